Context: an optimization exercise on an open-source flow, tuned for small area and a short achievable clock period. The choices shown serve that exercise and are no tape-out recipe. Function was checked by simulation only, so behaviour that the tests miss may differ from the original. The runs stand in the order in which they began. Some may have run side by side, so a run need not build on the results above it, and the first need not be the original design. The series may have gaps, and a smaller design here may also do less where the tests do not look.

## design/flow/config.mk

```make
export PLATFORM = sky130hd
export DESIGN_NAME = notch_filter
export DESIGN_NICKNAME = notch_filter
export VERILOG_FILES = /design/flow/design.v
export SDC_FILE = /design/flow/constraint.sdc
export NUM_CORES = 4
export LEC_CHECK = 0
export CAP_MARGIN = 20
export CORE_MARGIN = 2
export CORE_UTILIZATION = 40
export SLEW_MARGIN = 20
```

## design/flow/constraint.sdc

```tcl
create_clock -name core_clock -period 12.0 [get_ports {clk}]
set_input_delay 2.4000 -clock core_clock [delete_from_list [all_inputs] [get_ports {clk}]]
set_output_delay 2.4000 -clock core_clock [all_outputs]
set_load 0.01 [all_outputs]
```

## design/flow/design.v

```verilog
`timescale 1ns / 1ps
module notch_filter #(
    parameter int DATA_WIDTH = 16
)(
    input  logic                    clk,
    input  logic                    rst_n,
    input  logic                    valid_i,
    input  logic signed [DATA_WIDTH-1:0] data_i,
    output logic                    valid_o,
    output logic signed [DATA_WIDTH-1:0] data_o
);
    localparam signed [15:0] B0 = 16'd15725; 
    localparam signed [15:0] B1 = 16'd25443; 
    localparam signed [15:0] B2 = 16'd15725; 
    localparam signed [15:0] A1 = 16'd25443; 
    localparam signed [15:0] A2 = 16'd15066; 
    logic signed [31:0] s1, s2;
    logic signed [DATA_WIDTH-1:0] x_reg;  
    logic signed [31:0] y_reg;            
    typedef enum logic { ST_CALC_OUT, ST_UPDATE_STATE } state_t;
    state_t state;
    always_ff @(posedge clk or negedge rst_n) begin
        if (!rst_n) begin
            valid_o <= 0;
            data_o  <= 0;
            s1      <= 0;
            s2      <= 0;
            x_reg   <= 0;
            y_reg   <= 0;
            state   <= ST_CALC_OUT;
        end else begin
            valid_o <= 0;  
            case (state)
                ST_CALC_OUT: begin
                    if (valid_i) begin
                        x_reg <= data_i;
                        y_reg <= (data_i * B0) + s1;
                        state <= ST_UPDATE_STATE;
                    end
                end
                ST_UPDATE_STATE: begin
                    data_o  <= y_reg[29:14];  
                    valid_o <= 1;             
                    s1 <= (x_reg * B1) - ((y_reg >>> 14) * A1) + s2;
                    s2 <= (x_reg * B2) - ((y_reg >>> 14) * A2);
                    state <= ST_CALC_OUT;
                end
            endcase
        end
    end
endmodule
```

## design/flow/run.sh

```bash
#!/bin/bash
# synth_recipe.tcl (not shown) runs the flow's synth.tcl, then flattens the netlist and writes it again
# the make line also repeats each setting of config.mk as NAME=value (left out here)
make -C /OpenROAD-flow-scripts/flow DESIGN_CONFIG=/design/flow/config.mk WORK_HOME=/design/flow/orfs CLKGATE_MAP_FILE= SYNTH_SCRIPT=/design/flow/synth_recipe.tcl finish
```

==> results of run 1 <==
==> cells in the final DEF (no fill, tap or decap), types with 4 or more instances in the layout <==
cell type,n
a211oi_1,14
nand2b_1,15
o21ai_1,13
o21a_1,18
nor2b_1,6
clkbuf_16,17
clkdlybuf4s50_1,34
o211ai_1,6
buf_4,20
ha_1,579
or3_1,10
o21ai_0,89
xnor2_1,77
mux2i_1,8
a31oi_1,6
nand2_1,102
nand3b_1,5
nand4_1,10
xor2_1,44
inv_1,1082
mux2_2,41
and3_1,7
nor2_1,63
dfrtp_1,114
o31ai_1,7
a21oi_1,84
o21bai_1,12
a21o_1,51
or2_2,7
fa_1,692
nor3_1,14
clkinvlp_4,4
nand3_1,18
==> final cells by class <==
| class | count | share of cell area [%] |
|---|---|---|
| Tap cell | 1070 | 3.77 |
| Multi-Input combinational cell | 2047 | 73.5 |
| Timing Repair Buffer | 55 | 1.41 |
| Clock inverter | 13 | 0.486 |
| Inverter | 1083 | 11.4 |
| Sequential cell | 116 | 8.18 |
| Clock buffer | 19 | 1.25 |
==> worst register-to-register path, delay by kind of cell, from the launching register on <==
kind / cells / cell delay [ps]
adders and majority gates: 14 / 5920
AOI/OAI and AO/OA: 13 / 2690
xor gates and xnor gates: 2 / 700
DFF: 1 / 600
buffers and inverters: 9 / 560
and+or+nand+nor: 4 / 450
muxes: 1 / 270
==> routing by layer <==
metal	global-route usage [%]	up-vias	share of wire [%]
li1	-	9940	-
met2	34.9	413	47
met3	4.70	87	5.8
met1	29.3	10900	44
met4	6.01	4	2.8
met5	0	-	0.029
==> worst paths after layout <==
kind                                        from            endpoint  slack (ps)  cells after the start
max                        y_reg[22]$_DFFE_PN0P_  s2[31]$_DFFE_PN0P_         720                     43
min                            s1[0]$_DFFE_PN0P_   s1[0]$_DFFE_PN0P_         500                      1
max reg2reg                y_reg[22]$_DFFE_PN0P_  s2[31]$_DFFE_PN0P_         720                     43
min reg2reg                    s1[0]$_DFFE_PN0P_   s1[0]$_DFFE_PN0P_         500                      1
max in group asynchronous                  rst_n     state$_DFF_PN0_        8720                      2
min in group asynchronous                  rst_n  s2[18]$_DFFE_PN0P_        1880                      1
==> through the flow <==
step	util, %	cells	hold WS (ps)	area (sq um)	setup WS [ps]
floorplan	-	3272	352	33200	1300
global placement	42.6	4371	491	34900	1090
detailed placement	42.6	4371	494	34900	853
CTS	43.3	4403	507	35600	812
global route	43.3	4403	531	35600	124
finish	43.3	4403	504	35600	725
==> cell families (layout without fill, tap and decap cells) <==
logic type / count (synthesis) / count (layout)
buffers and inverters: 1109 / 1170
and+or+nand+nor: 272 / 272
adders and majority gates: 1271 / 1271
muxes: 51 / 51
AOI/OAI and AO/OA: 331 / 331
DFF: 116 / 116
xor gates and xnor gates: 122 / 122
==> flow_metrics.tcl, run 1 <==
set metrics [dict create \
    drive_above_1_share_pct 3.39 \
    drtIter0Drc 1097 \
    synthCells 3272 \
    postCtsHoldBufs 0 \
    synthArstFlopShare_pct 100 \
    grt_overflow 0 \
    synth_top_flop_cell "dfrtp_1" \
    clock-root-buffer "clkbuf_16" \
    yosys_warnings 1 \
    n_antenna_cell 0 \
    crit_buf_inv 9 \
    antenna_found_initial 1 \
    dp_hpwl_microns 76600 \
    drc_errors 0 \
    slowest_stage "dfrtp_1" \
    synth_area_leaders "fa_1 42%, ha_1 22%, inv_1 12%" \
    hold_path_class "flop to flop" \
    routed_wl_microns 86000 \
    fp.dieW_microns 292 \
    ys_seq_area_share_pct 8.75 \
    synth-compound-area-share_pct 6.31 \
    finClkSkew_ps 31.3 \
    cts_sinks 116 \
    cts_tree "yes" \
    start_kind "flop" \
    max_cap_violations 0 \
    io_buffers 35 \
    cts_resized 0 \
    critical_path.top_delay_family "adder cells" \
    synth_common_cells "1082 x inv_1, 692 x fa_1, 579 x ha_1" \
    fillers 7979 \
    yosysMostFrequentCell "inv_1" \
    slew_headroom_pct 29.6 \
    synth.area.mux_share_pct 1.70 \
    setup_violations 0 \
    rsz0062_at_grt "no" \
    cts_setup_buffers 0 \
    yosysTopAreaCell "fa_1" \
    synth_xor_area_share_pct 3.26 \
    worst_pin_slew_ps 1060 \
    multi_input_area_sq_um 26100 \
    cp_data_arrival_time_ps 11670 \
    syn-cell-area_sq_um 33200 \
    clkTransAtPathRegs_ps 80 \
    outcome "no timing/DRC/antenna violations" \
    cp_max_fo 8 \
    period_share_pct 94.0 \
    timing.fmax_mhz 88.7 \
    syn-num-nets 4562 \
    core_sq_um 82100 \
    cts_max_level 4 \
    ys_ff_latch 116 \
    antenna_left 0 \
    dr_total_vias 21300 \
    critPathKind "flop to flop" \
    synth_top_family_by_area "adder cells" \
    syn_to_final_growth_pct 7.12 \
    vias_per_cell 4.85 \
    avgSynthCellArea_sq_um 10.1 \
    endpoint_kind "flop" \
    synth-simple-area-share_pct 3.88 \
    globalplace.congestion 0.969 \
    ys_types 67 \
    cpPeakStageDelay_ps 600 \
    io_pins 36 \
    slew_violations 0 \
    synth_edf_count 0 \
    cts_buffers 17 \
    clk_latency_ps 510 \
    grt_pass1_vias 23100 \
    grt_pass1_wl_microns 136000 \
    grt_usage_pct 21.6 \
    fin_crit_ps 11280 \
    cts.path.max_buffers 2 \
    synth_top_area_share_pct 41.7 \
    die_y_microns 292 \
    rows 105 \
    start_util_pct 40.4 \
    nNetsFinal 4610 \
    cp.required_ps 12390 \
    dieArea_sq_um 85300 \
    hold_viol 0 \
    grt_max_degree 67 \
    firstDrtPassIters 5 \
    fin_setup_tns_ps 0 \
    wl_per_cell_microns 19.5 \
    seq_area_sq_um 2910 \
    synth_fa_ha_area_share_pct 63.6 \
]
Power of run 1 is left out: the tool's default activity adds up to more than one toggle a clock period on the data nets, which glitch-free logic cannot reach.
==> run 2, diff against run 1 <==
==> design/flow/design.v (replaced) <==
`timescale 1ns / 1ps
module notch_filter #(
    parameter int DATA_WIDTH = 16
)(
    input  logic                    clk,
    input  logic                    rst_n,
    input  logic                    valid_i,
    input  logic signed [DATA_WIDTH-1:0] data_i,
    output logic                    valid_o,
    output logic signed [DATA_WIDTH-1:0] data_o
);
    logic signed [15:0] x;
    logic signed [31:0] s1, s2;
    logic signed [18:0] d;
    logic p1, p2, p3;
    logic signed [31:0] xw, yq, dw, y, s1n, s2n;
    assign xw = 32'(x);
    assign yq = s1 >>> 14;
    assign dw = 32'(d);
    assign y   = (xw <<< 14) - (xw <<< 9) - (xw <<< 7) - (xw <<< 4) - (xw <<< 2) + xw + s1;
    assign s1n = (dw <<< 14) + (dw <<< 13) + (dw <<< 9) + (dw <<< 8) + (dw <<< 6) + (dw <<< 5) + (dw <<< 1) + dw + s2;
    assign s2n = (xw <<< 14) - (xw <<< 9) - (xw <<< 7) - (xw <<< 4) - (xw <<< 2) + xw
               - (yq <<< 14) + (yq <<< 10) + (yq <<< 8) + (yq <<< 5) + (yq <<< 3) - (yq <<< 1);
    always_ff @(posedge clk or negedge rst_n) begin
        if (!rst_n) begin
            p1 <= 1'b0; p2 <= 1'b0; p3 <= 1'b0;
            s1 <= '0; s2 <= '0; x <= '0; d <= '0;
        end else begin
            p1 <= valid_i;
            p2 <= p1;
            p3 <= p2;
            if (valid_i) x <= data_i;
            if (p1) s1 <= y;
            if (p2) d <= 19'(xw - yq);
            if (p3) begin
                s1 <= s1n;
                s2 <= s2n;
            end
        end
    end
    assign valid_o = p2;
    assign data_o  = s1[29:14];
endmodule
==> flow_metrics.tcl, run 2 <==
set metrics [dict create \
    outcome "no timing/DRC/antenna violations" \
    period_share_pct 70.5 \
    cts_tree "yes" \
    cts.path.max_buffers 2 \
    rows 79 \
    yosys_warnings 1 \
    clk_latency_ps 390 \
    syn-num-nets 2525 \
    cp.required_ps 12270 \
    min_to "s2[1]$_DFFE_PN0P_" \
    antenna_found_initial 0 \
    start_util_pct 40.6 \
    grt_pass1_vias 14300 \
    final_cell_mix "378 x inv_1, 281 x ha_1, 268 x fa_1" \
    slowest_stage "fa_1" \
    r2r-start "x[5]$_DFFE_PN0P_" \
    ys_seq_area_share_pct 13.5 \
    synthArstFlopShare_pct 100 \
    drtIter0Drc 698 \
    finClkSkew_ps 9.41 \
    endpoint_kind "flop" \
    worstHoldPathCells 2 \
    firstDrtPassIters 7 \
    r2r-end "s2[29]$_DFFE_PN0P_" \
    ys_ff_latch 102 \
    cpPeakStageDelay_ps 550 \
    final_common_cell "inv_1" \
    dr_total_vias 13500 \
    max_cap_violations 0 \
    clkTransAtPathRegs_ps 80 \
    die_y_microns 221 \
    fin_cells 2578 \
    fin_setup_tns_ps 0 \
    io_pins 36 \
    critical_path.top_delay_family "adder cells" \
    postCtsHoldBufs 0 \
    grt_max_degree 82 \
    dieArea_sq_um 49000 \
    syn-cell-area_sq_um 18900 \
    yosysTopAreaCell "fa_1" \
    crit_top_cell "fa_1" \
    drive_above_1_share_pct 4.57 \
    synth_area_leaders "fa_1 28%, ha_1 19%, dfrtp_1 14%" \
    worst_pin_slew_ps 1020 \
    io_buffers 35 \
    cts_resized 0 \
    grt_pass1_wl_microns 76500 \
    antenna_left 0 \
    yosysMostFrequentCell "inv_1" \
    hold_ws_ps 534 \
    synth_top_flop_cell "dfrtp_1" \
    nNetsFinal 2534 \
    hold_path_class "flop to flop" \
    dp_hpwl_microns 38400 \
    grt_overflow 0 \
    grt_usage_pct 19.8 \
    core_sq_um 46600 \
    cp_max_fo 6 \
    fp.dieW_microns 221 \
    timing.fmax_mhz 118 \
    clock-root-buffer "clkbuf_16" \
    cp_data_arrival_time_ps 8730 \
    n_antenna_cell 0 \
    start_kind "flop" \
    wl_per_cell_microns 18.0 \
    critPathKind "flop to flop" \
    setup_violations 0 \
    globalplace.congestion 0.888 \
    synth_top_area_share_pct 28.4 \
    vias_per_cell 5.25 \
    rsz0062_at_grt "no" \
    cts_buffers 9 \
    synth_edf_count 0 \
    slew_violations 0 \
    reg2reg_depth 28 \
    synth_common_cells "378 x inv_1, 281 x ha_1, 268 x fa_1" \
    avgSynthCellArea_sq_um 9.66 \
    synthCells 1957 \
    cts_setup_buffers 0 \
    syn_to_final_growth_pct 6.68 \
    reg2reg_slack_ps 3540 \
    cts_max_level 3 \
    hold_viol 0 \
    placed_cells 2562 \
    fin_crit_ps 8460 \
    routed_wl_microns 46300 \
    crit_buf_inv 5 \
    slew_headroom_pct 31.9 \
    hold_path.startpoint "s2[1]$_DFFE_PN0P_" \
    cts_sinks 102 \
    drc_errors 0 \
    ys_types 73 \
]
run 2: changes by cell type in the layout (fill, tap and decap cells not counted), sizes merged, moves of 10 or more:
cell	delta
inv	-703
fa	-424
ha	-298
a21oi	+24
xnor2	+19
mux2i	+16
buf	-14
dfrtp	-14
nor2	+11
clkbuf	-10
run 2: logic make-up after synthesis:
family	Yosys count	synth area share, %
fa+ha+maj	549	47.0
buf+inv	421	8.68
compound gates	393	13.7
simple gates	289	7.07
xor+xnor	141	6.54
flops	102	13.5
mux	62	3.56
run 2: worst max path at each step:
stage                                  from            endpoint  slack (ps)  cells after the start
after floorplan           x[15]$_DFFE_PN0P_  s2[29]$_DFFE_PN0P_        4330                     27
after global placement     x[2]$_DFFE_PN0P_  s2[29]$_DFFE_PN0P_        3820                     28
after detailed placement   x[0]$_DFFE_PN0P_  s2[29]$_DFFE_PN0P_        3600                     28
after CTS                  x[8]$_DFFE_PN0P_  s2[29]$_DFFE_PN0P_        3560                     29
after global routing      x[15]$_DFFE_PN0P_  s2[31]$_DFFE_PN0P_        2950                     28
final                      x[5]$_DFFE_PN0P_  s2[29]$_DFFE_PN0P_        3540                     28
run 2: cell type report:
| class | instances | area (sq um) |
|---|---|---|
| repair buffers | 41 | 393 |
| clock inverters | 7 | 104 |
| fillers | 4513 | 26400 |
| inverters | 378 | 1420 |
| flip-flops and latches | 102 | 2550 |
| multi-input cells | 1434 | 14700 |
| clock buffers | 9 | 225 |
| well taps | 607 | 759 |
run 2: stage by stage:
| step | utilization [%] | setup slack [ps] | area [sq um] |
|---|---|---|---|
| 2_1_floorplan | - | 4330 | 18900 |
| 4_1_cts | 43.3 | 3560 | 20200 |
| 3_3_place_gp | 42.6 | 3820 | 19800 |
| 5_1_grt | 43.3 | 2950 | 20200 |
| 6_report | 43.3 | 3540 | 20200 |
| 3_5_place_dp | 42.6 | 3600 | 19800 |
run 2: metal layers:
layer | GRT usage, % | routed length (microns) | up-vias
met5 | 0 | 0 | -
met4 | 6.04 | 1400 | 0
met3 | 2.50 | 1570 | 60
met2 | 33.1 | 22000 | 250
met1 | 26.9 | 21300 | 6778
li1 | - | - | 6443
run 2: worst reg2reg max path: cells and delay by family (launching register included):
| kind | cells | cell delay [ps] |
|---|---|---|
| xor+xnor | 2 | 290 |
| buf+inv | 5 | 480 |
| mux | 1 | 260 |
| compound gates | 7 | 1970 |
| fa+ha+maj | 9 | 3770 |
| simple gates | 4 | 1080 |
| flops | 1 | 520 |
Power of run 2 is left out for the same reason.
==> run 3, diff against run 2 <==
==> design/flow/design.v (replaced) <==
`timescale 1ns / 1ps
module notch_filter #(
    parameter int DATA_WIDTH = 16
)(
    input  logic                    clk,
    input  logic                    rst_n,
    input  logic                    valid_i,
    input  logic signed [DATA_WIDTH-1:0] data_i,
    output logic                    valid_o,
    output logic signed [DATA_WIDTH-1:0] data_o
);
    logic [15:0] x;
    logic [31:0] s1, s2;
    logic [6:1] p;
    logic n80;
    logic n81;
    logic n82;
    logic n83;
    logic n84;
    logic n85;
    logic n86;
    logic n87;
    logic n88;
    logic n89;
    logic n90;
    logic n91;
    logic n92;
    logic n93;
    logic n94;
    logic n95;
    logic n96;
    logic n97;
    logic n98;
    logic n99;
    logic n100;
    logic n101;
    logic n102;
    logic n103;
    logic n104;
    logic n105;
    logic n106;
    logic n107;
    logic n108;
    logic n109;
    logic n110;
    logic n111;
    logic n112;
    logic n113;
    logic n114;
    logic n115;
    logic n116;
    logic n117;
    logic n118;
    logic n119;
    logic n120;
    logic n121;
    logic n122;
    logic n123;
    logic n124;
    logic n125;
    logic n126;
    logic n127;
    logic n128;
    logic n129;
    logic n130;
    logic n131;
    logic n132;
    logic n133;
    logic n134;
    logic n135;
    logic n136;
    logic n137;
    logic n138;
    logic n139;
    logic n140;
    logic n141;
    logic n142;
    logic n143;
    logic n144;
    logic n145;
    logic n146;
    logic n147;
    logic n148;
    logic n149;
    logic n150;
    logic n151;
    logic n152;
    logic n153;
    logic n154;
    logic n155;
    logic n156;
    logic n157;
    logic n158;
    logic n159;
    logic n160;
    logic n161;
    logic n162;
    logic n163;
    logic n164;
    logic n165;
    logic n166;
    logic n167;
    logic n168;
    logic n169;
    logic n170;
    logic n171;
    logic n172;
    logic n173;
    logic n174;
    logic n175;
    logic n176;
    logic n177;
    logic n178;
    logic n179;
    logic n180;
    logic n181;
    logic n182;
    logic n183;
    logic n184;
    logic n185;
    logic n186;
    logic n187;
    logic n188;
    logic n189;
    logic n190;
    logic n191;
    logic n192;
    logic n193;
    logic n194;
    logic n195;
    logic n196;
    logic n197;
    logic n198;
    logic n199;
    logic n200;
    logic n201;
    logic n202;
    logic n203;
    logic n204;
    logic n205;
    logic n206;
    logic n207;
    logic n208;
    logic n209;
    logic n210;
    logic n211;
    logic n212;
    logic n213;
    logic n214;
    logic n215;
    logic n216;
    logic n217;
    logic n218;
    logic n219;
    logic n220;
    logic n221;
    logic n222;
    logic n223;
    logic n224;
    logic n225;
    logic n226;
    logic n227;
    logic n228;
    logic n229;
    logic n230;
    logic n231;
    logic n232;
    logic n233;
    logic n234;
    logic n235;
    logic n236;
    logic n237;
    logic n238;
    logic n239;
    logic n240;
    logic n241;
    logic n242;
    logic n243;
    logic n244;
    logic n245;
    logic n246;
    logic n247;
    logic n248;
    logic n249;
    logic n250;
    logic n251;
    logic n252;
    logic n253;
    logic n254;
    logic n255;
    logic n256;
    logic n257;
    logic n258;
    logic n259;
    logic n260;
    logic n261;
    logic n262;
    logic n263;
    logic n264;
    logic n265;
    logic n266;
    logic n267;
    logic n268;
    logic n269;
    logic n270;
    logic n271;
    logic n272;
    logic n273;
    logic n274;
    logic n275;
    logic n276;
    logic n277;
    logic n278;
    logic n279;
    logic n280;
    logic n281;
    logic n282;
    logic n283;
    logic n284;
    logic n285;
    logic n286;
    logic n287;
    logic n288;
    logic n289;
    logic n290;
    logic n291;
    logic n292;
    logic n293;
    logic n294;
    logic n295;
    logic n296;
    logic n297;
    logic n298;
    logic n299;
    logic n300;
    logic n301;
    logic n302;
    logic n303;
    logic n304;
    logic n305;
    logic n306;
    logic n307;
    logic n308;
    logic n309;
    logic n310;
    logic n311;
    logic n312;
    logic n313;
    logic n314;
    logic n315;
    logic n316;
    logic n317;
    logic n318;
    logic n319;
    logic n320;
    logic n321;
    logic n322;
    logic n323;
    logic n324;
    logic n325;
    logic n326;
    logic n327;
    logic n328;
    logic n329;
    logic n330;
    logic n331;
    logic n332;
    logic n333;
    logic n334;
    logic n335;
    logic n336;
    logic n337;
    logic n338;
    logic n339;
    logic n340;
    logic n341;
    logic n342;
    logic n343;
    logic n344;
    logic n345;
    logic n346;
    logic n347;
    logic n348;
    logic n349;
    logic n350;
    logic n351;
    logic n352;
    logic n353;
    logic n354;
    logic n355;
    logic n356;
    logic n357;
    logic n358;
    logic n359;
    logic n360;
    logic n361;
    logic n362;
    logic n363;
    logic n364;
    logic n365;
    logic n366;
    logic n367;
    logic n368;
    logic n369;
    logic n370;
    logic n371;
    logic n372;
    logic n373;
    logic n374;
    logic n375;
    logic n376;
    logic n377;
    logic n378;
    logic n379;
    logic n380;
    logic n381;
    logic n382;
    logic n383;
    logic n384;
    logic n385;
    logic n386;
    logic n387;
    logic n388;
    logic n389;
    logic n390;
    logic n391;
    logic n392;
    logic n393;
    logic n394;
    logic n395;
    logic n396;
    logic n397;
    logic n398;
    logic n399;
    logic n400;
    logic n401;
    logic n402;
    logic n403;
    logic n404;
    logic n405;
    logic n406;
    logic n407;
    logic n408;
    logic n409;
    logic n410;
    logic n411;
    logic n412;
    logic n413;
    logic n414;
    logic n415;
    logic n416;
    logic n417;
    logic n418;
    logic n419;
    logic n420;
    logic n421;
    logic n422;
    logic n423;
    logic n424;
    logic n425;
    logic n426;
    logic n427;
    logic n428;
    logic n429;
    logic n430;
    logic n431;
    logic n432;
    logic n433;
    logic n434;
    logic n435;
    logic n436;
    logic n437;
    logic n438;
    logic n439;
    logic n440;
    logic n441;
    logic n442;
    logic n443;
    logic n444;
    logic n445;
    logic n446;
    logic n447;
    logic n448;
    logic n449;
    logic n450;
    logic n451;
    logic n452;
    logic n453;
    logic n454;
    logic n455;
    logic n456;
    logic n457;
    logic n458;
    logic n459;
    logic n460;
    logic n461;
    logic n462;
    logic n463;
    logic n464;
    logic n465;
    logic n466;
    logic n467;
    logic n468;
    logic n469;
    logic n470;
    logic n471;
    logic n472;
    logic n473;
    logic n474;
    logic n475;
    logic n476;
    logic n477;
    logic n478;
    logic n479;
    logic n480;
    logic n481;
    logic n482;
    logic n483;
    logic n484;
    logic n485;
    logic n486;
    logic n487;
    logic n488;
    logic n489;
    logic n490;
    logic n491;
    logic n492;
    logic n493;
    logic n494;
    logic n495;
    logic n496;
    logic n497;
    logic n498;
    logic n499;
    logic n500;
    logic n501;
    logic n502;
    logic n503;
    logic n504;
    logic n505;
    logic n506;
    logic n507;
    logic n508;
    logic n509;
    logic n510;
    logic n511;
    logic n512;
    logic n513;
    logic n514;
    logic n515;
    logic n516;
    logic n517;
    logic n518;
    logic n519;
    logic n520;
    logic n521;
    logic n522;
    logic n523;
    logic n524;
    logic n525;
    logic n526;
    logic n527;
    logic n528;
    logic n529;
    logic n530;
    logic n531;
    logic n532;
    logic n533;
    logic n534;
    logic n535;
    logic n536;
    logic n537;
    logic n538;
    logic n539;
    logic n540;
    logic n541;
    logic n542;
    logic n543;
    logic n544;
    logic n545;
    logic n546;
    logic n547;
    logic n548;
    logic n549;
    logic n550;
    logic n551;
    logic n552;
    logic n553;
    logic n554;
    logic n555;
    logic n556;
    logic n557;
    logic n558;
    logic n559;
    logic n560;
    logic n561;
    logic n562;
    logic n563;
    logic n564;
    logic n565;
    logic n566;
    logic n567;
    logic n568;
    logic n569;
    logic n570;
    logic n571;
    logic n572;
    logic n573;
    logic n574;
    logic n575;
    logic n576;
    logic n577;
    logic n578;
    logic n579;
    logic n580;
    logic n581;
    logic n582;
    logic n583;
    logic n584;
    logic n585;
    logic n586;
    logic n587;
    logic n588;
    logic n589;
    logic n590;
    logic n591;
    logic n592;
    logic n593;
    logic n594;
    logic n595;
    logic n596;
    logic n597;
    logic n598;
    logic n599;
    logic n600;
    logic n601;
    logic n602;
    logic n603;
    logic n604;
    logic n605;
    logic n606;
    logic n607;
    logic n608;
    logic n609;
    logic n610;
    logic n611;
    logic n612;
    logic n613;
    logic n614;
    logic n615;
    logic n616;
    logic n617;
    logic n618;
    logic n619;
    logic n620;
    logic n621;
    logic n622;
    logic n623;
    logic n624;
    logic n625;
    logic n626;
    logic n627;
    logic n628;
    logic n629;
    logic n630;
    logic n631;
    logic n632;
    logic n633;
    logic n634;
    logic n635;
    logic n636;
    logic n637;
    logic n638;
    logic n639;
    logic n640;
    logic n641;
    logic n642;
    logic n643;
    logic n644;
    logic n645;
    logic n646;
    logic n647;
    logic n648;
    logic n649;
    logic n650;
    logic n651;
    logic n652;
    logic n653;
    logic n654;
    logic n655;
    logic n656;
    logic n657;
    logic n658;
    logic n659;
    logic n660;
    logic n661;
    logic n662;
    logic n663;
    logic n664;
    logic n665;
    logic n666;
    logic n667;
    logic n668;
    logic n669;
    logic n670;
    logic n671;
    logic n672;
    logic n673;
    logic n674;
    logic n675;
    logic n676;
    logic n677;
    logic n678;
    logic n679;
    logic n680;
    logic n681;
    logic n682;
    logic n683;
    logic n684;
    logic n685;
    logic n686;
    logic n687;
    logic n688;
    logic n689;
    logic n690;
    logic n691;
    logic n692;
    logic n693;
    logic n694;
    logic n695;
    logic n696;
    logic n697;
    logic n698;
    logic n699;
    logic n700;
    logic n701;
    logic n702;
    logic n703;
    logic n704;
    logic n705;
    logic n706;
    logic n707;
    logic n708;
    logic n709;
    logic n710;
    logic n711;
    logic n712;
    logic n713;
    logic n714;
    logic n715;
    logic n716;
    logic n717;
    logic n718;
    logic n719;
    logic n720;
    logic n721;
    logic n722;
    logic n723;
    logic n724;
    logic n725;
    logic n726;
    logic n727;
    logic n728;
    logic n729;
    logic n730;
    logic n731;
    logic n732;
    logic n733;
    logic n734;
    logic n735;
    logic n736;
    logic n737;
    logic n738;
    logic n739;
    logic n740;
    logic n741;
    logic n742;
    logic n743;
    logic n744;
    logic n745;
    logic n746;
    logic n747;
    logic n748;
    logic n749;
    logic n750;
    logic n751;
    logic n752;
    logic n753;
    logic n754;
    logic n755;
    logic n756;
    logic n757;
    logic n758;
    logic n759;
    logic n760;
    logic n761;
    logic n762;
    logic n763;
    logic n764;
    logic n765;
    logic n766;
    logic n767;
    logic n768;
    logic n769;
    logic n770;
    logic n771;
    logic n772;
    logic n773;
    logic n774;
    logic n775;
    logic n776;
    logic n777;
    logic n778;
    logic n779;
    logic n780;
    logic n781;
    logic n782;
    logic n783;
    logic n784;
    logic n785;
    logic n786;
    logic n787;
    logic n788;
    logic n789;
    logic n790;
    logic n791;
    logic n792;
    logic n793;
    logic n794;
    logic n795;
    logic n796;
    logic n797;
    logic n798;
    logic n799;
    logic n800;
    logic n801;
    logic n802;
    logic n803;
    logic n804;
    logic n805;
    logic n806;
    logic n807;
    logic n808;
    logic n809;
    logic n810;
    logic n811;
    logic n812;
    logic n813;
    logic n814;
    logic n815;
    logic n816;
    logic n817;
    logic n818;
    logic n819;
    logic n820;
    logic n821;
    logic n822;
    logic n823;
    logic n824;
    logic n825;
    logic n826;
    logic n827;
    logic n828;
    logic n829;
    logic n830;
    logic n831;
    logic n832;
    logic n833;
    logic n834;
    logic n835;
    logic n836;
    logic n837;
    logic n838;
    logic n839;
    logic n840;
    logic n841;
    logic n842;
    logic n843;
    logic n844;
    logic n845;
    logic n846;
    logic n847;
    logic n88_d1;
    logic n90_d1;
    logic n92_d1;
    logic n94_d1;
    logic n96_d1;
    logic n98_d1;
    logic n99_d1;
    logic n108_d1;
    logic n109_d1;
    logic n120_d1;
    logic n121_d1;
    logic n138_d1;
    logic n140_d1;
    logic n141_d1;
    logic n145_d1;
    logic n162_d1;
    logic n163_d1;
    logic n180_d1;
    logic n181_d1;
    logic n200_d1;
    logic n201_d1;
    logic n222_d1;
    logic n223_d1;
    logic n240_d1;
    logic n241_d1;
    logic n258_d1;
    logic n260_d1;
    logic n261_d1;
    logic n285_d1;
    logic n303_d1;
    logic n321_d1;
    logic n330_d1;
    logic n330_d2;
    logic n332_d1;
    logic n332_d2;
    logic n334_d1;
    logic n334_d2;
    logic n335_d1;
    logic n336_d1;
    logic n338_d1;
    logic n338_d2;
    logic n340_d1;
    logic n340_d2;
    logic n342_d1;
    logic n342_d2;
    logic n344_d1;
    logic n344_d2;
    logic n346_d1;
    logic n346_d2;
    logic n348_d1;
    logic n348_d2;
    logic n350_d1;
    logic n350_d2;
    logic n352_d1;
    logic n352_d2;
    logic n354_d1;
    logic n354_d2;
    logic n355_d1;
    logic n356_d1;
    logic n358_d1;
    logic n358_d2;
    logic n360_d1;
    logic n360_d2;
    logic n362_d1;
    logic n362_d2;
    logic n364_d1;
    logic n364_d2;
    logic n366_d1;
    logic n366_d2;
    logic n375_d1;
    logic n394_d1;
    logic n394_d2;
    logic n395_d1;
    logic n396_d1;
    logic n398_d1;
    logic n400_d1;
    logic n402_d1;
    logic n404_d1;
    logic n406_d1;
    logic n408_d1;
    logic n410_d1;
    logic n412_d1;
    logic n414_d1;
    logic n415_d1;
    logic n422_d1;
    logic n424_d1;
    logic n426_d1;
    logic n428_d1;
    logic n429_d1;
    logic n430_d1;
    logic n432_d1;
    logic n434_d1;
    logic n436_d1;
    logic n438_d1;
    logic n439_d1;
    logic n442_d1;
    logic n444_d1;
    logic n446_d1;
    logic n448_d1;
    logic n450_d1;
    logic n452_d1;
    logic n454_d1;
    logic n456_d1;
    logic n458_d1;
    logic n459_d1;
    logic n462_d1;
    logic n464_d1;
    logic n466_d1;
    logic n467_d1;
    logic n468_d1;
    logic n469_d1;
    logic n486_d1;
    logic n488_d1;
    logic n489_d1;
    logic n506_d1;
    logic n508_d1;
    logic n509_d1;
    logic n517_d1;
    logic n531_d1;
    logic n549_d1;
    logic n569_d1;
    logic n580_d1;
    logic n582_d1;
    logic n583_d1;
    logic n596_d1;
    logic n598_d1;
    logic n600_d1;
    logic n602_d1;
    logic n603_d1;
    logic n616_d1;
    logic n618_d1;
    logic n618_d2;
    logic n621_d1;
    logic n641_d1;
    logic n648_d1;
    logic n650_d1;
    logic n652_d1;
    logic n654_d1;
    logic n656_d1;
    logic n658_d1;
    logic n659_d1;
    logic n668_d1;
    logic n670_d1;
    logic n672_d1;
    logic n674_d1;
    logic n676_d1;
    logic n678_d1;
    logic n679_d1;
    logic n688_d1;
    logic n689_d1;
    logic n706_d1;
    logic n708_d1;
    logic n709_d1;
    logic n723_d1;
    logic n740_d1;
    logic n741_d1;
    logic n758_d1;
    logic n759_d1;
    logic n778_d1;
    logic n779_d1;
    logic n800_d1;
    logic n801_d1;
    logic n818_d1;
    logic n819_d1;
    logic n838_d1;
    logic n839_d1;
    logic xd15_1;
    assign n80 = x[2] ^ x[0];
    assign n81 = x[2] & x[0];
    assign n82 = x[3] ^ x[1] ^ n81;
    assign n83 = (x[3] & x[1]) | (x[3] & n81) | (x[1] & n81);
    assign n84 = x[4] ^ x[2] ^ n83;
    assign n85 = (x[4] & x[2]) | (x[4] & n83) | (x[2] & n83);
    assign n86 = x[5] ^ x[3] ^ n85;
    assign n87 = (x[5] & x[3]) | (x[5] & n85) | (x[3] & n85);
    assign n88 = x[6] ^ x[4] ^ n87;
    assign n89 = (x[6] & x[4]) | (x[6] & n87) | (x[4] & n87);
    assign n90 = x[7] ^ x[5] ^ n89;
    assign n91 = (x[7] & x[5]) | (x[7] & n89) | (x[5] & n89);
    assign n92 = x[8] ^ x[6] ^ n91;
    assign n93 = (x[8] & x[6]) | (x[8] & n91) | (x[6] & n91);
    assign n94 = x[9] ^ x[7] ^ n93;
    assign n95 = (x[9] & x[7]) | (x[9] & n93) | (x[7] & n93);
    assign n96 = x[10] ^ x[8] ^ n95;
    assign n97 = (x[10] & x[8]) | (x[10] & n95) | (x[8] & n95);
    assign n98 = x[11] ^ x[9] ^ n97;
    assign n99 = (x[11] & x[9]) | (x[11] & n97) | (x[9] & n97);
    assign n100 = x[12] ^ x[10] ^ n99_d1;
    assign n101 = (x[12] & x[10]) | (x[12] & n99_d1) | (x[10] & n99_d1);
    assign n102 = x[13] ^ x[11] ^ n101;
    assign n103 = (x[13] & x[11]) | (x[13] & n101) | (x[11] & n101);
    assign n104 = x[14] ^ x[12] ^ n103;
    assign n105 = (x[14] & x[12]) | (x[14] & n103) | (x[12] & n103);
    assign n106 = x[15] ^ x[13] ^ n105;
    assign n107 = (x[15] & x[13]) | (x[15] & n105) | (x[13] & n105);
    assign n108 = x[15] ^ x[14] ^ n107;
    assign n109 = (x[15] & x[14]) | (x[15] & n107) | (x[14] & n107);
    assign n110 = n86 ^ x[0];
    assign n111 = n86 & x[0];
    assign n112 = n88 ^ x[1] ^ n111;
    assign n113 = (n88 & x[1]) | (n88 & n111) | (x[1] & n111);
    assign n114 = n90 ^ n80 ^ n113;
    assign n115 = (n90 & n80) | (n90 & n113) | (n80 & n113);
    assign n116 = n92 ^ n82 ^ n115;
    assign n117 = (n92 & n82) | (n92 & n115) | (n82 & n115);
    assign n118 = n94 ^ n84 ^ n117;
    assign n119 = (n94 & n84) | (n94 & n117) | (n84 & n117);
    assign n120 = n96 ^ n86 ^ n119;
    assign n121 = (n96 & n86) | (n96 & n119) | (n86 & n119);
    assign n122 = n98_d1 ^ n88_d1 ^ n121_d1;
    assign n123 = (n98_d1 & n88_d1) | (n98_d1 & n121_d1) | (n88_d1 & n121_d1);
    assign n124 = n100 ^ n90_d1 ^ n123;
    assign n125 = (n100 & n90_d1) | (n100 & n123) | (n90_d1 & n123);
    assign n126 = n102 ^ n92_d1 ^ n125;
    assign n127 = (n102 & n92_d1) | (n102 & n125) | (n92_d1 & n125);
    assign n128 = n104 ^ n94_d1 ^ n127;
    assign n129 = (n104 & n94_d1) | (n104 & n127) | (n94_d1 & n127);
    assign n130 = n106 ^ n96_d1 ^ n129;
    assign n131 = (n106 & n96_d1) | (n106 & n129) | (n96_d1 & n129);
    assign n132 = n108 ^ n98_d1 ^ n131;
    assign n133 = (n108 & n98_d1) | (n108 & n131) | (n98_d1 & n131);
    assign n134 = n109 ^ n100 ^ n133;
    assign n135 = (n109 & n100) | (n109 & n133) | (n100 & n133);
    assign n136 = x[15] ^ n102 ^ n135;
    assign n137 = (x[15] & n102) | (x[15] & n135) | (n102 & n135);
    assign n138 = x[15] ^ n104 ^ n137;
    assign n139 = (x[15] & n104) | (x[15] & n137) | (n104 & n137);
    assign n140 = x[15] ^ n106 ^ n139;
    assign n141 = (x[15] & n106) | (x[15] & n139) | (n106 & n139);
    assign n142 = x[15] ^ n108_d1 ^ n141_d1;
    assign n143 = (x[15] & n108_d1) | (x[15] & n141_d1) | (n108_d1 & n141_d1);
    assign n144 = x[15] ^ n109_d1 ^ n143;
    assign n145 = (x[15] & n109_d1) | (x[15] & n143) | (n109_d1 & n143);
    assign n146 = ~x[1] ^ ~x[0];
    assign n147 = ~x[1] & ~x[0];
    assign n148 = ~n80 ^ n147;
    assign n149 = ~n80 & n147;
    assign n150 = ~n82 ^ n149;
    assign n151 = ~n82 & n149;
    assign n152 = ~n84 ^ n151;
    assign n153 = ~n84 & n151;
    assign n154 = ~n110 ^ n153;
    assign n155 = ~n110 & n153;
    assign n156 = ~n112 ^ n155;
    assign n157 = ~n112 & n155;
    assign n158 = ~n114 ^ n157;
    assign n159 = ~n114 & n157;
    assign n160 = ~n116 ^ n159;
    assign n161 = ~n116 & n159;
    assign n162 = ~n118 ^ n161;
    assign n163 = ~n118 & n161;
    assign n164 = ~n120_d1 ^ n163_d1;
    assign n165 = ~n120_d1 & n163_d1;
    assign n166 = ~n122 ^ n165;
    assign n167 = ~n122 & n165;
    assign n168 = x[0] ^ ~n124 ^ n167;
    assign n169 = (x[0] & ~n124) | (x[0] & n167) | (~n124 & n167);
    assign n170 = x[1] ^ ~n126 ^ n169;
    assign n171 = (x[1] & ~n126) | (x[1] & n169) | (~n126 & n169);
    assign n172 = x[2] ^ ~n128 ^ n171;
    assign n173 = (x[2] & ~n128) | (x[2] & n171) | (~n128 & n171);
    assign n174 = x[3] ^ ~n130 ^ n173;
    assign n175 = (x[3] & ~n130) | (x[3] & n173) | (~n130 & n173);
    assign n176 = x[4] ^ ~n132 ^ n175;
    assign n177 = (x[4] & ~n132) | (x[4] & n175) | (~n132 & n175);
    assign n178 = x[5] ^ ~n134 ^ n177;
    assign n179 = (x[5] & ~n134) | (x[5] & n177) | (~n134 & n177);
    assign n180 = x[6] ^ ~n136 ^ n179;
    assign n181 = (x[6] & ~n136) | (x[6] & n179) | (~n136 & n179);
    assign n182 = x[7] ^ ~n138_d1 ^ n181_d1;
    assign n183 = (x[7] & ~n138_d1) | (x[7] & n181_d1) | (~n138_d1 & n181_d1);
    assign n184 = x[8] ^ ~n140_d1 ^ n183;
    assign n185 = (x[8] & ~n140_d1) | (x[8] & n183) | (~n140_d1 & n183);
    assign n186 = x[9] ^ ~n142 ^ n185;
    assign n187 = (x[9] & ~n142) | (x[9] & n185) | (~n142 & n185);
    assign n188 = x[10] ^ ~n144 ^ n187;
    assign n189 = (x[10] & ~n144) | (x[10] & n187) | (~n144 & n187);
    assign n190 = x[11] ^ ~n145 ^ n189;
    assign n191 = (x[11] & ~n145) | (x[11] & n189) | (~n145 & n189);
    assign n192 = x[12] ^ ~n145 ^ n191;
    assign n193 = (x[12] & ~n145) | (x[12] & n191) | (~n145 & n191);
    assign n194 = x[13] ^ ~n145 ^ n193;
    assign n195 = (x[13] & ~n145) | (x[13] & n193) | (~n145 & n193);
    assign n196 = x[14] ^ ~n145 ^ n195;
    assign n197 = (x[14] & ~n145) | (x[14] & n195) | (~n145 & n195);
    assign n198 = x[15] ^ ~n145 ^ n197;
    assign n199 = (x[15] & ~n145) | (x[15] & n197) | (~n145 & n197);
    assign n200 = x[15] ^ ~n145 ^ n199;
    assign n201 = (x[15] & ~n145) | (x[15] & n199) | (~n145 & n199);
    assign n202 = x[15] ^ ~n145_d1 ^ n201_d1;
    assign n203 = (x[15] & ~n145_d1) | (x[15] & n201_d1) | (~n145_d1 & n201_d1);
    assign n204 = x[15] ^ ~n145_d1 ^ n203;
    assign n205 = (x[15] & ~n145_d1) | (x[15] & n203) | (~n145_d1 & n203);
    assign n206 = x[15] ^ ~n145_d1 ^ n205;
    assign n207 = (x[15] & ~n145_d1) | (x[15] & n205) | (~n145_d1 & n205);
    assign n208 = x[3] ^ n146 ^ n81;
    assign n209 = (x[3] & n146) | (x[3] & n81) | (n146 & n81);
    assign n210 = x[4] ^ n148 ^ n209;
    assign n211 = (x[4] & n148) | (x[4] & n209) | (n148 & n209);
    assign n212 = x[5] ^ n150 ^ n211;
    assign n213 = (x[5] & n150) | (x[5] & n211) | (n150 & n211);
    assign n214 = x[6] ^ n152 ^ n213;
    assign n215 = (x[6] & n152) | (x[6] & n213) | (n152 & n213);
    assign n216 = x[7] ^ n154 ^ n215;
    assign n217 = (x[7] & n154) | (x[7] & n215) | (n154 & n215);
    assign n218 = x[8] ^ n156 ^ n217;
    assign n219 = (x[8] & n156) | (x[8] & n217) | (n156 & n217);
    assign n220 = x[9] ^ n158 ^ n219;
    assign n221 = (x[9] & n158) | (x[9] & n219) | (n158 & n219);
    assign n222 = x[10] ^ n160 ^ n221;
    assign n223 = (x[10] & n160) | (x[10] & n221) | (n160 & n221);
    assign n224 = x[11] ^ n162_d1 ^ n223_d1;
    assign n225 = (x[11] & n162_d1) | (x[11] & n223_d1) | (n162_d1 & n223_d1);
    assign n226 = x[12] ^ n164 ^ n225;
    assign n227 = (x[12] & n164) | (x[12] & n225) | (n164 & n225);
    assign n228 = x[13] ^ n166 ^ n227;
    assign n229 = (x[13] & n166) | (x[13] & n227) | (n166 & n227);
    assign n230 = x[14] ^ n168 ^ n229;
    assign n231 = (x[14] & n168) | (x[14] & n229) | (n168 & n229);
    assign n232 = x[15] ^ n170 ^ n231;
    assign n233 = (x[15] & n170) | (x[15] & n231) | (n170 & n231);
    assign n234 = x[15] ^ n172 ^ n233;
    assign n235 = (x[15] & n172) | (x[15] & n233) | (n172 & n233);
    assign n236 = x[15] ^ n174 ^ n235;
    assign n237 = (x[15] & n174) | (x[15] & n235) | (n174 & n235);
    assign n238 = x[15] ^ n176 ^ n237;
    assign n239 = (x[15] & n176) | (x[15] & n237) | (n176 & n237);
    assign n240 = x[15] ^ n178 ^ n239;
    assign n241 = (x[15] & n178) | (x[15] & n239) | (n178 & n239);
    assign n242 = x[15] ^ n180_d1 ^ n241_d1;
    assign n243 = (x[15] & n180_d1) | (x[15] & n241_d1) | (n180_d1 & n241_d1);
    assign n244 = x[15] ^ n182 ^ n243;
    assign n245 = (x[15] & n182) | (x[15] & n243) | (n182 & n243);
    assign n246 = x[15] ^ n184 ^ n245;
    assign n247 = (x[15] & n184) | (x[15] & n245) | (n184 & n245);
    assign n248 = x[15] ^ n186 ^ n247;
    assign n249 = (x[15] & n186) | (x[15] & n247) | (n186 & n247);
    assign n250 = x[15] ^ n188 ^ n249;
    assign n251 = (x[15] & n188) | (x[15] & n249) | (n188 & n249);
    assign n252 = x[15] ^ n190 ^ n251;
    assign n253 = (x[15] & n190) | (x[15] & n251) | (n190 & n251);
    assign n254 = x[15] ^ n192 ^ n253;
    assign n255 = (x[15] & n192) | (x[15] & n253) | (n192 & n253);
    assign n256 = x[15] ^ n194 ^ n255;
    assign n257 = (x[15] & n194) | (x[15] & n255) | (n194 & n255);
    assign n258 = x[15] ^ n196 ^ n257;
    assign n259 = (x[15] & n196) | (x[15] & n257) | (n196 & n257);
    assign n260 = x[15] ^ n198 ^ n259;
    assign n261 = (x[15] & n198) | (x[15] & n259) | (n198 & n259);
    assign n262 = x[15] ^ n200_d1 ^ n261_d1;
    assign n263 = (x[15] & n200_d1) | (x[15] & n261_d1) | (n200_d1 & n261_d1);
    assign n264 = x[15] ^ n200_d1 ^ n263;
    assign n265 = (x[15] & n200_d1) | (x[15] & n263) | (n200_d1 & n263);
    assign n266 = s1[0] ^ x[0];
    assign n267 = s1[0] & x[0];
    assign n268 = s1[1] ^ x[1] ^ n267;
    assign n269 = (s1[1] & x[1]) | (s1[1] & n267) | (x[1] & n267);
    assign n270 = s1[2] ^ n80 ^ n269;
    assign n271 = (s1[2] & n80) | (s1[2] & n269) | (n80 & n269);
    assign n272 = s1[3] ^ n208 ^ n271;
    assign n273 = (s1[3] & n208) | (s1[3] & n271) | (n208 & n271);
    assign n274 = s1[4] ^ n210 ^ n273;
    assign n275 = (s1[4] & n210) | (s1[4] & n273) | (n210 & n273);
    assign n276 = s1[5] ^ n212 ^ n275;
    assign n277 = (s1[5] & n212) | (s1[5] & n275) | (n212 & n275);
    assign n278 = s1[6] ^ n214 ^ n277;
    assign n279 = (s1[6] & n214) | (s1[6] & n277) | (n214 & n277);
    assign n280 = s1[7] ^ n216 ^ n279;
    assign n281 = (s1[7] & n216) | (s1[7] & n279) | (n216 & n279);
    assign n282 = s1[8] ^ n218 ^ n281;
    assign n283 = (s1[8] & n218) | (s1[8] & n281) | (n218 & n281);
    assign n284 = s1[9] ^ n220 ^ n283;
    assign n285 = (s1[9] & n220) | (s1[9] & n283) | (n220 & n283);
    assign n286 = s1[10] ^ n222_d1 ^ n285_d1;
    assign n287 = (s1[10] & n222_d1) | (s1[10] & n285_d1) | (n222_d1 & n285_d1);
    assign n288 = s1[11] ^ n224 ^ n287;
    assign n289 = (s1[11] & n224) | (s1[11] & n287) | (n224 & n287);
    assign n290 = s1[12] ^ n226 ^ n289;
    assign n291 = (s1[12] & n226) | (s1[12] & n289) | (n226 & n289);
    assign n292 = s1[13] ^ n228 ^ n291;
    assign n293 = (s1[13] & n228) | (s1[13] & n291) | (n228 & n291);
    assign n294 = s1[14] ^ n230 ^ n293;
    assign n295 = (s1[14] & n230) | (s1[14] & n293) | (n230 & n293);
    assign n296 = s1[15] ^ n232 ^ n295;
    assign n297 = (s1[15] & n232) | (s1[15] & n295) | (n232 & n295);
    assign n298 = s1[16] ^ n234 ^ n297;
    assign n299 = (s1[16] & n234) | (s1[16] & n297) | (n234 & n297);
    assign n300 = s1[17] ^ n236 ^ n299;
    assign n301 = (s1[17] & n236) | (s1[17] & n299) | (n236 & n299);
    assign n302 = s1[18] ^ n238 ^ n301;
    assign n303 = (s1[18] & n238) | (s1[18] & n301) | (n238 & n301);
    assign n304 = s1[19] ^ n240_d1 ^ n303_d1;
    assign n305 = (s1[19] & n240_d1) | (s1[19] & n303_d1) | (n240_d1 & n303_d1);
    assign n306 = s1[20] ^ n242 ^ n305;
    assign n307 = (s1[20] & n242) | (s1[20] & n305) | (n242 & n305);
    assign n308 = s1[21] ^ n244 ^ n307;
    assign n309 = (s1[21] & n244) | (s1[21] & n307) | (n244 & n307);
    assign n310 = s1[22] ^ n246 ^ n309;
    assign n311 = (s1[22] & n246) | (s1[22] & n309) | (n246 & n309);
    assign n312 = s1[23] ^ n248 ^ n311;
    assign n313 = (s1[23] & n248) | (s1[23] & n311) | (n248 & n311);
    assign n314 = s1[24] ^ n250 ^ n313;
    assign n315 = (s1[24] & n250) | (s1[24] & n313) | (n250 & n313);
    assign n316 = s1[25] ^ n252 ^ n315;
    assign n317 = (s1[25] & n252) | (s1[25] & n315) | (n252 & n315);
    assign n318 = s1[26] ^ n254 ^ n317;
    assign n319 = (s1[26] & n254) | (s1[26] & n317) | (n254 & n317);
    assign n320 = s1[27] ^ n256 ^ n319;
    assign n321 = (s1[27] & n256) | (s1[27] & n319) | (n256 & n319);
    assign n322 = s1[28] ^ n258_d1 ^ n321_d1;
    assign n323 = (s1[28] & n258_d1) | (s1[28] & n321_d1) | (n258_d1 & n321_d1);
    assign n324 = s1[29] ^ n260_d1 ^ n323;
    assign n325 = (s1[29] & n260_d1) | (s1[29] & n323) | (n260_d1 & n323);
    assign n326 = s1[30] ^ n262 ^ n325;
    assign n327 = (s1[30] & n262) | (s1[30] & n325) | (n262 & n325);
    assign n328 = s1[31] ^ n262 ^ n327;
    assign n329 = (s1[31] & n262) | (s1[31] & n327) | (n262 & n327);
    assign n330 = ~x[0] ^ n294;
    assign n331 = ~x[0] & n294;
    assign n332 = ~x[1] ^ n296 ^ n331;
    assign n333 = (~x[1] & n296) | (~x[1] & n331) | (n296 & n331);
    assign n334 = ~x[2] ^ n298 ^ n333;
    assign n335 = (~x[2] & n298) | (~x[2] & n333) | (n298 & n333);
    assign n336 = ~x[3] ^ s1[17] ^ n335_d1;
    assign n337 = (~x[3] & s1[17]) | (~x[3] & n335_d1) | (s1[17] & n335_d1);
    assign n338 = ~x[4] ^ s1[18] ^ n337;
    assign n339 = (~x[4] & s1[18]) | (~x[4] & n337) | (s1[18] & n337);
    assign n340 = ~x[5] ^ n304 ^ n339;
    assign n341 = (~x[5] & n304) | (~x[5] & n339) | (n304 & n339);
    assign n342 = ~x[6] ^ n306 ^ n341;
    assign n343 = (~x[6] & n306) | (~x[6] & n341) | (n306 & n341);
    assign n344 = ~x[7] ^ n308 ^ n343;
    assign n345 = (~x[7] & n308) | (~x[7] & n343) | (n308 & n343);
    assign n346 = ~x[8] ^ n310 ^ n345;
    assign n347 = (~x[8] & n310) | (~x[8] & n345) | (n310 & n345);
    assign n348 = ~x[9] ^ n312 ^ n347;
    assign n349 = (~x[9] & n312) | (~x[9] & n347) | (n312 & n347);
    assign n350 = ~x[10] ^ n314 ^ n349;
    assign n351 = (~x[10] & n314) | (~x[10] & n349) | (n314 & n349);
    assign n352 = ~x[11] ^ n316 ^ n351;
    assign n353 = (~x[11] & n316) | (~x[11] & n351) | (n316 & n351);
    assign n354 = ~x[12] ^ n318 ^ n353;
    assign n355 = (~x[12] & n318) | (~x[12] & n353) | (n318 & n353);
    assign n356 = ~x[13] ^ s1[27] ^ n355_d1;
    assign n357 = (~x[13] & s1[27]) | (~x[13] & n355_d1) | (s1[27] & n355_d1);
    assign n358 = ~x[14] ^ n322 ^ n357;
    assign n359 = (~x[14] & n322) | (~x[14] & n357) | (n322 & n357);
    assign n360 = ~x[15] ^ n324 ^ n359;
    assign n361 = (~x[15] & n324) | (~x[15] & n359) | (n324 & n359);
    assign n362 = ~x[15] ^ n326 ^ n361;
    assign n363 = (~x[15] & n326) | (~x[15] & n361) | (n326 & n361);
    assign n364 = ~x[15] ^ n328 ^ n363;
    assign n365 = (~x[15] & n328) | (~x[15] & n363) | (n328 & n363);
    assign n366 = ~x[15] ^ n328 ^ n365;
    assign n367 = (~x[15] & n328) | (~x[15] & n365) | (n328 & n365);
    assign n368 = ~x[15] ^ n328 ^ n367;
    assign n369 = (~x[15] & n328) | (~x[15] & n367) | (n328 & n367);
    assign n370 = ~x[15] ^ n328 ^ n369;
    assign n371 = (~x[15] & n328) | (~x[15] & n369) | (n328 & n369);
    assign n372 = ~x[15] ^ n328 ^ n371;
    assign n373 = (~x[15] & n328) | (~x[15] & n371) | (n328 & n371);
    assign n374 = ~x[15] ^ n328 ^ n373;
    assign n375 = (~x[15] & n328) | (~x[15] & n373) | (n328 & n373);
    assign n376 = ~xd15_1 ^ s1[31] ^ n375_d1;
    assign n377 = (~xd15_1 & s1[31]) | (~xd15_1 & n375_d1) | (s1[31] & n375_d1);
    assign n378 = ~xd15_1 ^ s1[31] ^ n377;
    assign n379 = (~xd15_1 & s1[31]) | (~xd15_1 & n377) | (s1[31] & n377);
    assign n380 = ~xd15_1 ^ s1[31] ^ n379;
    assign n381 = (~xd15_1 & s1[31]) | (~xd15_1 & n379) | (s1[31] & n379);
    assign n382 = ~xd15_1 ^ s1[31] ^ n381;
    assign n383 = (~xd15_1 & s1[31]) | (~xd15_1 & n381) | (s1[31] & n381);
    assign n384 = ~xd15_1 ^ s1[31] ^ n383;
    assign n385 = (~xd15_1 & s1[31]) | (~xd15_1 & n383) | (s1[31] & n383);
    assign n386 = ~xd15_1 ^ s1[31] ^ n385;
    assign n387 = (~xd15_1 & s1[31]) | (~xd15_1 & n385) | (s1[31] & n385);
    assign n388 = ~xd15_1 ^ s1[31] ^ n387;
    assign n389 = (~xd15_1 & s1[31]) | (~xd15_1 & n387) | (s1[31] & n387);
    assign n390 = ~xd15_1 ^ s1[31] ^ n389;
    assign n391 = (~xd15_1 & s1[31]) | (~xd15_1 & n389) | (s1[31] & n389);
    assign n392 = ~xd15_1 ^ s1[31] ^ n391;
    assign n393 = (~xd15_1 & s1[31]) | (~xd15_1 & n391) | (s1[31] & n391);
    assign n394 = ~n332 ^ ~n330;
    assign n395 = ~n332 & ~n330;
    assign n396 = n334_d1 ^ n332_d1 ^ ~n395_d1;
    assign n397 = (n334_d1 & n332_d1) | (n334_d1 & ~n395_d1) | (n332_d1 & ~n395_d1);
    assign n398 = n336 ^ n334_d1 ^ n397;
    assign n399 = (n336 & n334_d1) | (n336 & n397) | (n334_d1 & n397);
    assign n400 = n338 ^ n336 ^ n399;
    assign n401 = (n338 & n336) | (n338 & n399) | (n336 & n399);
    assign n402 = n340 ^ n338 ^ n401;
    assign n403 = (n340 & n338) | (n340 & n401) | (n338 & n401);
    assign n404 = n342 ^ n340 ^ n403;
    assign n405 = (n342 & n340) | (n342 & n403) | (n340 & n403);
    assign n406 = n344 ^ n342 ^ n405;
    assign n407 = (n344 & n342) | (n344 & n405) | (n342 & n405);
    assign n408 = n346 ^ n344 ^ n407;
    assign n409 = (n346 & n344) | (n346 & n407) | (n344 & n407);
    assign n410 = n348 ^ n346 ^ n409;
    assign n411 = (n348 & n346) | (n348 & n409) | (n346 & n409);
    assign n412 = n350 ^ n348 ^ n411;
    assign n413 = (n350 & n348) | (n350 & n411) | (n348 & n411);
    assign n414 = n352 ^ n350 ^ n413;
    assign n415 = (n352 & n350) | (n352 & n413) | (n350 & n413);
    assign n416 = n354_d1 ^ n352_d1 ^ n415_d1;
    assign n417 = (n354_d1 & n352_d1) | (n354_d1 & n415_d1) | (n352_d1 & n415_d1);
    assign n418 = n356 ^ n354_d1 ^ n417;
    assign n419 = (n356 & n354_d1) | (n356 & n417) | (n354_d1 & n417);
    assign n420 = n358 ^ n356 ^ n419;
    assign n421 = (n358 & n356) | (n358 & n419) | (n356 & n419);
    assign n422 = n360 ^ n358 ^ n421;
    assign n423 = (n360 & n358) | (n360 & n421) | (n358 & n421);
    assign n424 = n362 ^ n360 ^ n423;
    assign n425 = (n362 & n360) | (n362 & n423) | (n360 & n423);
    assign n426 = n364 ^ n362 ^ n425;
    assign n427 = (n364 & n362) | (n364 & n425) | (n362 & n425);
    assign n428 = n366 ^ n364 ^ n427;
    assign n429 = (n366 & n364) | (n366 & n427) | (n364 & n427);
    assign n430 = ~n402 ^ ~n330_d1;
    assign n431 = ~n402 & ~n330_d1;
    assign n432 = ~n404 ^ n394_d1 ^ n431;
    assign n433 = (~n404 & n394_d1) | (~n404 & n431) | (n394_d1 & n431);
    assign n434 = n406 ^ n396 ^ ~n433;
    assign n435 = (n406 & n396) | (n406 & ~n433) | (n396 & ~n433);
    assign n436 = n408 ^ n398 ^ n435;
    assign n437 = (n408 & n398) | (n408 & n435) | (n398 & n435);
    assign n438 = n410 ^ n400 ^ n437;
    assign n439 = (n410 & n400) | (n410 & n437) | (n400 & n437);
    assign n440 = n412_d1 ^ n402_d1 ^ n439_d1;
    assign n441 = (n412_d1 & n402_d1) | (n412_d1 & n439_d1) | (n402_d1 & n439_d1);
    assign n442 = n414_d1 ^ n404_d1 ^ n441;
    assign n443 = (n414_d1 & n404_d1) | (n414_d1 & n441) | (n404_d1 & n441);
    assign n444 = n416 ^ n406_d1 ^ n443;
    assign n445 = (n416 & n406_d1) | (n416 & n443) | (n406_d1 & n443);
    assign n446 = n418 ^ n408_d1 ^ n445;
    assign n447 = (n418 & n408_d1) | (n418 & n445) | (n408_d1 & n445);
    assign n448 = n420 ^ n410_d1 ^ n447;
    assign n449 = (n420 & n410_d1) | (n420 & n447) | (n410_d1 & n447);
    assign n450 = n422 ^ n412_d1 ^ n449;
    assign n451 = (n422 & n412_d1) | (n422 & n449) | (n412_d1 & n449);
    assign n452 = n424 ^ n414_d1 ^ n451;
    assign n453 = (n424 & n414_d1) | (n424 & n451) | (n414_d1 & n451);
    assign n454 = n426 ^ n416 ^ n453;
    assign n455 = (n426 & n416) | (n426 & n453) | (n416 & n453);
    assign n456 = n428 ^ n418 ^ n455;
    assign n457 = (n428 & n418) | (n428 & n455) | (n418 & n455);
    assign n458 = n429 ^ n420 ^ n457;
    assign n459 = (n429 & n420) | (n429 & n457) | (n420 & n457);
    assign n460 = n429_d1 ^ n422_d1 ^ n459_d1;
    assign n461 = (n429_d1 & n422_d1) | (n429_d1 & n459_d1) | (n422_d1 & n459_d1);
    assign n462 = n429_d1 ^ n424_d1 ^ n461;
    assign n463 = (n429_d1 & n424_d1) | (n429_d1 & n461) | (n424_d1 & n461);
    assign n464 = n429_d1 ^ n426_d1 ^ n463;
    assign n465 = (n429_d1 & n426_d1) | (n429_d1 & n463) | (n426_d1 & n463);
    assign n466 = n429_d1 ^ n428_d1 ^ n465;
    assign n467 = (n429_d1 & n428_d1) | (n429_d1 & n465) | (n428_d1 & n465);
    assign n468 = ~n436 ^ ~n330_d1;
    assign n469 = ~n436 & ~n330_d1;
    assign n470 = ~n438_d1 ^ n394_d2 ^ n469_d1;
    assign n471 = (~n438_d1 & n394_d2) | (~n438_d1 & n469_d1) | (n394_d2 & n469_d1);
    assign n472 = n440 ^ n396_d1 ^ ~n471;
    assign n473 = (n440 & n396_d1) | (n440 & ~n471) | (n396_d1 & ~n471);
    assign n474 = n442 ^ n398_d1 ^ n473;
    assign n475 = (n442 & n398_d1) | (n442 & n473) | (n398_d1 & n473);
    assign n476 = n444 ^ n400_d1 ^ n475;
    assign n477 = (n444 & n400_d1) | (n444 & n475) | (n400_d1 & n475);
    assign n478 = n446 ^ ~n430_d1 ^ n477;
    assign n479 = (n446 & ~n430_d1) | (n446 & n477) | (~n430_d1 & n477);
    assign n480 = n448 ^ ~n432_d1 ^ n479;
    assign n481 = (n448 & ~n432_d1) | (n448 & n479) | (~n432_d1 & n479);
    assign n482 = n450 ^ n434_d1 ^ n481;
    assign n483 = (n450 & n434_d1) | (n450 & n481) | (n434_d1 & n481);
    assign n484 = n452 ^ n436_d1 ^ n483;
    assign n485 = (n452 & n436_d1) | (n452 & n483) | (n436_d1 & n483);
    assign n486 = n454 ^ n438_d1 ^ n485;
    assign n487 = (n454 & n438_d1) | (n454 & n485) | (n438_d1 & n485);
    assign n488 = n456 ^ n440 ^ n487;
    assign n489 = (n456 & n440) | (n456 & n487) | (n440 & n487);
    assign n490 = n458_d1 ^ n442_d1 ^ n489_d1;
    assign n491 = (n458_d1 & n442_d1) | (n458_d1 & n489_d1) | (n442_d1 & n489_d1);
    assign n492 = n460 ^ n444_d1 ^ n491;
    assign n493 = (n460 & n444_d1) | (n460 & n491) | (n444_d1 & n491);
    assign n494 = n462 ^ n446_d1 ^ n493;
    assign n495 = (n462 & n446_d1) | (n462 & n493) | (n446_d1 & n493);
    assign n496 = n464 ^ n448_d1 ^ n495;
    assign n497 = (n464 & n448_d1) | (n464 & n495) | (n448_d1 & n495);
    assign n498 = n466 ^ n450_d1 ^ n497;
    assign n499 = (n466 & n450_d1) | (n466 & n497) | (n450_d1 & n497);
    assign n500 = n467 ^ n452_d1 ^ n499;
    assign n501 = (n467 & n452_d1) | (n467 & n499) | (n452_d1 & n499);
    assign n502 = n467 ^ n454_d1 ^ n501;
    assign n503 = (n467 & n454_d1) | (n467 & n501) | (n454_d1 & n501);
    assign n504 = n467 ^ n456_d1 ^ n503;
    assign n505 = (n467 & n456_d1) | (n467 & n503) | (n456_d1 & n503);
    assign n506 = n467 ^ n458_d1 ^ n505;
    assign n507 = (n467 & n458_d1) | (n467 & n505) | (n458_d1 & n505);
    assign n508 = n467 ^ n460 ^ n507;
    assign n509 = (n467 & n460) | (n467 & n507) | (n460 & n507);
    assign n510 = n467_d1 ^ n462_d1 ^ n509_d1;
    assign n511 = (n467_d1 & n462_d1) | (n467_d1 & n509_d1) | (n462_d1 & n509_d1);
    assign n512 = n467_d1 ^ n464_d1 ^ n511;
    assign n513 = (n467_d1 & n464_d1) | (n467_d1 & n511) | (n464_d1 & n511);
    assign n514 = n467_d1 ^ n466_d1 ^ n513;
    assign n515 = (n467_d1 & n466_d1) | (n467_d1 & n513) | (n466_d1 & n513);
    assign n516 = ~n330 ^ s2[0];
    assign n517 = ~n330 & s2[0];
    assign n518 = n394_d1 ^ s2[1] ^ n517_d1;
    assign n519 = (n394_d1 & s2[1]) | (n394_d1 & n517_d1) | (s2[1] & n517_d1);
    assign n520 = ~n396 ^ s2[2] ^ n519;
    assign n521 = (~n396 & s2[2]) | (~n396 & n519) | (s2[2] & n519);
    assign n522 = ~n398 ^ s2[3] ^ n521;
    assign n523 = (~n398 & s2[3]) | (~n398 & n521) | (s2[3] & n521);
    assign n524 = ~n400 ^ s2[4] ^ n523;
    assign n525 = (~n400 & s2[4]) | (~n400 & n523) | (s2[4] & n523);
    assign n526 = n430 ^ s2[5] ^ n525;
    assign n527 = (n430 & s2[5]) | (n430 & n525) | (s2[5] & n525);
    assign n528 = n432 ^ s2[6] ^ n527;
    assign n529 = (n432 & s2[6]) | (n432 & n527) | (s2[6] & n527);
    assign n530 = ~n434 ^ s2[7] ^ n529;
    assign n531 = (~n434 & s2[7]) | (~n434 & n529) | (s2[7] & n529);
    assign n532 = n468_d1 ^ s2[8] ^ n531_d1;
    assign n533 = (n468_d1 & s2[8]) | (n468_d1 & n531_d1) | (s2[8] & n531_d1);
    assign n534 = n470 ^ s2[9] ^ n533;
    assign n535 = (n470 & s2[9]) | (n470 & n533) | (s2[9] & n533);
    assign n536 = ~n472 ^ s2[10] ^ n535;
    assign n537 = (~n472 & s2[10]) | (~n472 & n535) | (s2[10] & n535);
    assign n538 = ~n474 ^ s2[11] ^ n537;
    assign n539 = (~n474 & s2[11]) | (~n474 & n537) | (s2[11] & n537);
    assign n540 = ~n476 ^ s2[12] ^ n539;
    assign n541 = (~n476 & s2[12]) | (~n476 & n539) | (s2[12] & n539);
    assign n542 = ~n478 ^ s2[13] ^ n541;
    assign n543 = (~n478 & s2[13]) | (~n478 & n541) | (s2[13] & n541);
    assign n544 = ~n480 ^ s2[14] ^ n543;
    assign n545 = (~n480 & s2[14]) | (~n480 & n543) | (s2[14] & n543);
    assign n546 = ~n482 ^ s2[15] ^ n545;
    assign n547 = (~n482 & s2[15]) | (~n482 & n545) | (s2[15] & n545);
    assign n548 = ~n484 ^ s2[16] ^ n547;
    assign n549 = (~n484 & s2[16]) | (~n484 & n547) | (s2[16] & n547);
    assign n550 = ~n486_d1 ^ s2[17] ^ n549_d1;
    assign n551 = (~n486_d1 & s2[17]) | (~n486_d1 & n549_d1) | (s2[17] & n549_d1);
    assign n552 = ~n488_d1 ^ s2[18] ^ n551;
    assign n553 = (~n488_d1 & s2[18]) | (~n488_d1 & n551) | (s2[18] & n551);
    assign n554 = ~n490 ^ s2[19] ^ n553;
    assign n555 = (~n490 & s2[19]) | (~n490 & n553) | (s2[19] & n553);
    assign n556 = ~n492 ^ s2[20] ^ n555;
    assign n557 = (~n492 & s2[20]) | (~n492 & n555) | (s2[20] & n555);
    assign n558 = ~n494 ^ s2[21] ^ n557;
    assign n559 = (~n494 & s2[21]) | (~n494 & n557) | (s2[21] & n557);
    assign n560 = ~n496 ^ s2[22] ^ n559;
    assign n561 = (~n496 & s2[22]) | (~n496 & n559) | (s2[22] & n559);
    assign n562 = ~n498 ^ s2[23] ^ n561;
    assign n563 = (~n498 & s2[23]) | (~n498 & n561) | (s2[23] & n561);
    assign n564 = ~n500 ^ s2[24] ^ n563;
    assign n565 = (~n500 & s2[24]) | (~n500 & n563) | (s2[24] & n563);
    assign n566 = ~n502 ^ s2[25] ^ n565;
    assign n567 = (~n502 & s2[25]) | (~n502 & n565) | (s2[25] & n565);
    assign n568 = ~n504 ^ s2[26] ^ n567;
    assign n569 = (~n504 & s2[26]) | (~n504 & n567) | (s2[26] & n567);
    assign n570 = ~n506_d1 ^ s2[27] ^ n569_d1;
    assign n571 = (~n506_d1 & s2[27]) | (~n506_d1 & n569_d1) | (s2[27] & n569_d1);
    assign n572 = ~n508_d1 ^ s2[28] ^ n571;
    assign n573 = (~n508_d1 & s2[28]) | (~n508_d1 & n571) | (s2[28] & n571);
    assign n574 = ~n510 ^ s2[29] ^ n573;
    assign n575 = (~n510 & s2[29]) | (~n510 & n573) | (s2[29] & n573);
    assign n576 = ~n512 ^ s2[30] ^ n575;
    assign n577 = (~n512 & s2[30]) | (~n512 & n575) | (s2[30] & n575);
    assign n578 = ~n514 ^ s2[31] ^ n577;
    assign n579 = (~n514 & s2[31]) | (~n514 & n577) | (s2[31] & n577);
    assign n580 = n330 ^ n294;
    assign n581 = n330 & n294;
    assign n582 = n332 ^ n296 ^ n581;
    assign n583 = (n332 & n296) | (n332 & n581) | (n296 & n581);
    assign n584 = n334_d1 ^ s1[16] ^ n583_d1;
    assign n585 = (n334_d1 & s1[16]) | (n334_d1 & n583_d1) | (s1[16] & n583_d1);
    assign n586 = n336 ^ s1[17] ^ n585;
    assign n587 = (n336 & s1[17]) | (n336 & n585) | (s1[17] & n585);
    assign n588 = n338 ^ s1[18] ^ n587;
    assign n589 = (n338 & s1[18]) | (n338 & n587) | (s1[18] & n587);
    assign n590 = n340 ^ n304 ^ n589;
    assign n591 = (n340 & n304) | (n340 & n589) | (n304 & n589);
    assign n592 = n342 ^ n306 ^ n591;
    assign n593 = (n342 & n306) | (n342 & n591) | (n306 & n591);
    assign n594 = n344 ^ n308 ^ n593;
    assign n595 = (n344 & n308) | (n344 & n593) | (n308 & n593);
    assign n596 = n346 ^ n310 ^ n595;
    assign n597 = (n346 & n310) | (n346 & n595) | (n310 & n595);
    assign n598 = n348 ^ n312 ^ n597;
    assign n599 = (n348 & n312) | (n348 & n597) | (n312 & n597);
    assign n600 = n350 ^ n314 ^ n599;
    assign n601 = (n350 & n314) | (n350 & n599) | (n314 & n599);
    assign n602 = n352 ^ n316 ^ n601;
    assign n603 = (n352 & n316) | (n352 & n601) | (n316 & n601);
    assign n604 = n354_d1 ^ s1[26] ^ n603_d1;
    assign n605 = (n354_d1 & s1[26]) | (n354_d1 & n603_d1) | (s1[26] & n603_d1);
    assign n606 = n356 ^ s1[27] ^ n605;
    assign n607 = (n356 & s1[27]) | (n356 & n605) | (s1[27] & n605);
    assign n608 = n358 ^ n322 ^ n607;
    assign n609 = (n358 & n322) | (n358 & n607) | (n322 & n607);
    assign n610 = n360 ^ n324 ^ n609;
    assign n611 = (n360 & n324) | (n360 & n609) | (n324 & n609);
    assign n612 = n362 ^ n326 ^ n611;
    assign n613 = (n362 & n326) | (n362 & n611) | (n326 & n611);
    assign n614 = n364 ^ n328 ^ n613;
    assign n615 = (n364 & n328) | (n364 & n613) | (n328 & n613);
    assign n616 = n366 ^ n328 ^ n615;
    assign n617 = (n366 & n328) | (n366 & n615) | (n328 & n615);
    assign n618 = n366 ^ n328 ^ n617;
    assign n619 = (n366 & n328) | (n366 & n617) | (n328 & n617);
    assign n620 = n366 ^ n328 ^ n619;
    assign n621 = (n366 & n328) | (n366 & n619) | (n328 & n619);
    assign n622 = n366_d1 ^ s1[31] ^ n621_d1;
    assign n623 = (n366_d1 & s1[31]) | (n366_d1 & n621_d1) | (s1[31] & n621_d1);
    assign n624 = n366_d1 ^ s1[31] ^ n623;
    assign n625 = (n366_d1 & s1[31]) | (n366_d1 & n623) | (s1[31] & n623);
    assign n626 = n366_d1 ^ s1[31] ^ n625;
    assign n627 = (n366_d1 & s1[31]) | (n366_d1 & n625) | (s1[31] & n625);
    assign n628 = n366_d1 ^ s1[31] ^ n627;
    assign n629 = (n366_d1 & s1[31]) | (n366_d1 & n627) | (s1[31] & n627);
    assign n630 = n366_d1 ^ s1[31] ^ n629;
    assign n631 = (n366_d1 & s1[31]) | (n366_d1 & n629) | (s1[31] & n629);
    assign n632 = n366_d1 ^ s1[31] ^ n631;
    assign n633 = (n366_d1 & s1[31]) | (n366_d1 & n631) | (s1[31] & n631);
    assign n634 = n366_d1 ^ s1[31] ^ n633;
    assign n635 = (n366_d1 & s1[31]) | (n366_d1 & n633) | (s1[31] & n633);
    assign n636 = n366_d1 ^ s1[31] ^ n635;
    assign n637 = (n366_d1 & s1[31]) | (n366_d1 & n635) | (s1[31] & n635);
    assign n638 = n366_d1 ^ s1[31] ^ n637;
    assign n639 = (n366_d1 & s1[31]) | (n366_d1 & n637) | (s1[31] & n637);
    assign n640 = n366_d1 ^ s1[31] ^ n639;
    assign n641 = (n366_d1 & s1[31]) | (n366_d1 & n639) | (s1[31] & n639);
    assign n642 = n366_d2 ^ s1[31] ^ n641_d1;
    assign n643 = (n366_d2 & s1[31]) | (n366_d2 & n641_d1) | (s1[31] & n641_d1);
    assign n644 = ~n584 ^ ~n580_d1;
    assign n645 = ~n584 & ~n580_d1;
    assign n646 = n586 ^ n582_d1 ^ ~n645;
    assign n647 = (n586 & n582_d1) | (n586 & ~n645) | (n582_d1 & ~n645);
    assign n648 = n588 ^ n584 ^ n647;
    assign n649 = (n588 & n584) | (n588 & n647) | (n584 & n647);
    assign n650 = n590 ^ n586 ^ n649;
    assign n651 = (n590 & n586) | (n590 & n649) | (n586 & n649);
    assign n652 = n592 ^ n588 ^ n651;
    assign n653 = (n592 & n588) | (n592 & n651) | (n588 & n651);
    assign n654 = n594 ^ n590 ^ n653;
    assign n655 = (n594 & n590) | (n594 & n653) | (n590 & n653);
    assign n656 = n596 ^ n592 ^ n655;
    assign n657 = (n596 & n592) | (n596 & n655) | (n592 & n655);
    assign n658 = n598 ^ n594 ^ n657;
    assign n659 = (n598 & n594) | (n598 & n657) | (n594 & n657);
    assign n660 = n600_d1 ^ n596_d1 ^ n659_d1;
    assign n661 = (n600_d1 & n596_d1) | (n600_d1 & n659_d1) | (n596_d1 & n659_d1);
    assign n662 = n602_d1 ^ n598_d1 ^ n661;
    assign n663 = (n602_d1 & n598_d1) | (n602_d1 & n661) | (n598_d1 & n661);
    assign n664 = n604 ^ n600_d1 ^ n663;
    assign n665 = (n604 & n600_d1) | (n604 & n663) | (n600_d1 & n663);
    assign n666 = n606 ^ n602_d1 ^ n665;
    assign n667 = (n606 & n602_d1) | (n606 & n665) | (n602_d1 & n665);
    assign n668 = n608 ^ n604 ^ n667;
    assign n669 = (n608 & n604) | (n608 & n667) | (n604 & n667);
    assign n670 = n610 ^ n606 ^ n669;
    assign n671 = (n610 & n606) | (n610 & n669) | (n606 & n669);
    assign n672 = n612 ^ n608 ^ n671;
    assign n673 = (n612 & n608) | (n612 & n671) | (n608 & n671);
    assign n674 = n614 ^ n610 ^ n673;
    assign n675 = (n614 & n610) | (n614 & n673) | (n610 & n673);
    assign n676 = n616 ^ n612 ^ n675;
    assign n677 = (n616 & n612) | (n616 & n675) | (n612 & n675);
    assign n678 = n618 ^ n614 ^ n677;
    assign n679 = (n618 & n614) | (n618 & n677) | (n614 & n677);
    assign n680 = n618_d1 ^ n616_d1 ^ n679_d1;
    assign n681 = (n618_d1 & n616_d1) | (n618_d1 & n679_d1) | (n616_d1 & n679_d1);
    assign n682 = ~n650 ^ ~n580_d1;
    assign n683 = ~n650 & ~n580_d1;
    assign n684 = n652 ^ n582_d1 ^ ~n683;
    assign n685 = (n652 & n582_d1) | (n652 & ~n683) | (n582_d1 & ~n683);
    assign n686 = n654 ^ ~n644 ^ n685;
    assign n687 = (n654 & ~n644) | (n654 & n685) | (~n644 & n685);
    assign n688 = n656 ^ n646 ^ n687;
    assign n689 = (n656 & n646) | (n656 & n687) | (n646 & n687);
    assign n690 = n658_d1 ^ n648_d1 ^ n689_d1;
    assign n691 = (n658_d1 & n648_d1) | (n658_d1 & n689_d1) | (n648_d1 & n689_d1);
    assign n692 = n660 ^ n650_d1 ^ n691;
    assign n693 = (n660 & n650_d1) | (n660 & n691) | (n650_d1 & n691);
    assign n694 = n662 ^ n652_d1 ^ n693;
    assign n695 = (n662 & n652_d1) | (n662 & n693) | (n652_d1 & n693);
    assign n696 = n664 ^ n654_d1 ^ n695;
    assign n697 = (n664 & n654_d1) | (n664 & n695) | (n654_d1 & n695);
    assign n698 = n666 ^ n656_d1 ^ n697;
    assign n699 = (n666 & n656_d1) | (n666 & n697) | (n656_d1 & n697);
    assign n700 = n668 ^ n658_d1 ^ n699;
    assign n701 = (n668 & n658_d1) | (n668 & n699) | (n658_d1 & n699);
    assign n702 = n670 ^ n660 ^ n701;
    assign n703 = (n670 & n660) | (n670 & n701) | (n660 & n701);
    assign n704 = n672 ^ n662 ^ n703;
    assign n705 = (n672 & n662) | (n672 & n703) | (n662 & n703);
    assign n706 = n674 ^ n664 ^ n705;
    assign n707 = (n674 & n664) | (n674 & n705) | (n664 & n705);
    assign n708 = n676 ^ n666 ^ n707;
    assign n709 = (n676 & n666) | (n676 & n707) | (n666 & n707);
    assign n710 = n678_d1 ^ n668_d1 ^ n709_d1;
    assign n711 = (n678_d1 & n668_d1) | (n678_d1 & n709_d1) | (n668_d1 & n709_d1);
    assign n712 = n680 ^ n670_d1 ^ n711;
    assign n713 = (n680 & n670_d1) | (n680 & n711) | (n670_d1 & n711);
    assign n714 = n681 ^ n672_d1 ^ n713;
    assign n715 = (n681 & n672_d1) | (n681 & n713) | (n672_d1 & n713);
    assign n716 = n681 ^ n674_d1 ^ n715;
    assign n717 = (n681 & n674_d1) | (n681 & n715) | (n674_d1 & n715);
    assign n718 = n681 ^ n676_d1 ^ n717;
    assign n719 = (n681 & n676_d1) | (n681 & n717) | (n676_d1 & n717);
    assign n720 = n681 ^ n678_d1 ^ n719;
    assign n721 = (n681 & n678_d1) | (n681 & n719) | (n678_d1 & n719);
    assign n722 = n681 ^ n680 ^ n721;
    assign n723 = (n681 & n680) | (n681 & n721) | (n680 & n721);
    assign n724 = n582_d1 ^ n580_d1;
    assign n725 = n582_d1 & n580_d1;
    assign n726 = ~n580_d1 ^ n584 ^ n725;
    assign n727 = (~n580_d1 & n584) | (~n580_d1 & n725) | (n584 & n725);
    assign n728 = ~n582_d1 ^ n586 ^ n727;
    assign n729 = (~n582_d1 & n586) | (~n582_d1 & n727) | (n586 & n727);
    assign n730 = n644 ^ n588 ^ n729;
    assign n731 = (n644 & n588) | (n644 & n729) | (n588 & n729);
    assign n732 = ~n646 ^ n590 ^ n731;
    assign n733 = (~n646 & n590) | (~n646 & n731) | (n590 & n731);
    assign n734 = ~n648 ^ n592 ^ n733;
    assign n735 = (~n648 & n592) | (~n648 & n733) | (n592 & n733);
    assign n736 = n682 ^ n594 ^ n735;
    assign n737 = (n682 & n594) | (n682 & n735) | (n594 & n735);
    assign n738 = ~n684 ^ n596 ^ n737;
    assign n739 = (~n684 & n596) | (~n684 & n737) | (n596 & n737);
    assign n740 = ~n686 ^ n598 ^ n739;
    assign n741 = (~n686 & n598) | (~n686 & n739) | (n598 & n739);
    assign n742 = ~n688_d1 ^ n600_d1 ^ n741_d1;
    assign n743 = (~n688_d1 & n600_d1) | (~n688_d1 & n741_d1) | (n600_d1 & n741_d1);
    assign n744 = ~n690 ^ n602_d1 ^ n743;
    assign n745 = (~n690 & n602_d1) | (~n690 & n743) | (n602_d1 & n743);
    assign n746 = ~n692 ^ n604 ^ n745;
    assign n747 = (~n692 & n604) | (~n692 & n745) | (n604 & n745);
    assign n748 = ~n694 ^ n606 ^ n747;
    assign n749 = (~n694 & n606) | (~n694 & n747) | (n606 & n747);
    assign n750 = ~n696 ^ n608 ^ n749;
    assign n751 = (~n696 & n608) | (~n696 & n749) | (n608 & n749);
    assign n752 = ~n698 ^ n610 ^ n751;
    assign n753 = (~n698 & n610) | (~n698 & n751) | (n610 & n751);
    assign n754 = ~n700 ^ n612 ^ n753;
    assign n755 = (~n700 & n612) | (~n700 & n753) | (n612 & n753);
    assign n756 = ~n702 ^ n614 ^ n755;
    assign n757 = (~n702 & n614) | (~n702 & n755) | (n614 & n755);
    assign n758 = ~n704 ^ n616 ^ n757;
    assign n759 = (~n704 & n616) | (~n704 & n757) | (n616 & n757);
    assign n760 = ~n706_d1 ^ n618_d1 ^ n759_d1;
    assign n761 = (~n706_d1 & n618_d1) | (~n706_d1 & n759_d1) | (n618_d1 & n759_d1);
    assign n762 = ~n708_d1 ^ n618_d1 ^ n761;
    assign n763 = (~n708_d1 & n618_d1) | (~n708_d1 & n761) | (n618_d1 & n761);
    assign n764 = ~n710 ^ n618_d1 ^ n763;
    assign n765 = (~n710 & n618_d1) | (~n710 & n763) | (n618_d1 & n763);
    assign n766 = ~n712 ^ n618_d1 ^ n765;
    assign n767 = (~n712 & n618_d1) | (~n712 & n765) | (n618_d1 & n765);
    assign n768 = ~n714 ^ n618_d1 ^ n767;
    assign n769 = (~n714 & n618_d1) | (~n714 & n767) | (n618_d1 & n767);
    assign n770 = ~n716 ^ n618_d1 ^ n769;
    assign n771 = (~n716 & n618_d1) | (~n716 & n769) | (n618_d1 & n769);
    assign n772 = ~n718 ^ n618_d1 ^ n771;
    assign n773 = (~n718 & n618_d1) | (~n718 & n771) | (n618_d1 & n771);
    assign n774 = ~n720 ^ n618_d1 ^ n773;
    assign n775 = (~n720 & n618_d1) | (~n720 & n773) | (n618_d1 & n773);
    assign n776 = ~n722 ^ n618_d1 ^ n775;
    assign n777 = (~n722 & n618_d1) | (~n722 & n775) | (n618_d1 & n775);
    assign n778 = ~n723 ^ n618_d1 ^ n777;
    assign n779 = (~n723 & n618_d1) | (~n723 & n777) | (n618_d1 & n777);
    assign n780 = ~n723_d1 ^ n618_d2 ^ n779_d1;
    assign n781 = (~n723_d1 & n618_d2) | (~n723_d1 & n779_d1) | (n618_d2 & n779_d1);
    assign n782 = ~n723_d1 ^ n618_d2 ^ n781;
    assign n783 = (~n723_d1 & n618_d2) | (~n723_d1 & n781) | (n618_d2 & n781);
    assign n784 = ~n723_d1 ^ n618_d2 ^ n783;
    assign n785 = (~n723_d1 & n618_d2) | (~n723_d1 & n783) | (n618_d2 & n783);
    assign n786 = ~n724 ^ n580_d1;
    assign n787 = ~n724 & n580_d1;
    assign n788 = ~n726 ^ n787;
    assign n789 = ~n726 & n787;
    assign n790 = ~n728 ^ n789;
    assign n791 = ~n728 & n789;
    assign n792 = ~n730 ^ n791;
    assign n793 = ~n730 & n791;
    assign n794 = ~n732 ^ n793;
    assign n795 = ~n732 & n793;
    assign n796 = ~n734 ^ n795;
    assign n797 = ~n734 & n795;
    assign n798 = ~n736 ^ n797;
    assign n799 = ~n736 & n797;
    assign n800 = ~n738 ^ n799;
    assign n801 = ~n738 & n799;
    assign n802 = ~n740_d1 ^ n801_d1;
    assign n803 = ~n740_d1 & n801_d1;
    assign n804 = ~n742 ^ n803;
    assign n805 = ~n742 & n803;
    assign n806 = ~n744 ^ n805;
    assign n807 = ~n744 & n805;
    assign n808 = ~n746 ^ n807;
    assign n809 = ~n746 & n807;
    assign n810 = ~n748 ^ n809;
    assign n811 = ~n748 & n809;
    assign n812 = n330_d2 ^ n750 ^ ~n811;
    assign n813 = (n330_d2 & n750) | (n330_d2 & ~n811) | (n750 & ~n811);
    assign n814 = n332_d2 ^ n752 ^ n813;
    assign n815 = (n332_d2 & n752) | (n332_d2 & n813) | (n752 & n813);
    assign n816 = n334_d2 ^ n754 ^ n815;
    assign n817 = (n334_d2 & n754) | (n334_d2 & n815) | (n754 & n815);
    assign n818 = n336_d1 ^ n756 ^ n817;
    assign n819 = (n336_d1 & n756) | (n336_d1 & n817) | (n756 & n817);
    assign n820 = n338_d2 ^ n758_d1 ^ n819_d1;
    assign n821 = (n338_d2 & n758_d1) | (n338_d2 & n819_d1) | (n758_d1 & n819_d1);
    assign n822 = n340_d2 ^ n760 ^ n821;
    assign n823 = (n340_d2 & n760) | (n340_d2 & n821) | (n760 & n821);
    assign n824 = n342_d2 ^ n762 ^ n823;
    assign n825 = (n342_d2 & n762) | (n342_d2 & n823) | (n762 & n823);
    assign n826 = n344_d2 ^ n764 ^ n825;
    assign n827 = (n344_d2 & n764) | (n344_d2 & n825) | (n764 & n825);
    assign n828 = n346_d2 ^ n766 ^ n827;
    assign n829 = (n346_d2 & n766) | (n346_d2 & n827) | (n766 & n827);
    assign n830 = n348_d2 ^ n768 ^ n829;
    assign n831 = (n348_d2 & n768) | (n348_d2 & n829) | (n768 & n829);
    assign n832 = n350_d2 ^ n770 ^ n831;
    assign n833 = (n350_d2 & n770) | (n350_d2 & n831) | (n770 & n831);
    assign n834 = n352_d2 ^ n772 ^ n833;
    assign n835 = (n352_d2 & n772) | (n352_d2 & n833) | (n772 & n833);
    assign n836 = n354_d2 ^ n774 ^ n835;
    assign n837 = (n354_d2 & n774) | (n354_d2 & n835) | (n774 & n835);
    assign n838 = n356_d1 ^ n776 ^ n837;
    assign n839 = (n356_d1 & n776) | (n356_d1 & n837) | (n776 & n837);
    assign n840 = n358_d2 ^ n778_d1 ^ n839_d1;
    assign n841 = (n358_d2 & n778_d1) | (n358_d2 & n839_d1) | (n778_d1 & n839_d1);
    assign n842 = n360_d2 ^ n778_d1 ^ n841;
    assign n843 = (n360_d2 & n778_d1) | (n360_d2 & n841) | (n778_d1 & n841);
    assign n844 = n362_d2 ^ n778_d1 ^ n843;
    assign n845 = (n362_d2 & n778_d1) | (n362_d2 & n843) | (n778_d1 & n843);
    assign n846 = n364_d2 ^ n778_d1 ^ n845;
    assign n847 = (n364_d2 & n778_d1) | (n364_d2 & n845) | (n778_d1 & n845);
    always_ff @(posedge clk) begin
        n88_d1 <= n88;
        n90_d1 <= n90;
        n92_d1 <= n92;
        n94_d1 <= n94;
        n96_d1 <= n96;
        n98_d1 <= n98;
        n99_d1 <= n99;
        n108_d1 <= n108;
        n109_d1 <= n109;
        n120_d1 <= n120;
        n121_d1 <= n121;
        n138_d1 <= n138;
        n140_d1 <= n140;
        n141_d1 <= n141;
        n145_d1 <= n145;
        n162_d1 <= n162;
        n163_d1 <= n163;
        n180_d1 <= n180;
        n181_d1 <= n181;
        n200_d1 <= n200;
        n201_d1 <= n201;
        n222_d1 <= n222;
        n223_d1 <= n223;
        n240_d1 <= n240;
        n241_d1 <= n241;
        n258_d1 <= n258;
        n260_d1 <= n260;
        n261_d1 <= n261;
        n285_d1 <= n285;
        n303_d1 <= n303;
        n321_d1 <= n321;
        n330_d1 <= n330;
        n330_d2 <= n330_d1;
        n332_d1 <= n332;
        n332_d2 <= n332_d1;
        n334_d1 <= n334;
        n334_d2 <= n334_d1;
        n335_d1 <= n335;
        n336_d1 <= n336;
        n338_d1 <= n338;
        n338_d2 <= n338_d1;
        n340_d1 <= n340;
        n340_d2 <= n340_d1;
        n342_d1 <= n342;
        n342_d2 <= n342_d1;
        n344_d1 <= n344;
        n344_d2 <= n344_d1;
        n346_d1 <= n346;
        n346_d2 <= n346_d1;
        n348_d1 <= n348;
        n348_d2 <= n348_d1;
        n350_d1 <= n350;
        n350_d2 <= n350_d1;
        n352_d1 <= n352;
        n352_d2 <= n352_d1;
        n354_d1 <= n354;
        n354_d2 <= n354_d1;
        n355_d1 <= n355;
        n356_d1 <= n356;
        n358_d1 <= n358;
        n358_d2 <= n358_d1;
        n360_d1 <= n360;
        n360_d2 <= n360_d1;
        n362_d1 <= n362;
        n362_d2 <= n362_d1;
        n364_d1 <= n364;
        n364_d2 <= n364_d1;
        n366_d1 <= n366;
        n366_d2 <= n366_d1;
        n375_d1 <= n375;
        n394_d1 <= n394;
        n394_d2 <= n394_d1;
        n395_d1 <= n395;
        n396_d1 <= n396;
        n398_d1 <= n398;
        n400_d1 <= n400;
        n402_d1 <= n402;
        n404_d1 <= n404;
        n406_d1 <= n406;
        n408_d1 <= n408;
        n410_d1 <= n410;
        n412_d1 <= n412;
        n414_d1 <= n414;
        n415_d1 <= n415;
        n422_d1 <= n422;
        n424_d1 <= n424;
        n426_d1 <= n426;
        n428_d1 <= n428;
        n429_d1 <= n429;
        n430_d1 <= n430;
        n432_d1 <= n432;
        n434_d1 <= n434;
        n436_d1 <= n436;
        n438_d1 <= n438;
        n439_d1 <= n439;
        n442_d1 <= n442;
        n444_d1 <= n444;
        n446_d1 <= n446;
        n448_d1 <= n448;
        n450_d1 <= n450;
        n452_d1 <= n452;
        n454_d1 <= n454;
        n456_d1 <= n456;
        n458_d1 <= n458;
        n459_d1 <= n459;
        n462_d1 <= n462;
        n464_d1 <= n464;
        n466_d1 <= n466;
        n467_d1 <= n467;
        n468_d1 <= n468;
        n469_d1 <= n469;
        n486_d1 <= n486;
        n488_d1 <= n488;
        n489_d1 <= n489;
        n506_d1 <= n506;
        n508_d1 <= n508;
        n509_d1 <= n509;
        n517_d1 <= n517;
        n531_d1 <= n531;
        n549_d1 <= n549;
        n569_d1 <= n569;
        n580_d1 <= n580;
        n582_d1 <= n582;
        n583_d1 <= n583;
        n596_d1 <= n596;
        n598_d1 <= n598;
        n600_d1 <= n600;
        n602_d1 <= n602;
        n603_d1 <= n603;
        n616_d1 <= n616;
        n618_d1 <= n618;
        n618_d2 <= n618_d1;
        n621_d1 <= n621;
        n641_d1 <= n641;
        n648_d1 <= n648;
        n650_d1 <= n650;
        n652_d1 <= n652;
        n654_d1 <= n654;
        n656_d1 <= n656;
        n658_d1 <= n658;
        n659_d1 <= n659;
        n668_d1 <= n668;
        n670_d1 <= n670;
        n672_d1 <= n672;
        n674_d1 <= n674;
        n676_d1 <= n676;
        n678_d1 <= n678;
        n679_d1 <= n679;
        n688_d1 <= n688;
        n689_d1 <= n689;
        n706_d1 <= n706;
        n708_d1 <= n708;
        n709_d1 <= n709;
        n723_d1 <= n723;
        n740_d1 <= n740;
        n741_d1 <= n741;
        n758_d1 <= n758;
        n759_d1 <= n759;
        n778_d1 <= n778;
        n779_d1 <= n779;
        n800_d1 <= n800;
        n801_d1 <= n801;
        n818_d1 <= n818;
        n819_d1 <= n819;
        n838_d1 <= n838;
        n839_d1 <= n839;
        xd15_1 <= x[15];
        if (valid_i) x <= data_i;
    end
    always_ff @(posedge clk or negedge rst_n) begin
        if (!rst_n) begin
            p  <= '0;
            s1 <= '0;
            s2 <= '0;
        end else begin
            p <= {p[5:1], valid_i};
            if (p[2]) s1[0] <= n516;
            if (p[3]) s1[1] <= n518;
            if (p[3]) s1[2] <= n520;
            if (p[3]) s1[3] <= n522;
            if (p[3]) s1[4] <= n524;
            if (p[3]) s1[5] <= n526;
            if (p[3]) s1[6] <= n528;
            if (p[3]) s1[7] <= n530;
            if (p[4]) s1[8] <= n532;
            if (p[4]) s1[9] <= n534;
            if (p[4]) s1[10] <= n536;
            if (p[4]) s1[11] <= n538;
            if (p[4]) s1[12] <= n540;
            if (p[4]) s1[13] <= n542;
            if (p[2]) s1[14] <= n294;
            if (p[4]) s1[14] <= n544;
            if (p[2]) s1[15] <= n296;
            if (p[4]) s1[15] <= n546;
            if (p[2]) s1[16] <= n298;
            if (p[4]) s1[16] <= n548;
            if (p[2]) s1[17] <= n300;
            if (p[5]) s1[17] <= n550;
            if (p[2]) s1[18] <= n302;
            if (p[5]) s1[18] <= n552;
            if (p[3]) s1[19] <= n304;
            if (p[5]) s1[19] <= n554;
            if (p[3]) s1[20] <= n306;
            if (p[5]) s1[20] <= n556;
            if (p[3]) s1[21] <= n308;
            if (p[5]) s1[21] <= n558;
            if (p[3]) s1[22] <= n310;
            if (p[5]) s1[22] <= n560;
            if (p[3]) s1[23] <= n312;
            if (p[5]) s1[23] <= n562;
            if (p[3]) s1[24] <= n314;
            if (p[5]) s1[24] <= n564;
            if (p[3]) s1[25] <= n316;
            if (p[5]) s1[25] <= n566;
            if (p[3]) s1[26] <= n318;
            if (p[5]) s1[26] <= n568;
            if (p[3]) s1[27] <= n320;
            if (p[6]) s1[27] <= n570;
            if (p[4]) s1[28] <= n322;
            if (p[6]) s1[28] <= n572;
            if (p[4]) s1[29] <= n324;
            if (p[6]) s1[29] <= n574;
            if (p[4]) s1[30] <= n326;
            if (p[6]) s1[30] <= n576;
            if (p[4]) s1[31] <= n328;
            if (p[6]) s1[31] <= n578;
            if (p[2]) s2[0] <= ~n580;
            if (p[3]) s2[1] <= n786;
            if (p[3]) s2[2] <= n788;
            if (p[3]) s2[3] <= n790;
            if (p[3]) s2[4] <= n792;
            if (p[3]) s2[5] <= n794;
            if (p[3]) s2[6] <= n796;
            if (p[3]) s2[7] <= n798;
            if (p[4]) s2[8] <= n800_d1;
            if (p[4]) s2[9] <= n802;
            if (p[4]) s2[10] <= n804;
            if (p[4]) s2[11] <= n806;
            if (p[4]) s2[12] <= n808;
            if (p[4]) s2[13] <= n810;
            if (p[4]) s2[14] <= ~n812;
            if (p[4]) s2[15] <= ~n814;
            if (p[4]) s2[16] <= ~n816;
            if (p[5]) s2[17] <= ~n818_d1;
            if (p[5]) s2[18] <= ~n820;
            if (p[5]) s2[19] <= ~n822;
            if (p[5]) s2[20] <= ~n824;
            if (p[5]) s2[21] <= ~n826;
            if (p[5]) s2[22] <= ~n828;
            if (p[5]) s2[23] <= ~n830;
            if (p[5]) s2[24] <= ~n832;
            if (p[5]) s2[25] <= ~n834;
            if (p[5]) s2[26] <= ~n836;
            if (p[6]) s2[27] <= ~n838_d1;
            if (p[6]) s2[28] <= ~n840;
            if (p[6]) s2[29] <= ~n842;
            if (p[6]) s2[30] <= ~n844;
            if (p[6]) s2[31] <= ~n846;
        end
    end
    assign valid_o = p[4];
    assign data_o[0] = s1[14];
    assign data_o[1] = s1[15];
    assign data_o[2] = s1[16];
    assign data_o[3] = s1[17];
    assign data_o[4] = s1[18];
    assign data_o[5] = s1[19];
    assign data_o[6] = s1[20];
    assign data_o[7] = s1[21];
    assign data_o[8] = s1[22];
    assign data_o[9] = s1[23];
    assign data_o[10] = s1[24];
    assign data_o[11] = s1[25];
    assign data_o[12] = s1[26];
    assign data_o[13] = s1[27];
    assign data_o[14] = n322;
    assign data_o[15] = n324;
endmodule
==> flow_metrics.tcl, run 3 <==
set metrics [dict create \
    io_pins 36 \
    critPathKind "flop to flop" \
    firstDrtPassIters 4 \
    slew_headroom_pct 43.5 \
    wl_per_cell_microns 17.2 \
    fin_setup_tns_ps 0 \
    grt_pass1_wl_microns 45600 \
    wl_met1_microns 12800 \
    avgSynthCellArea_sq_um 13.0 \
    vias_per_cell 4.38 \
    cts.path.max_buffers 3 \
    synthCells 1104 \
    dp_slack_ps 6460 \
    cp.required_ps 12400 \
    dieArea_sq_um 37300 \
    cts_sinks 242 \
    cp_data_arrival_time_ps 5870 \
    r2r-end "s1[18]$_DFFE_PN0P_" \
    worst_pin_slew_ps 847 \
    rows 69 \
    drc_errors 0 \
    grt_overflow 0 \
    die_y_microns 193 \
    antenna_left 0 \
    yosysTopAreaCell "fa_1" \
    ys_types 34 \
    cts_buffers 27 \
    cp-endpoint "s1[18]$_DFFE_PN0P_" \
    period_share_pct 45.6 \
    synth_top_flop_cell "dfxtp_1" \
    n_antenna_cell 0 \
    start_util_pct 40.4 \
    cts_max_level 1 \
    reg2reg_slack_ps 6520 \
    cts_tree "yes" \
    clock-root-buffer "clkbuf_16" \
    wl_met2_microns 13900 \
    top_layer "met4" \
    syn-cell-area_sq_um 14300 \
    ys_seq_area_share_pct 37.4 \
    synth_area_leaders "fa_1 41%, dfxtp_1 22%, dfrtp_1 12%" \
    yosys_warnings 1 \
    multi_input_area_sq_um 7480 \
    hold_path.startpoint "n358_d1$_DFF_P_" \
    syn_to_final_growth_pct 11.8 \
    final_cell_mix "347 x inv_1, 295 x fa_1, 156 x dfxtp_1" \
    dp_hpwl_microns 22900 \
    grt_usage_pct 16.6 \
    slew_violations 0 \
    grt_pass1_vias 8226 \
    synth_top_area_share_pct 41.3 \
    ys_ff_latch 242 \
    timing.fmax_mhz 183 \
    routed_wl_microns 28000 \
    layout_setup_ws_ps 6520 \
    hold_path_class "flop to flop" \
    reg2reg_depth 16 \
    seq_area_sq_um 5360 \
    yosysMostFrequentCell "inv_1" \
    dr_wl_met3_microns 792 \
    cp-startpoint "x[10]$_DFFE_PP_" \
    r2r-start "x[10]$_DFFE_PP_" \
    fillers 3255 \
    dr_total_vias 7119 \
    synthArstFlopShare_pct 28.9 \
    synth_common_cells "347 x inv_1, 295 x fa_1, 156 x dfxtp_1" \
    fin_crit_ps 5480 \
    antenna_found_initial 0 \
    finClkSkew_ps 13.0 \
    rsz0062_at_grt "no" \
    core_sq_um 35400 \
    fp.dieW_microns 193 \
    final_common_cell "inv_1" \
    cts_setup_buffers 0 \
    setup_violations 0 \
    io_buffers 35 \
    hold_ws_ps 328 \
    drtIter0Drc 266 \
    clkTransAtPathRegs_ps 60 \
    postCtsHoldBufs 0 \
    max_cap_violations 0 \
    grt_max_degree 71 \
    clk_latency_ps 540 \
    synth_edf_count 16 \
    outcome "no timing/DRC/antenna violations" \
    endpoint_kind "flop" \
    syn-num-nets 1454 \
    drive_above_1_share_pct 6.19 \
    globalplace.congestion 0.808 \
    start_kind "flop" \
    nNetsFinal 1493 \
    hold_viol 0 \
    cp_max_fo 3 \
    cts_resized 0 \
]
==> run 3: critical path: stages (launching register included) <==
cell and delay [ps]:
edfxtp_1 490, inv_1 190, fa_1 470, fa_1 390
fa_1 550, inv_1 70, fa_1 480, fa_1 420
fa_1 490, inv_1 50, fa_1 510, inv_1 60
fa_1 380, inv_1 70, fa_1 400, a211oi_1 250
a21oi_1 60
==> run 3: worst min path at each step <==
stage,to,cells after the start
3_5_place_dp,n358_d2$_DFF_P_,0
5_1_grt,n342_d2$_DFF_P_,0
4_1_cts,n358_d2$_DFF_P_,0
3_3_place_gp,n358_d2$_DFF_P_,0
2_1_floorplan,n338_d2$_DFF_P_,0
6_report,n358_d2$_DFF_P_,0
==> run 3: routing by layer <==
layer  up-vias  global-route usage (%)
li1       3224                       -
met1      3776                    22.7
met2        83                    28.4
met3        36                    2.21
met4         0                    3.44
met5         -                       0
==> run 3: area by class of cell <==
class / count / area share, %
multi-input cells: 486 / 46.7
well taps: 461 / 3.61
clock buffers: 40 / 5.10
flip-flops and latches: 242 / 33.5
inverters: 348 / 8.17
clock inverters: 10 / 0.548
repair buffers: 38 / 2.34
==> run 3: kinds of logic (layout without fill, tap and decap cells) <==
group / Yosys count / in the layout / share of synthesized area (%)
buf+inv: 376 / 436 / 10.3
compound gates: 52 / 52 / 2.13
fa+ha+maj: 333 / 333 / 44.6
simple gates: 42 / 42 / 1.22
xor+xnor: 13 / 13 / 0.962
mux: 46 / 46 / 3.38
flops: 242 / 242 / 37.4
==> run 3: through the flow <==
step | instances | utilization (%) | area (sq um)
after floorplan | 1104 | - | 14300
after CTS | 1625 | 45.2 | 16000
after global placement | 1575 | 42.6 | 15100
final | 1625 | 45.2 | 16000
after detailed placement | 1575 | 42.6 | 15100
after global routing | 1625 | 45.2 | 16000
Power of run 3 is left out for the same reason.
==> run 4, diff against run 3 <==
--- a/design/flow/config.mk
+++ b/design/flow/config.mk
@@ -9,3 +9,5 @@
 export CORE_MARGIN = 2
 export CORE_UTILIZATION = 40
+export CTS_BUF_LIST = sky130_fd_sc_hd__clkbuf_8
+export CTS_CLUSTER_SIZE = 30
 export SLEW_MARGIN = 20
==> flow_metrics.tcl, run 4 <==
set metrics [dict create \
    reg2reg_slack_ps 6540 \
    cp_data_arrival_time_ps 5860 \
    final_common_cell "inv_1" \
    synth_area_leaders "fa_1 41%, dfxtp_1 22%, dfrtp_1 12%" \
    critPathKind "flop to flop" \
    slew_violations 0 \
    vias_per_cell 4.37 \
    ys_ff_latch 242 \
    n_antenna_cell 0 \
    cts_resized 0 \
    start_kind "flop" \
    cpPeakStageDelay_ps 550 \
    synthCells 1104 \
    syn-num-nets 1454 \
    avgSynthCellArea_sq_um 13.0 \
    globalplace.congestion 0.808 \
    crit_top_cell "fa_1" \
    start_util_pct 40.4 \
    fin_crit_ps 5460 \
    clk_latency_ps 540 \
    cp-startpoint "x[10]$_DFFE_PP_" \
    cts_tree "yes" \
    synth_edf_count 16 \
    yosys_warnings 1 \
    top_layer "met4" \
    wl_per_cell_microns 17.0 \
    cts.path.max_buffers 3 \
    ys_seq_area_share_pct 37.4 \
    hold_viol 0 \
    drive_above_1_share_pct 7.80 \
    cts_buffers 42 \
    place_area_sq_um 15100 \
    core_sq_um 35400 \
    worst_pin_slew_ps 852 \
    firstDrtPassIters 4 \
    grt_pass1_vias 8407 \
    rsz0062_at_grt "no" \
    dp_hpwl_microns 22900 \
    r2r-start "x[10]$_DFFE_PP_" \
    cp.required_ps 12400 \
    routed_wl_microns 28200 \
    outcome "no timing/DRC/antenna violations" \
    dr_wl_met3_microns 794 \
    synth_top_flop_cell "dfxtp_1" \
    nNetsFinal 1508 \
    max_cap_violations 0 \
    slew_headroom_pct 43.2 \
    ys_types 34 \
    grt_max_degree 71 \
    period_share_pct 45.5 \
    fin_area_sq_um 16000 \
    hold_path_class "flop to flop" \
    hold_ws_ps 324 \
    synth_top_area_share_pct 41.3 \
    syn_to_final_growth_pct 12.1 \
    fp.dieW_microns 193 \
    rows 69 \
    wl_met1_microns 12800 \
    finClkSkew_ps 16.2 \
    grt_pass1_wl_microns 46100 \
    timing.fmax_mhz 183 \
    crit_chain "inv_1 -> fa_1 -> fa_1 -> fa_1 -> inv_1 -> fa_1 -> fa_1 -> fa_1 -> inv_1 -> fa_1 -> inv_1 -> fa_1 -> inv_1 -> fa_1 -> a211oi_1 -> a21oi_1" \
    yosysMostFrequentCell "inv_1" \
    setup_violations 0 \
    io_buffers 35 \
    final_cell_mix "359 x inv_1, 295 x fa_1, 156 x dfxtp_1" \
    fin_setup_tns_ps 0 \
    grt_overflow 0 \
    endpoint_kind "flop" \
    cts_setup_buffers 0 \
    cts_sinks 242 \
    slowest_stage "fa_1" \
    grt_usage_pct 16.8 \
    antenna_left 0 \
    drtIter0Drc 277 \
    drc_errors 0 \
    dp_slack_ps 6460 \
    layout_setup_ws_ps 6540 \
    die_y_microns 193 \
    clkTransAtPathRegs_ps 60 \
    synthArstFlopShare_pct 28.9 \
    crit_buf_inv 5 \
    wl_met2_microns 14000 \
    antenna_found_initial 0 \
    cts_max_level 2 \
    critical_path.top_delay_family "adder cells" \
    dieArea_sq_um 37300 \
    yosysTopAreaCell "fa_1" \
    cp_max_fo 3 \
    postCtsHoldBufs 0 \
    hold_path.startpoint "n342_d1$_DFF_P_" \
    syn-cell-area_sq_um 14300 \
    clock-root-buffer "clkbuf_8" \
    synth_common_cells "347 x inv_1, 295 x fa_1, 156 x dfxtp_1" \
    dr_total_vias 7219 \
    io_pins 36 \
]
==> run 4: changes by cell type in the layout (fill, tap and decap cells not counted) <==
| cell | change |
|---|---|
| clkinvlp_4 | -2 |
| inv_6 | -2 |
| inv_1 | +12 |
| bufinv_16 | +2 |
| clkbuf_16 | -28 |
| clkinv_2 | +1 |
| clkbuf_8 | +50 |
| clkbuf_1 | -5 |
==> run 4: worst paths after layout <==
check | to | depth (start not counted)
max | s1[18]$_DFFE_PN0P_ | 16
min | n342_d2$_DFF_P_ | 0
max reg2reg | s1[18]$_DFFE_PN0P_ | 16
min reg2reg | n342_d2$_DFF_P_ | 0
max in group asynchronous | p[4]$_DFF_PN0_ | 1
min in group asynchronous | p[5]$_DFF_PN0_ | 1
==> run 4: per-layer routing <==
metal	GRT usage (%)	vias to the layer above
met5	0	-
met4	4.63	0
met3	2.66	54
met2	28.4	107
met1	22.5	3796
li1	-	3262
==> run 4: stage by stage <==
step                cells  utilization, %
floorplan            1104               -
finish               1653            45.3
global route         1653            45.3
CTS                  1653            45.3
global placement     1575            42.6
detailed placement   1575            42.6
==> run 4: layout make-up <==
type | instances | area (sq um)
Clock inverter | 21 | 165
Inverter | 348 | 1310
Tap cell | 461 | 577
Clock buffer | 57 | 785
Fill cell | 3260 | 19400
Sequential cell | 242 | 5360
Multi-Input combinational cell | 486 | 7480
Timing Repair Buffer | 38 | 374
==> run 4: logic make-up (layout without fill, tap and decap cells) <==
kind of cell	Yosys count	in the layout	share of synthesized area (%)
buffers and inverters	376	464	10.3
DFF	242	242	37.4
AOI/OAI and AO/OA	52	52	2.13
muxes	46	46	3.38
xor gates and xnor gates	13	13	0.962
and+or+nand+nor	42	42	1.22
adders and majority gates	333	333	44.6
Power of run 4 is left out for the same reason.
==> run 5, diff against run 4 <==
--- a/design/flow/config.mk
+++ b/design/flow/config.mk
@@ -8,6 +8,6 @@
 export CAP_MARGIN = 20
 export CORE_MARGIN = 2
-export CORE_UTILIZATION = 40
-export CTS_BUF_LIST = sky130_fd_sc_hd__clkbuf_8
-export CTS_CLUSTER_SIZE = 30
+export CORE_UTILIZATION = 60
+export CTS_BUF_LIST = sky130_fd_sc_hd__clkbuf_4 sky130_fd_sc_hd__clkbuf_8
+export PLACE_DENSITY = 0.75
 export SLEW_MARGIN = 20
==> flow_metrics.tcl, run 5 <==
set metrics [dict create \
    worst_pin_slew_ps 772 \
    clkTransAtPathRegs_ps 60 \
    antenna_found_initial 0 \
    slew_headroom_pct 48.4 \
    firstDrtPassIters 4 \
    die_y_microns 158 \
    synthArstFlopShare_pct 28.9 \
    endpoint_kind "flop" \
    cts_setup_buffers 0 \
    ys_seq_area_share_pct 37.4 \
    fillers 1654 \
    hold_viol 0 \
    cts_resized 0 \
    core_sq_um 23500 \
    cts_sinks 242 \
    timing.fmax_mhz 182 \
    finClkSkew_ps 19.8 \
    routed_wl_microns 27600 \
    grt_pass1_vias 8683 \
    drc_errors 0 \
    synth_top_flop_cell "dfxtp_1" \
    clock-root-buffer "clkbuf_8" \
    reg2reg_slack_ps 6510 \
    cts_max_level 2 \
    cts_buffers 42 \
    synth_edf_count 16 \
    dieArea_sq_um 25100 \
    io_pins 36 \
    nNetsFinal 1510 \
    grt_overflow 0 \
    setup_violations 0 \
    cp.required_ps 12420 \
    dp_hpwl_microns 22600 \
    grt_max_degree 52 \
    outcome "no timing/DRC/antenna violations" \
    critPathKind "flop to flop" \
    synth_top_area_share_pct 41.3 \
    yosysMostFrequentCell "inv_1" \
    yosysTopAreaCell "fa_1" \
    cp_data_arrival_time_ps 5910 \
    grt_usage_pct 25.0 \
    globalplace.congestion 0.871 \
    hold_path_class "flop to flop" \
    rsz0062_at_grt "no" \
    n_antenna_cell 0 \
    vias_per_cell 4.82 \
    io_buffers 35 \
    dr_total_vias 7283 \
    synth_common_cells "347 x inv_1, 295 x fa_1, 156 x dfxtp_1" \
    max_cap_violations 0 \
    postCtsHoldBufs 0 \
    final_cell_mix "347 x inv_1, 295 x fa_1, 156 x dfxtp_1" \
    syn_to_final_growth_pct 10.5 \
    grt_pass1_wl_microns 45500 \
    clk_latency_ps 550 \
    syn-num-nets 1454 \
    synthCells 1104 \
    period_share_pct 45.8 \
    yosys_warnings 1 \
    slew_violations 0 \
    avgSynthCellArea_sq_um 13.0 \
    fin_setup_tns_ps 0 \
    wl_per_cell_microns 18.3 \
    synth_area_leaders "fa_1 41%, dfxtp_1 22%, dfrtp_1 12%" \
    drtIter0Drc 327 \
    antenna_left 0 \
    ys_types 34 \
    start_util_pct 61.0 \
    cp_max_fo 3 \
    fin_crit_ps 5490 \
    final_common_cell "inv_1" \
    cts_tree "yes" \
    fp.dieW_microns 158 \
    rows 56 \
    ys_ff_latch 242 \
    start_kind "flop" \
    cts.path.max_buffers 3 \
    drive_above_1_share_pct 8.56 \
    syn-cell-area_sq_um 14300 \
]
run 5: metrics by stage:
stage	cells	cell area [sq um]	hold WS (ps)	util [%]	worst slack, ps
global placement	1435	14900	313	63.6	6600
finish	1511	15800	329	67.3	6510
CTS	1511	15800	328	67.3	6460
detailed placement	1435	14900	312	63.6	6460
floorplan	1104	14300	310	-	6330
global route	1511	15800	329	67.3	6230
run 5: per-layer routing:
layer / GRT usage (%) / part of all wire, % / up-vias
li1: - / - / 3267
met1: 33.1 / 40 / 3790
met2: 42.7 / 51 / 177
met3: 4.76 / 6.5 / 49
met4: 7.55 / 2.5 / 0
met5: 0 / 0 / -
run 5: worst max-delay path: stages (launching register included):
cell      delay, ps
edfxtp_1        480
inv_1           180
fa_1            460
fa_1            400
fa_1            560
inv_1            80
fa_1            480
fa_1            510
inv_1            50
fa_1            420
fa_1            500
inv_1            60
fa_1            380
inv_1            80
fa_1            400
a211oi_1        250
a21oi_1          60
run 5: kinds of logic (layout without fill, tap and decap cells):
group | count (synthesis) | count (layout) | synth area share (%)
xor+xnor | 13 | 13 | 0.962
flops | 242 | 242 | 37.4
compound gates | 52 | 52 | 2.13
buf+inv | 376 | 464 | 10.3
mux | 46 | 46 | 3.38
simple gates | 42 | 42 | 1.22
fa+ha+maj | 333 | 333 | 44.6
run 5: worst paths after layout:
check / depth (start not counted) / start / endpoint
min in group asynchronous: 1 / rst_n / s2[15]$_DFFE_PN0P_
worst min register to register: 0 / n360_d1$_DFF_P_ / n360_d2$_DFF_P_
max in group asynchronous: 2 / rst_n / s2[31]$_DFFE_PN0P_
worst max-delay path: 16 / x[10]$_DFFE_PP_ / s1[18]$_DFFE_PN0P_
worst max register to register: 16 / x[10]$_DFFE_PP_ / s1[18]$_DFFE_PN0P_
worst min-delay path: 0 / n360_d1$_DFF_P_ / n360_d2$_DFF_P_
run 5: cell type report:
cell class	count	area, sq um	area share [%]
sequential	242	5360	33.9
tap	319	399	2.53
multi-input combinational	486	7480	47.3
clock inverter	10	75.1	0.475
inverter	348	1310	8.26
timing repair buffer	40	385	2.44
clock buffer	66	808	5.11
Power of run 5 is left out for the same reason.
--- run 6: outline of the changes from run 5 ---
design/flow/design.v: 1996 -> 1942 lines; modules unchanged: 0
  notch_filter: edited, 1995 -> 1941 lines, shown in part
==> module notch_filter, changes in run 6, first 51 of 1651 lines <==
@@ -262,22 +262,4 @@
     logic n328;
     logic n329;
-    logic n330;
-    logic n331;
-    logic n332;
-    logic n333;
-    logic n334;
-    logic n335;
-    logic n336;
-    logic n337;
-    logic n338;
-    logic n339;
-    logic n340;
-    logic n341;
-    logic n342;
-    logic n343;
-    logic n344;
-    logic n345;
-    logic n346;
-    logic n347;
     logic n348;
     logic n349;
@@ -770,14 +752,4 @@
     logic n836;
     logic n837;
-    logic n838;
-    logic n839;
-    logic n840;
-    logic n841;
-    logic n842;
-    logic n843;
-    logic n844;
-    logic n845;
-    logic n846;
-    logic n847;
     logic n88_d1;
     logic n90_d1;
@@ -809,24 +781,7 @@
     logic n261_d1;
     logic n285_d1;
+    logic n302_d1;
     logic n303_d1;
     logic n321_d1;
-    logic n330_d1;
-    logic n330_d2;
-    logic n332_d1;
-    logic n332_d2;
-    logic n334_d1;
-    logic n334_d2;
-    logic n335_d1;
--- a/design/flow/config.mk
+++ b/design/flow/config.mk
@@ -8,6 +8,4 @@
 export CAP_MARGIN = 20
 export CORE_MARGIN = 2
-export CORE_UTILIZATION = 60
-export CTS_BUF_LIST = sky130_fd_sc_hd__clkbuf_4 sky130_fd_sc_hd__clkbuf_8
-export PLACE_DENSITY = 0.75
+export CORE_UTILIZATION = 40
 export SLEW_MARGIN = 20
==> flow_metrics.tcl, run 6 <==
set metrics [dict create \
    worst_pin_slew_ps 974 \
    final_common_cell "inv_1" \
    cp-startpoint "x[15]$_DFFE_PP_" \
    core_sq_um 34600 \
    antenna_left 0 \
    n_antenna_cell 0 \
    synth.area.mux_share_pct 1.88 \
    drc_errors 0 \
    final_core_util_pct 46.0 \
    nNetsFinal 1499 \
    cts_resized 0 \
    top_layer "met4" \
    wl_met2_microns 14100 \
    antenna_found_initial 0 \
    slew_headroom_pct 35.0 \
    yosysMostFrequentCell "inv_1" \
    ys_types 31 \
    synth_top_family_by_area "adder cells" \
    syn_to_final_growth_pct 13.2 \
    firstDrtPassIters 6 \
    io_buffers 35 \
    period_share_pct 44.7 \
    syn-cell-area_sq_um 14100 \
    dieArea_sq_um 36700 \
    synth_xor_area_share_pct 0.853 \
    ys_seq_area_share_pct 38.3 \
    max_cap_violations 0 \
    reg2reg_slack_ps 6630 \
    start_kind "flop" \
    yosysTopAreaCell "fa_1" \
    fp.dieW_microns 192 \
    layout_setup_ws_ps 6630 \
    start_util_pct 40.7 \
    timing.fmax_mhz 186 \
    synth_common_cells "359 x inv_1, 296 x fa_1, 158 x dfxtp_1" \
    syn-num-nets 1448 \
    critPathKind "flop to flop" \
    clkTransAtPathRegs_ps 60 \
    slew_violations 0 \
    synth_area_leaders "fa_1 42%, dfxtp_1 22%, dfrtp_1 12%" \
    cts_sinks 244 \
    synthArstFlopShare_pct 28.7 \
    clk_latency_ps 530 \
    clock-root-buffer "clkbuf_16" \
    cts.path.max_buffers 3 \
    synth_edf_count 16 \
    synth_fa_ha_area_share_pct 44.6 \
    slowest_stage "edfxtp_1" \
    cts_tree "yes" \
    grt_pass1_vias 8296 \
    rsz0062_at_grt "no" \
    crit_buf_inv 4 \
    reg2reg_depth 12 \
    fin_crit_ps 5370 \
    synth-simple-area-share_pct 1.63 \
    ys_ff_latch 244 \
    cts_setup_buffers 0 \
    io_pins 36 \
    synth_top_flop_cell "dfxtp_1" \
    cp-endpoint "n792_d1$_DFF_P_" \
    wl_met1_microns 12500 \
    vias_per_cell 4.38 \
    postCtsHoldBufs 0 \
    wl_per_cell_microns 17.2 \
    grt_max_degree 71 \
    yosys_warnings 1 \
    rows 68 \
    dp_hpwl_microns 23200 \
    finClkSkew_ps 12.5 \
    grt_pass1_wl_microns 46200 \
    crit_chain "fa_1 -> fa_1 -> fa_1 -> inv_1 -> fa_1 -> inv_1 -> fa_1 -> inv_1 -> fa_1 -> fa_1 -> inv_1 -> fa_1" \
    final_cell_mix "359 x inv_1, 296 x fa_1, 158 x dfxtp_1" \
    cp_data_arrival_time_ps 5780 \
    setup_violations 0 \
    cp_max_fo 9 \
    drive_above_1_share_pct 5.00 \
    endpoint_kind "flop" \
    grt_overflow 0 \
    synthCells 1109 \
    dp_slack_ps 6580 \
    crit_top_cell "fa_1" \
    cts_max_level 1 \
    cp_num_cells 12 \
    drtIter0Drc 284 \
    hold_viol 0 \
    cts_buffers 26 \
    hold_path_class "flop to flop" \
    avgSynthCellArea_sq_um 12.7 \
    r2r-end "n792_d1$_DFF_P_" \
    fin_setup_tns_ps 0 \
    dr_total_vias 7163 \
    r2r-start "x[15]$_DFFE_PP_" \
    die_y_microns 192 \
    globalplace.congestion 0.833 \
    cp.required_ps 12410 \
    grt_usage_pct 17.0 \
    dr_wl_met3_microns 818 \
    outcome "no timing/DRC/antenna violations" \
    routed_wl_microns 28100 \
    synth-compound-area-share_pct 2.66 \
    cpPeakStageDelay_ps 720 \
    synth_top_area_share_pct 42.1 \
    critical_path.top_delay_family "adder cells" \
]
-- run 6: cell families after synthesis --
family	after synthesis
and+or+nand+nor	59
buffers and inverters	375
adders and majority gates	325
DFF	244
xor gates and xnor gates	12
AOI/OAI and AO/OA	68
muxes	26
-- run 6: layer usage --
metal,global-route usage [%],vias up
met2,29.4,101
met3,1.79,42
met1,22.9,3769
met4,4.35,0
li1,-,3251
met5,0,-
-- run 6: final cells by class --
class | instances | area (sq um)
sequential | 244 | 5400
fill | 3099 | 18700
multi-input combinational | 490 | 7270
tap | 455 | 569
timing repair buffer | 39 | 378
inverter | 359 | 1350
clock inverter | 12 | 194
clock buffer | 36 | 791
-- run 6: worst min-delay path by stage --
stage / from / end / slack, ps / cells past startpoint
2_1_floorplan: n360_d1$_DFF_P_ / n360_d2$_DFF_P_ / 310 / 0
3_3_place_gp: n364_d1$_DFF_P_ / n364_d2$_DFF_P_ / 310 / 0
3_5_place_dp: n366_d1$_DFF_P_ / n366_d2$_DFF_P_ / 310 / 0
4_1_cts: n366_d1$_DFF_P_ / n366_d2$_DFF_P_ / 330 / 0
5_1_grt: n366_d1$_DFF_P_ / n366_d2$_DFF_P_ / 350 / 0
6_report: n364_d1$_DFF_P_ / n364_d2$_DFF_P_ / 330 / 0
-- run 6: per-stage QoR --
step / hold WS, ps / cell area (sq um) / std cells
2_1_floorplan: 310 / 14100 / 1109
3_3_place_gp: 313 / 15000 / 1587
3_5_place_dp: 313 / 15000 / 1587
5_1_grt: 348 / 15900 / 1635
4_1_cts: 334 / 15900 / 1635
6_report: 334 / 15900 / 1635
Power of run 6 is left out for the same reason.
==> run 7, diff against run 6 <==
--- a/design/flow/design.v
+++ b/design/flow/design.v
@@ -12,5 +12,5 @@
     logic [15:0] x;
     logic [31:0] s1, s2;
-    logic [6:1] p;
+    logic [8:1] p;
     logic n80;
     logic n81;
@@ -513,244 +513,4 @@
     logic n596;
     logic n597;
-    logic n598;
-    logic n599;
-    logic n600;
-    logic n601;
-    logic n602;
-    logic n603;
-    logic n604;
-    logic n605;
-    logic n606;
-    logic n607;
-    logic n608;
-    logic n609;
-    logic n610;
-    logic n611;
-    logic n612;
-    logic n613;
-    logic n614;
-    logic n615;
-    logic n616;
-    logic n617;
-    logic n618;
-    logic n619;
-    logic n620;
-    logic n621;
-    logic n622;
-    logic n623;
-    logic n624;
-    logic n625;
-    logic n626;
-    logic n627;
-    logic n628;
-    logic n629;
-    logic n630;
-    logic n631;
-    logic n632;
-    logic n633;
-    logic n634;
-    logic n635;
-    logic n636;
-    logic n637;
-    logic n638;
-    logic n639;
-    logic n640;
-    logic n641;
-    logic n642;
-    logic n643;
-    logic n644;
-    logic n645;
-    logic n646;
-    logic n647;
-    logic n648;
-    logic n649;
-    logic n650;
-    logic n651;
-    logic n652;
-    logic n653;
-    logic n654;
-    logic n655;
-    logic n656;
-    logic n657;
-    logic n658;
-    logic n659;
-    logic n660;
-    logic n661;
-    logic n662;
-    logic n663;
-    logic n664;
-    logic n665;
-    logic n666;
-    logic n667;
-    logic n668;
-    logic n669;
-    logic n670;
-    logic n671;
-    logic n672;
-    logic n673;
-    logic n674;
-    logic n675;
-    logic n676;
-    logic n677;
-    logic n678;
-    logic n679;
-    logic n680;
-    logic n681;
-    logic n682;
-    logic n683;
-    logic n684;
-    logic n685;
-    logic n686;
-    logic n687;
-    logic n688;
-    logic n689;
-    logic n690;
-    logic n691;
-    logic n692;
-    logic n693;
-    logic n694;
-    logic n695;
-    logic n696;
-    logic n697;
-    logic n698;
-    logic n699;
-    logic n700;
-    logic n701;
-    logic n702;
-    logic n703;
-    logic n704;
-    logic n705;
-    logic n706;
-    logic n707;
-    logic n708;
-    logic n709;
-    logic n710;
-    logic n711;
-    logic n712;
-    logic n713;
-    logic n714;
-    logic n715;
-    logic n716;
-    logic n717;
-    logic n718;
-    logic n719;
-    logic n720;
-    logic n721;
-    logic n722;
-    logic n723;
-    logic n724;
-    logic n725;
-    logic n726;
-    logic n727;
-    logic n728;
-    logic n729;
-    logic n730;
-    logic n731;
-    logic n732;
-    logic n733;
-    logic n734;
-    logic n735;
-    logic n736;
-    logic n737;
-    logic n738;
-    logic n739;
-    logic n740;
-    logic n741;
-    logic n742;
-    logic n743;
-    logic n744;
-    logic n745;
-    logic n746;
-    logic n747;
-    logic n748;
-    logic n749;
-    logic n750;
-    logic n751;
-    logic n752;
-    logic n753;
-    logic n754;
-    logic n755;
-    logic n756;
-    logic n757;
-    logic n758;
-    logic n759;
-    logic n760;
-    logic n761;
-    logic n762;
-    logic n763;
-    logic n764;
-    logic n765;
-    logic n766;
-    logic n767;
-    logic n768;
-    logic n769;
-    logic n770;
-    logic n771;
-    logic n772;
-    logic n773;
-    logic n774;
-    logic n775;
-    logic n776;
-    logic n777;
-    logic n778;
-    logic n779;
-    logic n780;
-    logic n781;
-    logic n782;
-    logic n783;
-    logic n784;
-    logic n785;
-    logic n786;
-    logic n787;
-    logic n788;
-    logic n789;
-    logic n790;
-    logic n791;
-    logic n792;
-    logic n793;
-    logic n794;
-    logic n795;
-    logic n796;
-    logic n797;
-    logic n798;
-    logic n799;
-    logic n800;
-    logic n801;
-    logic n802;
-    logic n803;
-    logic n804;
-    logic n805;
-    logic n806;
-    logic n807;
-    logic n808;
-    logic n809;
-    logic n810;
-    logic n811;
-    logic n812;
-    logic n813;
-    logic n814;
-    logic n815;
-    logic n816;
-    logic n817;
-    logic n818;
-    logic n819;
-    logic n820;
-    logic n821;
-    logic n822;
-    logic n823;
-    logic n824;
-    logic n825;
-    logic n826;
-    logic n827;
-    logic n828;
-    logic n829;
-    logic n830;
-    logic n831;
-    logic n832;
-    logic n833;
-    logic n834;
-    logic n835;
-    logic n836;
-    logic n837;
     logic n88_d1;
     logic n90_d1;
@@ -786,37 +546,11 @@
     logic n321_d1;
     logic n348_d1;
-    logic n348_d2;
     logic n350_d1;
-    logic n350_d2;
     logic n352_d1;
-    logic n352_d2;
     logic n353_d1;
-    logic n354_d1;
-    logic n356_d1;
-    logic n358_d1;
-    logic n360_d1;
-    logic n360_d2;
-    logic n362_d1;
-    logic n362_d2;
-    logic n364_d1;
-    logic n364_d2;
-    logic n366_d1;
-    logic n366_d2;
     logic n368_d1;
-    logic n368_d2;
     logic n370_d1;
-    logic n370_d2;
     logic n372_d1;
-    logic n372_d2;
     logic n373_d1;
-    logic n374_d1;
-    logic n376_d1;
-    logic n378_d1;
-    logic n380_d1;
-    logic n380_d2;
-    logic n382_d1;
-    logic n382_d2;
-    logic n384_d1;
-    logic n384_d2;
     logic n391_d1;
     logic n409_d1;
@@ -873,50 +607,5 @@
     logic n586_d1;
     logic n587_d1;
-    logic n598_d1;
-    logic n600_d1;
-    logic n601_d1;
-    logic n614_d1;
-    logic n616_d1;
-    logic n618_d1;
-    logic n620_d1;
-    logic n621_d1;
-    logic n634_d1;
-    logic n636_d1;
-    logic n636_d2;
-    logic n639_d1;
-    logic n659_d1;
-    logic n666_d1;
-    logic n668_d1;
-    logic n670_d1;
-    logic n672_d1;
-    logic n674_d1;
-    logic n676_d1;
-    logic n677_d1;
-    logic n686_d1;
-    logic n688_d1;
-    logic n690_d1;
-    logic n692_d1;
-    logic n694_d1;
-    logic n696_d1;
-    logic n697_d1;
-    logic n706_d1;
-    logic n707_d1;
-    logic n724_d1;
-    logic n726_d1;
-    logic n727_d1;
-    logic n741_d1;
-    logic n752_d1;
-    logic n753_d1;
-    logic n772_d1;
-    logic n773_d1;
-    logic n790_d1;
-    logic n792_d1;
-    logic n793_d1;
-    logic n808_d1;
-    logic n810_d1;
-    logic n811_d1;
-    logic n828_d1;
-    logic n830_d1;
-    logic n831_d1;
+    logic n596_d1;
     logic xd15_1;
     logic xd15_2;
@@ -1421,244 +1110,4 @@
     assign n596 = n532 ^ s2[31] ^ n595;
     assign n597 = (n532 & s2[31]) | (n532 & n595) | (s2[31] & n595);
-    assign n598 = n348 ^ n294;
-    assign n599 = n348 & n294;
-    assign n600 = n350 ^ n296 ^ n599;
-    assign n601 = (n350 & n296) | (n350 & n599) | (n296 & n599);
-    assign n602 = n352_d1 ^ ~s1[16] ^ n601_d1;
-    assign n603 = (n352_d1 & ~s1[16]) | (n352_d1 & n601_d1) | (~s1[16] & n601_d1);
-    assign n604 = n354 ^ s1[17] ^ ~n603;
-    assign n605 = (n354 & s1[17]) | (n354 & ~n603) | (s1[17] & ~n603);
-    assign n606 = n356 ^ ~n302_d1 ^ n605;
-    assign n607 = (n356 & ~n302_d1) | (n356 & n605) | (~n302_d1 & n605);
-    assign n608 = n358 ^ ~n304 ^ n607;
-    assign n609 = (n358 & ~n304) | (n358 & n607) | (~n304 & n607);
-    assign n610 = n360 ^ ~n306 ^ n609;
-    assign n611 = (n360 & ~n306) | (n360 & n609) | (~n306 & n609);
-    assign n612 = n362 ^ ~n308 ^ n611;
-    assign n613 = (n362 & ~n308) | (n362 & n611) | (~n308 & n611);
-    assign n614 = n364 ^ ~n310 ^ n613;
-    assign n615 = (n364 & ~n310) | (n364 & n613) | (~n310 & n613);
-    assign n616 = n366 ^ ~n312 ^ n615;
-    assign n617 = (n366 & ~n312) | (n366 & n615) | (~n312 & n615);
-    assign n618 = n368 ^ ~n314 ^ n617;
-    assign n619 = (n368 & ~n314) | (n368 & n617) | (~n314 & n617);
-    assign n620 = n370 ^ ~n316 ^ n619;
-    assign n621 = (n370 & ~n316) | (n370 & n619) | (~n316 & n619);
-    assign n622 = n372_d1 ^ s1[26] ^ n621_d1;
-    assign n623 = (n372_d1 & s1[26]) | (n372_d1 & n621_d1) | (s1[26] & n621_d1);
-    assign n624 = n374 ^ s1[27] ^ n623;
-    assign n625 = (n374 & s1[27]) | (n374 & n623) | (s1[27] & n623);
-    assign n626 = n376 ^ ~n322 ^ n625;
-    assign n627 = (n376 & ~n322) | (n376 & n625) | (~n322 & n625);
-    assign n628 = n378 ^ ~n324 ^ n627;
-    assign n629 = (n378 & ~n324) | (n378 & n627) | (~n324 & n627);
-    assign n630 = n380 ^ ~n326 ^ n629;
-    assign n631 = (n380 & ~n326) | (n380 & n629) | (~n326 & n629);
-    assign n632 = n382 ^ ~n328 ^ n631;
-    assign n633 = (n382 & ~n328) | (n382 & n631) | (~n328 & n631);
-    assign n634 = n384 ^ ~n328 ^ n633;
-    assign n635 = (n384 & ~n328) | (n384 & n633) | (~n328 & n633);
-    assign n636 = n384 ^ ~n328 ^ n635;
-    assign n637 = (n384 & ~n328) | (n384 & n635) | (~n328 & n635);
-    assign n638 = n384 ^ ~n328 ^ n637;
-    assign n639 = (n384 & ~n328) | (n384 & n637) | (~n328 & n637);
-    assign n640 = n384_d1 ^ s1[31] ^ n639_d1;
-    assign n641 = (n384_d1 & s1[31]) | (n384_d1 & n639_d1) | (s1[31] & n639_d1);
-    assign n642 = n384_d1 ^ s1[31] ^ n641;
-    assign n643 = (n384_d1 & s1[31]) | (n384_d1 & n641) | (s1[31] & n641);
-    assign n644 = n384_d1 ^ s1[31] ^ n643;
-    assign n645 = (n384_d1 & s1[31]) | (n384_d1 & n643) | (s1[31] & n643);
-    assign n646 = n384_d1 ^ s1[31] ^ n645;
-    assign n647 = (n384_d1 & s1[31]) | (n384_d1 & n645) | (s1[31] & n645);
-    assign n648 = n384_d1 ^ s1[31] ^ n647;
-    assign n649 = (n384_d1 & s1[31]) | (n384_d1 & n647) | (s1[31] & n647);
-    assign n650 = n384_d1 ^ s1[31] ^ n649;
-    assign n651 = (n384_d1 & s1[31]) | (n384_d1 & n649) | (s1[31] & n649);
-    assign n652 = n384_d1 ^ s1[31] ^ n651;
-    assign n653 = (n384_d1 & s1[31]) | (n384_d1 & n651) | (s1[31] & n651);
-    assign n654 = n384_d1 ^ s1[31] ^ n653;
-    assign n655 = (n384_d1 & s1[31]) | (n384_d1 & n653) | (s1[31] & n653);
-    assign n656 = n384_d1 ^ s1[31] ^ n655;
-    assign n657 = (n384_d1 & s1[31]) | (n384_d1 & n655) | (s1[31] & n655);
-    assign n658 = n384_d1 ^ s1[31] ^ n657;
-    assign n659 = (n384_d1 & s1[31]) | (n384_d1 & n657) | (s1[31] & n657);
-    assign n660 = n384_d2 ^ s1[31] ^ n659_d1;
-    assign n661 = (n384_d2 & s1[31]) | (n384_d2 & n659_d1) | (s1[31] & n659_d1);
-    assign n662 = ~n602 ^ ~n598_d1;
-    assign n663 = ~n602 & ~n598_d1;
-    assign n664 = n604 ^ ~n600_d1 ^ n663;
-    assign n665 = (n604 & ~n600_d1) | (n604 & n663) | (~n600_d1 & n663);
-    assign n666 = n606 ^ ~n602 ^ n665;
-    assign n667 = (n606 & ~n602) | (n606 & n665) | (~n602 & n665);
-    assign n668 = n608 ^ n604 ^ n667;
-    assign n669 = (n608 & n604) | (n608 & n667) | (n604 & n667);
-    assign n670 = n610 ^ n606 ^ n669;
-    assign n671 = (n610 & n606) | (n610 & n669) | (n606 & n669);
-    assign n672 = n612 ^ n608 ^ n671;
-    assign n673 = (n612 & n608) | (n612 & n671) | (n608 & n671);
-    assign n674 = n614 ^ n610 ^ n673;
-    assign n675 = (n614 & n610) | (n614 & n673) | (n610 & n673);
-    assign n676 = n616 ^ n612 ^ n675;
-    assign n677 = (n616 & n612) | (n616 & n675) | (n612 & n675);
-    assign n678 = n618_d1 ^ n614_d1 ^ n677_d1;
-    assign n679 = (n618_d1 & n614_d1) | (n618_d1 & n677_d1) | (n614_d1 & n677_d1);
-    assign n680 = n620_d1 ^ n616_d1 ^ n679;
-    assign n681 = (n620_d1 & n616_d1) | (n620_d1 & n679) | (n616_d1 & n679);
-    assign n682 = n622 ^ n618_d1 ^ n681;
-    assign n683 = (n622 & n618_d1) | (n622 & n681) | (n618_d1 & n681);
-    assign n684 = n624 ^ n620_d1 ^ n683;
-    assign n685 = (n624 & n620_d1) | (n624 & n683) | (n620_d1 & n683);
-    assign n686 = n626 ^ n622 ^ n685;
-    assign n687 = (n626 & n622) | (n626 & n685) | (n622 & n685);
-    assign n688 = n628 ^ n624 ^ n687;
-    assign n689 = (n628 & n624) | (n628 & n687) | (n624 & n687);
-    assign n690 = n630 ^ n626 ^ n689;
-    assign n691 = (n630 & n626) | (n630 & n689) | (n626 & n689);
-    assign n692 = n632 ^ n628 ^ n691;
-    assign n693 = (n632 & n628) | (n632 & n691) | (n628 & n691);
-    assign n694 = n634 ^ n630 ^ n693;
-    assign n695 = (n634 & n630) | (n634 & n693) | (n630 & n693);
-    assign n696 = n636 ^ n632 ^ n695;
-    assign n697 = (n636 & n632) | (n636 & n695) | (n632 & n695);
-    assign n698 = n636_d1 ^ n634_d1 ^ n697_d1;
-    assign n699 = (n636_d1 & n634_d1) | (n636_d1 & n697_d1) | (n634_d1 & n697_d1);
-    assign n700 = n668 ^ ~n598_d1;
-    assign n701 = n668 & ~n598_d1;
-    assign n702 = n670 ^ ~n600_d1 ^ n701;
-    assign n703 = (n670 & ~n600_d1) | (n670 & n701) | (~n600_d1 & n701);
-    assign n704 = n672 ^ n662 ^ n703;
-    assign n705 = (n672 & n662) | (n672 & n703) | (n662 & n703);
-    assign n706 = n674 ^ n664 ^ n705;
-    assign n707 = (n674 & n664) | (n674 & n705) | (n664 & n705);
-    assign n708 = n676_d1 ^ n666_d1 ^ n707_d1;
-    assign n709 = (n676_d1 & n666_d1) | (n676_d1 & n707_d1) | (n666_d1 & n707_d1);
-    assign n710 = n678 ^ n668_d1 ^ n709;
-    assign n711 = (n678 & n668_d1) | (n678 & n709) | (n668_d1 & n709);
-    assign n712 = n680 ^ n670_d1 ^ n711;
-    assign n713 = (n680 & n670_d1) | (n680 & n711) | (n670_d1 & n711);
-    assign n714 = n682 ^ n672_d1 ^ n713;
-    assign n715 = (n682 & n672_d1) | (n682 & n713) | (n672_d1 & n713);
-    assign n716 = n684 ^ n674_d1 ^ n715;
-    assign n717 = (n684 & n674_d1) | (n684 & n715) | (n674_d1 & n715);
-    assign n718 = n686 ^ n676_d1 ^ n717;
-    assign n719 = (n686 & n676_d1) | (n686 & n717) | (n676_d1 & n717);
-    assign n720 = n688 ^ n678 ^ n719;
-    assign n721 = (n688 & n678) | (n688 & n719) | (n678 & n719);
-    assign n722 = n690 ^ n680 ^ n721;
-    assign n723 = (n690 & n680) | (n690 & n721) | (n680 & n721);
-    assign n724 = n692 ^ n682 ^ n723;
-    assign n725 = (n692 & n682) | (n692 & n723) | (n682 & n723);
-    assign n726 = n694 ^ n684 ^ n725;
-    assign n727 = (n694 & n684) | (n694 & n725) | (n684 & n725);
-    assign n728 = n696_d1 ^ n686_d1 ^ n727_d1;
-    assign n729 = (n696_d1 & n686_d1) | (n696_d1 & n727_d1) | (n686_d1 & n727_d1);
-    assign n730 = n698 ^ n688_d1 ^ n729;
-    assign n731 = (n698 & n688_d1) | (n698 & n729) | (n688_d1 & n729);
-    assign n732 = n699 ^ n690_d1 ^ n731;
-    assign n733 = (n699 & n690_d1) | (n699 & n731) | (n690_d1 & n731);
-    assign n734 = n699 ^ n692_d1 ^ n733;
-    assign n735 = (n699 & n692_d1) | (n699 & n733) | (n692_d1 & n733);
-    assign n736 = n699 ^ n694_d1 ^ n735;
-    assign n737 = (n699 & n694_d1) | (n699 & n735) | (n694_d1 & n735);
-    assign n738 = n699 ^ n696_d1 ^ n737;
-    assign n739 = (n699 & n696_d1) | (n699 & n737) | (n696_d1 & n737);
-    assign n740 = n699 ^ n698 ^ n739;
-    assign n741 = (n699 & n698) | (n699 & n739) | (n698 & n739);
-    assign n742 = ~n348_d2 ^ n626;
-    assign n743 = ~n348_d2 & n626;
-    assign n744 = ~n350_d2 ^ n628 ^ n743;
-    assign n745 = (~n350_d2 & n628) | (~n350_d2 & n743) | (n628 & n743);
-    assign n746 = ~n352_d2 ^ n630 ^ n745;
-    assign n747 = (~n352_d2 & n630) | (~n352_d2 & n745) | (n630 & n745);
-    assign n748 = n354_d1 ^ n632 ^ n747;
-    assign n749 = (n354_d1 & n632) | (n354_d1 & n747) | (n632 & n747);
-    assign n750 = n356_d1 ^ n634 ^ n749;
-    assign n751 = (n356_d1 & n634) | (n356_d1 & n749) | (n634 & n749);
-    assign n752 = n358_d1 ^ n636 ^ n751;
-    assign n753 = (n358_d1 & n636) | (n358_d1 & n751) | (n636 & n751);
-    assign n754 = n360_d2 ^ n636_d1 ^ n753_d1;
-    assign n755 = (n360_d2 & n636_d1) | (n360_d2 & n753_d1) | (n636_d1 & n753_d1);
-    assign n756 = n362_d2 ^ n636_d1 ^ n755;
-    assign n757 = (n362_d2 & n636_d1) | (n362_d2 & n755) | (n636_d1 & n755);
-    assign n758 = n364_d2 ^ n636_d1 ^ n757;
-    assign n759 = (n364_d2 & n636_d1) | (n364_d2 & n757) | (n636_d1 & n757);
-    assign n760 = n366_d2 ^ n636_d1 ^ n759;
-    assign n761 = (n366_d2 & n636_d1) | (n366_d2 & n759) | (n636_d1 & n759);
-    assign n762 = n368_d2 ^ n636_d1 ^ n761;
-    assign n763 = (n368_d2 & n636_d1) | (n368_d2 & n761) | (n636_d1 & n761);
-    assign n764 = n370_d2 ^ n636_d1 ^ n763;
-    assign n765 = (n370_d2 & n636_d1) | (n370_d2 & n763) | (n636_d1 & n763);
-    assign n766 = n372_d2 ^ n636_d1 ^ n765;
-    assign n767 = (n372_d2 & n636_d1) | (n372_d2 & n765) | (n636_d1 & n765);
-    assign n768 = n374_d1 ^ n636_d1 ^ n767;
-    assign n769 = (n374_d1 & n636_d1) | (n374_d1 & n767) | (n636_d1 & n767);
-    assign n770 = n376_d1 ^ n636_d1 ^ n769;
-    assign n771 = (n376_d1 & n636_d1) | (n376_d1 & n769) | (n636_d1 & n769);
-    assign n772 = n378_d1 ^ n636_d1 ^ n771;
-    assign n773 = (n378_d1 & n636_d1) | (n378_d1 & n771) | (n636_d1 & n771);
-    assign n774 = n380_d2 ^ n636_d2 ^ n773_d1;
-    assign n775 = (n380_d2 & n636_d2) | (n380_d2 & n773_d1) | (n636_d2 & n773_d1);
-    assign n776 = n382_d2 ^ n636_d2 ^ n775;
-    assign n777 = (n382_d2 & n636_d2) | (n382_d2 & n775) | (n636_d2 & n775);
-    assign n778 = n602 ^ ~n598_d1;
-    assign n779 = n602 & ~n598_d1;
-    assign n780 = n604 ^ n600_d1 ^ ~n779;
-    assign n781 = (n604 & n600_d1) | (n604 & ~n779) | (n600_d1 & ~n779);
-    assign n782 = n606 ^ ~n662 ^ n781;
-    assign n783 = (n606 & ~n662) | (n606 & n781) | (~n662 & n781);
-    assign n784 = n608 ^ ~n664 ^ n783;
-    assign n785 = (n608 & ~n664) | (n608 & n783) | (~n664 & n783);
-    assign n786 = n610 ^ ~n666 ^ n785;
-    assign n787 = (n610 & ~n666) | (n610 & n785) | (~n666 & n785);
-    assign n788 = n612 ^ ~n700 ^ n787;
-    assign n789 = (n612 & ~n700) | (n612 & n787) | (~n700 & n787);
-    assign n790 = n614 ^ ~n702 ^ n789;
-    assign n791 = (n614 & ~n702) | (n614 & n789) | (~n702 & n789);
-    assign n792 = n616 ^ ~n704 ^ n791;
-    assign n793 = (n616 & ~n704) | (n616 & n791) | (~n704 & n791);
-    assign n794 = n618_d1 ^ ~n706_d1 ^ n793_d1;
-    assign n795 = (n618_d1 & ~n706_d1) | (n618_d1 & n793_d1) | (~n706_d1 & n793_d1);
-    assign n796 = n620_d1 ^ ~n708 ^ n795;
-    assign n797 = (n620_d1 & ~n708) | (n620_d1 & n795) | (~n708 & n795);
-    assign n798 = n622 ^ ~n710 ^ n797;
-    assign n799 = (n622 & ~n710) | (n622 & n797) | (~n710 & n797);
-    assign n800 = n624 ^ ~n712 ^ n799;
-    assign n801 = (n624 & ~n712) | (n624 & n799) | (~n712 & n799);
-    assign n802 = n742 ^ ~n714 ^ n801;
-    assign n803 = (n742 & ~n714) | (n742 & n801) | (~n714 & n801);
-    assign n804 = n744 ^ ~n716 ^ n803;
-    assign n805 = (n744 & ~n716) | (n744 & n803) | (~n716 & n803);
-    assign n806 = n746 ^ ~n718 ^ n805;
-    assign n807 = (n746 & ~n718) | (n746 & n805) | (~n718 & n805);
-    assign n808 = n748 ^ ~n720 ^ n807;
-    assign n809 = (n748 & ~n720) | (n748 & n807) | (~n720 & n807);
-    assign n810 = n750 ^ ~n722 ^ n809;
-    assign n811 = (n750 & ~n722) | (n750 & n809) | (~n722 & n809);
-    assign n812 = n752_d1 ^ ~n724_d1 ^ n811_d1;
-    assign n813 = (n752_d1 & ~n724_d1) | (n752_d1 & n811_d1) | (~n724_d1 & n811_d1);
-    assign n814 = n754 ^ ~n726_d1 ^ n813;
-    assign n815 = (n754 & ~n726_d1) | (n754 & n813) | (~n726_d1 & n813);
-    assign n816 = n756 ^ ~n728 ^ n815;
-    assign n817 = (n756 & ~n728) | (n756 & n815) | (~n728 & n815);
-    assign n818 = n758 ^ ~n730 ^ n817;
-    assign n819 = (n758 & ~n730) | (n758 & n817) | (~n730 & n817);
-    assign n820 = n760 ^ ~n732 ^ n819;
-    assign n821 = (n760 & ~n732) | (n760 & n819) | (~n732 & n819);
-    assign n822 = n762 ^ ~n734 ^ n821;
-    assign n823 = (n762 & ~n734) | (n762 & n821) | (~n734 & n821);
-    assign n824 = n764 ^ ~n736 ^ n823;
-    assign n825 = (n764 & ~n736) | (n764 & n823) | (~n736 & n823);
-    assign n826 = n766 ^ ~n738 ^ n825;
-    assign n827 = (n766 & ~n738) | (n766 & n825) | (~n738 & n825);
-    assign n828 = n768 ^ ~n740 ^ n827;
-    assign n829 = (n768 & ~n740) | (n768 & n827) | (~n740 & n827);
-    assign n830 = n770 ^ ~n741 ^ n829;
-    assign n831 = (n770 & ~n741) | (n770 & n829) | (~n741 & n829);
-    assign n832 = n772_d1 ^ ~n741_d1 ^ n831_d1;
-    assign n833 = (n772_d1 & ~n741_d1) | (n772_d1 & n831_d1) | (~n741_d1 & n831_d1);
-    assign n834 = n774 ^ ~n741_d1 ^ n833;
-    assign n835 = (n774 & ~n741_d1) | (n774 & n833) | (~n741_d1 & n833);
-    assign n836 = n776 ^ ~n741_d1 ^ n835;
-    assign n837 = (n776 & ~n741_d1) | (n776 & n835) | (~n741_d1 & n835);
     always_ff @(posedge clk) begin
         n88_d1 <= n88;
@@ -1695,37 +1144,11 @@
         n321_d1 <= n321;
         n348_d1 <= n348;
-        n348_d2 <= n348_d1;
         n350_d1 <= n350;
-        n350_d2 <= n350_d1;
         n352_d1 <= n352;
-        n352_d2 <= n352_d1;
         n353_d1 <= n353;
-        n354_d1 <= n354;
-        n356_d1 <= n356;
-        n358_d1 <= n358;
-        n360_d1 <= n360;
-        n360_d2 <= n360_d1;
-        n362_d1 <= n362;
-        n362_d2 <= n362_d1;
-        n364_d1 <= n364;
-        n364_d2 <= n364_d1;
-        n366_d1 <= n366;
-        n366_d2 <= n366_d1;
         n368_d1 <= n368;
-        n368_d2 <= n368_d1;
         n370_d1 <= n370;
-        n370_d2 <= n370_d1;
         n372_d1 <= n372;
-        n372_d2 <= n372_d1;
         n373_d1 <= n373;
-        n374_d1 <= n374;
-        n376_d1 <= n376;
-        n378_d1 <= n378;
-        n380_d1 <= n380;
-        n380_d2 <= n380_d1;
-        n382_d1 <= n382;
-        n382_d2 <= n382_d1;
-        n384_d1 <= n384;
-        n384_d2 <= n384_d1;
         n391_d1 <= n391;
         n409_d1 <= n409;
@@ -1782,50 +1205,5 @@
         n586_d1 <= n586;
         n587_d1 <= n587;
-        n598_d1 <= n598;
-        n600_d1 <= n600;
-        n601_d1 <= n601;
-        n614_d1 <= n614;
-        n616_d1 <= n616;
-        n618_d1 <= n618;
-        n620_d1 <= n620;
-        n621_d1 <= n621;
-        n634_d1 <= n634;
-        n636_d1 <= n636;
-        n636_d2 <= n636_d1;
-        n639_d1 <= n639;
-        n659_d1 <= n659;
-        n666_d1 <= n666;
-        n668_d1 <= n668;
-        n670_d1 <= n670;
-        n672_d1 <= n672;
-        n674_d1 <= n674;
-        n676_d1 <= n676;
-        n677_d1 <= n677;
-        n686_d1 <= n686;
-        n688_d1 <= n688;
-        n690_d1 <= n690;
-        n692_d1 <= n692;
-        n694_d1 <= n694;
-        n696_d1 <= n696;
-        n697_d1 <= n697;
-        n706_d1 <= n706;
-        n707_d1 <= n707;
-        n724_d1 <= n724;
-        n726_d1 <= n726;
-        n727_d1 <= n727;
-        n741_d1 <= n741;
-        n752_d1 <= n752;
-        n753_d1 <= n753;
-        n772_d1 <= n772;
-        n773_d1 <= n773;
-        n790_d1 <= n790;
-        n792_d1 <= n792;
-        n793_d1 <= n793;
-        n808_d1 <= n808;
-        n810_d1 <= n810;
-        n811_d1 <= n811;
-        n828_d1 <= n828;
-        n830_d1 <= n830;
-        n831_d1 <= n831;
+        n596_d1 <= n596;
         xd15_1 <= x[15];
         xd15_2 <= xd15_1;
@@ -1838,5 +1216,5 @@
             s2 <= '0;
         end else begin
-            p <= {p[5:1], valid_i};
+            p <= {p[7:1], valid_i};
             if (p[2]) s1[0] <= n534;
             if (p[3]) s1[1] <= n536;
@@ -1888,39 +1266,61 @@
             if (p[6]) s1[30] <= n594;
             if (p[4]) s1[31] <= ~n328;
-            if (p[6]) s1[31] <= n596;
-            if (p[2]) s2[0] <= ~n598;
-            if (p[3]) s2[1] <= ~n600_d1;
-            if (p[3]) s2[2] <= ~n778;
-            if (p[3]) s2[3] <= n780;
-            if (p[3]) s2[4] <= n782;
-            if (p[3]) s2[5] <= n784;
-            if (p[3]) s2[6] <= n786;
-            if (p[3]) s2[7] <= n788;
-            if (p[4]) s2[8] <= n790_d1;
-            if (p[4]) s2[9] <= n792_d1;
-            if (p[4]) s2[10] <= n794;
-            if (p[4]) s2[11] <= n796;
-            if (p[4]) s2[12] <= n798;
-            if (p[4]) s2[13] <= n800;
-            if (p[4]) s2[14] <= n802;
-            if (p[4]) s2[15] <= n804;
-            if (p[4]) s2[16] <= n806;
-            if (p[5]) s2[17] <= n808_d1;
-            if (p[5]) s2[18] <= n810_d1;
-            if (p[5]) s2[19] <= n812;
-            if (p[5]) s2[20] <= n814;
-            if (p[5]) s2[21] <= n816;
-            if (p[5]) s2[22] <= n818;
-            if (p[5]) s2[23] <= n820;
-            if (p[5]) s2[24] <= n822;
-            if (p[5]) s2[25] <= n824;
-            if (p[5]) s2[26] <= n826;
-            if (p[6]) s2[27] <= n828_d1;
-            if (p[6]) s2[28] <= n830_d1;
-            if (p[6]) s2[29] <= n832;
-            if (p[6]) s2[30] <= n834;
-            if (p[6]) s2[31] <= n836;
+            if (p[7]) s1[31] <= n596_d1;
+            if (p[5]) s2[7:0] <= ds_s2;
+            if (p[6]) s2[15:8] <= ds_s2;
+            if (p[7]) s2[23:16] <= ds_s2;
+            if (p[8]) s2[31:24] <= ds_s2;
         end
     end
+    function automatic logic [8:0] add8(input logic [7:0] a, input logic [7:0] b, input logic cin);
+        logic c;
+        c = cin;
+        for (int i = 0; i < 8; i++) begin
+            add8[i] = a[i] ^ b[i] ^ c;
+            c = (a[i] & b[i]) | (a[i] & c) | (b[i] & c);
+        end
+        add8[8] = c;
+    endfunction
+    logic [15:0] ds_xq1;
+    logic [15:0] ds_xq2;
+    logic [15:0] ds_xq3;
+    logic [7:0] ds_x, ds_q, ds_d, ds_e, ds_e5, ds_e165, ds_t2, ds_s2;
+    logic [7:0] ds_rd, ds_rd1, ds_rd2, ds_re;
+    logic [1:0] ds_eh, ds_e165h;
+    logic [4:0] ds_e5h;
+    logic ds_ca1, ds_ca2, ds_cb1, ds_cb2, ds_cc1, ds_cc2;
+    logic [8:0] ds_sa1, ds_sa2, ds_sb1, ds_sb2, ds_sc1, ds_sc2;
+    assign ds_x = p[4] ? x[7:0] : p[5] ? ds_xq1[15:8] : p[6] ? {8{ds_xq2[15]}} : {8{ds_xq3[15]}};
+    assign ds_q = p[4] ? s1[21:14] : p[5] ? s1[29:22] : p[6] ? {{6{s1[31]}}, s1[31:30]} : {8{s1[31]}};
+    assign ds_sa1 = add8(ds_x, ds_q, p[4] | ds_ca1);
+    assign ds_d = ds_sa1[7:0];
+    assign ds_sa2 = add8(ds_d, ds_q, p[4] | ds_ca2);
+    assign ds_e = ds_sa2[7:0];
+    assign ds_sb1 = add8(ds_re, {ds_re[5:0], p[5] ? 2'b0 : ds_eh}, ~p[5] & ds_cb1);
+    assign ds_e5 = ds_sb1[7:0];
+    assign ds_sb2 = add8(ds_e5, {ds_e5[2:0], p[5] ? 5'b0 : ds_e5h}, ~p[5] & ds_cb2);
+    assign ds_e165 = ds_sb2[7:0];
+    assign ds_sc1 = add8(ds_re, {p[5] ? 2'b0 : ds_rd1[1:0], (p[5] | p[6]) ? 6'b0 : ds_rd2[7:2]}, ~p[5] & ds_cc1);
+    assign ds_t2 = ds_sc1[7:0];
+    assign ds_sc2 = add8(ds_t2, ~{ds_e165[5:0], p[5] ? 2'b0 : ds_e165h}, p[5] | ds_cc2);
+    assign ds_s2 = ds_sc2[7:0];
+    always_ff @(posedge clk) begin
+        ds_xq1 <= x;
+        ds_xq2 <= ds_xq1;
+        ds_xq3 <= ds_xq2;
+        ds_ca1 <= ds_sa1[8];
+        ds_ca2 <= ds_sa2[8];
+        ds_re <= ds_e;
+        ds_rd <= ds_d;
+        ds_rd1 <= ds_rd;
+        ds_rd2 <= ds_rd1;
+        ds_cb1 <= ds_sb1[8];
+        ds_cb2 <= ds_sb2[8];
+        ds_cc1 <= ds_sc1[8];
+        ds_cc2 <= ds_sc2[8];
+        ds_eh <= ds_re[7:6];
+        ds_e5h <= ds_e5[7:3];
+        ds_e165h <= ds_e165[7:6];
+    end
     assign valid_o = p[4];
     assign data_o[0] = ~s1[14];
==> flow_metrics.tcl, run 7 <==
set metrics [dict create \
    grt_use_met2_pct 30.1 \
    worstHoldPathCells 0 \
    cts_max_level 1 \
    final_cell_mix "281 x inv_1, 244 x fa_1, 146 x dfxtp_1" \
    core_sq_um 31600 \
    cts.path.max_buffers 3 \
    firstDrtPassIters 4 \
    cp_data_arrival_time_ps 6310 \
    dp_hpwl_microns 21300 \
    grt_pass1_wl_microns 43000 \
    drc_errors 0 \
    fin_setup_tns_ps 0 \
    wl_per_cell_microns 18.0 \
    top_usage_layer "met2" \
    met1_usage_pct 23.6 \
    setup_violations 0 \
    syn-cell-area_sq_um 12900 \
    clkTransAtPathRegs_ps 70 \
    period_share_pct 49.1 \
    cts_setup_buffers 0 \
    yosysMostFrequentCell "inv_1" \
    io_pins 36 \
    fp.dieW_microns 183 \
    max_cap_violations 0 \
    cts_tree "yes" \
    hold_path.startpoint "ds_rd1[6]$_DFF_P_" \
    reg2reg_slack_ps 6110 \
    endpoint_kind "flop" \
    r2r-start "p[5]$_DFF_PN0_" \
    grt_max_degree 73 \
    ys_types 35 \
    synth_fa_ha_area_share_pct 39.8 \
    synth-compound-area-share_pct 4.13 \
    synth_common_cells "281 x inv_1, 244 x fa_1, 146 x dfxtp_1" \
    drive_above_1_share_pct 5.53 \
    ys_seq_area_share_pct 40.4 \
    critPathKind "flop to flop" \
    dr_total_vias 6697 \
    start_util_pct 40.7 \
    antenna_found_initial 0 \
    slew_violations 0 \
    cp.required_ps 12410 \
    ys_ff_latch 234 \
    fillers 2813 \
    dieArea_sq_um 33600 \
    grt_pass1_vias 7564 \
    multi_input_area_sq_um 6490 \
    globalplace.congestion 0.848 \
    seq_area_sq_um 5210 \
    vias_per_cell 4.50 \
    synth-simple-area-share_pct 2.93 \
    n_antenna_cell 0 \
    fin_crit_ps 5890 \
    antenna_left 0 \
    synth_top_flop_cell "dfxtp_1" \
    slew_headroom_pct 33.8 \
    hold_viol 0 \
    synth.area.mux_share_pct 2.87 \
    cts_buffers 25 \
    die_y_microns 183 \
    postCtsHoldBufs 0 \
    cts_sinks 234 \
    hold_path_class "flop to flop" \
    grt_overflow 0 \
    yosys_warnings 1 \
    reg2reg_depth 13 \
    syn_to_final_growth_pct 12.6 \
    clock-root-buffer "clkbuf_16" \
    synth_area_leaders "fa_1 38%, dfxtp_1 23%, dfrtp_1 14%" \
    min_to "ds_rd2[6]$_DFF_P_" \
    final_common_cell "inv_1" \
    clk_latency_ps 540 \
    synth_top_family_by_area "adder cells" \
    r2r-end "ds_re[7]$_DFF_P_" \
    rsz0062_at_grt "no" \
    cp_max_fo 60 \
    synthCells 1025 \
    worst_pin_slew_ps 992 \
    routed_wl_microns 26800 \
    io_buffers 35 \
    timing.fmax_mhz 170 \
    synth_xor_area_share_pct 0.602 \
    use_met3_pct 1.58 \
    grt_usage_pct 17.3 \
    synth_top_area_share_pct 37.9 \
    avgSynthCellArea_sq_um 12.6 \
    start_kind "flop" \
    yosysTopAreaCell "fa_1" \
    drtIter0Drc 319 \
    finClkSkew_ps 30.0 \
    nNetsFinal 1347 \
    syn-num-nets 1306 \
    cts_resized 0 \
    outcome "no timing/DRC/antenna violations" \
    synth_edf_count 16 \
    synthArstFlopShare_pct 30.8 \
    rows 65 \
]
==> run 7: worst max-delay path, cell delays in order, from the launching register on <==
cell      delay [ps]
dfrtp_2          340
buf_4            520
nor2_1           290
a211oi_1         290
a21oi_1           90
fa_1             450
fa_1             480
fa_1             460
fa_1             460
fa_1             460
fa_1             460
fa_1             540
fa_1             450
fa_1             430
==> run 7: layout make-up <==
cell class	count	share of cell area, %
clock buffers	30	4.81
clock inverters	16	1.19
inverters	281	7.27
multi-input cells	485	44.7
flip-flops and latches	234	35.9
well taps	402	3.47
repair buffers	39	2.61
==> run 7: kinds of logic (layout without fill, tap and decap cells) <==
kind of cell,Yosys count,count (layout)
buffers and inverters,306,366
xor gates and xnor gates,8,8
and+or+nand+nor,85,85
muxes,36,36
DFF,234,234
AOI/OAI and AO/OA,92,92
adders and majority gates,264,264
==> run 7: through the flow <==
stage / worst slack [ps] / util, % / std cells / cell area, sq um / hold WS [ps]
6_report: 6110 / 45.8 / 1487 / 14500 / 326
5_1_grt: 5890 / 45.8 / 1487 / 14500 / 330
4_1_cts: 6140 / 45.8 / 1487 / 14500 / 325
3_5_place_dp: 6170 / 43.1 / 1441 / 13600 / 312
3_3_place_gp: 6210 / 43.1 / 1441 / 13600 / 313
2_1_floorplan: 6510 / - / 1025 / 12900 / 310
==> run 7: how the worst max path moves through the flow <==
stage                     slack, ps            start  cells past startpoint                 end
after floorplan                6510  x[15]$_DFFE_PP_                     13  s1[27]$_DFFE_PN0P_
after global placement         6210   p[5]$_DFF_PN0_                     13    ds_re[7]$_DFF_P_
after detailed placement       6170   p[5]$_DFF_PN0_                     13    ds_re[7]$_DFF_P_
after CTS                      6140   p[5]$_DFF_PN0_                     13    ds_re[7]$_DFF_P_
after global routing           5890   p[5]$_DFF_PN0_                     13    ds_re[7]$_DFF_P_
final                          6110   p[5]$_DFF_PN0_                     13    ds_re[7]$_DFF_P_
==> run 7: routing by layer <==
| layer | vias to the layer above | share of wire [%] | routed length (microns) |
|---|---|---|---|
| li1 | 3096 | - | - |
| met1 | 3470 | 45 | 12100 |
| met2 | 90 | 50 | 13400 |
| met3 | 41 | 2.8 | 747 |
| met4 | 0 | 2.2 | 579 |
| met5 | - | 0 | 0 |
Power of run 7 is left out for the same reason.
==> run 8: too many edits to list; what changed since run 7 <==
design/flow/design.v: 1342 -> 1049 lines; modules unchanged: 0
  nf_fa: new, 4 lines
  nf_ha: new, 4 lines
  nf_add8: new, 8 lines, not shown
  notch_filter: edited, 1341 -> 1032 lines, shown in part
==> module nf_fa as of run 8 <==
module nf_fa (input logic a, input logic b, input logic c, output logic s, output logic co);
    assign s = a ^ b ^ c;
    assign co = (a & b) | (a & c) | (b & c);
endmodule
==> module nf_ha as of run 8 <==
module nf_ha (input logic a, input logic b, output logic s, output logic co);
    assign s = a ^ b;
    assign co = a & b;
endmodule
==> module notch_filter, changes in run 8, first 41 of 907 lines <==
@@ -134,10 +134,4 @@
     logic n200;
     logic n201;
-    logic n202;
-    logic n203;
-    logic n204;
-    logic n205;
-    logic n206;
-    logic n207;
     logic n208;
     logic n209;
@@ -196,6 +190,4 @@
     logic n262;
     logic n263;
-    logic n264;
-    logic n265;
     logic n266;
     logic n267;
@@ -300,30 +292,4 @@
     logic n384;
     logic n385;
-    logic n386;
-    logic n387;
-    logic n388;
-    logic n389;
-    logic n390;
-    logic n391;
-    logic n392;
-    logic n393;
-    logic n394;
-    logic n395;
-    logic n396;
-    logic n397;
-    logic n398;
-    logic n399;
-    logic n400;
-    logic n401;
-    logic n402;
-    logic n403;
-    logic n404;
-    logic n405;
--- a/design/flow/config.mk
+++ b/design/flow/config.mk
@@ -10,2 +10,3 @@
 export CORE_UTILIZATION = 40
 export SLEW_MARGIN = 20
+export SYNTH_HIERARCHICAL = 1
==> flow_metrics.tcl, run 8 <==
set metrics [dict create \
    globalplace.congestion 0.791 \
    clkTransAtPathRegs_ps 60 \
    syn-cell-area_sq_um 12500 \
    outcome "no timing/DRC/antenna violations" \
    slowest_stage "fa_1" \
    dieArea_sq_um 32800 \
    final_common_cell "fa_1" \
    wl_per_cell_microns 20.1 \
    hold_viol 0 \
    antenna_left 0 \
    yosys_warnings 7 \
    ys_ff_latch 250 \
    dr_total_vias 5827 \
    cts_buffers 27 \
    firstDrtPassIters 4 \
    timing.fmax_mhz 183 \
    antenna_found_initial 0 \
    synthArstFlopShare_pct 28.8 \
    use_met3_pct 2.56 \
    place_area_sq_um 13200 \
    grt_use_met2_pct 26.4 \
    cp.required_ps 12410 \
    drive_above_1_share_pct 12.2 \
    crit_buf_inv 1 \
    drc_errors 0 \
    met1_usage_pct 24.2 \
    cts_max_level 1 \
    clock-root-buffer "clkbuf_16" \
    grt_usage_pct 16.5 \
    routed_wl_microns 25300 \
    io_pins 36 \
    synthCells 797 \
    setup_violations 0 \
    period_share_pct 45.4 \
    grt_pass1_wl_microns 40700 \
    fin_crit_ps 5450 \
    avgSynthCellArea_sq_um 15.7 \
    max_cap_violations 0 \
    cpPeakStageDelay_ps 590 \
    syn_to_final_growth_pct 13.2 \
    crit_chain "buf_4 -> nor2_1 -> and2_1 -> fa_1 -> fa_1 -> fa_1 -> fa_1 -> fa_1 -> fa_1 -> fa_1 -> fa_1 -> fa_1 -> mux2_2" \
    cts_resized 0 \
    critical_path.top_delay_family "adder cells" \
    vias_per_cell 4.64 \
    postCtsHoldBufs 0 \
    synth_top_area_share_pct 40.6 \
    slew_violations 0 \
    rows 64 \
    ys_types 28 \
    die_y_microns 181 \
    start_kind "flop" \
    slew_headroom_pct 46.3 \
    synth_edf_count 16 \
    cts_sinks 250 \
    n_antenna_cell 0 \
    cts.path.max_buffers 3 \
    cp_data_arrival_time_ps 5860 \
    synth_top_flop_cell "dfxtp_1" \
    yosysMostFrequentCell "fa_1" \
    io_buffers 35 \
    syn-num-nets 1089 \
    final_cell_mix "254 x fa_1, 162 x dfxtp_1, 72 x dfrtp_1" \
    nNetsFinal 1132 \
    cp_max_fo 40 \
    cts_tree "yes" \
    yosysTopAreaCell "fa_1" \
    critPathKind "flop to flop" \
    start_util_pct 40.8 \
    fp.dieW_microns 181 \
    grt_max_degree 73 \
    hold_path_class "flop to flop" \
    synth_common_cells "254 x fa_1, 162 x dfxtp_1, 72 x dfrtp_1" \
    finClkSkew_ps 22.3 \
    rsz0062_at_grt "no" \
    clk_latency_ps 540 \
    fin_area_sq_um 14200 \
    endpoint_kind "flop" \
    dp_hpwl_microns 20000 \
    grt_overflow 0 \
    ys_seq_area_share_pct 44.1 \
    core_sq_um 30700 \
    crit_top_cell "fa_1" \
    cts_setup_buffers 0 \
    drtIter0Drc 266 \
    fin_setup_tns_ps 0 \
    top_usage_layer "met2" \
    worst_pin_slew_ps 803 \
    grt_pass1_vias 6761 \
    synth_area_leaders "fa_1 41%, dfxtp_1 26%, dfrtp_1 14%" \
]
==> run 8: cell count changes after synthesis, sizes merged, moves of 10 or more <==
cell,before,now
o21ai,19,29
dfxtp,146,162
inv,281,71
mux2i,29,6
nor2,34,11
a21oi,45,7
buf,13,24
fa,244,254
mux2,7,46
clkbuf,12,2
a211oi,19,7
==> run 8: cell families (layout without fill, tap and decap cells) <==
kind of cell	after synthesis	in the layout	share of synthesized area [%]
buffers and inverters	97	161	3.51
and+or+nand+nor	70	70	2.58
adders and majority gates	273	273	42.4
DFF	250	250	44.1
AOI/OAI and AO/OA	55	55	2.78
muxes	52	52	4.61
==> run 8: per-stage QoR <==
step / util (%) / hold WS [ps] / worst slack, ps / cells
floorplan: - / 310 / 6380 / 797
global placement: 43.1 / 310 / 6570 / 1207
detailed placement: 43.1 / 312 / 6520 / 1207
CTS: 46.1 / 322 / 6500 / 1257
global route: 46.2 / 329 / 6340 / 1257
finish: 46.2 / 324 / 6550 / 1257
==> run 8: Yosys stat by module, one instance, submodules excluded <==
module	flops+latches	cell area (sq um)	times used
notch_filter	250	7180	1
nf_fa	0	20.0	254
nf_ha	0	12.5	19
nf_add8	0	7.51	5
==> run 8: cell type report <==
| class | count | area [sq um] |
|---|---|---|
| Fill cell | 2739 | 16600 |
| Sequential cell | 250 | 5530 |
| Timing Repair Buffer | 40 | 389 |
| Multi-Input combinational cell | 450 | 6570 |
| Inverter | 71 | 267 |
| Tap cell | 396 | 495 |
| Clock buffer | 37 | 806 |
| Clock inverter | 13 | 135 |
==> run 8: path summary, 6_finish.rpt <==
path,from,endpoint,slack (ps),depth (start not counted)
worst max-delay path,p[5]$_DFF_PN0_,s2[15]$_DFFE_PN0P_,6550,13
worst min-delay path,ds_rd2[7]$_DFF_P_,ds_rd3[7]$_DFF_P_,320,0
worst max register to register,p[5]$_DFF_PN0_,s2[15]$_DFFE_PN0P_,6550,13
worst min register to register,ds_rd2[7]$_DFF_P_,ds_rd3[7]$_DFF_P_,320,0
max in group asynchronous,rst_n,s2[15]$_DFFE_PN0P_,9570,1
min in group asynchronous,rst_n,s1[29]$_DFFE_PN0P_,1840,1
==> run 8: metal layers <==
layer  vias to the layer above  share of wire [%]
met5                         -                  0
met4                         0                1.8
met3                        33                6.1
met2                       115                 47
met1                      3106                 45
li1                       2573                  -
Power of run 8 is left out for the same reason.
==> run 9, diff against run 8 <==
--- a/design/flow/design.v
+++ b/design/flow/design.v
@@ -8,4 +8,9 @@
     assign co = a & b;
 endmodule
+module nf_csa8 (input logic [7:0] a, input logic [7:0] b, input logic [7:0] c, output logic [15:0] y);
+    for (genvar i = 0; i < 8; i++) begin : g
+        nf_fa u (.a(a[i]), .b(b[i]), .c(c[i]), .s(y[i]), .co(y[8 + i]));
+    end
+endmodule
 module nf_add8 (input logic [7:0] a, input logic [7:0] b, input logic cin, output logic [8:0] y);
     logic [8:0] c;
@@ -495,4 +500,7 @@
     logic n596;
     logic n597;
+    logic xs1;
+    logic xs2;
+    logic xs3;
     logic n88_d1;
     logic n90_d1;
@@ -594,5 +602,4 @@
     logic n587_d1;
     logic xd15_1;
-    logic xd15_2;
     nf_ha u80 (.a(x[2]), .b(x[0]), .s(n80), .co(n81));
     nf_fa u82 (.a(x[3]), .b(x[1]), .c(n81), .s(n82), .co(n83));
@@ -608,6 +615,6 @@
     nf_fa u102 (.a(x[13]), .b(x[11]), .c(n101), .s(n102), .co(n103));
     nf_fa u104 (.a(x[14]), .b(x[12]), .c(n103), .s(n104), .co(n105));
-    nf_fa u106 (.a(x[15]), .b(x[13]), .c(n105), .s(n106), .co(n107));
-    nf_fa u108 (.a(x[15]), .b(x[14]), .c(n107), .s(n108), .co(n109));
+    nf_fa u106 (.a(xs1), .b(x[13]), .c(n105), .s(n106), .co(n107));
+    nf_fa u108 (.a(xs1), .b(x[14]), .c(n107), .s(n108), .co(n109));
     nf_ha u110 (.a(n86), .b(x[0]), .s(n110), .co(n111));
     nf_fa u112 (.a(n88), .b(x[1]), .c(n111), .s(n112), .co(n113));
@@ -623,9 +630,9 @@
     nf_fa u132 (.a(n108), .b(n98_d1), .c(n131), .s(n132), .co(n133));
     nf_fa u134 (.a(n109), .b(n100), .c(n133), .s(n134), .co(n135));
-    nf_fa u136 (.a(x[15]), .b(n102), .c(n135), .s(n136), .co(n137));
-    nf_fa u138 (.a(x[15]), .b(n104), .c(n137), .s(n138), .co(n139));
-    nf_fa u140 (.a(x[15]), .b(n106), .c(n139), .s(n140), .co(n141));
-    nf_fa u142 (.a(x[15]), .b(n108_d1), .c(n141_d1), .s(n142), .co(n143));
-    nf_fa u144 (.a(x[15]), .b(n109_d1), .c(n143), .s(n144), .co(n145));
+    nf_fa u136 (.a(xs1), .b(n102), .c(n135), .s(n136), .co(n137));
+    nf_fa u138 (.a(xs1), .b(n104), .c(n137), .s(n138), .co(n139));
+    nf_fa u140 (.a(xs1), .b(n106), .c(n139), .s(n140), .co(n141));
+    nf_fa u142 (.a(xs2), .b(n108_d1), .c(n141_d1), .s(n142), .co(n143));
+    nf_fa u144 (.a(xs2), .b(n109_d1), .c(n143), .s(n144), .co(n145));
     nf_ha u146 (.a(~x[1]), .b(~x[0]), .s(n146), .co(n147));
     nf_ha u148 (.a(~n80), .b(n147), .s(n148), .co(n149));
@@ -654,6 +661,6 @@
     nf_fa u194 (.a(x[13]), .b(~n145), .c(n193), .s(n194), .co(n195));
     nf_fa u196 (.a(x[14]), .b(~n145), .c(n195), .s(n196), .co(n197));
-    nf_fa u198 (.a(x[15]), .b(~n145), .c(n197), .s(n198), .co(n199));
-    nf_fa u200 (.a(x[15]), .b(~n145), .c(n199), .s(n200), .co(n201));
+    nf_fa u198 (.a(xs2), .b(~n145), .c(n197), .s(n198), .co(n199));
+    nf_fa u200 (.a(xs2), .b(~n145), .c(n199), .s(n200), .co(n201));
     nf_fa u208 (.a(x[3]), .b(n146), .c(n81), .s(n208), .co(n209));
     nf_fa u210 (.a(x[4]), .b(n148), .c(n209), .s(n210), .co(n211));
@@ -668,20 +675,20 @@
     nf_fa u228 (.a(x[13]), .b(n166), .c(n227), .s(n228), .co(n229));
     nf_fa u230 (.a(x[14]), .b(n168), .c(n229), .s(n230), .co(n231));
-    nf_fa u232 (.a(x[15]), .b(n170), .c(n231), .s(n232), .co(n233));
-    nf_fa u234 (.a(x[15]), .b(n172), .c(n233), .s(n234), .co(n235));
-    nf_fa u236 (.a(x[15]), .b(n174), .c(n235), .s(n236), .co(n237));
-    nf_fa u238 (.a(x[15]), .b(n176), .c(n237), .s(n238), .co(n239));
-    nf_fa u240 (.a(x[15]), .b(n178), .c(n239), .s(n240), .co(n241));
-    nf_fa u242 (.a(x[15]), .b(n180_d1), .c(n241_d1), .s(n242), .co(n243));
-    nf_fa u244 (.a(x[15]), .b(n182), .c(n243), .s(n244), .co(n245));
-    nf_fa u246 (.a(x[15]), .b(n184), .c(n245), .s(n246), .co(n247));
-    nf_fa u248 (.a(x[15]), .b(n186), .c(n247), .s(n248), .co(n249));
-    nf_fa u250 (.a(x[15]), .b(n188), .c(n249), .s(n250), .co(n251));
-    nf_fa u252 (.a(x[15]), .b(n190), .c(n251), .s(n252), .co(n253));
-    nf_fa u254 (.a(x[15]), .b(n192), .c(n253), .s(n254), .co(n255));
-    nf_fa u256 (.a(x[15]), .b(n194), .c(n255), .s(n256), .co(n257));
-    nf_fa u258 (.a(x[15]), .b(n196), .c(n257), .s(n258), .co(n259));
-    nf_fa u260 (.a(x[15]), .b(n198), .c(n259), .s(n260), .co(n261));
-    nf_fa u262 (.a(x[15]), .b(n200_d1), .c(n261_d1), .s(n262), .co(n263));
+    nf_fa u232 (.a(xs1), .b(n170), .c(n231), .s(n232), .co(n233));
+    nf_fa u234 (.a(xs1), .b(n172), .c(n233), .s(n234), .co(n235));
+    nf_fa u236 (.a(xs1), .b(n174), .c(n235), .s(n236), .co(n237));
+    nf_fa u238 (.a(xs1), .b(n176), .c(n237), .s(n238), .co(n239));
+    nf_fa u240 (.a(xs1), .b(n178), .c(n239), .s(n240), .co(n241));
+    nf_fa u242 (.a(xs2), .b(n180_d1), .c(n241_d1), .s(n242), .co(n243));
+    nf_fa u244 (.a(xs2), .b(n182), .c(n243), .s(n244), .co(n245));
+    nf_fa u246 (.a(xs2), .b(n184), .c(n245), .s(n246), .co(n247));
+    nf_fa u248 (.a(xs2), .b(n186), .c(n247), .s(n248), .co(n249));
+    nf_fa u250 (.a(xs2), .b(n188), .c(n249), .s(n250), .co(n251));
+    nf_fa u252 (.a(xs2), .b(n190), .c(n251), .s(n252), .co(n253));
+    nf_fa u254 (.a(xs2), .b(n192), .c(n253), .s(n254), .co(n255));
+    nf_fa u256 (.a(xs2), .b(n194), .c(n255), .s(n256), .co(n257));
+    nf_fa u258 (.a(xs2), .b(n196), .c(n257), .s(n258), .co(n259));
+    nf_fa u260 (.a(xs2), .b(n198), .c(n259), .s(n260), .co(n261));
+    nf_fa u262 (.a(xs3), .b(n200_d1), .c(n261_d1), .s(n262), .co(n263));
     nf_ha u266 (.a(s1[0]), .b(x[0]), .s(n266), .co(n267));
     nf_fa u268 (.a(s1[1]), .b(x[1]), .c(n267), .s(n268), .co(n269));
@@ -731,8 +738,8 @@
     nf_fa u374 (.a(x[13]), .b(s1[27]), .c(n373_d1), .s(n374), .co(n375));
     nf_fa u376 (.a(x[14]), .b(~n322), .c(n375), .s(n376), .co(n377));
-    nf_fa u378 (.a(x[15]), .b(~n324), .c(n377), .s(n378), .co(n379));
-    nf_fa u380 (.a(x[15]), .b(~n326), .c(n379), .s(n380), .co(n381));
-    nf_fa u382 (.a(x[15]), .b(~n328), .c(n381), .s(n382), .co(n383));
-    nf_fa u384 (.a(x[15]), .b(~n328), .c(n383), .s(n384), .co(n385));
+    nf_fa u378 (.a(xs3), .b(~n324), .c(n377), .s(n378), .co(n379));
+    nf_fa u380 (.a(xs3), .b(~n326), .c(n379), .s(n380), .co(n381));
+    nf_fa u382 (.a(xs3), .b(~n328), .c(n381), .s(n382), .co(n383));
+    nf_fa u384 (.a(xs3), .b(~n328), .c(n383), .s(n384), .co(n385));
     nf_ha u412 (.a(~n350), .b(~n348), .s(n412), .co(n413));
     nf_fa u414 (.a(n352_d1), .b(n350_d1), .c(~n413_d1), .s(n414), .co(n415));
@@ -829,4 +836,7 @@
     nf_fa u596 (.a(n532), .b(s2[31]), .c(n595), .s(n596), .co(n597));
     always_ff @(posedge clk) begin
+        xs1 <= x[15];
+        xs2 <= xs1;
+        xs3 <= xs2;
         n88_d1 <= n88;
         n90_d1 <= n90;
@@ -928,5 +938,4 @@
         n587_d1 <= n587;
         xd15_1 <= x[15];
-        xd15_2 <= xd15_1;
         if (valid_i) x <= data_i;
     end
@@ -1000,5 +1009,7 @@
     logic [7:0] ds_rd, ds_rd1, ds_rd2, ds_rd3, ds_re, ds_re165, ds_dr, ds_qr;
     logic [1:0] ds_eh, ds_e165h;
-    logic [4:0] ds_e5h;
+    logic [6:0] ds_e5h;
+    logic [7:0] ds_re5, ds_v, ds_w;
+    logic [15:0] ds_cs;
     logic ds_ca1, ds_ca2, ds_cb1, ds_cb2, ds_cc1, ds_cc2;
     logic [8:0] ds_sa1, ds_sa2, ds_sb1, ds_sb2, ds_sc1, ds_sc2;
@@ -1007,9 +1018,10 @@
     nf_add8 u_ds_sb1 (.a(ds_e), .b({ds_e[5:0], p[4] ? 2'b0 : ds_eh}), .cin(~p[4] & ds_cb1), .y(ds_sb1));
     assign ds_e5 = ds_sb1[7:0];
-    nf_add8 u_ds_sb2 (.a(ds_e5), .b({ds_e5[2:0], p[4] ? 5'b0 : ds_e5h}), .cin(~p[4] & ds_cb2), .y(ds_sb2));
-    assign ds_e165 = ds_sb2[7:0];
-    nf_add8 u_ds_sc1 (.a(ds_re), .b({p[5] ? 2'b0 : ds_rd2[1:0], (p[5] | p[6]) ? 6'b0 : ds_rd3[7:2]}), .cin(~p[5] & ds_cc1), .y(ds_sc1));
+    nf_add8 u_ds_sc1 (.a(ds_e), .b({p[4] ? 2'b0 : ds_rd1[1:0], (p[4] | p[5]) ? 6'b0 : ds_rd2[7:2]}), .cin(~p[4] & ds_cc1), .y(ds_sc1));
     assign ds_t2 = ds_sc1[7:0];
-    nf_add8 u_ds_sc2 (.a(ds_t2), .b(~{ds_re165[5:0], p[5] ? 2'b0 : ds_e165h}), .cin(p[5] | ds_cc2), .y(ds_sc2));
+    assign ds_v = ~{ds_re5[5:0], p[5] ? 2'b0 : ds_e5h[6:5]};
+    assign ds_w = ~{ds_re5[0], p[5] ? 7'b0 : ds_e5h};
+    nf_csa8 u_ds_cs (.a(ds_re), .b(ds_v), .c(ds_w), .y(ds_cs));
+    nf_add8 u_ds_sc2 (.a(ds_cs[7:0]), .b({ds_cs[14:8], p[5] | ds_cb2}), .cin(p[5] | ds_cc2), .y(ds_sc2));
     assign ds_s2 = ds_sc2[7:0];
     always_ff @(posedge clk) begin
@@ -1018,15 +1030,13 @@
         ds_ca2 <= ds_sa2[8];
         ds_cb1 <= ds_sb1[8];
-        ds_cb2 <= ds_sb2[8];
+        ds_cb2 <= ds_cs[15];
         ds_eh <= ds_e[7:6];
-        ds_e5h <= ds_e5[7:3];
-        ds_re <= ds_e;
-        ds_re165 <= ds_e165;
+        ds_e5h <= ds_re5[7:1];
+        ds_re <= ds_t2;
+        ds_re5 <= ds_e5;
         ds_rd1 <= ds_dr;
         ds_rd2 <= ds_rd1;
-        ds_rd3 <= ds_rd2;
         ds_cc1 <= ds_sc1[8];
         ds_cc2 <= ds_sc2[8];
-        ds_e165h <= ds_re165[7:6];
     end
     assign valid_o = p[4];
==> flow_metrics.tcl, run 9 <==
set metrics [dict create \
    synth-simple-area-share_pct 2.54 \
    ys_types 28 \
    synth_top_family_by_area "adder cells" \
    hold_path.startpoint "ds_rd1[5]$_DFF_P_" \
    core_sq_um 30600 \
    syn-cell-area_sq_um 12400 \
    critPathKind "flop to flop" \
    drive_above_1_share_pct 12.4 \
    vias_per_cell 4.60 \
    crit_chain "buf_4 -> inv_1 -> nand2_1 -> fa_1 -> fa_1 -> fa_1 -> fa_1 -> fa_1 -> fa_1 -> fa_1 -> fa_1 -> fa_1 -> mux2_2" \
    syn-num-nets 1085 \
    ys_ff_latch 247 \
    synth_edf_count 16 \
    grt_pass1_vias 6546 \
    grt_overflow 0 \
    clkTransAtPathRegs_ps 60 \
    cts_sinks 247 \
    outcome "no timing/DRC/antenna violations" \
    synth_common_cells "254 x fa_1, 159 x dfxtp_1, 72 x dfrtp_1" \
    hold_viol 0 \
    avgSynthCellArea_sq_um 15.7 \
    cp_max_fo 38 \
    yosysTopAreaCell "fa_1" \
    start_util_pct 40.7 \
    rsz0062_at_grt "no" \
    clk_latency_ps 540 \
    die_y_microns 180 \
    start_kind "flop" \
    grt_max_degree 73 \
    fp.dieW_microns 180 \
    layout_setup_ws_ps 6680 \
    cp_data_arrival_time_ps 5730 \
    cts_buffers 28 \
    place_area_sq_um 13200 \
    slew_headroom_pct 33.1 \
    endpoint_kind "flop" \
    yosysMostFrequentCell "fa_1" \
    timing.fmax_mhz 188 \
    fillers 2670 \
    crit_top_cell "fa_1" \
    grt_usage_pct 15.7 \
    fin_area_sq_um 14200 \
    fin_setup_tns_ps 0 \
    cts.path.max_buffers 3 \
    n_antenna_cell 0 \
    synth.area.mux_share_pct 4.64 \
    synthCells 793 \
    rows 64 \
    synth_xor_area_share_pct 0 \
    antenna_found_initial 0 \
    io_buffers 35 \
    cp-startpoint "p[5]$_DFF_PN0_" \
    r2r-start "p[5]$_DFF_PN0_" \
    ys_seq_area_share_pct 43.9 \
    max_cap_violations 0 \
    cts_tree "yes" \
    period_share_pct 44.4 \
    wl_per_cell_microns 19.3 \
    cts_resized 0 \
    synth-compound-area-share_pct 2.70 \
    finClkSkew_ps 14.5 \
    synth_fa_ha_area_share_pct 42.8 \
    clock-root-buffer "clkbuf_16" \
    drc_errors 0 \
    firstDrtPassIters 4 \
    hold_path_class "flop to flop" \
    io_pins 36 \
    synth_area_leaders "fa_1 41%, dfxtp_1 26%, dfrtp_1 14%" \
    cpPeakStageDelay_ps 500 \
    postCtsHoldBufs 0 \
    final_common_cell "fa_1" \
    slew_violations 0 \
    synth_top_flop_cell "dfxtp_1" \
    cts_max_level 1 \
    dieArea_sq_um 32500 \
    nNetsFinal 1129 \
    synth_top_area_share_pct 40.8 \
    setup_violations 0 \
    dr_total_vias 5766 \
    synthArstFlopShare_pct 29.1 \
    slowest_stage "fa_1" \
    fin_crit_ps 5320 \
    globalplace.congestion 0.831 \
    reg2reg_slack_ps 6680 \
    grt_pass1_wl_microns 38500 \
    drtIter0Drc 267 \
    routed_wl_microns 24200 \
    yosys_warnings 7 \
    dp_hpwl_microns 19100 \
    cp.required_ps 12410 \
    antenna_left 0 \
    worst_pin_slew_ps 1000 \
    final_cell_mix "254 x fa_1, 159 x dfxtp_1, 72 x dfrtp_1" \
    syn_to_final_growth_pct 14.0 \
    cts_setup_buffers 0 \
    dp_slack_ps 6680 \
]
run 9: cell count changes in the layout (fill, tap and decap cells not counted), moves of 3 or more:
cell / change
clkbuf_16: +3
clkbuf_8: -3
clkinv_2: +4
dfxtp_1: -3
inv_4: -3
nand2_1: +5
nor2b_1: -6
run 9: per-stage QoR:
stage,hold WS (ps),cells,util [%]
2_1_floorplan,310,793,-
3_3_place_gp,311,1202,43.0
3_5_place_dp,312,1202,43.0
4_1_cts,326,1253,46.3
5_1_grt,340,1254,46.4
6_report,327,1254,46.4
run 9: final timing paths:
kind,end,cells past startpoint
worst max-delay path,s2[7]$_DFFE_PN0P_,13
worst min-delay path,ds_rd2[5]$_DFF_P_,0
worst max register to register,s2[7]$_DFFE_PN0P_,13
worst min register to register,ds_rd2[5]$_DFF_P_,0
max in group asynchronous,s2[7]$_DFFE_PN0P_,1
min in group asynchronous,p[4]$_DFF_PN0_,1
run 9: final cells by class:
type	count	area [sq um]	share of cell area [%]
well taps	396	495	3.49
clock inverters	16	191	1.35
inverters	71	267	1.88
flip-flops and latches	247	5470	38.5
clock buffers	35	832	5.86
repair buffers	39	385	2.72
multi-input cells	450	6550	46.2
run 9: worst max-delay path: cells and delay by family, from the launching register on:
kind                       cells  cell delay [ps]
DFF                            1              320
buffers and inverters          2              660
adders and majority gates      9             3750
muxes                          1              290
and+or+nand+nor                1              180
run 9: layer usage:
metal | track usage (%) | vias to the layer above | routed length [microns]
met3 | 2.93 | 37 | 1230
li1 | - | 2561 | -
met2 | 23.8 | 115 | 10800
met5 | 0 | - | 0
met1 | 23.5 | 3053 | 11600
met4 | 4.00 | 0 | 588
run 9: cell families after synthesis:
logic type      after synthesis
fa+ha+maj                   273
flops                       247
buf+inv                      96
simple gates                 70
compound gates               55
mux                          52
run 9: per-module statistics from Yosys (local to each module, per instance), excerpt:
module / times used / flip-flops and latches
notch_filter: 1 / 247
nf_fa: 254 / 0
nf_ha: 19 / 0
nf_add8: 4 / 0
Power of run 9 is left out for the same reason.
==> run 10, diff against run 9 <==
--- a/design/flow/design.v
+++ b/design/flow/design.v
@@ -510,4 +510,5 @@
     logic n98_d1;
     logic n99_d1;
+    logic n106_d1;
     logic n108_d1;
     logic n109_d1;
@@ -515,6 +516,5 @@
     logic n121_d1;
     logic n138_d1;
-    logic n140_d1;
-    logic n141_d1;
+    logic n139_d1;
     logic n145_d1;
     logic n162_d1;
@@ -522,6 +522,6 @@
     logic n180_d1;
     logic n181_d1;
-    logic n200_d1;
-    logic n201_d1;
+    logic n198_d1;
+    logic n199_d1;
     logic n222_d1;
     logic n223_d1;
@@ -529,9 +529,9 @@
     logic n241_d1;
     logic n258_d1;
-    logic n260_d1;
-    logic n261_d1;
+    logic n259_d1;
     logic n285_d1;
     logic n302_d1;
     logic n303_d1;
+    logic n320_d1;
     logic n321_d1;
     logic n348_d1;
@@ -543,6 +543,5 @@
     logic n368_d1;
     logic n370_d1;
-    logic n372_d1;
-    logic n373_d1;
+    logic n371_d1;
     logic n380_d1;
     logic n382_d1;
@@ -562,4 +561,5 @@
     logic n430_d1;
     logic n431_d1;
+    logic n438_d1;
     logic n440_d1;
     logic n442_d1;
@@ -582,6 +582,6 @@
     logic n472_d1;
     logic n474_d1;
+    logic n475_d1;
     logic n476_d1;
-    logic n477_d1;
     logic n478_d1;
     logic n480_d1;
@@ -593,12 +593,12 @@
     logic n504_d1;
     logic n505_d1;
-    logic n524_d1;
-    logic n525_d1;
+    logic n522_d1;
+    logic n523_d1;
     logic n535_d1;
     logic n549_d1;
     logic n566_d1;
     logic n567_d1;
-    logic n586_d1;
-    logic n587_d1;
+    logic n584_d1;
+    logic n585_d1;
     logic xd15_1;
     nf_ha u80 (.a(x[2]), .b(x[0]), .s(n80), .co(n81));
@@ -632,6 +632,6 @@
     nf_fa u136 (.a(xs1), .b(n102), .c(n135), .s(n136), .co(n137));
     nf_fa u138 (.a(xs1), .b(n104), .c(n137), .s(n138), .co(n139));
-    nf_fa u140 (.a(xs1), .b(n106), .c(n139), .s(n140), .co(n141));
-    nf_fa u142 (.a(xs2), .b(n108_d1), .c(n141_d1), .s(n142), .co(n143));
+    nf_fa u140 (.a(xs2), .b(n106_d1), .c(n139_d1), .s(n140), .co(n141));
+    nf_fa u142 (.a(xs2), .b(n108_d1), .c(n141), .s(n142), .co(n143));
     nf_fa u144 (.a(xs2), .b(n109_d1), .c(n143), .s(n144), .co(n145));
     nf_ha u146 (.a(~x[1]), .b(~x[0]), .s(n146), .co(n147));
@@ -654,5 +654,5 @@
     nf_fa u180 (.a(x[6]), .b(~n136), .c(n179), .s(n180), .co(n181));
     nf_fa u182 (.a(x[7]), .b(~n138_d1), .c(n181_d1), .s(n182), .co(n183));
-    nf_fa u184 (.a(x[8]), .b(~n140_d1), .c(n183), .s(n184), .co(n185));
+    nf_fa u184 (.a(x[8]), .b(~n140), .c(n183), .s(n184), .co(n185));
     nf_fa u186 (.a(x[9]), .b(~n142), .c(n185), .s(n186), .co(n187));
     nf_fa u188 (.a(x[10]), .b(~n144), .c(n187), .s(n188), .co(n189));
@@ -662,5 +662,5 @@
     nf_fa u196 (.a(x[14]), .b(~n145), .c(n195), .s(n196), .co(n197));
     nf_fa u198 (.a(xs2), .b(~n145), .c(n197), .s(n198), .co(n199));
-    nf_fa u200 (.a(xs2), .b(~n145), .c(n199), .s(n200), .co(n201));
+    nf_fa u200 (.a(xs3), .b(~n145_d1), .c(n199_d1), .s(n200), .co(n201));
     nf_fa u208 (.a(x[3]), .b(n146), .c(n81), .s(n208), .co(n209));
     nf_fa u210 (.a(x[4]), .b(n148), .c(n209), .s(n210), .co(n211));
@@ -689,6 +689,6 @@
     nf_fa u256 (.a(xs2), .b(n194), .c(n255), .s(n256), .co(n257));
     nf_fa u258 (.a(xs2), .b(n196), .c(n257), .s(n258), .co(n259));
-    nf_fa u260 (.a(xs2), .b(n198), .c(n259), .s(n260), .co(n261));
-    nf_fa u262 (.a(xs3), .b(n200_d1), .c(n261_d1), .s(n262), .co(n263));
+    nf_fa u260 (.a(xs3), .b(n198_d1), .c(n259_d1), .s(n260), .co(n261));
+    nf_fa u262 (.a(xs3), .b(n200), .c(n261), .s(n262), .co(n263));
     nf_ha u266 (.a(s1[0]), .b(x[0]), .s(n266), .co(n267));
     nf_fa u268 (.a(s1[1]), .b(x[1]), .c(n267), .s(n268), .co(n269));
@@ -720,5 +720,5 @@
     nf_fa u320 (.a(s1[27]), .b(n256), .c(n319), .s(n320), .co(n321));
     nf_fa u322 (.a(s1[28]), .b(n258_d1), .c(n321_d1), .s(n322), .co(n323));
-    nf_fa u324 (.a(s1[29]), .b(n260_d1), .c(n323), .s(n324), .co(n325));
+    nf_fa u324 (.a(s1[29]), .b(n260), .c(n323), .s(n324), .co(n325));
     nf_fa u326 (.a(s1[30]), .b(n262), .c(n325), .s(n326), .co(n327));
     nf_fa u328 (.a(s1[31]), .b(n262), .c(n327), .s(n328), .co(n329));
@@ -735,6 +735,6 @@
     nf_fa u368 (.a(x[10]), .b(~n314), .c(n367), .s(n368), .co(n369));
     nf_fa u370 (.a(x[11]), .b(~n316), .c(n369), .s(n370), .co(n371));
-    nf_fa u372 (.a(x[12]), .b(~n318), .c(n371), .s(n372), .co(n373));
-    nf_fa u374 (.a(x[13]), .b(s1[27]), .c(n373_d1), .s(n374), .co(n375));
+    nf_fa u372 (.a(x[12]), .b(s1[26]), .c(n371_d1), .s(n372), .co(n373));
+    nf_fa u374 (.a(x[13]), .b(~n320_d1), .c(n373), .s(n374), .co(n375));
     nf_fa u376 (.a(x[14]), .b(~n322), .c(n375), .s(n376), .co(n377));
     nf_fa u378 (.a(xs3), .b(~n324), .c(n377), .s(n378), .co(n379));
@@ -753,6 +753,6 @@
     nf_fa u430 (.a(n368), .b(n366), .c(n429), .s(n430), .co(n431));
     nf_fa u432 (.a(n370_d1), .b(n368_d1), .c(n431_d1), .s(n432), .co(n433));
-    nf_fa u434 (.a(n372_d1), .b(n370_d1), .c(n433), .s(n434), .co(n435));
-    nf_fa u436 (.a(n374), .b(n372_d1), .c(n435), .s(n436), .co(n437));
+    nf_fa u434 (.a(n372), .b(n370_d1), .c(n433), .s(n434), .co(n435));
+    nf_fa u436 (.a(n374), .b(n372), .c(n435), .s(n436), .co(n437));
     nf_fa u438 (.a(n376), .b(n374), .c(n437), .s(n438), .co(n439));
     nf_fa u440 (.a(n378), .b(n376), .c(n439), .s(n440), .co(n441));
@@ -774,6 +774,6 @@
     nf_fa u472 (.a(n444), .b(n434), .c(n471), .s(n472), .co(n473));
     nf_fa u474 (.a(n446), .b(n436), .c(n473), .s(n474), .co(n475));
-    nf_fa u476 (.a(n447), .b(n438), .c(n475), .s(n476), .co(n477));
-    nf_fa u478 (.a(n447_d1), .b(n440_d1), .c(n477_d1), .s(n478), .co(n479));
+    nf_fa u476 (.a(n447_d1), .b(n438_d1), .c(n475_d1), .s(n476), .co(n477));
+    nf_fa u478 (.a(n447_d1), .b(n440_d1), .c(n477), .s(n478), .co(n479));
     nf_fa u480 (.a(n447_d1), .b(n442_d1), .c(n479), .s(n480), .co(n481));
     nf_fa u482 (.a(n447_d1), .b(n444_d1), .c(n481), .s(n482), .co(n483));
@@ -790,5 +790,5 @@
     nf_fa u504 (.a(n472), .b(n456_d1), .c(n503), .s(n504), .co(n505));
     nf_fa u506 (.a(n474_d1), .b(n458_d1), .c(n505_d1), .s(n506), .co(n507));
-    nf_fa u508 (.a(n476_d1), .b(n460_d1), .c(n507), .s(n508), .co(n509));
+    nf_fa u508 (.a(n476), .b(n460_d1), .c(n507), .s(n508), .co(n509));
     nf_fa u510 (.a(n478), .b(n462_d1), .c(n509), .s(n510), .co(n511));
     nf_fa u512 (.a(n480), .b(n464_d1), .c(n511), .s(n512), .co(n513));
@@ -798,6 +798,6 @@
     nf_fa u520 (.a(n485), .b(n472_d1), .c(n519), .s(n520), .co(n521));
     nf_fa u522 (.a(n485), .b(n474_d1), .c(n521), .s(n522), .co(n523));
-    nf_fa u524 (.a(n485), .b(n476_d1), .c(n523), .s(n524), .co(n525));
-    nf_fa u526 (.a(n485_d1), .b(n478_d1), .c(n525_d1), .s(n526), .co(n527));
+    nf_fa u524 (.a(n485_d1), .b(n476_d1), .c(n523_d1), .s(n524), .co(n525));
+    nf_fa u526 (.a(n485_d1), .b(n478_d1), .c(n525), .s(n526), .co(n527));
     nf_fa u528 (.a(n485_d1), .b(n480_d1), .c(n527), .s(n528), .co(n529));
     nf_fa u530 (.a(n485_d1), .b(n482_d1), .c(n529), .s(n530), .co(n531));
@@ -829,6 +829,6 @@
     nf_fa u582 (.a(n518), .b(s2[24]), .c(n581), .s(n582), .co(n583));
     nf_fa u584 (.a(n520), .b(s2[25]), .c(n583), .s(n584), .co(n585));
-    nf_fa u586 (.a(n522), .b(s2[26]), .c(n585), .s(n586), .co(n587));
-    nf_fa u588 (.a(n524_d1), .b(s2[27]), .c(n587_d1), .s(n588), .co(n589));
+    nf_fa u586 (.a(n522_d1), .b(s2[26]), .c(n585_d1), .s(n586), .co(n587));
+    nf_fa u588 (.a(n524), .b(s2[27]), .c(n587), .s(n588), .co(n589));
     nf_fa u590 (.a(n526), .b(s2[28]), .c(n589), .s(n590), .co(n591));
     nf_fa u592 (.a(n528), .b(s2[29]), .c(n591), .s(n592), .co(n593));
@@ -846,4 +846,5 @@
         n98_d1 <= n98;
         n99_d1 <= n99;
+        n106_d1 <= n106;
         n108_d1 <= n108;
         n109_d1 <= n109;
@@ -851,6 +852,5 @@
         n121_d1 <= n121;
         n138_d1 <= n138;
-        n140_d1 <= n140;
-        n141_d1 <= n141;
+        n139_d1 <= n139;
         n145_d1 <= n145;
         n162_d1 <= n162;
@@ -858,6 +858,6 @@
         n180_d1 <= n180;
         n181_d1 <= n181;
-        n200_d1 <= n200;
-        n201_d1 <= n201;
+        n198_d1 <= n198;
+        n199_d1 <= n199;
         n222_d1 <= n222;
         n223_d1 <= n223;
@@ -865,9 +865,9 @@
         n241_d1 <= n241;
         n258_d1 <= n258;
-        n260_d1 <= n260;
-        n261_d1 <= n261;
+        n259_d1 <= n259;
         n285_d1 <= n285;
         n302_d1 <= n302;
         n303_d1 <= n303;
+        n320_d1 <= n320;
         n321_d1 <= n321;
         n348_d1 <= n348;
@@ -879,6 +879,5 @@
         n368_d1 <= n368;
         n370_d1 <= n370;
-        n372_d1 <= n372;
-        n373_d1 <= n373;
+        n371_d1 <= n371;
         n380_d1 <= n380;
         n382_d1 <= n382;
@@ -898,4 +897,5 @@
         n430_d1 <= n430;
         n431_d1 <= n431;
+        n438_d1 <= n438;
         n440_d1 <= n440;
         n442_d1 <= n442;
@@ -918,6 +918,6 @@
         n472_d1 <= n472;
         n474_d1 <= n474;
+        n475_d1 <= n475;
         n476_d1 <= n476;
-        n477_d1 <= n477;
         n478_d1 <= n478;
         n480_d1 <= n480;
@@ -929,12 +929,12 @@
         n504_d1 <= n504;
         n505_d1 <= n505;
-        n524_d1 <= n524;
-        n525_d1 <= n525;
+        n522_d1 <= n522;
+        n523_d1 <= n523;
         n535_d1 <= n535;
         n549_d1 <= n549;
         n566_d1 <= n566;
         n567_d1 <= n567;
-        n586_d1 <= n586;
-        n587_d1 <= n587;
+        n584_d1 <= n584;
+        n585_d1 <= n585;
         xd15_1 <= x[15];
         if (valid_i) x <= data_i;
@@ -984,8 +984,8 @@
             if (p[5]) s1[24] <= n582;
             if (p[3]) s1[25] <= ~n316;
-            if (p[5]) s1[25] <= n584;
+            if (p[6]) s1[25] <= n584_d1;
             if (p[3]) s1[26] <= ~n318;
-            if (p[6]) s1[26] <= n586_d1;
-            if (p[3]) s1[27] <= ~n320;
+            if (p[6]) s1[26] <= n586;
+            if (p[4]) s1[27] <= ~n320_d1;
             if (p[6]) s1[27] <= n588;
             if (p[4]) s1[28] <= ~n322;
@@ -1014,29 +1014,29 @@
     logic ds_ca1, ds_ca2, ds_cb1, ds_cb2, ds_cc1, ds_cc2;
     logic [8:0] ds_sa1, ds_sa2, ds_sb1, ds_sb2, ds_sc1, ds_sc2;
-    nf_add8 u_ds_sa2 (.a(ds_dr), .b(ds_qr), .cin(p[4] | ds_ca2), .y(ds_sa2));
+    nf_add8 u_ds_sa2 (.a(ds_dr), .b(ds_qr), .cin(ds_ca2), .y(ds_sa2));
     assign ds_e = ds_sa2[7:0];
-    nf_add8 u_ds_sb1 (.a(ds_e), .b({ds_e[5:0], p[4] ? 2'b0 : ds_eh}), .cin(~p[4] & ds_cb1), .y(ds_sb1));
+    nf_add8 u_ds_sb1 (.a(ds_e), .b({ds_e[5:0], ds_eh}), .cin(ds_cb1), .y(ds_sb1));
     assign ds_e5 = ds_sb1[7:0];
-    nf_add8 u_ds_sc1 (.a(ds_e), .b({p[4] ? 2'b0 : ds_rd1[1:0], (p[4] | p[5]) ? 6'b0 : ds_rd2[7:2]}), .cin(~p[4] & ds_cc1), .y(ds_sc1));
+    nf_add8 u_ds_sc1 (.a(ds_e), .b({ds_rd1[1:0], ds_rd2[7:2]}), .cin(ds_cc1), .y(ds_sc1));
     assign ds_t2 = ds_sc1[7:0];
-    assign ds_v = ~{ds_re5[5:0], p[5] ? 2'b0 : ds_e5h[6:5]};
-    assign ds_w = ~{ds_re5[0], p[5] ? 7'b0 : ds_e5h};
+    assign ds_v = ~{ds_re5[5:0], ds_e5h[6:5]};
+    assign ds_w = ~{ds_re5[0], ds_e5h};
     nf_csa8 u_ds_cs (.a(ds_re), .b(ds_v), .c(ds_w), .y(ds_cs));
-    nf_add8 u_ds_sc2 (.a(ds_cs[7:0]), .b({ds_cs[14:8], p[5] | ds_cb2}), .cin(p[5] | ds_cc2), .y(ds_sc2));
+    nf_add8 u_ds_sc2 (.a(ds_cs[7:0]), .b({ds_cs[14:8], ds_cb2}), .cin(ds_cc2), .y(ds_sc2));
     assign ds_s2 = ds_sc2[7:0];
     always_ff @(posedge clk) begin
-        ds_dr <= p[3] ? {n362, n360, n358, n356, n354, ~n352_d1, ~n350_d1, ~n348_d1} : p[4] ? {n378, n376, n374, n372_d1, n370_d1, n368_d1, n366_d1, n364_d1} : p[5] ? {n384_d1, n384_d1, n384_d1, n384_d1, n384_d1, n384_d1, n382_d1, n380_d1} : {n384_d2, n384_d2, n384_d2, n384_d2, n384_d2, n384_d2, n384_d2, n384_d2};
-        ds_qr <= p[3] ? {~n308, ~n306, ~n304, ~n302_d1, s1[17], s1[16], s1[15], s1[14]} : p[4] ? {~n324, ~n322, s1[27], s1[26], s1[25], s1[24], s1[23], s1[22]} : p[5] ? {s1[31], s1[31], s1[31], s1[31], s1[31], s1[31], s1[31], s1[30]} : {s1[31], s1[31], s1[31], s1[31], s1[31], s1[31], s1[31], s1[31]};
-        ds_ca2 <= ds_sa2[8];
-        ds_cb1 <= ds_sb1[8];
-        ds_cb2 <= ds_cs[15];
-        ds_eh <= ds_e[7:6];
-        ds_e5h <= ds_re5[7:1];
+        ds_dr <= p[3] ? {n362, n360, n358, n356, n354, ~n352_d1, ~n350_d1, ~n348_d1} : p[4] ? {n378, n376, n374, n372, n370_d1, n368_d1, n366_d1, n364_d1} : p[5] ? {n384_d1, n384_d1, n384_d1, n384_d1, n384_d1, n384_d1, n382_d1, n380_d1} : {n384_d2, n384_d2, n384_d2, n384_d2, n384_d2, n384_d2, n384_d2, n384_d2};
+        ds_qr <= p[3] ? {~n308, ~n306, ~n304, ~n302_d1, s1[17], s1[16], s1[15], s1[14]} : p[4] ? {~n324, ~n322, ~n320_d1, s1[26], s1[25], s1[24], s1[23], s1[22]} : p[5] ? {s1[31], s1[31], s1[31], s1[31], s1[31], s1[31], s1[31], s1[30]} : {s1[31], s1[31], s1[31], s1[31], s1[31], s1[31], s1[31], s1[31]};
+        ds_ca2 <= p[3] | ds_sa2[8];
+        ds_cb1 <= ~p[3] & ds_sb1[8];
+        ds_cc1 <= ~p[3] & ds_sc1[8];
+        ds_eh <= p[3] ? 2'b0 : ds_e[7:6];
+        ds_rd1 <= p[3] ? 8'b0 : ds_dr;
+        ds_rd2 <= (p[3] | p[4]) ? 8'b0 : ds_rd1;
         ds_re <= ds_t2;
         ds_re5 <= ds_e5;
-        ds_rd1 <= ds_dr;
-        ds_rd2 <= ds_rd1;
-        ds_cc1 <= ds_sc1[8];
-        ds_cc2 <= ds_sc2[8];
+        ds_cb2 <= p[4] | ds_cs[15];
+        ds_cc2 <= p[4] | ds_sc2[8];
+        ds_e5h <= p[4] ? 7'b0 : ds_re5[7:1];
     end
     assign valid_o = p[4];
@@ -1054,5 +1054,5 @@
     assign data_o[11] = ~s1[25];
     assign data_o[12] = ~s1[26];
-    assign data_o[13] = ~s1[27];
+    assign data_o[13] = n320_d1;
     assign data_o[14] = n322;
     assign data_o[15] = n324;
==> flow_metrics.tcl, run 10 <==
set metrics [dict create \
    worstHoldPathCells 0 \
    setup_violations 0 \
    drtIter0Drc 252 \
    fin_crit_ps 5210 \
    final_common_cell "fa_1" \
    endpoint_kind "flop" \
    layout_setup_ws_ps 6790 \
    synth_top_area_share_pct 40.5 \
    io_pins 36 \
    finClkSkew_ps 9.95 \
    synthArstFlopShare_pct 28.9 \
    cts_max_level 1 \
    io_buffers 35 \
    rsz0062_at_grt "no" \
    clkTransAtPathRegs_ps 60 \
    n_antenna_cell 0 \
    grt_max_degree 70 \
    cp_max_fo 5 \
    hold_ws_ps 343 \
    cts_sinks 249 \
    slew_headroom_pct 35.5 \
    grt_usage_pct 16.0 \
    cts_resized 0 \
    core_sq_um 30700 \
    ys_types 31 \
    hold_path.startpoint "x[15]$_DFFE_PP_" \
    r2r-end "n566_d1$_DFF_P_" \
    worst_pin_slew_ps 968 \
    timing.fmax_mhz 192 \
    syn-cell-area_sq_um 12500 \
    die_y_microns 181 \
    syn_to_final_growth_pct 12.9 \
    hold_viol 0 \
    slew_violations 0 \
    avgSynthCellArea_sq_um 15.6 \
    drive_above_1_share_pct 12.8 \
    firstDrtPassIters 4 \
    synth_top_flop_cell "dfxtp_1" \
    dp_hpwl_microns 19700 \
    cts_tree "yes" \
    synth_area_leaders "fa_1 41%, dfxtp_1 26%, dfrtp_1 14%" \
    yosys_warnings 7 \
    outcome "no timing/DRC/antenna violations" \
    fp.dieW_microns 181 \
    ys_seq_area_share_pct 43.9 \
    vias_per_cell 4.61 \
    dp_slack_ps 6710 \
    fin_cells 1262 \
    final_cell_mix "254 x fa_1, 161 x dfxtp_1, 76 x inv_1" \
    syn-num-nets 1094 \
    start_kind "flop" \
    cts_setup_buffers 0 \
    postCtsHoldBufs 0 \
    reg2reg_slack_ps 6790 \
    clk_latency_ps 540 \
    reg2reg_depth 9 \
    cts_buffers 27 \
    cp.required_ps 12410 \
    synth_edf_count 16 \
    r2r-start "x[12]$_DFFE_PP_" \
    synthCells 802 \
    start_util_pct 40.8 \
    clock-root-buffer "clkbuf_16" \
    ys_ff_latch 249 \
    dieArea_sq_um 32800 \
    rows 64 \
    grt_pass1_wl_microns 39400 \
    max_cap_violations 0 \
    yosysTopAreaCell "fa_1" \
    wl_per_cell_microns 19.5 \
    cts.path.max_buffers 3 \
    drc_errors 0 \
    antenna_left 0 \
    dr_total_vias 5817 \
    grt_pass1_vias 6697 \
    placed_cells 1212 \
    routed_wl_microns 24600 \
    cp_data_arrival_time_ps 5620 \
    fin_setup_tns_ps 0 \
    period_share_pct 43.4 \
    yosysMostFrequentCell "fa_1" \
    globalplace.congestion 0.790 \
    grt_overflow 0 \
    synth_common_cells "254 x fa_1, 161 x dfxtp_1, 76 x inv_1" \
    nNetsFinal 1137 \
    min_to "xs1$_DFF_P_" \
    hold_path_class "flop to flop" \
    critPathKind "flop to flop" \
    antenna_found_initial 2 \
]
[run 10: changes by cell type in the layout (fill, tap and decap cells not counted), sizes merged, moves of 2 or more]
cell      previous run  this run
a211oi               7         5
dfxtp              159       161
nor2b                8        16
o22ai                7         2
o221a                0         5
clkinvlp             3         1
bufinv               4         1
inv                 71        83
nand2               40        31
o21ai               29        31
[run 10: per-stage QoR]
stage,area [sq um],utilization [%]
5_1_grt,14200,46.1
3_3_place_gp,13300,43.2
4_1_cts,14200,46.1
3_5_place_dp,13300,43.2
6_report,14200,46.1
2_1_floorplan,12500,-
[run 10: how the worst max path moves through the flow]
stage	slack [ps]	start	endpoint
4_1_cts	6700	xs2$_DFF_P_	n456_d1$_DFF_P_
2_1_floorplan	7000	xs2$_DFF_P_	n456_d1$_DFF_P_
5_1_grt	6510	xs2$_DFF_P_	n456_d1$_DFF_P_
6_report	6790	x[12]$_DFFE_PP_	n566_d1$_DFF_P_
3_3_place_gp	6740	xs2$_DFF_P_	s1[7]$_DFFE_PN0P_
3_5_place_dp	6710	xs2$_DFF_P_	s1[7]$_DFFE_PN0P_
[run 10: cells by family (layout without fill, tap and decap cells)]
| family | count (synthesis) | in the layout | share of synthesized area, % |
|---|---|---|---|
| buffers and inverters | 103 | 167 | 3.53 |
| multiplexers | 52 | 52 | 4.61 |
| AO/OA/AOI/OAI | 55 | 55 | 2.88 |
| adder cells (fa/ha/maj) | 273 | 273 | 42.4 |
| AND/OR/NAND/NOR | 70 | 70 | 2.68 |
| flip-flops | 249 | 249 | 43.9 |
[run 10: critical path: stages (launching register included)]
cell,delay [ps]
edfxtp_1,620
fa_1,660
fa_1,590
fa_1,480
fa_1,400
fa_1,400
fa_1,510
fa_1,530
fa_1,440
fa_1,450
[run 10: layout make-up]
cell class	count	area, sq um
Clock inverter	15	133
Fill cell	2759	16600
Sequential cell	249	5510
Inverter	78	293
Tap cell	396	495
Clock buffer	35	767
Multi-Input combinational cell	450	6600
Timing Repair Buffer	39	378
[run 10: metal layers]
| layer | routed length [microns] | global-route usage (%) |
|---|---|---|
| met1 | 11900 | 23.7 |
| met2 | 11500 | 25.3 |
| met3 | 841 | 2.34 |
| met4 | 463 | 3.61 |
| met5 | 0 | 0 |
[run 10: modules after synthesis, one instance, submodules excluded, a selection]
module / area (sq um) / flops+latches
notch_filter: 7190 / 249
nf_add8: 7.51 / 0
nf_fa: 20.0 / 0
nf_ha: 12.5 / 0
Power of run 10 is left out for the same reason.
==> run 11, diff against run 10 <==
--- a/design/flow/design.v
+++ b/design/flow/design.v
@@ -615,6 +615,6 @@
     nf_fa u102 (.a(x[13]), .b(x[11]), .c(n101), .s(n102), .co(n103));
     nf_fa u104 (.a(x[14]), .b(x[12]), .c(n103), .s(n104), .co(n105));
-    nf_fa u106 (.a(xs1), .b(x[13]), .c(n105), .s(n106), .co(n107));
-    nf_fa u108 (.a(xs1), .b(x[14]), .c(n107), .s(n108), .co(n109));
+    nf_fa u106 (.a(x[15]), .b(x[13]), .c(n105), .s(n106), .co(n107));
+    nf_fa u108 (.a(x[15]), .b(x[14]), .c(n107), .s(n108), .co(n109));
     nf_ha u110 (.a(n86), .b(x[0]), .s(n110), .co(n111));
     nf_fa u112 (.a(n88), .b(x[1]), .c(n111), .s(n112), .co(n113));
@@ -630,9 +630,9 @@
     nf_fa u132 (.a(n108), .b(n98_d1), .c(n131), .s(n132), .co(n133));
     nf_fa u134 (.a(n109), .b(n100), .c(n133), .s(n134), .co(n135));
-    nf_fa u136 (.a(xs1), .b(n102), .c(n135), .s(n136), .co(n137));
-    nf_fa u138 (.a(xs1), .b(n104), .c(n137), .s(n138), .co(n139));
+    nf_fa u136 (.a(x[15]), .b(n102), .c(n135), .s(n136), .co(n137));
+    nf_fa u138 (.a(x[15]), .b(n104), .c(n137), .s(n138), .co(n139));
     nf_fa u140 (.a(xs2), .b(n106_d1), .c(n139_d1), .s(n140), .co(n141));
     nf_fa u142 (.a(xs2), .b(n108_d1), .c(n141), .s(n142), .co(n143));
-    nf_fa u144 (.a(xs2), .b(n109_d1), .c(n143), .s(n144), .co(n145));
+    nf_fa u144 (.a(x[15]), .b(n109_d1), .c(n143), .s(n144), .co(n145));
     nf_ha u146 (.a(~x[1]), .b(~x[0]), .s(n146), .co(n147));
     nf_ha u148 (.a(~n80), .b(n147), .s(n148), .co(n149));
@@ -684,9 +684,9 @@
     nf_fa u246 (.a(xs2), .b(n184), .c(n245), .s(n246), .co(n247));
     nf_fa u248 (.a(xs2), .b(n186), .c(n247), .s(n248), .co(n249));
-    nf_fa u250 (.a(xs2), .b(n188), .c(n249), .s(n250), .co(n251));
-    nf_fa u252 (.a(xs2), .b(n190), .c(n251), .s(n252), .co(n253));
+    nf_fa u250 (.a(xs1), .b(n188), .c(n249), .s(n250), .co(n251));
+    nf_fa u252 (.a(x[15]), .b(n190), .c(n251), .s(n252), .co(n253));
     nf_fa u254 (.a(xs2), .b(n192), .c(n253), .s(n254), .co(n255));
-    nf_fa u256 (.a(xs2), .b(n194), .c(n255), .s(n256), .co(n257));
-    nf_fa u258 (.a(xs2), .b(n196), .c(n257), .s(n258), .co(n259));
+    nf_fa u256 (.a(xs1), .b(n194), .c(n255), .s(n256), .co(n257));
+    nf_fa u258 (.a(x[15]), .b(n196), .c(n257), .s(n258), .co(n259));
     nf_fa u260 (.a(xs3), .b(n198_d1), .c(n259_d1), .s(n260), .co(n261));
     nf_fa u262 (.a(xs3), .b(n200), .c(n261), .s(n262), .co(n263));
==> flow_metrics.tcl, run 11 <==
set metrics [dict create \
    slew_violations 0 \
    fp.dieW_microns 181 \
    synthArstFlopShare_pct 28.9 \
    globalplace.congestion 0.780 \
    fin_crit_ps 5210 \
    hold_path_class "flop to flop" \
    drive_above_1_share_pct 11.6 \
    endpoint_kind "primary output" \
    io_buffers 35 \
    yosys_warnings 7 \
    synth_common_cells "254 x fa_1, 161 x dfxtp_1, 76 x inv_1" \
    firstDrtPassIters 4 \
    top_usage_layer "met2" \
    fillers 2747 \
    timing.fmax_mhz 192 \
    outcome "no timing/DRC/antenna violations" \
    syn-num-nets 1094 \
    hold_viol 0 \
    finClkSkew_ps 28.1 \
    cp_max_fo 7 \
    ys_types 31 \
    die_y_microns 181 \
    grt_max_degree 73 \
    setup_violations 0 \
    cts_buffers 27 \
    dieArea_sq_um 32800 \
    drc_errors 0 \
    period_share_pct 43.4 \
    wl_per_cell_microns 19.9 \
    synthCells 802 \
    min_to "n384_d2$_DFF_P_" \
    cts_sinks 249 \
    synth_top_flop_cell "dfxtp_1" \
    critPathKind "flop to primary output" \
    start_kind "flop" \
    core_sq_um 30700 \
    yosysTopAreaCell "fa_1" \
    ys_seq_area_share_pct 43.9 \
    cp.required_ps 9600 \
    cts_max_level 1 \
    ys_ff_latch 249 \
    cts_tree "yes" \
    syn-cell-area_sq_um 12500 \
    avgSynthCellArea_sq_um 15.6 \
    syn_to_final_growth_pct 12.7 \
    rows 64 \
    grt_pass1_wl_microns 39900 \
    slew_headroom_pct 33.3 \
    start_util_pct 40.8 \
    worstHoldPathCells 0 \
    synth_area_leaders "fa_1 41%, dfxtp_1 26%, dfrtp_1 14%" \
    cts_setup_buffers 0 \
    fin_setup_tns_ps 0 \
    grt_overflow 0 \
    clk_latency_ps 550 \
    dp_hpwl_microns 19700 \
    antenna_found_initial 2 \
    cp_data_arrival_time_ps 2810 \
    yosysMostFrequentCell "fa_1" \
    worst_pin_slew_ps 1000 \
    reg2reg_slack_ps 6810 \
    hold_ws_ps 354 \
    max_cap_violations 0 \
    synth_top_area_share_pct 40.5 \
    hold_path.startpoint "n384_d1$_DFF_P_" \
    grt_pass1_vias 6716 \
    io_pins 36 \
    nNetsFinal 1137 \
    antenna_left 0 \
    met1_usage_pct 23.9 \
    dr_total_vias 5835 \
    r2r-end "n566_d1$_DFF_P_" \
    cts.path.max_buffers 3 \
    final_cell_mix "254 x fa_1, 161 x dfxtp_1, 76 x inv_1" \
    synth_edf_count 16 \
    grt_usage_pct 16.3 \
    r2r-start "x[12]$_DFFE_PP_" \
    clock-root-buffer "clkbuf_16" \
    clkTransAtPathRegs_ps 60 \
    drtIter0Drc 230 \
    cts_resized 0 \
    reg2reg_depth 9 \
    vias_per_cell 4.63 \
    use_met3_pct 2.36 \
    rsz0062_at_grt "no" \
    grt_use_met2_pct 25.9 \
    postCtsHoldBufs 0 \
    final_common_cell "fa_1" \
    routed_wl_microns 25000 \
    n_antenna_cell 0 \
]
==> run 11: cell types whose count changed in the layout (fill, tap and decap cells not counted), moves of 2 or more <==
| cell | delta |
|---|---|
| clkinv_1 | +4 |
| clkbuf_8 | -2 |
| clkinv_4 | -2 |
| clkbuf_1 | +4 |
| inv_4 | -3 |
| clkinv_2 | -2 |
==> run 11: area by class of cell <==
type	instances	area, sq um	area share [%]
clock buffer	36	729	5.16
clock inverter	11	115	0.814
inverter	78	293	2.07
multi-input combinational	450	6600	46.7
sequential	249	5510	38.9
tap	396	495	3.51
timing repair buffer	39	398	2.81
==> run 11: worst max path at each step <==
| stage | end | from | slack, ps | depth (start not counted) |
|---|---|---|---|---|
| 2_1_floorplan | n566_d1$_DFF_P_ | xs3$_DFF_P_ | 7110 | 9 |
| 3_3_place_gp | n566_d1$_DFF_P_ | x[12]$_DFFE_PP_ | 6860 | 9 |
| 3_5_place_dp | n566_d1$_DFF_P_ | x[12]$_DFFE_PP_ | 6790 | 9 |
| 4_1_cts | data_o[15] | xs3$_DFF_P_ | 6740 | 3 |
| 5_1_grt | n566_d1$_DFF_P_ | xs3$_DFF_P_ | 6630 | 9 |
| 6_report | data_o[15] | xs3$_DFF_P_ | 6790 | 3 |
==> run 11: metal layers <==
layer | wire length [microns] | part of all wire [%]
met1 | 11700 | 47
met5 | 0 | 0
met2 | 11800 | 47
met3 | 950 | 3.8
met4 | 595 | 2.4
==> run 11: per-module statistics from Yosys (local to each module, per instance), excerpt <==
module	cells inside	times used	flops+latches	area [sq um]
nf_ha	1	19	0	12.5
nf_add8	1	4	0	7.51
notch_filter	525	1	249	7190
nf_fa	1	254	0	20.0
==> run 11: stage by stage <==
stage               cells  util (%)  worst slack, ps  area [sq um]
floorplan             802         -             7110         12500
global placement     1211      43.1             6860         13300
detailed placement   1211      43.1             6790         13300
CTS                  1258      45.9             6740         14100
global route         1259      46.0             6630         14100
finish               1259      46.0             6790         14100
==> run 11: cell families after synthesis <==
family	share of synthesized area (%)
DFF	43.9
buffers and inverters	3.53
and+or+nand+nor	2.68
muxes	4.61
AOI/OAI and AO/OA	2.88
adders and majority gates	42.4
==> run 11: worst max-delay path, stage by stage, from the launching register on <==
cell             delay, ps
dfxtp_1                630
fa_1                   510
fa_1                   550
clkdlybuf4s50_1        560
Power of run 11 is left out for the same reason.
==> run 12, diff against run 11 <==
--- a/design/flow/config.mk
+++ b/design/flow/config.mk
@@ -9,4 +9,6 @@
 export CORE_MARGIN = 2
 export CORE_UTILIZATION = 40
+export CTS_CLUSTER_DIAMETER = 80
+export CTS_CLUSTER_SIZE = 24
 export SLEW_MARGIN = 20
 export SYNTH_HIERARCHICAL = 1
==> flow_metrics.tcl, run 12 <==
set metrics [dict create \
    fin_setup_tns_ps 0 \
    yosys_warnings 7 \
    globalplace.congestion 0.780 \
    cts.path.max_buffers 3 \
    final_core_util_pct 45.0 \
    grt_max_degree 73 \
    cts_resized 0 \
    fin_cells 1239 \
    rows 64 \
    fp.dieW_microns 181 \
    core_sq_um 30700 \
    crit_buf_inv 1 \
    syn-cell-area_sq_um 12500 \
    clock-root-buffer "clkbuf_16" \
    synthArstFlopShare_pct 28.9 \
    slowest_stage "dfxtp_1" \
    use_met3_pct 2.00 \
    critPathKind "flop to primary output" \
    wl_per_cell_microns 19.9 \
    ys_ff_latch 249 \
    grt_pass1_vias 6579 \
    grt_pass1_wl_microns 39200 \
    nNetsFinal 1126 \
    cpPeakStageDelay_ps 640 \
    synthCells 802 \
    grt_usage_pct 16.0 \
    synth_edf_count 16 \
    synth_top_area_share_pct 40.5 \
    synth_common_cells "254 x fa_1, 161 x dfxtp_1, 76 x inv_1" \
    placed_cells 1211 \
    syn_to_final_growth_pct 10.4 \
    vias_per_cell 4.60 \
    cp_data_arrival_time_ps 2780 \
    drc_errors 0 \
    rsz0062_at_grt "no" \
    cts_tree "yes" \
    firstDrtPassIters 6 \
    drive_above_1_share_pct 10.6 \
    critical_path.top_delay_family "adder cells" \
    fillers 2763 \
    clkTransAtPathRegs_ps 90 \
    cp_max_fo 7 \
    ys_seq_area_share_pct 43.9 \
    antenna_found_initial 2 \
    slew_headroom_pct 35.3 \
    timing.fmax_mhz 193 \
    antenna_left 0 \
    max_cap_violations 0 \
    worst_pin_slew_ps 970 \
    io_buffers 35 \
    clk_latency_ps 510 \
    dp_hpwl_microns 19700 \
    n_antenna_cell 0 \
    dieArea_sq_um 32800 \
    setup_violations 0 \
    r2r-start "x[12]$_DFFE_PP_" \
    crit_chain "fa_1 -> fa_1 -> clkdlybuf4s50_1" \
    synth_top_flop_cell "dfxtp_1" \
    postCtsHoldBufs 0 \
    avgSynthCellArea_sq_um 15.6 \
    top_usage_layer "met2" \
    outcome "no timing/DRC/antenna violations" \
    yosysMostFrequentCell "fa_1" \
    synth_area_leaders "fa_1 41%, dfxtp_1 26%, dfrtp_1 14%" \
    cts_setup_buffers 0 \
    drtIter0Drc 206 \
    cts_sinks 249 \
    grt_use_met2_pct 25.3 \
    ys_types 31 \
    routed_wl_microns 24600 \
    dr_total_vias 5698 \
    grt_overflow 0 \
    crit_top_cell "fa_1" \
    yosysTopAreaCell "fa_1" \
    start_util_pct 40.8 \
    period_share_pct 43.1 \
    io_pins 36 \
    cp.required_ps 9600 \
    hold_path_class "flop to flop" \
    final_common_cell "fa_1" \
    layout_setup_ws_ps 6820 \
    met1_usage_pct 23.8 \
    syn-num-nets 1094 \
    hold_path.startpoint "n384_d1$_DFF_P_" \
    hold_viol 0 \
    fin_crit_ps 5180 \
    cp-startpoint "xs3$_DFF_P_" \
    dp_slack_ps 6790 \
    cts_buffers 16 \
    endpoint_kind "primary output" \
    slew_violations 0 \
    die_y_microns 181 \
    final_cell_mix "254 x fa_1, 161 x dfxtp_1, 76 x inv_1" \
    start_kind "flop" \
    cts_max_level 1 \
    finClkSkew_ps 26.3 \
]
[run 12: area by class of cell]
cell class              count  area [sq um]  share of cell area, %
multi-input cells         450          6600                   47.7
flip-flops and latches    249          5510                   39.8
well taps                 396           495                   3.58
clock buffers              21           483                   3.49
repair buffers             39           398                   2.87
inverters                  78           293                   2.11
clock inverters             6          75.1                  0.542
[run 12: cell families (layout without fill, tap and decap cells)]
| family | Yosys count | count (layout) | synth area share [%] |
|---|---|---|---|
| muxes | 52 | 52 | 4.61 |
| adders and majority gates | 273 | 273 | 42.4 |
| DFF | 249 | 249 | 43.9 |
| buffers and inverters | 103 | 144 | 3.53 |
| and+or+nand+nor | 70 | 70 | 2.68 |
| AOI/OAI and AO/OA | 55 | 55 | 2.88 |
[run 12: layer usage]
layer / share of wire [%] / wire length [microns] / up-vias
met5: 0 / 0 / -
met4: 2.4 / 593 / 0
met2: 47 / 11500 / 84
met1: 48 / 11800 / 3023
li1: - / - / 2556
met3: 3.0 / 738 / 35
[run 12: stage by stage]
stage / hold WS [ps] / cell area, sq um
6_report: 361 / 13800
5_1_grt: 380 / 13800
2_1_floorplan: 331 / 12500
4_1_cts: 361 / 13800
3_5_place_dp: 343 / 13300
3_3_place_gp: 336 / 13300
[run 12: Yosys stat by module, one instance, submodules excluded, excerpt]
module | flip-flops and latches | area (sq um) | cells inside
nf_fa | 0 | 20.0 | 1
nf_add8 | 0 | 7.51 | 1
nf_ha | 0 | 12.5 | 1
notch_filter | 249 | 7190 | 525
[run 12: worst paths after layout]
check,endpoint,slack [ps],cells after the start
max,data_o[15],6820,3
min,n384_d2$_DFF_P_,360,0
max reg2reg,n566_d1$_DFF_P_,6840,9
min reg2reg,n384_d2$_DFF_P_,360,0
max in group asynchronous,s2[25]$_DFFE_PN0P_,9630,2
min in group asynchronous,s1[24]$_DFFE_PN0P_,1770,1
Power of run 12 is left out for the same reason.
==> run 13, diff against run 12 <==
--- a/design/flow/config.mk
+++ b/design/flow/config.mk
@@ -9,6 +9,6 @@
 export CORE_MARGIN = 2
 export CORE_UTILIZATION = 40
-export CTS_CLUSTER_DIAMETER = 80
-export CTS_CLUSTER_SIZE = 24
+export CTS_CLUSTER_DIAMETER = 100
+export CTS_CLUSTER_SIZE = 30
 export SLEW_MARGIN = 20
 export SYNTH_HIERARCHICAL = 1
==> flow_metrics.tcl, run 13 <==
set metrics [dict create \
    outcome "no timing/DRC/antenna violations" \
    crit_top_cell "fa_1" \
    start_kind "flop" \
    synth_edf_count 16 \
    grt_use_met2_pct 25.3 \
    wl_per_cell_microns 19.7 \
    grt_usage_pct 15.9 \
    drive_above_1_share_pct 9.57 \
    globalplace.congestion 0.780 \
    grt_overflow 0 \
    worst_pin_slew_ps 982 \
    routed_wl_microns 24300 \
    cts_buffers 12 \
    placed_cells 1211 \
    synth_top_flop_cell "dfxtp_1" \
    cpPeakStageDelay_ps 660 \
    die_y_microns 181 \
    ys_types 31 \
    max_cap_violations 0 \
    n_antenna_cell 0 \
    crit_chain "fa_1 -> fa_1 -> fa_1 -> fa_1 -> fa_1 -> fa_1 -> fa_1 -> fa_1 -> fa_1" \
    cp_max_fo 5 \
    io_buffers 35 \
    dr_total_vias 5666 \
    met1_usage_pct 23.6 \
    synth_top_area_share_pct 40.5 \
    endpoint_kind "flop" \
    avgSynthCellArea_sq_um 15.6 \
    io_pins 36 \
    cts_sinks 249 \
    yosysMostFrequentCell "fa_1" \
    clkTransAtPathRegs_ps 110 \
    hold_path_class "flop to flop" \
    firstDrtPassIters 4 \
    slew_violations 0 \
    dieArea_sq_um 32800 \
    cp_data_arrival_time_ps 5550 \
    fillers 2778 \
    rows 64 \
    finClkSkew_ps 13.4 \
    multi_input_area_sq_um 6600 \
    rsz0062_at_grt "no" \
    cp-endpoint "n566_d1$_DFF_P_" \
    r2r-start "x[12]$_DFFE_PP_" \
    synth_area_leaders "fa_1 41%, dfxtp_1 26%, dfrtp_1 14%" \
    synth_common_cells "254 x fa_1, 161 x dfxtp_1, 76 x inv_1" \
    cts_tree "yes" \
    drtIter0Drc 243 \
    vias_per_cell 4.60 \
    reg2reg_depth 9 \
    syn-num-nets 1094 \
    critPathKind "flop to flop" \
    cp.required_ps 12370 \
    cp-startpoint "x[12]$_DFFE_PP_" \
    antenna_left 0 \
    use_met3_pct 2.12 \
    slowest_stage "fa_1" \
    timing.fmax_mhz 193 \
    syn-cell-area_sq_um 12500 \
    drc_errors 0 \
    clk_latency_ps 490 \
    final_core_util_pct 44.4 \
    clock-root-buffer "clkbuf_16" \
    ys_seq_area_share_pct 43.9 \
    core_sq_um 30700 \
    grt_pass1_wl_microns 38800 \
    fin_setup_tns_ps 0 \
    yosysTopAreaCell "fa_1" \
    synthCells 802 \
    synthArstFlopShare_pct 28.9 \
    hold_viol 0 \
    grt_max_degree 73 \
    syn_to_final_growth_pct 8.84 \
    cts_setup_buffers 0 \
    fin_crit_ps 5170 \
    grt_pass1_vias 6489 \
    nNetsFinal 1122 \
    reg2reg_slack_ps 6830 \
    slew_headroom_pct 34.6 \
    antenna_found_initial 2 \
    r2r-end "n566_d1$_DFF_P_" \
    setup_violations 0 \
    cts.path.max_buffers 3 \
    fin_cells 1232 \
    final_cell_mix "254 x fa_1, 161 x dfxtp_1, 76 x inv_1" \
    seq_area_sq_um 5510 \
    final_common_cell "fa_1" \
    cts_max_level 1 \
    dp_hpwl_microns 19700 \
    cts_resized 0 \
    fp.dieW_microns 181 \
    yosys_warnings 7 \
    top_usage_layer "met2" \
    period_share_pct 43.1 \
    ys_ff_latch 249 \
    start_util_pct 40.8 \
    postCtsHoldBufs 0 \
]
## run 13: changes by cell type in the layout (fill, tap and decap cells not counted)
cell	before	now
clkinv_16	1	0
inv_4	1	0
clkbuf_1	2	4
clkinv_4	2	0
clkinv_2	1	2
clkbuf_16	19	13
## run 13: cell type report
type	instances	share of cell area [%]
clock buffers	17	2.49
clock inverters	3	0.192
inverters	78	2.14
multi-input cells	450	48.3
flip-flops and latches	249	40.3
well taps	396	3.63
repair buffers	39	2.91
## run 13: per-layer routing
layer  routed length (microns)  vias up
li1                          -     2542
met2                     11600       81
met1                     11500     3019
met5                         0        -
met3                       760       24
met4                       437        0
## run 13: stage by stage
stage | area, sq um | setup slack, ps | hold WS (ps)
final | 13700 | 6830 | 358
after global routing | 13700 | 6650 | 369
after CTS | 13600 | 6770 | 357
after detailed placement | 13300 | 6790 | 343
after global placement | 13300 | 6860 | 336
after floorplan | 12500 | 7110 | 331
## run 13: logic make-up after synthesis
family	after synthesis	synth area share [%]
adders and majority gates	273	42.4
AOI/OAI and AO/OA	55	2.88
DFF	249	43.9
and+or+nand+nor	70	2.68
muxes	52	4.61
buffers and inverters	103	3.53
## run 13: Yosys stat by module, one instance, submodules excluded, a selection
| module | area (sq um) | copies in the design | cells |
|---|---|---|---|
| nf_add8 | 7.51 | 4 | 1 |
| notch_filter | 7190 | 1 | 525 |
| nf_fa | 20.0 | 254 | 1 |
| nf_ha | 12.5 | 19 | 1 |
## run 13: worst max-delay path: cells and delay by family, from the launching register on
kind | cells | cell delay [ps]
adder cells (fa/ha/maj) | 9 | 4430
flip-flops | 1 | 630
## run 13: worst min-delay path by stage
| stage | from | endpoint | depth (start not counted) |
|---|---|---|---|
| finish | n384_d1$_DFF_P_ | n384_d2$_DFF_P_ | 0 |
| global route | n384_d1$_DFF_P_ | n384_d2$_DFF_P_ | 0 |
| CTS | n384_d1$_DFF_P_ | n384_d2$_DFF_P_ | 0 |
| detailed placement | p[1]$_DFF_PN0_ | p[2]$_DFF_PN0_ | 0 |
| global placement | p[1]$_DFF_PN0_ | p[2]$_DFF_PN0_ | 0 |
| floorplan | n384_d1$_DFF_P_ | n384_d2$_DFF_P_ | 0 |
Power of run 13 is left out for the same reason.
--- run 14: outline of the changes from run 13 ---
design/flow/design.v: 1059 -> 1093 lines; modules unchanged: 4
  notch_filter: edited, 1037 -> 1071 lines, shown in part
==> module notch_filter, changes in run 14, first 61 of 546 lines <==
@@ -481,31 +481,42 @@
     logic xs2;
     logic xs3;
-    logic n88_d1;
-    logic n90_d1;
+    logic n80_d1;
+    logic n82_d1;
+    logic n84_d1;
+    logic n85_d1;
     logic n92_d1;
     logic n94_d1;
     logic n96_d1;
     logic n98_d1;
-    logic n99_d1;
-    logic n106_d1;
-    logic n108_d1;
+    logic n100_d1;
+    logic n102_d1;
+    logic n103_d1;
     logic n109_d1;
-    logic n120_d1;
-    logic n121_d1;
-    logic n138_d1;
-    logic n139_d1;
+    logic n124_d1;
+    logic n125_d1;
+    logic n142_d1;
+    logic n143_d1;
     logic n145_d1;
-    logic n162_d1;
-    logic n163_d1;
-    logic n180_d1;
-    logic n181_d1;
-    logic n198_d1;
-    logic n199_d1;
+    logic n150_d1;
+    logic n151_d1;
+    logic n166_d1;
+    logic n167_d1;
+    logic n182_d1;
+    logic n184_d1;
+    logic n185_d1;
+    logic n200_d1;
+    logic n208_d1;
+    logic n210_d1;
+    logic n211_d1;
     logic n222_d1;
-    logic n223_d1;
+    logic n224_d1;
+    logic n226_d1;
+    logic n227_d1;
     logic n240_d1;
-    logic n241_d1;
+    logic n242_d1;
+    logic n243_d1;
     logic n258_d1;
-    logic n259_d1;
+    logic n260_d1;
+    logic n261_d1;
     logic n285_d1;
     logic n302_d1;
==> flow_metrics.tcl, run 14 <==
set metrics [dict create \
    outcome "no timing/DRC/antenna violations" \
    synth_top_flop_cell "dfxtp_1" \
    syn_to_final_growth_pct 8.24 \
    routed_wl_microns 25100 \
    cts_setup_buffers 0 \
    antenna_left 0 \
    fillers 2964 \
    drive_above_1_share_pct 9.56 \
    firstDrtPassIters 4 \
    yosysMostFrequentCell "fa_1" \
    dr_total_vias 5872 \
    cts_tree "yes" \
    cpPeakStageDelay_ps 680 \
    io_buffers 35 \
    ys_ff_latch 264 \
    slew_headroom_pct 33.2 \
    nNetsFinal 1165 \
    cts_max_level 1 \
    grt_overflow 0 \
    start_util_pct 40.5 \
    hold_ws_ps 361 \
    yosys_warnings 7 \
    grt_pass1_wl_microns 39700 \
    cp_data_arrival_time_ps 2670 \
    globalplace.congestion 0.800 \
    wl_per_cell_microns 19.0 \
    grt_pass1_vias 6620 \
    drtIter0Drc 370 \
    cp.required_ps 9600 \
    crit_top_cell "fa_1" \
    r2r-start "x[13]$_DFFE_PP_" \
    yosysTopAreaCell "fa_1" \
    io_pins 36 \
    worst_pin_slew_ps 1000 \
    setup_violations 0 \
    postCtsHoldBufs 0 \
    die_y_microns 185 \
    cts.path.max_buffers 3 \
    slew_violations 0 \
    ys_types 34 \
    timing.fmax_mhz 197 \
    synth_top_area_share_pct 38.8 \
    ys_seq_area_share_pct 44.3 \
    hold_path.startpoint "n384_d1$_DFF_P_" \
    final_common_cell "fa_1" \
    fp.dieW_microns 185 \
    critical_path.top_delay_family "adder cells" \
    syn-num-nets 1137 \
    clock-root-buffer "clkbuf_16" \
    fin_setup_tns_ps 0 \
    synth_area_leaders "fa_1 39%, dfxtp_1 27%, dfrtp_1 14%" \
    antenna_found_initial 0 \
    fin_crit_ps 5070 \
    max_cap_violations 0 \
    synthArstFlopShare_pct 27.3 \
    endpoint_kind "primary output" \
    vias_per_cell 4.44 \
    clk_latency_ps 500 \
    min_to "n384_d2$_DFF_P_" \
    cp_max_fo 4 \
    hold_viol 0 \
    clkTransAtPathRegs_ps 110 \
    synth_edf_count 16 \
    synthCells 845 \
    dieArea_sq_um 34200 \
    syn-cell-area_sq_um 13100 \
    slowest_stage "fa_1" \
    finClkSkew_ps 29.3 \
    start_kind "flop" \
    crit_chain "fa_1 -> fa_1 -> clkdlybuf4s50_1" \
    crit_buf_inv 1 \
    critPathKind "flop to primary output" \
    cts_sinks 264 \
    core_sq_um 32400 \
    rsz0062_at_grt "no" \
    hold_path_class "flop to flop" \
    reg2reg_depth 10 \
    reg2reg_slack_ps 7050 \
    r2r-end "n566_d1$_DFF_P_" \
    worstHoldPathCells 0 \
    drc_errors 0 \
    period_share_pct 42.2 \
    rows 66 \
    grt_max_degree 73 \
    cts_resized 0 \
    dp_hpwl_microns 20300 \
    final_cell_mix "254 x fa_1, 176 x dfxtp_1, 107 x inv_1" \
    cts_buffers 12 \
    grt_usage_pct 16.0 \
    avgSynthCellArea_sq_um 15.5 \
    synth_common_cells "254 x fa_1, 176 x dfxtp_1, 107 x inv_1" \
]
## run 14: cell count changes in the layout (fill, tap and decap cells not counted), sizes merged, moves of 3 or more
cell,change
inv,+30
o221ai,+8
nor2,-3
o221a,-5
dfxtp,+15
o21ai,-4
a221oi,-3
## run 14: final cells by class
class / count / area [sq um] / area share (%)
multi-input cells: 447 / 6670 / 47.0
flip-flops and latches: 264 / 5810 / 40.9
well taps: 442 / 553 / 3.90
inverters: 108 / 408 / 2.87
repair buffers: 40 / 398 / 2.80
clock buffers: 19 / 348 / 2.45
clock inverters: 1 / 6.26 / 0.0441
diodes: 2 / 5.00 / 0.0353
## run 14: modules after synthesis (local to each module, per instance), excerpt
module	copies in the design	cells	flops+latches	cell area (sq um)
nf_fa	254	1	0	20.0
nf_add8	4	1	0	7.51
nf_ha	19	1	0	12.5
notch_filter	1	568	264	7760
## run 14: worst max-delay path by stage
stage,start,slack (ps),to,depth (start not counted)
2_1_floorplan,x[13]$_DFFE_PP_,7420,n566_d1$_DFF_P_,10
3_3_place_gp,x[13]$_DFFE_PP_,7120,n566_d1$_DFF_P_,10
3_5_place_dp,x[13]$_DFFE_PP_,7020,n566_d1$_DFF_P_,10
4_1_cts,s1[28]$_DFFE_PN0P_,6900,data_o[15],3
5_1_grt,x[13]$_DFFE_PP_,6890,n566_d1$_DFF_P_,10
6_report,s1[28]$_DFFE_PN0P_,6930,data_o[15],3
## run 14: stage by stage
step / cells / instance area (sq um) / setup slack [ps] / utilization, %
2_1_floorplan: 845 / 13100 / 7420 / -
3_3_place_gp: 1300 / 13800 / 7120 / 42.7
3_5_place_dp: 1300 / 13800 / 7020 / 42.7
4_1_cts: 1320 / 14200 / 6900 / 43.8
5_1_grt: 1321 / 14200 / 6890 / 43.8
6_report: 1323 / 14200 / 6930 / 43.8
## run 14: cells by family (layout without fill, tap and decap cells)
family	Yosys count	in the layout	synth area share, %
other cells	0	2	0
fa+ha+maj	273	273	40.6
flops	264	264	44.3
buf+inv	134	168	4.87
mux	54	54	4.81
compound gates	52	52	2.77
simple gates	68	68	2.66
## run 14: layer usage
metal | up-vias | routed length, microns | track usage (%) | share of wire, %
met5 | - | 0 | 0 | 0
met4 | 0 | 390 | 3.02 | 1.6
met3 | 17 | 675 | 1.51 | 2.7
met2 | 84 | 11600 | 24.9 | 46
met1 | 3132 | 12400 | 24.6 | 49
li1 | 2639 | - | - | -
Power of run 14 is left out for the same reason.
==> run 15, diff against run 14 <==
==> design/flow/design.v: back to that of run 11 <==
--- a/design/flow/config.mk
+++ b/design/flow/config.mk
@@ -8,7 +8,8 @@
 export CAP_MARGIN = 20
 export CORE_MARGIN = 2
-export CORE_UTILIZATION = 40
+export CORE_UTILIZATION = 55
 export CTS_CLUSTER_DIAMETER = 100
 export CTS_CLUSTER_SIZE = 30
+export PLACE_DENSITY = 0.7
 export SLEW_MARGIN = 20
 export SYNTH_HIERARCHICAL = 1
==> flow_metrics.tcl, run 15 <==
set metrics [dict create \
    outcome "no timing/DRC/antenna violations" \
    start_kind "flop" \
    syn_to_final_growth_pct 7.67 \
    core_sq_um 22500 \
    synth_top_area_share_pct 40.5 \
    cts_sinks 249 \
    synth_fa_ha_area_share_pct 42.4 \
    yosysMostFrequentCell "fa_1" \
    fin_crit_ps 5220 \
    slew_violations 0 \
    clkTransAtPathRegs_ps 110 \
    grt_pass1_vias 6922 \
    start_util_pct 55.8 \
    setup_violations 0 \
    syn-cell-area_sq_um 12500 \
    period_share_pct 43.5 \
    synth_area_leaders "fa_1 41%, dfxtp_1 26%, dfrtp_1 14%" \
    globalplace.congestion 0.885 \
    ys_seq_area_share_pct 43.9 \
    dr_total_vias 5910 \
    synth_xor_area_share_pct 0 \
    routed_wl_microns 24900 \
    synth_top_flop_cell "dfxtp_1" \
    cts_tree "yes" \
    synth_edf_count 16 \
    ys_types 31 \
    worst_pin_slew_ps 969 \
    firstDrtPassIters 4 \
    cts_buffers 12 \
    rows 55 \
    die_y_microns 155 \
    synth_common_cells "254 x fa_1, 161 x dfxtp_1, 76 x inv_1" \
    clk_latency_ps 500 \
    yosysTopAreaCell "fa_1" \
    final_cell_mix "254 x fa_1, 161 x dfxtp_1, 76 x inv_1" \
    n_antenna_cell 0 \
    io_pins 36 \
    yosys_warnings 7 \
    drc_errors 0 \
    fillers 1651 \
    finClkSkew_ps 33.1 \
    fp.dieW_microns 155 \
    vias_per_cell 5.28 \
    postCtsHoldBufs 0 \
    ys_ff_latch 249 \
    hold_path_class "flop to flop" \
    wl_per_cell_microns 22.2 \
    cts_setup_buffers 0 \
    clock-root-buffer "clkbuf_16" \
    dieArea_sq_um 24000 \
    rsz0062_at_grt "no" \
    drtIter0Drc 290 \
    reg2reg_slack_ps 6780 \
    antenna_left 0 \
    synth-compound-area-share_pct 2.88 \
    drive_above_1_share_pct 9.34 \
    cts_max_level 1 \
    timing.fmax_mhz 192 \
    grt_usage_pct 22.7 \
    synth_top_family_by_area "adder cells" \
    dp_hpwl_microns 20300 \
    final_common_cell "fa_1" \
    cts_resized 0 \
    cp_data_arrival_time_ps 5600 \
    antenna_found_initial 0 \
    io_buffers 35 \
    grt_pass1_wl_microns 40100 \
    critPathKind "flop to flop" \
    slew_headroom_pct 35.4 \
    cts.path.max_buffers 3 \
    cp_max_fo 5 \
    cp.required_ps 12370 \
    synthArstFlopShare_pct 28.9 \
    synth-simple-area-share_pct 2.68 \
    syn-num-nets 1094 \
    nNetsFinal 1121 \
    fin_setup_tns_ps 0 \
    avgSynthCellArea_sq_um 15.6 \
    synth.area.mux_share_pct 4.61 \
    endpoint_kind "flop" \
    max_cap_violations 0 \
    grt_max_degree 73 \
    grt_overflow 0 \
    synthCells 802 \
    hold_viol 0 \
]
run 15: cell count changes after synthesis, sizes merged, moves of 3 or more:
cell	change
buf	-4
nor2	+3
inv	-30
clkbuf	+3
o221a	+5
dfxtp	-15
a221oi	+3
o21ai	+4
o221ai	-8
run 15: layer usage:
metal | part of all wire (%) | track usage [%]
met1 | 40 | 30.2
met2 | 53 | 39.9
met3 | 5.2 | 3.90
met4 | 1.9 | 4.50
met5 | 0 | 0
run 15: per-module statistics from Yosys (local to each module, per instance), a selection:
module | cells inside | area (sq um) | flops+latches
nf_fa | 1 | 20.0 | 0
nf_add8 | 1 | 7.51 | 0
nf_ha | 1 | 12.5 | 0
notch_filter | 525 | 7190 | 249
run 15: worst paths after layout:
path,start,end,cells past startpoint
max,x[12]$_DFFE_PP_,n566_d1$_DFF_P_,9
min,p[1]$_DFF_PN0_,p[2]$_DFF_PN0_,0
max reg2reg,x[12]$_DFFE_PP_,n566_d1$_DFF_P_,9
min reg2reg,p[1]$_DFF_PN0_,p[2]$_DFF_PN0_,0
max in group asynchronous,rst_n,s1[1]$_DFFE_PN0P_,1
min in group asynchronous,rst_n,s2[29]$_DFFE_PN0P_,1
run 15: cells by family after synthesis:
family,count (synthesis)
AO/OA/AOI/OAI,55
multiplexers,52
adder cells (fa/ha/maj),273
flip-flops,249
buffers and inverters,103
AND/OR/NAND/NOR,70
run 15: stage by stage:
step                hold slack (ps)  setup WS [ps]  util [%]  instance area, sq um  cells
floorplan                       331           7110         -                 12500    802
global placement                338           6920      58.3                 13100   1100
detailed placement              335           6780      58.3                 13100   1100
CTS                             360           6770      60.0                 13500   1120
global route                    378           6600      60.0                 13500   1120
finish                          359           6780      60.0                 13500   1120
run 15: critical path: stages, from the launching register on:
cell and delay, ps:
edfxtp_1 620, fa_1 650, fa_1 480, fa_1 510
fa_1 480, fa_1 520, fa_1 490, fa_1 490
fa_1 450, fa_1 420
run 15: area by class of cell:
type | instances | area, sq um | share of cell area [%]
clock buffers | 19 | 369 | 2.73
inverters | 78 | 293 | 2.17
flip-flops and latches | 249 | 5510 | 40.8
multi-input cells | 450 | 6600 | 48.8
repair buffers | 38 | 370 | 2.74
well taps | 285 | 357 | 2.64
clock inverters | 1 | 16.3 | 0.120
Power of run 15 is left out for the same reason.
==> run 16, diff against run 15 <==
--- a/design/flow/design.v
+++ b/design/flow/design.v
@@ -524,16 +524,19 @@
     logic n198_d1;
     logic n199_d1;
+    logic n220_d1;
     logic n222_d1;
     logic n223_d1;
+    logic n238_d1;
     logic n240_d1;
     logic n241_d1;
     logic n258_d1;
     logic n259_d1;
-    logic n285_d1;
-    logic n302_d1;
-    logic n303_d1;
+    logic n283_d1;
+    logic n300_d1;
+    logic n301_d1;
     logic n320_d1;
     logic n321_d1;
     logic n348_d1;
+    logic n348_d2;
     logic n350_d1;
     logic n352_d1;
@@ -561,4 +564,5 @@
     logic n430_d1;
     logic n431_d1;
+    logic n436_d1;
     logic n438_d1;
     logic n440_d1;
@@ -571,6 +575,6 @@
     logic n452_d1;
     logic n454_d1;
+    logic n455_d1;
     logic n456_d1;
-    logic n457_d1;
     logic n458_d1;
     logic n460_d1;
@@ -581,6 +585,6 @@
     logic n470_d1;
     logic n472_d1;
+    logic n473_d1;
     logic n474_d1;
-    logic n475_d1;
     logic n476_d1;
     logic n478_d1;
@@ -589,16 +593,15 @@
     logic n484_d1;
     logic n485_d1;
-    logic n486_d1;
-    logic n487_d1;
-    logic n504_d1;
-    logic n505_d1;
-    logic n522_d1;
-    logic n523_d1;
+    logic n500_d1;
+    logic n502_d1;
+    logic n503_d1;
+    logic n520_d1;
+    logic n521_d1;
     logic n535_d1;
+    logic n548_d1;
     logic n549_d1;
-    logic n566_d1;
-    logic n567_d1;
-    logic n584_d1;
-    logic n585_d1;
+    logic n563_d1;
+    logic n582_d1;
+    logic n583_d1;
     logic xd15_1;
     nf_ha u80 (.a(x[2]), .b(x[0]), .s(n80), .co(n81));
@@ -700,6 +703,6 @@
     nf_fa u280 (.a(s1[7]), .b(n216), .c(n279), .s(n280), .co(n281));
     nf_fa u282 (.a(s1[8]), .b(n218), .c(n281), .s(n282), .co(n283));
-    nf_fa u284 (.a(s1[9]), .b(n220), .c(n283), .s(n284), .co(n285));
-    nf_fa u286 (.a(s1[10]), .b(n222_d1), .c(n285_d1), .s(n286), .co(n287));
+    nf_fa u284 (.a(s1[9]), .b(n220_d1), .c(n283_d1), .s(n284), .co(n285));
+    nf_fa u286 (.a(s1[10]), .b(n222_d1), .c(n285), .s(n286), .co(n287));
     nf_fa u288 (.a(s1[11]), .b(n224), .c(n287), .s(n288), .co(n289));
     nf_fa u290 (.a(s1[12]), .b(n226), .c(n289), .s(n290), .co(n291));
@@ -709,6 +712,6 @@
     nf_fa u298 (.a(s1[16]), .b(n234), .c(n297), .s(n298), .co(n299));
     nf_fa u300 (.a(s1[17]), .b(n236), .c(n299), .s(n300), .co(n301));
-    nf_fa u302 (.a(s1[18]), .b(n238), .c(n301), .s(n302), .co(n303));
-    nf_fa u304 (.a(s1[19]), .b(n240_d1), .c(n303_d1), .s(n304), .co(n305));
+    nf_fa u302 (.a(s1[18]), .b(n238_d1), .c(n301_d1), .s(n302), .co(n303));
+    nf_fa u304 (.a(s1[19]), .b(n240_d1), .c(n303), .s(n304), .co(n305));
     nf_fa u306 (.a(s1[20]), .b(n242), .c(n305), .s(n306), .co(n307));
     nf_fa u308 (.a(s1[21]), .b(n244), .c(n307), .s(n308), .co(n309));
@@ -726,14 +729,14 @@
     nf_fa u350 (.a(~x[1]), .b(n296), .c(n349), .s(n350), .co(n351));
     nf_fa u352 (.a(~x[2]), .b(n298), .c(n351), .s(n352), .co(n353));
-    nf_fa u354 (.a(x[3]), .b(s1[17]), .c(~n353_d1), .s(n354), .co(n355));
-    nf_fa u356 (.a(x[4]), .b(~n302_d1), .c(n355), .s(n356), .co(n357));
-    nf_fa u358 (.a(x[5]), .b(~n304), .c(n357), .s(n358), .co(n359));
-    nf_fa u360 (.a(x[6]), .b(~n306), .c(n359), .s(n360), .co(n361));
-    nf_fa u362 (.a(x[7]), .b(~n308), .c(n361), .s(n362), .co(n363));
-    nf_fa u364 (.a(x[8]), .b(~n310), .c(n363), .s(n364), .co(n365));
-    nf_fa u366 (.a(x[9]), .b(~n312), .c(n365), .s(n366), .co(n367));
-    nf_fa u368 (.a(x[10]), .b(~n314), .c(n367), .s(n368), .co(n369));
-    nf_fa u370 (.a(x[11]), .b(~n316), .c(n369), .s(n370), .co(n371));
-    nf_fa u372 (.a(x[12]), .b(s1[26]), .c(n371_d1), .s(n372), .co(n373));
+    nf_fa u354 (.a(~x[3]), .b(n300_d1), .c(n353_d1), .s(n354), .co(n355));
+    nf_fa u356 (.a(~x[4]), .b(n302), .c(n355), .s(n356), .co(n357));
+    nf_fa u358 (.a(~x[5]), .b(n304), .c(n357), .s(n358), .co(n359));
+    nf_fa u360 (.a(~x[6]), .b(n306), .c(n359), .s(n360), .co(n361));
+    nf_fa u362 (.a(~x[7]), .b(n308), .c(n361), .s(n362), .co(n363));
+    nf_fa u364 (.a(~x[8]), .b(n310), .c(n363), .s(n364), .co(n365));
+    nf_fa u366 (.a(~x[9]), .b(n312), .c(n365), .s(n366), .co(n367));
+    nf_fa u368 (.a(~x[10]), .b(n314), .c(n367), .s(n368), .co(n369));
+    nf_fa u370 (.a(~x[11]), .b(n316), .c(n369), .s(n370), .co(n371));
+    nf_fa u372 (.a(x[12]), .b(s1[26]), .c(~n371_d1), .s(n372), .co(n373));
     nf_fa u374 (.a(x[13]), .b(~n320_d1), .c(n373), .s(n374), .co(n375));
     nf_fa u376 (.a(x[14]), .b(~n322), .c(n375), .s(n376), .co(n377));
@@ -744,6 +747,6 @@
     nf_ha u412 (.a(~n350), .b(~n348), .s(n412), .co(n413));
     nf_fa u414 (.a(n352_d1), .b(n350_d1), .c(~n413_d1), .s(n414), .co(n415));
-    nf_fa u416 (.a(~n354), .b(n352_d1), .c(n415), .s(n416), .co(n417));
-    nf_fa u418 (.a(n356), .b(n354), .c(~n417), .s(n418), .co(n419));
+    nf_fa u416 (.a(n354), .b(n352_d1), .c(n415), .s(n416), .co(n417));
+    nf_fa u418 (.a(n356), .b(n354), .c(n417), .s(n418), .co(n419));
     nf_fa u420 (.a(n358), .b(n356), .c(n419), .s(n420), .co(n421));
     nf_fa u422 (.a(n360), .b(n358), .c(n421), .s(n422), .co(n423));
@@ -753,6 +756,6 @@
     nf_fa u430 (.a(n368), .b(n366), .c(n429), .s(n430), .co(n431));
     nf_fa u432 (.a(n370_d1), .b(n368_d1), .c(n431_d1), .s(n432), .co(n433));
-    nf_fa u434 (.a(n372), .b(n370_d1), .c(n433), .s(n434), .co(n435));
-    nf_fa u436 (.a(n374), .b(n372), .c(n435), .s(n436), .co(n437));
+    nf_fa u434 (.a(~n372), .b(n370_d1), .c(n433), .s(n434), .co(n435));
+    nf_fa u436 (.a(n374), .b(n372), .c(~n435), .s(n436), .co(n437));
     nf_fa u438 (.a(n376), .b(n374), .c(n437), .s(n438), .co(n439));
     nf_fa u440 (.a(n378), .b(n376), .c(n439), .s(n440), .co(n441));
@@ -760,43 +763,43 @@
     nf_fa u444 (.a(n382), .b(n380), .c(n443), .s(n444), .co(n445));
     nf_fa u446 (.a(n384), .b(n382), .c(n445), .s(n446), .co(n447));
-    nf_ha u448 (.a(n420), .b(~n348_d1), .s(n448), .co(n449));
-    nf_fa u450 (.a(n422), .b(n412_d1), .c(n449), .s(n450), .co(n451));
-    nf_fa u452 (.a(n424), .b(~n414), .c(n451), .s(n452), .co(n453));
-    nf_fa u454 (.a(n426), .b(~n416), .c(n453), .s(n454), .co(n455));
-    nf_fa u456 (.a(n428), .b(n418), .c(n455), .s(n456), .co(n457));
-    nf_fa u458 (.a(n430_d1), .b(n420_d1), .c(n457_d1), .s(n458), .co(n459));
+    nf_ha u448 (.a(~n420), .b(~n348_d1), .s(n448), .co(n449));
+    nf_fa u450 (.a(~n422), .b(n412_d1), .c(n449), .s(n450), .co(n451));
+    nf_fa u452 (.a(n424), .b(n414), .c(~n451), .s(n452), .co(n453));
+    nf_fa u454 (.a(n426), .b(n416), .c(n453), .s(n454), .co(n455));
+    nf_fa u456 (.a(n428_d1), .b(n418_d1), .c(n455_d1), .s(n456), .co(n457));
+    nf_fa u458 (.a(n430_d1), .b(n420_d1), .c(n457), .s(n458), .co(n459));
     nf_fa u460 (.a(n432), .b(n422_d1), .c(n459), .s(n460), .co(n461));
     nf_fa u462 (.a(n434), .b(n424_d1), .c(n461), .s(n462), .co(n463));
-    nf_fa u464 (.a(n436), .b(n426_d1), .c(n463), .s(n464), .co(n465));
-    nf_fa u466 (.a(n438), .b(n428_d1), .c(n465), .s(n466), .co(n467));
-    nf_fa u468 (.a(n440), .b(n430_d1), .c(n467), .s(n468), .co(n469));
-    nf_fa u470 (.a(n442), .b(n432), .c(n469), .s(n470), .co(n471));
-    nf_fa u472 (.a(n444), .b(n434), .c(n471), .s(n472), .co(n473));
-    nf_fa u474 (.a(n446), .b(n436), .c(n473), .s(n474), .co(n475));
-    nf_fa u476 (.a(n447_d1), .b(n438_d1), .c(n475_d1), .s(n476), .co(n477));
+    nf_fa u464 (.a(~n436), .b(n426_d1), .c(n463), .s(n464), .co(n465));
+    nf_fa u466 (.a(~n438), .b(n428_d1), .c(n465), .s(n466), .co(n467));
+    nf_fa u468 (.a(~n440), .b(n430_d1), .c(n467), .s(n468), .co(n469));
+    nf_fa u470 (.a(~n442), .b(n432), .c(n469), .s(n470), .co(n471));
+    nf_fa u472 (.a(~n444), .b(n434), .c(n471), .s(n472), .co(n473));
+    nf_fa u474 (.a(n446_d1), .b(n436_d1), .c(~n473_d1), .s(n474), .co(n475));
+    nf_fa u476 (.a(n447_d1), .b(n438_d1), .c(n475), .s(n476), .co(n477));
     nf_fa u478 (.a(n447_d1), .b(n440_d1), .c(n477), .s(n478), .co(n479));
     nf_fa u480 (.a(n447_d1), .b(n442_d1), .c(n479), .s(n480), .co(n481));
     nf_fa u482 (.a(n447_d1), .b(n444_d1), .c(n481), .s(n482), .co(n483));
     nf_fa u484 (.a(n447_d1), .b(n446_d1), .c(n483), .s(n484), .co(n485));
-    nf_ha u486 (.a(n454), .b(~n348_d1), .s(n486), .co(n487));
-    nf_fa u488 (.a(n456_d1), .b(n412_d2), .c(n487_d1), .s(n488), .co(n489));
-    nf_fa u490 (.a(n458), .b(~n414_d1), .c(n489), .s(n490), .co(n491));
-    nf_fa u492 (.a(n460), .b(~n416_d1), .c(n491), .s(n492), .co(n493));
+    nf_ha u486 (.a(~n454_d1), .b(~n348_d2), .s(n486), .co(n487));
+    nf_fa u488 (.a(~n456), .b(n412_d2), .c(n487), .s(n488), .co(n489));
+    nf_fa u490 (.a(n458), .b(n414_d1), .c(~n489), .s(n490), .co(n491));
+    nf_fa u492 (.a(n460), .b(n416_d1), .c(n491), .s(n492), .co(n493));
     nf_fa u494 (.a(n462), .b(n418_d1), .c(n493), .s(n494), .co(n495));
-    nf_fa u496 (.a(n464), .b(n448_d1), .c(n495), .s(n496), .co(n497));
-    nf_fa u498 (.a(n466), .b(n450_d1), .c(n497), .s(n498), .co(n499));
+    nf_fa u496 (.a(n464), .b(~n448_d1), .c(n495), .s(n496), .co(n497));
+    nf_fa u498 (.a(n466), .b(~n450_d1), .c(n497), .s(n498), .co(n499));
     nf_fa u500 (.a(n468), .b(n452_d1), .c(n499), .s(n500), .co(n501));
     nf_fa u502 (.a(n470), .b(n454_d1), .c(n501), .s(n502), .co(n503));
-    nf_fa u504 (.a(n472), .b(n456_d1), .c(n503), .s(n504), .co(n505));
-    nf_fa u506 (.a(n474_d1), .b(n458_d1), .c(n505_d1), .s(n506), .co(n507));
-    nf_fa u508 (.a(n476), .b(n460_d1), .c(n507), .s(n508), .co(n509));
-    nf_fa u510 (.a(n478), .b(n462_d1), .c(n509), .s(n510), .co(n511));
-    nf_fa u512 (.a(n480), .b(n464_d1), .c(n511), .s(n512), .co(n513));
-    nf_fa u514 (.a(n482), .b(n466_d1), .c(n513), .s(n514), .co(n515));
-    nf_fa u516 (.a(n484), .b(n468_d1), .c(n515), .s(n516), .co(n517));
-    nf_fa u518 (.a(n485), .b(n470_d1), .c(n517), .s(n518), .co(n519));
-    nf_fa u520 (.a(n485), .b(n472_d1), .c(n519), .s(n520), .co(n521));
-    nf_fa u522 (.a(n485), .b(n474_d1), .c(n521), .s(n522), .co(n523));
-    nf_fa u524 (.a(n485_d1), .b(n476_d1), .c(n523_d1), .s(n524), .co(n525));
+    nf_fa u504 (.a(n472_d1), .b(n456_d1), .c(n503_d1), .s(n504), .co(n505));
+    nf_fa u506 (.a(~n474), .b(n458_d1), .c(n505), .s(n506), .co(n507));
+    nf_fa u508 (.a(~n476), .b(n460_d1), .c(n507), .s(n508), .co(n509));
+    nf_fa u510 (.a(~n478), .b(n462_d1), .c(n509), .s(n510), .co(n511));
+    nf_fa u512 (.a(~n480), .b(n464_d1), .c(n511), .s(n512), .co(n513));
+    nf_fa u514 (.a(~n482), .b(n466_d1), .c(n513), .s(n514), .co(n515));
+    nf_fa u516 (.a(~n484), .b(n468_d1), .c(n515), .s(n516), .co(n517));
+    nf_fa u518 (.a(~n485), .b(n470_d1), .c(n517), .s(n518), .co(n519));
+    nf_fa u520 (.a(~n485), .b(n472_d1), .c(n519), .s(n520), .co(n521));
+    nf_fa u522 (.a(n485_d1), .b(n474_d1), .c(~n521_d1), .s(n522), .co(n523));
+    nf_fa u524 (.a(n485_d1), .b(n476_d1), .c(n523), .s(n524), .co(n525));
     nf_fa u526 (.a(n485_d1), .b(n478_d1), .c(n525), .s(n526), .co(n527));
     nf_fa u528 (.a(n485_d1), .b(n480_d1), .c(n527), .s(n528), .co(n529));
@@ -807,27 +810,27 @@
     nf_fa u538 (.a(~n414), .b(s2[2]), .c(n537), .s(n538), .co(n539));
     nf_fa u540 (.a(~n416), .b(s2[3]), .c(n539), .s(n540), .co(n541));
-    nf_fa u542 (.a(n418), .b(s2[4]), .c(n541), .s(n542), .co(n543));
+    nf_fa u542 (.a(~n418), .b(s2[4]), .c(n541), .s(n542), .co(n543));
     nf_fa u544 (.a(n448), .b(s2[5]), .c(n543), .s(n544), .co(n545));
     nf_fa u546 (.a(n450), .b(s2[6]), .c(n545), .s(n546), .co(n547));
-    nf_fa u548 (.a(n452), .b(s2[7]), .c(n547), .s(n548), .co(n549));
-    nf_fa u550 (.a(n486_d1), .b(s2[8]), .c(n549_d1), .s(n550), .co(n551));
+    nf_fa u548 (.a(~n452), .b(s2[7]), .c(n547), .s(n548), .co(n549));
+    nf_fa u550 (.a(n486), .b(s2[8]), .c(n549_d1), .s(n550), .co(n551));
     nf_fa u552 (.a(n488), .b(s2[9]), .c(n551), .s(n552), .co(n553));
-    nf_fa u554 (.a(n490), .b(s2[10]), .c(n553), .s(n554), .co(n555));
-    nf_fa u556 (.a(n492), .b(s2[11]), .c(n555), .s(n556), .co(n557));
-    nf_fa u558 (.a(n494), .b(s2[12]), .c(n557), .s(n558), .co(n559));
-    nf_fa u560 (.a(n496), .b(s2[13]), .c(n559), .s(n560), .co(n561));
-    nf_fa u562 (.a(n498), .b(s2[14]), .c(n561), .s(n562), .co(n563));
-    nf_fa u564 (.a(n500), .b(s2[15]), .c(n563), .s(n564), .co(n565));
-    nf_fa u566 (.a(n502), .b(s2[16]), .c(n565), .s(n566), .co(n567));
-    nf_fa u568 (.a(n504_d1), .b(s2[17]), .c(n567_d1), .s(n568), .co(n569));
-    nf_fa u570 (.a(n506), .b(s2[18]), .c(n569), .s(n570), .co(n571));
-    nf_fa u572 (.a(n508), .b(s2[19]), .c(n571), .s(n572), .co(n573));
-    nf_fa u574 (.a(n510), .b(s2[20]), .c(n573), .s(n574), .co(n575));
-    nf_fa u576 (.a(n512), .b(s2[21]), .c(n575), .s(n576), .co(n577));
-    nf_fa u578 (.a(n514), .b(s2[22]), .c(n577), .s(n578), .co(n579));
-    nf_fa u580 (.a(n516), .b(s2[23]), .c(n579), .s(n580), .co(n581));
-    nf_fa u582 (.a(n518), .b(s2[24]), .c(n581), .s(n582), .co(n583));
-    nf_fa u584 (.a(n520), .b(s2[25]), .c(n583), .s(n584), .co(n585));
-    nf_fa u586 (.a(n522_d1), .b(s2[26]), .c(n585_d1), .s(n586), .co(n587));
+    nf_fa u554 (.a(~n490), .b(s2[10]), .c(n553), .s(n554), .co(n555));
+    nf_fa u556 (.a(~n492), .b(s2[11]), .c(n555), .s(n556), .co(n557));
+    nf_fa u558 (.a(~n494), .b(s2[12]), .c(n557), .s(n558), .co(n559));
+    nf_fa u560 (.a(~n496), .b(s2[13]), .c(n559), .s(n560), .co(n561));
+    nf_fa u562 (.a(~n498), .b(s2[14]), .c(n561), .s(n562), .co(n563));
+    nf_fa u564 (.a(~n500_d1), .b(s2[15]), .c(n563_d1), .s(n564), .co(n565));
+    nf_fa u566 (.a(~n502_d1), .b(s2[16]), .c(n565), .s(n566), .co(n567));
+    nf_fa u568 (.a(~n504), .b(s2[17]), .c(n567), .s(n568), .co(n569));
+    nf_fa u570 (.a(~n506), .b(s2[18]), .c(n569), .s(n570), .co(n571));
+    nf_fa u572 (.a(~n508), .b(s2[19]), .c(n571), .s(n572), .co(n573));
+    nf_fa u574 (.a(~n510), .b(s2[20]), .c(n573), .s(n574), .co(n575));
+    nf_fa u576 (.a(~n512), .b(s2[21]), .c(n575), .s(n576), .co(n577));
+    nf_fa u578 (.a(~n514), .b(s2[22]), .c(n577), .s(n578), .co(n579));
+    nf_fa u580 (.a(~n516), .b(s2[23]), .c(n579), .s(n580), .co(n581));
+    nf_fa u582 (.a(~n518), .b(s2[24]), .c(n581), .s(n582), .co(n583));
+    nf_fa u584 (.a(~n520_d1), .b(s2[25]), .c(n583_d1), .s(n584), .co(n585));
+    nf_fa u586 (.a(n522), .b(s2[26]), .c(n585), .s(n586), .co(n587));
     nf_fa u588 (.a(n524), .b(s2[27]), .c(n587), .s(n588), .co(n589));
     nf_fa u590 (.a(n526), .b(s2[28]), .c(n589), .s(n590), .co(n591));
@@ -860,16 +863,19 @@
         n198_d1 <= n198;
         n199_d1 <= n199;
+        n220_d1 <= n220;
         n222_d1 <= n222;
         n223_d1 <= n223;
+        n238_d1 <= n238;
         n240_d1 <= n240;
         n241_d1 <= n241;
         n258_d1 <= n258;
         n259_d1 <= n259;
-        n285_d1 <= n285;
-        n302_d1 <= n302;
-        n303_d1 <= n303;
+        n283_d1 <= n283;
+        n300_d1 <= n300;
+        n301_d1 <= n301;
         n320_d1 <= n320;
         n321_d1 <= n321;
         n348_d1 <= n348;
+        n348_d2 <= n348_d1;
         n350_d1 <= n350;
         n352_d1 <= n352;
@@ -897,4 +903,5 @@
         n430_d1 <= n430;
         n431_d1 <= n431;
+        n436_d1 <= n436;
         n438_d1 <= n438;
         n440_d1 <= n440;
@@ -907,6 +914,6 @@
         n452_d1 <= n452;
         n454_d1 <= n454;
+        n455_d1 <= n455;
         n456_d1 <= n456;
-        n457_d1 <= n457;
         n458_d1 <= n458;
         n460_d1 <= n460;
@@ -917,6 +924,6 @@
         n470_d1 <= n470;
         n472_d1 <= n472;
+        n473_d1 <= n473;
         n474_d1 <= n474;
-        n475_d1 <= n475;
         n476_d1 <= n476;
         n478_d1 <= n478;
@@ -925,16 +932,15 @@
         n484_d1 <= n484;
         n485_d1 <= n485;
-        n486_d1 <= n486;
-        n487_d1 <= n487;
-        n504_d1 <= n504;
-        n505_d1 <= n505;
-        n522_d1 <= n522;
-        n523_d1 <= n523;
+        n500_d1 <= n500;
+        n502_d1 <= n502;
+        n503_d1 <= n503;
+        n520_d1 <= n520;
+        n521_d1 <= n521;
         n535_d1 <= n535;
+        n548_d1 <= n548;
         n549_d1 <= n549;
-        n566_d1 <= n566;
-        n567_d1 <= n567;
-        n584_d1 <= n584;
-        n585_d1 <= n585;
+        n563_d1 <= n563;
+        n582_d1 <= n582;
+        n583_d1 <= n583;
         xd15_1 <= x[15];
         if (valid_i) x <= data_i;
@@ -954,5 +960,5 @@
             if (p[3]) s1[5] <= n544;
             if (p[3]) s1[6] <= n546;
-            if (p[3]) s1[7] <= n548;
+            if (p[4]) s1[7] <= n548_d1;
             if (p[4]) s1[8] <= n550;
             if (p[4]) s1[9] <= n552;
@@ -964,10 +970,10 @@
             if (p[4]) s1[14] <= n562;
             if (p[2]) s1[15] <= ~n296;
-            if (p[4]) s1[15] <= n564;
+            if (p[5]) s1[15] <= n564;
             if (p[2]) s1[16] <= ~n298;
-            if (p[5]) s1[16] <= n566_d1;
-            if (p[2]) s1[17] <= ~n300;
+            if (p[5]) s1[16] <= n566;
+            if (p[3]) s1[17] <= ~n300_d1;
             if (p[5]) s1[17] <= n568;
-            if (p[3]) s1[18] <= ~n302_d1;
+            if (p[3]) s1[18] <= ~n302;
             if (p[5]) s1[18] <= n570;
             if (p[3]) s1[19] <= ~n304;
@@ -982,7 +988,7 @@
             if (p[5]) s1[23] <= n580;
             if (p[3]) s1[24] <= ~n314;
-            if (p[5]) s1[24] <= n582;
+            if (p[6]) s1[24] <= n582_d1;
             if (p[3]) s1[25] <= ~n316;
-            if (p[6]) s1[25] <= n584_d1;
+            if (p[6]) s1[25] <= n584;
             if (p[3]) s1[26] <= ~n318;
             if (p[6]) s1[26] <= n586;
@@ -1026,6 +1032,6 @@
     assign ds_s2 = ds_sc2[7:0];
     always_ff @(posedge clk) begin
-        ds_dr <= p[3] ? {n362, n360, n358, n356, n354, ~n352_d1, ~n350_d1, ~n348_d1} : p[4] ? {n378, n376, n374, n372, n370_d1, n368_d1, n366_d1, n364_d1} : p[5] ? {n384_d1, n384_d1, n384_d1, n384_d1, n384_d1, n384_d1, n382_d1, n380_d1} : {n384_d2, n384_d2, n384_d2, n384_d2, n384_d2, n384_d2, n384_d2, n384_d2};
-        ds_qr <= p[3] ? {~n308, ~n306, ~n304, ~n302_d1, s1[17], s1[16], s1[15], s1[14]} : p[4] ? {~n324, ~n322, ~n320_d1, s1[26], s1[25], s1[24], s1[23], s1[22]} : p[5] ? {s1[31], s1[31], s1[31], s1[31], s1[31], s1[31], s1[31], s1[30]} : {s1[31], s1[31], s1[31], s1[31], s1[31], s1[31], s1[31], s1[31]};
+        ds_dr <= p[3] ? {~n362, ~n360, ~n358, ~n356, ~n354, ~n352_d1, ~n350_d1, ~n348_d1} : p[4] ? {n378, n376, n374, n372, ~n370_d1, ~n368_d1, ~n366_d1, ~n364_d1} : p[5] ? {n384_d1, n384_d1, n384_d1, n384_d1, n384_d1, n384_d1, n382_d1, n380_d1} : {n384_d2, n384_d2, n384_d2, n384_d2, n384_d2, n384_d2, n384_d2, n384_d2};
+        ds_qr <= p[3] ? {~n308, ~n306, ~n304, ~n302, ~n300_d1, s1[16], s1[15], s1[14]} : p[4] ? {~n324, ~n322, ~n320_d1, s1[26], s1[25], s1[24], s1[23], s1[22]} : p[5] ? {s1[31], s1[31], s1[31], s1[31], s1[31], s1[31], s1[31], s1[30]} : {s1[31], s1[31], s1[31], s1[31], s1[31], s1[31], s1[31], s1[31]};
         ds_ca2 <= p[3] | ds_sa2[8];
         ds_cb1 <= ~p[3] & ds_sb1[8];
--- a/design/flow/config.mk
+++ b/design/flow/config.mk
@@ -8,8 +8,7 @@
 export CAP_MARGIN = 20
 export CORE_MARGIN = 2
-export CORE_UTILIZATION = 55
+export CORE_UTILIZATION = 40
 export CTS_CLUSTER_DIAMETER = 100
 export CTS_CLUSTER_SIZE = 30
-export PLACE_DENSITY = 0.7
 export SLEW_MARGIN = 20
 export SYNTH_HIERARCHICAL = 1
==> flow_metrics.tcl, run 16 <==
set metrics [dict create \
    outcome "no timing/DRC/antenna violations" \
    core_sq_um 31500 \
    cp.required_ps 9600 \
    clock-root-buffer "clkbuf_16" \
    grt_pass1_vias 6595 \
    placed_cells 1258 \
    clkTransAtPathRegs_ps 110 \
    synth_area_leaders "fa_1 40%, dfxtp_1 26%, dfrtp_1 14%" \
    ys_seq_area_share_pct 43.6 \
    synth_top_area_share_pct 39.8 \
    firstDrtPassIters 4 \
    die_y_microns 183 \
    synth_edf_count 16 \
    globalplace.congestion 0.784 \
    ys_ff_latch 252 \
    r2r-start "x[12]$_DFFE_PP_" \
    synth_top_flop_cell "dfxtp_1" \
    critPathKind "flop to primary output" \
    antenna_found_initial 0 \
    max_cap_violations 0 \
    yosysTopAreaCell "fa_1" \
    syn-num-nets 1134 \
    worst_pin_slew_ps 1070 \
    setup_violations 0 \
    avgSynthCellArea_sq_um 15.2 \
    fillers 2774 \
    cpPeakStageDelay_ps 650 \
    fin_crit_ps 5240 \
    synthArstFlopShare_pct 28.6 \
    crit_top_cell "fa_1" \
    grt_pass1_wl_microns 40000 \
    hold_viol 0 \
    synth_common_cells "254 x fa_1, 164 x dfxtp_1, 117 x inv_1" \
    rsz0062_at_grt "no" \
    reg2reg_slack_ps 7150 \
    dieArea_sq_um 33400 \
    nNetsFinal 1163 \
    n_antenna_cell 0 \
    dp_hpwl_microns 20300 \
    fin_area_sq_um 13900 \
    rows 65 \
    yosysMostFrequentCell "fa_1" \
    wl_per_cell_microns 19.5 \
    fp.dieW_microns 183 \
    cp_max_fo 7 \
    cts_resized 0 \
    start_util_pct 40.6 \
    slew_violations 0 \
    final_common_cell "fa_1" \
    drc_errors 0 \
    antenna_left 0 \
    drtIter0Drc 348 \
    cts_sinks 252 \
    cts_buffers 13 \
    cts.path.max_buffers 3 \
    clk_latency_ps 510 \
    fin_cells 1280 \
    endpoint_kind "primary output" \
    ys_types 31 \
    postCtsHoldBufs 0 \
    place_area_sq_um 13500 \
    multi_input_area_sq_um 6600 \
    grt_max_degree 59 \
    syn-cell-area_sq_um 12800 \
    grt_overflow 0 \
    crit_chain "fa_1 -> fa_1 -> clkdlybuf4s50_1" \
    cp-startpoint "xs3$_DFF_P_" \
    fin_setup_tns_ps 0 \
    io_pins 36 \
    slew_headroom_pct 28.9 \
    cts_max_level 1 \
    routed_wl_microns 25000 \
    r2r-end "n240_d1$_DFF_P_" \
    start_kind "flop" \
    io_buffers 35 \
    seq_area_sq_um 5570 \
    vias_per_cell 4.53 \
    dr_total_vias 5794 \
    cp-endpoint "data_o[15]" \
    drive_above_1_share_pct 9.23 \
    syn_to_final_growth_pct 9.08 \
    slowest_stage "dfxtp_1" \
    period_share_pct 43.7 \
    cts_setup_buffers 0 \
    finClkSkew_ps 41.8 \
    reg2reg_depth 10 \
    cp_data_arrival_time_ps 2840 \
    yosys_warnings 7 \
    timing.fmax_mhz 191 \
    final_cell_mix "254 x fa_1, 164 x dfxtp_1, 117 x inv_1" \
    cts_tree "yes" \
    grt_usage_pct 16.2 \
    synthCells 842 \
    hold_path_class "flop to flop" \
]
run 16: cell count changes after synthesis, sizes merged, moves of 3 or more:
cell    delta
o221a      -5
a211oi     +3
dfxtp      +3
mux2       +3
o21ai      -6
inv       +40
run 16: area by class of cell:
class / count / share of cell area, %
timing repair buffer: 39 / 2.71
sequential: 252 / 39.9
clock inverter: 4 / 0.386
tap: 402 / 3.61
inverter: 118 / 3.18
clock buffer: 18 / 2.77
multi-input combinational: 447 / 47.4
run 16: through the flow:
step                utilization [%]  worst slack (ps)  hold slack, ps
global placement               42.9              7170             338
CTS                            44.3              6710             362
finish                         44.3              6760             360
global route                   44.3              6620             383
floorplan                         -              7350             331
detailed placement             42.9              7120             336
run 16: routing by layer:
layer	up-vias	global-route usage (%)	part of all wire (%)
met1	3062	25.0	50
met5	-	0	0
met4	0	4.42	2.7
met2	81	24.4	44
li1	2621	-	-
met3	30	1.90	2.5
run 16: per-module statistics from Yosys (local to each module, per instance), excerpt:
module	cells	cell area [sq um]	copies in the design
notch_filter	565	7420	1
nf_ha	1	12.5	19
nf_add8	1	7.51	4
nf_fa	1	20.0	254
run 16: worst min path at each step:
| stage | from | to | slack, ps | depth (start not counted) |
|---|---|---|---|---|
| global placement | p[1]$_DFF_PN0_ | p[2]$_DFF_PN0_ | 340 | 0 |
| CTS | p[1]$_DFF_PN0_ | p[2]$_DFF_PN0_ | 360 | 0 |
| detailed placement | p[1]$_DFF_PN0_ | p[2]$_DFF_PN0_ | 340 | 0 |
| floorplan | p[1]$_DFF_PN0_ | p[2]$_DFF_PN0_ | 330 | 0 |
| finish | p[1]$_DFF_PN0_ | p[2]$_DFF_PN0_ | 360 | 0 |
| global route | p[1]$_DFF_PN0_ | p[2]$_DFF_PN0_ | 380 | 0 |
run 16: kinds of logic after synthesis:
family	share of synthesized area, %
buf+inv	4.74
flops	43.6
fa+ha+maj	41.7
simple gates	2.59
mux	4.87
compound gates	2.58
run 16: worst max-delay path, delay by kind of cell (launching register included):
family / cells / cell delay, ps
adders and majority gates: 2 / 1100
buffers and inverters: 1 / 580
DFF: 1 / 650
Power of run 16 is left out for the same reason.
==> run 17, diff against run 16 <==
--- a/design/flow/design.v
+++ b/design/flow/design.v
@@ -509,34 +509,32 @@
     logic n96_d1;
     logic n98_d1;
-    logic n99_d1;
-    logic n106_d1;
+    logic n100_d1;
+    logic n101_d1;
     logic n108_d1;
     logic n109_d1;
     logic n120_d1;
     logic n121_d1;
-    logic n138_d1;
-    logic n139_d1;
+    logic n140_d1;
+    logic n141_d1;
     logic n145_d1;
     logic n162_d1;
     logic n163_d1;
     logic n180_d1;
-    logic n181_d1;
-    logic n198_d1;
-    logic n199_d1;
+    logic n182_d1;
+    logic n183_d1;
+    logic n200_d1;
     logic n220_d1;
     logic n222_d1;
     logic n223_d1;
-    logic n238_d1;
     logic n240_d1;
     logic n241_d1;
-    logic n258_d1;
-    logic n259_d1;
+    logic n260_d1;
+    logic n261_d1;
     logic n283_d1;
-    logic n300_d1;
-    logic n301_d1;
-    logic n320_d1;
-    logic n321_d1;
+    logic n302_d1;
+    logic n303_d1;
+    logic n322_d1;
+    logic n323_d1;
     logic n348_d1;
-    logic n348_d2;
     logic n350_d1;
     logic n352_d1;
@@ -546,5 +544,6 @@
     logic n368_d1;
     logic n370_d1;
-    logic n371_d1;
+    logic n372_d1;
+    logic n373_d1;
     logic n380_d1;
     logic n382_d1;
@@ -564,6 +563,4 @@
     logic n430_d1;
     logic n431_d1;
-    logic n436_d1;
-    logic n438_d1;
     logic n440_d1;
     logic n442_d1;
@@ -575,6 +572,6 @@
     logic n452_d1;
     logic n454_d1;
-    logic n455_d1;
     logic n456_d1;
+    logic n457_d1;
     logic n458_d1;
     logic n460_d1;
@@ -585,7 +582,7 @@
     logic n470_d1;
     logic n472_d1;
-    logic n473_d1;
     logic n474_d1;
     logic n476_d1;
+    logic n477_d1;
     logic n478_d1;
     logic n480_d1;
@@ -593,15 +590,16 @@
     logic n484_d1;
     logic n485_d1;
-    logic n500_d1;
-    logic n502_d1;
-    logic n503_d1;
-    logic n520_d1;
-    logic n521_d1;
+    logic n486_d1;
+    logic n487_d1;
+    logic n504_d1;
+    logic n505_d1;
+    logic n524_d1;
+    logic n525_d1;
     logic n535_d1;
-    logic n548_d1;
     logic n549_d1;
-    logic n563_d1;
-    logic n582_d1;
-    logic n583_d1;
+    logic n566_d1;
+    logic n567_d1;
+    logic n586_d1;
+    logic n587_d1;
     logic xd15_1;
     nf_ha u80 (.a(x[2]), .b(x[0]), .s(n80), .co(n81));
@@ -615,6 +613,6 @@
     nf_fa u96 (.a(x[10]), .b(x[8]), .c(n95), .s(n96), .co(n97));
     nf_fa u98 (.a(x[11]), .b(x[9]), .c(n97), .s(n98), .co(n99));
-    nf_fa u100 (.a(x[12]), .b(x[10]), .c(n99_d1), .s(n100), .co(n101));
-    nf_fa u102 (.a(x[13]), .b(x[11]), .c(n101), .s(n102), .co(n103));
+    nf_fa u100 (.a(x[12]), .b(x[10]), .c(n99), .s(n100), .co(n101));
+    nf_fa u102 (.a(x[13]), .b(x[11]), .c(n101_d1), .s(n102), .co(n103));
     nf_fa u104 (.a(x[14]), .b(x[12]), .c(n103), .s(n104), .co(n105));
     nf_fa u106 (.a(x[15]), .b(x[13]), .c(n105), .s(n106), .co(n107));
@@ -627,15 +625,15 @@
     nf_fa u120 (.a(n96), .b(n86), .c(n119), .s(n120), .co(n121));
     nf_fa u122 (.a(n98_d1), .b(n88_d1), .c(n121_d1), .s(n122), .co(n123));
-    nf_fa u124 (.a(n100), .b(n90_d1), .c(n123), .s(n124), .co(n125));
+    nf_fa u124 (.a(n100_d1), .b(n90_d1), .c(n123), .s(n124), .co(n125));
     nf_fa u126 (.a(n102), .b(n92_d1), .c(n125), .s(n126), .co(n127));
     nf_fa u128 (.a(n104), .b(n94_d1), .c(n127), .s(n128), .co(n129));
     nf_fa u130 (.a(n106), .b(n96_d1), .c(n129), .s(n130), .co(n131));
     nf_fa u132 (.a(n108), .b(n98_d1), .c(n131), .s(n132), .co(n133));
-    nf_fa u134 (.a(n109), .b(n100), .c(n133), .s(n134), .co(n135));
+    nf_fa u134 (.a(n109), .b(n100_d1), .c(n133), .s(n134), .co(n135));
     nf_fa u136 (.a(x[15]), .b(n102), .c(n135), .s(n136), .co(n137));
     nf_fa u138 (.a(x[15]), .b(n104), .c(n137), .s(n138), .co(n139));
-    nf_fa u140 (.a(xs2), .b(n106_d1), .c(n139_d1), .s(n140), .co(n141));
-    nf_fa u142 (.a(xs2), .b(n108_d1), .c(n141), .s(n142), .co(n143));
-    nf_fa u144 (.a(x[15]), .b(n109_d1), .c(n143), .s(n144), .co(n145));
+    nf_fa u140 (.a(x[15]), .b(n106), .c(n139), .s(n140), .co(n141));
+    nf_fa u142 (.a(xs2), .b(n108_d1), .c(n141_d1), .s(n142), .co(n143));
+    nf_fa u144 (.a(xs2), .b(n109_d1), .c(n143), .s(n144), .co(n145));
     nf_ha u146 (.a(~x[1]), .b(~x[0]), .s(n146), .co(n147));
     nf_ha u148 (.a(~n80), .b(n147), .s(n148), .co(n149));
@@ -656,6 +654,6 @@
     nf_fa u178 (.a(x[5]), .b(~n134), .c(n177), .s(n178), .co(n179));
     nf_fa u180 (.a(x[6]), .b(~n136), .c(n179), .s(n180), .co(n181));
-    nf_fa u182 (.a(x[7]), .b(~n138_d1), .c(n181_d1), .s(n182), .co(n183));
-    nf_fa u184 (.a(x[8]), .b(~n140), .c(n183), .s(n184), .co(n185));
+    nf_fa u182 (.a(x[7]), .b(~n138), .c(n181), .s(n182), .co(n183));
+    nf_fa u184 (.a(x[8]), .b(~n140_d1), .c(n183_d1), .s(n184), .co(n185));
     nf_fa u186 (.a(x[9]), .b(~n142), .c(n185), .s(n186), .co(n187));
     nf_fa u188 (.a(x[10]), .b(~n144), .c(n187), .s(n188), .co(n189));
@@ -665,5 +663,5 @@
     nf_fa u196 (.a(x[14]), .b(~n145), .c(n195), .s(n196), .co(n197));
     nf_fa u198 (.a(xs2), .b(~n145), .c(n197), .s(n198), .co(n199));
-    nf_fa u200 (.a(xs3), .b(~n145_d1), .c(n199_d1), .s(n200), .co(n201));
+    nf_fa u200 (.a(xs1), .b(~n145), .c(n199), .s(n200), .co(n201));
     nf_fa u208 (.a(x[3]), .b(n146), .c(n81), .s(n208), .co(n209));
     nf_fa u210 (.a(x[4]), .b(n148), .c(n209), .s(n210), .co(n211));
@@ -678,20 +676,20 @@
     nf_fa u228 (.a(x[13]), .b(n166), .c(n227), .s(n228), .co(n229));
     nf_fa u230 (.a(x[14]), .b(n168), .c(n229), .s(n230), .co(n231));
-    nf_fa u232 (.a(xs1), .b(n170), .c(n231), .s(n232), .co(n233));
-    nf_fa u234 (.a(xs1), .b(n172), .c(n233), .s(n234), .co(n235));
-    nf_fa u236 (.a(xs1), .b(n174), .c(n235), .s(n236), .co(n237));
-    nf_fa u238 (.a(xs1), .b(n176), .c(n237), .s(n238), .co(n239));
-    nf_fa u240 (.a(xs1), .b(n178), .c(n239), .s(n240), .co(n241));
+    nf_fa u232 (.a(x[15]), .b(n170), .c(n231), .s(n232), .co(n233));
+    nf_fa u234 (.a(x[15]), .b(n172), .c(n233), .s(n234), .co(n235));
+    nf_fa u236 (.a(x[15]), .b(n174), .c(n235), .s(n236), .co(n237));
+    nf_fa u238 (.a(x[15]), .b(n176), .c(n237), .s(n238), .co(n239));
+    nf_fa u240 (.a(x[15]), .b(n178), .c(n239), .s(n240), .co(n241));
     nf_fa u242 (.a(xs2), .b(n180_d1), .c(n241_d1), .s(n242), .co(n243));
-    nf_fa u244 (.a(xs2), .b(n182), .c(n243), .s(n244), .co(n245));
+    nf_fa u244 (.a(xs2), .b(n182_d1), .c(n243), .s(n244), .co(n245));
     nf_fa u246 (.a(xs2), .b(n184), .c(n245), .s(n246), .co(n247));
-    nf_fa u248 (.a(xs2), .b(n186), .c(n247), .s(n248), .co(n249));
-    nf_fa u250 (.a(xs1), .b(n188), .c(n249), .s(n250), .co(n251));
-    nf_fa u252 (.a(x[15]), .b(n190), .c(n251), .s(n252), .co(n253));
-    nf_fa u254 (.a(xs2), .b(n192), .c(n253), .s(n254), .co(n255));
-    nf_fa u256 (.a(xs1), .b(n194), .c(n255), .s(n256), .co(n257));
-    nf_fa u258 (.a(x[15]), .b(n196), .c(n257), .s(n258), .co(n259));
-    nf_fa u260 (.a(xs3), .b(n198_d1), .c(n259_d1), .s(n260), .co(n261));
-    nf_fa u262 (.a(xs3), .b(n200), .c(n261), .s(n262), .co(n263));
+    nf_fa u248 (.a(xs1), .b(n186), .c(n247), .s(n248), .co(n249));
+    nf_fa u250 (.a(x[15]), .b(n188), .c(n249), .s(n250), .co(n251));
+    nf_fa u252 (.a(xs2), .b(n190), .c(n251), .s(n252), .co(n253));
+    nf_fa u254 (.a(xs1), .b(n192), .c(n253), .s(n254), .co(n255));
+    nf_fa u256 (.a(x[15]), .b(n194), .c(n255), .s(n256), .co(n257));
+    nf_fa u258 (.a(xs2), .b(n196), .c(n257), .s(n258), .co(n259));
+    nf_fa u260 (.a(xs1), .b(n198), .c(n259), .s(n260), .co(n261));
+    nf_fa u262 (.a(xs3), .b(n200_d1), .c(n261_d1), .s(n262), .co(n263));
     nf_ha u266 (.a(s1[0]), .b(x[0]), .s(n266), .co(n267));
     nf_fa u268 (.a(s1[1]), .b(x[1]), .c(n267), .s(n268), .co(n269));
@@ -712,6 +710,6 @@
     nf_fa u298 (.a(s1[16]), .b(n234), .c(n297), .s(n298), .co(n299));
     nf_fa u300 (.a(s1[17]), .b(n236), .c(n299), .s(n300), .co(n301));
-    nf_fa u302 (.a(s1[18]), .b(n238_d1), .c(n301_d1), .s(n302), .co(n303));
-    nf_fa u304 (.a(s1[19]), .b(n240_d1), .c(n303), .s(n304), .co(n305));
+    nf_fa u302 (.a(s1[18]), .b(n238), .c(n301), .s(n302), .co(n303));
+    nf_fa u304 (.a(s1[19]), .b(n240_d1), .c(n303_d1), .s(n304), .co(n305));
     nf_fa u306 (.a(s1[20]), .b(n242), .c(n305), .s(n306), .co(n307));
     nf_fa u308 (.a(s1[21]), .b(n244), .c(n307), .s(n308), .co(n309));
@@ -722,6 +720,6 @@
     nf_fa u318 (.a(s1[26]), .b(n254), .c(n317), .s(n318), .co(n319));
     nf_fa u320 (.a(s1[27]), .b(n256), .c(n319), .s(n320), .co(n321));
-    nf_fa u322 (.a(s1[28]), .b(n258_d1), .c(n321_d1), .s(n322), .co(n323));
-    nf_fa u324 (.a(s1[29]), .b(n260), .c(n323), .s(n324), .co(n325));
+    nf_fa u322 (.a(s1[28]), .b(n258), .c(n321), .s(n322), .co(n323));
+    nf_fa u324 (.a(s1[29]), .b(n260_d1), .c(n323_d1), .s(n324), .co(n325));
     nf_fa u326 (.a(s1[30]), .b(n262), .c(n325), .s(n326), .co(n327));
     nf_fa u328 (.a(s1[31]), .b(n262), .c(n327), .s(n328), .co(n329));
@@ -729,16 +727,16 @@
     nf_fa u350 (.a(~x[1]), .b(n296), .c(n349), .s(n350), .co(n351));
     nf_fa u352 (.a(~x[2]), .b(n298), .c(n351), .s(n352), .co(n353));
-    nf_fa u354 (.a(~x[3]), .b(n300_d1), .c(n353_d1), .s(n354), .co(n355));
-    nf_fa u356 (.a(~x[4]), .b(n302), .c(n355), .s(n356), .co(n357));
-    nf_fa u358 (.a(~x[5]), .b(n304), .c(n357), .s(n358), .co(n359));
-    nf_fa u360 (.a(~x[6]), .b(n306), .c(n359), .s(n360), .co(n361));
-    nf_fa u362 (.a(~x[7]), .b(n308), .c(n361), .s(n362), .co(n363));
-    nf_fa u364 (.a(~x[8]), .b(n310), .c(n363), .s(n364), .co(n365));
-    nf_fa u366 (.a(~x[9]), .b(n312), .c(n365), .s(n366), .co(n367));
-    nf_fa u368 (.a(~x[10]), .b(n314), .c(n367), .s(n368), .co(n369));
-    nf_fa u370 (.a(~x[11]), .b(n316), .c(n369), .s(n370), .co(n371));
-    nf_fa u372 (.a(x[12]), .b(s1[26]), .c(~n371_d1), .s(n372), .co(n373));
-    nf_fa u374 (.a(x[13]), .b(~n320_d1), .c(n373), .s(n374), .co(n375));
-    nf_fa u376 (.a(x[14]), .b(~n322), .c(n375), .s(n376), .co(n377));
+    nf_fa u354 (.a(x[3]), .b(s1[17]), .c(~n353_d1), .s(n354), .co(n355));
+    nf_fa u356 (.a(x[4]), .b(~n302_d1), .c(n355), .s(n356), .co(n357));
+    nf_fa u358 (.a(x[5]), .b(~n304), .c(n357), .s(n358), .co(n359));
+    nf_fa u360 (.a(x[6]), .b(~n306), .c(n359), .s(n360), .co(n361));
+    nf_fa u362 (.a(x[7]), .b(~n308), .c(n361), .s(n362), .co(n363));
+    nf_fa u364 (.a(x[8]), .b(~n310), .c(n363), .s(n364), .co(n365));
+    nf_fa u366 (.a(x[9]), .b(~n312), .c(n365), .s(n366), .co(n367));
+    nf_fa u368 (.a(x[10]), .b(~n314), .c(n367), .s(n368), .co(n369));
+    nf_fa u370 (.a(x[11]), .b(~n316), .c(n369), .s(n370), .co(n371));
+    nf_fa u372 (.a(x[12]), .b(~n318), .c(n371), .s(n372), .co(n373));
+    nf_fa u374 (.a(x[13]), .b(s1[27]), .c(n373_d1), .s(n374), .co(n375));
+    nf_fa u376 (.a(x[14]), .b(~n322_d1), .c(n375), .s(n376), .co(n377));
     nf_fa u378 (.a(xs3), .b(~n324), .c(n377), .s(n378), .co(n379));
     nf_fa u380 (.a(xs3), .b(~n326), .c(n379), .s(n380), .co(n381));
@@ -747,6 +745,6 @@
     nf_ha u412 (.a(~n350), .b(~n348), .s(n412), .co(n413));
     nf_fa u414 (.a(n352_d1), .b(n350_d1), .c(~n413_d1), .s(n414), .co(n415));
-    nf_fa u416 (.a(n354), .b(n352_d1), .c(n415), .s(n416), .co(n417));
-    nf_fa u418 (.a(n356), .b(n354), .c(n417), .s(n418), .co(n419));
+    nf_fa u416 (.a(~n354), .b(n352_d1), .c(n415), .s(n416), .co(n417));
+    nf_fa u418 (.a(n356), .b(n354), .c(~n417), .s(n418), .co(n419));
     nf_fa u420 (.a(n358), .b(n356), .c(n419), .s(n420), .co(n421));
     nf_fa u422 (.a(n360), .b(n358), .c(n421), .s(n422), .co(n423));
@@ -756,6 +754,6 @@
     nf_fa u430 (.a(n368), .b(n366), .c(n429), .s(n430), .co(n431));
     nf_fa u432 (.a(n370_d1), .b(n368_d1), .c(n431_d1), .s(n432), .co(n433));
-    nf_fa u434 (.a(~n372), .b(n370_d1), .c(n433), .s(n434), .co(n435));
-    nf_fa u436 (.a(n374), .b(n372), .c(~n435), .s(n436), .co(n437));
+    nf_fa u434 (.a(n372_d1), .b(n370_d1), .c(n433), .s(n434), .co(n435));
+    nf_fa u436 (.a(n374), .b(n372_d1), .c(n435), .s(n436), .co(n437));
     nf_fa u438 (.a(n376), .b(n374), .c(n437), .s(n438), .co(n439));
     nf_fa u440 (.a(n378), .b(n376), .c(n439), .s(n440), .co(n441));
@@ -763,44 +761,44 @@
     nf_fa u444 (.a(n382), .b(n380), .c(n443), .s(n444), .co(n445));
     nf_fa u446 (.a(n384), .b(n382), .c(n445), .s(n446), .co(n447));
-    nf_ha u448 (.a(~n420), .b(~n348_d1), .s(n448), .co(n449));
-    nf_fa u450 (.a(~n422), .b(n412_d1), .c(n449), .s(n450), .co(n451));
-    nf_fa u452 (.a(n424), .b(n414), .c(~n451), .s(n452), .co(n453));
-    nf_fa u454 (.a(n426), .b(n416), .c(n453), .s(n454), .co(n455));
-    nf_fa u456 (.a(n428_d1), .b(n418_d1), .c(n455_d1), .s(n456), .co(n457));
-    nf_fa u458 (.a(n430_d1), .b(n420_d1), .c(n457), .s(n458), .co(n459));
+    nf_ha u448 (.a(n420), .b(~n348_d1), .s(n448), .co(n449));
+    nf_fa u450 (.a(n422), .b(n412_d1), .c(n449), .s(n450), .co(n451));
+    nf_fa u452 (.a(n424), .b(~n414), .c(n451), .s(n452), .co(n453));
+    nf_fa u454 (.a(n426), .b(~n416), .c(n453), .s(n454), .co(n455));
+    nf_fa u456 (.a(n428), .b(n418), .c(n455), .s(n456), .co(n457));
+    nf_fa u458 (.a(n430_d1), .b(n420_d1), .c(n457_d1), .s(n458), .co(n459));
     nf_fa u460 (.a(n432), .b(n422_d1), .c(n459), .s(n460), .co(n461));
     nf_fa u462 (.a(n434), .b(n424_d1), .c(n461), .s(n462), .co(n463));
-    nf_fa u464 (.a(~n436), .b(n426_d1), .c(n463), .s(n464), .co(n465));
-    nf_fa u466 (.a(~n438), .b(n428_d1), .c(n465), .s(n466), .co(n467));
-    nf_fa u468 (.a(~n440), .b(n430_d1), .c(n467), .s(n468), .co(n469));
-    nf_fa u470 (.a(~n442), .b(n432), .c(n469), .s(n470), .co(n471));
-    nf_fa u472 (.a(~n444), .b(n434), .c(n471), .s(n472), .co(n473));
-    nf_fa u474 (.a(n446_d1), .b(n436_d1), .c(~n473_d1), .s(n474), .co(n475));
-    nf_fa u476 (.a(n447_d1), .b(n438_d1), .c(n475), .s(n476), .co(n477));
-    nf_fa u478 (.a(n447_d1), .b(n440_d1), .c(n477), .s(n478), .co(n479));
+    nf_fa u464 (.a(n436), .b(n426_d1), .c(n463), .s(n464), .co(n465));
+    nf_fa u466 (.a(n438), .b(n428_d1), .c(n465), .s(n466), .co(n467));
+    nf_fa u468 (.a(n440), .b(n430_d1), .c(n467), .s(n468), .co(n469));
+    nf_fa u470 (.a(n442), .b(n432), .c(n469), .s(n470), .co(n471));
+    nf_fa u472 (.a(n444), .b(n434), .c(n471), .s(n472), .co(n473));
+    nf_fa u474 (.a(n446), .b(n436), .c(n473), .s(n474), .co(n475));
+    nf_fa u476 (.a(n447), .b(n438), .c(n475), .s(n476), .co(n477));
+    nf_fa u478 (.a(n447_d1), .b(n440_d1), .c(n477_d1), .s(n478), .co(n479));
     nf_fa u480 (.a(n447_d1), .b(n442_d1), .c(n479), .s(n480), .co(n481));
     nf_fa u482 (.a(n447_d1), .b(n444_d1), .c(n481), .s(n482), .co(n483));
     nf_fa u484 (.a(n447_d1), .b(n446_d1), .c(n483), .s(n484), .co(n485));
-    nf_ha u486 (.a(~n454_d1), .b(~n348_d2), .s(n486), .co(n487));
-    nf_fa u488 (.a(~n456), .b(n412_d2), .c(n487), .s(n488), .co(n489));
-    nf_fa u490 (.a(n458), .b(n414_d1), .c(~n489), .s(n490), .co(n491));
-    nf_fa u492 (.a(n460), .b(n416_d1), .c(n491), .s(n492), .co(n493));
+    nf_ha u486 (.a(n454), .b(~n348_d1), .s(n486), .co(n487));
+    nf_fa u488 (.a(n456_d1), .b(n412_d2), .c(n487_d1), .s(n488), .co(n489));
+    nf_fa u490 (.a(n458), .b(~n414_d1), .c(n489), .s(n490), .co(n491));
+    nf_fa u492 (.a(n460), .b(~n416_d1), .c(n491), .s(n492), .co(n493));
     nf_fa u494 (.a(n462), .b(n418_d1), .c(n493), .s(n494), .co(n495));
-    nf_fa u496 (.a(n464), .b(~n448_d1), .c(n495), .s(n496), .co(n497));
-    nf_fa u498 (.a(n466), .b(~n450_d1), .c(n497), .s(n498), .co(n499));
+    nf_fa u496 (.a(n464), .b(n448_d1), .c(n495), .s(n496), .co(n497));
+    nf_fa u498 (.a(n466), .b(n450_d1), .c(n497), .s(n498), .co(n499));
     nf_fa u500 (.a(n468), .b(n452_d1), .c(n499), .s(n500), .co(n501));
     nf_fa u502 (.a(n470), .b(n454_d1), .c(n501), .s(n502), .co(n503));
-    nf_fa u504 (.a(n472_d1), .b(n456_d1), .c(n503_d1), .s(n504), .co(n505));
-    nf_fa u506 (.a(~n474), .b(n458_d1), .c(n505), .s(n506), .co(n507));
-    nf_fa u508 (.a(~n476), .b(n460_d1), .c(n507), .s(n508), .co(n509));
-    nf_fa u510 (.a(~n478), .b(n462_d1), .c(n509), .s(n510), .co(n511));
-    nf_fa u512 (.a(~n480), .b(n464_d1), .c(n511), .s(n512), .co(n513));
-    nf_fa u514 (.a(~n482), .b(n466_d1), .c(n513), .s(n514), .co(n515));
-    nf_fa u516 (.a(~n484), .b(n468_d1), .c(n515), .s(n516), .co(n517));
-    nf_fa u518 (.a(~n485), .b(n470_d1), .c(n517), .s(n518), .co(n519));
-    nf_fa u520 (.a(~n485), .b(n472_d1), .c(n519), .s(n520), .co(n521));
-    nf_fa u522 (.a(n485_d1), .b(n474_d1), .c(~n521_d1), .s(n522), .co(n523));
-    nf_fa u524 (.a(n485_d1), .b(n476_d1), .c(n523), .s(n524), .co(n525));
-    nf_fa u526 (.a(n485_d1), .b(n478_d1), .c(n525), .s(n526), .co(n527));
+    nf_fa u504 (.a(n472), .b(n456_d1), .c(n503), .s(n504), .co(n505));
+    nf_fa u506 (.a(n474_d1), .b(n458_d1), .c(n505_d1), .s(n506), .co(n507));
+    nf_fa u508 (.a(n476_d1), .b(n460_d1), .c(n507), .s(n508), .co(n509));
+    nf_fa u510 (.a(n478), .b(n462_d1), .c(n509), .s(n510), .co(n511));
+    nf_fa u512 (.a(n480), .b(n464_d1), .c(n511), .s(n512), .co(n513));
+    nf_fa u514 (.a(n482), .b(n466_d1), .c(n513), .s(n514), .co(n515));
+    nf_fa u516 (.a(n484), .b(n468_d1), .c(n515), .s(n516), .co(n517));
+    nf_fa u518 (.a(n485), .b(n470_d1), .c(n517), .s(n518), .co(n519));
+    nf_fa u520 (.a(n485), .b(n472_d1), .c(n519), .s(n520), .co(n521));
+    nf_fa u522 (.a(n485), .b(n474_d1), .c(n521), .s(n522), .co(n523));
+    nf_fa u524 (.a(n485), .b(n476_d1), .c(n523), .s(n524), .co(n525));
+    nf_fa u526 (.a(n485_d1), .b(n478_d1), .c(n525_d1), .s(n526), .co(n527));
     nf_fa u528 (.a(n485_d1), .b(n480_d1), .c(n527), .s(n528), .co(n529));
     nf_fa u530 (.a(n485_d1), .b(n482_d1), .c(n529), .s(n530), .co(n531));
@@ -810,28 +808,28 @@
     nf_fa u538 (.a(~n414), .b(s2[2]), .c(n537), .s(n538), .co(n539));
     nf_fa u540 (.a(~n416), .b(s2[3]), .c(n539), .s(n540), .co(n541));
-    nf_fa u542 (.a(~n418), .b(s2[4]), .c(n541), .s(n542), .co(n543));
+    nf_fa u542 (.a(n418), .b(s2[4]), .c(n541), .s(n542), .co(n543));
     nf_fa u544 (.a(n448), .b(s2[5]), .c(n543), .s(n544), .co(n545));
     nf_fa u546 (.a(n450), .b(s2[6]), .c(n545), .s(n546), .co(n547));
-    nf_fa u548 (.a(~n452), .b(s2[7]), .c(n547), .s(n548), .co(n549));
-    nf_fa u550 (.a(n486), .b(s2[8]), .c(n549_d1), .s(n550), .co(n551));
+    nf_fa u548 (.a(n452), .b(s2[7]), .c(n547), .s(n548), .co(n549));
+    nf_fa u550 (.a(n486_d1), .b(s2[8]), .c(n549_d1), .s(n550), .co(n551));
     nf_fa u552 (.a(n488), .b(s2[9]), .c(n551), .s(n552), .co(n553));
-    nf_fa u554 (.a(~n490), .b(s2[10]), .c(n553), .s(n554), .co(n555));
-    nf_fa u556 (.a(~n492), .b(s2[11]), .c(n555), .s(n556), .co(n557));
-    nf_fa u558 (.a(~n494), .b(s2[12]), .c(n557), .s(n558), .co(n559));
-    nf_fa u560 (.a(~n496), .b(s2[13]), .c(n559), .s(n560), .co(n561));
-    nf_fa u562 (.a(~n498), .b(s2[14]), .c(n561), .s(n562), .co(n563));
-    nf_fa u564 (.a(~n500_d1), .b(s2[15]), .c(n563_d1), .s(n564), .co(n565));
-    nf_fa u566 (.a(~n502_d1), .b(s2[16]), .c(n565), .s(n566), .co(n567));
-    nf_fa u568 (.a(~n504), .b(s2[17]), .c(n567), .s(n568), .co(n569));
-    nf_fa u570 (.a(~n506), .b(s2[18]), .c(n569), .s(n570), .co(n571));
-    nf_fa u572 (.a(~n508), .b(s2[19]), .c(n571), .s(n572), .co(n573));
-    nf_fa u574 (.a(~n510), .b(s2[20]), .c(n573), .s(n574), .co(n575));
-    nf_fa u576 (.a(~n512), .b(s2[21]), .c(n575), .s(n576), .co(n577));
-    nf_fa u578 (.a(~n514), .b(s2[22]), .c(n577), .s(n578), .co(n579));
-    nf_fa u580 (.a(~n516), .b(s2[23]), .c(n579), .s(n580), .co(n581));
-    nf_fa u582 (.a(~n518), .b(s2[24]), .c(n581), .s(n582), .co(n583));
-    nf_fa u584 (.a(~n520_d1), .b(s2[25]), .c(n583_d1), .s(n584), .co(n585));
+    nf_fa u554 (.a(n490), .b(s2[10]), .c(n553), .s(n554), .co(n555));
+    nf_fa u556 (.a(n492), .b(s2[11]), .c(n555), .s(n556), .co(n557));
+    nf_fa u558 (.a(n494), .b(s2[12]), .c(n557), .s(n558), .co(n559));
+    nf_fa u560 (.a(n496), .b(s2[13]), .c(n559), .s(n560), .co(n561));
+    nf_fa u562 (.a(n498), .b(s2[14]), .c(n561), .s(n562), .co(n563));
+    nf_fa u564 (.a(n500), .b(s2[15]), .c(n563), .s(n564), .co(n565));
+    nf_fa u566 (.a(n502), .b(s2[16]), .c(n565), .s(n566), .co(n567));
+    nf_fa u568 (.a(n504_d1), .b(s2[17]), .c(n567_d1), .s(n568), .co(n569));
+    nf_fa u570 (.a(n506), .b(s2[18]), .c(n569), .s(n570), .co(n571));
+    nf_fa u572 (.a(n508), .b(s2[19]), .c(n571), .s(n572), .co(n573));
+    nf_fa u574 (.a(n510), .b(s2[20]), .c(n573), .s(n574), .co(n575));
+    nf_fa u576 (.a(n512), .b(s2[21]), .c(n575), .s(n576), .co(n577));
+    nf_fa u578 (.a(n514), .b(s2[22]), .c(n577), .s(n578), .co(n579));
+    nf_fa u580 (.a(n516), .b(s2[23]), .c(n579), .s(n580), .co(n581));
+    nf_fa u582 (.a(n518), .b(s2[24]), .c(n581), .s(n582), .co(n583));
+    nf_fa u584 (.a(n520), .b(s2[25]), .c(n583), .s(n584), .co(n585));
     nf_fa u586 (.a(n522), .b(s2[26]), .c(n585), .s(n586), .co(n587));
-    nf_fa u588 (.a(n524), .b(s2[27]), .c(n587), .s(n588), .co(n589));
+    nf_fa u588 (.a(n524_d1), .b(s2[27]), .c(n587_d1), .s(n588), .co(n589));
     nf_fa u590 (.a(n526), .b(s2[28]), .c(n589), .s(n590), .co(n591));
     nf_fa u592 (.a(n528), .b(s2[29]), .c(n591), .s(n592), .co(n593));
@@ -848,34 +846,32 @@
         n96_d1 <= n96;
         n98_d1 <= n98;
-        n99_d1 <= n99;
-        n106_d1 <= n106;
+        n100_d1 <= n100;
+        n101_d1 <= n101;
         n108_d1 <= n108;
         n109_d1 <= n109;
         n120_d1 <= n120;
         n121_d1 <= n121;
-        n138_d1 <= n138;
-        n139_d1 <= n139;
+        n140_d1 <= n140;
+        n141_d1 <= n141;
         n145_d1 <= n145;
         n162_d1 <= n162;
         n163_d1 <= n163;
         n180_d1 <= n180;
-        n181_d1 <= n181;
-        n198_d1 <= n198;
-        n199_d1 <= n199;
+        n182_d1 <= n182;
+        n183_d1 <= n183;
+        n200_d1 <= n200;
         n220_d1 <= n220;
         n222_d1 <= n222;
         n223_d1 <= n223;
-        n238_d1 <= n238;
         n240_d1 <= n240;
         n241_d1 <= n241;
-        n258_d1 <= n258;
-        n259_d1 <= n259;
+        n260_d1 <= n260;
+        n261_d1 <= n261;
         n283_d1 <= n283;
-        n300_d1 <= n300;
-        n301_d1 <= n301;
-        n320_d1 <= n320;
-        n321_d1 <= n321;
+        n302_d1 <= n302;
+        n303_d1 <= n303;
+        n322_d1 <= n322;
+        n323_d1 <= n323;
         n348_d1 <= n348;
-        n348_d2 <= n348_d1;
         n350_d1 <= n350;
         n352_d1 <= n352;
@@ -885,5 +881,6 @@
         n368_d1 <= n368;
         n370_d1 <= n370;
-        n371_d1 <= n371;
+        n372_d1 <= n372;
+        n373_d1 <= n373;
         n380_d1 <= n380;
         n382_d1 <= n382;
@@ -903,6 +900,4 @@
         n430_d1 <= n430;
         n431_d1 <= n431;
-        n436_d1 <= n436;
-        n438_d1 <= n438;
         n440_d1 <= n440;
         n442_d1 <= n442;
@@ -914,6 +909,6 @@
         n452_d1 <= n452;
         n454_d1 <= n454;
-        n455_d1 <= n455;
         n456_d1 <= n456;
+        n457_d1 <= n457;
         n458_d1 <= n458;
         n460_d1 <= n460;
@@ -924,7 +919,7 @@
         n470_d1 <= n470;
         n472_d1 <= n472;
-        n473_d1 <= n473;
         n474_d1 <= n474;
         n476_d1 <= n476;
+        n477_d1 <= n477;
         n478_d1 <= n478;
         n480_d1 <= n480;
@@ -932,15 +927,16 @@
         n484_d1 <= n484;
         n485_d1 <= n485;
-        n500_d1 <= n500;
-        n502_d1 <= n502;
-        n503_d1 <= n503;
-        n520_d1 <= n520;
-        n521_d1 <= n521;
+        n486_d1 <= n486;
+        n487_d1 <= n487;
+        n504_d1 <= n504;
+        n505_d1 <= n505;
+        n524_d1 <= n524;
+        n525_d1 <= n525;
         n535_d1 <= n535;
-        n548_d1 <= n548;
         n549_d1 <= n549;
-        n563_d1 <= n563;
-        n582_d1 <= n582;
-        n583_d1 <= n583;
+        n566_d1 <= n566;
+        n567_d1 <= n567;
+        n586_d1 <= n586;
+        n587_d1 <= n587;
         xd15_1 <= x[15];
         if (valid_i) x <= data_i;
@@ -960,5 +956,5 @@
             if (p[3]) s1[5] <= n544;
             if (p[3]) s1[6] <= n546;
-            if (p[4]) s1[7] <= n548_d1;
+            if (p[3]) s1[7] <= n548;
             if (p[4]) s1[8] <= n550;
             if (p[4]) s1[9] <= n552;
@@ -970,10 +966,10 @@
             if (p[4]) s1[14] <= n562;
             if (p[2]) s1[15] <= ~n296;
-            if (p[5]) s1[15] <= n564;
+            if (p[4]) s1[15] <= n564;
             if (p[2]) s1[16] <= ~n298;
-            if (p[5]) s1[16] <= n566;
-            if (p[3]) s1[17] <= ~n300_d1;
+            if (p[5]) s1[16] <= n566_d1;
+            if (p[2]) s1[17] <= ~n300;
             if (p[5]) s1[17] <= n568;
-            if (p[3]) s1[18] <= ~n302;
+            if (p[3]) s1[18] <= ~n302_d1;
             if (p[5]) s1[18] <= n570;
             if (p[3]) s1[19] <= ~n304;
@@ -988,12 +984,12 @@
             if (p[5]) s1[23] <= n580;
             if (p[3]) s1[24] <= ~n314;
-            if (p[6]) s1[24] <= n582_d1;
+            if (p[5]) s1[24] <= n582;
             if (p[3]) s1[25] <= ~n316;
-            if (p[6]) s1[25] <= n584;
+            if (p[5]) s1[25] <= n584;
             if (p[3]) s1[26] <= ~n318;
-            if (p[6]) s1[26] <= n586;
-            if (p[4]) s1[27] <= ~n320_d1;
+            if (p[6]) s1[26] <= n586_d1;
+            if (p[3]) s1[27] <= ~n320;
             if (p[6]) s1[27] <= n588;
-            if (p[4]) s1[28] <= ~n322;
+            if (p[4]) s1[28] <= ~n322_d1;
             if (p[6]) s1[28] <= n590;
             if (p[4]) s1[29] <= ~n324;
@@ -1032,6 +1028,6 @@
     assign ds_s2 = ds_sc2[7:0];
     always_ff @(posedge clk) begin
-        ds_dr <= p[3] ? {~n362, ~n360, ~n358, ~n356, ~n354, ~n352_d1, ~n350_d1, ~n348_d1} : p[4] ? {n378, n376, n374, n372, ~n370_d1, ~n368_d1, ~n366_d1, ~n364_d1} : p[5] ? {n384_d1, n384_d1, n384_d1, n384_d1, n384_d1, n384_d1, n382_d1, n380_d1} : {n384_d2, n384_d2, n384_d2, n384_d2, n384_d2, n384_d2, n384_d2, n384_d2};
-        ds_qr <= p[3] ? {~n308, ~n306, ~n304, ~n302, ~n300_d1, s1[16], s1[15], s1[14]} : p[4] ? {~n324, ~n322, ~n320_d1, s1[26], s1[25], s1[24], s1[23], s1[22]} : p[5] ? {s1[31], s1[31], s1[31], s1[31], s1[31], s1[31], s1[31], s1[30]} : {s1[31], s1[31], s1[31], s1[31], s1[31], s1[31], s1[31], s1[31]};
+        ds_dr <= p[3] ? {n362, n360, n358, n356, n354, ~n352_d1, ~n350_d1, ~n348_d1} : p[4] ? {n378, n376, n374, n372_d1, n370_d1, n368_d1, n366_d1, n364_d1} : p[5] ? {n384_d1, n384_d1, n384_d1, n384_d1, n384_d1, n384_d1, n382_d1, n380_d1} : {n384_d2, n384_d2, n384_d2, n384_d2, n384_d2, n384_d2, n384_d2, n384_d2};
+        ds_qr <= p[3] ? {~n308, ~n306, ~n304, ~n302_d1, s1[17], s1[16], s1[15], s1[14]} : p[4] ? {~n324, ~n322_d1, s1[27], s1[26], s1[25], s1[24], s1[23], s1[22]} : p[5] ? {s1[31], s1[31], s1[31], s1[31], s1[31], s1[31], s1[31], s1[30]} : {s1[31], s1[31], s1[31], s1[31], s1[31], s1[31], s1[31], s1[31]};
         ds_ca2 <= p[3] | ds_sa2[8];
         ds_cb1 <= ~p[3] & ds_sb1[8];
@@ -1060,6 +1056,6 @@
     assign data_o[11] = ~s1[25];
     assign data_o[12] = ~s1[26];
-    assign data_o[13] = n320_d1;
-    assign data_o[14] = n322;
+    assign data_o[13] = ~s1[27];
+    assign data_o[14] = n322_d1;
     assign data_o[15] = n324;
 endmodule
==> flow_metrics.tcl, run 17 <==
set metrics [dict create \
    period_share_pct 41.4 \
    yosysTopAreaCell "fa_1" \
    clk_latency_ps 500 \
    synth_edf_count 16 \
    grt_usage_pct 16.2 \
    io_pins 36 \
    drive_above_1_share_pct 10.8 \
    grt_overflow 0 \
    cts_max_level 1 \
    hold_path.startpoint "n384_d1$_DFF_P_" \
    critPathKind "flop to flop" \
    drc_errors 0 \
    outcome "no timing/DRC/antenna violations" \
    routed_wl_microns 24700 \
    drtIter0Drc 380 \
    cts_buffers 12 \
    rsz0062_at_grt "no" \
    die_y_microns 182 \
    start_util_pct 40.3 \
    cp_max_fo 9 \
    r2r-start "xs2$_DFF_P_" \
    slew_headroom_pct 39.4 \
    reg2reg_depth 10 \
    fin_setup_tns_ps 0 \
    synth_top_area_share_pct 40.3 \
    syn_to_final_growth_pct 8.65 \
    rows 65 \
    finClkSkew_ps 31.8 \
    synthArstFlopShare_pct 28.9 \
    synth_common_cells "254 x fa_1, 161 x dfxtp_1, 76 x inv_1" \
    io_buffers 35 \
    setup_violations 0 \
    reg2reg_slack_ps 7040 \
    dr_total_vias 5775 \
    yosys_warnings 7 \
    n_antenna_cell 0 \
    cts_resized 0 \
    endpoint_kind "flop" \
    antenna_left 0 \
    cts_setup_buffers 0 \
    ys_seq_area_share_pct 43.7 \
    ys_types 35 \
    hold_viol 0 \
    cts_sinks 249 \
    syn-num-nets 1094 \
    worstHoldPathCells 0 \
    r2r-end "n322_d1$_DFF_P_" \
    grt_max_degree 73 \
    cts.path.max_buffers 3 \
    core_sq_um 31300 \
    dp_hpwl_microns 19900 \
    final_cell_mix "254 x fa_1, 161 x dfxtp_1, 76 x inv_1" \
    start_kind "flop" \
    min_to "n384_d2$_DFF_P_" \
    yosysMostFrequentCell "fa_1" \
    dieArea_sq_um 33000 \
    antenna_found_initial 4 \
    cp_data_arrival_time_ps 5350 \
    slew_violations 0 \
    syn-cell-area_sq_um 12600 \
    wl_per_cell_microns 19.9 \
    grt_pass1_vias 6535 \
    fin_crit_ps 4960 \
    fp.dieW_microns 182 \
    postCtsHoldBufs 0 \
    clkTransAtPathRegs_ps 110 \
    max_cap_violations 0 \
    grt_pass1_wl_microns 39800 \
    clock-root-buffer "clkbuf_16" \
    ys_ff_latch 249 \
    hold_ws_ps 366 \
    globalplace.congestion 0.787 \
    cts_tree "yes" \
    synth_area_leaders "fa_1 40%, dfxtp_1 26%, dfrtp_1 14%" \
    vias_per_cell 4.66 \
    hold_path_class "flop to flop" \
    final_common_cell "fa_1" \
    worst_pin_slew_ps 910 \
    synth_top_flop_cell "dfxtp_1" \
    avgSynthCellArea_sq_um 15.7 \
    timing.fmax_mhz 201 \
    nNetsFinal 1123 \
    firstDrtPassIters 5 \
    synthCells 802 \
    cp.required_ps 12390 \
]
run 17: critical path: stages, from the launching register on:
cell and delay, ps:
dfxtp_1 730, fa_1 530, fa_1 430, fa_1 390, fa_1 390, fa_1 390
fa_1 400, fa_1 390, fa_1 390, fa_1 390, fa_1 430
run 17: how the worst max path moves through the flow:
stage,startpoint,endpoint,cells past startpoint
after detailed placement,xs2$_DFF_P_,n322_d1$_DFF_P_,10
final,xs2$_DFF_P_,n322_d1$_DFF_P_,10
after CTS,xs2$_DFF_P_,n322_d1$_DFF_P_,10
after global placement,xs2$_DFF_P_,n322_d1$_DFF_P_,10
after global routing,xs2$_DFF_P_,n322_d1$_DFF_P_,10
after floorplan,xs2$_DFF_P_,n322_d1$_DFF_P_,10
run 17: layer usage:
layer / GRT usage (%) / wire length, microns
met1: 24.2 / 11700
met2: 25.5 / 11600
met3: 2.17 / 901
met4: 3.80 / 542
met5: 0 / 0
run 17: per-module statistics from Yosys (local to each module, per instance), a selection:
module | flops+latches | cells inside | copies in the design | area (sq um)
nf_add8 | 0 | 1 | 4 | 7.51
nf_fa | 0 | 1 | 254 | 20.0
nf_ha | 0 | 1 | 19 | 12.5
notch_filter | 249 | 525 | 1 | 7250
run 17: kinds of logic (layout without fill, tap and decap cells):
logic type | count (synthesis) | count (layout) | share of synthesized area, %
adders and majority gates | 273 | 273 | 42.2
DFF | 249 | 249 | 43.7
buffers and inverters | 102 | 137 | 3.72
and+or+nand+nor | 72 | 72 | 2.79
AOI/OAI and AO/OA | 54 | 54 | 3.02
muxes | 52 | 52 | 4.59
run 17: stage by stage:
stage / instance area [sq um] / cells / util (%) / setup slack [ps]
detailed placement: 13300 / 1218 / 42.5 / 6990
global placement: 13300 / 1218 / 42.5 / 7090
floorplan: 12600 / 802 / - / 7240
CTS: 13700 / 1238 / 43.7 / 6990
finish: 13700 / 1239 / 43.7 / 7040
global route: 13700 / 1239 / 43.7 / 6820
run 17: area by class of cell:
type / instances / area, sq um
Multi-Input combinational cell: 451 / 6630
Tap cell: 402 / 503
Inverter: 77 / 289
Clock inverter: 3 / 28.8
Clock buffer: 17 / 340
Fill cell: 2783 / 17600
Timing Repair Buffer: 40 / 398
Sequential cell: 249 / 5510
Power of run 17 is left out for the same reason.
==> run 18, diff against run 17 <==
--- a/design/flow/design.v
+++ b/design/flow/design.v
@@ -527,13 +527,14 @@
     logic n222_d1;
     logic n223_d1;
+    logic n238_d1;
     logic n240_d1;
     logic n241_d1;
+    logic n258_d1;
     logic n260_d1;
     logic n261_d1;
     logic n283_d1;
-    logic n302_d1;
-    logic n303_d1;
-    logic n322_d1;
-    logic n323_d1;
+    logic n301_d1;
+    logic n320_d1;
+    logic n321_d1;
     logic n348_d1;
     logic n350_d1;
@@ -563,4 +564,5 @@
     logic n430_d1;
     logic n431_d1;
+    logic n438_d1;
     logic n440_d1;
     logic n442_d1;
@@ -572,6 +574,5 @@
     logic n452_d1;
     logic n454_d1;
-    logic n456_d1;
-    logic n457_d1;
+    logic n455_d1;
     logic n458_d1;
     logic n460_d1;
@@ -583,6 +584,5 @@
     logic n472_d1;
     logic n474_d1;
-    logic n476_d1;
-    logic n477_d1;
+    logic n475_d1;
     logic n478_d1;
     logic n480_d1;
@@ -592,14 +592,17 @@
     logic n486_d1;
     logic n487_d1;
+    logic n502_d1;
     logic n504_d1;
     logic n505_d1;
+    logic n522_d1;
     logic n524_d1;
     logic n525_d1;
     logic n535_d1;
+    logic n548_d1;
     logic n549_d1;
-    logic n566_d1;
-    logic n567_d1;
-    logic n586_d1;
-    logic n587_d1;
+    logic n564_d1;
+    logic n565_d1;
+    logic n584_d1;
+    logic n585_d1;
     logic xd15_1;
     nf_ha u80 (.a(x[2]), .b(x[0]), .s(n80), .co(n81));
@@ -710,6 +713,6 @@
     nf_fa u298 (.a(s1[16]), .b(n234), .c(n297), .s(n298), .co(n299));
     nf_fa u300 (.a(s1[17]), .b(n236), .c(n299), .s(n300), .co(n301));
-    nf_fa u302 (.a(s1[18]), .b(n238), .c(n301), .s(n302), .co(n303));
-    nf_fa u304 (.a(s1[19]), .b(n240_d1), .c(n303_d1), .s(n304), .co(n305));
+    nf_fa u302 (.a(s1[18]), .b(n238_d1), .c(n301_d1), .s(n302), .co(n303));
+    nf_fa u304 (.a(s1[19]), .b(n240_d1), .c(n303), .s(n304), .co(n305));
     nf_fa u306 (.a(s1[20]), .b(n242), .c(n305), .s(n306), .co(n307));
     nf_fa u308 (.a(s1[21]), .b(n244), .c(n307), .s(n308), .co(n309));
@@ -720,6 +723,6 @@
     nf_fa u318 (.a(s1[26]), .b(n254), .c(n317), .s(n318), .co(n319));
     nf_fa u320 (.a(s1[27]), .b(n256), .c(n319), .s(n320), .co(n321));
-    nf_fa u322 (.a(s1[28]), .b(n258), .c(n321), .s(n322), .co(n323));
-    nf_fa u324 (.a(s1[29]), .b(n260_d1), .c(n323_d1), .s(n324), .co(n325));
+    nf_fa u322 (.a(s1[28]), .b(n258_d1), .c(n321_d1), .s(n322), .co(n323));
+    nf_fa u324 (.a(s1[29]), .b(n260_d1), .c(n323), .s(n324), .co(n325));
     nf_fa u326 (.a(s1[30]), .b(n262), .c(n325), .s(n326), .co(n327));
     nf_fa u328 (.a(s1[31]), .b(n262), .c(n327), .s(n328), .co(n329));
@@ -728,5 +731,5 @@
     nf_fa u352 (.a(~x[2]), .b(n298), .c(n351), .s(n352), .co(n353));
     nf_fa u354 (.a(x[3]), .b(s1[17]), .c(~n353_d1), .s(n354), .co(n355));
-    nf_fa u356 (.a(x[4]), .b(~n302_d1), .c(n355), .s(n356), .co(n357));
+    nf_fa u356 (.a(x[4]), .b(~n302), .c(n355), .s(n356), .co(n357));
     nf_fa u358 (.a(x[5]), .b(~n304), .c(n357), .s(n358), .co(n359));
     nf_fa u360 (.a(x[6]), .b(~n306), .c(n359), .s(n360), .co(n361));
@@ -737,6 +740,6 @@
     nf_fa u370 (.a(x[11]), .b(~n316), .c(n369), .s(n370), .co(n371));
     nf_fa u372 (.a(x[12]), .b(~n318), .c(n371), .s(n372), .co(n373));
-    nf_fa u374 (.a(x[13]), .b(s1[27]), .c(n373_d1), .s(n374), .co(n375));
-    nf_fa u376 (.a(x[14]), .b(~n322_d1), .c(n375), .s(n376), .co(n377));
+    nf_fa u374 (.a(x[13]), .b(~n320_d1), .c(n373_d1), .s(n374), .co(n375));
+    nf_fa u376 (.a(x[14]), .b(~n322), .c(n375), .s(n376), .co(n377));
     nf_fa u378 (.a(xs3), .b(~n324), .c(n377), .s(n378), .co(n379));
     nf_fa u380 (.a(xs3), .b(~n326), .c(n379), .s(n380), .co(n381));
@@ -765,6 +768,6 @@
     nf_fa u452 (.a(n424), .b(~n414), .c(n451), .s(n452), .co(n453));
     nf_fa u454 (.a(n426), .b(~n416), .c(n453), .s(n454), .co(n455));
-    nf_fa u456 (.a(n428), .b(n418), .c(n455), .s(n456), .co(n457));
-    nf_fa u458 (.a(n430_d1), .b(n420_d1), .c(n457_d1), .s(n458), .co(n459));
+    nf_fa u456 (.a(n428_d1), .b(n418_d1), .c(n455_d1), .s(n456), .co(n457));
+    nf_fa u458 (.a(n430_d1), .b(n420_d1), .c(n457), .s(n458), .co(n459));
     nf_fa u460 (.a(n432), .b(n422_d1), .c(n459), .s(n460), .co(n461));
     nf_fa u462 (.a(n434), .b(n424_d1), .c(n461), .s(n462), .co(n463));
@@ -775,11 +778,11 @@
     nf_fa u472 (.a(n444), .b(n434), .c(n471), .s(n472), .co(n473));
     nf_fa u474 (.a(n446), .b(n436), .c(n473), .s(n474), .co(n475));
-    nf_fa u476 (.a(n447), .b(n438), .c(n475), .s(n476), .co(n477));
-    nf_fa u478 (.a(n447_d1), .b(n440_d1), .c(n477_d1), .s(n478), .co(n479));
+    nf_fa u476 (.a(n447_d1), .b(n438_d1), .c(n475_d1), .s(n476), .co(n477));
+    nf_fa u478 (.a(n447_d1), .b(n440_d1), .c(n477), .s(n478), .co(n479));
     nf_fa u480 (.a(n447_d1), .b(n442_d1), .c(n479), .s(n480), .co(n481));
     nf_fa u482 (.a(n447_d1), .b(n444_d1), .c(n481), .s(n482), .co(n483));
     nf_fa u484 (.a(n447_d1), .b(n446_d1), .c(n483), .s(n484), .co(n485));
     nf_ha u486 (.a(n454), .b(~n348_d1), .s(n486), .co(n487));
-    nf_fa u488 (.a(n456_d1), .b(n412_d2), .c(n487_d1), .s(n488), .co(n489));
+    nf_fa u488 (.a(n456), .b(n412_d2), .c(n487_d1), .s(n488), .co(n489));
     nf_fa u490 (.a(n458), .b(~n414_d1), .c(n489), .s(n490), .co(n491));
     nf_fa u492 (.a(n460), .b(~n416_d1), .c(n491), .s(n492), .co(n493));
@@ -789,7 +792,7 @@
     nf_fa u500 (.a(n468), .b(n452_d1), .c(n499), .s(n500), .co(n501));
     nf_fa u502 (.a(n470), .b(n454_d1), .c(n501), .s(n502), .co(n503));
-    nf_fa u504 (.a(n472), .b(n456_d1), .c(n503), .s(n504), .co(n505));
+    nf_fa u504 (.a(n472), .b(n456), .c(n503), .s(n504), .co(n505));
     nf_fa u506 (.a(n474_d1), .b(n458_d1), .c(n505_d1), .s(n506), .co(n507));
-    nf_fa u508 (.a(n476_d1), .b(n460_d1), .c(n507), .s(n508), .co(n509));
+    nf_fa u508 (.a(n476), .b(n460_d1), .c(n507), .s(n508), .co(n509));
     nf_fa u510 (.a(n478), .b(n462_d1), .c(n509), .s(n510), .co(n511));
     nf_fa u512 (.a(n480), .b(n464_d1), .c(n511), .s(n512), .co(n513));
@@ -799,5 +802,5 @@
     nf_fa u520 (.a(n485), .b(n472_d1), .c(n519), .s(n520), .co(n521));
     nf_fa u522 (.a(n485), .b(n474_d1), .c(n521), .s(n522), .co(n523));
-    nf_fa u524 (.a(n485), .b(n476_d1), .c(n523), .s(n524), .co(n525));
+    nf_fa u524 (.a(n485), .b(n476), .c(n523), .s(n524), .co(n525));
     nf_fa u526 (.a(n485_d1), .b(n478_d1), .c(n525_d1), .s(n526), .co(n527));
     nf_fa u528 (.a(n485_d1), .b(n480_d1), .c(n527), .s(n528), .co(n529));
@@ -820,6 +823,6 @@
     nf_fa u562 (.a(n498), .b(s2[14]), .c(n561), .s(n562), .co(n563));
     nf_fa u564 (.a(n500), .b(s2[15]), .c(n563), .s(n564), .co(n565));
-    nf_fa u566 (.a(n502), .b(s2[16]), .c(n565), .s(n566), .co(n567));
-    nf_fa u568 (.a(n504_d1), .b(s2[17]), .c(n567_d1), .s(n568), .co(n569));
+    nf_fa u566 (.a(n502_d1), .b(s2[16]), .c(n565_d1), .s(n566), .co(n567));
+    nf_fa u568 (.a(n504_d1), .b(s2[17]), .c(n567), .s(n568), .co(n569));
     nf_fa u570 (.a(n506), .b(s2[18]), .c(n569), .s(n570), .co(n571));
     nf_fa u572 (.a(n508), .b(s2[19]), .c(n571), .s(n572), .co(n573));
@@ -830,6 +833,6 @@
     nf_fa u582 (.a(n518), .b(s2[24]), .c(n581), .s(n582), .co(n583));
     nf_fa u584 (.a(n520), .b(s2[25]), .c(n583), .s(n584), .co(n585));
-    nf_fa u586 (.a(n522), .b(s2[26]), .c(n585), .s(n586), .co(n587));
-    nf_fa u588 (.a(n524_d1), .b(s2[27]), .c(n587_d1), .s(n588), .co(n589));
+    nf_fa u586 (.a(n522_d1), .b(s2[26]), .c(n585_d1), .s(n586), .co(n587));
+    nf_fa u588 (.a(n524_d1), .b(s2[27]), .c(n587), .s(n588), .co(n589));
     nf_fa u590 (.a(n526), .b(s2[28]), .c(n589), .s(n590), .co(n591));
     nf_fa u592 (.a(n528), .b(s2[29]), .c(n591), .s(n592), .co(n593));
@@ -864,13 +867,14 @@
         n222_d1 <= n222;
         n223_d1 <= n223;
+        n238_d1 <= n238;
         n240_d1 <= n240;
         n241_d1 <= n241;
+        n258_d1 <= n258;
         n260_d1 <= n260;
         n261_d1 <= n261;
         n283_d1 <= n283;
-        n302_d1 <= n302;
-        n303_d1 <= n303;
-        n322_d1 <= n322;
-        n323_d1 <= n323;
+        n301_d1 <= n301;
+        n320_d1 <= n320;
+        n321_d1 <= n321;
         n348_d1 <= n348;
         n350_d1 <= n350;
@@ -900,4 +904,5 @@
         n430_d1 <= n430;
         n431_d1 <= n431;
+        n438_d1 <= n438;
         n440_d1 <= n440;
         n442_d1 <= n442;
@@ -909,6 +914,5 @@
         n452_d1 <= n452;
         n454_d1 <= n454;
-        n456_d1 <= n456;
-        n457_d1 <= n457;
+        n455_d1 <= n455;
         n458_d1 <= n458;
         n460_d1 <= n460;
@@ -920,6 +924,5 @@
         n472_d1 <= n472;
         n474_d1 <= n474;
-        n476_d1 <= n476;
-        n477_d1 <= n477;
+        n475_d1 <= n475;
         n478_d1 <= n478;
         n480_d1 <= n480;
@@ -929,14 +932,17 @@
         n486_d1 <= n486;
         n487_d1 <= n487;
+        n502_d1 <= n502;
         n504_d1 <= n504;
         n505_d1 <= n505;
+        n522_d1 <= n522;
         n524_d1 <= n524;
         n525_d1 <= n525;
         n535_d1 <= n535;
+        n548_d1 <= n548;
         n549_d1 <= n549;
-        n566_d1 <= n566;
-        n567_d1 <= n567;
-        n586_d1 <= n586;
-        n587_d1 <= n587;
+        n564_d1 <= n564;
+        n565_d1 <= n565;
+        n584_d1 <= n584;
+        n585_d1 <= n585;
         xd15_1 <= x[15];
         if (valid_i) x <= data_i;
@@ -956,5 +962,5 @@
             if (p[3]) s1[5] <= n544;
             if (p[3]) s1[6] <= n546;
-            if (p[3]) s1[7] <= n548;
+            if (p[4]) s1[7] <= n548_d1;
             if (p[4]) s1[8] <= n550;
             if (p[4]) s1[9] <= n552;
@@ -966,10 +972,10 @@
             if (p[4]) s1[14] <= n562;
             if (p[2]) s1[15] <= ~n296;
-            if (p[4]) s1[15] <= n564;
+            if (p[5]) s1[15] <= n564_d1;
             if (p[2]) s1[16] <= ~n298;
-            if (p[5]) s1[16] <= n566_d1;
+            if (p[5]) s1[16] <= n566;
             if (p[2]) s1[17] <= ~n300;
             if (p[5]) s1[17] <= n568;
-            if (p[3]) s1[18] <= ~n302_d1;
+            if (p[3]) s1[18] <= ~n302;
             if (p[5]) s1[18] <= n570;
             if (p[3]) s1[19] <= ~n304;
@@ -986,10 +992,10 @@
             if (p[5]) s1[24] <= n582;
             if (p[3]) s1[25] <= ~n316;
-            if (p[5]) s1[25] <= n584;
+            if (p[6]) s1[25] <= n584_d1;
             if (p[3]) s1[26] <= ~n318;
-            if (p[6]) s1[26] <= n586_d1;
-            if (p[3]) s1[27] <= ~n320;
+            if (p[6]) s1[26] <= n586;
+            if (p[4]) s1[27] <= ~n320_d1;
             if (p[6]) s1[27] <= n588;
-            if (p[4]) s1[28] <= ~n322_d1;
+            if (p[4]) s1[28] <= ~n322;
             if (p[6]) s1[28] <= n590;
             if (p[4]) s1[29] <= ~n324;
@@ -1029,5 +1035,5 @@
     always_ff @(posedge clk) begin
         ds_dr <= p[3] ? {n362, n360, n358, n356, n354, ~n352_d1, ~n350_d1, ~n348_d1} : p[4] ? {n378, n376, n374, n372_d1, n370_d1, n368_d1, n366_d1, n364_d1} : p[5] ? {n384_d1, n384_d1, n384_d1, n384_d1, n384_d1, n384_d1, n382_d1, n380_d1} : {n384_d2, n384_d2, n384_d2, n384_d2, n384_d2, n384_d2, n384_d2, n384_d2};
-        ds_qr <= p[3] ? {~n308, ~n306, ~n304, ~n302_d1, s1[17], s1[16], s1[15], s1[14]} : p[4] ? {~n324, ~n322_d1, s1[27], s1[26], s1[25], s1[24], s1[23], s1[22]} : p[5] ? {s1[31], s1[31], s1[31], s1[31], s1[31], s1[31], s1[31], s1[30]} : {s1[31], s1[31], s1[31], s1[31], s1[31], s1[31], s1[31], s1[31]};
+        ds_qr <= p[3] ? {~n308, ~n306, ~n304, ~n302, s1[17], s1[16], s1[15], s1[14]} : p[4] ? {~n324, ~n322, ~n320_d1, s1[26], s1[25], s1[24], s1[23], s1[22]} : p[5] ? {s1[31], s1[31], s1[31], s1[31], s1[31], s1[31], s1[31], s1[30]} : {s1[31], s1[31], s1[31], s1[31], s1[31], s1[31], s1[31], s1[31]};
         ds_ca2 <= p[3] | ds_sa2[8];
         ds_cb1 <= ~p[3] & ds_sb1[8];
@@ -1056,6 +1062,6 @@
     assign data_o[11] = ~s1[25];
     assign data_o[12] = ~s1[26];
-    assign data_o[13] = ~s1[27];
-    assign data_o[14] = n322_d1;
+    assign data_o[13] = n320_d1;
+    assign data_o[14] = n322;
     assign data_o[15] = n324;
 endmodule
==> flow_metrics.tcl, run 18 <==
set metrics [dict create \
    grt_overflow 0 \
    synth_top_flop_cell "dfxtp_1" \
    io_pins 36 \
    final_common_cell "fa_1" \
    ys_types 32 \
    cpPeakStageDelay_ps 520 \
    worst_pin_slew_ps 947 \
    avgSynthCellArea_sq_um 15.7 \
    synth_edf_count 16 \
    synthCells 805 \
    rsz0062_at_grt "no" \
    cts_sinks 252 \
    wl_per_cell_microns 19.2 \
    synthArstFlopShare_pct 28.6 \
    grt_pass1_wl_microns 38200 \
    firstDrtPassIters 4 \
    n_antenna_cell 0 \
    grt_usage_pct 15.4 \
    cts_max_level 1 \
    r2r-start "x[2]$_DFFE_PP_" \
    grt_max_degree 72 \
    critPathKind "flop to flop" \
    io_buffers 35 \
    hold_path.startpoint "p[1]$_DFF_PN0_" \
    period_share_pct 40.5 \
    hold_ws_ps 360 \
    max_cap_violations 0 \
    clock-root-buffer "clkbuf_16" \
    hold_path_class "flop to flop" \
    cp_num_cells 11 \
    cts_tree "yes" \
    outcome "no timing/DRC/antenna violations" \
    cp-startpoint "x[2]$_DFFE_PP_" \
    r2r-end "n100_d1$_DFF_P_" \
    crit_chain "ha_1 -> fa_1 -> fa_1 -> fa_1 -> fa_1 -> fa_1 -> fa_1 -> fa_1 -> fa_1 -> fa_1 -> fa_1" \
    crit_buf_inv 0 \
    ys_seq_area_share_pct 44.2 \
    final_cell_mix "254 x fa_1, 164 x dfxtp_1, 76 x inv_1" \
    antenna_found_initial 0 \
    clk_latency_ps 490 \
    endpoint_kind "flop" \
    drtIter0Drc 246 \
    grt_pass1_vias 6443 \
    dieArea_sq_um 32900 \
    nNetsFinal 1126 \
    dr_total_vias 5653 \
    fp.dieW_microns 181 \
    globalplace.congestion 0.802 \
    fin_crit_ps 4860 \
    fillers 2721 \
    fin_cells 1236 \
    start_util_pct 40.9 \
    cts_resized 0 \
    yosys_warnings 7 \
    yosysMostFrequentCell "fa_1" \
    cts_buffers 12 \
    ys_ff_latch 252 \
    cp.required_ps 12370 \
    slew_violations 0 \
    cp_max_fo 4 \
    postCtsHoldBufs 0 \
    setup_violations 0 \
    synth_common_cells "254 x fa_1, 164 x dfxtp_1, 76 x inv_1" \
    slew_headroom_pct 36.9 \
    dp_slack_ps 7110 \
    cts_setup_buffers 0 \
    rows 64 \
    vias_per_cell 4.57 \
    core_sq_um 30800 \
    drc_errors 0 \
    synth_top_area_share_pct 40.4 \
    worstHoldPathCells 0 \
    routed_wl_microns 23800 \
    start_kind "flop" \
    syn-cell-area_sq_um 12600 \
    layout_setup_ws_ps 7140 \
    dp_hpwl_microns 19300 \
    min_to "p[2]$_DFF_PN0_" \
    cts.path.max_buffers 3 \
    finClkSkew_ps 27.3 \
    placed_cells 1216 \
    drive_above_1_share_pct 9.40 \
    syn_to_final_growth_pct 8.87 \
    cp_data_arrival_time_ps 5230 \
    timing.fmax_mhz 206 \
    critical_path.top_delay_family "adder cells" \
    syn-num-nets 1097 \
    die_y_microns 181 \
    synth_area_leaders "fa_1 40%, dfxtp_1 26%, dfrtp_1 14%" \
    fin_setup_tns_ps 0 \
    reg2reg_slack_ps 7140 \
    yosysTopAreaCell "fa_1" \
    clkTransAtPathRegs_ps 110 \
    crit_top_cell "fa_1" \
    hold_viol 0 \
    slowest_stage "edfxtp_1" \
    reg2reg_depth 11 \
    antenna_left 0 \
]
run 18: cell families after synthesis:
group,share of synthesized area [%]
AO/OA/AOI/OAI,2.68
buffers and inverters,3.58
adder cells (fa/ha/maj),42.2
flip-flops,44.2
multiplexers,4.59
AND/OR/NAND/NOR,2.74
run 18: metal layers:
layer	part of all wire, %	up-vias	global-route usage [%]
met2	48	92	25.1
met1	47	2993	22.5
met3	4.1	20	2.07
met4	1.5	0	2.76
li1	-	2548	-
met5	0	-	0
run 18: worst max path at each step:
stage	endpoint
3_3_place_gp	n486_d1$_DFF_P_
4_1_cts	n100_d1$_DFF_P_
6_report	n100_d1$_DFF_P_
2_1_floorplan	n100_d1$_DFF_P_
3_5_place_dp	n100_d1$_DFF_P_
5_1_grt	n372_d1$_DFF_P_
run 18: area by class of cell:
class	instances	area, sq um	share of cell area, %
Clock buffer	19	379	2.76
Clock inverter	1	16.3	0.119
Inverter	78	293	2.13
Multi-Input combinational cell	450	6580	48.0
Sequential cell	252	5570	40.6
Tap cell	396	495	3.61
Timing Repair Buffer	40	385	2.81
run 18: metrics by stage:
stage / util, % / area (sq um)
finish: 44.5 / 13700
global placement: 43.2 / 13300
global route: 44.5 / 13700
CTS: 44.5 / 13700
floorplan: - / 12600
detailed placement: 43.2 / 13300
run 18: modules after synthesis, one instance, submodules excluded, excerpt:
| module | flops+latches | times used | cell area (sq um) | cells |
|---|---|---|---|---|
| nf_ha | 0 | 19 | 12.5 | 1 |
| notch_filter | 252 | 1 | 7250 | 528 |
| nf_add8 | 0 | 4 | 7.51 | 1 |
| nf_fa | 0 | 254 | 20.0 | 1 |
run 18: worst reg2reg max path, stage by stage (launching register included):
cell and delay, ps:
edfxtp_1 520, ha_1 290, fa_1 390, fa_1 390, fa_1 390, fa_1 390, fa_1 390, fa_1 380
fa_1 390, fa_1 390, fa_1 390, fa_1 440
Power of run 18 is left out for the same reason.
==> run 19, diff against run 18 <==
==> design/flow/design.v: back to that of run 17 <==
--- a/design/flow/config.mk
+++ b/design/flow/config.mk
@@ -10,5 +10,5 @@
 export CORE_UTILIZATION = 40
 export CTS_CLUSTER_DIAMETER = 100
-export CTS_CLUSTER_SIZE = 30
+export CTS_CLUSTER_SIZE = 32
 export SLEW_MARGIN = 20
 export SYNTH_HIERARCHICAL = 1
==> flow_metrics.tcl, run 19 <==
set metrics [dict create \
    die_y_microns 182 \
    grt_max_degree 73 \
    core_sq_um 31300 \
    hold_path.startpoint "n384_d1$_DFF_P_" \
    outcome "no timing/DRC/antenna violations" \
    syn_to_final_growth_pct 8.75 \
    rows 65 \
    period_share_pct 41.4 \
    synth.area.mux_share_pct 4.59 \
    cts_tree "yes" \
    critPathKind "flop to flop" \
    synth_top_family_by_area "adder cells" \
    yosysTopAreaCell "fa_1" \
    nNetsFinal 1123 \
    globalplace.congestion 0.787 \
    clk_latency_ps 500 \
    r2r-start "xs2$_DFF_P_" \
    avgSynthCellArea_sq_um 15.7 \
    synth_xor_area_share_pct 0 \
    wl_per_cell_microns 19.9 \
    synth_top_area_share_pct 40.3 \
    synth-compound-area-share_pct 3.02 \
    grt_overflow 0 \
    ys_seq_area_share_pct 43.7 \
    cts_max_level 1 \
    synth_common_cells "254 x fa_1, 161 x dfxtp_1, 76 x inv_1" \
    start_util_pct 40.3 \
    clkTransAtPathRegs_ps 120 \
    hold_path_class "flop to flop" \
    reg2reg_depth 10 \
    synth_edf_count 16 \
    synthArstFlopShare_pct 28.9 \
    drive_above_1_share_pct 10.9 \
    fin_crit_ps 4960 \
    timing.fmax_mhz 201 \
    final_cell_mix "254 x fa_1, 161 x dfxtp_1, 76 x inv_1" \
    yosysMostFrequentCell "fa_1" \
    start_kind "flop" \
    drc_errors 0 \
    grt_pass1_wl_microns 39500 \
    slew_violations 0 \
    reg2reg_slack_ps 7040 \
    endpoint_kind "flop" \
    finClkSkew_ps 24.4 \
    hold_viol 0 \
    final_common_cell "fa_1" \
    antenna_found_initial 4 \
    r2r-end "n322_d1$_DFF_P_" \
    ys_ff_latch 249 \
    clock-root-buffer "clkbuf_16" \
    dr_total_vias 5779 \
    fp.dieW_microns 182 \
    min_to "n384_d2$_DFF_P_" \
    grt_pass1_vias 6523 \
    postCtsHoldBufs 0 \
    firstDrtPassIters 4 \
    syn-num-nets 1094 \
    synth_top_flop_cell "dfxtp_1" \
    worstHoldPathCells 0 \
    dieArea_sq_um 33000 \
    synth_area_leaders "fa_1 40%, dfxtp_1 26%, dfrtp_1 14%" \
    max_cap_violations 0 \
    cts_resized 0 \
    yosys_warnings 7 \
    vias_per_cell 4.66 \
    synth-simple-area-share_pct 2.79 \
    setup_violations 0 \
    routed_wl_microns 24600 \
    cts_setup_buffers 0 \
    cp.required_ps 12360 \
    antenna_left 0 \
    cts_buffers 12 \
    grt_usage_pct 16.1 \
    cts_sinks 249 \
    synth_fa_ha_area_share_pct 42.2 \
    syn-cell-area_sq_um 12600 \
    cp_max_fo 9 \
    worst_pin_slew_ps 942 \
    cp_data_arrival_time_ps 5320 \
    ys_types 35 \
    slew_headroom_pct 37.2 \
    rsz0062_at_grt "no" \
    synthCells 802 \
    drtIter0Drc 358 \
    n_antenna_cell 0 \
    dp_hpwl_microns 19900 \
    fin_setup_tns_ps 0 \
    io_pins 36 \
    cts.path.max_buffers 3 \
    io_buffers 35 \
]
run 19: kinds of logic after synthesis:
group | after synthesis
compound gates | 54
fa+ha+maj | 273
flops | 249
buf+inv | 102
mux | 52
simple gates | 72
run 19: final cells by class:
cell class	instances	area [sq um]
flip-flops and latches	249	5510
fillers	2775	17600
clock buffers	16	337
well taps	402	503
inverters	77	289
multi-input cells	451	6630
clock inverters	4	45.0
repair buffers	40	398
run 19: per-module statistics from Yosys, one instance, submodules excluded, excerpt:
| module | flops+latches | cell area (sq um) |
|---|---|---|
| nf_add8 | 0 | 7.51 |
| nf_ha | 0 | 12.5 |
| notch_filter | 249 | 7250 |
| nf_fa | 0 | 20.0 |
run 19: through the flow:
step	util (%)	hold slack, ps	setup WS (ps)	instance area, sq um	instances
finish	43.8	368	7040	13700	1239
CTS	43.7	367	6990	13700	1238
detailed placement	42.5	349	6990	13300	1218
floorplan	-	331	7240	12600	802
global placement	42.5	334	7090	13300	1218
global route	43.8	380	6830	13700	1239
run 19: worst max-delay path by stage:
stage	startpoint	end	slack, ps	cells after the start
after floorplan	xs2$_DFF_P_	n322_d1$_DFF_P_	7240	10
after global placement	xs2$_DFF_P_	n322_d1$_DFF_P_	7090	10
after detailed placement	xs2$_DFF_P_	n322_d1$_DFF_P_	6990	10
after CTS	xs2$_DFF_P_	n322_d1$_DFF_P_	6990	10
after global routing	xs2$_DFF_P_	n322_d1$_DFF_P_	6830	10
final	xs2$_DFF_P_	n322_d1$_DFF_P_	7040	10
run 19: per-layer routing:
metal,up-vias,GRT usage (%),share of wire (%)
li1,2543,-,-
met2,74,25.2,47
met1,3138,24.2,48
met3,24,1.97,2.5
met5,-,0,0
met4,0,3.77,2.3
run 19: critical path, cell delays in order, from the launching register on:
cell	delay, ps
dfxtp_1	730
fa_1	530
fa_1	430
fa_1	390
fa_1	390
fa_1	390
fa_1	400
fa_1	390
fa_1	390
fa_1	390
fa_1	420
Power of run 19 is left out for the same reason.
==> run 20, diff against run 19 <==
==> design/flow/design.v: back to that of run 18 <==
--- a/design/flow/config.mk
+++ b/design/flow/config.mk
@@ -8,7 +8,7 @@
 export CAP_MARGIN = 20
 export CORE_MARGIN = 2
-export CORE_UTILIZATION = 40
+export CORE_UTILIZATION = 35
 export CTS_CLUSTER_DIAMETER = 100
-export CTS_CLUSTER_SIZE = 32
+export CTS_CLUSTER_SIZE = 30
 export SLEW_MARGIN = 20
 export SYNTH_HIERARCHICAL = 1
==> flow_metrics.tcl, run 20 <==
set metrics [dict create \
    synthCells 805 \
    clkTransAtPathRegs_ps 110 \
    fillers 3343 \
    slowest_stage "edfxtp_1" \
    hold_ws_ps 353 \
    fp.dieW_microns 194 \
    ys_types 32 \
    yosys_warnings 7 \
    ys_seq_area_share_pct 44.2 \
    grt_use_met2_pct 23.1 \
    setup_violations 0 \
    yosysTopAreaCell "fa_1" \
    cp_data_arrival_time_ps 5240 \
    min_to "p[2]$_DFF_PN0_" \
    worst_pin_slew_ps 1030 \
    cts_sinks 252 \
    final_cell_mix "254 x fa_1, 164 x dfxtp_1, 76 x inv_1" \
    drc_errors 0 \
    cpPeakStageDelay_ps 530 \
    crit_top_cell "fa_1" \
    slew_headroom_pct 31.5 \
    use_met3_pct 1.70 \
    cts_buffers 12 \
    antenna_left 0 \
    vias_per_cell 4.43 \
    critical_path.top_delay_family "adder cells" \
    synth_common_cells "254 x fa_1, 164 x dfxtp_1, 76 x inv_1" \
    crit_buf_inv 0 \
    met1_usage_pct 20.3 \
    clk_latency_ps 490 \
    endpoint_kind "flop" \
    cts_resized 0 \
    fin_setup_tns_ps 0 \
    outcome "no timing/DRC/antenna violations" \
    ys_ff_latch 252 \
    reg2reg_depth 11 \
    multi_input_area_sq_um 6580 \
    grt_usage_pct 14.2 \
    yosysMostFrequentCell "fa_1" \
    rsz0062_at_grt "no" \
    clock-root-buffer "clkbuf_16" \
    period_share_pct 40.6 \
    rows 69 \
    n_antenna_cell 0 \
    synth_edf_count 16 \
    synthArstFlopShare_pct 28.6 \
    io_pins 36 \
    finClkSkew_ps 16.1 \
    grt_pass1_vias 6790 \
    hold_viol 0 \
    nNetsFinal 1125 \
    antenna_found_initial 0 \
    final_common_cell "fa_1" \
    syn-num-nets 1097 \
    hold_path_class "flop to flop" \
    timing.fmax_mhz 205 \
    cts_setup_buffers 0 \
    seq_area_sq_um 5570 \
    crit_chain "ha_1 -> fa_1 -> fa_1 -> fa_1 -> fa_1 -> fa_1 -> fa_1 -> fa_1 -> fa_1 -> fa_1 -> fa_1" \
    dr_total_vias 5749 \
    synth_top_flop_cell "dfxtp_1" \
    grt_pass1_wl_microns 40300 \
    worstHoldPathCells 0 \
    synth_top_area_share_pct 40.4 \
    start_util_pct 35.5 \
    avgSynthCellArea_sq_um 15.7 \
    wl_per_cell_microns 19.2 \
    grt_overflow 0 \
    top_usage_layer "met2" \
    cp.required_ps 12370 \
    grt_max_degree 73 \
    start_kind "flop" \
    slew_violations 0 \
    routed_wl_microns 24900 \
    postCtsHoldBufs 0 \
    io_buffers 35 \
    cts.path.max_buffers 3 \
    reg2reg_slack_ps 7130 \
    core_sq_um 35500 \
    synth_area_leaders "fa_1 40%, dfxtp_1 26%, dfrtp_1 14%" \
    cts_max_level 1 \
    r2r-end "n100_d1$_DFF_P_" \
    firstDrtPassIters 4 \
    dp_hpwl_microns 20300 \
    die_y_microns 194 \
    critPathKind "flop to flop" \
    r2r-start "x[2]$_DFFE_PP_" \
    syn-cell-area_sq_um 12600 \
    cts_tree "yes" \
    drtIter0Drc 318 \
    hold_path.startpoint "p[1]$_DFF_PN0_" \
    max_cap_violations 0 \
    fin_crit_ps 4870 \
    drive_above_1_share_pct 9.19 \
    globalplace.congestion 0.795 \
    cp_max_fo 4 \
    dieArea_sq_um 37500 \
    syn_to_final_growth_pct 9.17 \
]
==> run 20: cell count changes after synthesis, sizes merged <==
cell,change
and2b,+5
nor2b,-4
dfxtp,+3
nand2,-3
buf,-2
clkbuf,+2
o21ai,+2
a211oi,-1
inv,+1
==> run 20: area by class of cell <==
type / instances / area share (%)
Clock buffer: 17 / 2.47
Clock inverter: 2 / 0.146
Inverter: 78 / 2.13
Multi-Input combinational cell: 450 / 47.9
Sequential cell: 252 / 40.5
Tap cell: 461 / 4.19
Timing Repair Buffer: 39 / 2.75
==> run 20: cell families after synthesis <==
family / after synthesis / share of synthesized area [%]
AO/OA/AOI/OAI: 55 / 2.68
adder cells (fa/ha/maj): 273 / 42.2
buffers and inverters: 103 / 3.58
flip-flops: 252 / 44.2
multiplexers: 52 / 4.59
AND/OR/NAND/NOR: 70 / 2.74
==> run 20: Yosys stat by module, one instance, submodules excluded, a selection <==
module        copies in the design  cells
notch_filter                     1    528
nf_fa                          254      1
nf_ha                           19      1
nf_add8                          4      1
==> run 20: metal layers <==
layer | part of all wire [%] | vias up
met5 | 0 | -
met4 | 2.4 | 0
met3 | 3.7 | 29
met2 | 48 | 84
met1 | 45 | 3100
li1 | - | 2536
==> run 20: worst max path at each step <==
stage / slack, ps / cells past startpoint / start / end
after floorplan: 7330 / 11 / x[2]$_DFFE_PP_ / n100_d1$_DFF_P_
after global placement: 7170 / 11 / x[2]$_DFFE_PP_ / n100_d1$_DFF_P_
after detailed placement: 7100 / 11 / x[2]$_DFFE_PP_ / n100_d1$_DFF_P_
after CTS: 7090 / 11 / x[2]$_DFFE_PP_ / n100_d1$_DFF_P_
after global routing: 6980 / 11 / x[2]$_DFFE_PP_ / n100_d1$_DFF_P_
final: 7130 / 11 / x[2]$_DFFE_PP_ / n100_d1$_DFF_P_
==> run 20: per-stage QoR <==
step / worst slack (ps) / std cells / cell area (sq um) / utilization, %
after detailed placement: 7100 / 1280 / 13400 / 37.8
after global placement: 7170 / 1280 / 13400 / 37.8
after global routing: 6980 / 1299 / 13800 / 38.8
final: 7130 / 1299 / 13800 / 38.8
after CTS: 7090 / 1299 / 13800 / 38.8
after floorplan: 7330 / 805 / 12600 / -
Power of run 20 is left out for the same reason.
==> run 21, diff against run 20 <==
--- a/design/flow/config.mk
+++ b/design/flow/config.mk
@@ -8,5 +8,5 @@
 export CAP_MARGIN = 20
 export CORE_MARGIN = 2
-export CORE_UTILIZATION = 35
+export CORE_UTILIZATION = 48
 export CTS_CLUSTER_DIAMETER = 100
 export CTS_CLUSTER_SIZE = 30
==> flow_metrics.tcl, run 21 <==
set metrics [dict create \
    cts_max_level 1 \
    yosys_warnings 7 \
    outcome "no timing/DRC/antenna violations" \
    crit_top_cell "fa_1" \
    cpPeakStageDelay_ps 630 \
    io_buffers 35 \
    rows 59 \
    syn-num-nets 1097 \
    cp_data_arrival_time_ps 5270 \
    clock-root-buffer "clkbuf_16" \
    drive_above_1_share_pct 9.43 \
    grt_pass1_vias 6914 \
    dr_total_vias 5752 \
    drc_errors 0 \
    max_cap_violations 0 \
    globalplace.congestion 0.842 \
    synth_area_leaders "fa_1 40%, dfxtp_1 26%, dfrtp_1 14%" \
    synthCells 805 \
    synth_top_flop_cell "dfxtp_1" \
    cts.path.max_buffers 3 \
    cts_setup_buffers 0 \
    final_cell_mix "254 x fa_1, 164 x dfxtp_1, 76 x inv_1" \
    finClkSkew_ps 12.3 \
    grt_pass1_wl_microns 40300 \
    fp.dieW_microns 166 \
    postCtsHoldBufs 0 \
    r2r-start "s1[18]$_DFFE_PN0P_" \
    critPathKind "flop to flop" \
    grt_overflow 0 \
    synthArstFlopShare_pct 28.6 \
    die_y_microns 166 \
    cp-startpoint "s1[18]$_DFFE_PN0P_" \
    dieArea_sq_um 27600 \
    core_sq_um 25900 \
    final_common_cell "fa_1" \
    reg2reg_depth 11 \
    rsz0062_at_grt "no" \
    start_kind "flop" \
    ys_types 32 \
    fin_crit_ps 4900 \
    clk_latency_ps 480 \
    cp_max_fo 3 \
    cts_buffers 12 \
    hold_viol 0 \
    firstDrtPassIters 4 \
    timing.fmax_mhz 204 \
    grt_max_degree 73 \
    crit_chain "fa_1 -> inv_1 -> fa_1 -> fa_1 -> fa_1 -> fa_1 -> fa_1 -> fa_1 -> fa_1 -> fa_1 -> fa_1" \
    fin_setup_tns_ps 0 \
    reg2reg_slack_ps 7100 \
    ys_ff_latch 252 \
    slew_headroom_pct 30.0 \
    setup_violations 0 \
    nNetsFinal 1125 \
    cts_sinks 252 \
    drtIter0Drc 303 \
    start_util_pct 48.6 \
    routed_wl_microns 25000 \
    worst_pin_slew_ps 1050 \
    synth_common_cells "254 x fa_1, 164 x dfxtp_1, 76 x inv_1" \
    hold_path_class "flop to flop" \
    yosysMostFrequentCell "fa_1" \
    r2r-end "n372_d1$_DFF_P_" \
    cts_tree "yes" \
    crit_buf_inv 1 \
    ys_seq_area_share_pct 44.2 \
    cts_resized 0 \
    clkTransAtPathRegs_ps 110 \
    dp_hpwl_microns 20400 \
    antenna_found_initial 2 \
    yosysTopAreaCell "fa_1" \
    antenna_left 0 \
    slew_violations 0 \
    vias_per_cell 4.90 \
    grt_usage_pct 19.3 \
    cp.required_ps 12370 \
    slowest_stage "fa_1" \
    critical_path.top_delay_family "adder cells" \
    io_pins 36 \
    cp-endpoint "n372_d1$_DFF_P_" \
    cp_num_cells 11 \
    endpoint_kind "flop" \
    period_share_pct 40.8 \
    synth_top_area_share_pct 40.4 \
    syn_to_final_growth_pct 8.03 \
    syn-cell-area_sq_um 12600 \
    synth_edf_count 16 \
    wl_per_cell_microns 21.3 \
    avgSynthCellArea_sq_um 15.7 \
]
## run 21: through the flow
stage | hold slack [ps] | setup WS, ps | util [%] | cells | area, sq um
final | 360 | 7100 | 52.5 | 1174 | 13600
after detailed placement | 336 | 7060 | 51.1 | 1154 | 13200
after global placement | 336 | 7200 | 51.1 | 1154 | 13200
after floorplan | 331 | 7330 | - | 805 | 12600
after CTS | 361 | 7060 | 52.5 | 1173 | 13600
after global routing | 367 | 6880 | 52.5 | 1173 | 13600
## run 21: cell type report
class / instances / area, sq um
Antenna cell: 1 / 2.50
Clock buffer: 17 / 354
Clock inverter: 2 / 17.5
Fill cell: 2093 / 12300
Inverter: 78 / 293
Multi-Input combinational cell: 450 / 6580
Sequential cell: 252 / 5570
Tap cell: 335 / 419
Timing Repair Buffer: 39 / 378
## run 21: kinds of logic after synthesis
family	Yosys count	share of synthesized area [%]
AND/OR/NAND/NOR	70	2.74
flip-flops	252	44.2
AO/OA/AOI/OAI	55	2.68
adder cells (fa/ha/maj)	273	42.2
buffers and inverters	103	3.58
multiplexers	52	4.59
## run 21: worst min path at each step
| stage | from | endpoint | slack (ps) | cells past startpoint |
|---|---|---|---|---|
| after floorplan | n384_d1$_DFF_P_ | n384_d2$_DFF_P_ | 330 | 0 |
| after global placement | p[1]$_DFF_PN0_ | p[2]$_DFF_PN0_ | 340 | 0 |
| after detailed placement | p[1]$_DFF_PN0_ | p[2]$_DFF_PN0_ | 340 | 0 |
| after CTS | n384_d1$_DFF_P_ | n384_d2$_DFF_P_ | 360 | 0 |
| after global routing | p[1]$_DFF_PN0_ | p[2]$_DFF_PN0_ | 370 | 0 |
| final | p[1]$_DFF_PN0_ | p[2]$_DFF_PN0_ | 360 | 0 |
## run 21: modules after synthesis (local to each module, per instance), excerpt
module        cell area, sq um  flops+latches
notch_filter              7250            252
nf_ha                     12.5              0
nf_fa                     20.0              0
nf_add8                   7.51              0
## run 21: routing by layer
layer / GRT usage, % / vias up / wire (microns)
li1: - / 2548 / -
met3: 2.76 / 18 / 1190
met5: 0 / - / 0
met1: 27.9 / 3074 / 11200
met4: 3.10 / 0 / 322
met2: 32.2 / 112 / 12300
## run 21: worst reg2reg max path, cell delays in order, from the launching register on
cell and delay, ps:
dfrtp_1 440, fa_1 630, inv_1 100, fa_1 410
fa_1 390, fa_1 410, fa_1 410, fa_1 400
fa_1 390, fa_1 380, fa_1 390, fa_1 440
Power of run 21 is left out for the same reason.
==> run 22, diff against run 21 <==
--- a/design/flow/design.v
+++ b/design/flow/design.v
@@ -503,6 +503,8 @@
     logic xs2;
     logic xs3;
-    logic n88_d1;
-    logic n90_d1;
+    logic n80_d1;
+    logic n82_d1;
+    logic n84_d1;
+    logic n85_d1;
     logic n92_d1;
     logic n94_d1;
@@ -510,32 +512,40 @@
     logic n98_d1;
     logic n100_d1;
-    logic n101_d1;
-    logic n108_d1;
+    logic n102_d1;
+    logic n103_d1;
     logic n109_d1;
-    logic n120_d1;
-    logic n121_d1;
+    logic n124_d1;
+    logic n125_d1;
     logic n140_d1;
-    logic n141_d1;
+    logic n142_d1;
+    logic n143_d1;
     logic n145_d1;
-    logic n162_d1;
-    logic n163_d1;
-    logic n180_d1;
+    logic n150_d1;
+    logic n151_d1;
+    logic n164_d1;
+    logic n166_d1;
+    logic n167_d1;
     logic n182_d1;
     logic n183_d1;
     logic n200_d1;
-    logic n220_d1;
+    logic n201_d1;
+    logic n208_d1;
+    logic n210_d1;
+    logic n211_d1;
     logic n222_d1;
-    logic n223_d1;
-    logic n238_d1;
+    logic n224_d1;
+    logic n225_d1;
     logic n240_d1;
-    logic n241_d1;
+    logic n242_d1;
+    logic n243_d1;
     logic n258_d1;
     logic n260_d1;
     logic n261_d1;
-    logic n283_d1;
-    logic n301_d1;
-    logic n320_d1;
+    logic n285_d1;
+    logic n302_d1;
+    logic n303_d1;
     logic n321_d1;
     logic n348_d1;
+    logic n348_d2;
     logic n350_d1;
     logic n352_d1;
@@ -545,6 +555,5 @@
     logic n368_d1;
     logic n370_d1;
-    logic n372_d1;
-    logic n373_d1;
+    logic n371_d1;
     logic n380_d1;
     logic n382_d1;
@@ -562,6 +571,6 @@
     logic n426_d1;
     logic n428_d1;
-    logic n430_d1;
-    logic n431_d1;
+    logic n429_d1;
+    logic n436_d1;
     logic n438_d1;
     logic n440_d1;
@@ -574,5 +583,7 @@
     logic n452_d1;
     logic n454_d1;
+    logic n454_d2;
     logic n455_d1;
+    logic n456_d1;
     logic n458_d1;
     logic n460_d1;
@@ -583,6 +594,8 @@
     logic n470_d1;
     logic n472_d1;
+    logic n472_d2;
+    logic n473_d1;
     logic n474_d1;
-    logic n475_d1;
+    logic n476_d1;
     logic n478_d1;
     logic n480_d1;
@@ -590,24 +603,19 @@
     logic n484_d1;
     logic n485_d1;
-    logic n486_d1;
-    logic n487_d1;
-    logic n502_d1;
-    logic n504_d1;
-    logic n505_d1;
-    logic n522_d1;
-    logic n524_d1;
-    logic n525_d1;
+    logic n500_d1;
+    logic n501_d1;
+    logic n518_d1;
+    logic n519_d1;
     logic n535_d1;
-    logic n548_d1;
-    logic n549_d1;
-    logic n564_d1;
-    logic n565_d1;
-    logic n584_d1;
-    logic n585_d1;
+    logic n547_d1;
+    logic n562_d1;
+    logic n563_d1;
+    logic n580_d1;
+    logic n581_d1;
     logic xd15_1;
-    nf_ha u80 (.a(x[2]), .b(x[0]), .s(n80), .co(n81));
-    nf_fa u82 (.a(x[3]), .b(x[1]), .c(n81), .s(n82), .co(n83));
-    nf_fa u84 (.a(x[4]), .b(x[2]), .c(n83), .s(n84), .co(n85));
-    nf_fa u86 (.a(x[5]), .b(x[3]), .c(n85), .s(n86), .co(n87));
+    nf_ha u80 (.a(data_i[2]), .b(data_i[0]), .s(n80), .co(n81));
+    nf_fa u82 (.a(data_i[3]), .b(data_i[1]), .c(n81), .s(n82), .co(n83));
+    nf_fa u84 (.a(data_i[4]), .b(data_i[2]), .c(n83), .s(n84), .co(n85));
+    nf_fa u86 (.a(x[5]), .b(x[3]), .c(n85_d1), .s(n86), .co(n87));
     nf_fa u88 (.a(x[6]), .b(x[4]), .c(n87), .s(n88), .co(n89));
     nf_fa u90 (.a(x[7]), .b(x[5]), .c(n89), .s(n90), .co(n91));
@@ -617,30 +625,30 @@
     nf_fa u98 (.a(x[11]), .b(x[9]), .c(n97), .s(n98), .co(n99));
     nf_fa u100 (.a(x[12]), .b(x[10]), .c(n99), .s(n100), .co(n101));
-    nf_fa u102 (.a(x[13]), .b(x[11]), .c(n101_d1), .s(n102), .co(n103));
-    nf_fa u104 (.a(x[14]), .b(x[12]), .c(n103), .s(n104), .co(n105));
+    nf_fa u102 (.a(x[13]), .b(x[11]), .c(n101), .s(n102), .co(n103));
+    nf_fa u104 (.a(x[14]), .b(x[12]), .c(n103_d1), .s(n104), .co(n105));
     nf_fa u106 (.a(x[15]), .b(x[13]), .c(n105), .s(n106), .co(n107));
     nf_fa u108 (.a(x[15]), .b(x[14]), .c(n107), .s(n108), .co(n109));
     nf_ha u110 (.a(n86), .b(x[0]), .s(n110), .co(n111));
     nf_fa u112 (.a(n88), .b(x[1]), .c(n111), .s(n112), .co(n113));
-    nf_fa u114 (.a(n90), .b(n80), .c(n113), .s(n114), .co(n115));
-    nf_fa u116 (.a(n92), .b(n82), .c(n115), .s(n116), .co(n117));
-    nf_fa u118 (.a(n94), .b(n84), .c(n117), .s(n118), .co(n119));
+    nf_fa u114 (.a(n90), .b(n80_d1), .c(n113), .s(n114), .co(n115));
+    nf_fa u116 (.a(n92), .b(n82_d1), .c(n115), .s(n116), .co(n117));
+    nf_fa u118 (.a(n94), .b(n84_d1), .c(n117), .s(n118), .co(n119));
     nf_fa u120 (.a(n96), .b(n86), .c(n119), .s(n120), .co(n121));
-    nf_fa u122 (.a(n98_d1), .b(n88_d1), .c(n121_d1), .s(n122), .co(n123));
-    nf_fa u124 (.a(n100_d1), .b(n90_d1), .c(n123), .s(n124), .co(n125));
-    nf_fa u126 (.a(n102), .b(n92_d1), .c(n125), .s(n126), .co(n127));
+    nf_fa u122 (.a(n98), .b(n88), .c(n121), .s(n122), .co(n123));
+    nf_fa u124 (.a(n100), .b(n90), .c(n123), .s(n124), .co(n125));
+    nf_fa u126 (.a(n102_d1), .b(n92_d1), .c(n125_d1), .s(n126), .co(n127));
     nf_fa u128 (.a(n104), .b(n94_d1), .c(n127), .s(n128), .co(n129));
     nf_fa u130 (.a(n106), .b(n96_d1), .c(n129), .s(n130), .co(n131));
     nf_fa u132 (.a(n108), .b(n98_d1), .c(n131), .s(n132), .co(n133));
     nf_fa u134 (.a(n109), .b(n100_d1), .c(n133), .s(n134), .co(n135));
-    nf_fa u136 (.a(x[15]), .b(n102), .c(n135), .s(n136), .co(n137));
+    nf_fa u136 (.a(x[15]), .b(n102_d1), .c(n135), .s(n136), .co(n137));
     nf_fa u138 (.a(x[15]), .b(n104), .c(n137), .s(n138), .co(n139));
     nf_fa u140 (.a(x[15]), .b(n106), .c(n139), .s(n140), .co(n141));
-    nf_fa u142 (.a(xs2), .b(n108_d1), .c(n141_d1), .s(n142), .co(n143));
-    nf_fa u144 (.a(xs2), .b(n109_d1), .c(n143), .s(n144), .co(n145));
-    nf_ha u146 (.a(~x[1]), .b(~x[0]), .s(n146), .co(n147));
+    nf_fa u142 (.a(x[15]), .b(n108), .c(n141), .s(n142), .co(n143));
+    nf_fa u144 (.a(xs2), .b(n109_d1), .c(n143_d1), .s(n144), .co(n145));
+    nf_ha u146 (.a(~data_i[1]), .b(~data_i[0]), .s(n146), .co(n147));
     nf_ha u148 (.a(~n80), .b(n147), .s(n148), .co(n149));
     nf_ha u150 (.a(~n82), .b(n149), .s(n150), .co(n151));
-    nf_ha u152 (.a(~n84), .b(n151), .s(n152), .co(n153));
+    nf_ha u152 (.a(~n84_d1), .b(n151_d1), .s(n152), .co(n153));
     nf_ha u154 (.a(~n110), .b(n153), .s(n154), .co(n155));
     nf_ha u156 (.a(~n112), .b(n155), .s(n156), .co(n157));
@@ -648,7 +656,7 @@
     nf_ha u160 (.a(~n116), .b(n159), .s(n160), .co(n161));
     nf_ha u162 (.a(~n118), .b(n161), .s(n162), .co(n163));
-    nf_ha u164 (.a(~n120_d1), .b(n163_d1), .s(n164), .co(n165));
+    nf_ha u164 (.a(~n120), .b(n163), .s(n164), .co(n165));
     nf_ha u166 (.a(~n122), .b(n165), .s(n166), .co(n167));
-    nf_fa u168 (.a(x[0]), .b(~n124), .c(n167), .s(n168), .co(n169));
+    nf_fa u168 (.a(x[0]), .b(~n124_d1), .c(n167_d1), .s(n168), .co(n169));
     nf_fa u170 (.a(x[1]), .b(~n126), .c(n169), .s(n170), .co(n171));
     nf_fa u172 (.a(x[2]), .b(~n128), .c(n171), .s(n172), .co(n173));
@@ -659,5 +667,5 @@
     nf_fa u182 (.a(x[7]), .b(~n138), .c(n181), .s(n182), .co(n183));
     nf_fa u184 (.a(x[8]), .b(~n140_d1), .c(n183_d1), .s(n184), .co(n185));
-    nf_fa u186 (.a(x[9]), .b(~n142), .c(n185), .s(n186), .co(n187));
+    nf_fa u186 (.a(x[9]), .b(~n142_d1), .c(n185), .s(n186), .co(n187));
     nf_fa u188 (.a(x[10]), .b(~n144), .c(n187), .s(n188), .co(n189));
     nf_fa u190 (.a(x[11]), .b(~n145), .c(n189), .s(n190), .co(n191));
@@ -666,8 +674,8 @@
     nf_fa u196 (.a(x[14]), .b(~n145), .c(n195), .s(n196), .co(n197));
     nf_fa u198 (.a(xs2), .b(~n145), .c(n197), .s(n198), .co(n199));
-    nf_fa u200 (.a(xs1), .b(~n145), .c(n199), .s(n200), .co(n201));
-    nf_fa u208 (.a(x[3]), .b(n146), .c(n81), .s(n208), .co(n209));
-    nf_fa u210 (.a(x[4]), .b(n148), .c(n209), .s(n210), .co(n211));
-    nf_fa u212 (.a(x[5]), .b(n150), .c(n211), .s(n212), .co(n213));
+    nf_fa u200 (.a(xs2), .b(~n145), .c(n199), .s(n200), .co(n201));
+    nf_fa u208 (.a(data_i[3]), .b(n146), .c(n81), .s(n208), .co(n209));
+    nf_fa u210 (.a(data_i[4]), .b(n148), .c(n209), .s(n210), .co(n211));
+    nf_fa u212 (.a(x[5]), .b(n150_d1), .c(n211_d1), .s(n212), .co(n213));
     nf_fa u214 (.a(x[6]), .b(n152), .c(n213), .s(n214), .co(n215));
     nf_fa u216 (.a(x[7]), .b(n154), .c(n215), .s(n216), .co(n217));
@@ -675,7 +683,7 @@
     nf_fa u220 (.a(x[9]), .b(n158), .c(n219), .s(n220), .co(n221));
     nf_fa u222 (.a(x[10]), .b(n160), .c(n221), .s(n222), .co(n223));
-    nf_fa u224 (.a(x[11]), .b(n162_d1), .c(n223_d1), .s(n224), .co(n225));
-    nf_fa u226 (.a(x[12]), .b(n164), .c(n225), .s(n226), .co(n227));
-    nf_fa u228 (.a(x[13]), .b(n166), .c(n227), .s(n228), .co(n229));
+    nf_fa u224 (.a(x[11]), .b(n162), .c(n223), .s(n224), .co(n225));
+    nf_fa u226 (.a(x[12]), .b(n164_d1), .c(n225_d1), .s(n226), .co(n227));
+    nf_fa u228 (.a(x[13]), .b(n166_d1), .c(n227), .s(n228), .co(n229));
     nf_fa u230 (.a(x[14]), .b(n168), .c(n229), .s(n230), .co(n231));
     nf_fa u232 (.a(x[15]), .b(n170), .c(n231), .s(n232), .co(n233));
@@ -684,8 +692,8 @@
     nf_fa u238 (.a(x[15]), .b(n176), .c(n237), .s(n238), .co(n239));
     nf_fa u240 (.a(x[15]), .b(n178), .c(n239), .s(n240), .co(n241));
-    nf_fa u242 (.a(xs2), .b(n180_d1), .c(n241_d1), .s(n242), .co(n243));
-    nf_fa u244 (.a(xs2), .b(n182_d1), .c(n243), .s(n244), .co(n245));
+    nf_fa u242 (.a(x[15]), .b(n180), .c(n241), .s(n242), .co(n243));
+    nf_fa u244 (.a(xs2), .b(n182_d1), .c(n243_d1), .s(n244), .co(n245));
     nf_fa u246 (.a(xs2), .b(n184), .c(n245), .s(n246), .co(n247));
-    nf_fa u248 (.a(xs1), .b(n186), .c(n247), .s(n248), .co(n249));
+    nf_fa u248 (.a(xs2), .b(n186), .c(n247), .s(n248), .co(n249));
     nf_fa u250 (.a(x[15]), .b(n188), .c(n249), .s(n250), .co(n251));
     nf_fa u252 (.a(xs2), .b(n190), .c(n251), .s(n252), .co(n253));
@@ -697,14 +705,14 @@
     nf_ha u266 (.a(s1[0]), .b(x[0]), .s(n266), .co(n267));
     nf_fa u268 (.a(s1[1]), .b(x[1]), .c(n267), .s(n268), .co(n269));
-    nf_fa u270 (.a(s1[2]), .b(n80), .c(n269), .s(n270), .co(n271));
-    nf_fa u272 (.a(s1[3]), .b(n208), .c(n271), .s(n272), .co(n273));
-    nf_fa u274 (.a(s1[4]), .b(n210), .c(n273), .s(n274), .co(n275));
+    nf_fa u270 (.a(s1[2]), .b(n80_d1), .c(n269), .s(n270), .co(n271));
+    nf_fa u272 (.a(s1[3]), .b(n208_d1), .c(n271), .s(n272), .co(n273));
+    nf_fa u274 (.a(s1[4]), .b(n210_d1), .c(n273), .s(n274), .co(n275));
     nf_fa u276 (.a(s1[5]), .b(n212), .c(n275), .s(n276), .co(n277));
     nf_fa u278 (.a(s1[6]), .b(n214), .c(n277), .s(n278), .co(n279));
     nf_fa u280 (.a(s1[7]), .b(n216), .c(n279), .s(n280), .co(n281));
     nf_fa u282 (.a(s1[8]), .b(n218), .c(n281), .s(n282), .co(n283));
-    nf_fa u284 (.a(s1[9]), .b(n220_d1), .c(n283_d1), .s(n284), .co(n285));
-    nf_fa u286 (.a(s1[10]), .b(n222_d1), .c(n285), .s(n286), .co(n287));
-    nf_fa u288 (.a(s1[11]), .b(n224), .c(n287), .s(n288), .co(n289));
+    nf_fa u284 (.a(s1[9]), .b(n220), .c(n283), .s(n284), .co(n285));
+    nf_fa u286 (.a(s1[10]), .b(n222_d1), .c(n285_d1), .s(n286), .co(n287));
+    nf_fa u288 (.a(s1[11]), .b(n224_d1), .c(n287), .s(n288), .co(n289));
     nf_fa u290 (.a(s1[12]), .b(n226), .c(n289), .s(n290), .co(n291));
     nf_fa u292 (.a(s1[13]), .b(n228), .c(n291), .s(n292), .co(n293));
@@ -713,7 +721,7 @@
     nf_fa u298 (.a(s1[16]), .b(n234), .c(n297), .s(n298), .co(n299));
     nf_fa u300 (.a(s1[17]), .b(n236), .c(n299), .s(n300), .co(n301));
-    nf_fa u302 (.a(s1[18]), .b(n238_d1), .c(n301_d1), .s(n302), .co(n303));
-    nf_fa u304 (.a(s1[19]), .b(n240_d1), .c(n303), .s(n304), .co(n305));
-    nf_fa u306 (.a(s1[20]), .b(n242), .c(n305), .s(n306), .co(n307));
+    nf_fa u302 (.a(s1[18]), .b(n238), .c(n301), .s(n302), .co(n303));
+    nf_fa u304 (.a(s1[19]), .b(n240_d1), .c(n303_d1), .s(n304), .co(n305));
+    nf_fa u306 (.a(s1[20]), .b(n242_d1), .c(n305), .s(n306), .co(n307));
     nf_fa u308 (.a(s1[21]), .b(n244), .c(n307), .s(n308), .co(n309));
     nf_fa u310 (.a(s1[22]), .b(n246), .c(n309), .s(n310), .co(n311));
@@ -731,5 +739,5 @@
     nf_fa u352 (.a(~x[2]), .b(n298), .c(n351), .s(n352), .co(n353));
     nf_fa u354 (.a(x[3]), .b(s1[17]), .c(~n353_d1), .s(n354), .co(n355));
-    nf_fa u356 (.a(x[4]), .b(~n302), .c(n355), .s(n356), .co(n357));
+    nf_fa u356 (.a(x[4]), .b(~n302_d1), .c(n355), .s(n356), .co(n357));
     nf_fa u358 (.a(x[5]), .b(~n304), .c(n357), .s(n358), .co(n359));
     nf_fa u360 (.a(x[6]), .b(~n306), .c(n359), .s(n360), .co(n361));
@@ -739,6 +747,6 @@
     nf_fa u368 (.a(x[10]), .b(~n314), .c(n367), .s(n368), .co(n369));
     nf_fa u370 (.a(x[11]), .b(~n316), .c(n369), .s(n370), .co(n371));
-    nf_fa u372 (.a(x[12]), .b(~n318), .c(n371), .s(n372), .co(n373));
-    nf_fa u374 (.a(x[13]), .b(~n320_d1), .c(n373_d1), .s(n374), .co(n375));
+    nf_fa u372 (.a(x[12]), .b(s1[26]), .c(n371_d1), .s(n372), .co(n373));
+    nf_fa u374 (.a(x[13]), .b(s1[27]), .c(n373), .s(n374), .co(n375));
     nf_fa u376 (.a(x[14]), .b(~n322), .c(n375), .s(n376), .co(n377));
     nf_fa u378 (.a(xs3), .b(~n324), .c(n377), .s(n378), .co(n379));
@@ -755,8 +763,8 @@
     nf_fa u426 (.a(n364), .b(n362), .c(n425), .s(n426), .co(n427));
     nf_fa u428 (.a(n366), .b(n364), .c(n427), .s(n428), .co(n429));
-    nf_fa u430 (.a(n368), .b(n366), .c(n429), .s(n430), .co(n431));
-    nf_fa u432 (.a(n370_d1), .b(n368_d1), .c(n431_d1), .s(n432), .co(n433));
-    nf_fa u434 (.a(n372_d1), .b(n370_d1), .c(n433), .s(n434), .co(n435));
-    nf_fa u436 (.a(n374), .b(n372_d1), .c(n435), .s(n436), .co(n437));
+    nf_fa u430 (.a(n368_d1), .b(n366_d1), .c(n429_d1), .s(n430), .co(n431));
+    nf_fa u432 (.a(n370_d1), .b(n368_d1), .c(n431), .s(n432), .co(n433));
+    nf_fa u434 (.a(n372), .b(n370_d1), .c(n433), .s(n434), .co(n435));
+    nf_fa u436 (.a(n374), .b(n372), .c(n435), .s(n436), .co(n437));
     nf_fa u438 (.a(n376), .b(n374), .c(n437), .s(n438), .co(n439));
     nf_fa u440 (.a(n378), .b(n376), .c(n439), .s(n440), .co(n441));
@@ -769,20 +777,20 @@
     nf_fa u454 (.a(n426), .b(~n416), .c(n453), .s(n454), .co(n455));
     nf_fa u456 (.a(n428_d1), .b(n418_d1), .c(n455_d1), .s(n456), .co(n457));
-    nf_fa u458 (.a(n430_d1), .b(n420_d1), .c(n457), .s(n458), .co(n459));
+    nf_fa u458 (.a(n430), .b(n420_d1), .c(n457), .s(n458), .co(n459));
     nf_fa u460 (.a(n432), .b(n422_d1), .c(n459), .s(n460), .co(n461));
     nf_fa u462 (.a(n434), .b(n424_d1), .c(n461), .s(n462), .co(n463));
     nf_fa u464 (.a(n436), .b(n426_d1), .c(n463), .s(n464), .co(n465));
     nf_fa u466 (.a(n438), .b(n428_d1), .c(n465), .s(n466), .co(n467));
-    nf_fa u468 (.a(n440), .b(n430_d1), .c(n467), .s(n468), .co(n469));
+    nf_fa u468 (.a(n440), .b(n430), .c(n467), .s(n468), .co(n469));
     nf_fa u470 (.a(n442), .b(n432), .c(n469), .s(n470), .co(n471));
     nf_fa u472 (.a(n444), .b(n434), .c(n471), .s(n472), .co(n473));
-    nf_fa u474 (.a(n446), .b(n436), .c(n473), .s(n474), .co(n475));
-    nf_fa u476 (.a(n447_d1), .b(n438_d1), .c(n475_d1), .s(n476), .co(n477));
+    nf_fa u474 (.a(n446_d1), .b(n436_d1), .c(n473_d1), .s(n474), .co(n475));
+    nf_fa u476 (.a(n447_d1), .b(n438_d1), .c(n475), .s(n476), .co(n477));
     nf_fa u478 (.a(n447_d1), .b(n440_d1), .c(n477), .s(n478), .co(n479));
     nf_fa u480 (.a(n447_d1), .b(n442_d1), .c(n479), .s(n480), .co(n481));
     nf_fa u482 (.a(n447_d1), .b(n444_d1), .c(n481), .s(n482), .co(n483));
     nf_fa u484 (.a(n447_d1), .b(n446_d1), .c(n483), .s(n484), .co(n485));
-    nf_ha u486 (.a(n454), .b(~n348_d1), .s(n486), .co(n487));
-    nf_fa u488 (.a(n456), .b(n412_d2), .c(n487_d1), .s(n488), .co(n489));
+    nf_ha u486 (.a(n454_d1), .b(~n348_d2), .s(n486), .co(n487));
+    nf_fa u488 (.a(n456), .b(n412_d2), .c(n487), .s(n488), .co(n489));
     nf_fa u490 (.a(n458), .b(~n414_d1), .c(n489), .s(n490), .co(n491));
     nf_fa u492 (.a(n460), .b(~n416_d1), .c(n491), .s(n492), .co(n493));
@@ -791,7 +799,7 @@
     nf_fa u498 (.a(n466), .b(n450_d1), .c(n497), .s(n498), .co(n499));
     nf_fa u500 (.a(n468), .b(n452_d1), .c(n499), .s(n500), .co(n501));
-    nf_fa u502 (.a(n470), .b(n454_d1), .c(n501), .s(n502), .co(n503));
-    nf_fa u504 (.a(n472), .b(n456), .c(n503), .s(n504), .co(n505));
-    nf_fa u506 (.a(n474_d1), .b(n458_d1), .c(n505_d1), .s(n506), .co(n507));
+    nf_fa u502 (.a(n470_d1), .b(n454_d2), .c(n501_d1), .s(n502), .co(n503));
+    nf_fa u504 (.a(n472_d1), .b(n456_d1), .c(n503), .s(n504), .co(n505));
+    nf_fa u506 (.a(n474), .b(n458_d1), .c(n505), .s(n506), .co(n507));
     nf_fa u508 (.a(n476), .b(n460_d1), .c(n507), .s(n508), .co(n509));
     nf_fa u510 (.a(n478), .b(n462_d1), .c(n509), .s(n510), .co(n511));
@@ -800,8 +808,8 @@
     nf_fa u516 (.a(n484), .b(n468_d1), .c(n515), .s(n516), .co(n517));
     nf_fa u518 (.a(n485), .b(n470_d1), .c(n517), .s(n518), .co(n519));
-    nf_fa u520 (.a(n485), .b(n472_d1), .c(n519), .s(n520), .co(n521));
-    nf_fa u522 (.a(n485), .b(n474_d1), .c(n521), .s(n522), .co(n523));
-    nf_fa u524 (.a(n485), .b(n476), .c(n523), .s(n524), .co(n525));
-    nf_fa u526 (.a(n485_d1), .b(n478_d1), .c(n525_d1), .s(n526), .co(n527));
+    nf_fa u520 (.a(n485_d1), .b(n472_d2), .c(n519_d1), .s(n520), .co(n521));
+    nf_fa u522 (.a(n485_d1), .b(n474_d1), .c(n521), .s(n522), .co(n523));
+    nf_fa u524 (.a(n485_d1), .b(n476_d1), .c(n523), .s(n524), .co(n525));
+    nf_fa u526 (.a(n485_d1), .b(n478_d1), .c(n525), .s(n526), .co(n527));
     nf_fa u528 (.a(n485_d1), .b(n480_d1), .c(n527), .s(n528), .co(n529));
     nf_fa u530 (.a(n485_d1), .b(n482_d1), .c(n529), .s(n530), .co(n531));
@@ -814,6 +822,6 @@
     nf_fa u544 (.a(n448), .b(s2[5]), .c(n543), .s(n544), .co(n545));
     nf_fa u546 (.a(n450), .b(s2[6]), .c(n545), .s(n546), .co(n547));
-    nf_fa u548 (.a(n452), .b(s2[7]), .c(n547), .s(n548), .co(n549));
-    nf_fa u550 (.a(n486_d1), .b(s2[8]), .c(n549_d1), .s(n550), .co(n551));
+    nf_fa u548 (.a(n452_d1), .b(s2[7]), .c(n547_d1), .s(n548), .co(n549));
+    nf_fa u550 (.a(n486), .b(s2[8]), .c(n549), .s(n550), .co(n551));
     nf_fa u552 (.a(n488), .b(s2[9]), .c(n551), .s(n552), .co(n553));
     nf_fa u554 (.a(n490), .b(s2[10]), .c(n553), .s(n554), .co(n555));
@@ -822,7 +830,7 @@
     nf_fa u560 (.a(n496), .b(s2[13]), .c(n559), .s(n560), .co(n561));
     nf_fa u562 (.a(n498), .b(s2[14]), .c(n561), .s(n562), .co(n563));
-    nf_fa u564 (.a(n500), .b(s2[15]), .c(n563), .s(n564), .co(n565));
-    nf_fa u566 (.a(n502_d1), .b(s2[16]), .c(n565_d1), .s(n566), .co(n567));
-    nf_fa u568 (.a(n504_d1), .b(s2[17]), .c(n567), .s(n568), .co(n569));
+    nf_fa u564 (.a(n500_d1), .b(s2[15]), .c(n563_d1), .s(n564), .co(n565));
+    nf_fa u566 (.a(n502), .b(s2[16]), .c(n565), .s(n566), .co(n567));
+    nf_fa u568 (.a(n504), .b(s2[17]), .c(n567), .s(n568), .co(n569));
     nf_fa u570 (.a(n506), .b(s2[18]), .c(n569), .s(n570), .co(n571));
     nf_fa u572 (.a(n508), .b(s2[19]), .c(n571), .s(n572), .co(n573));
@@ -831,8 +839,8 @@
     nf_fa u578 (.a(n514), .b(s2[22]), .c(n577), .s(n578), .co(n579));
     nf_fa u580 (.a(n516), .b(s2[23]), .c(n579), .s(n580), .co(n581));
-    nf_fa u582 (.a(n518), .b(s2[24]), .c(n581), .s(n582), .co(n583));
+    nf_fa u582 (.a(n518_d1), .b(s2[24]), .c(n581_d1), .s(n582), .co(n583));
     nf_fa u584 (.a(n520), .b(s2[25]), .c(n583), .s(n584), .co(n585));
-    nf_fa u586 (.a(n522_d1), .b(s2[26]), .c(n585_d1), .s(n586), .co(n587));
-    nf_fa u588 (.a(n524_d1), .b(s2[27]), .c(n587), .s(n588), .co(n589));
+    nf_fa u586 (.a(n522), .b(s2[26]), .c(n585), .s(n586), .co(n587));
+    nf_fa u588 (.a(n524), .b(s2[27]), .c(n587), .s(n588), .co(n589));
     nf_fa u590 (.a(n526), .b(s2[28]), .c(n589), .s(n590), .co(n591));
     nf_fa u592 (.a(n528), .b(s2[29]), .c(n591), .s(n592), .co(n593));
@@ -843,6 +851,8 @@
         xs2 <= xs1;
         xs3 <= xs2;
-        n88_d1 <= n88;
-        n90_d1 <= n90;
+        n80_d1 <= n80;
+        n82_d1 <= n82;
+        n84_d1 <= n84;
+        n85_d1 <= n85;
         n92_d1 <= n92;
         n94_d1 <= n94;
@@ -850,32 +860,40 @@
         n98_d1 <= n98;
         n100_d1 <= n100;
-        n101_d1 <= n101;
-        n108_d1 <= n108;
+        n102_d1 <= n102;
+        n103_d1 <= n103;
         n109_d1 <= n109;
-        n120_d1 <= n120;
-        n121_d1 <= n121;
+        n124_d1 <= n124;
+        n125_d1 <= n125;
         n140_d1 <= n140;
-        n141_d1 <= n141;
+        n142_d1 <= n142;
+        n143_d1 <= n143;
         n145_d1 <= n145;
-        n162_d1 <= n162;
-        n163_d1 <= n163;
-        n180_d1 <= n180;
+        n150_d1 <= n150;
+        n151_d1 <= n151;
+        n164_d1 <= n164;
+        n166_d1 <= n166;
+        n167_d1 <= n167;
         n182_d1 <= n182;
         n183_d1 <= n183;
         n200_d1 <= n200;
-        n220_d1 <= n220;
+        n201_d1 <= n201;
+        n208_d1 <= n208;
+        n210_d1 <= n210;
+        n211_d1 <= n211;
         n222_d1 <= n222;
-        n223_d1 <= n223;
-        n238_d1 <= n238;
+        n224_d1 <= n224;
+        n225_d1 <= n225;
         n240_d1 <= n240;
-        n241_d1 <= n241;
+        n242_d1 <= n242;
+        n243_d1 <= n243;
         n258_d1 <= n258;
         n260_d1 <= n260;
         n261_d1 <= n261;
-        n283_d1 <= n283;
-        n301_d1 <= n301;
-        n320_d1 <= n320;
+        n285_d1 <= n285;
+        n302_d1 <= n302;
+        n303_d1 <= n303;
         n321_d1 <= n321;
         n348_d1 <= n348;
+        n348_d2 <= n348_d1;
         n350_d1 <= n350;
         n352_d1 <= n352;
@@ -885,6 +903,5 @@
         n368_d1 <= n368;
         n370_d1 <= n370;
-        n372_d1 <= n372;
-        n373_d1 <= n373;
+        n371_d1 <= n371;
         n380_d1 <= n380;
         n382_d1 <= n382;
@@ -902,6 +919,6 @@
         n426_d1 <= n426;
         n428_d1 <= n428;
-        n430_d1 <= n430;
-        n431_d1 <= n431;
+        n429_d1 <= n429;
+        n436_d1 <= n436;
         n438_d1 <= n438;
         n440_d1 <= n440;
@@ -914,5 +931,7 @@
         n452_d1 <= n452;
         n454_d1 <= n454;
+        n454_d2 <= n454_d1;
         n455_d1 <= n455;
+        n456_d1 <= n456;
         n458_d1 <= n458;
         n460_d1 <= n460;
@@ -923,6 +942,8 @@
         n470_d1 <= n470;
         n472_d1 <= n472;
+        n472_d2 <= n472_d1;
+        n473_d1 <= n473;
         n474_d1 <= n474;
-        n475_d1 <= n475;
+        n476_d1 <= n476;
         n478_d1 <= n478;
         n480_d1 <= n480;
@@ -930,19 +951,14 @@
         n484_d1 <= n484;
         n485_d1 <= n485;
-        n486_d1 <= n486;
-        n487_d1 <= n487;
-        n502_d1 <= n502;
-        n504_d1 <= n504;
-        n505_d1 <= n505;
-        n522_d1 <= n522;
-        n524_d1 <= n524;
-        n525_d1 <= n525;
+        n500_d1 <= n500;
+        n501_d1 <= n501;
+        n518_d1 <= n518;
+        n519_d1 <= n519;
         n535_d1 <= n535;
-        n548_d1 <= n548;
-        n549_d1 <= n549;
-        n564_d1 <= n564;
-        n565_d1 <= n565;
-        n584_d1 <= n584;
-        n585_d1 <= n585;
+        n547_d1 <= n547;
+        n562_d1 <= n562;
+        n563_d1 <= n563;
+        n580_d1 <= n580;
+        n581_d1 <= n581;
         xd15_1 <= x[15];
         if (valid_i) x <= data_i;
@@ -962,5 +978,5 @@
             if (p[3]) s1[5] <= n544;
             if (p[3]) s1[6] <= n546;
-            if (p[4]) s1[7] <= n548_d1;
+            if (p[4]) s1[7] <= n548;
             if (p[4]) s1[8] <= n550;
             if (p[4]) s1[9] <= n552;
@@ -970,12 +986,12 @@
             if (p[4]) s1[13] <= n560;
             if (p[2]) s1[14] <= ~n294;
-            if (p[4]) s1[14] <= n562;
+            if (p[5]) s1[14] <= n562_d1;
             if (p[2]) s1[15] <= ~n296;
-            if (p[5]) s1[15] <= n564_d1;
+            if (p[5]) s1[15] <= n564;
             if (p[2]) s1[16] <= ~n298;
             if (p[5]) s1[16] <= n566;
             if (p[2]) s1[17] <= ~n300;
             if (p[5]) s1[17] <= n568;
-            if (p[3]) s1[18] <= ~n302;
+            if (p[3]) s1[18] <= ~n302_d1;
             if (p[5]) s1[18] <= n570;
             if (p[3]) s1[19] <= ~n304;
@@ -988,12 +1004,12 @@
             if (p[5]) s1[22] <= n578;
             if (p[3]) s1[23] <= ~n312;
-            if (p[5]) s1[23] <= n580;
+            if (p[6]) s1[23] <= n580_d1;
             if (p[3]) s1[24] <= ~n314;
-            if (p[5]) s1[24] <= n582;
+            if (p[6]) s1[24] <= n582;
             if (p[3]) s1[25] <= ~n316;
-            if (p[6]) s1[25] <= n584_d1;
+            if (p[6]) s1[25] <= n584;
             if (p[3]) s1[26] <= ~n318;
             if (p[6]) s1[26] <= n586;
-            if (p[4]) s1[27] <= ~n320_d1;
+            if (p[3]) s1[27] <= ~n320;
             if (p[6]) s1[27] <= n588;
             if (p[4]) s1[28] <= ~n322;
@@ -1034,6 +1050,6 @@
     assign ds_s2 = ds_sc2[7:0];
     always_ff @(posedge clk) begin
-        ds_dr <= p[3] ? {n362, n360, n358, n356, n354, ~n352_d1, ~n350_d1, ~n348_d1} : p[4] ? {n378, n376, n374, n372_d1, n370_d1, n368_d1, n366_d1, n364_d1} : p[5] ? {n384_d1, n384_d1, n384_d1, n384_d1, n384_d1, n384_d1, n382_d1, n380_d1} : {n384_d2, n384_d2, n384_d2, n384_d2, n384_d2, n384_d2, n384_d2, n384_d2};
-        ds_qr <= p[3] ? {~n308, ~n306, ~n304, ~n302, s1[17], s1[16], s1[15], s1[14]} : p[4] ? {~n324, ~n322, ~n320_d1, s1[26], s1[25], s1[24], s1[23], s1[22]} : p[5] ? {s1[31], s1[31], s1[31], s1[31], s1[31], s1[31], s1[31], s1[30]} : {s1[31], s1[31], s1[31], s1[31], s1[31], s1[31], s1[31], s1[31]};
+        ds_dr <= p[3] ? {n362, n360, n358, n356, n354, ~n352_d1, ~n350_d1, ~n348_d1} : p[4] ? {n378, n376, n374, n372, n370_d1, n368_d1, n366_d1, n364_d1} : p[5] ? {n384_d1, n384_d1, n384_d1, n384_d1, n384_d1, n384_d1, n382_d1, n380_d1} : {n384_d2, n384_d2, n384_d2, n384_d2, n384_d2, n384_d2, n384_d2, n384_d2};
+        ds_qr <= p[3] ? {~n308, ~n306, ~n304, ~n302_d1, s1[17], s1[16], s1[15], s1[14]} : p[4] ? {~n324, ~n322, s1[27], s1[26], s1[25], s1[24], s1[23], s1[22]} : p[5] ? {s1[31], s1[31], s1[31], s1[31], s1[31], s1[31], s1[31], s1[30]} : {s1[31], s1[31], s1[31], s1[31], s1[31], s1[31], s1[31], s1[31]};
         ds_ca2 <= p[3] | ds_sa2[8];
         ds_cb1 <= ~p[3] & ds_sb1[8];
@@ -1062,5 +1078,5 @@
     assign data_o[11] = ~s1[25];
     assign data_o[12] = ~s1[26];
-    assign data_o[13] = n320_d1;
+    assign data_o[13] = ~s1[27];
     assign data_o[14] = n322;
     assign data_o[15] = n324;
--- a/design/flow/config.mk
+++ b/design/flow/config.mk
@@ -8,5 +8,5 @@
 export CAP_MARGIN = 20
 export CORE_MARGIN = 2
-export CORE_UTILIZATION = 48
+export CORE_UTILIZATION = 40
 export CTS_CLUSTER_DIAMETER = 100
 export CTS_CLUSTER_SIZE = 30
==> flow_metrics.tcl, run 22 <==
set metrics [dict create \
    multi_input_area_sq_um 6610 \
    fillers 2775 \
    setup_violations 0 \
    grt_usage_pct 15.8 \
    cp_max_fo 3 \
    syn-num-nets 1106 \
    syn-cell-area_sq_um 12800 \
    finClkSkew_ps 31.4 \
    yosysMostFrequentCell "fa_1" \
    fin_setup_tns_ps 0 \
    io_buffers 35 \
    routed_wl_microns 24500 \
    cp.required_ps 9600 \
    grt_overflow 0 \
    fin_area_sq_um 13900 \
    synth_edf_count 16 \
    synth_top_area_share_pct 39.8 \
    cts_tree "yes" \
    wl_per_cell_microns 19.6 \
    firstDrtPassIters 4 \
    vias_per_cell 4.61 \
    dr_total_vias 5761 \
    max_cap_violations 0 \
    rows 65 \
    clock-root-buffer "clkbuf_16" \
    synth_area_leaders "fa_1 40%, dfxtp_1 27%, dfrtp_1 14%" \
    start_util_pct 40.6 \
    core_sq_um 31500 \
    postCtsHoldBufs 0 \
    critPathKind "flop to primary output" \
    synth_top_flop_cell "dfxtp_1" \
    cp_data_arrival_time_ps 2490 \
    grt_pass1_vias 6500 \
    syn_to_final_growth_pct 8.60 \
    dp_hpwl_microns 19800 \
    cpPeakStageDelay_ps 590 \
    fin_crit_ps 4890 \
    yosysTopAreaCell "fa_1" \
    synthCells 814 \
    die_y_microns 183 \
    cts_buffers 12 \
    antenna_found_initial 1 \
    seq_area_sq_um 5710 \
    worst_pin_slew_ps 730 \
    rsz0062_at_grt "no" \
    globalplace.congestion 0.811 \
    drtIter0Drc 276 \
    synth_common_cells "254 x fa_1, 171 x dfxtp_1, 79 x inv_1" \
    cts_setup_buffers 0 \
    ys_types 31 \
    start_kind "flop" \
    place_area_sq_um 13500 \
    final_common_cell "fa_1" \
    hold_path_class "flop to flop" \
    period_share_pct 40.8 \
    drive_above_1_share_pct 9.42 \
    yosys_warnings 7 \
    avgSynthCellArea_sq_um 15.7 \
    dieArea_sq_um 33400 \
    io_pins 36 \
    hold_viol 0 \
    slew_violations 0 \
    slowest_stage "clkdlybuf4s50_1" \
    n_antenna_cell 0 \
    clk_latency_ps 500 \
    synthArstFlopShare_pct 27.8 \
    slew_headroom_pct 51.2 \
    cts_max_level 1 \
    crit_chain "fa_1 -> fa_1 -> clkdlybuf4s50_1" \
    final_cell_mix "254 x fa_1, 171 x dfxtp_1, 79 x inv_1" \
    crit_top_cell "fa_1" \
    ys_ff_latch 259 \
    cts.path.max_buffers 3 \
    timing.fmax_mhz 204 \
    cts_resized 0 \
    grt_pass1_wl_microns 39100 \
    cts_sinks 259 \
    drc_errors 0 \
    nNetsFinal 1135 \
    antenna_left 0 \
    clkTransAtPathRegs_ps 110 \
    grt_max_degree 73 \
    ys_seq_area_share_pct 44.6 \
    fp.dieW_microns 183 \
    endpoint_kind "primary output" \
    outcome "no timing/DRC/antenna violations" \
    hold_ws_ps 360 \
]
-- run 22: cell count changes in the layout (fill, tap and decap cells not counted), sizes merged --
cell,previous run,this run
a211oi,5,6
and2b,5,4
buf,5,6
clkbuf,17,19
dfxtp,164,171
diode,1,0
nand2,31,34
o21ai,31,29
-- run 22: worst max-delay path: cells and delay by family, from the launching register on --
family                     cells  cell delay (ps)
DFF                            1              420
adders and majority gates      2              990
buffers and inverters          1              590
-- run 22: kinds of logic after synthesis --
| logic type | count (synthesis) | synth area share (%) |
|---|---|---|
| mux | 52 | 4.52 |
| buf+inv | 104 | 3.65 |
| flops | 259 | 44.6 |
| fa+ha+maj | 273 | 41.7 |
| compound gates | 54 | 2.81 |
| simple gates | 72 | 2.71 |
-- run 22: per-layer routing --
| layer | vias to the layer above | GRT usage [%] | share of wire, % |
|---|---|---|---|
| li1 | 2577 | - | - |
| met1 | 3082 | 24.3 | 49 |
| met2 | 78 | 24.3 | 45 |
| met3 | 24 | 2.14 | 3.6 |
| met4 | 0 | 3.06 | 1.9 |
| met5 | - | 0 | 0 |
-- run 22: through the flow --
step	worst slack, ps	cells	utilization, %
5_1_grt	7040	1251	44.1
6_report	7110	1251	44.1
3_5_place_dp	7390	1230	42.9
4_1_cts	7090	1250	44.0
3_3_place_gp	7450	1230	42.9
2_1_floorplan	7600	814	-
-- run 22: final timing paths --
kind | from | to | slack, ps | cells past startpoint
max | s1[28]$_DFFE_PN0P_ | data_o[15] | 7110 | 3
min | p[1]$_DFF_PN0_ | p[2]$_DFF_PN0_ | 360 | 0
max reg2reg | x[14]$_DFFE_PP_ | n142_d1$_DFF_P_ | 7390 | 9
min reg2reg | p[1]$_DFF_PN0_ | p[2]$_DFF_PN0_ | 360 | 0
max in group asynchronous | rst_n | p[6]$_DFF_PN0_ | 9600 | 2
min in group asynchronous | rst_n | p[4]$_DFF_PN0_ | 1780 | 1
-- run 22: area by class of cell --
type	instances	area share, %
Sequential cell	259	41.1
Timing Repair Buffer	40	2.92
Clock inverter	1	0.0811
Tap cell	402	3.62
Multi-Input combinational cell	451	47.6
Clock buffer	19	2.51
Inverter	79	2.14
-- run 22: Yosys stat by module (local to each module, per instance), excerpt --
module,cells inside,cell area (sq um),copies in the design
nf_fa,1,20.0,254
notch_filter,537,7430,1
nf_ha,1,12.5,19
nf_add8,1,7.51,4
Power of run 22 is left out for the same reason.
--- run 23: outline of the changes from run 22 ---
design/flow/design.v: 1083 -> 1075 lines; modules unchanged: 4
  notch_filter: edited, 1061 -> 1053 lines, shown in part
==> module notch_filter, changes in run 23, first 61 of 593 lines <==
@@ -481,8 +481,10 @@
     logic xs2;
     logic xs3;
-    logic n80_d1;
-    logic n82_d1;
-    logic n84_d1;
-    logic n85_d1;
+    logic xq15_1;
+    logic xq15_2;
+    logic xq15_3;
+    logic xq15_4;
+    logic n88_d1;
+    logic n90_d1;
     logic n92_d1;
     logic n94_d1;
@@ -490,40 +492,32 @@
     logic n98_d1;
     logic n100_d1;
-    logic n102_d1;
-    logic n103_d1;
+    logic n101_d1;
+    logic n108_d1;
     logic n109_d1;
-    logic n124_d1;
-    logic n125_d1;
+    logic n120_d1;
+    logic n121_d1;
     logic n140_d1;
-    logic n142_d1;
-    logic n143_d1;
+    logic n141_d1;
     logic n145_d1;
-    logic n150_d1;
-    logic n151_d1;
-    logic n164_d1;
-    logic n166_d1;
-    logic n167_d1;
+    logic n162_d1;
+    logic n163_d1;
+    logic n180_d1;
     logic n182_d1;
     logic n183_d1;
     logic n200_d1;
-    logic n201_d1;
-    logic n208_d1;
-    logic n210_d1;
-    logic n211_d1;
+    logic n220_d1;
     logic n222_d1;
-    logic n224_d1;
-    logic n225_d1;
+    logic n223_d1;
+    logic n238_d1;
     logic n240_d1;
-    logic n242_d1;
-    logic n243_d1;
+    logic n241_d1;
     logic n258_d1;
     logic n260_d1;
     logic n261_d1;
-    logic n285_d1;
==> flow_metrics.tcl, run 23 <==
set metrics [dict create \
    wl_per_cell_microns 19.8 \
    crit_buf_inv 0 \
    antenna_found_initial 1 \
    cp.required_ps 12360 \
    grt_overflow 0 \
    fillers 2860 \
    synth_area_leaders "fa_1 40%, dfxtp_1 26%, dfrtp_1 14%" \
    globalplace.congestion 0.798 \
    syn-cell-area_sq_um 12700 \
    fin_setup_tns_ps 0 \
    ys_seq_area_share_pct 44.4 \
    start_kind "flop" \
    drive_above_1_share_pct 9.50 \
    cts_buffers 13 \
    start_util_pct 40.3 \
    syn-num-nets 1100 \
    crit_chain "fa_1 -> fa_1 -> fa_1 -> fa_1 -> fa_1 -> fa_1 -> fa_1 -> fa_1 -> fa_1 -> fa_1" \
    cts.path.max_buffers 3 \
    grt_pass1_wl_microns 39900 \
    timing.fmax_mhz 205 \
    crit_top_cell "fa_1" \
    outcome "no timing/DRC/antenna violations" \
    io_buffers 35 \
    dp_hpwl_microns 20000 \
    yosys_warnings 7 \
    n_antenna_cell 0 \
    max_cap_violations 0 \
    hold_path_class "flop to flop" \
    final_cell_mix "254 x fa_1, 167 x dfxtp_1, 76 x inv_1" \
    synth_top_area_share_pct 40.2 \
    drc_errors 0 \
    drtIter0Drc 258 \
    nNetsFinal 1129 \
    cpPeakStageDelay_ps 560 \
    synthCells 808 \
    synthArstFlopShare_pct 28.2 \
    slew_violations 0 \
    hold_viol 0 \
    routed_wl_microns 24600 \
    clock-root-buffer "clkbuf_16" \
    die_y_microns 182 \
    cts_max_level 1 \
    dieArea_sq_um 33100 \
    vias_per_cell 4.61 \
    finClkSkew_ps 21.7 \
    fin_crit_ps 4880 \
    layout_setup_ws_ps 7120 \
    clkTransAtPathRegs_ps 110 \
    io_pins 36 \
    final_core_util_pct 43.9 \
    synth_top_flop_cell "dfxtp_1" \
    cp_data_arrival_time_ps 5240 \
    clk_latency_ps 490 \
    worstHoldPathCells 0 \
    cts_tree "yes" \
    critical_path.top_delay_family "adder cells" \
    ys_ff_latch 255 \
    dp_slack_ps 7120 \
    slew_headroom_pct 30.7 \
    cp_max_fo 5 \
    worst_pin_slew_ps 1040 \
    grt_max_degree 62 \
    cts_sinks 255 \
    rows 65 \
    antenna_left 0 \
    dr_total_vias 5733 \
    fin_cells 1244 \
    grt_usage_pct 16.2 \
    placed_cells 1224 \
    postCtsHoldBufs 0 \
    syn_to_final_growth_pct 8.75 \
    critPathKind "flop to flop" \
    synth_common_cells "254 x fa_1, 167 x dfxtp_1, 76 x inv_1" \
    endpoint_kind "flop" \
    reg2reg_depth 10 \
    cp_num_cells 10 \
    avgSynthCellArea_sq_um 15.7 \
    cts_resized 0 \
    rsz0062_at_grt "no" \
    yosysTopAreaCell "fa_1" \
    final_common_cell "fa_1" \
    core_sq_um 31400 \
    fp.dieW_microns 182 \
    yosysMostFrequentCell "fa_1" \
    synth_edf_count 16 \
    firstDrtPassIters 4 \
    setup_violations 0 \
    period_share_pct 40.6 \
    slowest_stage "dfxtp_1" \
    cts_setup_buffers 0 \
    grt_pass1_vias 6705 \
    ys_types 32 \
]
==> run 23: cell types whose count changed after synthesis, sizes merged, moves of 2 or more <==
cell,delta
dfxtp,-4
buf,-2
nand2,-3
o21ai,+2
clkbuf,+2
==> run 23: per-stage QoR <==
step / instance area, sq um / hold slack, ps
after global routing: 13800 / 352
after floorplan: 12700 / 310
after detailed placement: 13400 / 314
after global placement: 13400 / 310
final: 13800 / 336
after CTS: 13800 / 338
==> run 23: per-module statistics from Yosys, one instance, submodules excluded, a selection <==
module | cells | copies in the design
notch_filter | 531 | 1
nf_fa | 1 | 254
nf_ha | 1 | 19
nf_add8 | 1 | 4
==> run 23: final timing paths <==
path	start	end	slack [ps]
max reg2reg	n447_d1$_DFF_P_	n524_d1$_DFF_P_	7120
max	n447_d1$_DFF_P_	n524_d1$_DFF_P_	7120
min	xq15_1$_DFF_P_	xq15_2$_DFF_P_	340
min in group asynchronous	rst_n	s2[27]$_DFFE_PN0P_	1740
min reg2reg	xq15_1$_DFF_P_	xq15_2$_DFF_P_	340
max in group asynchronous	rst_n	s1[30]$_DFFE_PN0P_	9180
==> run 23: cells by family (layout without fill, tap and decap cells) <==
family | after synthesis | in the layout | synth area share (%)
AND/OR/NAND/NOR | 70 | 70 | 2.73
multiplexers | 52 | 52 | 4.57
flip-flops | 255 | 255 | 44.4
AO/OA/AOI/OAI | 55 | 55 | 2.67
buffers and inverters | 103 | 137 | 3.57
adder cells (fa/ha/maj) | 273 | 273 | 42.0
==> run 23: area by class of cell <==
class,instances,area [sq um],area share [%]
Sequential cell,255,5630,40.9
Clock buffer,15,333,2.42
Tap cell,402,503,3.65
Clock inverter,5,52.6,0.382
Multi-Input combinational cell,450,6580,47.8
Timing Repair Buffer,39,378,2.74
Inverter,78,293,2.13
==> run 23: per-layer routing <==
metal	vias up	wire length [microns]	track usage [%]
li1	2564	-	-
met1	3037	11400	23.6
met2	108	11600	26.1
met3	24	1240	2.61
met4	0	399	3.03
met5	-	0	0
Power of run 23 is left out for the same reason.
## Run 24: large edit since run 23, in outline
design/flow/design.v: 1075 -> 1089 lines; modules unchanged: 4
  notch_filter: edited, 1053 -> 1067 lines, shown in part
==> module notch_filter, changes in run 24, first 61 of 603 lines <==
@@ -481,10 +481,8 @@
     logic xs2;
     logic xs3;
-    logic xq15_1;
-    logic xq15_2;
-    logic xq15_3;
-    logic xq15_4;
-    logic n88_d1;
-    logic n90_d1;
+    logic n80_d1;
+    logic n82_d1;
+    logic n84_d1;
+    logic n85_d1;
     logic n92_d1;
     logic n94_d1;
@@ -492,35 +490,42 @@
     logic n98_d1;
     logic n100_d1;
-    logic n101_d1;
-    logic n108_d1;
+    logic n102_d1;
+    logic n103_d1;
     logic n109_d1;
-    logic n120_d1;
-    logic n121_d1;
+    logic n124_d1;
+    logic n125_d1;
     logic n140_d1;
-    logic n141_d1;
+    logic n142_d1;
+    logic n143_d1;
     logic n145_d1;
-    logic n162_d1;
-    logic n163_d1;
-    logic n180_d1;
+    logic n150_d1;
+    logic n151_d1;
+    logic n166_d1;
+    logic n167_d1;
     logic n182_d1;
     logic n183_d1;
     logic n200_d1;
-    logic n220_d1;
-    logic n222_d1;
-    logic n223_d1;
-    logic n238_d1;
-    logic n240_d1;
-    logic n241_d1;
-    logic n258_d1;
+    logic n201_d1;
+    logic n208_d1;
+    logic n210_d1;
+    logic n211_d1;
+    logic n224_d1;
+    logic n226_d1;
+    logic n227_d1;
+    logic n242_d1;
+    logic n243_d1;
     logic n260_d1;
     logic n261_d1;
-    logic n283_d1;
==> flow_metrics.tcl, run 24 <==
set metrics [dict create \
    wl_per_cell_microns 19.3 \
    io_pins 36 \
    finClkSkew_ps 19.2 \
    core_sq_um 31600 \
    n_antenna_cell 0 \
    synthArstFlopShare_pct 27.5 \
    synth_common_cells "254 x fa_1, 174 x dfxtp_1, 80 x inv_1" \
    cp.required_ps 12440 \
    antenna_left 0 \
    cts.path.max_buffers 3 \
    syn-cell-area_sq_um 12800 \
    endpoint_kind "flop" \
    syn-num-nets 1116 \
    rsz0062_at_grt "no" \
    worst_pin_slew_ps 1000 \
    clock-root-buffer "clkbuf_16" \
    synth_top_area_share_pct 39.8 \
    synthCells 824 \
    cts_max_level 1 \
    dp_hpwl_microns 19800 \
    vias_per_cell 4.56 \
    dieArea_sq_um 33400 \
    r2r-start "x[13]$_DFFE_PP_" \
    cts_buffers 13 \
    dr_total_vias 5744 \
    r2r-end "n566_d1$_DFF_P_" \
    reg2reg_depth 8 \
    fin_cells 1261 \
    antenna_found_initial 3 \
    synth_area_leaders "fa_1 40%, dfxtp_1 27%, dfrtp_1 14%" \
    start_kind "flop" \
    drtIter0Drc 341 \
    setup_violations 0 \
    drc_errors 0 \
    synth_top_flop_cell "dfxtp_1" \
    clk_latency_ps 490 \
    grt_pass1_vias 6539 \
    cts_setup_buffers 0 \
    yosysTopAreaCell "fa_1" \
    routed_wl_microns 24400 \
    period_share_pct 39.5 \
    die_y_microns 183 \
    io_buffers 35 \
    final_common_cell "fa_1" \
    ys_ff_latch 262 \
    slew_violations 0 \
    rows 65 \
    outcome "no timing/DRC/antenna violations" \
    synth_edf_count 16 \
    syn_to_final_growth_pct 8.87 \
    cp_data_arrival_time_ps 5180 \
    clkTransAtPathRegs_ps 110 \
    placed_cells 1240 \
    firstDrtPassIters 4 \
    cts_resized 0 \
    timing.fmax_mhz 211 \
    layout_setup_ws_ps 7260 \
    ys_seq_area_share_pct 45.1 \
    grt_max_degree 73 \
    cp-endpoint "n566_d1$_DFF_P_" \
    cts_sinks 262 \
    globalplace.congestion 0.808 \
    hold_path_class "flop to flop" \
    postCtsHoldBufs 0 \
    final_core_util_pct 44.1 \
    fp.dieW_microns 183 \
    grt_overflow 0 \
    yosysMostFrequentCell "fa_1" \
    reg2reg_slack_ps 7260 \
    nNetsFinal 1145 \
    slew_headroom_pct 33.0 \
    critPathKind "flop to flop" \
    hold_viol 0 \
    cp-startpoint "x[13]$_DFFE_PP_" \
    cts_tree "yes" \
    grt_usage_pct 15.9 \
    grt_pass1_wl_microns 39400 \
    fin_setup_tns_ps 0 \
    dp_slack_ps 7200 \
    avgSynthCellArea_sq_um 15.5 \
    drive_above_1_share_pct 8.50 \
    cp_max_fo 5 \
    ys_types 27 \
    start_util_pct 40.5 \
    fin_crit_ps 4740 \
    yosys_warnings 7 \
    max_cap_violations 0 \
    final_cell_mix "254 x fa_1, 174 x dfxtp_1, 80 x inv_1" \
]
## run 24: metal layers
layer	up-vias	part of all wire [%]	track usage, %
met5	-	0	0
met4	0	2.0	3.55
met3	25	3.1	1.73
met2	84	46	24.7
met1	3033	49	24.4
li1	2602	-	-
## run 24: worst min path at each step
stage | start | to | slack (ps) | depth (start not counted)
6_report | p[1]$_DFF_PN0_ | p[2]$_DFF_PN0_ | 360 | 0
5_1_grt | n414_d1$_DFF_P_ | n414_d2$_DFF_P_ | 380 | 0
4_1_cts | p[1]$_DFF_PN0_ | p[2]$_DFF_PN0_ | 360 | 0
3_5_place_dp | p[1]$_DFF_PN0_ | p[2]$_DFF_PN0_ | 330 | 0
3_3_place_gp | p[1]$_DFF_PN0_ | p[2]$_DFF_PN0_ | 330 | 0
2_1_floorplan | n414_d1$_DFF_P_ | n414_d2$_DFF_P_ | 330 | 0
## run 24: cell families after synthesis
| family | Yosys count | share of synthesized area [%] |
|---|---|---|
| AOI/OAI and AO/OA | 56 | 2.68 |
| DFF | 262 | 45.1 |
| buffers and inverters | 106 | 3.43 |
| and+or+nand+nor | 76 | 2.75 |
| muxes | 51 | 4.44 |
| adders and majority gates | 273 | 41.6 |
## run 24: area by class of cell
class | count | area (sq um)
multi-input cells | 456 | 6590
clock buffers | 17 | 340
repair buffers | 39 | 378
fillers | 2842 | 17600
flip-flops and latches | 262 | 5770
well taps | 402 | 503
clock inverters | 4 | 47.5
inverters | 81 | 304
## run 24: modules after synthesis (local to each module, per instance), a selection
module | cells | cell area, sq um | times used | flops+latches
notch_filter | 547 | 7440 | 1 | 262
nf_fa | 1 | 20.0 | 254 | 0
nf_ha | 1 | 12.5 | 19 | 0
nf_add8 | 1 | 7.51 | 4 | 0
## run 24: worst max-delay path: stages (launching register included)
cell and delay, ps:
edfxtp_1 640, fa_1 520, fa_1 390, fa_1 540, fa_1 470, fa_1 500
fa_1 550, fa_1 530, fa_1 540
## run 24: metrics by stage
stage | hold slack [ps] | area (sq um)
after floorplan | 331 | 12800
after global placement | 332 | 13500
after detailed placement | 335 | 13500
after CTS | 362 | 13900
after global routing | 380 | 13900
final | 360 | 13900
Power of run 24 is left out for the same reason.
==> run 25, diff against run 24 <==
--- a/design/flow/design.v
+++ b/design/flow/design.v
@@ -573,6 +573,5 @@
     logic n428_d1;
     logic n430_d1;
-    logic n432_d1;
-    logic n433_d1;
+    logic n431_d1;
     logic n438_d1;
     logic n440_d1;
@@ -605,16 +604,18 @@
     logic n486_d1;
     logic n487_d1;
+    logic n502_d1;
     logic n504_d1;
     logic n505_d1;
+    logic n520_d1;
     logic n522_d1;
     logic n523_d1;
-    logic n536_d1;
     logic n537_d1;
     logic n549_d1;
-    logic n566_d1;
-    logic n567_d1;
-    logic n584_d1;
-    logic n585_d1;
+    logic n564_d1;
+    logic n565_d1;
+    logic n582_d1;
+    logic n583_d1;
     logic xd15_1;
+    logic xd15_2;
     nf_ha u80 (.a(data_i[2]), .b(data_i[0]), .s(n80), .co(n81));
     nf_fa u82 (.a(data_i[3]), .b(data_i[1]), .c(n81), .s(n82), .co(n83));
@@ -767,6 +768,6 @@
     nf_fa u428 (.a(n366), .b(n364), .c(n427), .s(n428), .co(n429));
     nf_fa u430 (.a(n368), .b(n366), .c(n429), .s(n430), .co(n431));
-    nf_fa u432 (.a(n370), .b(n368), .c(n431), .s(n432), .co(n433));
-    nf_fa u434 (.a(n372_d1), .b(n370_d1), .c(n433_d1), .s(n434), .co(n435));
+    nf_fa u432 (.a(n370_d1), .b(n368_d1), .c(n431_d1), .s(n432), .co(n433));
+    nf_fa u434 (.a(n372_d1), .b(n370_d1), .c(n433), .s(n434), .co(n435));
     nf_fa u436 (.a(n374), .b(n372_d1), .c(n435), .s(n436), .co(n437));
     nf_fa u438 (.a(n376), .b(n374), .c(n437), .s(n438), .co(n439));
@@ -781,10 +782,10 @@
     nf_fa u456 (.a(n428), .b(~n418), .c(n455), .s(n456), .co(n457));
     nf_fa u458 (.a(n430_d1), .b(n420_d1), .c(n457_d1), .s(n458), .co(n459));
-    nf_fa u460 (.a(n432_d1), .b(n422_d1), .c(n459), .s(n460), .co(n461));
+    nf_fa u460 (.a(n432), .b(n422_d1), .c(n459), .s(n460), .co(n461));
     nf_fa u462 (.a(n434), .b(n424_d1), .c(n461), .s(n462), .co(n463));
     nf_fa u464 (.a(n436), .b(n426_d1), .c(n463), .s(n464), .co(n465));
     nf_fa u466 (.a(n438), .b(n428_d1), .c(n465), .s(n466), .co(n467));
     nf_fa u468 (.a(n440), .b(n430_d1), .c(n467), .s(n468), .co(n469));
-    nf_fa u470 (.a(n442), .b(n432_d1), .c(n469), .s(n470), .co(n471));
+    nf_fa u470 (.a(n442), .b(n432), .c(n469), .s(n470), .co(n471));
     nf_fa u472 (.a(n444), .b(n434), .c(n471), .s(n472), .co(n473));
     nf_fa u474 (.a(n446), .b(n436), .c(n473), .s(n474), .co(n475));
@@ -834,6 +835,6 @@
     nf_fa u562 (.a(n498), .b(s2[14]), .c(n561), .s(n562), .co(n563));
     nf_fa u564 (.a(n500), .b(s2[15]), .c(n563), .s(n564), .co(n565));
-    nf_fa u566 (.a(n502), .b(s2[16]), .c(n565), .s(n566), .co(n567));
-    nf_fa u568 (.a(n504_d1), .b(s2[17]), .c(n567_d1), .s(n568), .co(n569));
+    nf_fa u566 (.a(n502_d1), .b(s2[16]), .c(n565_d1), .s(n566), .co(n567));
+    nf_fa u568 (.a(n504_d1), .b(s2[17]), .c(n567), .s(n568), .co(n569));
     nf_fa u570 (.a(n506), .b(s2[18]), .c(n569), .s(n570), .co(n571));
     nf_fa u572 (.a(n508), .b(s2[19]), .c(n571), .s(n572), .co(n573));
@@ -843,6 +844,6 @@
     nf_fa u580 (.a(n516), .b(s2[23]), .c(n579), .s(n580), .co(n581));
     nf_fa u582 (.a(n518), .b(s2[24]), .c(n581), .s(n582), .co(n583));
-    nf_fa u584 (.a(n520), .b(s2[25]), .c(n583), .s(n584), .co(n585));
-    nf_fa u586 (.a(n522_d1), .b(s2[26]), .c(n585_d1), .s(n586), .co(n587));
+    nf_fa u584 (.a(n520_d1), .b(s2[25]), .c(n583_d1), .s(n584), .co(n585));
+    nf_fa u586 (.a(n522_d1), .b(s2[26]), .c(n585), .s(n586), .co(n587));
     nf_fa u588 (.a(n524), .b(s2[27]), .c(n587), .s(n588), .co(n589));
     nf_fa u590 (.a(n526), .b(s2[28]), .c(n589), .s(n590), .co(n591));
@@ -924,6 +925,5 @@
         n428_d1 <= n428;
         n430_d1 <= n430;
-        n432_d1 <= n432;
-        n433_d1 <= n433;
+        n431_d1 <= n431;
         n438_d1 <= n438;
         n440_d1 <= n440;
@@ -956,16 +956,18 @@
         n486_d1 <= n486;
         n487_d1 <= n487;
+        n502_d1 <= n502;
         n504_d1 <= n504;
         n505_d1 <= n505;
+        n520_d1 <= n520;
         n522_d1 <= n522;
         n523_d1 <= n523;
-        n536_d1 <= n536;
         n537_d1 <= n537;
         n549_d1 <= n549;
-        n566_d1 <= n566;
-        n567_d1 <= n567;
-        n584_d1 <= n584;
-        n585_d1 <= n585;
+        n564_d1 <= n564;
+        n565_d1 <= n565;
+        n582_d1 <= n582;
+        n583_d1 <= n583;
         xd15_1 <= x[15];
+        xd15_2 <= xd15_1;
         if (valid_i) x <= data_i;
     end
@@ -978,5 +980,5 @@
             p <= {p[7:1], valid_i};
             if (p[2]) s1[0] <= n534;
-            if (p[3]) s1[1] <= n536_d1;
+            if (p[2]) s1[1] <= n536;
             if (p[3]) s1[2] <= n538;
             if (p[3]) s1[3] <= n540;
@@ -994,7 +996,7 @@
             if (p[4]) s1[14] <= n562;
             if (p[2]) s1[15] <= ~n296;
-            if (p[4]) s1[15] <= n564;
+            if (p[5]) s1[15] <= n564_d1;
             if (p[2]) s1[16] <= ~n298;
-            if (p[5]) s1[16] <= n566_d1;
+            if (p[5]) s1[16] <= n566;
             if (p[2]) s1[17] <= ~n300;
             if (p[5]) s1[17] <= n568;
@@ -1012,7 +1014,7 @@
             if (p[5]) s1[23] <= n580;
             if (p[3]) s1[24] <= ~n314;
-            if (p[5]) s1[24] <= n582;
+            if (p[6]) s1[24] <= n582_d1;
             if (p[3]) s1[25] <= ~n316;
-            if (p[6]) s1[25] <= n584_d1;
+            if (p[6]) s1[25] <= n584;
             if (p[3]) s1[26] <= ~n318;
             if (p[6]) s1[26] <= n586;
==> flow_metrics.tcl, run 25 <==
set metrics [dict create \
    outcome "no timing/DRC/antenna violations" \
    grt_usage_pct 16.1 \
    period_share_pct 39.5 \
    final_cell_mix "254 x fa_1, 174 x dfxtp_1, 80 x inv_1" \
    wl_met1_microns 12000 \
    worstHoldPathCells 0 \
    cts_buffers 13 \
    synthCells 825 \
    yosysMostFrequentCell "fa_1" \
    yosysTopAreaCell "fa_1" \
    rows 65 \
    cpPeakStageDelay_ps 620 \
    cp_data_arrival_time_ps 5100 \
    firstDrtPassIters 5 \
    timing.fmax_mhz 211 \
    globalplace.congestion 0.814 \
    synthArstFlopShare_pct 27.5 \
    syn_to_final_growth_pct 8.88 \
    rsz0062_at_grt "no" \
    cts_max_level 1 \
    synth_common_cells "254 x fa_1, 174 x dfxtp_1, 80 x inv_1" \
    hold_ws_ps 357 \
    top_layer "met4" \
    critPathKind "flop to flop" \
    dr_wl_met3_microns 742 \
    grt_pass1_vias 6532 \
    ys_ff_latch 262 \
    synth_area_leaders "fa_1 40%, dfxtp_1 27%, dfrtp_1 14%" \
    finClkSkew_ps 20.5 \
    dp_hpwl_microns 20200 \
    reg2reg_depth 9 \
    yosys_warnings 7 \
    cts_tree "yes" \
    slew_headroom_pct 33.1 \
    r2r-end "n322_d1$_DFF_P_" \
    hold_path.startpoint "p[1]$_DFF_PN0_" \
    crit_chain "fa_1 -> fa_1 -> fa_1 -> fa_1 -> fa_1 -> fa_1 -> fa_1 -> fa_1 -> fa_1" \
    synth_top_flop_cell "dfxtp_1" \
    clk_latency_ps 490 \
    drtIter0Drc 256 \
    grt_overflow 0 \
    cts_setup_buffers 0 \
    fillers 2825 \
    slew_violations 0 \
    crit_top_cell "fa_1" \
    postCtsHoldBufs 0 \
    n_antenna_cell 0 \
    place_area_sq_um 13500 \
    start_kind "flop" \
    die_y_microns 183 \
    fin_setup_tns_ps 0 \
    grt_pass1_wl_microns 39700 \
    wl_met2_microns 11600 \
    setup_violations 0 \
    ys_types 27 \
    crit_buf_inv 0 \
    drc_errors 0 \
    synth_edf_count 16 \
    antenna_left 0 \
    avgSynthCellArea_sq_um 15.5 \
    nNetsFinal 1146 \
    io_pins 36 \
    synth_top_area_share_pct 39.8 \
    start_util_pct 40.5 \
    drive_above_1_share_pct 8.72 \
    worst_pin_slew_ps 1000 \
    routed_wl_microns 24800 \
    clkTransAtPathRegs_ps 100 \
    endpoint_kind "flop" \
    fin_crit_ps 4740 \
    cp_max_fo 5 \
    min_to "p[2]$_DFF_PN0_" \
    dieArea_sq_um 33400 \
    cts_sinks 262 \
    final_common_cell "fa_1" \
    fp.dieW_microns 183 \
    slowest_stage "edfxtp_1" \
    cts.path.max_buffers 3 \
    max_cap_violations 0 \
    hold_path_class "flop to flop" \
    cp_num_cells 9 \
    vias_per_cell 4.65 \
    fin_area_sq_um 13900 \
    grt_max_degree 55 \
    io_buffers 35 \
    critical_path.top_delay_family "adder cells" \
    syn-num-nets 1117 \
    core_sq_um 31600 \
    dr_total_vias 5864 \
    hold_viol 0 \
    wl_per_cell_microns 19.6 \
    syn-cell-area_sq_um 12800 \
    cts_resized 0 \
    cp.required_ps 12360 \
    clock-root-buffer "clkbuf_16" \
    reg2reg_slack_ps 7260 \
    ys_seq_area_share_pct 45.1 \
    antenna_found_initial 2 \
    r2r-start "x[8]$_DFFE_PP_" \
]
[run 25: cell types whose count changed after synthesis]
cell	delta
buf_2	+1
buf_4	-1
clkbuf_1	+1
[run 25: per-layer routing]
layer | global-route usage, % | vias to the layer above
met3 | 1.75 | 22
met5 | 0 | -
met2 | 25.2 | 94
li1 | - | 2601
met4 | 3.55 | 0
met1 | 24.4 | 3147
[run 25: Yosys stat by module (local to each module, per instance), a selection]
module        cells inside  area, sq um  copies in the design
nf_add8                  1         7.51                     4
nf_fa                    1         20.0                   254
nf_ha                    1         12.5                    19
notch_filter           548         7440                     1
[run 25: how the worst max path moves through the flow]
| stage | start | slack (ps) | end |
|---|---|---|---|
| finish | x[8]$_DFFE_PP_ | 7260 | n322_d1$_DFF_P_ |
| global route | x[8]$_DFFE_PP_ | 7110 | n322_d1$_DFF_P_ |
| CTS | x[8]$_DFFE_PP_ | 7240 | n322_d1$_DFF_P_ |
| detailed placement | x[8]$_DFFE_PP_ | 7260 | n322_d1$_DFF_P_ |
| global placement | x[5]$_DFFE_PP_ | 7300 | n226_d1$_DFF_P_ |
| floorplan | x[5]$_DFFE_PP_ | 7550 | n226_d1$_DFF_P_ |
[run 25: cell families after synthesis]
| kind of cell | count (synthesis) | synth area share, % |
|---|---|---|
| buffers and inverters | 107 | 3.44 |
| multiplexers | 51 | 4.44 |
| adder cells (fa/ha/maj) | 273 | 41.6 |
| AO/OA/AOI/OAI | 56 | 2.68 |
| flip-flops | 262 | 45.1 |
| AND/OR/NAND/NOR | 76 | 2.75 |
[run 25: area by class of cell]
| cell class | instances | area, sq um | share of cell area [%] |
|---|---|---|---|
| tap | 402 | 503 | 3.61 |
| multi-input combinational | 456 | 6590 | 47.3 |
| sequential | 262 | 5770 | 41.4 |
| timing repair buffer | 40 | 385 | 2.77 |
| inverter | 81 | 304 | 2.18 |
| clock buffer | 16 | 337 | 2.42 |
| clock inverter | 5 | 46.3 | 0.332 |
[run 25: through the flow]
step                      std cells  setup WS [ps]  utilization, %
after detailed placement       1241           7260            42.9
after CTS                      1262           7240            44.1
after global placement         1241           7300            42.9
final                          1262           7260            44.1
after floorplan                 825           7550               -
after global routing           1262           7110            44.1
[run 25: worst register-to-register path: cells and delay by family (launching register included)]
family	cells	cell delay, ps
adders and majority gates	9	4000
DFF	1	620
Power of run 25 is left out for the same reason.
==> run 26, diff against run 25 <==
==> design/flow/design.v: back to that of run 24 <==
--- a/design/flow/config.mk
+++ b/design/flow/config.mk
@@ -9,5 +9,5 @@
 export CORE_MARGIN = 2
 export CORE_UTILIZATION = 40
-export CTS_CLUSTER_DIAMETER = 100
+export CTS_CLUSTER_DIAMETER = 60
 export CTS_CLUSTER_SIZE = 30
 export SLEW_MARGIN = 20
==> flow_metrics.tcl, run 26 <==
set metrics [dict create \
    drtIter0Drc 383 \
    io_buffers 35 \
    grt_overflow 0 \
    firstDrtPassIters 4 \
    critical_path.top_delay_family "adder cells" \
    cp_max_fo 5 \
    start_kind "flop" \
    drive_above_1_share_pct 10.7 \
    hold_viol 0 \
    yosys_warnings 7 \
    cpPeakStageDelay_ps 660 \
    ys_ff_latch 262 \
    wl_per_cell_microns 19.4 \
    crit_chain "fa_1 -> fa_1 -> fa_1 -> fa_1 -> fa_1 -> fa_1 -> fa_1 -> fa_1" \
    cp_data_arrival_time_ps 5130 \
    rsz0062_at_grt "no" \
    synthCells 824 \
    slew_headroom_pct 33.5 \
    dieArea_sq_um 33400 \
    cp.required_ps 12400 \
    synthArstFlopShare_pct 27.5 \
    vias_per_cell 4.57 \
    routed_wl_microns 24800 \
    globalplace.congestion 0.808 \
    multi_input_area_sq_um 6590 \
    hold_path_class "flop to flop" \
    critPathKind "flop to flop" \
    cts.path.max_buffers 3 \
    synth_common_cells "254 x fa_1, 174 x dfxtp_1, 80 x inv_1" \
    core_sq_um 31600 \
    synth_edf_count 16 \
    grt_pass1_vias 6650 \
    syn_to_final_growth_pct 12.0 \
    cts_resized 0 \
    final_cell_mix "254 x fa_1, 174 x dfxtp_1, 80 x inv_1" \
    n_antenna_cell 0 \
    io_pins 36 \
    ys_seq_area_share_pct 45.1 \
    fillers 2803 \
    rows 65 \
    max_cap_violations 0 \
    ys_types 27 \
    avgSynthCellArea_sq_um 15.5 \
    slowest_stage "fa_1" \
    crit_buf_inv 0 \
    drc_errors 0 \
    postCtsHoldBufs 0 \
    endpoint_kind "flop" \
    clkTransAtPathRegs_ps 70 \
    final_common_cell "fa_1" \
    outcome "no timing/DRC/antenna violations" \
    yosysTopAreaCell "fa_1" \
    start_util_pct 40.5 \
    cts_setup_buffers 0 \
    synth_area_leaders "fa_1 40%, dfxtp_1 27%, dfrtp_1 14%" \
    fin_crit_ps 4740 \
    grt_pass1_wl_microns 39900 \
    worst_pin_slew_ps 997 \
    slew_violations 0 \
    antenna_left 0 \
    period_share_pct 39.5 \
    nNetsFinal 1155 \
    setup_violations 0 \
    fp.dieW_microns 183 \
    yosysMostFrequentCell "fa_1" \
    grt_max_degree 73 \
    antenna_found_initial 3 \
    fin_setup_tns_ps 0 \
    cts_buffers 23 \
    clock-root-buffer "clkbuf_16" \
    crit_top_cell "fa_1" \
    syn-cell-area_sq_um 12800 \
    clk_latency_ps 520 \
    reg2reg_slack_ps 7260 \
    cts_max_level 1 \
    syn-num-nets 1116 \
    finClkSkew_ps 21.7 \
    die_y_microns 183 \
    seq_area_sq_um 5770 \
    cts_sinks 262 \
    dr_total_vias 5849 \
    timing.fmax_mhz 211 \
    synth_top_area_share_pct 39.8 \
    cts_tree "yes" \
    dp_hpwl_microns 19800 \
    grt_usage_pct 16.1 \
    synth_top_flop_cell "dfxtp_1" \
]
run 26: changes by cell type after synthesis:
cell	previous run	this run
buf_2	10	9
buf_4	7	8
clkbuf_1	9	8
run 26: Yosys stat by module (local to each module, per instance), excerpt:
module,cells inside,flip-flops and latches
nf_add8,1,0
nf_fa,1,0
nf_ha,1,0
notch_filter,547,262
run 26: layer usage:
metal	wire length, microns	GRT usage (%)
met1	11900	24.5
met2	11500	25.0
met3	811	1.99
met4	568	3.81
met5	0	0
run 26: worst register-to-register path, cell delays in order (launching register included):
cell and delay, ps:
edfxtp_1 620, fa_1 660, fa_1 580, fa_1 460, fa_1 490, fa_1 450, fa_1 470, fa_1 460
fa_1 430
run 26: layout make-up:
type	count	area share [%]
repair buffers	39	2.64
well taps	402	3.51
flip-flops and latches	262	40.3
multi-input cells	456	46.0
clock inverters	12	1.12
inverters	81	2.12
clock buffers	29	4.38
run 26: cells by family after synthesis:
kind of cell	after synthesis	share of synthesized area, %
simple gates	76	2.75
compound gates	56	2.68
buf+inv	106	3.43
flops	262	45.1
mux	51	4.44
fa+ha+maj	273	41.6
run 26: final timing paths:
kind / cells past startpoint / to / startpoint
min: 0 / p[2]$_DFF_PN0_ / p[1]$_DFF_PN0_
max in group asynchronous: 1 / p[3]$_DFF_PN0_ / rst_n
min in group asynchronous: 1 / p[4]$_DFF_PN0_ / rst_n
max reg2reg: 8 / n566_d1$_DFF_P_ / x[13]$_DFFE_PP_
max: 8 / n566_d1$_DFF_P_ / x[13]$_DFFE_PP_
min reg2reg: 0 / p[2]$_DFF_PN0_ / p[1]$_DFF_PN0_
run 26: stage by stage:
stage,instance area (sq um),std cells,worst slack (ps),utilization (%),hold slack [ps]
after floorplan,12800,824,7520,-,331
after global placement,13500,1240,7250,42.9,332
after detailed placement,13500,1240,7200,42.9,335
after CTS,14300,1281,7230,45.4,350
after global routing,14300,1281,7080,45.4,372
final,14300,1281,7260,45.4,349
Power of run 26 is left out for the same reason.
==> run 27, diff against run 26 <==
--- a/design/flow/config.mk
+++ b/design/flow/config.mk
@@ -9,5 +9,5 @@
 export CORE_MARGIN = 2
 export CORE_UTILIZATION = 40
-export CTS_CLUSTER_DIAMETER = 60
+export CTS_CLUSTER_DIAMETER = 150
 export CTS_CLUSTER_SIZE = 30
 export SLEW_MARGIN = 20
==> flow_metrics.tcl, run 27 <==
set metrics [dict create \
    grt_pass1_vias 6486 \
    synth_common_cells "254 x fa_1, 174 x dfxtp_1, 80 x inv_1" \
    slowest_stage "fa_1" \
    grt_usage_pct 15.8 \
    finClkSkew_ps 21.2 \
    n_antenna_cell 0 \
    outcome "no timing/DRC/antenna violations" \
    avgSynthCellArea_sq_um 15.5 \
    grt_pass1_wl_microns 39200 \
    fin_crit_ps 4730 \
    grt_overflow 0 \
    fin_setup_tns_ps 0 \
    cts_setup_buffers 0 \
    crit_top_cell "fa_1" \
    yosysMostFrequentCell "fa_1" \
    synth_edf_count 16 \
    drtIter0Drc 341 \
    hold_path_class "flop to flop" \
    ys_types 27 \
    cts_sinks 262 \
    yosysTopAreaCell "fa_1" \
    cp.required_ps 12380 \
    drc_errors 0 \
    worst_pin_slew_ps 1010 \
    fin_cells 1260 \
    seq_area_sq_um 5770 \
    synth_top_flop_cell "dfxtp_1" \
    layout_setup_ws_ps 7270 \
    period_share_pct 39.4 \
    die_y_microns 183 \
    core_sq_um 31600 \
    start_util_pct 40.5 \
    hold_viol 0 \
    synthArstFlopShare_pct 27.5 \
    yosys_warnings 7 \
    max_cap_violations 0 \
    clock-root-buffer "clkbuf_16" \
    cts.path.max_buffers 3 \
    rsz0062_at_grt "no" \
    synth_area_leaders "fa_1 40%, dfxtp_1 27%, dfrtp_1 14%" \
    synth_top_area_share_pct 39.8 \
    timing.fmax_mhz 212 \
    ys_ff_latch 262 \
    final_common_cell "fa_1" \
    cpPeakStageDelay_ps 660 \
    cts_tree "yes" \
    final_cell_mix "254 x fa_1, 174 x dfxtp_1, 80 x inv_1" \
    cp_max_fo 5 \
    antenna_found_initial 3 \
    synthCells 824 \
    dr_total_vias 5787 \
    grt_max_degree 73 \
    dp_slack_ps 7200 \
    io_pins 36 \
    dieArea_sq_um 33400 \
    vias_per_cell 4.59 \
    start_kind "flop" \
    placed_cells 1240 \
    clkTransAtPathRegs_ps 110 \
    routed_wl_microns 24300 \
    slew_violations 0 \
    setup_violations 0 \
    firstDrtPassIters 4 \
    clk_latency_ps 500 \
    multi_input_area_sq_um 6590 \
    critPathKind "flop to flop" \
    io_buffers 35 \
    nNetsFinal 1144 \
    cts_resized 0 \
    fillers 2834 \
    rows 65 \
    cp_data_arrival_time_ps 5110 \
    postCtsHoldBufs 0 \
    syn-cell-area_sq_um 12800 \
    crit_chain "fa_1 -> fa_1 -> fa_1 -> fa_1 -> fa_1 -> fa_1 -> fa_1 -> fa_1" \
    cts_buffers 12 \
    cts_max_level 1 \
    final_core_util_pct 44.0 \
    ys_seq_area_share_pct 45.1 \
    drive_above_1_share_pct 8.16 \
    slew_headroom_pct 32.8 \
    antenna_left 0 \
    syn-num-nets 1116 \
    dp_hpwl_microns 19800 \
    syn_to_final_growth_pct 8.63 \
    globalplace.congestion 0.808 \
    wl_per_cell_microns 19.3 \
    endpoint_kind "flop" \
    fp.dieW_microns 183 \
]
## run 27: cell counts after synthesis
Identical to the previous run, type by type.
## run 27: Yosys stat by module (local to each module, per instance), a selection
| module | copies in the design | cell area [sq um] | flops+latches |
|---|---|---|---|
| nf_ha | 19 | 12.5 | 0 |
| nf_add8 | 4 | 7.51 | 0 |
| nf_fa | 254 | 20.0 | 0 |
| notch_filter | 1 | 7440 | 262 |
## run 27: cell families (layout without fill, tap and decap cells)
family | after synthesis | count (layout) | synth area share, %
AND/OR/NAND/NOR | 76 | 76 | 2.75
multiplexers | 51 | 51 | 4.44
buffers and inverters | 106 | 140 | 3.43
AO/OA/AOI/OAI | 56 | 56 | 2.68
flip-flops | 262 | 262 | 45.1
adder cells (fa/ha/maj) | 273 | 273 | 41.6
## run 27: cell type report
class,count,area share (%)
multi-input combinational,456,47.4
sequential,262,41.5
clock buffer,19,2.50
inverter,81,2.19
clock inverter,1,0.0630
tap,402,3.62
timing repair buffer,39,2.72
## run 27: per-stage QoR
| step | hold slack (ps) | instance area (sq um) |
|---|---|---|
| global route | 380 | 13900 |
| CTS | 362 | 13900 |
| detailed placement | 335 | 13500 |
| global placement | 332 | 13500 |
| floorplan | 331 | 12800 |
| finish | 360 | 13900 |
## run 27: worst max-delay path: cells and delay by family, from the launching register on
family	cells	cell delay [ps]
DFF	1	630
adders and majority gates	8	3990
## run 27: worst paths after layout
path,start,end,slack (ps),cells after the start
worst max-delay path,x[13]$_DFFE_PP_,n566_d1$_DFF_P_,7270,8
worst min-delay path,p[1]$_DFF_PN0_,p[2]$_DFF_PN0_,360,0
worst max register to register,x[13]$_DFFE_PP_,n566_d1$_DFF_P_,7270,8
worst min register to register,p[1]$_DFF_PN0_,p[2]$_DFF_PN0_,360,0
max in group asynchronous,rst_n,p[3]$_DFF_PN0_,9250,1
min in group asynchronous,rst_n,p[4]$_DFF_PN0_,2000,1
## run 27: per-layer routing
layer / wire [microns] / track usage, %
met3: 824 / 1.69
met4: 450 / 3.20
met1: 11800 / 24.3
met2: 11300 / 24.6
met5: 0 / 0
Power of run 27 is left out for the same reason.
==> run 28: too many edits to list; what changed since run 27 <==
design/flow/design.v: 1089 -> 1032 lines; modules unchanged: 4
  notch_filter: edited, 1067 -> 1010 lines, shown in part
==> module notch_filter, changes in run 28, first 56 of 998 lines <==
@@ -126,12 +126,6 @@
     logic n192;
     logic n193;
-    logic n194;
-    logic n195;
-    logic n196;
-    logic n197;
-    logic n198;
-    logic n199;
-    logic n200;
-    logic n201;
+    logic n206;
+    logic n207;
     logic n208;
     logic n209;
@@ -166,6 +160,4 @@
     logic n238;
     logic n239;
-    logic n240;
-    logic n241;
     logic n242;
     logic n243;
@@ -190,4 +182,6 @@
     logic n262;
     logic n263;
+    logic n264;
+    logic n265;
     logic n266;
     logic n267;
@@ -230,22 +224,4 @@
     logic n304;
     logic n305;
-    logic n306;
-    logic n307;
-    logic n308;
-    logic n309;
-    logic n310;
-    logic n311;
-    logic n312;
-    logic n313;
-    logic n314;
-    logic n315;
-    logic n316;
-    logic n317;
-    logic n318;
-    logic n319;
-    logic n320;
-    logic n321;
-    logic n322;
-    logic n323;
     logic n324;
     logic n325;
@@ -254,4 +230,22 @@
     logic n328;
     logic n329;
+    logic n330;
--- a/design/flow/config.mk
+++ b/design/flow/config.mk
@@ -9,5 +9,5 @@
 export CORE_MARGIN = 2
 export CORE_UTILIZATION = 40
-export CTS_CLUSTER_DIAMETER = 150
+export CTS_CLUSTER_DIAMETER = 100
 export CTS_CLUSTER_SIZE = 30
 export SLEW_MARGIN = 20
==> flow_metrics.tcl, run 28 <==
set metrics [dict create \
    outcome "no timing/DRC/antenna violations" \
    die_y_microns 181 \
    grt_max_degree 73 \
    io_buffers 35 \
    slew_headroom_pct 33.0 \
    syn-cell-area_sq_um 12500 \
    dp_hpwl_microns 20300 \
    grt_overflow 0 \
    nNetsFinal 1125 \
    synth.area.mux_share_pct 4.53 \
    cts_tree "yes" \
    cts_resized 0 \
    rows 64 \
    grt_pass1_vias 6698 \
    synth-simple-area-share_pct 2.80 \
    globalplace.congestion 0.852 \
    seq_area_sq_um 5690 \
    fin_setup_tns_ps 0 \
    reg2reg_slack_ps 7270 \
    timing.fmax_mhz 211 \
    final_common_cell "fa_1" \
    synth_common_cells "248 x fa_1, 170 x dfxtp_1, 96 x inv_1" \
    fillers 2805 \
    start_kind "flop" \
    worst_pin_slew_ps 1010 \
    cts_sinks 258 \
    synth_edf_count 16 \
    clock-root-buffer "clkbuf_16" \
    io_pins 36 \
    final_core_util_pct 44.3 \
    n_antenna_cell 0 \
    wl_per_cell_microns 20.1 \
    clk_latency_ps 500 \
    cts.path.max_buffers 3 \
    yosysMostFrequentCell "fa_1" \
    ys_types 27 \
    grt_usage_pct 16.5 \
    drive_above_1_share_pct 8.20 \
    postCtsHoldBufs 0 \
    avgSynthCellArea_sq_um 15.3 \
    clkTransAtPathRegs_ps 110 \
    grt_pass1_wl_microns 40200 \
    cts_setup_buffers 0 \
    ys_ff_latch 258 \
    fin_crit_ps 4730 \
    synth_top_area_share_pct 39.6 \
    critPathKind "flop to flop" \
    synthArstFlopShare_pct 27.9 \
    hold_viol 0 \
    antenna_left 0 \
    ys_seq_area_share_pct 45.3 \
    synth_area_leaders "fa_1 40%, dfxtp_1 27%, dfrtp_1 14%" \
    multi_input_area_sq_um 6350 \
    syn-num-nets 1098 \
    fin_cells 1250 \
    period_share_pct 39.4 \
    final_cell_mix "248 x fa_1, 170 x dfxtp_1, 96 x inv_1" \
    cts_max_level 1 \
    max_cap_violations 0 \
    core_sq_um 30700 \
    cp_max_fo 5 \
    cts_buffers 12 \
    slew_violations 0 \
    rsz0062_at_grt "no" \
    endpoint_kind "flop" \
    cp_data_arrival_time_ps 5090 \
    fp.dieW_microns 181 \
    dieArea_sq_um 32800 \
    yosys_warnings 7 \
    vias_per_cell 4.56 \
    synth-compound-area-share_pct 2.73 \
    dr_total_vias 5704 \
    drc_errors 0 \
    syn_to_final_growth_pct 8.70 \
    finClkSkew_ps 25.9 \
    placed_cells 1230 \
    routed_wl_microns 25100 \
    drtIter0Drc 318 \
    firstDrtPassIters 4 \
    setup_violations 0 \
    synth_top_flop_cell "dfxtp_1" \
    synthCells 821 \
    synth_fa_ha_area_share_pct 40.6 \
    synth_xor_area_share_pct 0 \
    synth_top_family_by_area "adder cells" \
    start_util_pct 40.8 \
    hold_path_class "flop to flop" \
    cp.required_ps 12370 \
    yosysTopAreaCell "fa_1" \
    antenna_found_initial 0 \
]
run 28: final cells by class:
| cell class | instances | area share [%] |
|---|---|---|
| Clock buffer | 18 | 2.52 |
| Clock inverter | 2 | 0.110 |
| Inverter | 97 | 2.67 |
| Multi-Input combinational cell | 441 | 46.6 |
| Sequential cell | 258 | 41.7 |
| Tap cell | 396 | 3.64 |
| Timing Repair Buffer | 38 | 2.72 |
run 28: metal layers:
metal,wire (microns),global-route usage (%),vias up
li1,-,-,2561
met1,11500,23.4,3028
met2,12300,27.5,87
met3,769,2.02,28
met4,592,3.84,0
met5,0,0,-
run 28: critical path, stage by stage, from the launching register on:
cell      delay, ps
edfxtp_1        550
fa_1            480
fa_1            440
fa_1            560
fa_1            490
fa_1            500
fa_1            560
fa_1            530
fa_1            500
run 28: logic make-up after synthesis:
kind of cell | count (synthesis)
fa+ha+maj | 258
flops | 258
buf+inv | 122
simple gates | 76
compound gates | 56
mux | 51
run 28: through the flow:
stage | instance area, sq um | worst slack [ps] | hold WS (ps)
after CTS | 13600 | 7210 | 345
after floorplan | 12500 | 7530 | 310
after global placement | 13300 | 7300 | 313
after global routing | 13600 | 7110 | 358
final | 13600 | 7270 | 343
after detailed placement | 13300 | 7280 | 319
run 28: final timing paths:
path | end | depth (start not counted) | from
min in group asynchronous | s1[29]$_DFFE_PN0P_ | 1 | rst_n
worst max register to register | n542_d1$_DFF_P_ | 8 | x[13]$_DFFE_PP_
worst min register to register | xs2$_DFF_P_ | 0 | xs1$_DFF_P_
worst min-delay path | xs2$_DFF_P_ | 0 | xs1$_DFF_P_
worst max-delay path | n542_d1$_DFF_P_ | 8 | x[13]$_DFFE_PP_
max in group asynchronous | p[3]$_DFF_PN0_ | 1 | rst_n
run 28: modules after synthesis, one instance, submodules excluded, a selection:
module | cell area [sq um] | cells
notch_filter | 7420 | 559
nf_fa | 20.0 | 1
nf_ha | 12.5 | 1
nf_add8 | 7.51 | 1
Power of run 28 is left out for the same reason.

[afterwards: timing with drivers on the ports]
Ports are ideal in the flow. The routed layouts listed here were re-timed in OpenROAD. Step 1, drivers: a clkbuf_16 drives clk and a buf_2 each remaining input, both assumed. Step 2 times the ports against the registers' clock, not the clock port: input delays grow and output delays shrink by t, the midpoint of the rising clock arrivals with the driver on. Three values: no drivers, after step 1, after step 2; two values: the first two.
| run | shift t [ns] | setup slack, ns | worst setup path at the end | latest minus earliest clock arrival (ns) |
|---|---|---|---|---|
| run 1 | 0.561 | 0.725 / 0.725 / 0.725 | register to register | 0.031 / 0.031 |
| run 2 | 0.439 | 3.540 / 3.540 / 3.540 | register to register | 0.009 / 0.010 |
| run 3 | 0.585 | 6.525 / 6.525 / 6.525 | register to register | 0.014 / 0.015 |
| run 4 | 0.581 | 6.542 / 6.542 / 6.542 | register to register | 0.018 / 0.018 |
| run 5 | 0.587 | 6.509 / 6.509 / 6.509 | register to register | 0.021 / 0.021 |
| run 6 | 0.575 | 6.630 / 6.630 / 6.630 | register to register | 0.013 / 0.013 |
| run 7 | 0.574 | 6.109 / 6.109 / 6.109 | register to register | 0.031 / 0.030 |
| run 8 | 0.579 | 6.546 / 6.546 / 6.546 | register to register | 0.025 / 0.025 |
| run 9 | 0.579 | 6.676 / 6.676 / 6.676 | register to register | 0.015 / 0.015 |
| run 10 | 0.590 | 6.791 / 6.754 / 6.791 | register to register | 0.010 / 0.010 |
| run 11 | 0.589 | 6.793 / 6.745 / 6.812 | register to register | 0.029 / 0.030 |
| run 12 | 0.538 | 6.824 / 6.781 / 6.837 | register to register | 0.027 / 0.027 |
| run 13 | 0.525 | 6.826 / 6.799 / 6.826 | register to register | 0.014 / 0.014 |
| run 14 | 0.534 | 6.932 / 6.884 / 7.048 | register to register | 0.030 / 0.030 |
| run 15 | 0.524 | 6.778 / 6.778 / 6.778 | register to register | 0.034 / 0.035 |
| run 16 | 0.539 | 6.758 / 6.711 / 7.154 | register to register | 0.042 / 0.042 |
| run 17 | 0.538 | 7.037 / 7.037 / 7.037 | register to register | 0.033 / 0.033 |
| run 18 | 0.520 | 7.137 / 7.137 / 7.137 | register to register | 0.027 / 0.028 |
| run 19 | 0.532 | 7.036 / 7.036 / 7.036 | register to register | 0.025 / 0.025 |
| run 20 | 0.530 | 7.131 / 7.118 / 7.131 | register to register | 0.018 / 0.019 |
| run 21 | 0.520 | 7.100 / 7.100 / 7.100 | register to register | 0.013 / 0.013 |
| run 22 | 0.534 | 7.107 / 7.059 / 7.386 | register to register | 0.033 / 0.033 |
| run 23 | 0.526 | 7.124 / 7.107 / 7.124 | register to register | 0.023 / 0.023 |
| run 24 | 0.536 | 7.258 / 7.258 / 7.258 | register to register | 0.022 / 0.021 |
| run 25 | 0.530 | 7.258 / 7.258 / 7.258 | register to register | 0.021 / 0.021 |
| run 26 | 0.564 | 7.265 / 7.265 / 7.265 | register to register | 0.027 / 0.028 |
| run 27 | 0.537 | 7.272 / 7.272 / 7.272 | register to register | 0.022 / 0.022 |
| run 28 | 0.532 | 7.271 / 7.271 / 7.271 | register to register | 0.028 / 0.028 |
After both steps setup and hold are still met in every run listed.
